Background: an optimization exercise with open tools, aiming at small area. Do not read the settings as production practice.
RTL that was checked went through simulation tests only; none was proved equivalent to the original.
The runs stand in the order in which they began. Some may have run side by side, so a run need not build on the results above it, and the first need not be the original design.
The series may have gaps, and a smaller design here may also do less where the tests do not look.
Only the layout flow was run in runs 2 to 9, 15, 17, 20, 24, 35 and 42; the RTL was not checked for function there.
Power and IR drop assume default switching activity.

### run.sh
#!/bin/bash
# synth_recipe.tcl (not shown) runs the flow's synth.tcl, then flattens the netlist and writes it again
# the make line also repeats each setting of config.mk as NAME=value (left out here)
make -C /OpenROAD-flow-scripts/flow DESIGN_CONFIG=/design/flow/config.mk WORK_HOME=/design/flow/orfs CLKGATE_MAP_FILE= SYNTH_SCRIPT=/design/flow/synth_recipe.tcl finish
### config.mk
export PLATFORM = sky130hd
export DESIGN_NAME = Median_Finder_9inputs_8bits
export DESIGN_NICKNAME = Median_Finder_9inputs_8bits
export VERILOG_FILES = /design/flow/design.v
export SDC_FILE = /design/flow/constraint.sdc
export NUM_CORES = 4
export LEC_CHECK = 0
export CAP_MARGIN = 20
export CORE_MARGIN = 2
export CORE_UTILIZATION = 40
export SLEW_MARGIN = 20
### constraint.sdc
create_clock -name core_clock -period 2.5 [get_ports {clk}]
set_input_delay 0.5000 -clock core_clock [delete_from_list [all_inputs] [get_ports {clk}]]
set_output_delay 0.5000 -clock core_clock [all_outputs]
set_load 0.01 [all_outputs]
### design.v
module Ascending_Sorter_3inputs_8bits(min, mid, max, 
                                      in0, in1, in2,
                                      clk);
    input   wire        clk;
    input   wire [7:0]  in0, in1, in2;
    output  reg  [7:0]  min, mid, max;
    reg [7:0] rin0, rin1, rin2;
    reg       cmp0, cmp1, cmp2;   
    always @(posedge clk) begin
        rin0 <= in0;
        rin1 <= in1;
        rin2 <= in2;
        cmp0 <= (in0 < in1);
        cmp1 <= (in1 < in2);
        cmp2 <= (in2 < in0);
        case ({cmp0, cmp1, cmp2})
            3'b110: begin min <= rin0; mid <= rin1; max <= rin2; end 
            3'b100: begin min <= rin0; mid <= rin2; max <= rin1; end 
            3'b010: begin min <= rin1; mid <= rin0; max <= rin2; end 
            3'b011: begin min <= rin1; mid <= rin2; max <= rin0; end 
            3'b101: begin min <= rin2; mid <= rin0; max <= rin1; end 
            3'b001: begin min <= rin2; mid <= rin1; max <= rin0; end 
            default: begin min <= rin0; mid <= rin1; max <= rin2; end
        endcase
    end 
endmodule
module Median_Finder_9inputs_8bits(
    output wire [7:0] median_pixel,
    output wire       out_valid,
    input  wire [7:0] pixel0, pixel1, pixel2,
    input  wire [7:0] pixel3, pixel4, pixel5,
    input  wire [7:0] pixel6, pixel7, pixel8,
    input  wire       in_valid,
    input  wire       rst,
    input  wire       clk
);
    wire    [7:0] wmin0, wmid0, wmax0;
    wire    [7:0] wmin1, wmid1, wmax1;
    wire    [7:0] wmin2, wmid2, wmax2;
    wire    [7:0] wmax_col0, wmid_col1, wmin_col2;
    reg     [5:0] valid_pipe;
    always @(posedge clk) begin
        if (rst)
            valid_pipe <= 6'b0;
        else
            valid_pipe <= {valid_pipe[4:0], in_valid};
    end
    assign out_valid = valid_pipe[5];
    Ascending_Sorter_3inputs_8bits Row0(
        .min(wmin0), .mid(wmid0), .max(wmax0),
        .in0(pixel0), .in1(pixel1), .in2(pixel2),
        .clk(clk)
    );
    Ascending_Sorter_3inputs_8bits Row1(
        .min(wmin1), .mid(wmid1), .max(wmax1),
        .in0(pixel3), .in1(pixel4), .in2(pixel5),
        .clk(clk)
    );
    Ascending_Sorter_3inputs_8bits Row2(
        .min(wmin2), .mid(wmid2), .max(wmax2),
        .in0(pixel6), .in1(pixel7), .in2(pixel8),
        .clk(clk)
    );
    Ascending_Sorter_3inputs_8bits FindMax(
        .min(), .mid(), .max(wmax_col0),
        .in0(wmin0), .in1(wmin1), .in2(wmin2),        
        .clk(clk)
    );
    Ascending_Sorter_3inputs_8bits FindMid(
        .min(), .mid(wmid_col1), .max(),
        .in0(wmid0), .in1(wmid1), .in2(wmid2),        
        .clk(clk)
    );
    Ascending_Sorter_3inputs_8bits FindMin(
        .min(wmin_col2), .mid(), .max(),
        .in0(wmax0), .in1(wmax1), .in2(wmax2),        
        .clk(clk)
    );
    Ascending_Sorter_3inputs_8bits FindMedian(
        .min(), .mid(median_pixel), .max(),
        .in0(wmax_col0), .in1(wmid_col1), .in2(wmin_col2),
        .clk(clk)
    );
endmodule
==> summary.md, run 1 <==
| Metric | Value |
|---|---|
| Global routing usage on met3 | 2.51% |
| Vias in the first global route | 8915 |
| Critical-path top delay cell | clkdlybuf4s50_1 |
| Clock Latency Late Sink | 0.51 ns |
| Port Buf Inserts | 83 |
| Logic pwr share | 24.2% |
| Post-CTS setup buffer count | 0 |
| Post-synthesis register bit count | 299 |
| Max clock buf depth | 3 |
| Pint | 11.2 mW |
| WP data required | 2.00 ns |
| Initial DRC count | 528 |
| Syn Std Cell Area | 12700 sq um |
| Mean post-synth cell area | 9.72 sq um |
| Setup crit end kind | output pin |
| R2R Path Start | Row0.cmp1$_DFF_P_ |
| Post-route setup slack | 0.667 ns |
| Hold EP | FindMedian.rin1[0]$_DFF_P_ |
| Crit-path max FO | 1 |
| Layer with the highest usage | met2 |
| ANT cells | 0 |
| Initial Util | 40.5% |
| Area growth from synthesis to layout | 18.8% |
| Post-route clock skew | 0.0108 ns |
| Max_cap viols | 0 |
| Site row count | 65 |
| Switching Power | 5.02 mW |
| Final nets | 1608 |
| Setup CP Type | flip-flop to output pin |
| RR Endpoint | Row0.mid[7]$_DFF_P_ |
| 1st-pass router iterations | 5 |
| Hold path depth | 0 |
| Grt ovf | 0 |
| DRC violations left | 0 |
| Crit path cell chain | clkdlybuf4s50_1 |
| Core Region | 31400 sq um |
| Final Non-Filler Cells | 1813 |
| Syn Nets | 1531 |
| Worst path buffer plus inverter count | 1 |
| RSZ-0062 raised after global routing | false |
| Die width | 182 um |
| Post-layout instance area | 15100 sq um |
| Mapped Cells | 1309 |
| CTS tree | done |
| Setup Viol. Count Final | 0 |
| Die height | 182 um |
| GPL Wtd Cong | 0.859 |
| Worst-Margin Slew | 0.637 ns |
| Number of flops mapped to enable cells by yosys | 0 |
| Total wire length | 28300 um |
| First-pass GRT wire length | 45800 um |
| LEAKAGE | 6.91 nW |
| Hold Fails Final Rpt | 0 |
| Pins Over Slew Limit | 0 |
| Count of different cell masters after synthesis | 28 |
| Setup tns final | 0 ns |
| CP Launch Type | flip-flop |
| Number of routed nets with antenna violations | 0 |
| Initial antenna violation count | 0 |
| Power per standard cell area | 1070 nW/um^2 |
| Yosys warns | 2 |
| Vias | 9299 |
| CTS clock-pin slew for the worst setup and hold paths | 0.06 ns |
| Gr usage total | 17.2% |
| Final Cycle Share | 73.3% |
| Worst min-delay path startpoint | FindMid.mid[0]$_DFF_P_ |
| Total CTS buffers | 34 |
| Crit path time final | 1.83 ns |
| H-tree depth | 2 |
| HP Class | flip-flop to flip-flop |
| Max incr delay on CP | 0.53 ns |
| Post-CTS Hold Buffers | 0 |
| Post-DR wirelength/cell | 15.6 um |
| GR Util met2 | 28.2% |
| Top Family by Delay on Critical Path | buffers and inverters |
| Status | no timing/DRC/antenna violations |
| Hold slack | 0.370 ns |
| Commonest cells after routing, fill and taps aside | dfxtp_1, inv_1, ha_1 |
| Worst R2R Path Depth | 4 |
| Drt via density | 5.13 |
| Power share of the clock group | 32.2% |
| Switching Share | 31.0% |
| Synth Flop Type | dfxtp_1 |
| CTS Sinks | 299 |
| Share of post-route cells with drive strength above 1 | 5.39% |
| Total power | 16.2 mW |
| Commonest non-fill, non-tap cell in the layout | dfxtp_1 |
| Placed Instance Area | 13900 sq um |
| Final core utilization | 48.1% |
| Cells after DPL | 1752 |
| Max-slew headroom at the worst pin | 57.5% |
| CP arrival | 1.33 ns |
| Dpl hpwl | 21900 um |
| Clock root buffer | clkbuf_16 |
| I/O pin count | 84 |
| GR met1 Demand/Resource | 23.1% |
| Max Clock Freq | 0.545 GHz |
| Die ar. | 33200 sq um |
| Setup WS pre-CTS | 0.458 ns |
| Largest net degree at the start of global routing | 49 |
| PostCTS Resize Cnt | 0 |
| Seq pwr share | 43.6% |
| Register area share after synthesis | 47.1% |
| Share of flip-flops with an asynchronous set or reset | 0% |
| R2r setup slk | 0.74 ns |
| Peak supply drop | 0.446 mV |
## power groups by stage
stage | sequential [mW] | combinational [mW] | clock (mW)
floorplan | 6.53 | 3.18 | 0
global placement | 7.17 | 3.81 | 0
detailed placement | 7.19 | 3.93 | 0
CTS | 7.09 | 3.95 | 5.33
global route | 7.25 | 4.49 | 5.52
finish | 7.07 | 3.93 | 5.22
## Yosys cell counts (all sizes together), types with 29 or more instances
| master | n | area share (%) |
|---|---|---|
| a21o | 29 | 1.7 |
| dfxtp | 299 | 47 |
| mux2i | 33 | 2.6 |
| nand2b | 50 | 2.5 |
| o22a | 33 | 2.3 |
| inv | 147 | 4.3 |
| nor2b | 56 | 2.8 |
| buf | 29 | 1.3 |
| clkbuf | 30 | 0.89 |
| o21ai | 61 | 2.4 |
| nor2 | 73 | 2.2 |
| a21oi | 103 | 4.1 |
| o22ai | 76 | 3.7 |
| a211oi | 76 | 4.5 |
| ha | 147 | 14 |
## layer usage
metal / share of wire, % / up-vias
li1: - / 4785
met1: 48 / 4280
met2: 45 / 178
met3: 3.8 / 56
met4: 3.3 / 0
met5: 0 / -
## worst max path at each step
stage	startpoint	end	slack [ns]	cells past startpoint
finish	FindMedian.mid[0]$_DFF_P_	median_pixel[0]	0.67	1
global route	Row1.cmp1$_DFF_P_	Row1.mid[3]$_DFF_P_	0.55	4
CTS	FindMedian.mid[0]$_DFF_P_	median_pixel[0]	0.64	1
detailed placement	pixel4[1]	Row1.cmp0$_DFF_P_	0.46	6
global placement	pixel4[1]	Row1.cmp0$_DFF_P_	0.50	6
floorplan	pixel0[6]	Row0.cmp2$_DFF_P_	1.15	5
## cell type report
type / instances / area [sq um]
fill: 2879 / 16300
sequential: 299 / 5990
multi-input combinational: 804 / 5900
clock buffer: 47 / 1020
timing repair buffer: 100 / 958
inverter: 147 / 552
tap: 402 / 503
clock inverter: 14 / 189
## cells by family after synthesis
logic type	count (synthesis)	synth area share, %
adders and majority gates	147	14.5
DFF	299	47.1
buffers and inverters	206	6.53
AOI/OAI and AO/OA	407	20.5
muxes	35	2.80
and+or+nand+nor	215	8.62
## worst reg2reg max path, delay by kind of cell (launching register included)
kind | cells | cell delay [ns]
flops | 1 | 0.54
simple gates | 2 | 0.77
compound gates | 2 | 0.33
==> inputs of run 2 (changes only) <==
==> design.v (replaced) <==
module Median9_Bit(
    input  wire [8:0] b,
    output wire       m
);
    wire lo0 = b[0] & b[1] & b[2];
    wire lo1 = b[3] & b[4] & b[5];
    wire lo2 = b[6] & b[7] & b[8];
    wire hi0 = b[0] | b[1] | b[2];
    wire hi1 = b[3] | b[4] | b[5];
    wire hi2 = b[6] | b[7] | b[8];
    wire md0 = (b[0] & b[1]) | (b[1] & b[2]) | (b[0] & b[2]);
    wire md1 = (b[3] & b[4]) | (b[4] & b[5]) | (b[3] & b[5]);
    wire md2 = (b[6] & b[7]) | (b[7] & b[8]) | (b[6] & b[8]);
    wire a   = lo0 | lo1 | lo2;
    wire c   = hi0 & hi1 & hi2;
    wire d   = (md0 & md1) | (md1 & md2) | (md0 & md2);
    assign m = (a & c) | (c & d) | (a & d);
endmodule
module Median9_Level #(parameter integer B = 7) (
    input  wire [71:0] vin,
    output wire        med,
    output wire [71:0] vout
);
    wire [8:0] top;
    genvar i;
    generate
        for (i = 0; i < 9; i = i + 1) begin : g_top
            assign top[i] = vin[i*8 + B];
        end
    endgenerate
    Median9_Bit u_maj(.b(top), .m(med));
    generate
        for (i = 0; i < 9; i = i + 1) begin : g_force
            wire up = top[i] & ~med;    
            wire dn = ~top[i] & med;    
            if (B > 0) begin : g_lo
                assign vout[i*8 +: B] = ({B{up}} | vin[i*8 +: B]) & ~{B{dn}};
            end
            assign vout[i*8 + B +: 8 - B] = vin[i*8 + B +: 8 - B];
        end
    endgenerate
endmodule
module Median_Finder_9inputs_8bits(
    output wire [7:0] median_pixel,
    output wire       out_valid,
    input  wire [7:0] pixel0, pixel1, pixel2,
    input  wire [7:0] pixel3, pixel4, pixel5,
    input  wire [7:0] pixel6, pixel7, pixel8,
    input  wire       in_valid,
    input  wire       rst,
    input  wire       clk
);
    localparam integer K = 3;    
    reg valid_q;
    always @(posedge clk) begin
        if (rst) valid_q <= 1'b0;
        else     valid_q <= in_valid;
    end
    assign out_valid = valid_q;
    wire [71:0] st [0:8];
    wire [7:0]  med;
    assign st[8] = {pixel8, pixel7, pixel6, pixel5, pixel4,
                    pixel3, pixel2, pixel1, pixel0};
    wire [71:0] lvl_out [0:7];
    genvar b, i;
    generate
        for (b = 7; b >= 0; b = b - 1) begin : g_lvl
            Median9_Level #(.B(b)) u_lvl(.vin(st[b+1]), .med(med[b]), .vout(lvl_out[b]));
            if (b == K) begin : g_cut
                reg [9*K-1:0] q;
                for (i = 0; i < 9; i = i + 1) begin : g_q
                    always @(posedge clk) q[i*K +: K] <= lvl_out[b][i*8 +: K];
                    assign st[b][i*8 +: 8] = {{(8-K){1'b0}}, q[i*K +: K]};
                end
            end else begin : g_wire
                assign st[b] = lvl_out[b];
            end
        end
    endgenerate
    reg [7-K:0] med_hi_q;
    always @(posedge clk) med_hi_q <= med[7:K];
    assign median_pixel = {med_hi_q, med[K-1:0]};
endmodule
==> run 2 against run 1 <==
- the layout now fails its checks (negative setup slack)
- global-route usage up 11 points
- highest routed layer unchanged
- sequential share of layout area fell by 32 points
- die area down 59%
==> summary.md, run 2 <==
| Metric | Value |
|---|---|
| Total CTS buffers | 5 |
| Gr usage total | 28.1% |
| Die ar. | 13600 sq um |
| Most numerous cell in the Yosys netlist | maj3_1 |
| Max-slew headroom at the worst pin | 58.7% |
| WP data required | 2.66 ns |
| Vias in the first global route | 6381 |
| Most common cell on crit path | buf_4 |
| I/O pin count | 84 |
| Commonest cells after routing, fill and taps aside | buf_4, nand2_1, maj3_1 |
| DRC violations left | 0 |
| Port Buf Inserts | 83 |
| Crit-path max FO | 21 |
| Vias | 6748 |
| Final nets | 1100 |
| Number of routed nets with antenna violations | 0 |
| RSZ-0062 raised after global routing | true |
| Hold Fails Final Rpt | 0 |
| Area growth from synthesis to layout | 73.8% |
| Mean post-synth cell area | 7.07 sq um |
| Initial antenna violation count | 0 |
| SO Viols | negative setup slack |
| CTS Sinks | 33 |
| Max incr delay on CP | 0.40 ns |
| Worst-Margin Slew | 0.612 ns |
| WP depth | 38 |
| Post-route setup slack | -5.31 ns |
| Largest register FFs | 27 |
| Total wire length | 19800 um |
| Most common library cells after synthesis | maj3_1, nand2_1, a21oi_1, nor2_1, o21ai_0 |
| Commonest non-fill, non-tap cell in the layout | buf_4 |
| Crit path time final | 7.81 ns |
| Share of flip-flops with an asynchronous set or reset | 0% |
| Die height | 117 um |
| GR met1 Demand/Resource | 32.2% |
| Setup tns final | -157.90 ns |
| Mapped Cells | 719 |
| CTS clock-pin slew for the worst setup and hold paths | 0.05 ns |
| Largest net degree at the start of global routing | 31 |
| Layer with the highest usage | met2 |
| Max Clock Freq | 0.128 GHz |
| Top cell type by total area after synthesis | maj3_1 |
| Top Family by Delay on Critical Path | compound AO/OA/AOI/OAI gates |
| Setup crit end kind | flip-flop |
| Final Non-Filler Cells | 1198 |
| Yosys warns | 1 |
| Dpl hpwl | 15400 um |
| Syn Nets | 794 |
| ANT cells | 0 |
| Post-DR wirelength/cell | 16.5 um |
| Initial Util | 40.6% |
| Status | failed layout checks |
| Grt ovf | 0 |
| Hold path depth | 2 |
| Pins Over Slew Limit | 0 |
| Post-CTS Hold Buffers | 0 |
| CP Launch Type | input pin |
| Die width | 117 um |
| CP arrival | 7.97 ns |
| Global routing usage on met3 | 2.08% |
| Share of post-route cells with drive strength above 1 | 41.6% |
| Syn Std Cell Area | 5080 sq um |
| GR Util met2 | 52.7% |
| Yosys top cell area share | 23.6% |
| Setup CP Type | input pin to flip-flop |
| CTS tree | done |
| Cells after DPL | 1149 |
| Fillers | 997 |
| Post-synthesis register bit count | 33 |
| First-pass GRT wire length | 30300 um |
| Final core utilization | 70.6% |
| Top Registers | g_lvl.g_cut.q x27, med_hi_q x5, valid_q x1 |
| Clock root buffer | clkbuf_16 |
| Site row count | 41 |
| Max clock buf depth | 2 |
| Number of flops mapped to enable cells by yosys | 0 |
| 1st-pass router iterations | 5 |
| HP Class | input pin to flip-flop |
| Setup Viol. Count Final | 34 |
| Max_cap viols | 0 |
| Worst path buffer plus inverter count | 12 |
| Top cells by area, synth | maj3_1, dfxtp_1, nand2_1 |
| Critical-path top delay cell | o31a_4 |
| Final Cycle Share | 312% |
| H-tree depth | 2 |
| Core Region | 12500 sq um |
| GPL Wtd Cong | 1.01 |
| Drt via density | 5.63 |
| Synth Flop Type | dfxtp_1 |
| Register area share after synthesis | 13.0% |
| Count of different cell masters after synthesis | 68 |
| Register bank with the most flops | g_lvl.g_cut.q |
| Initial DRC count | 382 |
[run 2: changes by cell type after synthesis, sizes merged, moves of 69 or more]
cell,change
dfxtp,-266
ha,-147
maj3,+138
inv,-129
nand2,+75
a211oi,-69
[run 2: cell type report]
type	count	area, sq um	share of cell area [%]
Inverter	18	77.6	0.878
Sequential cell	33	661	7.48
Multi-Input combinational cell	624	4830	54.7
Timing Repair Buffer	343	2880	32.6
Clock buffer	5	125	1.42
Tap cell	172	215	2.44
Clock inverter	3	46.3	0.524
[run 2: metal layers]
layer	wire (um)	share of wire, %
met3	755	3.8
met5	0	0
met4	903	4.6
met1	7940	40
met2	10200	51
[run 2: what timing repair did]
item                       CTS  global route
pin swaps                   62            14
gates resized for setup    135            18
cloned                       2             0
setup endpoints to repair   34            34
setup buffers               33             8
[run 2: final timing paths]
| path | start | end | slack, ns |
|---|---|---|---|
| setup / recovery | pixel8[7] | g_lvl[3].g_cut.q[10]$_DFF_P_ | -5.31 |
| hold / removal | rst | valid_q$_SDFF_PP0_ | 0.75 |
[run 2: through the flow]
stage                     hold WS [ns]  setup slack, ns  area [sq um]
after floorplan                  0.572            -5.20          5490
after global placement            1.03            -6.04          7790
after detailed placement          1.04            -6.15          7790
after CTS                        0.755            -5.12          8670
after global routing             0.762            -5.59          8830
final                            0.748            -5.31          8830
[run 2: kinds of logic after synthesis]
| group | Yosys count | synth area share [%] |
|---|---|---|
| compound gates | 255 | 33.3 |
| simple gates | 230 | 19.9 |
| fa+ha+maj | 138 | 27.6 |
| buf+inv | 63 | 6.18 |
| flops | 33 | 13.0 |
Power of run 2 is left out: the tool's default activity adds up to more than one toggle a clock period on the data nets, which glitch-free logic cannot reach.
==> inputs of run 3 (changes only) <==
==> design.v (replaced) <==
module Median9_Bit(
    input  wire [8:0] b,
    output wire       m
);
    wire lo0 = b[0] & b[1] & b[2];
    wire lo1 = b[3] & b[4] & b[5];
    wire lo2 = b[6] & b[7] & b[8];
    wire hi0 = b[0] | b[1] | b[2];
    wire hi1 = b[3] | b[4] | b[5];
    wire hi2 = b[6] | b[7] | b[8];
    wire md0 = (b[0] & b[1]) | (b[1] & b[2]) | (b[0] & b[2]);
    wire md1 = (b[3] & b[4]) | (b[4] & b[5]) | (b[3] & b[5]);
    wire md2 = (b[6] & b[7]) | (b[7] & b[8]) | (b[6] & b[8]);
    wire a   = lo0 | lo1 | lo2;
    wire c   = hi0 & hi1 & hi2;
    wire d   = (md0 & md1) | (md1 & md2) | (md0 & md2);
    assign m = (a & c) | (c & d) | (a & d);
endmodule
module Median9_Stage #(parameter integer HI = 7, parameter integer LO = 0) (
    input  wire [9*(HI+1)-1:0] vin,
    output reg  [HI:LO]        med,
    output reg  [9*(LO+1)-1:0] vout    
);
    reg [8:0] gt, lt, e;
    integer b, i;
    always @* begin
        gt = 9'b0;
        lt = 9'b0;
        e  = 9'b0;
        for (b = HI; b >= LO; b = b - 1) begin
            for (i = 0; i < 9; i = i + 1)
                e[i] = gt[i] | (vin[i*(HI+1) + b] & ~lt[i]);
            med[b] = maj9(e);
            gt = gt | (e & ~{9{med[b]}});
            lt = lt | (~e & {9{med[b]}});
        end
        vout = {9*(LO+1){1'b0}};
        for (i = 0; i < 9; i = i + 1)
            for (b = 0; b < LO; b = b + 1)
                vout[i*(LO+1) + b] = gt[i] | (vin[i*(HI+1) + b] & ~lt[i]);
    end
    function maj9(input [8:0] x);
        reg a, c, d;
        begin
            a = (&x[2:0]) | (&x[5:3]) | (&x[8:6]);
            c = (|x[2:0]) & (|x[5:3]) & (|x[8:6]);
            d = maj3(maj3(x[0], x[1], x[2]), maj3(x[3], x[4], x[5]), maj3(x[6], x[7], x[8]));
            maj9 = maj3(a, c, d);
        end
    endfunction
    function maj3(input p, input q, input r);
        maj3 = (p & q) | (q & r) | (p & r);
    endfunction
endmodule
module Median_Finder_9inputs_8bits(
    output wire [7:0] median_pixel,
    output wire       out_valid,
    input  wire [7:0] pixel0, pixel1, pixel2,
    input  wire [7:0] pixel3, pixel4, pixel5,
    input  wire [7:0] pixel6, pixel7, pixel8,
    input  wire       in_valid,
    input  wire       rst,
    input  wire       clk
);
    localparam integer C1 = 5;    
    localparam integer C2 = 2;    
    reg [1:0] valid_q;
    always @(posedge clk) begin
        if (rst) valid_q <= 2'b0;
        else     valid_q <= {valid_q[0], in_valid};
    end
    assign out_valid = valid_q[1];
    wire [71:0] v0 = {pixel8, pixel7, pixel6, pixel5, pixel4,
                      pixel3, pixel2, pixel1, pixel0};
    wire [7:C1]      m1;
    wire [9*C1+8:0]  o1;
    Median9_Stage #(.HI(7), .LO(C1)) s1(.vin(v0), .med(m1), .vout(o1));
    reg  [9*C1-1:0]  v1_q;
    reg  [7:C1]      m1_q;
    integer i;
    always @(posedge clk) begin
        for (i = 0; i < 9; i = i + 1) v1_q[i*C1 +: C1] <= o1[i*(C1+1) +: C1];
        m1_q <= m1;
    end
    wire [C1-1:C2]   m2;
    wire [9*C2+8:0]  o2;
    Median9_Stage #(.HI(C1-1), .LO(C2)) s2(.vin(v1_q), .med(m2), .vout(o2));
    reg  [9*C2-1:0]  v2_q;
    reg  [7:C2]      m2_q;
    always @(posedge clk) begin
        for (i = 0; i < 9; i = i + 1) v2_q[i*C2 +: C2] <= o2[i*(C2+1) +: C2];
        m2_q <= {m1_q, m2};
    end
    wire [C2-1:0]    m3;
    wire [8:0]       o3;
    Median9_Stage #(.HI(C2-1), .LO(0)) s3(.vin(v2_q), .med(m3), .vout(o3));
    assign median_pixel = {m2_q, m3};
endmodule
--- a/config.mk
+++ b/config.mk
@@ -6,4 +6,5 @@
 export NUM_CORES = 4
 export LEC_CHECK = 0
+export ABC_AREA = 1
 export CAP_MARGIN = 20
 export CORE_MARGIN = 2
==> run 3 against run 2 <==
- sequential cell count grew 41
- utilization grew 15 points
- first-iteration DRC count grew 9.7%
- via count grew 5.1%
- wire length grew 20%
- maximum frequency grew 120%
- non-clock buffer count shrank 15
- the layout still fails its checks (negative setup slack)
- die area shrank 4.4%
- sequential share of layout area grew 7.3 points
- critical endpoint is now v2_q[5]$_DFF_P_
- clock-buffer cell count grew 5
- final area grew 15%
==> summary.md, run 3 <==
| Metric | Value |
|---|---|
| Largest register FFs | 45 |
| Syn Nets | 875 |
| Worst-Margin Slew | 0.332 ns |
| Core Region | 11900 sq um |
| Initial antenna violation count | 0 |
| Total CTS buffers | 9 |
| Synth Area in Compound Gates | 9.63% |
| Die ar. | 13000 sq um |
| First-pass GRT wire length | 31500 um |
| Most numerous cell in the Yosys netlist | nand2_1 |
| Yosys warns | 4 |
| Top Family by Delay on Critical Path | simple AND/OR/NAND/NOR gates |
| I/O pin count | 84 |
| Crit path time final | 3.49 ns |
| Number of routed nets with antenna violations | 0 |
| Clock Latency Late Sink | 0.35 ns |
| Post-DR wirelength/cell | 18.4 um |
| 1st-pass router iterations | 7 |
| Status | failed layout checks |
| SO Viols | negative setup slack |
| ANT cells | 0 |
| H-tree depth | 3 |
| Final Cycle Share | 139% |
| Commonest cells after routing, fill and taps aside | buf_4, nand2_1, nand3_2 |
| HP Class | flip-flop to flip-flop |
| Final core utilization | 85.5% |
| Total wire length | 23800 um |
| Most common library cells after synthesis | nand2_1, nand3_1, inv_1, dfxtp_1, nor2_1 |
| Footprint of the multi-input gates | 4810 sq um |
| Setup CP Type | flip-flop to flip-flop |
| Top Registers | v1_q x45, v2_q x18, m2_q x6 |
| Die height | 114 um |
| Fillers | 580 |
| Max clock buf depth | 2 |
| Largest family of logic cells by synthesized area | simple AND/OR/NAND/NOR gates |
| Top cells by area, synth | dfxtp_1, nand2_1, nand3_1 |
| Top cell type by total area after synthesis | dfxtp_1 |
| Register bank with the most flops | v1_q |
| Max_cap viols | 0 |
| Max Clock Freq | 0.287 GHz |
| Drt via density | 5.49 |
| Reg area | 1510 sq um |
| Syn Std Cell Area | 4850 sq um |
| Post-Synth XOR/XNOR Area | 0% |
| Adder-Cell Fraction of Synth Area | 0.413% |
| Post-synthesis register bit count | 74 |
| Post-route clock skew | 0.0104 ns |
| Vias | 7093 |
| Crit-path max FO | 6 |
| Count of different cell masters after synthesis | 35 |
| Critical-path top delay cell | dfxtp_4 |
| Post-CTS Hold Buffers | 0 |
| GPL Wtd Cong | 0.908 |
| Mapped Cells | 800 |
| Gr usage total | 31.0% |
| Port Buf Inserts | 83 |
| Largest net degree at the start of global routing | 14 |
| CTS clock-pin slew for the worst setup and hold paths | 0.06 ns |
| Simple-gate share of the synthesized area | 49.2% |
| Number of flops mapped to enable cells by yosys | 0 |
| CTS tree | done |
| Pins Over Slew Limit | 0 |
| Yosys top cell area share | 30.6% |
| Max incr delay on CP | 0.39 ns |
| Share of flip-flops with an asynchronous set or reset | 0% |
| Area growth from synthesis to layout | 110% |
| Worst path buffer plus inverter count | 2 |
| WP data required | 2.73 ns |
| RSZ-0062 raised after global routing | true |
| Post-route setup slack | -0.985 ns |
| Synth Flop Type | dfxtp_1 |
| Grt ovf | 0 |
| Setup Viol. Count Final | 68 |
| Commonest non-fill, non-tap cell in the layout | buf_4 |
| Mean post-synth cell area | 6.06 sq um |
| Max-slew headroom at the worst pin | 77.6% |
| Final nets | 1216 |
| DRC violations left | 0 |
| CP arrival | 3.72 ns |
| Clock root buffer | clkbuf_16 |
| Site row count | 40 |
| Setup crit end kind | flip-flop |
| Hold Fails Final Rpt | 0 |
| Register area share after synthesis | 30.6% |
| Share of post-route cells with drive strength above 1 | 59.1% |
| Dpl hpwl | 12800 um |
| Mux cell area share after synthesis | 0% |
| Die width | 114 um |
| CP Launch Type | flip-flop |
| Initial DRC count | 419 |
| Initial Util | 40.7% |
| CTS Sinks | 74 |
| Vias in the first global route | 6824 |
## run 3: worst reg2reg max path, cell delays in order, from the launching register on
cell and delay (ns):
dfxtp_4 0.39, nand3_2 0.11, nand2_2 0.11, nor2_4 0.04
or2_4 0.33, nand2_4 0.14, nand2_2 0.12, nand2_1 0.14
o21ai_4 0.09, nand2_1 0.09, nand2_1 0.07, nand2_2 0.08
nand2_1 0.07, nand2_2 0.09, nand2_4 0.10, buf_4 0.16
nand3_1 0.07, nand3_1 0.10, nand2_2 0.16, buf_4 0.15
nor2_4 0.05, nor2_4 0.13, nand2_4 0.11, nand2_8 0.15
nand2_8 0.10, a21oi_4 0.15, nand2_1 0.08
## run 3: repair_timing
item                                   CTS  global route
gates cloned                            10             1
setup endpoints to repair               68            68
buffers inserted                        65            21
endpoints found under the hold margin    0             0
pin swaps                              129            98
gates resized for setup                347           137
## run 3: area by class of cell
type	instances	share of cell area (%)
Multi-Input combinational cell	613	47.2
Clock inverter	6	0.417
Timing Repair Buffer	328	28.8
Sequential cell	74	14.8
Clock buffer	10	2.35
Tap cell	147	1.81
Timing Repair inverter	1	0.0491
Inverter	114	4.58
## run 3: worst paths after layout
| check | startpoint | to | slack (ns) | depth (start not counted) |
|---|---|---|---|---|
| worst min register to register | m1_q[6]$_DFF_P_ | m2_q[6]$_DFF_P_ | 0.33 | 0 |
| worst min-delay path | m1_q[6]$_DFF_P_ | m2_q[6]$_DFF_P_ | 0.33 | 0 |
| worst max-delay path | v1_q[4]$_DFF_P_ | v2_q[5]$_DFF_P_ | -0.99 | 26 |
| worst max register to register | v1_q[4]$_DFF_P_ | v2_q[5]$_DFF_P_ | -0.99 | 26 |
## run 3: routing by layer
metal | share of wire [%] | up-vias | GRT usage, %
met2 | 54 | 332 | 61.7
met4 | 8.2 | 0 | 22.8
li1 | - | 3255 | -
met5 | 0 | - | 0
met3 | 4.4 | 160 | 4.45
met1 | 33 | 3346 | 27.9
## run 3: per-stage QoR
stage / setup TNS [ns] / std cells / hold WS, ns / area [sq um] / setup slack, ns
3_3_place_gp: -91.24 / 1183 / 0.310 / 7390 / -1.66
6_report: -61.32 / 1293 / 0.330 / 10200 / -0.985
2_1_floorplan: -34.29 / 800 / 0.310 / 5200 / -0.550
4_1_cts: -44.41 / 1272 / 0.332 / 9500 / -0.796
3_5_place_dp: -98.46 / 1183 / 0.318 / 7390 / -1.76
5_1_grt: -70.78 / 1293 / 0.341 / 10200 / -1.13
## run 3: cell families after synthesis
| group | after synthesis |
|---|---|
| AO/OA/AOI/OAI | 70 |
| adder cells (fa/ha/maj) | 2 |
| buffers and inverters | 121 |
| flip-flops | 74 |
| AND/OR/NAND/NOR | 533 |
Power of run 3 is left out for the same reason.
==> inputs of run 4 (changes only) <==
==> design.v (replaced) <==
module Median_Finder_9inputs_8bits(
    output wire [7:0] median_pixel,
    output wire       out_valid,
    input  wire [7:0] pixel0, pixel1, pixel2,
    input  wire [7:0] pixel3, pixel4, pixel5,
    input  wire [7:0] pixel6, pixel7, pixel8,
    input  wire       in_valid,
    input  wire       rst,
    input  wire       clk
);
    reg [1:0] valid_q;
    always @(posedge clk) begin
        if (rst) valid_q <= 2'b0;
        else     valid_q <= {valid_q[0:0], in_valid};
    end
    assign out_valid = valid_q[1];
    wire [7:0] x0_0 = pixel0, x0_1 = pixel1, x0_2 = pixel2;
    wire [7:0] x0_3 = pixel3, x0_4 = pixel4, x0_5 = pixel5;
    wire [7:0] x0_6 = pixel6, x0_7 = pixel7, x0_8 = pixel8;
    wire [7:0] m;    
    wire e7_0 = x0_0[7];
    wire e7_1 = x0_1[7];
    wire e7_2 = x0_2[7];
    wire e7_3 = x0_3[7];
    wire e7_4 = x0_4[7];
    wire e7_5 = x0_5[7];
    wire e7_6 = x0_6[7];
    wire e7_7 = x0_7[7];
    wire e7_8 = x0_8[7];
    assign m[7] = maj9({e7_8, e7_7, e7_6, e7_5, e7_4, e7_3, e7_2, e7_1, e7_0});
    wire g7_0 = 1'b0, l7_0 = 1'b0;
    wire g7_1 = 1'b0, l7_1 = 1'b0;
    wire g7_2 = 1'b0, l7_2 = 1'b0;
    wire g7_3 = 1'b0, l7_3 = 1'b0;
    wire g7_4 = 1'b0, l7_4 = 1'b0;
    wire g7_5 = 1'b0, l7_5 = 1'b0;
    wire g7_6 = 1'b0, l7_6 = 1'b0;
    wire g7_7 = 1'b0, l7_7 = 1'b0;
    wire g7_8 = 1'b0, l7_8 = 1'b0;
    wire P6_0 = g7_0 | (x0_0[6] & e7_0);
    wire Q6_0 = e7_0 | (x0_0[6] & ~l7_0);
    wire e6_0 = m[7] ? P6_0 : Q6_0;
    wire P6_1 = g7_1 | (x0_1[6] & e7_1);
    wire Q6_1 = e7_1 | (x0_1[6] & ~l7_1);
    wire e6_1 = m[7] ? P6_1 : Q6_1;
    wire P6_2 = g7_2 | (x0_2[6] & e7_2);
    wire Q6_2 = e7_2 | (x0_2[6] & ~l7_2);
    wire e6_2 = m[7] ? P6_2 : Q6_2;
    wire P6_3 = g7_3 | (x0_3[6] & e7_3);
    wire Q6_3 = e7_3 | (x0_3[6] & ~l7_3);
    wire e6_3 = m[7] ? P6_3 : Q6_3;
    wire P6_4 = g7_4 | (x0_4[6] & e7_4);
    wire Q6_4 = e7_4 | (x0_4[6] & ~l7_4);
    wire e6_4 = m[7] ? P6_4 : Q6_4;
    wire P6_5 = g7_5 | (x0_5[6] & e7_5);
    wire Q6_5 = e7_5 | (x0_5[6] & ~l7_5);
    wire e6_5 = m[7] ? P6_5 : Q6_5;
    wire P6_6 = g7_6 | (x0_6[6] & e7_6);
    wire Q6_6 = e7_6 | (x0_6[6] & ~l7_6);
    wire e6_6 = m[7] ? P6_6 : Q6_6;
    wire P6_7 = g7_7 | (x0_7[6] & e7_7);
    wire Q6_7 = e7_7 | (x0_7[6] & ~l7_7);
    wire e6_7 = m[7] ? P6_7 : Q6_7;
    wire P6_8 = g7_8 | (x0_8[6] & e7_8);
    wire Q6_8 = e7_8 | (x0_8[6] & ~l7_8);
    wire e6_8 = m[7] ? P6_8 : Q6_8;
    wire majP6 = maj9({P6_8, P6_7, P6_6, P6_5, P6_4, P6_3, P6_2, P6_1, P6_0});
    wire majQ6 = maj9({Q6_8, Q6_7, Q6_6, Q6_5, Q6_4, Q6_3, Q6_2, Q6_1, Q6_0});
    assign m[6] = m[7] ? majP6 : majQ6;
    wire g6_0 = m[7] ? g7_0 : e7_0;
    wire l6_0 = m[7] ? (l7_0 | ~e7_0) : l7_0;
    wire g6_1 = m[7] ? g7_1 : e7_1;
    wire l6_1 = m[7] ? (l7_1 | ~e7_1) : l7_1;
    wire g6_2 = m[7] ? g7_2 : e7_2;
    wire l6_2 = m[7] ? (l7_2 | ~e7_2) : l7_2;
    wire g6_3 = m[7] ? g7_3 : e7_3;
    wire l6_3 = m[7] ? (l7_3 | ~e7_3) : l7_3;
    wire g6_4 = m[7] ? g7_4 : e7_4;
    wire l6_4 = m[7] ? (l7_4 | ~e7_4) : l7_4;
    wire g6_5 = m[7] ? g7_5 : e7_5;
    wire l6_5 = m[7] ? (l7_5 | ~e7_5) : l7_5;
    wire g6_6 = m[7] ? g7_6 : e7_6;
    wire l6_6 = m[7] ? (l7_6 | ~e7_6) : l7_6;
    wire g6_7 = m[7] ? g7_7 : e7_7;
    wire l6_7 = m[7] ? (l7_7 | ~e7_7) : l7_7;
    wire g6_8 = m[7] ? g7_8 : e7_8;
    wire l6_8 = m[7] ? (l7_8 | ~e7_8) : l7_8;
    wire P5_0 = g6_0 | (x0_0[5] & e6_0);
    wire Q5_0 = e6_0 | (x0_0[5] & ~l6_0);
    wire e5_0 = m[6] ? P5_0 : Q5_0;
    wire P5_1 = g6_1 | (x0_1[5] & e6_1);
    wire Q5_1 = e6_1 | (x0_1[5] & ~l6_1);
    wire e5_1 = m[6] ? P5_1 : Q5_1;
    wire P5_2 = g6_2 | (x0_2[5] & e6_2);
    wire Q5_2 = e6_2 | (x0_2[5] & ~l6_2);
    wire e5_2 = m[6] ? P5_2 : Q5_2;
    wire P5_3 = g6_3 | (x0_3[5] & e6_3);
    wire Q5_3 = e6_3 | (x0_3[5] & ~l6_3);
    wire e5_3 = m[6] ? P5_3 : Q5_3;
    wire P5_4 = g6_4 | (x0_4[5] & e6_4);
    wire Q5_4 = e6_4 | (x0_4[5] & ~l6_4);
    wire e5_4 = m[6] ? P5_4 : Q5_4;
    wire P5_5 = g6_5 | (x0_5[5] & e6_5);
    wire Q5_5 = e6_5 | (x0_5[5] & ~l6_5);
    wire e5_5 = m[6] ? P5_5 : Q5_5;
    wire P5_6 = g6_6 | (x0_6[5] & e6_6);
    wire Q5_6 = e6_6 | (x0_6[5] & ~l6_6);
    wire e5_6 = m[6] ? P5_6 : Q5_6;
    wire P5_7 = g6_7 | (x0_7[5] & e6_7);
    wire Q5_7 = e6_7 | (x0_7[5] & ~l6_7);
    wire e5_7 = m[6] ? P5_7 : Q5_7;
    wire P5_8 = g6_8 | (x0_8[5] & e6_8);
    wire Q5_8 = e6_8 | (x0_8[5] & ~l6_8);
    wire e5_8 = m[6] ? P5_8 : Q5_8;
    wire majP5 = maj9({P5_8, P5_7, P5_6, P5_5, P5_4, P5_3, P5_2, P5_1, P5_0});
    wire majQ5 = maj9({Q5_8, Q5_7, Q5_6, Q5_5, Q5_4, Q5_3, Q5_2, Q5_1, Q5_0});
    assign m[5] = m[6] ? majP5 : majQ5;
    wire g5_0 = m[6] ? g6_0 : e6_0;
    wire l5_0 = m[6] ? (l6_0 | ~e6_0) : l6_0;
    wire g5_1 = m[6] ? g6_1 : e6_1;
    wire l5_1 = m[6] ? (l6_1 | ~e6_1) : l6_1;
    wire g5_2 = m[6] ? g6_2 : e6_2;
    wire l5_2 = m[6] ? (l6_2 | ~e6_2) : l6_2;
    wire g5_3 = m[6] ? g6_3 : e6_3;
    wire l5_3 = m[6] ? (l6_3 | ~e6_3) : l6_3;
    wire g5_4 = m[6] ? g6_4 : e6_4;
    wire l5_4 = m[6] ? (l6_4 | ~e6_4) : l6_4;
    wire g5_5 = m[6] ? g6_5 : e6_5;
    wire l5_5 = m[6] ? (l6_5 | ~e6_5) : l6_5;
    wire g5_6 = m[6] ? g6_6 : e6_6;
    wire l5_6 = m[6] ? (l6_6 | ~e6_6) : l6_6;
    wire g5_7 = m[6] ? g6_7 : e6_7;
    wire l5_7 = m[6] ? (l6_7 | ~e6_7) : l6_7;
    wire g5_8 = m[6] ? g6_8 : e6_8;
    wire l5_8 = m[6] ? (l6_8 | ~e6_8) : l6_8;
    wire P4_0 = g5_0 | (x0_0[4] & e5_0);
    wire Q4_0 = e5_0 | (x0_0[4] & ~l5_0);
    wire e4_0 = m[5] ? P4_0 : Q4_0;
    wire P4_1 = g5_1 | (x0_1[4] & e5_1);
    wire Q4_1 = e5_1 | (x0_1[4] & ~l5_1);
    wire e4_1 = m[5] ? P4_1 : Q4_1;
    wire P4_2 = g5_2 | (x0_2[4] & e5_2);
    wire Q4_2 = e5_2 | (x0_2[4] & ~l5_2);
    wire e4_2 = m[5] ? P4_2 : Q4_2;
    wire P4_3 = g5_3 | (x0_3[4] & e5_3);
    wire Q4_3 = e5_3 | (x0_3[4] & ~l5_3);
    wire e4_3 = m[5] ? P4_3 : Q4_3;
    wire P4_4 = g5_4 | (x0_4[4] & e5_4);
    wire Q4_4 = e5_4 | (x0_4[4] & ~l5_4);
    wire e4_4 = m[5] ? P4_4 : Q4_4;
    wire P4_5 = g5_5 | (x0_5[4] & e5_5);
    wire Q4_5 = e5_5 | (x0_5[4] & ~l5_5);
    wire e4_5 = m[5] ? P4_5 : Q4_5;
    wire P4_6 = g5_6 | (x0_6[4] & e5_6);
    wire Q4_6 = e5_6 | (x0_6[4] & ~l5_6);
    wire e4_6 = m[5] ? P4_6 : Q4_6;
    wire P4_7 = g5_7 | (x0_7[4] & e5_7);
    wire Q4_7 = e5_7 | (x0_7[4] & ~l5_7);
    wire e4_7 = m[5] ? P4_7 : Q4_7;
    wire P4_8 = g5_8 | (x0_8[4] & e5_8);
    wire Q4_8 = e5_8 | (x0_8[4] & ~l5_8);
    wire e4_8 = m[5] ? P4_8 : Q4_8;
    wire majP4 = maj9({P4_8, P4_7, P4_6, P4_5, P4_4, P4_3, P4_2, P4_1, P4_0});
    wire majQ4 = maj9({Q4_8, Q4_7, Q4_6, Q4_5, Q4_4, Q4_3, Q4_2, Q4_1, Q4_0});
    assign m[4] = m[5] ? majP4 : majQ4;
    wire g4_0 = m[5] ? g5_0 : e5_0;
    wire l4_0 = m[5] ? (l5_0 | ~e5_0) : l5_0;
    wire g4_1 = m[5] ? g5_1 : e5_1;
    wire l4_1 = m[5] ? (l5_1 | ~e5_1) : l5_1;
    wire g4_2 = m[5] ? g5_2 : e5_2;
    wire l4_2 = m[5] ? (l5_2 | ~e5_2) : l5_2;
    wire g4_3 = m[5] ? g5_3 : e5_3;
    wire l4_3 = m[5] ? (l5_3 | ~e5_3) : l5_3;
    wire g4_4 = m[5] ? g5_4 : e5_4;
    wire l4_4 = m[5] ? (l5_4 | ~e5_4) : l5_4;
    wire g4_5 = m[5] ? g5_5 : e5_5;
    wire l4_5 = m[5] ? (l5_5 | ~e5_5) : l5_5;
    wire g4_6 = m[5] ? g5_6 : e5_6;
    wire l4_6 = m[5] ? (l5_6 | ~e5_6) : l5_6;
    wire g4_7 = m[5] ? g5_7 : e5_7;
    wire l4_7 = m[5] ? (l5_7 | ~e5_7) : l5_7;
    wire g4_8 = m[5] ? g5_8 : e5_8;
    wire l4_8 = m[5] ? (l5_8 | ~e5_8) : l5_8;
    wire gf0_0 = g4_0 | (e4_0 & ~m[4]);
    wire lf0_0 = l4_0 | (~e4_0 & m[4]);
    wire gf0_1 = g4_1 | (e4_1 & ~m[4]);
    wire lf0_1 = l4_1 | (~e4_1 & m[4]);
    wire gf0_2 = g4_2 | (e4_2 & ~m[4]);
    wire lf0_2 = l4_2 | (~e4_2 & m[4]);
    wire gf0_3 = g4_3 | (e4_3 & ~m[4]);
    wire lf0_3 = l4_3 | (~e4_3 & m[4]);
    wire gf0_4 = g4_4 | (e4_4 & ~m[4]);
    wire lf0_4 = l4_4 | (~e4_4 & m[4]);
    wire gf0_5 = g4_5 | (e4_5 & ~m[4]);
    wire lf0_5 = l4_5 | (~e4_5 & m[4]);
    wire gf0_6 = g4_6 | (e4_6 & ~m[4]);
    wire lf0_6 = l4_6 | (~e4_6 & m[4]);
    wire gf0_7 = g4_7 | (e4_7 & ~m[4]);
    wire lf0_7 = l4_7 | (~e4_7 & m[4]);
    wire gf0_8 = g4_8 | (e4_8 & ~m[4]);
    wire lf0_8 = l4_8 | (~e4_8 & m[4]);
    reg [3:0] x1_0, x1_1, x1_2, x1_3, x1_4, x1_5, x1_6, x1_7, x1_8;
    reg [7:4] mr0;
    always @(posedge clk) begin
        x1_0 <= ({4{gf0_0}} | x0_0[3:0]) & ~{4{lf0_0}};
        x1_1 <= ({4{gf0_1}} | x0_1[3:0]) & ~{4{lf0_1}};
        x1_2 <= ({4{gf0_2}} | x0_2[3:0]) & ~{4{lf0_2}};
        x1_3 <= ({4{gf0_3}} | x0_3[3:0]) & ~{4{lf0_3}};
        x1_4 <= ({4{gf0_4}} | x0_4[3:0]) & ~{4{lf0_4}};
        x1_5 <= ({4{gf0_5}} | x0_5[3:0]) & ~{4{lf0_5}};
        x1_6 <= ({4{gf0_6}} | x0_6[3:0]) & ~{4{lf0_6}};
        x1_7 <= ({4{gf0_7}} | x0_7[3:0]) & ~{4{lf0_7}};
        x1_8 <= ({4{gf0_8}} | x0_8[3:0]) & ~{4{lf0_8}};
        mr0 <= m[7:4];
    end
    wire e3_0 = x1_0[3];
    wire e3_1 = x1_1[3];
    wire e3_2 = x1_2[3];
    wire e3_3 = x1_3[3];
    wire e3_4 = x1_4[3];
    wire e3_5 = x1_5[3];
    wire e3_6 = x1_6[3];
    wire e3_7 = x1_7[3];
    wire e3_8 = x1_8[3];
    assign m[3] = maj9({e3_8, e3_7, e3_6, e3_5, e3_4, e3_3, e3_2, e3_1, e3_0});
    wire g3_0 = 1'b0, l3_0 = 1'b0;
    wire g3_1 = 1'b0, l3_1 = 1'b0;
    wire g3_2 = 1'b0, l3_2 = 1'b0;
    wire g3_3 = 1'b0, l3_3 = 1'b0;
    wire g3_4 = 1'b0, l3_4 = 1'b0;
    wire g3_5 = 1'b0, l3_5 = 1'b0;
    wire g3_6 = 1'b0, l3_6 = 1'b0;
    wire g3_7 = 1'b0, l3_7 = 1'b0;
    wire g3_8 = 1'b0, l3_8 = 1'b0;
    wire P2_0 = g3_0 | (x1_0[2] & e3_0);
    wire Q2_0 = e3_0 | (x1_0[2] & ~l3_0);
    wire e2_0 = m[3] ? P2_0 : Q2_0;
    wire P2_1 = g3_1 | (x1_1[2] & e3_1);
    wire Q2_1 = e3_1 | (x1_1[2] & ~l3_1);
    wire e2_1 = m[3] ? P2_1 : Q2_1;
    wire P2_2 = g3_2 | (x1_2[2] & e3_2);
    wire Q2_2 = e3_2 | (x1_2[2] & ~l3_2);
    wire e2_2 = m[3] ? P2_2 : Q2_2;
    wire P2_3 = g3_3 | (x1_3[2] & e3_3);
    wire Q2_3 = e3_3 | (x1_3[2] & ~l3_3);
    wire e2_3 = m[3] ? P2_3 : Q2_3;
    wire P2_4 = g3_4 | (x1_4[2] & e3_4);
    wire Q2_4 = e3_4 | (x1_4[2] & ~l3_4);
    wire e2_4 = m[3] ? P2_4 : Q2_4;
    wire P2_5 = g3_5 | (x1_5[2] & e3_5);
    wire Q2_5 = e3_5 | (x1_5[2] & ~l3_5);
    wire e2_5 = m[3] ? P2_5 : Q2_5;
    wire P2_6 = g3_6 | (x1_6[2] & e3_6);
    wire Q2_6 = e3_6 | (x1_6[2] & ~l3_6);
    wire e2_6 = m[3] ? P2_6 : Q2_6;
    wire P2_7 = g3_7 | (x1_7[2] & e3_7);
    wire Q2_7 = e3_7 | (x1_7[2] & ~l3_7);
    wire e2_7 = m[3] ? P2_7 : Q2_7;
    wire P2_8 = g3_8 | (x1_8[2] & e3_8);
    wire Q2_8 = e3_8 | (x1_8[2] & ~l3_8);
    wire e2_8 = m[3] ? P2_8 : Q2_8;
    wire majP2 = maj9({P2_8, P2_7, P2_6, P2_5, P2_4, P2_3, P2_2, P2_1, P2_0});
    wire majQ2 = maj9({Q2_8, Q2_7, Q2_6, Q2_5, Q2_4, Q2_3, Q2_2, Q2_1, Q2_0});
    assign m[2] = m[3] ? majP2 : majQ2;
    wire g2_0 = m[3] ? g3_0 : e3_0;
    wire l2_0 = m[3] ? (l3_0 | ~e3_0) : l3_0;
    wire g2_1 = m[3] ? g3_1 : e3_1;
    wire l2_1 = m[3] ? (l3_1 | ~e3_1) : l3_1;
    wire g2_2 = m[3] ? g3_2 : e3_2;
    wire l2_2 = m[3] ? (l3_2 | ~e3_2) : l3_2;
    wire g2_3 = m[3] ? g3_3 : e3_3;
    wire l2_3 = m[3] ? (l3_3 | ~e3_3) : l3_3;
    wire g2_4 = m[3] ? g3_4 : e3_4;
    wire l2_4 = m[3] ? (l3_4 | ~e3_4) : l3_4;
    wire g2_5 = m[3] ? g3_5 : e3_5;
    wire l2_5 = m[3] ? (l3_5 | ~e3_5) : l3_5;
    wire g2_6 = m[3] ? g3_6 : e3_6;
    wire l2_6 = m[3] ? (l3_6 | ~e3_6) : l3_6;
    wire g2_7 = m[3] ? g3_7 : e3_7;
    wire l2_7 = m[3] ? (l3_7 | ~e3_7) : l3_7;
    wire g2_8 = m[3] ? g3_8 : e3_8;
    wire l2_8 = m[3] ? (l3_8 | ~e3_8) : l3_8;
    wire P1_0 = g2_0 | (x1_0[1] & e2_0);
    wire Q1_0 = e2_0 | (x1_0[1] & ~l2_0);
    wire e1_0 = m[2] ? P1_0 : Q1_0;
    wire P1_1 = g2_1 | (x1_1[1] & e2_1);
    wire Q1_1 = e2_1 | (x1_1[1] & ~l2_1);
    wire e1_1 = m[2] ? P1_1 : Q1_1;
    wire P1_2 = g2_2 | (x1_2[1] & e2_2);
    wire Q1_2 = e2_2 | (x1_2[1] & ~l2_2);
    wire e1_2 = m[2] ? P1_2 : Q1_2;
    wire P1_3 = g2_3 | (x1_3[1] & e2_3);
    wire Q1_3 = e2_3 | (x1_3[1] & ~l2_3);
    wire e1_3 = m[2] ? P1_3 : Q1_3;
    wire P1_4 = g2_4 | (x1_4[1] & e2_4);
    wire Q1_4 = e2_4 | (x1_4[1] & ~l2_4);
    wire e1_4 = m[2] ? P1_4 : Q1_4;
    wire P1_5 = g2_5 | (x1_5[1] & e2_5);
    wire Q1_5 = e2_5 | (x1_5[1] & ~l2_5);
    wire e1_5 = m[2] ? P1_5 : Q1_5;
    wire P1_6 = g2_6 | (x1_6[1] & e2_6);
    wire Q1_6 = e2_6 | (x1_6[1] & ~l2_6);
    wire e1_6 = m[2] ? P1_6 : Q1_6;
    wire P1_7 = g2_7 | (x1_7[1] & e2_7);
    wire Q1_7 = e2_7 | (x1_7[1] & ~l2_7);
    wire e1_7 = m[2] ? P1_7 : Q1_7;
    wire P1_8 = g2_8 | (x1_8[1] & e2_8);
    wire Q1_8 = e2_8 | (x1_8[1] & ~l2_8);
    wire e1_8 = m[2] ? P1_8 : Q1_8;
    wire majP1 = maj9({P1_8, P1_7, P1_6, P1_5, P1_4, P1_3, P1_2, P1_1, P1_0});
    wire majQ1 = maj9({Q1_8, Q1_7, Q1_6, Q1_5, Q1_4, Q1_3, Q1_2, Q1_1, Q1_0});
    assign m[1] = m[2] ? majP1 : majQ1;
    wire g1_0 = m[2] ? g2_0 : e2_0;
    wire l1_0 = m[2] ? (l2_0 | ~e2_0) : l2_0;
    wire g1_1 = m[2] ? g2_1 : e2_1;
    wire l1_1 = m[2] ? (l2_1 | ~e2_1) : l2_1;
    wire g1_2 = m[2] ? g2_2 : e2_2;
    wire l1_2 = m[2] ? (l2_2 | ~e2_2) : l2_2;
    wire g1_3 = m[2] ? g2_3 : e2_3;
    wire l1_3 = m[2] ? (l2_3 | ~e2_3) : l2_3;
    wire g1_4 = m[2] ? g2_4 : e2_4;
    wire l1_4 = m[2] ? (l2_4 | ~e2_4) : l2_4;
    wire g1_5 = m[2] ? g2_5 : e2_5;
    wire l1_5 = m[2] ? (l2_5 | ~e2_5) : l2_5;
    wire g1_6 = m[2] ? g2_6 : e2_6;
    wire l1_6 = m[2] ? (l2_6 | ~e2_6) : l2_6;
    wire g1_7 = m[2] ? g2_7 : e2_7;
    wire l1_7 = m[2] ? (l2_7 | ~e2_7) : l2_7;
    wire g1_8 = m[2] ? g2_8 : e2_8;
    wire l1_8 = m[2] ? (l2_8 | ~e2_8) : l2_8;
    wire gf1_0 = g1_0 | (e1_0 & ~m[1]);
    wire lf1_0 = l1_0 | (~e1_0 & m[1]);
    wire gf1_1 = g1_1 | (e1_1 & ~m[1]);
    wire lf1_1 = l1_1 | (~e1_1 & m[1]);
    wire gf1_2 = g1_2 | (e1_2 & ~m[1]);
    wire lf1_2 = l1_2 | (~e1_2 & m[1]);
    wire gf1_3 = g1_3 | (e1_3 & ~m[1]);
    wire lf1_3 = l1_3 | (~e1_3 & m[1]);
    wire gf1_4 = g1_4 | (e1_4 & ~m[1]);
    wire lf1_4 = l1_4 | (~e1_4 & m[1]);
    wire gf1_5 = g1_5 | (e1_5 & ~m[1]);
    wire lf1_5 = l1_5 | (~e1_5 & m[1]);
    wire gf1_6 = g1_6 | (e1_6 & ~m[1]);
    wire lf1_6 = l1_6 | (~e1_6 & m[1]);
    wire gf1_7 = g1_7 | (e1_7 & ~m[1]);
    wire lf1_7 = l1_7 | (~e1_7 & m[1]);
    wire gf1_8 = g1_8 | (e1_8 & ~m[1]);
    wire lf1_8 = l1_8 | (~e1_8 & m[1]);
    reg [0:0] x2_0, x2_1, x2_2, x2_3, x2_4, x2_5, x2_6, x2_7, x2_8;
    reg [7:1] mr1;
    always @(posedge clk) begin
        x2_0 <= ({1{gf1_0}} | x1_0[0:0]) & ~{1{lf1_0}};
        x2_1 <= ({1{gf1_1}} | x1_1[0:0]) & ~{1{lf1_1}};
        x2_2 <= ({1{gf1_2}} | x1_2[0:0]) & ~{1{lf1_2}};
        x2_3 <= ({1{gf1_3}} | x1_3[0:0]) & ~{1{lf1_3}};
        x2_4 <= ({1{gf1_4}} | x1_4[0:0]) & ~{1{lf1_4}};
        x2_5 <= ({1{gf1_5}} | x1_5[0:0]) & ~{1{lf1_5}};
        x2_6 <= ({1{gf1_6}} | x1_6[0:0]) & ~{1{lf1_6}};
        x2_7 <= ({1{gf1_7}} | x1_7[0:0]) & ~{1{lf1_7}};
        x2_8 <= ({1{gf1_8}} | x1_8[0:0]) & ~{1{lf1_8}};
        mr1 <= {mr0, m[3:1]};
    end
    wire e0_0 = x2_0[0];
    wire e0_1 = x2_1[0];
    wire e0_2 = x2_2[0];
    wire e0_3 = x2_3[0];
    wire e0_4 = x2_4[0];
    wire e0_5 = x2_5[0];
    wire e0_6 = x2_6[0];
    wire e0_7 = x2_7[0];
    wire e0_8 = x2_8[0];
    assign m[0] = maj9({e0_8, e0_7, e0_6, e0_5, e0_4, e0_3, e0_2, e0_1, e0_0});
    wire g0_0 = 1'b0, l0_0 = 1'b0;
    wire g0_1 = 1'b0, l0_1 = 1'b0;
    wire g0_2 = 1'b0, l0_2 = 1'b0;
    wire g0_3 = 1'b0, l0_3 = 1'b0;
    wire g0_4 = 1'b0, l0_4 = 1'b0;
    wire g0_5 = 1'b0, l0_5 = 1'b0;
    wire g0_6 = 1'b0, l0_6 = 1'b0;
    wire g0_7 = 1'b0, l0_7 = 1'b0;
    wire g0_8 = 1'b0, l0_8 = 1'b0;
    wire gf2_0 = g0_0 | (e0_0 & ~m[0]);
    wire lf2_0 = l0_0 | (~e0_0 & m[0]);
    wire gf2_1 = g0_1 | (e0_1 & ~m[0]);
    wire lf2_1 = l0_1 | (~e0_1 & m[0]);
    wire gf2_2 = g0_2 | (e0_2 & ~m[0]);
    wire lf2_2 = l0_2 | (~e0_2 & m[0]);
    wire gf2_3 = g0_3 | (e0_3 & ~m[0]);
    wire lf2_3 = l0_3 | (~e0_3 & m[0]);
    wire gf2_4 = g0_4 | (e0_4 & ~m[0]);
    wire lf2_4 = l0_4 | (~e0_4 & m[0]);
    wire gf2_5 = g0_5 | (e0_5 & ~m[0]);
    wire lf2_5 = l0_5 | (~e0_5 & m[0]);
    wire gf2_6 = g0_6 | (e0_6 & ~m[0]);
    wire lf2_6 = l0_6 | (~e0_6 & m[0]);
    wire gf2_7 = g0_7 | (e0_7 & ~m[0]);
    wire lf2_7 = l0_7 | (~e0_7 & m[0]);
    wire gf2_8 = g0_8 | (e0_8 & ~m[0]);
    wire lf2_8 = l0_8 | (~e0_8 & m[0]);
    assign median_pixel = {mr1, m[0:0]};
    function maj9(input [8:0] v);
        begin
            maj9 = maj3((&v[2:0]) | (&v[5:3]) | (&v[8:6]),
                        (|v[2:0]) & (|v[5:3]) & (|v[8:6]),
                        maj3(maj3(v[0], v[1], v[2]), maj3(v[3], v[4], v[5]),
                             maj3(v[6], v[7], v[8])));
        end
    endfunction
    function maj3(input a, input b, input c);
        maj3 = (a & b) | (b & c) | (a & c);
    endfunction
endmodule
==> run 4 against run 3 <==
- still fails the layout checks on negative setup slack
- sequential share of layout area decreased by 4.1 points
- worst setup slack improved by 0.37 ns
- die area up 27%
- clock skew fell by 0.0026 ns
- first-iteration DRC count up 48%
- global-route usage fell by 2.2 points
- via count up 22%
- clock-buffer cell count shrank 1
- worst hold slack lost 0.0056 ns
- synthesized area grew 28%
- synthesized cell count grew 45%
==> summary.md, run 4 <==
| Metric | Value |
|---|---|
| Clock root buffer | clkbuf_16 |
| Most numerous cell in the Yosys netlist | nand2_1 |
| Status | failed layout checks |
| Setup CP Type | input pin to flip-flop |
| H-tree depth | 3 |
| LEAKAGE | 5.86 nW |
| CTS Sinks | 58 |
| Setup Viol. Count Final | 47 |
| Share of flip-flops with an asynchronous set or reset | 0% |
| Gr usage total | 28.8% |
| Yosys warns | 1 |
| CP Launch Type | input pin |
| First-pass GRT wire length | 38000 um |
| CP arrival | 3.40 ns |
| Core Region | 15200 sq um |
| HP Class | flip-flop to flip-flop |
| 1st-pass router iterations | 5 |
| Post-layout instance area | 11100 sq um |
| Mean post-synth cell area | 5.38 sq um |
| Register area share after synthesis | 18.6% |
| Top cells by area, synth | nand2_1, dfxtp_1, nand3_1 |
| Worst R2R Path Depth | 20 |
| Critical-path top delay cell | a21oi_4 |
| Grt ovf | 0 |
| Initial Util | 41.0% |
| Port Buf Inserts | 83 |
| Vias in the first global route | 8057 |
| Max incr delay on CP | 0.23 ns |
| Post-route clock skew | 0.00773 ns |
| Count of different cell masters after synthesis | 44 |
| Top cell type by total area after synthesis | nand2_1 |
| Clock Latency Late Sink | 0.34 ns |
| Top Family by Delay on Critical Path | simple AND/OR/NAND/NOR gates |
| Fillers | 1215 |
| Setup crit end kind | flip-flop |
| Commonest non-fill, non-tap cell in the layout | nand2_1 |
| Most common library cells after synthesis | nand2_1, inv_1, nand3_1, nor2_1, dfxtp_1 |
| Die height | 129 um |
| RSZ-0062 raised after global routing | true |
| Vias | 8619 |
| Met1 wire length | 11100 um |
| Footprint of the multi-input gates | 5530 sq um |
| Worst-Margin Slew | 0.425 ns |
| Area growth from synthesis to layout | 77.8% |
| Final nets | 1546 |
| CTS tree | done |
| Total wire length | 25200 um |
| Top layer in use | met4 |
| Most common cell on crit path | nand2_1 |
| Mux cell area share after synthesis | 0.161% |
| Syn Std Cell Area | 6230 sq um |
| Adder-Cell Fraction of Synth Area | 0.643% |
| I/O pin count | 84 |
| ANT cells | 0 |
| Dpl hpwl | 16800 um |
| Post-synthesis register bit count | 58 |
| Site row count | 45 |
| Final Cycle Share | 124% |
| Setup tns final | -20.84 ns |
| Routed wl met3 | 1460 um |
| Met2 wire len | 11800 um |
| Number of flops mapped to enable cells by yosys | 0 |
| Pins Over Slew Limit | 0 |
| Hold slack | 0.324 ns |
| Worst path buffer plus inverter count | 6 |
| DRC violations left | 0 |
| Max clock buf depth | 2 |
| Register bank with the most flops | mr1 |
| Reg area | 1180 sq um |
| Post-DR wirelength/cell | 15.2 um |
| Crit-path max FO | 6 |
| Total power | 13.7 mW |
| Initial DRC count | 622 |
| WP data required | 2.79 ns |
| Share of post-route cells with drive strength above 1 | 43.8% |
| Yosys top cell area share | 25.1% |
| Die ar. | 16600 sq um |
| Number of routed nets with antenna violations | 0 |
| Mapped Cells | 1157 |
| Drt via density | 5.18 |
| Largest register FFs | 7 |
| CTS clock-pin slew for the worst setup and hold paths | 0.06 ns |
| Synth Flop Type | dfxtp_1 |
| Syn Nets | 1232 |
| Max-slew headroom at the worst pin | 71.4% |
| Post-route setup slack | -0.612 ns |
| Placed Instance Area | 8710 sq um |
| Commonest cells after routing, fill and taps aside | nand2_1, buf_4, inv_1 |
| Initial antenna violation count | 0 |
| Die width | 129 um |
| GPL Wtd Cong | 0.892 |
| Largest family of logic cells by synthesized area | simple AND/OR/NAND/NOR gates |
| Hold Fails Final Rpt | 0 |
| Hold path depth | 0 |
| Synth Area in Compound Gates | 14.6% |
| Largest net degree at the start of global routing | 28 |
| Max Clock Freq | 0.321 GHz |
| SO Viols | negative setup slack |
| Simple-gate share of the synthesized area | 50.3% |
| Total CTS buffers | 9 |
| Max_cap viols | 0 |
| Peak supply drop | 0.820 mV |
| WP depth | 28 |
| Post-Synth XOR/XNOR Area | 0% |
| Crit path time final | 3.11 ns |
| Power per standard cell area | 1230 nW/um^2 |
## run 4: what timing repair did
item | CTS | global route
resized for setup | 326 | 170
endpoints found under the setup margin | 49 | 48
pin swaps | 94 | 113
cloned | 11 | 0
hold buffers | 0 | 0
setup buffers | 44 | 9
## run 4: cell type report
| class | count | area share [%] |
|---|---|---|
| flip-flops and latches | 58 | 10.7 |
| clock inverters | 7 | 0.915 |
| well taps | 188 | 2.12 |
| inverters | 203 | 7.10 |
| clock buffers | 9 | 2.03 |
| repair buffers | 328 | 27.2 |
| multi-input cells | 871 | 50.0 |
## run 4: report_power, final
part / switching (mW) / internal (mW)
Sequential: 0.322 / 1.43
Clock: 0.472 / 0.879
Combinational: 5.93 / 4.64
## run 4: cell families (layout without fill, tap and decap cells)
kind of cell / Yosys count / in the layout
flops: 58 / 58
mux: 1 / 1
simple gates: 716 / 719
compound gates: 147 / 147
fa+ha+maj: 4 / 4
buf+inv: 231 / 547
## run 4: metal layers
layer,track usage (%),vias to the layer above
met2,47.8,317
met4,8.63,0
met1,38.6,3927
li1,-,4293
met5,0,-
met3,4.32,82
## run 4: final timing paths
check	startpoint	endpoint	slack (ns)
max reg2reg	x1_7[3]$_DFF_P_	mr1[1]$_DFF_P_	-0.12
max	pixel8[6]	x1_0[0]$_DFF_P_	-0.61
min	mr0[5]$_DFF_P_	mr1[5]$_DFF_P_	0.32
min reg2reg	mr0[5]$_DFF_P_	mr1[5]$_DFF_P_	0.32
## run 4: metrics by stage
stage	instances	worst slack (ns)	utilization (%)
final	1664	-0.612	72.8
after detailed placement	1586	-1.35	57.3
after global placement	1586	-1.35	57.3
after CTS	1657	-0.388	69.1
after global routing	1664	-0.748	72.8
after floorplan	1157	-0.297	-
--- run 5: outline of the changes from run 4 ---
design.v: 412 -> 371 lines; modules unchanged: 0
  Median_Finder_9inputs_8bits: edited, 412 -> 371 lines, not shown
==> run 5 against run 4 <==
- the layout still fails its checks (negative setup slack)
- first-iteration DRC count shrank 53%
- global-route usage is 10 points lower
- die area is 6.3% higher
- largest cell class unchanged
- synthesized area grew 6.5%
- synthesized cell count decreased by 5.5%
- final area is 6.1% lower
- via count is 21% lower
- non-clock buffer count down 110
- maximum frequency is 9.8% higher
- critical path depth fell by 12
==> summary.md, run 5 <==
| Metric | Value |
|---|---|
| Number of routed nets with antenna violations | 0 |
| Port Buf Inserts | 83 |
| Final core utilization | 63.3% |
| Vias in the first global route | 6208 |
| Most common library cells after synthesis | nand2_1, inv_1, nand3_1, dfxtp_1, nor2_1 |
| Reg area | 2520 sq um |
| GPL Wtd Cong | 0.831 |
| Commonest non-fill, non-tap cell in the layout | nand2_1 |
| Register area share after synthesis | 37.1% |
| H-tree depth | 4 |
| HP Class | flip-flop to flip-flop |
| Most numerous cell in the Yosys netlist | nand2_1 |
| Setup Viol. Count Final | 5 |
| 1st-pass router iterations | 5 |
| Synth Flop Type | dfxtp_1 |
| CTS tree | done |
| Gr usage total | 18.4% |
| Post-layout instance area | 10400 sq um |
| Hold Fails Final Rpt | 0 |
| Global routing usage on met3 | 3.56% |
| Post-synthesis register bit count | 123 |
| Vias | 6843 |
| Post-CTS Hold Buffers | 0 |
| Yosys top cell area share | 37.1% |
| Clock root buffer | clkbuf_16 |
| Syn Nets | 1168 |
| Pins Over Slew Limit | 0 |
| Post-route clock skew | 0.00677 ns |
| DRC violations left | 0 |
| Die height | 133 um |
| Footprint of the multi-input gates | 3900 sq um |
| Worst R2R Path Depth | 18 |
| First-pass GRT wire length | 26500 um |
| Top cell type by total area after synthesis | dfxtp_1 |
| Mapped Cells | 1093 |
| GR met1 Demand/Resource | 21.7% |
| Die ar. | 17600 sq um |
| Hold slack | 0.326 ns |
| Dpl hpwl | 12400 um |
| Syn Std Cell Area | 6630 sq um |
| CP Launch Type | flip-flop |
| Worst-Margin Slew | 0.264 ns |
| Setup crit end kind | output pin |
| Grt ovf | 0 |
| Placed Instance Area | 8600 sq um |
| CP arrival | 2.33 ns |
| Total wire length | 17300 um |
| Initial antenna violation count | 0 |
| Fillers | 1449 |
| RSZ-0062 raised after global routing | true |
| Share of post-route cells with drive strength above 1 | 32.3% |
| Crit path time final | 2.83 ns |
| Max incr delay on CP | 0.34 ns |
| Total CTS buffers | 17 |
| Clock Latency Late Sink | 0.41 ns |
| Initial Util | 40.4% |
| Final nets | 1401 |
| Count of different cell masters after synthesis | 25 |
| Status | failed layout checks |
| Simple-gate share of the synthesized area | 41.2% |
| Site row count | 47 |
| CTS Sinks | 123 |
| Post-DR wirelength/cell | 11.1 um |
| Initial DRC count | 294 |
| Hold path depth | 0 |
| Core Region | 16400 sq um |
| Share of flip-flops with an asynchronous set or reset | 0% |
| GR Util met2 | 32.6% |
| Number of flops mapped to enable cells by yosys | 0 |
| I/O pin count | 84 |
| Max Clock Freq | 0.353 GHz |
| Post-Synth XOR/XNOR Area | 0% |
| WP data required | 2.00 ns |
| Largest family of logic cells by synthesized area | simple AND/OR/NAND/NOR gates |
| Adder-Cell Fraction of Synth Area | 0% |
| Max-slew headroom at the worst pin | 82.3% |
| Max clock buf depth | 2 |
| Area growth from synthesis to layout | 56.7% |
| Top cells by area, synth | dfxtp_1, nand2_1, inv_1 |
| Post-route setup slack | -0.333 ns |
| Yosys warns | 1 |
| CTS clock-pin slew for the worst setup and hold paths | 0.06 ns |
| Largest net degree at the start of global routing | 20 |
| Mux cell area share after synthesis | 0% |
| Synth Area in Compound Gates | 3.39% |
| Layer with the highest usage | met2 |
| Drt via density | 4.39 |
| ANT cells | 0 |
| Setup CP Type | flip-flop to output pin |
| Commonest cells after routing, fill and taps aside | nand2_1, inv_1, nand3_1 |
| Crit path cell chain | nand2_1 -> a21oi_2 -> nor2_1 -> a31oi_1 -> o21ai_1 -> nand2_2 -> buf_6 -> a21oi_2 -> buf_4 -> o21ai_1 -> nand2_1 -> nand2_1 -> nand3_1 -> nor2_1 -> nor2_1 -> buf_2 |
| Die width | 133 um |
| Final Cycle Share | 113% |
| Mean post-synth cell area | 6.07 sq um |
| Max_cap viols | 0 |
| SO Viols | negative setup slack |
| Crit-path max FO | 6 |
| Critical-path top delay cell | dfxtp_2 |
==> run 5: cell count changes after synthesis, sizes merged, moves of 5 or more <==
cell / change
o21ai: -50
o221ai: -5
a21boi: +9
buf: -17
nand3: +17
inv: +107
dfxtp: +65
a21oi: -51
nand2: -62
nor2: -55
==> run 5: final cells by class <==
class | count | area share [%]
tap | 220 | 2.65
timing repair buffer | 218 | 19.0
inverter | 308 | 11.2
clock inverter | 13 | 1.22
clock buffer | 19 | 4.26
sequential | 123 | 24.2
multi-input combinational | 658 | 37.5
==> run 5: routing by layer <==
layer / part of all wire [%] / wire [um]
met1: 43 / 7390
met2: 52 / 8980
met3: 3.1 / 540
met4: 2.1 / 368
met5: 0 / 0
==> run 5: worst paths after layout <==
path | start | endpoint | slack [ns]
worst max-delay path | x3_0[1]$_DFF_P_ | median_pixel[0] | -0.33
worst max register to register | x1_8[5]$_DFF_P_ | x2_5[2]$_DFF_P_ | -0.03
worst min register to register | mr0[7]$_DFF_P_ | mr1[7]$_DFF_P_ | 0.33
worst min-delay path | mr0[7]$_DFF_P_ | mr1[7]$_DFF_P_ | 0.33
==> run 5: logic make-up after synthesis <==
group	after synthesis
flip-flops	123
buffers and inverters	315
AND/OR/NAND/NOR	619
AO/OA/AOI/OAI	36
==> run 5: what timing repair did <==
item | in CTS | in global routing
gates resized for setup | 103 | 253
gates cloned | 3 | 3
pin swaps | 18 | 57
buffers inserted | 4 | 12
endpoints found under the setup margin | 111 | 113
==> run 5: through the flow <==
stage	instances	setup TNS [ns]	setup slack (ns)
2_1_floorplan	1093	0	0.0315
3_3_place_gp	1505	-48.00	-0.796
3_5_place_dp	1505	-50.20	-0.829
4_1_cts	1544	-0.355	-0.355
5_1_grt	1559	-4.32	-0.537
6_report	1559	-0.384	-0.333
==> run 5: critical path, delay by kind of cell (launching register included) <==
kind / cells / cell delay (ns)
DFF: 1 / 0.34
buffers and inverters: 3 / 0.40
and+or+nand+nor: 8 / 0.65
AOI/OAI and AO/OA: 5 / 0.54
Power of run 5 is not shown: the default activity estimate is doubtful for this run.
==> inputs of run 6 (changes only) <==
--- a/design.v
+++ b/design.v
@@ -9,10 +9,10 @@
     input  wire       clk
 );
-    reg [2:0] valid_q;
+    reg [3:0] valid_q;
     always @(posedge clk) begin
-        if (rst) valid_q <= 3'b0;
-        else     valid_q <= {valid_q[1:0], in_valid};
+        if (rst) valid_q <= 4'b0;
+        else     valid_q <= {valid_q[2:0], in_valid};
     end
-    assign out_valid = valid_q[2];
+    assign out_valid = valid_q[3];
     wire [7:0] x0_0 = pixel0, x0_1 = pixel1, x0_2 = pixel2;
     wire [7:0] x0_3 = pixel3, x0_4 = pixel4, x0_5 = pixel5;
@@ -357,5 +357,9 @@
     wire gf3_8 = g0_8 | (e0_8 & ~m[0]);
     wire lf3_8 = l0_8 | (~e0_8 & m[0]);
-    assign median_pixel = {mr2, m[1:0]};
+    reg [7:0] mr3;
+    always @(posedge clk) begin
+        mr3 <= {mr2, m[1:0]};
+    end
+    assign median_pixel = mr3;
     function maj9(input [8:0] v);
         begin
==> run 6 against run 5 <==
- still fails the layout checks on negative setup slack
- final area is 2.0% higher
- largest cell class unchanged
- maximum frequency rose by 12%
- synthesized area rose by 1.4%
- register-to-register slack about the same
- critical path depth up 3
- utilization increased by 0.81 points
- clock skew rose by 0.0041 ns
==> summary.md, run 6 <==
| Metric | Value |
|---|---|
| Die height | 134 um |
| Top Family by Delay on Critical Path | simple AND/OR/NAND/NOR gates |
| CTS clock-pin slew for the worst setup and hold paths | 0.06 ns |
| Max clock buf depth | 2 |
| Yosys warns | 1 |
| WP data required | 2.87 ns |
| Initial DRC count | 289 |
| Clock root buffer | clkbuf_16 |
| Register bank with the most flops | mr3 |
| Hold EP | mr3[2]$_DFF_P_ |
| Vias | 6866 |
| Max Clock Freq | 0.394 GHz |
| I/O pin count | 84 |
| Die ar. | 17900 sq um |
| Core Region | 16500 sq um |
| Post-CTS Hold Buffers | 0 |
| First-pass GRT wire length | 28300 um |
| Setup Viol. Count Final | 9 |
| Grt ovf | 0 |
| Setup CP Type | flip-flop to flip-flop |
| Gr usage total | 19.9% |
| Pins Over Slew Limit | 0 |
| Final Cycle Share | 102% |
| Post-route setup slack | -0.0393 ns |
| Top cells by area, synth | dfxtp_1, nand2_1, inv_1 |
| Site row count | 47 |
| H-tree depth | 4 |
| DRC violations left | 0 |
| Initial Util | 40.7% |
| Worst path buffer plus inverter count | 4 |
| Critical-path top delay cell | dfxtp_4 |
| R2r setup slk | -0.04 ns |
| Clock Latency Late Sink | 0.43 ns |
| Die width | 134 um |
| Area growth from synthesis to layout | 57.7% |
| Final nets | 1436 |
| Largest net degree at the start of global routing | 20 |
| Top cell type by total area after synthesis | dfxtp_1 |
| HP Class | flip-flop to flip-flop |
| CP Launch Type | flip-flop |
| Syn Std Cell Area | 6720 sq um |
| Status | failed layout checks |
| Mapped Cells | 1105 |
| Commonest non-fill, non-tap cell in the layout | nand2_1 |
| Crit path time final | 2.54 ns |
| Mean post-synth cell area | 6.09 sq um |
| Post-route clock skew | 0.0108 ns |
| CTS tree | done |
| Setup crit end kind | flip-flop |
| Fillers | 1459 |
| Share of flip-flops with an asynchronous set or reset | 0% |
| Largest register FFs | 8 |
| Initial antenna violation count | 0 |
| RSZ-0062 raised after global routing | true |
| R2R Path Start | x1_2[5]$_DFF_P_ |
| Number of routed nets with antenna violations | 0 |
| Synth Flop Type | dfxtp_1 |
| Count of different cell masters after synthesis | 24 |
| Port Buf Inserts | 83 |
| Register area share after synthesis | 39.3% |
| Crit-path max FO | 9 |
| Vias in the first global route | 6497 |
| Worst min-delay path startpoint | mr2[2]$_DFF_P_ |
| Drt via density | 4.31 |
| ANT cells | 0 |
| Worst-Margin Slew | 0.312 ns |
| Hold Fails Final Rpt | 0 |
| Total CTS buffers | 17 |
| Most common library cells after synthesis | nand2_1, inv_1, nand3_1, dfxtp_1, nor2_1 |
| Max-slew headroom at the worst pin | 79.0% |
| CP arrival | 2.91 ns |
| Post-synthesis register bit count | 132 |
| Crit path cell chain | inv_2 -> nand3_2 -> nand3_2 -> or2_4 -> nand2_4 -> buf_8 -> nand2_4 -> nand2_2 -> nand2_1 -> buf_4 -> nand2_1 -> nand3_2 -> nand2_2 -> nand3_4 -> nand2_8 -> nand3_2 -> nand2_2 -> nand2_1 -> inv_1 |
| Commonest cells after routing, fill and taps aside | nand2_1, inv_1, buf_4 |
| 1st-pass router iterations | 5 |
| CTS Sinks | 132 |
| Most common cell on crit path | nand3_2 |
| Share of post-route cells with drive strength above 1 | 30.3% |
| Setup WS pre-CTS | -0.905 ns |
| Max incr delay on CP | 0.40 ns |
| Syn Nets | 1180 |
| Total wire length | 17900 um |
| RR Endpoint | x2_0[0]$_DFF_P_ |
| Max_cap viols | 0 |
| Hold path depth | 0 |
| Worst R2R Path Depth | 19 |
| GPL Wtd Cong | 0.899 |
| Yosys top cell area share | 39.3% |
| Footprint of the multi-input gates | 3700 sq um |
| Reg area | 2680 sq um |
| Number of flops mapped to enable cells by yosys | 0 |
| SO Viols | negative setup slack |
| Post-DR wirelength/cell | 11.2 um |
| Most numerous cell in the Yosys netlist | nand2_1 |
| Dpl hpwl | 12700 um |
## run 6: cell types whose count changed after synthesis, moves of 2 or more
cell / delta
a21boi_0: -10
dfxtp_1: +9
nand2_4: -9
a21oi_1: +2
nand2_1: +19
nor2_1: +2
inv_2: +5
buf_2: +2
inv_1: -9
nand2_2: +4
o21ai_0: +2
buf_4: -2
## run 6: timing repair
| action | 4_1_cts | 5_1_grt |
|---|---|---|
| pin swaps | 17 | 51 |
| setup buffers | 6 | 7 |
| endpoints found under the setup margin | 111 | 110 |
| hold endpoints to repair | 0 | 0 |
| resized for setup | 132 | 161 |
| cloned | 5 | 3 |
## run 6: area by class of cell
type / count / area share [%]
multi-input cells: 665 / 34.9
flip-flops and latches: 132 / 25.3
repair buffers: 241 / 20.5
inverters: 304 / 10.8
clock buffers: 19 / 4.27
well taps: 220 / 2.60
clock inverters: 13 / 1.63
## run 6: cell families (layout without fill, tap and decap cells)
| kind of cell | Yosys count | count (layout) | share of synthesized area [%] |
|---|---|---|---|
| flip-flops | 132 | 132 | 39.3 |
| AND/OR/NAND/NOR | 632 | 635 | 40.4 |
| AO/OA/AOI/OAI | 30 | 30 | 2.53 |
| buffers and inverters | 311 | 577 | 17.8 |
## run 6: worst max path at each step
stage	start	end	slack [ns]	cells after the start
2_1_floorplan	pixel7[7]	x1_3[0]$_DFF_P_	0.008	21
3_3_place_gp	pixel2[7]	x1_3[5]$_DFF_P_	-0.91	22
3_5_place_dp	pixel2[7]	x1_1[3]$_DFF_P_	-0.90	22
4_1_cts	x1_2[5]$_DFF_P_	x2_1[1]$_DFF_P_	0.002	21
5_1_grt	x1_2[5]$_DFF_P_	x2_0[1]$_DFF_P_	-0.17	19
6_report	x1_2[5]$_DFF_P_	x2_0[0]$_DFF_P_	-0.04	19
## run 6: per-layer routing
metal	share of wire (%)	vias up	global-route usage [%]
met5	0	-	0
met4	3.7	0	8.51
met3	3.8	48	4.72
li1	-	3792	-
met1	43	2897	22.7
met2	50	129	35.3
## run 6: per-stage QoR
stage / instances / area, sq um / setup TNS (ns) / util [%] / hold WS [ns]
after floorplan: 1105 / 6730 / 0 / - / 0.310
after global placement: 1541 / 8870 / -57.07 / 53.7 / 0.310
after detailed placement: 1541 / 8870 / -58.28 / 53.7 / 0.312
after CTS: 1584 / 10000 / 0 / 60.6 / 0.325
after global routing: 1594 / 10600 / -4.99 / 64.2 / 0.330
final: 1594 / 10600 / -0.176 / 64.2 / 0.325
Power of run 6 is not shown: default switching activity piles up to over one toggle a cycle in this logic, so the estimate is an artifact.
==> inputs of run 7 (changes only) <==
==> flow/run.sh (new file) <==
#!/bin/bash
# Own layout flow: the standard flow, with two changes:
#  - synthesis maps the logic with the ABC script in flow/abc.script (an
#    area-oriented mapping) instead of ORFS's; the rest of the standard
#    synthesis (synth_recipe.tcl) is unchanged, so registers keep their names;
#  - port buffers are plain buffers (flow/ports.txt names the cell) instead
#    of the default delay cell.
# Each tool's output goes to a log file in the folder this runs in.
set -euo pipefail
W=$PWD
F=$W/flow
sed 's|log_cmd abc {\*}\$abc_args|log_cmd abc {*}[lreplace $abc_args 1 1 '"$F"'/abc.script]|' \
    "$FLOW_HOME/scripts/synth.tcl" > "$W/own_synth_core.tcl"
grep -q "$F/abc.script" "$W/own_synth_core.tcl"
sed "s|source \$::env(SCRIPTS_DIR)/synth.tcl|source $W/own_synth_core.tcl|" \
    "$W/synth_recipe.tcl" > "$W/own_synth.tcl"
grep -q "own_synth_core.tcl" "$W/own_synth.tcl"
bash "$W/standard.sh" "SYNTH_SCRIPT=$W/own_synth.tcl" synth > "$W/own_synth.log" 2>&1
EXTRA=()
while read -r line; do
    [[ -z "$line" || "$line" == \#* ]] || EXTRA+=("$line")
done < "$F/make_vars.txt"
bash "$W/standard.sh" "${EXTRA[@]}" finish > "$W/own_layout.log" 2>&1
==> flow/abc.script (new file) <==
strash
dch
map -a
topo
stime -c
buffer -c
upsize -c
dnsize -c
==> flow/make_vars.txt (new file) <==
# extra make variables for the layout, one per line
BUFFER_PORTS_ARGS=-buffer_cell sky130_fd_sc_hd__buf_2
==> standard.sh (new file) <==
#!/bin/bash
# synth_recipe.tcl (not shown) runs the flow's synth.tcl, then flattens the netlist and writes it again
# the make line also repeats each setting of config.mk as NAME=value (left out here)
make -C /OpenROAD-flow-scripts/flow DESIGN_CONFIG=/design/flow/config.mk WORK_HOME=/design/flow/orfs CLKGATE_MAP_FILE= SYNTH_SCRIPT=/design/flow/synth_recipe.tcl "${@:-finish}"
removed: run.sh
==> run 7 against run 6 <==
- cell count shrank 21%
- worst hold slack lost 0.047 ns
- largest cell class unchanged
- worst setup slack lost 0.49 ns
- die area shrank 16%
- clock-buffer cell count is the same
- maximum frequency shrank 16%
- still fails the layout checks on negative setup slack
- synthesized cell count shrank 31%
- sequential cell count is the same
- global-route usage grew 2.3 points
- utilization grew 8.5 points
==> summary.md, run 7 <==
| Metric | Value |
|---|---|
| Register area share after synthesis | 46.9% |
| Clock Latency Late Sink | 0.42 ns |
| Total wire length | 18000 um |
| Commonest cells after routing, fill and taps aside | buf_4, inv_1, a21oi_2 |
| Max_cap viols | 0 |
| Die height | 123 um |
| CP arrival | 3.37 ns |
| Post-synthesis register bit count | 132 |
| CTS Sinks | 132 |
| Crit path time final | 3.02 ns |
| Setup WS pre-CTS | -0.696 ns |
| First-pass GRT wire length | 25800 um |
| Number of routed nets with antenna violations | 0 |
| Most numerous cell in the Yosys netlist | inv_1 |
| Grt ovf | 0 |
| Setup CP Type | flip-flop to flip-flop |
| Setup tns final | -32.48 ns |
| Syn Nets | 838 |
| DRC violations left | 0 |
| Mean post-synth cell area | 7.38 sq um |
| Drt via density | 4.78 |
| Initial DRC count | 210 |
| Worst-Margin Slew | 0.635 ns |
| Crit-path max FO | 7 |
| Status | failed layout checks |
| Top cells by area, synth | dfxtp_1, a21oi_1, inv_1 |
| Final nets | 1134 |
| WP data required | 2.84 ns |
| Max Clock Freq | 0.331 GHz |
| R2r setup slk | -0.52 ns |
| Vias in the first global route | 5763 |
| Share of flip-flops with an asynchronous set or reset | 0% |
| CTS tree | done |
| Largest register FFs | 8 |
| Max-slew headroom at the worst pin | 57.4% |
| Final Cycle Share | 121% |
| RSZ-0062 raised after global routing | true |
| Core Region | 13800 sq um |
| Area growth from synthesis to layout | 78.5% |
| Yosys top cell area share | 46.9% |
| Clock root buffer | clkbuf_16 |
| Gr usage total | 22.2% |
| Post-CTS Hold Buffers | 0 |
| Dpl hpwl | 10800 um |
| CTS clock-pin slew for the worst setup and hold paths | 0.06 ns |
| Initial antenna violation count | 0 |
| Count of different cell masters after synthesis | 29 |
| Die ar. | 15000 sq um |
| Top cell type by total area after synthesis | dfxtp_1 |
| I/O pin count | 84 |
| Die width | 123 um |
| GPL Wtd Cong | 0.852 |
| Post-route clock skew | 0.00972 ns |
| Number of flops mapped to enable cells by yosys | 0 |
| Synth Flop Type | dfxtp_1 |
| Register bank with the most flops | mr3 |
| Largest net degree at the start of global routing | 17 |
| Total CTS buffers | 17 |
| Setup crit end kind | flip-flop |
| HP Class | input pin to flip-flop |
| Syn Std Cell Area | 5630 sq um |
| Initial Util | 40.7% |
| SO Viols | negative setup slack |
| Setup Viol. Count Final | 109 |
| Vias | 5981 |
| Most common library cells after synthesis | inv_1, a21oi_1, dfxtp_1, nor2_1, nand2_1 |
| Site row count | 43 |
| 1st-pass router iterations | 4 |
| CP Launch Type | flip-flop |
| Post-route setup slack | -0.525 ns |
| Max clock buf depth | 2 |
| Port Buf Inserts | 83 |
| H-tree depth | 4 |
| Pins Over Slew Limit | 0 |
| Hold Fails Final Rpt | 0 |
| Commonest non-fill, non-tap cell in the layout | buf_4 |
| ANT cells | 0 |
| Post-DR wirelength/cell | 14.3 um |
| Yosys warns | 1 |
| Share of post-route cells with drive strength above 1 | 61.5% |
| Mapped Cells | 763 |
-- run 7: path summary, 6_finish.rpt --
| path | cells past startpoint | endpoint | from |
|---|---|---|---|
| max | 21 | x2_8[3]$_DFF_P_ | x1_3[5]$_DFF_P_ |
| min | 2 | valid_q[2]$_SDFF_PP0_ | rst |
| max reg2reg | 21 | x2_8[3]$_DFF_P_ | x1_3[5]$_DFF_P_ |
| min reg2reg | 0 | mr3[3]$_DFF_P_ | mr2[3]$_DFF_P_ |
-- run 7: worst max-delay path, cell delays in order, from the launching register on --
cell        delay [ns]
dfxtp_2           0.36
inv_1             0.10
nor2_4            0.13
nand2_1           0.11
o221ai_1          0.14
o221ai_2          0.14
nand2_2           0.15
clkinvlp_4        0.21
nor2_2            0.17
inv_2             0.06
a21oi_4           0.19
inv_2             0.07
nor2_4            0.11
nor2_2            0.04
maj3_2            0.29
o21ai_2           0.06
nand2_2           0.09
clkinv_4          0.10
buf_12            0.12
buf_8             0.10
a21oi_4           0.07
a21oi_1           0.11
-- run 7: layout make-up --
type	count	area, sq um
sequential	132	2690
timing repair buffer	281	2160
inverter	210	826
fill	945	3780
timing repair inverter	2	15.0
clock buffer	19	433
clock inverter	13	231
multi-input combinational	415	3470
tap	180	225
-- run 7: repair_timing --
| item | CTS | global route |
|---|---|---|
| gates cloned | 5 | 0 |
| gates resized for setup | 209 | 203 |
| endpoints found under the setup margin | 111 | 111 |
| buffers inserted | 37 | 18 |
| pin swaps | 66 | 83 |
-- run 7: through the flow --
stage / instance area (sq um) / utilization, % / cells / hold slack (ns)
floorplan: 5760 / - / 763 / 0.310
global placement: 7490 / 54.2 / 1169 / 0.310
detailed placement: 7490 / 54.2 / 1169 / 0.312
CTS: 9190 / 66.4 / 1239 / 0.260
global route: 10000 / 72.7 / 1252 / 0.277
finish: 10000 / 72.7 / 1252 / 0.277
-- run 7: logic make-up after synthesis --
logic type,count (synthesis),share of synthesized area [%]
adder cells (fa/ha/maj),11,1.98
buffers and inverters,216,15.0
AO/OA/AOI/OAI,232,23.8
AND/OR/NAND/NOR,172,12.3
flip-flops,132,46.9
-- run 7: per-layer routing --
layer	up-vias	global-route usage [%]	routed length (um)
li1	2987	-	-
met5	-	0	0
met4	0	7.61	661
met1	2815	24.0	6910
met3	45	4.97	515
met2	134	42.0	9880
Power of run 7 is left out for the same reason.
## Run 8: large edit since run 7, in outline
design.v: 375 -> 451 lines; modules unchanged: 0
  Median_Finder_9inputs_8bits: edited, 375 -> 451 lines, not shown
==> flow/abc.script (replaced) <==
strash
dch
amap
topo
stime -c
==> run 8 against run 7 <==
- still fails the layout checks on negative setup slack
- die area decreased by 14%
- global-route usage increased by 6.5 points
- synthesized cell count decreased by 12%
- critical endpoint is now x2_7[0]$_DFF_P_
- worst hold slack improved by 0.052 ns
- sequential share of layout area decreased by 6.9 points
- non-clock buffer count increased by 57
- cell count decreased by 6.5%
- worst setup slack got worse by 0.73 ns
==> summary.md, run 8 <==
| Metric | Value |
|---|---|
| Status | failed layout checks |
| Initial DRC count | 371 |
| Max_cap viols | 0 |
| Total wire length | 18500 um |
| Yosys top cell area share | 34.7% |
| Worst R2R Path Depth | 20 |
| H-tree depth | 3 |
| Worst path buffer plus inverter count | 5 |
| Syn Std Cell Area | 4790 sq um |
| Critical-path top delay cell | dfxtp_4 |
| Area growth from synthesis to layout | 75.6% |
| Mux cell area share after synthesis | 0% |
| Post-CTS Hold Buffers | 0 |
| Grt ovf | 0 |
| Vias in the first global route | 6317 |
| Post-synthesis register bit count | 83 |
| Mean post-synth cell area | 7.14 sq um |
| ANT cells | 0 |
| Setup CP Type | flip-flop to flip-flop |
| Final Non-Filler Cells | 1171 |
| Largest register FFs | 8 |
| First-pass GRT wire length | 29100 um |
| Synth Flop Type | dfxtp_1 |
| Post-Synth XOR/XNOR Area | 0% |
| Initial Util | 41.4% |
| Post-DR wirelength/cell | 15.8 um |
| Setup crit end kind | flip-flop |
| Simple-gate share of the synthesized area | 20.8% |
| Cells after DPL | 1110 |
| Crit path cell chain | inv_4 -> nor2_4 -> o22ai_2 -> o221a_1 -> a21oi_2 -> a222oi_1 -> buf_4 -> inv_8 -> nor2_4 -> or2_1 -> o21ai_2 -> clkinv_2 -> nor2_4 -> nor2_1 -> o32a_1 -> a222oi_1 -> buf_4 -> o21ai_4 -> a222oi_1 -> o21a_1 |
| Die height | 113 um |
| Post-route clock skew | 0.00739 ns |
| Top Family by Delay on Critical Path | compound AO/OA/AOI/OAI gates |
| Adder-Cell Fraction of Synth Area | 0% |
| Number of routed nets with antenna violations | 0 |
| Core Region | 11600 sq um |
| Max incr delay on CP | 0.38 ns |
| CTS clock-pin slew for the worst setup and hold paths | 0.07 ns |
| Worst min-delay path startpoint | mr1[2]$_DFF_P_ |
| Setup WS pre-CTS | -1.77 ns |
| CTS Sinks | 83 |
| Hold slack | 0.330 ns |
| Final Cycle Share | 150% |
| RR Endpoint | x2_7[0]$_DFF_P_ |
| Most common library cells after synthesis | nor2_1, dfxtp_1, o21a_1, o21ai_0, nand2_1 |
| I/O pin count | 84 |
| Pins Over Slew Limit | 0 |
| Most numerous cell in the Yosys netlist | nor2_1 |
| Fillers | 919 |
| Synth Area in Compound Gates | 39.6% |
| Commonest non-fill, non-tap cell in the layout | buf_4 |
| CTS tree | done |
| Post-route setup slack | -1.26 ns |
| Hold path depth | 0 |
| Mapped Cells | 671 |
| Share of flip-flops with an asynchronous set or reset | 0% |
| CP Launch Type | flip-flop |
| Die ar. | 12900 sq um |
| Max-slew headroom at the worst pin | 60.2% |
| Crit path time final | 3.76 ns |
| 1st-pass router iterations | 7 |
| Initial antenna violation count | 0 |
| Hold EP | mr2[2]$_DFF_P_ |
| DRC violations left | 0 |
| Port Buf Inserts | 83 |
| Clock root buffer | clkbuf_16 |
| Top cell type by total area after synthesis | dfxtp_1 |
| Largest family of logic cells by synthesized area | compound AO/OA/AOI/OAI gates |
| Yosys warns | 1 |
| Vias | 6341 |
| Hold Fails Final Rpt | 0 |
| WP data required | 2.80 ns |
| Final core utilization | 72.7% |
| Largest net degree at the start of global routing | 18 |
| SO Viols | negative setup slack |
| Max clock buf depth | 2 |
| Commonest cells after routing, fill and taps aside | buf_4, nor2_1, buf_2 |
| Register area share after synthesis | 34.7% |
| Count of different cell masters after synthesis | 32 |
| R2r setup slk | -1.26 ns |
| Site row count | 39 |
| Setup Viol. Count Final | 65 |
| Clock Latency Late Sink | 0.36 ns |
| HP Class | flip-flop to flip-flop |
| Register bank with the most flops | mr2 |
| Top Registers | mr2 x8, mr1 x6 |
| Worst-Margin Slew | 0.591 ns |
| Syn Nets | 746 |
| Top cells by area, synth | dfxtp_1, nor2_1, o21a_1 |
| R2R Path Start | x1_7[4]$_DFF_P_ |
| CP arrival | 4.05 ns |
| Crit-path max FO | 8 |
| Dpl hpwl | 13900 um |
| Final nets | 1098 |
| GPL Wtd Cong | 0.917 |
| RSZ-0062 raised after global routing | true |
| Max Clock Freq | 0.266 GHz |
| Share of post-route cells with drive strength above 1 | 45.6% |
| Drt via density | 5.42 |
| Number of flops mapped to enable cells by yosys | 0 |
| Total CTS buffers | 9 |
| Die width | 113 um |
| Gr usage total | 28.6% |
-- run 8: changes by cell type after synthesis, sizes merged, moves of 34 or more --
cell,previous run,this run
o21a,2,72
dfxtp,132,83
nor2,110,144
clkinv,1,63
a21oi,182,31
inv,209,0
o21ai,28,68
-- run 8: what timing repair did --
action                                  CTS  global route
pin swaps                                40            35
gates resized for setup                  98            71
gates cloned                              3             0
endpoints found under the setup margin   66            66
setup buffers                            30            15
-- run 8: cell type report --
type / count / area [sq um] / share of cell area, %
Tap cell: 143 / 179 / 2.13
Timing Repair inverter: 1 / 16.3 / 0.193
Sequential cell: 83 / 1670 / 19.9
Clock buffer: 9 / 225 / 2.68
Clock inverter: 7 / 92.6 / 1.10
Timing Repair Buffer: 338 / 2420 / 28.8
Inverter: 63 / 314 / 3.74
Multi-Input combinational cell: 527 / 3490 / 41.5
-- run 8: worst max-delay path by stage --
stage	from	end	slack (ns)	cells after the start
final	x1_7[4]$_DFF_P_	x2_7[0]$_DFF_P_	-1.26	20
after global routing	x1_0[4]$_DFF_P_	x2_4[1]$_DFF_P_	-1.44	20
after CTS	x1_1[4]$_DFF_P_	x2_4[1]$_DFF_P_	-1.20	20
after detailed placement	pixel3[7]	x1_4[0]$_DFF_P_	-1.77	23
after global placement	pixel3[7]	x1_4[1]$_DFF_P_	-1.71	23
after floorplan	pixel3[7]	x1_4[0]$_DFF_P_	-2.11	19
-- run 8: layer usage --
metal  wire length, um  track usage (%)  part of all wire, %
met4               613             11.1                  3.3
met3               871             6.32                  4.7
met1              7440             30.9                   40
met5                 0                0                    0
met2              9570             54.2                   52
-- run 8: kinds of logic after synthesis --
logic type	Yosys count
compound gates	280
buf+inv	63
flops	83
simple gates	245
-- run 8: worst reg2reg max path, stage by stage (launching register included) --
cell      delay, ns
dfxtp_4        0.38
inv_4          0.05
nor2_4         0.13
o22ai_2        0.09
o221a_1        0.23
a21oi_2        0.12
a222oi_1       0.10
buf_4          0.19
inv_8          0.08
nor2_4         0.04
or2_1          0.22
o21ai_2        0.17
clkinv_2       0.11
nor2_4         0.10
nor2_1         0.05
o32a_1         0.36
a222oi_1       0.36
buf_4          0.23
o21ai_4        0.13
a222oi_1       0.39
o21a_1         0.18
-- run 8: stage by stage --
| stage | area, sq um | setup TNS (ns) |
|---|---|---|
| 3_5_place_dp | 7170 | -105.43 |
| 3_3_place_gp | 7170 | -100.43 |
| 2_1_floorplan | 4960 | -132.29 |
| 6_report | 8410 | -70.16 |
| 4_1_cts | 8040 | -64.39 |
| 5_1_grt | 8410 | -83.16 |
Power of run 8 is not shown: the default activity estimate is doubtful for this run.
==> inputs of run 9 (changes only) <==
==> flow/abc.script (replaced) <==
strash
dch
map -a
topo
stime -c
buffer -c
upsize -c
dnsize -c
==> run 9 against run 8 <==
- still fails the layout checks on negative setup slack
- critical path depth unchanged
- register-to-register slack better by 0.48 ns
- clock-buffer cell count up 1
- first-iteration DRC count decreased by 23%
- sequential share of layout area fell by 2.2 points
- die area grew 10%
- wire length grew 6.3%
- worst hold slack worse by 0.0044 ns
- sequential cell count did not move
- worst setup slack better by 0.48 ns
- global-route usage is 3.3 points lower
- maximum frequency grew 15%
- critical path type unchanged
- largest cell class unchanged
==> summary.md, run 9 <==
| Metric | Value |
|---|---|
| Clock root buffer | clkbuf_16 |
| RR Endpoint | x2_8[1]$_DFF_P_ |
| Reg area | 1680 sq um |
| Initial Util | 40.6% |
| Layer with the highest usage | met2 |
| Total CTS buffers | 9 |
| Setup Viol. Count Final | 65 |
| Worst path buffer plus inverter count | 5 |
| Worst-Margin Slew | 0.712 ns |
| Vias in the first global route | 6413 |
| Mean post-synth cell area | 6.32 sq um |
| Area growth from synthesis to layout | 79.4% |
| Syn Std Cell Area | 5310 sq um |
| CP arrival | 3.56 ns |
| Synth Flop Type | dfxtp_1 |
| Post-route clock skew | 0.0127 ns |
| Yosys warns | 1 |
| Hold Fails Final Rpt | 0 |
| Number of flops mapped to enable cells by yosys | 0 |
| Max_cap viols | 0 |
| Count of different cell masters after synthesis | 48 |
| Setup crit end kind | flip-flop |
| Crit path time final | 3.28 ns |
| SO Viols | negative setup slack |
| Top Family by Delay on Critical Path | compound AO/OA/AOI/OAI gates |
| Commonest non-fill, non-tap cell in the layout | buf_4 |
| Global routing usage on met3 | 3.11% |
| Crit-path max FO | 8 |
| Crit path cell chain | nand2_1 -> a21oi_4 -> nor2_1 -> o21ai_4 -> nand2_8 -> buf_8 -> nor2_4 -> inv_2 -> a21oi_4 -> o21ai_4 -> a21oi_2 -> o22ai_2 -> maj3_2 -> o31ai_4 -> nand2_4 -> inv_4 -> buf_12 -> buf_6 -> a21oi_2 -> a21oi_2 |
| Mapped Cells | 840 |
| Syn Nets | 915 |
| H-tree depth | 3 |
| Final Non-Filler Cells | 1341 |
| Clock Latency Late Sink | 0.35 ns |
| Die width | 119 um |
| Register bank with the most flops | mr2 |
| Hold EP | valid_q[1]$_SDFF_PP0_ |
| GPL Wtd Cong | 0.880 |
| CTS clock-pin slew for the worst setup and hold paths | 0.07 ns |
| Largest net degree at the start of global routing | 16 |
| Share of flip-flops with an asynchronous set or reset | 0% |
| Grt ovf | 0 |
| Cells after DPL | 1269 |
| Core Region | 13100 sq um |
| Yosys top cell area share | 31.3% |
| Dpl hpwl | 13100 um |
| Drt via density | 5.07 |
| Post-route setup slack | -0.777 ns |
| Worst min-delay path startpoint | rst |
| Initial DRC count | 287 |
| ANT cells | 0 |
| Top cell type by total area after synthesis | dfxtp_1 |
| R2r setup slk | -0.78 ns |
| Port Buf Inserts | 83 |
| Top cells by area, synth | dfxtp_1, a21oi_1, inv_1 |
| Die height | 119 um |
| Hold path depth | 2 |
| Status | failed layout checks |
| Final Cycle Share | 131% |
| 1st-pass router iterations | 5 |
| Pins Over Slew Limit | 0 |
| Site row count | 42 |
| Critical-path top delay cell | dfxtp_2 |
| Top Registers | mr2 x8, mr1 x6 |
| RSZ-0062 raised after global routing | true |
| Most common cell on crit path | a21oi_2 |
| Post-DR wirelength/cell | 14.7 um |
| Share of post-route cells with drive strength above 1 | 50.7% |
| Footprint of the multi-input gates | 4150 sq um |
| Max Clock Freq | 0.305 GHz |
| Max incr delay on CP | 0.38 ns |
| Most common library cells after synthesis | inv_1, nor2_1, a21oi_1, dfxtp_1, nand2_1 |
| Initial antenna violation count | 0 |
| WP data required | 2.78 ns |
| R2R Path Start | x1_1[4]$_DFF_P_ |
| Total wire length | 19700 um |
| I/O pin count | 84 |
| Setup CP Type | flip-flop to flip-flop |
| Register area share after synthesis | 31.3% |
| Fillers | 1010 |
| DRC violations left | 0 |
| CTS Sinks | 83 |
| Gr usage total | 25.4% |
| Max clock buf depth | 2 |
| Most numerous cell in the Yosys netlist | inv_1 |
| GR Util met2 | 47.3% |
| First-pass GRT wire length | 29100 um |
| Largest register FFs | 8 |
| HP Class | input pin to flip-flop |
| Post-synthesis register bit count | 83 |
| Max-slew headroom at the worst pin | 52.1% |
| CP Launch Type | flip-flop |
| Final nets | 1235 |
| Vias | 6801 |
| Die ar. | 14200 sq um |
| Number of routed nets with antenna violations | 0 |
| GR met1 Demand/Resource | 29.1% |
| Worst R2R Path Depth | 20 |
| Commonest cells after routing, fill and taps aside | buf_4, inv_1, nor2_1 |
| CTS tree | done |
==> run 9: cell families after synthesis <==
kind of cell / synth area share, %
simple gates: 21.1
mux: 0.377
flops: 31.3
fa+ha+maj: 0.943
compound gates: 31.5
buf+inv: 14.7
==> run 9: timing repair <==
action                                 4_1_cts  5_1_grt
buffers inserted                            40       15
cloned                                       1        1
resized for setup                          214      135
pin swaps                                   31       53
setup endpoints to repair                   65       65
endpoints found under the hold margin        0        0
hold buffers                                 0        0
==> run 9: worst max-delay path by stage <==
stage                     from               to  slack [ns]  depth (start not counted)
4_1_cts        x1_6[4]$_DFF_P_  x2_6[1]$_DFF_P_       -0.61                         18
3_5_place_dp         pixel4[7]  x1_4[4]$_DFF_P_       -1.19                         21
5_1_grt        x1_1[4]$_DFF_P_  x2_8[1]$_DFF_P_       -0.92                         21
3_3_place_gp         pixel4[7]  x1_4[4]$_DFF_P_       -1.18                         21
6_report       x1_1[4]$_DFF_P_  x2_8[1]$_DFF_P_       -0.78                         20
2_1_floorplan        pixel8[7]  x1_6[0]$_DFF_P_       -0.57                         21
==> run 9: cell type report <==
| cell class | instances | area share [%] |
|---|---|---|
| inverter | 189 | 7.87 |
| clock inverter | 6 | 0.775 |
| timing repair buffer | 321 | 25.2 |
| clock buffer | 10 | 2.51 |
| sequential | 83 | 17.7 |
| tap | 176 | 2.31 |
| timing repair inverter | 1 | 0.0920 |
| multi-input combinational | 555 | 43.5 |
==> run 9: per-layer routing <==
layer  wire length (um)  part of all wire (%)  vias up
met5                  0                     0        -
met4                669                   3.4        0
met3                711                   3.6       54
met2              10300                    52      177
met1               7980                    41     3145
li1                   -                     -     3425
==> run 9: stage by stage <==
stage	instance area, sq um	setup WS, ns	hold slack (ns)	util (%)	setup TNS, ns
floorplan	5430	-0.566	0.310	-	-28.15
global placement	7390	-1.18	0.310	56.5	-66.65
detailed placement	7390	-1.19	0.312	56.5	-66.37
CTS	8810	-0.612	0.326	67.4	-34.01
global route	9520	-0.923	0.331	72.8	-53.20
finish	9520	-0.777	0.325	72.8	-42.89
Power of run 9 is not shown: the default activity estimate is doubtful for this run.
--- run 10: outline of the changes from run 9 ---
design.v: 451 -> 447 lines; modules unchanged: 0
  Median_Finder_9inputs_8bits: edited, 451 -> 447 lines, not shown
==> flow/abc.script (replaced) <==
strash
dch
map -B 0.9
topo
stime -c
buffer -c
upsize -c
dnsize -c
==> run 10 against run 9 <==
- now clean on timing, DRC and antenna
- sequential cell count rose by 49
- non-clock buffer count fell by 224
- clock skew fell by 0.0067 ns
- largest cell class unchanged
==> summary.md, run 10 <==
| Metric | Value |
|---|---|
| Status | no timing/DRC/antenna violations |
| Yosys warns | 1 |
| Setup crit end kind | flip-flop |
| Post-DR wirelength/cell | 11.1 um |
| Post-route clock skew | 0.00599 ns |
| Vias | 6702 |
| Post-CTS setup buffer count | 0 |
| CTS clock-pin slew for the worst setup and hold paths | 0.06 ns |
| Placed Instance Area | 8130 sq um |
| Share of flip-flops with an asynchronous set or reset | 0% |
| ANT cells | 0 |
| HP Class | input pin to flip-flop |
| Synth Area in Compound Gates | 8.90% |
| Crit path time final | 2.28 ns |
| Gr usage total | 17.8% |
| Max-slew headroom at the worst pin | 55.9% |
| Total power | 12.8 mW |
| Most numerous cell in the Yosys netlist | nand2_1 |
| Grt ovf | 0 |
| Share of post-route cells with drive strength above 1 | 15.5% |
| Initial antenna violation count | 0 |
| Register bank with the most flops | mr3 |
| Site row count | 49 |
| Count of different cell masters after synthesis | 43 |
| Clock Latency Late Sink | 0.42 ns |
| Clock root buffer | clkbuf_16 |
| CTS tree | done |
| Adder-Cell Fraction of Synth Area | 0.806% |
| Footprint of the multi-input gates | 3570 sq um |
| Dpl hpwl | 13700 um |
| Cells after DPL | 1459 |
| H-tree depth | 4 |
| Mean post-synth cell area | 6.48 sq um |
| Hold Fails Final Rpt | 0 |
| Most common library cells after synthesis | nand2_1, inv_1, dfxtp_1, nand3_1, nor2_1 |
| Final nets | 1324 |
| Final Cycle Share | 91.0% |
| Register area share after synthesis | 35.4% |
| Top cells by area, synth | dfxtp_1, nand2_1, inv_1 |
| R2R Path Start | x1_0[5]$_DFF_P_ |
| Syn Std Cell Area | 7450 sq um |
| Final core utilization | 48.0% |
| Hold slack | 0.283 ns |
| Synth Flop Type | dfxtp_1 |
| Vias in the first global route | 6329 |
| Reg area | 2640 sq um |
| Initial Util | 41.1% |
| Worst min-delay path startpoint | rst |
| Total CTS buffers | 17 |
| Number of routed nets with antenna violations | 0 |
| CP arrival | 2.59 ns |
| Die height | 141 um |
| Area growth from synthesis to layout | 16.8% |
| Post-route setup slack | 0.224 ns |
| Core Region | 18100 sq um |
| DRC violations left | 0 |
| Setup CP Type | flip-flop to flip-flop |
| Drt via density | 4.50 |
| Final Non-Filler Cells | 1490 |
| Mapped Cells | 1151 |
| Largest family of logic cells by synthesized area | simple AND/OR/NAND/NOR gates |
| Top cell type by total area after synthesis | dfxtp_1 |
| RSZ-0062 raised after global routing | false |
| 1st-pass router iterations | 5 |
| Critical Path Source | x1_0[5]$_DFF_P_ |
| Largest net degree at the start of global routing | 22 |
| Mux cell area share after synthesis | 0% |
| Commonest cells after routing, fill and taps aside | nand2_1, inv_1, dfxtp_1 |
| CP Launch Type | flip-flop |
| Number of flops mapped to enable cells by yosys | 0 |
| Setup WS pre-CTS | 0.0702 ns |
| Power per standard cell area | 1470 nW/um^2 |
| Worst-Margin Slew | 0.661 ns |
| Initial DRC count | 312 |
| Post-synthesis register bit count | 132 |
| Pins Over Slew Limit | 0 |
| Die width | 141 um |
| Commonest non-fill, non-tap cell in the layout | nand2_1 |
| Peak supply drop | 0.513 mV |
| Crit-path max FO | 8 |
| Post-layout instance area | 8710 sq um |
| Die ar. | 19700 sq um |
| WP data required | 2.82 ns |
| GPL Wtd Cong | 0.857 |
| Total wire length | 16600 um |
| Max clock buf depth | 2 |
| PostCTS Resize Cnt | 0 |
| Simple-gate share of the synthesized area | 38.2% |
| Max Clock Freq | 0.439 GHz |
| Yosys top cell area share | 35.4% |
| LEAKAGE | 5.12 nW |
| I/O pin count | 84 |
| Syn Nets | 1226 |
| Post-Synth XOR/XNOR Area | 0% |
| Port Buf Inserts | 83 |
| CTS Sinks | 132 |
| Max_cap viols | 0 |
| First-pass GRT wire length | 28500 um |
| Fillers | 1895 |
| Setup Viol. Count Final | 0 |
| Post-CTS Hold Buffers | 0 |
| Largest register FFs | 8 |
| Setup tns final | 0 ns |
-- run 10: cell families after synthesis --
| group | Yosys count |
|---|---|
| AO/OA/AOI/OAI | 98 |
| adder cells (fa/ha/maj) | 6 |
| buffers and inverters | 309 |
| flip-flops | 132 |
| AND/OR/NAND/NOR | 606 |
-- run 10: path summary, 6_finish.rpt --
path | endpoint | slack (ns) | cells past startpoint
hold / removal | valid_q[3]$_SDFF_PP0_ | 0.28 | 2
hold reg to reg | mr3[4]$_DFF_P_ | 0.32 | 0
setup reg to reg | x2_5[2]$_DFF_P_ | 0.22 | 13
setup / recovery | x2_5[2]$_DFF_P_ | 0.22 | 13
-- run 10: report_power, final --
part | switching (mW) | total (mW) | internal (mW)
clock | 0.861 | 2.44 | 1.58
sequential | 0.512 | 3.59 | 3.08
combinational | 4.40 | 6.80 | 2.40
total | 5.78 | 12.8 | 7.05
-- run 10: worst max-delay path, stage by stage (launching register included) --
cell     delay (ns)
dfxtp_1        0.52
nand2_1        0.16
nand2_1        0.10
inv_1          0.05
nand2_1        0.05
inv_1          0.04
nor3_1         0.26
o21ai_0        0.16
o21a_1         0.26
buf_4          0.21
nand3_1        0.14
nand3_1        0.11
nand2_1        0.08
inv_1          0.04
-- run 10: layout make-up --
type | instances | share of cell area [%]
clock buffers | 21 | 5.17
clock inverters | 10 | 1.52
inverters | 291 | 12.5
multi-input cells | 710 | 41.0
flip-flops and latches | 132 | 30.3
well taps | 229 | 3.29
repair buffers | 97 | 6.12
-- run 10: routing by layer --
metal	GRT usage, %	up-vias	wire length [um]
li1	-	3702	-
met1	21.8	2856	7880
met2	31.3	125	7900
met3	3.11	19	538
met4	6.42	0	267
met5	0	-	0
==> inputs of run 11 (changes only) <==
==> flow/abc.script (replaced) <==
strash
dch
amap
topo
stime -c
==> run 11 against run 10 <==
- the layout now fails its checks (negative setup slack)
- utilization is 12 points higher
- cell count is 29% lower
- clock-buffer cell count is 1 lower
- die area is 24% lower
- critical path type unchanged
==> summary.md, run 11 <==
| Metric | Value |
|---|---|
| Total wire length | 17100 um |
| Yosys warns | 1 |
| Worst-Margin Slew | 0.608 ns |
| CTS Sinks | 132 |
| Post-CTS Hold Buffers | 0 |
| ANT cells | 0 |
| Crit path time final | 2.57 ns |
| Initial antenna violation count | 0 |
| Post-synthesis register bit count | 132 |
| Top cells by area, synth | dfxtp_1, o21a_1, nor2_1 |
| Most common library cells after synthesis | dfxtp_1, o21a_1, nor2_1, nand2_1, o22ai_1 |
| Top cell type by total area after synthesis | dfxtp_1 |
| Crit path cell chain | clkinv_1 -> a222oi_1 -> o22ai_2 -> o21ai_4 -> clkinv_2 -> o31a_4 -> a22oi_1 -> o21a_1 |
| Max-slew headroom at the worst pin | 59.2% |
| Port Buf Inserts | 83 |
| First-pass GRT wire length | 26900 um |
| Footprint of the multi-input gates | 3450 sq um |
| WP data required | 2.86 ns |
| Largest family of logic cells by synthesized area | compound AO/OA/AOI/OAI gates |
| RR Endpoint | x3_8[0]$_DFF_P_ |
| Number of routed nets with antenna violations | 0 |
| Status | failed layout checks |
| Site row count | 43 |
| Area growth from synthesis to layout | 47.7% |
| Worst path buffer plus inverter count | 2 |
| RSZ-0062 raised after global routing | true |
| Commonest non-fill, non-tap cell in the layout | dfxtp_1 |
| Synth Area in Compound Gates | 34.9% |
| I/O pin count | 84 |
| Setup CP Type | flip-flop to flip-flop |
| Hold EP | x1_7[3]$_DFF_P_ |
| Max Clock Freq | 0.388 GHz |
| Post-DR wirelength/cell | 16.3 um |
| Synth Flop Type | dfxtp_1 |
| Yosys top cell area share | 47.0% |
| Setup tns final | -0.810 ns |
| Total CTS buffers | 17 |
| CTS clock-pin slew for the worst setup and hold paths | 0.06 ns |
| Top Family by Delay on Critical Path | compound AO/OA/AOI/OAI gates |
| Die height | 123 um |
| Syn Std Cell Area | 5620 sq um |
| Adder-Cell Fraction of Synth Area | 0% |
| CP arrival | 2.93 ns |
| Hold Fails Final Rpt | 0 |
| Dpl hpwl | 12500 um |
| Share of post-route cells with drive strength above 1 | 36.1% |
| Count of different cell masters after synthesis | 31 |
| Gr usage total | 23.4% |
| Drt via density | 5.38 |
| Worst min-delay path startpoint | pixel7[3] |
| CTS tree | done |
| Mapped Cells | 654 |
| Max incr delay on CP | 0.57 ns |
| Crit-path max FO | 9 |
| 1st-pass router iterations | 7 |
| Final Cycle Share | 103% |
| Setup crit end kind | flip-flop |
| Hold path depth | 2 |
| SO Viols | negative setup slack |
| Post-layout instance area | 8300 sq um |
| Most numerous cell in the Yosys netlist | dfxtp_1 |
| Hold slack | 0.288 ns |
| Post-route setup slack | -0.0746 ns |
| Final nets | 934 |
| Largest register FFs | 8 |
| Commonest cells after routing, fill and taps aside | dfxtp_1, o21a_1, nor2_1 |
| Register bank with the most flops | mr3 |
| Share of flip-flops with an asynchronous set or reset | 0% |
| Post-Synth XOR/XNOR Area | 0% |
| Mux cell area share after synthesis | 0% |
| HP Class | input pin to flip-flop |
| Setup Viol. Count Final | 50 |
| Vias | 5654 |
| Die width | 123 um |
| Mean post-synth cell area | 8.59 sq um |
| Grt ovf | 0 |
| Reg area | 2650 sq um |
| R2R Path Start | x2_8[3]$_DFF_P_ |
| Die ar. | 15000 sq um |
| R2r setup slk | -0.07 ns |
| Max_cap viols | 0 |
| Register area share after synthesis | 47.0% |
| Max clock buf depth | 2 |
| Largest net degree at the start of global routing | 20 |
| Number of flops mapped to enable cells by yosys | 0 |
| Initial Util | 40.6% |
| H-tree depth | 4 |
| Syn Nets | 729 |
| Placed Instance Area | 6970 sq um |
| Final Non-Filler Cells | 1051 |
| CP Launch Type | flip-flop |
| Core Region | 13800 sq um |
| Post-route clock skew | 0.00829 ns |
| DRC violations left | 0 |
| Simple-gate share of the synthesized area | 15.5% |
| Worst R2R Path Depth | 8 |
| Vias in the first global route | 5663 |
| Clock Latency Late Sink | 0.42 ns |
| GPL Wtd Cong | 0.922 |
| Critical-path top delay cell | a222oi_1 |
| Pins Over Slew Limit | 0 |
| Initial DRC count | 322 |
| Cells after DPL | 1004 |
| Fillers | 1177 |
| Clock root buffer | clkbuf_16 |
==> run 11: cell count changes after synthesis, sizes merged, moves of 13 or more <==
cell | previous run | this run
a22oi | 0 | 32
nor2 | 91 | 108
o22ai | 16 | 41
nand3b | 19 | 0
nor2b | 0 | 15
a21oi | 26 | 13
inv | 291 | 0
o21a | 1 | 119
clkinv | 0 | 39
nand4 | 13 | 0
nand2 | 324 | 58
nand3 | 129 | 6
==> run 11: kinds of logic after synthesis <==
logic type | Yosys count
DFF | 132
buffers and inverters | 39
and+or+nand+nor | 207
AOI/OAI and AO/OA | 276
==> run 11: how the worst max path moves through the flow <==
stage | startpoint | endpoint | cells after the start
6_report | x2_8[3]$_DFF_P_ | x3_8[0]$_DFF_P_ | 8
5_1_grt | pixel8[7] | x1_8[1]$_DFF_P_ | 15
3_5_place_dp | pixel7[7] | x1_1[2]$_DFF_P_ | 15
2_1_floorplan | pixel7[7] | x1_0[0]$_DFF_P_ | 13
4_1_cts | x1_4[5]$_DFF_P_ | x2_6[0]$_DFF_P_ | 12
3_3_place_gp | pixel7[7] | x1_6[0]$_DFF_P_ | 15
==> run 11: stage by stage <==
stage / setup WS (ns) / util (%)
floorplan: -1.04 / -
global placement: -0.586 / 50.4
detailed placement: -0.759 / 50.4
CTS: -0.0109 / 58.0
global route: -0.196 / 60.0
finish: -0.0746 / 60.0
==> run 11: timing repair <==
item / CTS / global route
cloned: 4 / 1
gates resized for setup: 81 / 63
endpoints found under the setup margin: 90 / 109
pin swaps: 23 / 29
hold endpoints to repair: 0 / 0
buffers inserted: 11 / 8
==> run 11: final cells by class <==
class / instances / area share, %
multi-input cells: 486 / 41.5
flip-flops and latches: 132 / 31.9
repair buffers: 183 / 14.9
clock buffers: 20 / 5.62
well taps: 180 / 2.71
inverters: 39 / 2.08
clock inverters: 11 / 1.24
==> run 11: metal layers <==
metal / track usage (%) / share of wire [%]
met1: 26.0 / 41
met4: 13.1 / 3.7
met2: 41.2 / 51
met5: 0 / 0
met3: 5.30 / 3.5
Power of run 11 is not shown: the default activity estimate is doubtful for this run.
==> inputs of run 12 (changes only) <==
--- a/design.v
+++ b/design.v
@@ -9,10 +9,10 @@
     input  wire       clk
 );
-    reg [3:0] valid_q;
+    reg [2:0] valid_q;
     always @(posedge clk) begin
-        if (rst) valid_q <= 4'b0;
-        else     valid_q <= {valid_q[2:0], in_valid};
+        if (rst) valid_q <= 3'b0;
+        else     valid_q <= {valid_q[1:0], in_valid};
     end
-    assign out_valid = valid_q[3];
+    assign out_valid = valid_q[2];
     wire [7:0] x0_0 = pixel0, x0_1 = pixel1, x0_2 = pixel2;
     wire [7:0] x0_3 = pixel3, x0_4 = pixel4, x0_5 = pixel5;
@@ -429,9 +429,5 @@
     wire gf3_8 = g0_8 | (e0_8 & ~m[0]);
     wire lf3_8 = l0_8 | (~e0_8 & m[0]);
-    reg [7:0] mr3;
-    always @(posedge clk) begin
-        mr3 <= {mr2, m[1:0]};
-    end
-    assign median_pixel = mr3;
+    assign median_pixel = {mr2, m[1:0]};
     function maj9(input [8:0] v);
         begin
==> flow/abc.script (replaced) <==
strash
dch
map -B 0.9
topo
stime -c
buffer -c
upsize -c
dnsize -c
==> run 12 against run 11 <==
- the run now finishes clean
- first-iteration DRC count increased by 16%
- die area grew 27%
- synthesized cell count rose by 82%
- critical path type is now flip-flop to output pin
- utilization fell by 12 points
- worst setup slack improved by 0.24 ns
- via count is 20% higher
- wire length decreased by 1.2%
- maximum frequency increased by 10%
==> summary.md, run 12 <==
| Metric | Value |
|---|---|
| Footprint of the multi-input gates | 3550 sq um |
| Max clock buf depth | 2 |
| Initial DRC count | 375 |
| Top cell type by total area after synthesis | dfxtp_1 |
| Final nets | 1370 |
| Crit path cell chain | or2_2 -> o21ai_0 -> maj3_1 -> a21oi_1 -> nor2_1 -> o211ai_1 -> nand2_1 -> buf_2 |
| Max_cap viols | 0 |
| Post-DR wirelength/cell | 11.0 um |
| Fillers | 1915 |
| Power per standard cell area | 1420 nW/um^2 |
| Count of different cell masters after synthesis | 31 |
| I/O pin count | 84 |
| Commonest cells after routing, fill and taps aside | nand2_1, inv_1, nand3_1 |
| Final core utilization | 47.8% |
| GPL Wtd Cong | 0.924 |
| Total wire length | 16900 um |
| Final Cycle Share | 93.4% |
| Cells after DPL | 1504 |
| Most common library cells after synthesis | nand2_1, inv_1, nand3_1, dfxtp_1, nor2_1 |
| CP arrival | 1.84 ns |
| Clock Latency Late Sink | 0.41 ns |
| Switching Power | 5.45 mW |
| Worst path buffer plus inverter count | 1 |
| H-tree depth | 4 |
| Reg area | 2470 sq um |
| Critical-path top delay cell | dfxtp_2 |
| Die width | 138 um |
| Vias | 6803 |
| Grt ovf | 0 |
| Setup CP Type | flip-flop to output pin |
| Clock root buffer | clkbuf_16 |
| Most numerous cell in the Yosys netlist | nand2_1 |
| Syn Std Cell Area | 7210 sq um |
| Total CTS buffers | 17 |
| Mapped Cells | 1191 |
| Drt via density | 4.43 |
| Pins Over Slew Limit | 0 |
| Final Non-Filler Cells | 1535 |
| WP data required | 2.00 ns |
| Total power | 12.1 mW |
| Crit-path max FO | 4 |
| Area growth from synthesis to layout | 18.4% |
| Worst-Margin Slew | 0.498 ns |
| Hold Fails Final Rpt | 0 |
| CTS clock-pin slew for the worst setup and hold paths | 0.06 ns |
| CTS Sinks | 123 |
| Top Family by Delay on Critical Path | simple AND/OR/NAND/NOR gates |
| Gr usage total | 18.3% |
| Top cells by area, synth | dfxtp_1, nand2_1, inv_1 |
| Setup WS pre-CTS | -0.0352 ns |
| Placed Instance Area | 7940 sq um |
| Register area share after synthesis | 34.2% |
| Yosys top cell area share | 34.2% |
| Logic pwr share | 54.0% |
| Setup crit end kind | output pin |
| Vias in the first global route | 6406 |
| Core Region | 17800 sq um |
| Yosys warns | 1 |
| Share of post-route cells with drive strength above 1 | 14.1% |
| Post-CTS Hold Buffers | 0 |
| Crit path time final | 2.34 ns |
| Post-synthesis register bit count | 123 |
| Number of routed nets with antenna violations | 0 |
| Max-slew headroom at the worst pin | 66.5% |
| LEAKAGE | 5.25 nW |
| ANT cells | 0 |
| Largest net degree at the start of global routing | 30 |
| CP Launch Type | flip-flop |
| Seq pwr share | 27.1% |
| Post-route setup slack | 0.164 ns |
| Synth Flop Type | dfxtp_1 |
| Switching Share | 44.9% |
| Max incr delay on CP | 0.33 ns |
| Max Clock Freq | 0.428 GHz |
| Die ar. | 19100 sq um |
| First-pass GRT wire length | 28800 um |
| Mean post-synth cell area | 6.05 sq um |
| Peak supply drop | 0.604 mV |
| HP Class | input pin to flip-flop |
| Initial antenna violation count | 0 |
| DRC violations left | 0 |
| Setup Viol. Count Final | 0 |
| Initial Util | 40.4% |
| Site row count | 49 |
| Port Buf Inserts | 83 |
| Status | no timing/DRC/antenna violations |
| Commonest non-fill, non-tap cell in the layout | nand2_1 |
| Syn Nets | 1266 |
| R2r setup slk | 0.25 ns |
| 1st-pass router iterations | 5 |
| Post-layout instance area | 8540 sq um |
| Post-route clock skew | 0.00824 ns |
| Power share of the clock group | 18.8% |
| CTS tree | done |
| Dpl hpwl | 13900 um |
| Share of flip-flops with an asynchronous set or reset | 0% |
| Number of flops mapped to enable cells by yosys | 0 |
| RSZ-0062 raised after global routing | true |
| Die height | 138 um |
| Pint | 6.68 mW |
run 12: kinds of logic (layout without fill, tap and decap cells):
family                     count (synthesis)  in the layout  synth area share [%]
adders and majority gates                  4              4                 0.556
DFF                                      123            123                  34.2
and+or+nand+nor                          671            671                  41.2
AOI/OAI and AO/OA                         77             77                  7.31
buffers and inverters                    316            431                  16.8
run 12: final cells by class:
| type | count | area share, % |
|---|---|---|
| Multi-Input combinational cell | 752 | 41.6 |
| Inverter | 307 | 13.5 |
| Timing Repair Buffer | 94 | 5.98 |
| Tap cell | 229 | 3.36 |
| Clock buffer | 24 | 5.88 |
| Clock inverter | 6 | 0.733 |
| Sequential cell | 123 | 29.0 |
run 12: what timing repair did:
action / in CTS / in global routing
endpoints found under the setup margin: 0 / 2
resized for setup: 0 / 11
setup buffers: 0 / 1
run 12: routing by layer:
| metal | vias to the layer above | track usage (%) | wire length (um) | part of all wire [%] |
|---|---|---|---|---|
| met1 | 2869 | 22.4 | 7730 | 46 |
| met5 | - | 0 | 0 | 0 |
| li1 | 3773 | - | - | - |
| met2 | 132 | 31.5 | 8120 | 48 |
| met4 | 0 | 7.79 | 417 | 2.5 |
| met3 | 29 | 3.53 | 630 | 3.7 |
run 12: power groups by stage:
stage | clock (mW) | combinational, mW | sequential (mW)
2_1_floorplan | 0 | 5.17 | 3.17
3_3_place_gp | 0 | 6.44 | 3.30
3_5_place_dp | 0 | 6.52 | 3.32
4_1_cts | 2.34 | 6.56 | 3.28
5_1_grt | 2.43 | 7.68 | 3.39
6_report | 2.28 | 6.55 | 3.29
run 12: worst paths after layout:
| path | startpoint | to | depth (start not counted) |
|---|---|---|---|
| worst max-delay path | x3_7[1]$_DFF_P_ | median_pixel[0] | 8 |
| worst min-delay path | rst | valid_q[0]$_SDFF_PP0_ | 2 |
| worst max register to register | x2_7[3]$_DFF_P_ | x3_6[1]$_DFF_P_ | 12 |
| worst min register to register | mr1[5]$_DFF_P_ | mr2[5]$_DFF_P_ | 0 |
run 12: per-stage QoR:
step	setup TNS, ns	hold slack [ns]
4_1_cts	0	0.247
5_1_grt	-0.00482	0.265
6_report	0	0.264
3_5_place_dp	-0.683	0.314
3_3_place_gp	-0.720	0.310
2_1_floorplan	0	0.310
==> inputs of run 13 (changes only) <==
==> flow/abc.script (replaced) <==
strash
dch
map -D 2000
topo
stime -c
buffer -c
upsize -D 2000 -c
dnsize -D 2000 -c
==> run 13 against run 12 <==
- first-iteration DRC count fell by 19%
- maximum frequency is 1.2% lower
- critical endpoint unchanged
- cell count decreased by 25%
- critical path type unchanged
==> summary.md, run 13 <==
| Metric | Value |
|---|---|
| Gr usage total | 18.8% |
| Mapped Cells | 839 |
| DRC violations left | 0 |
| Number of flops mapped to enable cells by yosys | 0 |
| Syn Std Cell Area | 5780 sq um |
| Largest net degree at the start of global routing | 20 |
| Crit path cell chain | a22oi_1 -> o21ai_0 -> maj3_1 -> a21oi_1 -> o22ai_1 -> buf_2 |
| Mean post-synth cell area | 6.89 sq um |
| Die ar. | 15400 sq um |
| Initial Util | 41.3% |
| Grt ovf | 0 |
| Clock root buffer | clkbuf_16 |
| Max incr delay on CP | 0.36 ns |
| Max-slew headroom at the worst pin | 60.6% |
| Post-CTS Hold Buffers | 0 |
| Drt via density | 4.88 |
| Pint | 6.19 mW |
| Die height | 124 um |
| Final nets | 1033 |
| CTS clock-pin slew for the worst setup and hold paths | 0.05 ns |
| Most common library cells after synthesis | inv_1, a21oi_1, dfxtp_1, nor2_1, nand2_1 |
| Yosys top cell area share | 42.6% |
| Clock Latency Late Sink | 0.41 ns |
| Setup Viol. Count Final | 0 |
| Power per standard cell area | 1470 nW/um^2 |
| Total CTS buffers | 17 |
| Register area share after synthesis | 42.6% |
| CTS Sinks | 123 |
| Vias | 5616 |
| GPL Wtd Cong | 0.863 |
| Port Buf Inserts | 83 |
| Number of routed nets with antenna violations | 0 |
| Logic pwr share | 47.9% |
| WP data required | 2.00 ns |
| Status | no timing/DRC/antenna violations |
| Pins Over Slew Limit | 0 |
| Switching Power | 4.51 mW |
| CTS tree | done |
| Setup crit end kind | output pin |
| Vias in the first global route | 5402 |
| Commonest non-fill, non-tap cell in the layout | inv_1 |
| Hold slack | 0.272 ns |
| Max clock buf depth | 2 |
| Initial DRC count | 302 |
| LEAKAGE | 3.65 nW |
| I/O pin count | 84 |
| Dpl hpwl | 11200 um |
| ANT cells | 0 |
| 1st-pass router iterations | 5 |
| Share of post-route cells with drive strength above 1 | 18.0% |
| Power share of the clock group | 21.2% |
| Hold Fails Final Rpt | 0 |
| Max_cap viols | 0 |
| Most numerous cell in the Yosys netlist | inv_1 |
| Site row count | 43 |
| Fillers | 1415 |
| Core Region | 14000 sq um |
| H-tree depth | 4 |
| Setup tns final | 0 ns |
| Die width | 124 um |
| Total wire length | 14200 um |
| Yosys warns | 1 |
| Post-DR wirelength/cell | 12.4 um |
| Commonest cells after routing, fill and taps aside | inv_1, a21oi_1, nor2_1 |
| Critical-path top delay cell | dfxtp_1 |
| CP arrival | 1.86 ns |
| Setup CP Type | flip-flop to output pin |
| Syn Nets | 914 |
| Crit path time final | 2.36 ns |
| Share of flip-flops with an asynchronous set or reset | 0% |
| Max Clock Freq | 0.423 GHz |
| Peak supply drop | 0.577 mV |
| Top cells by area, synth | dfxtp_1, inv_1, a21oi_1 |
| Switching Share | 42.1% |
| Final core utilization | 51.9% |
| First-pass GRT wire length | 23700 um |
| Crit-path max FO | 4 |
| Synth Flop Type | dfxtp_1 |
| HP Class | input pin to flip-flop |
| Final Cycle Share | 94.6% |
| Area growth from synthesis to layout | 25.6% |
| Post-synthesis register bit count | 123 |
| Seq pwr share | 31.0% |
| Count of different cell masters after synthesis | 29 |
| Post-route clock skew | 0.00512 ns |
| Worst-Margin Slew | 0.590 ns |
| Top cell type by total area after synthesis | dfxtp_1 |
| Initial antenna violation count | 0 |
| CP Launch Type | flip-flop |
## run 13: path summary, 6_finish.rpt
check,from,endpoint,slack (ns),cells after the start
worst max-delay path,x3_7[0]$_DFF_P_,median_pixel[0],0.14,6
worst min-delay path,rst,valid_q[1]$_SDFF_PP0_,0.27,2
worst max register to register,x1_1[5]$_DFF_P_,x2_6[1]$_DFF_P_,0.14,10
worst min register to register,mr1[5]$_DFF_P_,mr2[5]$_DFF_P_,0.32,0
## run 13: repair_timing
action	CTS	global route
setup buffers	0	0
gates resized for setup	0	31
setup endpoints to repair	0	73
hold endpoints to repair	0	0
## run 13: per-stage QoR
step	area [sq um]	std cells	power, mW	setup slack, ns
floorplan	5780	839	6.82	0.226
global placement	6590	1119	8.15	-0.123
detailed placement	6590	1119	8.18	-0.199
CTS	7140	1150	10.5	0.0259
global route	7260	1150	11.6	-0.0266
finish	7260	1150	10.7	0.136
## run 13: kinds of logic (layout without fill, tap and decap cells)
group           count (synthesis)  count (layout)  share of synthesized area [%]
compound gates                279             279                           27.6
flops                         123             123                           42.6
buf+inv                       217             348                           14.4
fa+ha+maj                       3               3                          0.520
simple gates                  217             217                           15.0
## run 13: power by group through the flow
stage	registers, mW	logic [mW]	clock network (mW)
after floorplan	3.20	3.62	0
after global placement	3.30	4.84	0
after detailed placement	3.31	4.87	0
after CTS	3.27	4.90	2.30
after global routing	3.42	5.84	2.39
final	3.31	5.12	2.27
## run 13: metal layers
layer	up-vias	part of all wire (%)	GRT usage, %
met3	22	3.7	4.26
li1	2977	-	-
met5	-	0	0
met1	2503	45	22.2
met2	114	49	33.0
met4	0	1.9	6.87
## run 13: critical path: cells and delay by family (launching register included)
kind / cells / cell delay [ns]
buf+inv: 1 / 0.14
fa+ha+maj: 1 / 0.36
compound gates: 4 / 0.60
flops: 1 / 0.36
## run 13: final cells by class
type                            count  area (sq um)  share of cell area, %
Sequential cell                   123          2470                   34.0
Clock inverter                      7          65.1                  0.896
Multi-Input combinational cell    499          2600                   35.8
Inverter                          203           762                   10.5
Timing Repair Buffer              114           648                   8.93
Clock buffer                       24           492                   6.77
Tap cell                          180           225                   3.10
==> inputs of run 14 (changes only) <==
--- a/design.v
+++ b/design.v
@@ -9,10 +9,10 @@
     input  wire       clk
 );
-    reg [2:0] valid_q;
+    reg [3:0] valid_q;
     always @(posedge clk) begin
-        if (rst) valid_q <= 3'b0;
-        else     valid_q <= {valid_q[1:0], in_valid};
+        if (rst) valid_q <= 4'b0;
+        else     valid_q <= {valid_q[2:0], in_valid};
     end
-    assign out_valid = valid_q[2];
+    assign out_valid = valid_q[3];
     wire [7:0] x0_0 = pixel0, x0_1 = pixel1, x0_2 = pixel2;
     wire [7:0] x0_3 = pixel3, x0_4 = pixel4, x0_5 = pixel5;
@@ -65,14 +65,7 @@
     wire Q6_8 = e7_8 | (x0_8[6] & ~l7_8);
     wire e6_8 = m[7] ? P6_8 : Q6_8;
-    wire lo6_0 = m[7] ? (P6_0 & P6_1 & P6_2) : (Q6_0 & Q6_1 & Q6_2);
-    wire hi6_0 = m[7] ? (P6_0 | P6_1 | P6_2) : (Q6_0 | Q6_1 | Q6_2);
-    wire md6_0 = m[7] ? maj3(P6_0, P6_1, P6_2) : maj3(Q6_0, Q6_1, Q6_2);
-    wire lo6_1 = m[7] ? (P6_3 & P6_4 & P6_5) : (Q6_3 & Q6_4 & Q6_5);
-    wire hi6_1 = m[7] ? (P6_3 | P6_4 | P6_5) : (Q6_3 | Q6_4 | Q6_5);
-    wire md6_1 = m[7] ? maj3(P6_3, P6_4, P6_5) : maj3(Q6_3, Q6_4, Q6_5);
-    wire lo6_2 = m[7] ? (P6_6 & P6_7 & P6_8) : (Q6_6 & Q6_7 & Q6_8);
-    wire hi6_2 = m[7] ? (P6_6 | P6_7 | P6_8) : (Q6_6 | Q6_7 | Q6_8);
-    wire md6_2 = m[7] ? maj3(P6_6, P6_7, P6_8) : maj3(Q6_6, Q6_7, Q6_8);
-    assign m[6] = maj3(lo6_0 | lo6_1 | lo6_2, hi6_0 & hi6_1 & hi6_2, maj3(md6_0, md6_1, md6_2));
+    wire majP6 = maj9({P6_8, P6_7, P6_6, P6_5, P6_4, P6_3, P6_2, P6_1, P6_0});
+    wire majQ6 = maj9({Q6_8, Q6_7, Q6_6, Q6_5, Q6_4, Q6_3, Q6_2, Q6_1, Q6_0});
+    assign m[6] = m[7] ? majP6 : majQ6;
     wire g6_0 = m[7] ? g7_0 : e7_0;
     wire l6_0 = m[7] ? (l7_0 | ~e7_0) : l7_0;
@@ -111,16 +104,25 @@
     wire gf0_8 = g6_8 | (e6_8 & ~m[6]);
     wire lf0_8 = l6_8 | (~e6_8 & m[6]);
-    reg [5:0] x1_0, x1_1, x1_2, x1_3, x1_4, x1_5, x1_6, x1_7, x1_8;
+    reg [5:0] xr1_0, xr1_1, xr1_2, xr1_3, xr1_4, xr1_5, xr1_6, xr1_7, xr1_8;
+    wire [5:0] x1_0 = ~xr1_0;
+    wire [5:0] x1_1 = ~xr1_1;
+    wire [5:0] x1_2 = ~xr1_2;
+    wire [5:0] x1_3 = ~xr1_3;
+    wire [5:0] x1_4 = ~xr1_4;
+    wire [5:0] x1_5 = ~xr1_5;
+    wire [5:0] x1_6 = ~xr1_6;
+    wire [5:0] x1_7 = ~xr1_7;
+    wire [5:0] x1_8 = ~xr1_8;
     reg [7:6] mr0;
     always @(posedge clk) begin
-        x1_0 <= ({6{gf0_0}} | x0_0[5:0]) & ~{6{lf0_0}};
-        x1_1 <= ({6{gf0_1}} | x0_1[5:0]) & ~{6{lf0_1}};
-        x1_2 <= ({6{gf0_2}} | x0_2[5:0]) & ~{6{lf0_2}};
-        x1_3 <= ({6{gf0_3}} | x0_3[5:0]) & ~{6{lf0_3}};
-        x1_4 <= ({6{gf0_4}} | x0_4[5:0]) & ~{6{lf0_4}};
-        x1_5 <= ({6{gf0_5}} | x0_5[5:0]) & ~{6{lf0_5}};
-        x1_6 <= ({6{gf0_6}} | x0_6[5:0]) & ~{6{lf0_6}};
-        x1_7 <= ({6{gf0_7}} | x0_7[5:0]) & ~{6{lf0_7}};
-        x1_8 <= ({6{gf0_8}} | x0_8[5:0]) & ~{6{lf0_8}};
+        xr1_0 <= ~(({6{gf0_0}} | x0_0[5:0]) & ~{6{lf0_0}});
+        xr1_1 <= ~(({6{gf0_1}} | x0_1[5:0]) & ~{6{lf0_1}});
+        xr1_2 <= ~(({6{gf0_2}} | x0_2[5:0]) & ~{6{lf0_2}});
+        xr1_3 <= ~(({6{gf0_3}} | x0_3[5:0]) & ~{6{lf0_3}});
+        xr1_4 <= ~(({6{gf0_4}} | x0_4[5:0]) & ~{6{lf0_4}});
+        xr1_5 <= ~(({6{gf0_5}} | x0_5[5:0]) & ~{6{lf0_5}});
+        xr1_6 <= ~(({6{gf0_6}} | x0_6[5:0]) & ~{6{lf0_6}});
+        xr1_7 <= ~(({6{gf0_7}} | x0_7[5:0]) & ~{6{lf0_7}});
+        xr1_8 <= ~(({6{gf0_8}} | x0_8[5:0]) & ~{6{lf0_8}});
         mr0 <= m[7:6];
     end
@@ -171,14 +173,7 @@
     wire Q4_8 = e5_8 | (x1_8[4] & ~l5_8);
     wire e4_8 = m[5] ? P4_8 : Q4_8;
-    wire lo4_0 = m[5] ? (P4_0 & P4_1 & P4_2) : (Q4_0 & Q4_1 & Q4_2);
-    wire hi4_0 = m[5] ? (P4_0 | P4_1 | P4_2) : (Q4_0 | Q4_1 | Q4_2);
-    wire md4_0 = m[5] ? maj3(P4_0, P4_1, P4_2) : maj3(Q4_0, Q4_1, Q4_2);
-    wire lo4_1 = m[5] ? (P4_3 & P4_4 & P4_5) : (Q4_3 & Q4_4 & Q4_5);
-    wire hi4_1 = m[5] ? (P4_3 | P4_4 | P4_5) : (Q4_3 | Q4_4 | Q4_5);
-    wire md4_1 = m[5] ? maj3(P4_3, P4_4, P4_5) : maj3(Q4_3, Q4_4, Q4_5);
-    wire lo4_2 = m[5] ? (P4_6 & P4_7 & P4_8) : (Q4_6 & Q4_7 & Q4_8);
-    wire hi4_2 = m[5] ? (P4_6 | P4_7 | P4_8) : (Q4_6 | Q4_7 | Q4_8);
-    wire md4_2 = m[5] ? maj3(P4_6, P4_7, P4_8) : maj3(Q4_6, Q4_7, Q4_8);
-    assign m[4] = maj3(lo4_0 | lo4_1 | lo4_2, hi4_0 & hi4_1 & hi4_2, maj3(md4_0, md4_1, md4_2));
+    wire majP4 = maj9({P4_8, P4_7, P4_6, P4_5, P4_4, P4_3, P4_2, P4_1, P4_0});
+    wire majQ4 = maj9({Q4_8, Q4_7, Q4_6, Q4_5, Q4_4, Q4_3, Q4_2, Q4_1, Q4_0});
+    assign m[4] = m[5] ? majP4 : majQ4;
     wire g4_0 = m[5] ? g5_0 : e5_0;
     wire l4_0 = m[5] ? (l5_0 | ~e5_0) : l5_0;
@@ -217,16 +212,25 @@
     wire gf1_8 = g4_8 | (e4_8 & ~m[4]);
     wire lf1_8 = l4_8 | (~e4_8 & m[4]);
-    reg [3:0] x2_0, x2_1, x2_2, x2_3, x2_4, x2_5, x2_6, x2_7, x2_8;
+    reg [3:0] xr2_0, xr2_1, xr2_2, xr2_3, xr2_4, xr2_5, xr2_6, xr2_7, xr2_8;
+    wire [3:0] x2_0 = xr2_0;
+    wire [3:0] x2_1 = xr2_1;
+    wire [3:0] x2_2 = xr2_2;
+    wire [3:0] x2_3 = xr2_3;
+    wire [3:0] x2_4 = xr2_4;
+    wire [3:0] x2_5 = xr2_5;
+    wire [3:0] x2_6 = xr2_6;
+    wire [3:0] x2_7 = xr2_7;
+    wire [3:0] x2_8 = xr2_8;
     reg [7:4] mr1;
     always @(posedge clk) begin
-        x2_0 <= ({4{gf1_0}} | x1_0[3:0]) & ~{4{lf1_0}};
-        x2_1 <= ({4{gf1_1}} | x1_1[3:0]) & ~{4{lf1_1}};
-        x2_2 <= ({4{gf1_2}} | x1_2[3:0]) & ~{4{lf1_2}};
-        x2_3 <= ({4{gf1_3}} | x1_3[3:0]) & ~{4{lf1_3}};
-        x2_4 <= ({4{gf1_4}} | x1_4[3:0]) & ~{4{lf1_4}};
-        x2_5 <= ({4{gf1_5}} | x1_5[3:0]) & ~{4{lf1_5}};
-        x2_6 <= ({4{gf1_6}} | x1_6[3:0]) & ~{4{lf1_6}};
-        x2_7 <= ({4{gf1_7}} | x1_7[3:0]) & ~{4{lf1_7}};
-        x2_8 <= ({4{gf1_8}} | x1_8[3:0]) & ~{4{lf1_8}};
+        xr2_0 <= (({4{gf1_0}} | x1_0[3:0]) & ~{4{lf1_0}});
+        xr2_1 <= (({4{gf1_1}} | x1_1[3:0]) & ~{4{lf1_1}});
+        xr2_2 <= (({4{gf1_2}} | x1_2[3:0]) & ~{4{lf1_2}});
+        xr2_3 <= (({4{gf1_3}} | x1_3[3:0]) & ~{4{lf1_3}});
+        xr2_4 <= (({4{gf1_4}} | x1_4[3:0]) & ~{4{lf1_4}});
+        xr2_5 <= (({4{gf1_5}} | x1_5[3:0]) & ~{4{lf1_5}});
+        xr2_6 <= (({4{gf1_6}} | x1_6[3:0]) & ~{4{lf1_6}});
+        xr2_7 <= (({4{gf1_7}} | x1_7[3:0]) & ~{4{lf1_7}});
+        xr2_8 <= (({4{gf1_8}} | x1_8[3:0]) & ~{4{lf1_8}});
         mr1 <= {mr0, m[5:4]};
     end
@@ -277,14 +281,7 @@
     wire Q2_8 = e3_8 | (x2_8[2] & ~l3_8);
     wire e2_8 = m[3] ? P2_8 : Q2_8;
-    wire lo2_0 = m[3] ? (P2_0 & P2_1 & P2_2) : (Q2_0 & Q2_1 & Q2_2);
-    wire hi2_0 = m[3] ? (P2_0 | P2_1 | P2_2) : (Q2_0 | Q2_1 | Q2_2);
-    wire md2_0 = m[3] ? maj3(P2_0, P2_1, P2_2) : maj3(Q2_0, Q2_1, Q2_2);
-    wire lo2_1 = m[3] ? (P2_3 & P2_4 & P2_5) : (Q2_3 & Q2_4 & Q2_5);
-    wire hi2_1 = m[3] ? (P2_3 | P2_4 | P2_5) : (Q2_3 | Q2_4 | Q2_5);
-    wire md2_1 = m[3] ? maj3(P2_3, P2_4, P2_5) : maj3(Q2_3, Q2_4, Q2_5);
-    wire lo2_2 = m[3] ? (P2_6 & P2_7 & P2_8) : (Q2_6 & Q2_7 & Q2_8);
-    wire hi2_2 = m[3] ? (P2_6 | P2_7 | P2_8) : (Q2_6 | Q2_7 | Q2_8);
-    wire md2_2 = m[3] ? maj3(P2_6, P2_7, P2_8) : maj3(Q2_6, Q2_7, Q2_8);
-    assign m[2] = maj3(lo2_0 | lo2_1 | lo2_2, hi2_0 & hi2_1 & hi2_2, maj3(md2_0, md2_1, md2_2));
+    wire majP2 = maj9({P2_8, P2_7, P2_6, P2_5, P2_4, P2_3, P2_2, P2_1, P2_0});
+    wire majQ2 = maj9({Q2_8, Q2_7, Q2_6, Q2_5, Q2_4, Q2_3, Q2_2, Q2_1, Q2_0});
+    assign m[2] = m[3] ? majP2 : majQ2;
     wire g2_0 = m[3] ? g3_0 : e3_0;
     wire l2_0 = m[3] ? (l3_0 | ~e3_0) : l3_0;
@@ -323,16 +320,25 @@
     wire gf2_8 = g2_8 | (e2_8 & ~m[2]);
     wire lf2_8 = l2_8 | (~e2_8 & m[2]);
-    reg [1:0] x3_0, x3_1, x3_2, x3_3, x3_4, x3_5, x3_6, x3_7, x3_8;
+    reg [1:0] xr3_0, xr3_1, xr3_2, xr3_3, xr3_4, xr3_5, xr3_6, xr3_7, xr3_8;
+    wire [1:0] x3_0 = ~xr3_0;
+    wire [1:0] x3_1 = ~xr3_1;
+    wire [1:0] x3_2 = ~xr3_2;
+    wire [1:0] x3_3 = ~xr3_3;
+    wire [1:0] x3_4 = ~xr3_4;
+    wire [1:0] x3_5 = ~xr3_5;
+    wire [1:0] x3_6 = ~xr3_6;
+    wire [1:0] x3_7 = ~xr3_7;
+    wire [1:0] x3_8 = ~xr3_8;
     reg [7:2] mr2;
     always @(posedge clk) begin
-        x3_0 <= ({2{gf2_0}} | x2_0[1:0]) & ~{2{lf2_0}};
-        x3_1 <= ({2{gf2_1}} | x2_1[1:0]) & ~{2{lf2_1}};
-        x3_2 <= ({2{gf2_2}} | x2_2[1:0]) & ~{2{lf2_2}};
-        x3_3 <= ({2{gf2_3}} | x2_3[1:0]) & ~{2{lf2_3}};
-        x3_4 <= ({2{gf2_4}} | x2_4[1:0]) & ~{2{lf2_4}};
-        x3_5 <= ({2{gf2_5}} | x2_5[1:0]) & ~{2{lf2_5}};
-        x3_6 <= ({2{gf2_6}} | x2_6[1:0]) & ~{2{lf2_6}};
-        x3_7 <= ({2{gf2_7}} | x2_7[1:0]) & ~{2{lf2_7}};
-        x3_8 <= ({2{gf2_8}} | x2_8[1:0]) & ~{2{lf2_8}};
+        xr3_0 <= ~(({2{gf2_0}} | x2_0[1:0]) & ~{2{lf2_0}});
+        xr3_1 <= ~(({2{gf2_1}} | x2_1[1:0]) & ~{2{lf2_1}});
+        xr3_2 <= ~(({2{gf2_2}} | x2_2[1:0]) & ~{2{lf2_2}});
+        xr3_3 <= ~(({2{gf2_3}} | x2_3[1:0]) & ~{2{lf2_3}});
+        xr3_4 <= ~(({2{gf2_4}} | x2_4[1:0]) & ~{2{lf2_4}});
+        xr3_5 <= ~(({2{gf2_5}} | x2_5[1:0]) & ~{2{lf2_5}});
+        xr3_6 <= ~(({2{gf2_6}} | x2_6[1:0]) & ~{2{lf2_6}});
+        xr3_7 <= ~(({2{gf2_7}} | x2_7[1:0]) & ~{2{lf2_7}});
+        xr3_8 <= ~(({2{gf2_8}} | x2_8[1:0]) & ~{2{lf2_8}});
         mr2 <= {mr1, m[3:2]};
     end
@@ -383,14 +389,7 @@
     wire Q0_8 = e1_8 | (x3_8[0] & ~l1_8);
     wire e0_8 = m[1] ? P0_8 : Q0_8;
-    wire lo0_0 = m[1] ? (P0_0 & P0_1 & P0_2) : (Q0_0 & Q0_1 & Q0_2);
-    wire hi0_0 = m[1] ? (P0_0 | P0_1 | P0_2) : (Q0_0 | Q0_1 | Q0_2);
-    wire md0_0 = m[1] ? maj3(P0_0, P0_1, P0_2) : maj3(Q0_0, Q0_1, Q0_2);
-    wire lo0_1 = m[1] ? (P0_3 & P0_4 & P0_5) : (Q0_3 & Q0_4 & Q0_5);
-    wire hi0_1 = m[1] ? (P0_3 | P0_4 | P0_5) : (Q0_3 | Q0_4 | Q0_5);
-    wire md0_1 = m[1] ? maj3(P0_3, P0_4, P0_5) : maj3(Q0_3, Q0_4, Q0_5);
-    wire lo0_2 = m[1] ? (P0_6 & P0_7 & P0_8) : (Q0_6 & Q0_7 & Q0_8);
-    wire hi0_2 = m[1] ? (P0_6 | P0_7 | P0_8) : (Q0_6 | Q0_7 | Q0_8);
-    wire md0_2 = m[1] ? maj3(P0_6, P0_7, P0_8) : maj3(Q0_6, Q0_7, Q0_8);
-    assign m[0] = maj3(lo0_0 | lo0_1 | lo0_2, hi0_0 & hi0_1 & hi0_2, maj3(md0_0, md0_1, md0_2));
+    wire majP0 = maj9({P0_8, P0_7, P0_6, P0_5, P0_4, P0_3, P0_2, P0_1, P0_0});
+    wire majQ0 = maj9({Q0_8, Q0_7, Q0_6, Q0_5, Q0_4, Q0_3, Q0_2, Q0_1, Q0_0});
+    assign m[0] = m[1] ? majP0 : majQ0;
     wire g0_0 = m[1] ? g1_0 : e1_0;
     wire l0_0 = m[1] ? (l1_0 | ~e1_0) : l1_0;
@@ -429,5 +428,9 @@
     wire gf3_8 = g0_8 | (e0_8 & ~m[0]);
     wire lf3_8 = l0_8 | (~e0_8 & m[0]);
-    assign median_pixel = {mr2, m[1:0]};
+    reg [7:0] mr3;
+    always @(posedge clk) begin
+        mr3 <= {mr2, m[1:0]};
+    end
+    assign median_pixel = mr3;
     function maj9(input [8:0] v);
         begin
==> run 14 against run 13 <==
- still clean
- sequential share of layout area is 2.1 points higher
- wire length is 5.7% higher
- critical path depth is 5 higher
- critical endpoint is now xr3_8[0]$_DFF_P_
- largest cell class is now sequential cells
- largest power group unchanged
==> summary.md, run 14 <==
| Metric | Value |
|---|---|
| H-tree depth | 4 |
| Count of different cell masters after synthesis | 27 |
| Placed Instance Area | 6590 sq um |
| Met2 wire len | 7740 um |
| Final nets | 964 |
| Clock root buffer | clkbuf_16 |
| Largest net degree at the start of global routing | 21 |
| WP data required | 2.81 ns |
| Routed wl met3 | 496 um |
| DRC violations left | 0 |
| Hold EP | xr1_3[2]$_DFF_P_ |
| Die width | 122 um |
| Vias | 5455 |
| RR Endpoint | xr3_8[0]$_DFF_P_ |
| Syn Std Cell Area | 5540 sq um |
| Peak supply drop | 0.676 mV |
| Top cell type by total area after synthesis | dfxtp_1 |
| Power per standard cell area | 1500 nW/um^2 |
| Core Region | 13400 sq um |
| Die ar. | 14800 sq um |
| Top layer in use | met4 |
| ANT cells | 0 |
| Most common library cells after synthesis | dfxtp_1, nor2_1, o21ai_0, inv_1, a21oi_1 |
| Max Clock Freq | 0.424 GHz |
| Commonest cells after routing, fill and taps aside | dfxtp_1, nor2_1, o21ai_0 |
| Synth Flop Type | dfxtp_1 |
| Hold path depth | 2 |
| Largest register FFs | 8 |
| Port Buf Inserts | 83 |
| Register area share after synthesis | 47.7% |
| CTS tree | done |
| Mean post-synth cell area | 7.54 sq um |
| Status | no timing/DRC/antenna violations |
| Clock Latency Late Sink | 0.42 ns |
| Crit-path max FO | 11 |
| Site row count | 42 |
| Gr usage total | 21.2% |
| Grt ovf | 0 |
| Most numerous cell in the Yosys netlist | dfxtp_1 |
| Max clock buf depth | 2 |
| 1st-pass router iterations | 5 |
| Post-DR wirelength/cell | 13.9 um |
| Initial Util | 41.3% |
| CTS clock-pin slew for the worst setup and hold paths | 0.06 ns |
| LEAKAGE | 3.38 nW |
| Post-route clock skew | 0.00667 ns |
| First-pass GRT wire length | 24400 um |
| Syn Nets | 810 |
| Dpl hpwl | 12100 um |
| Yosys top cell area share | 47.7% |
| Number of flops mapped to enable cells by yosys | 0 |
| Cells after DPL | 1045 |
| Pins Over Slew Limit | 0 |
| Commonest non-fill, non-tap cell in the layout | dfxtp_1 |
| Total wire length | 15000 um |
| Worst R2R Path Depth | 11 |
| Worst min-delay path startpoint | pixel3[2] |
| Number of routed nets with antenna violations | 0 |
| Initial DRC count | 358 |
| Crit path time final | 2.36 ns |
| Post-layout instance area | 7310 sq um |
| CP Launch Type | flip-flop |
| Drt via density | 5.06 |
| Final Non-Filler Cells | 1078 |
| CTS Sinks | 132 |
| Final Cycle Share | 94.3% |
| Vias in the first global route | 5351 |
| Post-synthesis register bit count | 132 |
| Post-CTS Hold Buffers | 0 |
| I/O pin count | 84 |
| Setup crit end kind | flip-flop |
| Top cells by area, synth | dfxtp_1, o21ai_0, nor2_1 |
| Die height | 122 um |
| Setup Viol. Count Final | 0 |
| Max_cap viols | 0 |
| Share of flip-flops with an asynchronous set or reset | 0% |
| Mapped Cells | 735 |
| Area growth from synthesis to layout | 31.9% |
| Met1 wire length | 6510 um |
| Register bank with the most flops | mr3 |
| Worst-Margin Slew | 0.525 ns |
| GPL Wtd Cong | 0.880 |
| Hold Fails Final Rpt | 0 |
| R2R Path Start | xr2_0[3]$_DFF_P_ |
| CP arrival | 2.67 ns |
| Yosys warns | 1 |
| Total CTS buffers | 17 |
| Setup CP Type | flip-flop to flip-flop |
| Share of post-route cells with drive strength above 1 | 21.4% |
| HP Class | input pin to flip-flop |
| Initial antenna violation count | 1 |
| R2r setup slk | 0.14 ns |
| Max-slew headroom at the worst pin | 64.6% |
[run 14: changes by cell type after synthesis, sizes merged, moves of 4 or more]
cell,change
buf,-5
nand3,+5
o21ai,+72
a221oi,+6
or2,-4
o22ai,-5
dfxtp,+9
nand2,-7
maj3,+9
a22oi,-9
a21oi,-77
inv,-94
[run 14: layer usage]
layer  vias up  global-route usage, %
li1       2815                      -
met1      2517                   23.3
met2       103                   39.3
met3        20                   5.01
met4         0                   8.19
met5         -                      0
[run 14: power breakdown]
| group | switching (mW) | total, mW | internal, mW |
|---|---|---|---|
| Clock | 0.940 | 2.62 | 1.68 |
| Combinational | 3.03 | 4.90 | 1.87 |
| Sequential | 0.436 | 3.42 | 2.98 |
| Total | 4.41 | 10.9 | 6.53 |
[run 14: logic make-up after synthesis]
kind of cell | Yosys count | synth area share, %
adder cells (fa/ha/maj) | 12 | 2.17
flip-flops | 132 | 47.7
AO/OA/AOI/OAI | 263 | 27.2
buffers and inverters | 117 | 8.00
AND/OR/NAND/NOR | 211 | 15.0
[run 14: layout make-up]
| cell class | instances | area, sq um |
|---|---|---|
| repair buffers | 144 | 877 |
| fillers | 1289 | 6090 |
| multi-input cells | 486 | 2530 |
| clock buffers | 18 | 429 |
| flip-flops and latches | 132 | 2640 |
| well taps | 176 | 220 |
| clock inverters | 14 | 200 |
| inverters | 108 | 405 |
[run 14: worst max path at each step]
stage	start	end	cells after the start
after global routing	xr1_0[5]$_DFF_P_	xr2_4[0]$_DFF_P_	13
after global placement	pixel4[7]	xr1_0[0]$_DFF_P_	15
final	xr2_0[3]$_DFF_P_	xr3_8[0]$_DFF_P_	11
after CTS	xr1_0[5]$_DFF_P_	xr2_4[0]$_DFF_P_	13
after detailed placement	pixel4[7]	xr1_0[2]$_DFF_P_	15
after floorplan	pixel4[7]	xr1_3[0]$_DFF_P_	9
[run 14: what timing repair did]
item                                    CTS  global route
setup buffers                             0             1
gates resized for setup                   0            19
endpoints found under the setup margin    0            39
[run 14: per-stage QoR]
step	util (%)	setup slack (ns)	TNS (ns)	hold WS [ns]	total power, mW
after floorplan	-	0.261	0	0.310	6.58
after global placement	49.2	-0.0312	-0.361	0.310	7.91
after detailed placement	49.2	-0.102	-1.86	0.312	8.11
after CTS	53.9	0.0387	0	0.247	10.8
after global routing	54.5	-0.0115	-0.0115	0.259	11.7
final	54.5	0.142	0	0.261	10.9
[run 14: worst max-delay path, cell delays in order, from the launching register on]
cell,delay [ns]
dfxtp_1,0.41
nor2_1,0.12
nor2_1,0.14
nor2_1,0.06
a21oi_1,0.20
o221a_2,0.22
a21oi_1,0.04
maj3_1,0.36
o21ai_2,0.17
buf_4,0.20
o22ai_1,0.10
o21ai_0,0.25
==> inputs of run 15 (changes only) <==
--- a/design.v
+++ b/design.v
@@ -9,10 +9,10 @@
     input  wire       clk
 );
-    reg [3:0] valid_q;
+    reg [2:0] valid_q;
     always @(posedge clk) begin
-        if (rst) valid_q <= 4'b0;
-        else     valid_q <= {valid_q[2:0], in_valid};
+        if (rst) valid_q <= 3'b0;
+        else     valid_q <= {valid_q[1:0], in_valid};
     end
-    assign out_valid = valid_q[3];
+    assign out_valid = valid_q[2];
     wire [7:0] x0_0 = pixel0, x0_1 = pixel1, x0_2 = pixel2;
     wire [7:0] x0_3 = pixel3, x0_4 = pixel4, x0_5 = pixel5;
@@ -428,9 +428,5 @@
     wire gf3_8 = g0_8 | (e0_8 & ~m[0]);
     wire lf3_8 = l0_8 | (~e0_8 & m[0]);
-    reg [7:0] mr3;
-    always @(posedge clk) begin
-        mr3 <= {mr2, m[1:0]};
-    end
-    assign median_pixel = mr3;
+    assign median_pixel = {mr2, m[1:0]};
     function maj9(input [8:0] v);
         begin
==> run 15 against run 14 <==
- now fails the layout checks on negative setup slack
- critical path type is now flip-flop to output pin
- synthesized cell count up 1.1%
- sequential cell count decreased by 9
- sequential power fell by 7.9%
- maximum frequency decreased by 6.7%
- highest routed layer unchanged
==> summary.md, run 15 <==
| Metric | Value |
|---|---|
| Status | failed layout checks |
| SO Viols | negative setup slack |
| Largest family of logic cells by synthesized area | compound AO/OA/AOI/OAI gates |
| Max Clock Freq | 0.396 GHz |
| Total CTS buffers | 17 |
| Syn Std Cell Area | 5390 sq um |
| First-pass GRT wire length | 23000 um |
| Final core utilization | 53.0% |
| Routed wl met3 | 515 um |
| Most common library cells after synthesis | nor2_1, dfxtp_1, o21ai_0, inv_1, a21oi_1 |
| Setup tns final | -0.0264 ns |
| CTS Sinks | 123 |
| Met2 wire len | 7460 um |
| H-tree depth | 4 |
| Post-route setup slack | -0.0264 ns |
| Mux cell area share after synthesis | 0% |
| Vias in the first global route | 5113 |
| Mapped Cells | 743 |
| RSZ-0062 raised after global routing | true |
| Footprint of the multi-input gates | 2560 sq um |
| Top cells by area, synth | dfxtp_1, nor2_1, o21ai_0 |
| DRC violations left | 0 |
| Final nets | 950 |
| Site row count | 42 |
| Yosys top cell area share | 45.7% |
| Number of routed nets with antenna violations | 0 |
| Post-DR wirelength/cell | 13.7 um |
| Max_cap viols | 0 |
| LEAKAGE | 3.23 nW |
| Max clock buf depth | 2 |
| Met1 wire length | 6090 um |
| Hold slack | 0.275 ns |
| Initial DRC count | 244 |
| Setup CP Type | flip-flop to output pin |
| CP arrival | 2.03 ns |
| Crit path time final | 2.53 ns |
| Die ar. | 14400 sq um |
| GPL Wtd Cong | 0.925 |
| Vias | 5417 |
| Post-synthesis register bit count | 123 |
| Initial Util | 40.9% |
| Port Buf Inserts | 83 |
| Synth Flop Type | dfxtp_1 |
| Clock Latency Late Sink | 0.40 ns |
| Syn Nets | 818 |
| Register area share after synthesis | 45.7% |
| Hold path depth | 2 |
| Synth Area in Compound Gates | 27.7% |
| Drt via density | 5.09 |
| Largest net degree at the start of global routing | 28 |
| Hold Fails Final Rpt | 0 |
| CTS clock-pin slew for the worst setup and hold paths | 0.06 ns |
| Worst min-delay path startpoint | rst |
| Crit-path max FO | 3 |
| Mean post-synth cell area | 7.25 sq um |
| Total power | 10.5 mW |
| R2R Path Start | xr1_7[5]$_DFF_P_ |
| Cells after DPL | 1031 |
| Most numerous cell in the Yosys netlist | nor2_1 |
| Placed Instance Area | 6270 sq um |
| Top layer in use | met4 |
| Share of flip-flops with an asynchronous set or reset | 0% |
| Power per standard cell area | 1510 nW/um^2 |
| Setup WS pre-CTS | -0.175 ns |
| Initial antenna violation count | 0 |
| Pins Over Slew Limit | 0 |
| Total wire length | 14600 um |
| 1st-pass router iterations | 7 |
| Reg area | 2470 sq um |
| Setup Viol. Count Final | 1 |
| Fillers | 1267 |
| I/O pin count | 84 |
| Post-Synth XOR/XNOR Area | 0% |
| Die width | 120 um |
| Setup crit end kind | output pin |
| Adder-Cell Fraction of Synth Area | 1.30% |
| Dpl hpwl | 11700 um |
| Worst-Margin Slew | 0.636 ns |
| Hold EP | valid_q[2]$_SDFF_PP0_ |
| Final Cycle Share | 101% |
| Worst R2R Path Depth | 13 |
| Final Non-Filler Cells | 1064 |
| Clock root buffer | clkbuf_16 |
| Commonest non-fill, non-tap cell in the layout | nor2_1 |
| Post-route clock skew | 0.00799 ns |
| RR Endpoint | xr2_4[0]$_DFF_P_ |
| Gr usage total | 20.5% |
| Top cell type by total area after synthesis | dfxtp_1 |
| WP data required | 2.00 ns |
| Area growth from synthesis to layout | 29.6% |
| Post-layout instance area | 6990 sq um |
| R2r setup slk | 0.08 ns |
| ANT cells | 0 |
| Count of different cell masters after synthesis | 28 |
| HP Class | input pin to flip-flop |
| Commonest cells after routing, fill and taps aside | nor2_1, dfxtp_1, o21ai_0 |
| Yosys warns | 1 |
| Grt ovf | 0 |
| Core Region | 13200 sq um |
| Number of flops mapped to enable cells by yosys | 0 |
| Share of post-route cells with drive strength above 1 | 20.8% |
| Peak supply drop | 0.519 mV |
| CTS tree | done |
| Simple-gate share of the synthesized area | 16.9% |
| Max-slew headroom at the worst pin | 57.2% |
| CP Launch Type | flip-flop |
| Die height | 120 um |
## run 15: power breakdown
part | switching (mW) | leakage [nW] | internal, mW
clock | 0.877 | 0.290 | 1.60
combinational | 3.03 | 1.91 | 1.86
sequential | 0.365 | 1.04 | 2.78
total | 4.28 | 3.23 | 6.24
## run 15: routing by layer
| metal | vias to the layer above | track usage, % |
|---|---|---|
| met3 | 33 | 3.71 |
| met5 | - | 0 |
| met1 | 2454 | 22.8 |
| met2 | 134 | 37.0 |
| li1 | 2796 | - |
| met4 | 0 | 10.4 |
## run 15: final cells by class
| cell class | count | area share, % |
|---|---|---|
| Clock buffer | 19 | 6.34 |
| Multi-Input combinational cell | 502 | 36.7 |
| Timing Repair Buffer | 124 | 10.4 |
| Inverter | 107 | 5.75 |
| Clock inverter | 13 | 2.38 |
| Tap cell | 176 | 3.15 |
| Sequential cell | 123 | 35.3 |
## run 15: worst max path at each step
stage	startpoint	to	slack, ns	cells after the start
2_1_floorplan	pixel8[7]	xr1_8[0]$_DFF_P_	0.29	11
3_3_place_gp	pixel4[7]	xr1_4[3]$_DFF_P_	-0.09	13
3_5_place_dp	pixel7[7]	xr1_4[1]$_DFF_P_	-0.18	11
4_1_cts	xr3_8[0]$_DFF_P_	median_pixel[0]	-0.03	7
5_1_grt	xr3_8[0]$_DFF_P_	median_pixel[0]	-0.07	7
6_report	xr3_8[0]$_DFF_P_	median_pixel[0]	-0.03	7
## run 15: repair_timing
| item | 4_1_cts | 5_1_grt |
|---|---|---|
| buffers inserted | 1 | 0 |
| hold endpoints to repair | 0 | 0 |
| pin swaps | 3 | 4 |
| endpoints found under the setup margin | 1 | 53 |
| gates resized for setup | 5 | 26 |
| hold buffers | 0 | 0 |
## run 15: cells by family after synthesis
family | Yosys count
compound gates | 261
simple gates | 234
flops | 123
buf+inv | 118
fa+ha+maj | 7
## run 15: critical path: stages (launching register included)
cell     delay [ns]
dfxtp_1        0.31
and2_4         0.16
maj3_2         0.35
a21oi_2        0.16
a21oi_2        0.06
maj3_2         0.31
o22ai_1        0.12
buf_2          0.15
==> inputs of run 16 (changes only) <==
--- a/design.v
+++ b/design.v
@@ -9,10 +9,10 @@
     input  wire       clk
 );
-    reg [2:0] valid_q;
+    reg [3:0] valid_q;
     always @(posedge clk) begin
-        if (rst) valid_q <= 3'b0;
-        else     valid_q <= {valid_q[1:0], in_valid};
+        if (rst) valid_q <= 4'b0;
+        else     valid_q <= {valid_q[2:0], in_valid};
     end
-    assign out_valid = valid_q[2];
+    assign out_valid = valid_q[3];
     wire [7:0] x0_0 = pixel0, x0_1 = pixel1, x0_2 = pixel2;
     wire [7:0] x0_3 = pixel3, x0_4 = pixel4, x0_5 = pixel5;
@@ -428,5 +428,9 @@
     wire gf3_8 = g0_8 | (e0_8 & ~m[0]);
     wire lf3_8 = l0_8 | (~e0_8 & m[0]);
-    assign median_pixel = {mr2, m[1:0]};
+    reg [7:0] mr3;
+    always @(posedge clk) begin
+        mr3 <= {mr2, m[1:0]};
+    end
+    assign median_pixel = mr3;
     function maj9(input [8:0] v);
         begin
--- a/config.mk
+++ b/config.mk
@@ -10,3 +10,4 @@
 export CORE_MARGIN = 2
 export CORE_UTILIZATION = 40
+export CTS_BUF_LIST = sky130_fd_sc_hd__clkbuf_8
 export SLEW_MARGIN = 20
==> run 16 against run 15 <==
- the run now finishes clean
- sequential power is 8.6% higher
- sequential share of layout area rose by 1.8 points
- worst hold slack worse by 0.043 ns
- total power fell by 2.6%
- clock power decreased by 22%
- via count rose by 0.31%
- synthesized cell count decreased by 1.1%
- critical path type is now flip-flop to flip-flop
- largest cell class is now sequential cells
- largest power group unchanged
- highest routed layer unchanged
==> summary.md, run 16 <==
| Metric | Value |
|---|---|
| Status | no timing/DRC/antenna violations |
| Core Region | 13400 sq um |
| Max-slew headroom at the worst pin | 65.9% |
| Power per standard cell area | 1440 nW/um^2 |
| Setup WS pre-CTS | -0.102 ns |
| Max clock buf depth | 2 |
| CTS Sinks | 132 |
| Max Clock Freq | 0.424 GHz |
| Grt ovf | 0 |
| I/O pin count | 84 |
| Total power | 10.2 mW |
| Dpl hpwl | 12100 um |
| Largest register FFs | 8 |
| CTS tree | done |
| Pins Over Slew Limit | 0 |
| Setup CP Type | flip-flop to flip-flop |
| Top cell type by total area after synthesis | dfxtp_1 |
| Mapped Cells | 735 |
| 1st-pass router iterations | 5 |
| LEAKAGE | 3.29 nW |
| Die ar. | 14800 sq um |
| Final nets | 964 |
| Worst R2R Path Depth | 11 |
| Yosys warns | 1 |
| Die width | 122 um |
| Vias | 5434 |
| Peak supply drop | 0.573 mV |
| Syn Std Cell Area | 5540 sq um |
| First-pass GRT wire length | 24200 um |
| Clock Latency Late Sink | 0.45 ns |
| Hold path depth | 2 |
| Crit path time final | 2.36 ns |
| CP Launch Type | flip-flop |
| Max_cap viols | 0 |
| Final Non-Filler Cells | 1078 |
| Share of flip-flops with an asynchronous set or reset | 0% |
| Commonest non-fill, non-tap cell in the layout | dfxtp_1 |
| Share of post-route cells with drive strength above 1 | 21.4% |
| H-tree depth | 4 |
| Total wire length | 14800 um |
| Register area share after synthesis | 47.7% |
| Post-DR wirelength/cell | 13.7 um |
| Fillers | 1316 |
| Setup crit end kind | flip-flop |
| Mean post-synth cell area | 7.54 sq um |
| Yosys top cell area share | 47.7% |
| Initial antenna violation count | 1 |
| Port Buf Inserts | 83 |
| Commonest cells after routing, fill and taps aside | dfxtp_1, nor2_1, o21ai_0 |
| Count of different cell masters after synthesis | 27 |
| Gr usage total | 20.9% |
| Post-synthesis register bit count | 132 |
| Hold slack | 0.232 ns |
| Largest net degree at the start of global routing | 21 |
| Number of routed nets with antenna violations | 0 |
| Most common library cells after synthesis | dfxtp_1, nor2_1, o21ai_0, inv_1, a21oi_1 |
| Die height | 122 um |
| Most numerous cell in the Yosys netlist | dfxtp_1 |
| Syn Nets | 810 |
| Post-CTS Hold Buffers | 0 |
| Post-route setup slack | 0.143 ns |
| Cells after DPL | 1045 |
| Register bank with the most flops | mr3 |
| Initial DRC count | 283 |
| CP arrival | 2.70 ns |
| Number of flops mapped to enable cells by yosys | 0 |
| Initial Util | 41.3% |
| Synth Flop Type | dfxtp_1 |
| Site row count | 42 |
| DRC violations left | 0 |
| Setup tns final | 0 ns |
| ANT cells | 0 |
| Hold Fails Final Rpt | 0 |
| Setup Viol. Count Final | 0 |
| Total CTS buffers | 17 |
| Crit-path max FO | 11 |
| WP data required | 2.84 ns |
| Vias in the first global route | 5335 |
| Final Cycle Share | 94.3% |
| GPL Wtd Cong | 0.880 |
| Drt via density | 5.04 |
| Post-route clock skew | 0.0111 ns |
| Worst-Margin Slew | 0.506 ns |
| Clock root buffer | clkbuf_8 |
| Top cells by area, synth | dfxtp_1, o21ai_0, nor2_1 |
| HP Class | input pin to flip-flop |
| CTS clock-pin slew for the worst setup and hold paths | 0.08 ns |
| Area growth from synthesis to layout | 28.4% |
-- run 16: cell types whose count changed after synthesis, moves of 2 or more --
cell,change
a21oi_1,-3
buf_4,-2
dfxtp_1,+9
maj3_1,+5
nand2_1,-6
nor2_1,-19
nor4_1,+2
o21ai_0,+5
-- run 16: final timing paths --
check                        start               end  slack, ns
hold reg to reg     mr2[6]$_DFF_P_    mr3[6]$_DFF_P_       0.33
setup reg to reg  xr2_0[3]$_DFF_P_  xr3_8[0]$_DFF_P_       0.14
setup / recovery  xr2_0[3]$_DFF_P_  xr3_8[0]$_DFF_P_       0.14
hold / removal           pixel3[2]  xr1_3[2]$_DFF_P_       0.23
-- run 16: logic make-up (layout without fill, tap and decap cells) --
group,Yosys count,in the layout,synth area share [%]
compound gates,263,263,27.2
simple gates,211,211,15.0
flops,132,132,47.7
buf+inv,117,284,8.00
fa+ha+maj,12,12,2.17
-- run 16: layout make-up --
type                       count  area (sq um)  area share, %
inverter                     108           405           5.70
sequential                   132          2640           37.1
tap                          176           220           3.10
multi-input combinational    486          2530           35.6
clock buffer                  17           234           3.29
timing repair buffer         144           877           12.3
clock inverter                15           204           2.87
-- run 16: through the flow --
step / area [sq um] / utilization, %
after floorplan: 5540 / -
after global placement: 6590 / 49.2
after detailed placement: 6590 / 49.2
after CTS: 7030 / 52.4
after global routing: 7110 / 53.1
final: 7110 / 53.1
-- run 16: metal layers --
layer | global-route usage (%) | part of all wire (%) | up-vias
li1 | - | - | 2814
met1 | 23.2 | 43 | 2490
met2 | 38.0 | 51 | 108
met3 | 4.96 | 3.7 | 22
met4 | 8.98 | 2.1 | 0
met5 | 0 | 0 | -
-- run 16: timing repair --
item	CTS	global route
setup buffers	0	1
gates resized for setup	0	19
endpoints found under the setup margin	0	39
-- run 16: worst max-delay path, cell delays in order (launching register included) --
cell	delay, ns
dfxtp_1	0.42
nor2_1	0.12
nor2_1	0.13
nor2_1	0.06
a21oi_1	0.21
o221a_2	0.23
a21oi_1	0.04
maj3_1	0.36
o21ai_2	0.17
buf_4	0.20
o22ai_1	0.10
o21ai_0	0.23
-- run 16: power by group --
part	switching (mW)	total, mW	internal, mW
clock	0.841	1.94	1.09
sequential	0.436	3.42	2.98
combinational	3.02	4.89	1.86
total	4.30	10.2	5.94
==> run 17: too many edits to list; what changed since run 16 <==
design.v: 446 -> 171 lines; modules unchanged: 0
  Median_Finder_9inputs_8bits: edited, 446 -> 171 lines, not shown
==> run 17 against run 16 <==
- still clean
- non-clock buffer count increased by 78
- synthesized cell count increased by 12%
- final area increased by 7.8%
- clock-buffer cell count decreased by 8
- sequential cell count decreased by 49
- worst setup slack got worse by 0.068 ns
- synthesized area decreased by 1.4%
- total power decreased by 29%
==> summary.md, run 17 <==
| Metric | Value |
|---|---|
| Die width | 121 um |
| Clock root buffer | clkbuf_8 |
| Critical Path Source | xr1_3[4]$_DFF_P_ |
| Count of different cell masters after synthesis | 42 |
| Post-CTS Hold Buffers | 0 |
| CTS tree | done |
| Worst path buffer plus inverter count | 2 |
| WP data required | 2.74 ns |
| Largest net degree at the start of global routing | 20 |
| CP arrival | 2.67 ns |
| CTS Sinks | 83 |
| Most common cell on crit path | nor2_1 |
| HP Class | input pin to flip-flop |
| Setup crit end kind | flip-flop |
| Core Region | 13300 sq um |
| R2R Path Start | xr1_3[4]$_DFF_P_ |
| Power per standard cell area | 942 nW/um^2 |
| WP depth | 12 |
| Number of flops mapped to enable cells by yosys | 0 |
| Register bank with the most flops | mr2 |
| Port Buf Inserts | 83 |
| Register area share after synthesis | 30.4% |
| Share of flip-flops with an asynchronous set or reset | 0% |
| 1st-pass router iterations | 5 |
| Synth Flop Type | dfxtp_1 |
| Final Cycle Share | 97.0% |
| Commonest cells after routing, fill and taps aside | buf_4, nor2_1, nand2_1 |
| Post-synthesis register bit count | 83 |
| Total power | 7.23 mW |
| Peak supply drop | 0.500 mV |
| Site row count | 42 |
| Pins Over Slew Limit | 0 |
| Placed Instance Area | 7040 sq um |
| Area growth from synthesis to layout | 40.5% |
| Number of routed nets with antenna violations | 0 |
| Hold Fails Final Rpt | 0 |
| Total wire length | 17400 um |
| Footprint of the multi-input gates | 3700 sq um |
| Dpl hpwl | 14400 um |
| RSZ-0062 raised after global routing | true |
| Crit-path max FO | 18 |
| R2r setup slk | 0.07 ns |
| Share of post-route cells with drive strength above 1 | 34.4% |
| Yosys warns | 1 |
| Worst-Margin Slew | 0.423 ns |
| Max incr delay on CP | 0.38 ns |
| DRC violations left | 0 |
| Syn Nets | 899 |
| Post-layout instance area | 7670 sq um |
| Die height | 121 um |
| I/O pin count | 84 |
| Commonest non-fill, non-tap cell in the layout | buf_4 |
| Syn Std Cell Area | 5460 sq um |
| Most common library cells after synthesis | nor2_1, nand2_1, inv_1, a21oi_1, o21ai_0 |
| Initial DRC count | 278 |
| Max-slew headroom at the worst pin | 71.5% |
| CTS clock-pin slew for the worst setup and hold paths | 0.08 ns |
| LEAKAGE | 3.47 nW |
| Top Family by Delay on Critical Path | adder cells |
| H-tree depth | 3 |
| Most numerous cell in the Yosys netlist | nor2_1 |
| Drt via density | 5.20 |
| Crit path time final | 2.43 ns |
| Vias | 6369 |
| Gr usage total | 23.6% |
| RR Endpoint | xr2_7[1]$_DFF_P_ |
| Yosys top cell area share | 30.4% |
| GPL Wtd Cong | 0.920 |
| Vias in the first global route | 5928 |
| Largest register FFs | 8 |
| Top cells by area, synth | dfxtp_1, nor2_1, a21oi_1 |
| Top Registers | mr2 x8, mr1 x6 |
| Initial Util | 41.1% |
| Top cell type by total area after synthesis | dfxtp_1 |
| Max clock buf depth | 2 |
| Total CTS buffers | 9 |
| CP Capture Point | xr2_7[1]$_DFF_P_ |
| Mean post-synth cell area | 6.62 sq um |
| CP Launch Type | flip-flop |
| Post-route clock skew | 0.0105 ns |
| Worst R2R Path Depth | 12 |
| Fillers | 1304 |
| Mapped Cells | 824 |
| Initial antenna violation count | 1 |
| Clock Latency Late Sink | 0.36 ns |
| Max Clock Freq | 0.412 GHz |
| Crit path cell chain | inv_1 -> nor3_1 -> nor2_1 -> o21ai_0 -> maj3_1 -> maj3_2 -> nor2_1 -> o31ai_2 -> nand2_2 -> inv_8 -> o31ai_1 -> a21oi_1 |
| Status | no timing/DRC/antenna violations |
| Max_cap viols | 0 |
| Post-DR wirelength/cell | 14.2 um |
| Setup CP Type | flip-flop to flip-flop |
| Setup Viol. Count Final | 0 |
| Reg area | 1690 sq um |
| Die ar. | 14600 sq um |
| Final nets | 1119 |
| Grt ovf | 0 |
| Critical-path top delay cell | dfxtp_4 |
| First-pass GRT wire length | 27200 um |
run 17: cell types whose count changed in the layout (fill, tap and decap cells not counted), sizes merged, moves of 20 or more:
cell,previous run,this run
nor3,6,30
a31oi,1,25
dfxtp,132,83
o22ai,31,9
nor2,125,149
o31ai,0,20
nand2,63,107
buf,144,222
run 17: layout make-up:
cell class                 instances  area share (%)
antenna                            1          0.0326
multi-input combinational        623            48.2
tap                              176            2.87
sequential                        83            22.0
clock inverter                     6           0.750
clock buffer                       9            1.61
timing repair buffer             222            19.2
inverter                         105            5.33
run 17: what timing repair did:
| action | CTS | global route |
|---|---|---|
| setup endpoints to repair | 24 | 63 |
| resized for setup | 6 | 119 |
| pin swaps | 0 | 5 |
| buffers inserted | 0 | 2 |
run 17: through the flow:
stage	hold WS, ns	utilization [%]	setup TNS [ns]	instances	setup WS [ns]
detailed placement	0.312	53.0	-17.21	1207	-0.393
global placement	0.311	53.0	-15.74	1207	-0.384
finish	0.306	57.7	0	1225	0.0749
CTS	0.299	54.5	0	1222	0.00167
global route	0.308	57.7	-0.415	1224	-0.0533
floorplan	0.310	-	0	824	0.000405
run 17: report_power, final:
part	total, mW	switching, mW	internal [mW]
logic	4.14	2.50	1.64
registers	2.17	0.374	1.80
clock network	0.919	0.471	0.448
run 17: worst min-delay path by stage:
stage	depth (start not counted)	start	to	slack (ns)
floorplan	0	mr0[0]$_DFF_P_	mr1[3]$_DFF_P_	0.31
global placement	0	mr1[5]$_DFF_P_	mr2[7]$_DFF_P_	0.31
detailed placement	0	mr1[0]$_DFF_P_	mr2[2]$_DFF_P_	0.31
CTS	2	rst	valid_q[1]$_SDFF_PP0_	0.30
global route	2	rst	valid_q[1]$_SDFF_PP0_	0.31
finish	2	pixel6[3]	xr1_6[3]$_DFF_P_	0.31
run 17: metal layers:
metal | share of wire [%] | vias to the layer above | wire [um] | GRT usage (%)
met1 | 42 | 2922 | 7310 | 27.4
met2 | 52 | 139 | 9100 | 44.1
met4 | 2.0 | 0 | 357 | 7.19
met5 | 0 | - | 0 | 0
li1 | - | 3284 | - | -
met3 | 3.9 | 24 | 675 | 3.73
run 17: cell families after synthesis:
logic type / share of synthesized area, %
compound gates: 32.3
fa+ha+maj: 4.74
simple gates: 23.6
flops: 30.4
buf+inv: 8.94
==> inputs of run 18 (changes only) <==
==> design.v: back to that of run 12 <==
--- a/config.mk
+++ b/config.mk
@@ -11,3 +11,4 @@
 export CORE_UTILIZATION = 40
 export CTS_BUF_LIST = sky130_fd_sc_hd__clkbuf_8
+export GPL_TIMING_DRIVEN = 0
 export SLEW_MARGIN = 20
==> run 18 against run 17 <==
- sequential power grew 58%
- largest cell class unchanged
- largest power group unchanged
- die area up 5.7%
- worst hold slack got worse by 0.061 ns
==> summary.md, run 18 <==
| Metric | Value |
|---|---|
| Status | no timing/DRC/antenna violations |
| Mapped Cells | 839 |
| Commonest cells after routing, fill and taps aside | inv_1, a21oi_1, nor2_1 |
| Clock root buffer | clkbuf_8 |
| CP Launch Type | flip-flop |
| Final Cycle Share | 93.7% |
| Largest net degree at the start of global routing | 17 |
| Number of flops mapped to enable cells by yosys | 0 |
| Gr usage total | 18.6% |
| Max-slew headroom at the worst pin | 58.1% |
| Power share of the clock group | 17.7% |
| Hold Fails Final Rpt | 0 |
| Global routing usage on met3 | 3.61% |
| Switching Power | 4.84 mW |
| RR Endpoint | x3_2[0]$_DFF_P_ |
| Worst min-delay path startpoint | rst |
| Crit path time final | 2.34 ns |
| Commonest non-fill, non-tap cell in the layout | inv_1 |
| Layer with the highest usage | met2 |
| Critical Path Source | x3_1[1]$_DFF_P_ |
| Count of different cell masters after synthesis | 29 |
| Max clock buf depth | 2 |
| Max incr delay on CP | 0.38 ns |
| R2r setup slk | 0.20 ns |
| H-tree depth | 4 |
| Die width | 124 um |
| Grt ovf | 0 |
| Site row count | 43 |
| Power per standard cell area | 1470 nW/um^2 |
| Dpl hpwl | 11200 um |
| CTS tree | done |
| I/O pin count | 84 |
| WP depth | 7 |
| Hold path depth | 2 |
| Post-route clock skew | 0.0161 ns |
| Logic pwr share | 50.8% |
| Final core utilization | 53.0% |
| Core Region | 14000 sq um |
| Switching Share | 44.4% |
| Max_cap viols | 0 |
| Seq pwr share | 31.5% |
| Share of flip-flops with an asynchronous set or reset | 0% |
| Critical-path top delay cell | dfxtp_4 |
| WP data required | 2.00 ns |
| Yosys warns | 1 |
| Total power | 10.9 mW |
| Most numerous cell in the Yosys netlist | inv_1 |
| Clock Latency Late Sink | 0.43 ns |
| Cells after DPL | 1102 |
| Total CTS buffers | 17 |
| GPL Wtd Cong | 0.891 |
| Vias | 5637 |
| Share of post-route cells with drive strength above 1 | 22.8% |
| Syn Nets | 914 |
| Top cells by area, synth | dfxtp_1, inv_1, a21oi_1 |
| GR Util met2 | 33.0% |
| Setup Viol. Count Final | 0 |
| Worst R2R Path Depth | 15 |
| Register area share after synthesis | 42.6% |
| HP Class | input pin to flip-flop |
| Top cell type by total area after synthesis | dfxtp_1 |
| Post-DR wirelength/cell | 12.9 um |
| Mean post-synth cell area | 6.89 sq um |
| Crit path cell chain | and2_4 -> a21oi_4 -> o21ai_1 -> maj3_1 -> a21oi_1 -> o22ai_1 -> buf_6 |
| LEAKAGE | 3.64 nW |
| Pint | 6.06 mW |
| Setup crit end kind | output pin |
| Fillers | 1419 |
| Pins Over Slew Limit | 0 |
| Total wire length | 14800 um |
| Die ar. | 15400 sq um |
| Post-synthesis register bit count | 123 |
| Placed Instance Area | 6420 sq um |
| Syn Std Cell Area | 5780 sq um |
| Initial DRC count | 322 |
| R2R Path Start | x2_7[3]$_DFF_P_ |
| Setup CP Type | flip-flop to output pin |
| CTS clock-pin slew for the worst setup and hold paths | 0.08 ns |
| ANT cells | 0 |
| Worst-Margin Slew | 0.622 ns |
| Port Buf Inserts | 83 |
| Initial antenna violation count | 0 |
| CTS Sinks | 123 |
| Synth Flop Type | dfxtp_1 |
| Vias in the first global route | 5195 |
| Crit-path max FO | 5 |
| First-pass GRT wire length | 23500 um |
| Final Non-Filler Cells | 1148 |
| Drt via density | 4.91 |
| Die height | 124 um |
| Hold EP | valid_q[1]$_SDFF_PP0_ |
| Footprint of the multi-input gates | 2850 sq um |
| CP arrival | 1.84 ns |
| GR met1 Demand/Resource | 22.6% |
| Initial Util | 41.3% |
| Worst path buffer plus inverter count | 1 |
| Most common library cells after synthesis | inv_1, a21oi_1, dfxtp_1, nor2_1, nand2_1 |
| Reg area | 2490 sq um |
| Top Family by Delay on Critical Path | compound AO/OA/AOI/OAI gates |
| Max Clock Freq | 0.427 GHz |
| Area growth from synthesis to layout | 28.2% |
| Final nets | 1030 |
| Number of routed nets with antenna violations | 0 |
| Yosys top cell area share | 42.6% |
| Peak supply drop | 0.446 mV |
| Post-layout instance area | 7410 sq um |
| 1st-pass router iterations | 5 |
| DRC violations left | 0 |
-- run 18: cell count changes after synthesis, sizes merged, moves of 9 or more --
cell   change
o22ai     +27
maj3      -22
nor3      -24
a22oi     +23
inv       +96
a31oi     -23
nand3     -13
dfxtp     +40
o21ai     -55
a21oi     +62
o31ai     -20
o21a       -9
nand2     -37
nor2      -26
-- run 18: repair_timing --
action	CTS	global route
cloned	0	1
setup endpoints to repair	56	110
buffers inserted	0	14
pin swaps	2	19
gates resized for setup	20	113
hold buffers	0	0
-- run 18: power groups by stage --
stage	Sequential [mW]	Combinational [mW]	Clock, mW
finish	3.43	5.54	1.93
global route	3.54	6.24	2.05
CTS	3.32	4.91	1.96
detailed placement	3.32	4.79	0
global placement	3.30	4.75	0
floorplan	3.20	3.62	0
-- run 18: final cells by class --
type,instances,area share (%)
buffer,13,1.25
clock buffer,18,3.34
multi-input combinational,499,38.5
inverter,203,10.4
clock inverter,14,2.62
timing repair inverter,1,0.101
tap,180,3.04
timing repair buffer,97,7.11
sequential,123,33.7
-- run 18: worst max path at each step --
stage and end:
6_report median_pixel[0], 5_1_grt median_pixel[0], 4_1_cts median_pixel[0], 3_5_place_dp x1_2[3]$_DFF_P_, 3_3_place_gp x1_2[3]$_DFF_P_, 2_1_floorplan x1_1[0]$_DFF_P_
-- run 18: cells by family after synthesis --
family / after synthesis / synth area share [%]
AO/OA/AOI/OAI: 279 / 27.6
buffers and inverters: 217 / 14.4
AND/OR/NAND/NOR: 217 / 15.0
flip-flops: 123 / 42.6
adder cells (fa/ha/maj): 3 / 0.520
-- run 18: worst register-to-register path, stage by stage, from the launching register on --
cell and delay [ns]:
dfxtp_1 0.40, inv_1 0.08, nor2_1 0.11, inv_1 0.07, a21oi_1 0.14, inv_1 0.06
maj3_1 0.32, nand2_1 0.06, nand2_1 0.12, a21oi_1 0.15, nand2_1 0.07, nand2_2 0.13
inv_1 0.12, nor3_1 0.15, a21oi_1 0.08, a21oi_1 0.16
-- run 18: metal layers --
layer / part of all wire, % / up-vias
li1: - / 2974
met1: 45 / 2538
met2: 50 / 105
met3: 3.4 / 20
met4: 1.4 / 0
met5: 0 / -
-- run 18: stage by stage --
stage               TNS, ns  hold WS (ns)  setup slack [ns]
floorplan                 0         0.310             0.226
global placement     -24.11         0.310            -0.525
detailed placement   -24.59         0.312            -0.504
CTS                 -0.0198         0.223           -0.0198
global route        -0.0420         0.228           -0.0162
finish                    0         0.245             0.156
==> inputs of run 19 (changes only) <==
==> design.v: back to that of run 14 <==
==> run 19 against run 18 <==
- still clean on timing, DRC and antenna
- global-route usage grew 1.8 points
- combinational power shrank 8.8%
- total power shrank 4.6%
- clock power is essentially flat
- critical endpoint is now xr2_0[1]$_DFF_P_
- largest cell class unchanged
- largest power group unchanged
==> summary.md, run 19 <==
| Metric | Value |
|---|---|
| Status | no timing/DRC/antenna violations |
| Peak supply drop | 0.498 mV |
| Final nets | 916 |
| Simple-gate share of the synthesized area | 15.0% |
| Commonest cells after routing, fill and taps aside | dfxtp_1, nor2_1, inv_1, o21ai_0, buf_2 |
| Number of routed nets with antenna violations | 0 |
| Dpl hpwl | 11700 um |
| Top cell type by total area after synthesis | dfxtp_1 |
| Max Clock Freq | 0.420 GHz |
| Area growth from synthesis to layout | 24.6% |
| Crit path time final | 2.38 ns |
| Most numerous cell in the Yosys netlist | dfxtp_1 |
| Synth Area in Compound Gates | 27.2% |
| Count of different cell masters after synthesis | 27 |
| Drt via density | 5.18 |
| Max clock buf depth | 2 |
| Commonest non-fill, non-tap cell in the layout | dfxtp_1 |
| Share of flip-flops with an asynchronous set or reset | 0% |
| Vias in the first global route | 5192 |
| WP data required | 2.85 ns |
| Yosys top cell area share | 47.7% |
| Setup Viol. Count Final | 0 |
| Largest family of logic cells by synthesized area | compound AO/OA/AOI/OAI gates |
| CP Launch Type | flip-flop |
| Largest net degree at the start of global routing | 17 |
| Register bank with the most flops | mr3 |
| Max-slew headroom at the worst pin | 57.4% |
| CTS Sinks | 132 |
| GPL Wtd Cong | 0.925 |
| Max incr delay on CP | 0.34 ns |
| Worst path buffer plus inverter count | 4 |
| RSZ-0062 raised after global routing | true |
| Grt ovf | 0 |
| CTS clock-pin slew for the worst setup and hold paths | 0.08 ns |
| Site row count | 42 |
| Die ar. | 14800 sq um |
| Fillers | 1318 |
| Power per standard cell area | 1510 nW/um^2 |
| Top Family by Delay on Critical Path | compound AO/OA/AOI/OAI gates |
| Cells after DPL | 994 |
| Syn Nets | 810 |
| Core Region | 13400 sq um |
| Setup CP Type | flip-flop to flip-flop |
| Initial antenna violation count | 0 |
| Final Cycle Share | 95.2% |
| Post-route setup slack | 0.120 ns |
| Post-synthesis register bit count | 132 |
| Mux cell area share after synthesis | 0% |
| DRC violations left | 0 |
| Worst-Margin Slew | 0.632 ns |
| Most common cell on crit path | inv_1 |
| Mean post-synth cell area | 7.54 sq um |
| Most common library cells after synthesis | dfxtp_1, nor2_1, o21ai_0, inv_1, a21oi_1 |
| Setup crit end kind | flip-flop |
| Crit-path max FO | 10 |
| Post-CTS Hold Buffers | 0 |
| Pins Over Slew Limit | 0 |
| Post-route clock skew | 0.0110 ns |
| Gr usage total | 20.4% |
| LEAKAGE | 3.08 nW |
| Clock root buffer | clkbuf_8 |
| Top cells by area, synth | dfxtp_1, o21ai_0, nor2_1 |
| Syn Std Cell Area | 5540 sq um |
| Die width | 122 um |
| CP arrival | 2.73 ns |
| Initial DRC count | 407 |
| Number of flops mapped to enable cells by yosys | 0 |
| Largest register FFs | 8 |
| Initial Util | 41.3% |
| Hold slack | 0.242 ns |
| HP Class | input pin to flip-flop |
| Adder-Cell Fraction of Synth Area | 2.17% |
| First-pass GRT wire length | 23600 um |
| Synth Flop Type | dfxtp_1 |
| Port Buf Inserts | 83 |
| Final Non-Filler Cells | 1030 |
| I/O pin count | 84 |
| Setup WS pre-CTS | -0.670 ns |
| Post-Synth XOR/XNOR Area | 0% |
| Yosys warns | 1 |
| CTS tree | done |
| Crit path cell chain | inv_1 -> nor2_1 -> a221oi_2 -> o221ai_1 -> nand2_2 -> inv_1 -> o21ai_0 -> nand2_1 -> inv_4 -> buf_6 -> o22ai_4 -> a21oi_1 |
| Die height | 122 um |
| Clock Latency Late Sink | 0.44 ns |
| Mapped Cells | 735 |
| Final core utilization | 51.5% |
| 1st-pass router iterations | 5 |
| Register area share after synthesis | 47.7% |
| Share of post-route cells with drive strength above 1 | 19.6% |
| Max_cap viols | 0 |
| H-tree depth | 4 |
| Post-DR wirelength/cell | 14.2 um |
| Vias | 5340 |
| ANT cells | 0 |
| Critical-path top delay cell | dfxtp_1 |
| Total CTS buffers | 17 |
| Hold Fails Final Rpt | 0 |
| Total wire length | 14600 um |
-- run 19: final cells by class --
cell class | instances | area, sq um | area share [%]
flip-flops and latches | 132 | 2650 | 38.4
repair buffers | 87 | 445 | 6.46
clock buffers | 18 | 248 | 3.59
plain buffers | 9 | 55.1 | 0.798
inverters | 108 | 408 | 5.91
clock inverters | 14 | 188 | 2.72
well taps | 176 | 220 | 3.19
multi-input cells | 486 | 2690 | 39.0
-- run 19: logic make-up (layout without fill, tap and decap cells) --
kind of cell,count (synthesis),in the layout
buf+inv,117,236
compound gates,263,263
fa+ha+maj,12,12
simple gates,211,211
flops,132,132
-- run 19: metal layers --
metal  vias up  global-route usage (%)  share of wire, %  routed length (um)
li1       2723                       -                 -                   -
met3        33                    4.12               3.5                 506
met1      2454                    22.8                43                6320
met5         -                       0                 0                   0
met2       130                    37.9                51                7420
met4         0                    7.97               2.7                 388
-- run 19: report_power, final --
group	switching [mW]	internal, mW
Clock	0.883	1.04
Combinational	3.18	1.87
Sequential	0.440	2.98
-- run 19: timing repair --
action / 4_1_cts / 5_1_grt
gates cloned: 0 / 0
resized for setup: 15 / 53
pin swaps: 1 / 4
buffers inserted: 0 / 4
setup endpoints to repair: 89 / 108
-- run 19: worst paths after layout --
path / slack (ns) / cells past startpoint / from / endpoint
worst max-delay path: 0.12 / 12 / xr1_3[5]$_DFF_P_ / xr2_0[1]$_DFF_P_
worst min-delay path: 0.24 / 2 / pixel0[1] / xr1_0[1]$_DFF_P_
worst max register to register: 0.12 / 12 / xr1_3[5]$_DFF_P_ / xr2_0[1]$_DFF_P_
worst min register to register: 0.33 / 0 / mr2[3]$_DFF_P_ / mr3[3]$_DFF_P_
-- run 19: per-stage QoR --
| step | TNS [ns] | cell area (sq um) | power, mW |
|---|---|---|---|
| after floorplan | 0 | 5540 | 6.58 |
| after CTS | -1.49 | 6690 | 9.92 |
| after detailed placement | -33.96 | 6170 | 7.83 |
| after global routing | -0.196 | 6900 | 11.3 |
| after global placement | -28.99 | 6170 | 7.72 |
| final | 0 | 6900 | 10.4 |
==> inputs of run 20 (changes only) <==
==> design.v (replaced) <==
module Median_Finder_9inputs_8bits(
    output wire [7:0] median_pixel,
    output wire       out_valid,
    input  wire [7:0] pixel0, pixel1, pixel2,
    input  wire [7:0] pixel3, pixel4, pixel5,
    input  wire [7:0] pixel6, pixel7, pixel8,
    input  wire       in_valid,
    input  wire       rst,
    input  wire       clk
);
    reg [2:0] valid_q;
    always @(posedge clk) begin
        if (rst) valid_q <= 3'b0;
        else     valid_q <= {valid_q[1:0], in_valid};
    end
    assign out_valid = valid_q[2];
    wire [7:0] x0_0 = pixel0, x0_1 = pixel1, x0_2 = pixel2;
    wire [7:0] x0_3 = pixel3, x0_4 = pixel4, x0_5 = pixel5;
    wire [7:0] x0_6 = pixel6, x0_7 = pixel7, x0_8 = pixel8;
    wire [1:0] d0_0 = x0_0[7:6];
    wire [1:0] d0_1 = x0_1[7:6];
    wire [1:0] d0_2 = x0_2[7:6];
    wire [1:0] d0_3 = x0_3[7:6];
    wire [1:0] d0_4 = x0_4[7:6];
    wire [1:0] d0_5 = x0_5[7:6];
    wire [1:0] d0_6 = x0_6[7:6];
    wire [1:0] d0_7 = x0_7[7:6];
    wire [1:0] d0_8 = x0_8[7:6];
    wire c0_1 = maj9({(d0_8[1] | d0_8[0]), (d0_7[1] | d0_7[0]), (d0_6[1] | d0_6[0]), (d0_5[1] | d0_5[0]), (d0_4[1] | d0_4[0]), (d0_3[1] | d0_3[0]), (d0_2[1] | d0_2[0]), (d0_1[1] | d0_1[0]), (d0_0[1] | d0_0[0])});
    wire c0_2 = maj9({d0_8[1], d0_7[1], d0_6[1], d0_5[1], d0_4[1], d0_3[1], d0_2[1], d0_1[1], d0_0[1]});
    wire c0_3 = maj9({(d0_8[1] & d0_8[0]), (d0_7[1] & d0_7[0]), (d0_6[1] & d0_6[0]), (d0_5[1] & d0_5[0]), (d0_4[1] & d0_4[0]), (d0_3[1] & d0_3[0]), (d0_2[1] & d0_2[0]), (d0_1[1] & d0_1[0]), (d0_0[1] & d0_0[0])});
    wire [1:0] D0;
    assign D0[1] = c0_2;
    assign D0[0] = (D0[1] ? c0_3 : c0_1);
    reg [5:0] xr1_0, xr1_1, xr1_2, xr1_3, xr1_4, xr1_5, xr1_6, xr1_7, xr1_8;
    wire gt0_0 = ((d0_0[1] & ~D0[1]) | (~(~d0_0[1] & D0[1]) & d0_0[0] & ~D0[0]));
    wire lt0_0 = ((~d0_0[1] & D0[1]) | (~(d0_0[1] & ~D0[1]) & ~d0_0[0] & D0[0]));
    wire [5:0] x1_0 = ~xr1_0;
    wire gt0_1 = ((d0_1[1] & ~D0[1]) | (~(~d0_1[1] & D0[1]) & d0_1[0] & ~D0[0]));
    wire lt0_1 = ((~d0_1[1] & D0[1]) | (~(d0_1[1] & ~D0[1]) & ~d0_1[0] & D0[0]));
    wire [5:0] x1_1 = ~xr1_1;
    wire gt0_2 = ((d0_2[1] & ~D0[1]) | (~(~d0_2[1] & D0[1]) & d0_2[0] & ~D0[0]));
    wire lt0_2 = ((~d0_2[1] & D0[1]) | (~(d0_2[1] & ~D0[1]) & ~d0_2[0] & D0[0]));
    wire [5:0] x1_2 = ~xr1_2;
    wire gt0_3 = ((d0_3[1] & ~D0[1]) | (~(~d0_3[1] & D0[1]) & d0_3[0] & ~D0[0]));
    wire lt0_3 = ((~d0_3[1] & D0[1]) | (~(d0_3[1] & ~D0[1]) & ~d0_3[0] & D0[0]));
    wire [5:0] x1_3 = ~xr1_3;
    wire gt0_4 = ((d0_4[1] & ~D0[1]) | (~(~d0_4[1] & D0[1]) & d0_4[0] & ~D0[0]));
    wire lt0_4 = ((~d0_4[1] & D0[1]) | (~(d0_4[1] & ~D0[1]) & ~d0_4[0] & D0[0]));
    wire [5:0] x1_4 = ~xr1_4;
    wire gt0_5 = ((d0_5[1] & ~D0[1]) | (~(~d0_5[1] & D0[1]) & d0_5[0] & ~D0[0]));
    wire lt0_5 = ((~d0_5[1] & D0[1]) | (~(d0_5[1] & ~D0[1]) & ~d0_5[0] & D0[0]));
    wire [5:0] x1_5 = ~xr1_5;
    wire gt0_6 = ((d0_6[1] & ~D0[1]) | (~(~d0_6[1] & D0[1]) & d0_6[0] & ~D0[0]));
    wire lt0_6 = ((~d0_6[1] & D0[1]) | (~(d0_6[1] & ~D0[1]) & ~d0_6[0] & D0[0]));
    wire [5:0] x1_6 = ~xr1_6;
    wire gt0_7 = ((d0_7[1] & ~D0[1]) | (~(~d0_7[1] & D0[1]) & d0_7[0] & ~D0[0]));
    wire lt0_7 = ((~d0_7[1] & D0[1]) | (~(d0_7[1] & ~D0[1]) & ~d0_7[0] & D0[0]));
    wire [5:0] x1_7 = ~xr1_7;
    wire gt0_8 = ((d0_8[1] & ~D0[1]) | (~(~d0_8[1] & D0[1]) & d0_8[0] & ~D0[0]));
    wire lt0_8 = ((~d0_8[1] & D0[1]) | (~(d0_8[1] & ~D0[1]) & ~d0_8[0] & D0[0]));
    wire [5:0] x1_8 = ~xr1_8;
    always @(posedge clk) begin
        xr1_0 <= ~(({6{gt0_0}} | x0_0[5:0]) & ~{6{lt0_0}});
        xr1_1 <= ~(({6{gt0_1}} | x0_1[5:0]) & ~{6{lt0_1}});
        xr1_2 <= ~(({6{gt0_2}} | x0_2[5:0]) & ~{6{lt0_2}});
        xr1_3 <= ~(({6{gt0_3}} | x0_3[5:0]) & ~{6{lt0_3}});
        xr1_4 <= ~(({6{gt0_4}} | x0_4[5:0]) & ~{6{lt0_4}});
        xr1_5 <= ~(({6{gt0_5}} | x0_5[5:0]) & ~{6{lt0_5}});
        xr1_6 <= ~(({6{gt0_6}} | x0_6[5:0]) & ~{6{lt0_6}});
        xr1_7 <= ~(({6{gt0_7}} | x0_7[5:0]) & ~{6{lt0_7}});
        xr1_8 <= ~(({6{gt0_8}} | x0_8[5:0]) & ~{6{lt0_8}});
    end
    reg [1:0] mr0;
    always @(posedge clk) mr0 <= D0;
    wire [1:0] d1_0 = x1_0[5:4];
    wire [1:0] d1_1 = x1_1[5:4];
    wire [1:0] d1_2 = x1_2[5:4];
    wire [1:0] d1_3 = x1_3[5:4];
    wire [1:0] d1_4 = x1_4[5:4];
    wire [1:0] d1_5 = x1_5[5:4];
    wire [1:0] d1_6 = x1_6[5:4];
    wire [1:0] d1_7 = x1_7[5:4];
    wire [1:0] d1_8 = x1_8[5:4];
    wire c1_1 = maj9({(d1_8[1] | d1_8[0]), (d1_7[1] | d1_7[0]), (d1_6[1] | d1_6[0]), (d1_5[1] | d1_5[0]), (d1_4[1] | d1_4[0]), (d1_3[1] | d1_3[0]), (d1_2[1] | d1_2[0]), (d1_1[1] | d1_1[0]), (d1_0[1] | d1_0[0])});
    wire c1_2 = maj9({d1_8[1], d1_7[1], d1_6[1], d1_5[1], d1_4[1], d1_3[1], d1_2[1], d1_1[1], d1_0[1]});
    wire c1_3 = maj9({(d1_8[1] & d1_8[0]), (d1_7[1] & d1_7[0]), (d1_6[1] & d1_6[0]), (d1_5[1] & d1_5[0]), (d1_4[1] & d1_4[0]), (d1_3[1] & d1_3[0]), (d1_2[1] & d1_2[0]), (d1_1[1] & d1_1[0]), (d1_0[1] & d1_0[0])});
    wire [1:0] D1;
    assign D1[1] = c1_2;
    assign D1[0] = (D1[1] ? c1_3 : c1_1);
    reg [3:0] xr2_0, xr2_1, xr2_2, xr2_3, xr2_4, xr2_5, xr2_6, xr2_7, xr2_8;
    wire gt1_0 = ((d1_0[1] & ~D1[1]) | (~(~d1_0[1] & D1[1]) & d1_0[0] & ~D1[0]));
    wire lt1_0 = ((~d1_0[1] & D1[1]) | (~(d1_0[1] & ~D1[1]) & ~d1_0[0] & D1[0]));
    wire [3:0] x2_0 = xr2_0;
    wire gt1_1 = ((d1_1[1] & ~D1[1]) | (~(~d1_1[1] & D1[1]) & d1_1[0] & ~D1[0]));
    wire lt1_1 = ((~d1_1[1] & D1[1]) | (~(d1_1[1] & ~D1[1]) & ~d1_1[0] & D1[0]));
    wire [3:0] x2_1 = xr2_1;
    wire gt1_2 = ((d1_2[1] & ~D1[1]) | (~(~d1_2[1] & D1[1]) & d1_2[0] & ~D1[0]));
    wire lt1_2 = ((~d1_2[1] & D1[1]) | (~(d1_2[1] & ~D1[1]) & ~d1_2[0] & D1[0]));
    wire [3:0] x2_2 = xr2_2;
    wire gt1_3 = ((d1_3[1] & ~D1[1]) | (~(~d1_3[1] & D1[1]) & d1_3[0] & ~D1[0]));
    wire lt1_3 = ((~d1_3[1] & D1[1]) | (~(d1_3[1] & ~D1[1]) & ~d1_3[0] & D1[0]));
    wire [3:0] x2_3 = xr2_3;
    wire gt1_4 = ((d1_4[1] & ~D1[1]) | (~(~d1_4[1] & D1[1]) & d1_4[0] & ~D1[0]));
    wire lt1_4 = ((~d1_4[1] & D1[1]) | (~(d1_4[1] & ~D1[1]) & ~d1_4[0] & D1[0]));
    wire [3:0] x2_4 = xr2_4;
    wire gt1_5 = ((d1_5[1] & ~D1[1]) | (~(~d1_5[1] & D1[1]) & d1_5[0] & ~D1[0]));
    wire lt1_5 = ((~d1_5[1] & D1[1]) | (~(d1_5[1] & ~D1[1]) & ~d1_5[0] & D1[0]));
    wire [3:0] x2_5 = xr2_5;
    wire gt1_6 = ((d1_6[1] & ~D1[1]) | (~(~d1_6[1] & D1[1]) & d1_6[0] & ~D1[0]));
    wire lt1_6 = ((~d1_6[1] & D1[1]) | (~(d1_6[1] & ~D1[1]) & ~d1_6[0] & D1[0]));
    wire [3:0] x2_6 = xr2_6;
    wire gt1_7 = ((d1_7[1] & ~D1[1]) | (~(~d1_7[1] & D1[1]) & d1_7[0] & ~D1[0]));
    wire lt1_7 = ((~d1_7[1] & D1[1]) | (~(d1_7[1] & ~D1[1]) & ~d1_7[0] & D1[0]));
    wire [3:0] x2_7 = xr2_7;
    wire gt1_8 = ((d1_8[1] & ~D1[1]) | (~(~d1_8[1] & D1[1]) & d1_8[0] & ~D1[0]));
    wire lt1_8 = ((~d1_8[1] & D1[1]) | (~(d1_8[1] & ~D1[1]) & ~d1_8[0] & D1[0]));
    wire [3:0] x2_8 = xr2_8;
    always @(posedge clk) begin
        xr2_0 <= (({4{gt1_0}} | x1_0[3:0]) & ~{4{lt1_0}});
        xr2_1 <= (({4{gt1_1}} | x1_1[3:0]) & ~{4{lt1_1}});
        xr2_2 <= (({4{gt1_2}} | x1_2[3:0]) & ~{4{lt1_2}});
        xr2_3 <= (({4{gt1_3}} | x1_3[3:0]) & ~{4{lt1_3}});
        xr2_4 <= (({4{gt1_4}} | x1_4[3:0]) & ~{4{lt1_4}});
        xr2_5 <= (({4{gt1_5}} | x1_5[3:0]) & ~{4{lt1_5}});
        xr2_6 <= (({4{gt1_6}} | x1_6[3:0]) & ~{4{lt1_6}});
        xr2_7 <= (({4{gt1_7}} | x1_7[3:0]) & ~{4{lt1_7}});
        xr2_8 <= (({4{gt1_8}} | x1_8[3:0]) & ~{4{lt1_8}});
    end
    reg [3:0] mr1;
    always @(posedge clk) mr1 <= {mr0, D1};
    wire [1:0] d2_0 = x2_0[3:2];
    wire [1:0] d2_1 = x2_1[3:2];
    wire [1:0] d2_2 = x2_2[3:2];
    wire [1:0] d2_3 = x2_3[3:2];
    wire [1:0] d2_4 = x2_4[3:2];
    wire [1:0] d2_5 = x2_5[3:2];
    wire [1:0] d2_6 = x2_6[3:2];
    wire [1:0] d2_7 = x2_7[3:2];
    wire [1:0] d2_8 = x2_8[3:2];
    wire c2_1 = maj9({(d2_8[1] | d2_8[0]), (d2_7[1] | d2_7[0]), (d2_6[1] | d2_6[0]), (d2_5[1] | d2_5[0]), (d2_4[1] | d2_4[0]), (d2_3[1] | d2_3[0]), (d2_2[1] | d2_2[0]), (d2_1[1] | d2_1[0]), (d2_0[1] | d2_0[0])});
    wire c2_2 = maj9({d2_8[1], d2_7[1], d2_6[1], d2_5[1], d2_4[1], d2_3[1], d2_2[1], d2_1[1], d2_0[1]});
    wire c2_3 = maj9({(d2_8[1] & d2_8[0]), (d2_7[1] & d2_7[0]), (d2_6[1] & d2_6[0]), (d2_5[1] & d2_5[0]), (d2_4[1] & d2_4[0]), (d2_3[1] & d2_3[0]), (d2_2[1] & d2_2[0]), (d2_1[1] & d2_1[0]), (d2_0[1] & d2_0[0])});
    wire [1:0] D2;
    assign D2[1] = c2_2;
    assign D2[0] = (D2[1] ? c2_3 : c2_1);
    wire gt2_0 = ((d2_0[1] & ~D2[1]) | (~(~d2_0[1] & D2[1]) & d2_0[0] & ~D2[0]));
    wire lt2_0 = ((~d2_0[1] & D2[1]) | (~(d2_0[1] & ~D2[1]) & ~d2_0[0] & D2[0]));
    wire [1:0] f2_0 = ({2{gt2_0}} | x2_0[1:0]) & ~{2{lt2_0}};
    wire gt2_1 = ((d2_1[1] & ~D2[1]) | (~(~d2_1[1] & D2[1]) & d2_1[0] & ~D2[0]));
    wire lt2_1 = ((~d2_1[1] & D2[1]) | (~(d2_1[1] & ~D2[1]) & ~d2_1[0] & D2[0]));
    wire [1:0] f2_1 = ({2{gt2_1}} | x2_1[1:0]) & ~{2{lt2_1}};
    wire gt2_2 = ((d2_2[1] & ~D2[1]) | (~(~d2_2[1] & D2[1]) & d2_2[0] & ~D2[0]));
    wire lt2_2 = ((~d2_2[1] & D2[1]) | (~(d2_2[1] & ~D2[1]) & ~d2_2[0] & D2[0]));
    wire [1:0] f2_2 = ({2{gt2_2}} | x2_2[1:0]) & ~{2{lt2_2}};
    wire gt2_3 = ((d2_3[1] & ~D2[1]) | (~(~d2_3[1] & D2[1]) & d2_3[0] & ~D2[0]));
    wire lt2_3 = ((~d2_3[1] & D2[1]) | (~(d2_3[1] & ~D2[1]) & ~d2_3[0] & D2[0]));
    wire [1:0] f2_3 = ({2{gt2_3}} | x2_3[1:0]) & ~{2{lt2_3}};
    wire gt2_4 = ((d2_4[1] & ~D2[1]) | (~(~d2_4[1] & D2[1]) & d2_4[0] & ~D2[0]));
    wire lt2_4 = ((~d2_4[1] & D2[1]) | (~(d2_4[1] & ~D2[1]) & ~d2_4[0] & D2[0]));
    wire [1:0] f2_4 = ({2{gt2_4}} | x2_4[1:0]) & ~{2{lt2_4}};
    wire gt2_5 = ((d2_5[1] & ~D2[1]) | (~(~d2_5[1] & D2[1]) & d2_5[0] & ~D2[0]));
    wire lt2_5 = ((~d2_5[1] & D2[1]) | (~(d2_5[1] & ~D2[1]) & ~d2_5[0] & D2[0]));
    wire [1:0] f2_5 = ({2{gt2_5}} | x2_5[1:0]) & ~{2{lt2_5}};
    wire gt2_6 = ((d2_6[1] & ~D2[1]) | (~(~d2_6[1] & D2[1]) & d2_6[0] & ~D2[0]));
    wire lt2_6 = ((~d2_6[1] & D2[1]) | (~(d2_6[1] & ~D2[1]) & ~d2_6[0] & D2[0]));
    wire [1:0] f2_6 = ({2{gt2_6}} | x2_6[1:0]) & ~{2{lt2_6}};
    wire gt2_7 = ((d2_7[1] & ~D2[1]) | (~(~d2_7[1] & D2[1]) & d2_7[0] & ~D2[0]));
    wire lt2_7 = ((~d2_7[1] & D2[1]) | (~(d2_7[1] & ~D2[1]) & ~d2_7[0] & D2[0]));
    wire [1:0] f2_7 = ({2{gt2_7}} | x2_7[1:0]) & ~{2{lt2_7}};
    wire gt2_8 = ((d2_8[1] & ~D2[1]) | (~(~d2_8[1] & D2[1]) & d2_8[0] & ~D2[0]));
    wire lt2_8 = ((~d2_8[1] & D2[1]) | (~(d2_8[1] & ~D2[1]) & ~d2_8[0] & D2[0]));
    wire [1:0] f2_8 = ({2{gt2_8}} | x2_8[1:0]) & ~{2{lt2_8}};
    wire [8:0] v_1 = {(f2_8[1] | f2_8[0]), (f2_7[1] | f2_7[0]), (f2_6[1] | f2_6[0]), (f2_5[1] | f2_5[0]), (f2_4[1] | f2_4[0]), (f2_3[1] | f2_3[0]), (f2_2[1] | f2_2[0]), (f2_1[1] | f2_1[0]), (f2_0[1] | f2_0[0])};
    reg  [2:0] pr_1;
    always @(posedge clk) pr_1 <= {(&v_1[2:0]) | (&v_1[5:3]) | (&v_1[8:6]),
                              (|v_1[2:0]) & (|v_1[5:3]) & (|v_1[8:6]),
                              maj3(maj3(v_1[0], v_1[1], v_1[2]), maj3(v_1[3], v_1[4], v_1[5]),
                                   maj3(v_1[6], v_1[7], v_1[8]))};
    wire [8:0] v_2 = {f2_8[1], f2_7[1], f2_6[1], f2_5[1], f2_4[1], f2_3[1], f2_2[1], f2_1[1], f2_0[1]};
    reg  [2:0] pr_2;
    always @(posedge clk) pr_2 <= {(&v_2[2:0]) | (&v_2[5:3]) | (&v_2[8:6]),
                              (|v_2[2:0]) & (|v_2[5:3]) & (|v_2[8:6]),
                              maj3(maj3(v_2[0], v_2[1], v_2[2]), maj3(v_2[3], v_2[4], v_2[5]),
                                   maj3(v_2[6], v_2[7], v_2[8]))};
    wire [8:0] v_3 = {(f2_8[1] & f2_8[0]), (f2_7[1] & f2_7[0]), (f2_6[1] & f2_6[0]), (f2_5[1] & f2_5[0]), (f2_4[1] & f2_4[0]), (f2_3[1] & f2_3[0]), (f2_2[1] & f2_2[0]), (f2_1[1] & f2_1[0]), (f2_0[1] & f2_0[0])};
    reg  [2:0] pr_3;
    always @(posedge clk) pr_3 <= {(&v_3[2:0]) | (&v_3[5:3]) | (&v_3[8:6]),
                              (|v_3[2:0]) & (|v_3[5:3]) & (|v_3[8:6]),
                              maj3(maj3(v_3[0], v_3[1], v_3[2]), maj3(v_3[3], v_3[4], v_3[5]),
                                   maj3(v_3[6], v_3[7], v_3[8]))};
    reg [5:0] mr2;
    always @(posedge clk) mr2 <= {mr1, D2};
    wire c3_1 = maj3(pr_1[2], pr_1[1], pr_1[0]);
    wire c3_2 = maj3(pr_2[2], pr_2[1], pr_2[0]);
    wire c3_3 = maj3(pr_3[2], pr_3[1], pr_3[0]);
    wire [1:0] D3;
    assign D3[1] = c3_2;
    assign D3[0] = (D3[1] ? c3_3 : c3_1);
    assign median_pixel = {mr2, D3};
    function maj9(input [8:0] v);
        begin
            maj9 = maj3((&v[2:0]) | (&v[5:3]) | (&v[8:6]),
                        (|v[2:0]) & (|v[5:3]) & (|v[8:6]),
                        maj3(maj3(v[0], v[1], v[2]), maj3(v[3], v[4], v[5]),
                             maj3(v[6], v[7], v[8])));
        end
    endfunction
    function maj3(input a, input b, input c);
        maj3 = (a & b) | (b & c) | (a & c);
    endfunction
endmodule
==> flow/abc.script (replaced) <==
strash
dch
map -D 1500
topo
stime -c
buffer -c
upsize -D 1500 -c
dnsize -D 1500 -c
==> run 20 against run 19 <==
- sequential share of layout area decreased by 5.4 points
- worst setup slack worse by 0.22 ns
- via count is 4.4% higher
- highest routed layer unchanged
- cell count fell by 1.4%
- wire length grew 3.5%
- critical path depth grew 2
- clock skew shrank 0.0035 ns
- utilization decreased by 0.60 points
- the layout now fails its checks (negative setup slack)
- first-iteration DRC count shrank 14%
==> summary.md, run 20 <==
| Metric | Value |
|---|---|
| Status | failed layout checks |
| SO Viols | negative setup slack |
| Worst min-delay path startpoint | pixel4[5] |
| CP Launch Type | flip-flop |
| Hold Fails Final Rpt | 0 |
| Max incr delay on CP | 0.46 ns |
| R2R Path Start | xr2_7[3]$_DFF_P_ |
| I/O pin count | 84 |
| Worst path buffer plus inverter count | 2 |
| Max clock buf depth | 2 |
| Setup crit end kind | flip-flop |
| Syn Std Cell Area | 5550 sq um |
| Initial antenna violation count | 0 |
| Vias | 5574 |
| Count of different cell masters after synthesis | 48 |
| Worst R2R Path Depth | 14 |
| ANT cells | 0 |
| Initial Util | 40.5% |
| WP data required | 2.82 ns |
| HP Class | input pin to flip-flop |
| Drt via density | 5.49 |
| Post-DR wirelength/cell | 14.9 um |
| Share of post-route cells with drive strength above 1 | 27.4% |
| Number of flops mapped to enable cells by yosys | 0 |
| Top cell type by total area after synthesis | dfxtp_1 |
| CTS tree | done |
| H-tree depth | 4 |
| Commonest non-fill, non-tap cell in the layout | dfxtp_1 |
| Max-slew headroom at the worst pin | 62.6% |
| Most common cell on crit path | nor2_1 |
| Number of routed nets with antenna violations | 0 |
| RSZ-0062 raised after global routing | true |
| Gr usage total | 21.1% |
| Post-layout instance area | 6980 sq um |
| Synth Flop Type | dfxtp_1 |
| Register area share after synthesis | 41.1% |
| Critical-path top delay cell | o211ai_1 |
| Site row count | 43 |
| 1st-pass router iterations | 5 |
| GR met1 Demand/Resource | 23.3% |
| Mapped Cells | 725 |
| Share of flip-flops with an asynchronous set or reset | 0% |
| Clock Latency Late Sink | 0.43 ns |
| Crit path cell chain | buf_6 -> nor2_1 -> nand2_1 -> o311ai_2 -> a22oi_1 -> nor2_2 -> o211ai_2 -> nand2_2 -> buf_8 -> o21ai_0 -> o211ai_1 -> nor2_1 -> o22ai_1 -> nand3_1 |
| Most numerous cell in the Yosys netlist | dfxtp_1 |
| Core Region | 13700 sq um |
| Layer with the highest usage | met2 |
| R2r setup slk | -0.10 ns |
| Setup Viol. Count Final | 5 |
| Worst-Margin Slew | 0.561 ns |
| Placed Instance Area | 6170 sq um |
| Top Family by Delay on Critical Path | compound AO/OA/AOI/OAI gates |
| Post-synthesis register bit count | 114 |
| Syn Nets | 800 |
| Mean post-synth cell area | 7.66 sq um |
| Total wire length | 15100 um |
| Die width | 122 um |
| First-pass GRT wire length | 24300 um |
| Hold EP | xr1_4[5]$_DFF_P_ |
| Vias in the first global route | 5399 |
| Yosys top cell area share | 41.1% |
| Yosys warns | 1 |
| Max_cap viols | 0 |
| DRC violations left | 0 |
| RR Endpoint | pr_3[0]$_DFF_P_ |
| CTS clock-pin slew for the worst setup and hold paths | 0.07 ns |
| Total CTS buffers | 17 |
| Crit path time final | 2.60 ns |
| Final nets | 899 |
| Hold path depth | 2 |
| CTS Sinks | 114 |
| Dpl hpwl | 11900 um |
| Max Clock Freq | 0.384 GHz |
| Port Buf Inserts | 79 |
| Largest net degree at the start of global routing | 17 |
| Post-route clock skew | 0.00750 ns |
| Grt ovf | 0 |
| Commonest cells after routing, fill and taps aside | dfxtp_1, nor2_1, nand2_1 |
| Clock root buffer | clkbuf_8 |
| Most common library cells after synthesis | dfxtp_1, nor2_1, nand2_1, a21oi_1, o21ai_0 |
| Post-route setup slack | -0.102 ns |
| Pins Over Slew Limit | 0 |
| Area growth from synthesis to layout | 25.7% |
| GPL Wtd Cong | 0.899 |
| GR Util met2 | 37.4% |
| Crit-path max FO | 10 |
| Die ar. | 14800 sq um |
| Final Cycle Share | 104% |
| Setup CP Type | flip-flop to flip-flop |
| Die height | 122 um |
| Global routing usage on met3 | 4.49% |
| Top cells by area, synth | dfxtp_1, a21oi_1, o21ai_0 |
| Initial DRC count | 348 |
| CP arrival | 2.92 ns |
==> run 20: logic make-up after synthesis <==
family	count (synthesis)	share of synthesized area, %
fa+ha+maj	8	1.49
flops	114	41.1
buf+inv	95	8.11
compound gates	279	31.6
simple gates	229	17.7
==> run 20: routing by layer <==
| metal | part of all wire [%] | vias to the layer above | routed length, um |
|---|---|---|---|
| met1 | 41 | 2598 | 6250 |
| li1 | - | 2772 | - |
| met2 | 51 | 160 | 7740 |
| met4 | 3.5 | 0 | 525 |
| met5 | 0 | - | 0 |
| met3 | 4.1 | 44 | 628 |
==> run 20: area by class of cell <==
cell class | count | area, sq um
sequential | 114 | 2300
tap | 180 | 225
multi-input combinational | 516 | 3120
clock buffer | 23 | 317
fill | 1375 | 6740
clock inverter | 8 | 125
inverter | 72 | 273
buffer | 20 | 185
timing repair buffer | 83 | 438
==> run 20: repair_timing <==
action,CTS,global route
buffers inserted,3,1
resized for setup,35,63
pin swaps,7,18
hold endpoints to repair,0,0
setup endpoints to repair,43,81
hold buffers,0,0
==> run 20: stage by stage <==
| step | instances | worst slack (ns) | hold slack [ns] | util (%) | TNS, ns |
|---|---|---|---|---|---|
| after floorplan | 725 | 0.104 | 0.310 | - | 0 |
| after CTS | 1017 | -0.0585 | 0.210 | 49.3 | -0.175 |
| final | 1016 | -0.102 | 0.244 | 50.9 | -0.215 |
| after detailed placement | 984 | -0.358 | 0.315 | 45.0 | -17.04 |
| after global routing | 1016 | -0.252 | 0.220 | 50.9 | -1.70 |
| after global placement | 984 | -0.278 | 0.311 | 45.0 | -13.29 |
==> run 20: worst max path at each step <==
stage	to	start	cells after the start
final	pr_3[0]$_DFF_P_	xr2_7[3]$_DFF_P_	14
after global routing	pr_3[0]$_DFF_P_	xr2_0[3]$_DFF_P_	14
after CTS	pr_3[0]$_DFF_P_	xr2_6[3]$_DFF_P_	14
after detailed placement	xr1_5[0]$_DFF_P_	pixel4[7]	12
after global placement	xr1_5[1]$_DFF_P_	pixel7[7]	11
after floorplan	xr1_3[0]$_DFF_P_	pixel6[7]	9
Power of run 20 is not shown: the default activity estimate is doubtful for this run.
==> inputs of run 21 (changes only) <==
==> design.v: back to that of run 14 <==
==> flow/abc.script (replaced) <==
strash
dch
map -D 2000
topo
stime -c
buffer -c
upsize -D 2000 -c
dnsize -D 2000 -c
==> flow/make_vars.txt (replaced) <==
# extra make variables for the layout, one per line
BUFFER_PORTS_ARGS=-buffer_cell sky130_fd_sc_hd__buf_1
--- a/config.mk
+++ b/config.mk
@@ -10,5 +10,5 @@
 export CORE_MARGIN = 2
 export CORE_UTILIZATION = 40
-export CTS_BUF_LIST = sky130_fd_sc_hd__clkbuf_8
+export CTS_BUF_LIST = sky130_fd_sc_hd__clkbuf_4 sky130_fd_sc_hd__clkbuf_8
 export GPL_TIMING_DRIVEN = 0
 export SLEW_MARGIN = 20
==> run 21 against run 20 <==
- cell count rose by 1.2%
- worst hold slack worse by 0.0081 ns
- the run now finishes clean
- sequential cell count rose by 18
- die area down 0.24%
- wire length is 0.49% lower
- first-iteration DRC count grew 7.2%
- non-clock buffer count shrank 8
- synthesized cell count grew 1.4%
- highest routed layer unchanged
- critical path depth decreased by 4
- synthesized area down 0.25%
- final area down 3.9%
==> summary.md, run 21 <==
| Metric | Value |
|---|---|
| Site row count | 42 |
| Commonest cells after routing, fill and taps aside | dfxtp_1, nor2_1, inv_1 |
| CTS clock-pin slew for the worst setup and hold paths | 0.07 ns |
| Max-slew headroom at the worst pin | 59.6% |
| Power per standard cell area | 1520 nW/um^2 |
| CP arrival | 2.67 ns |
| Worst min-delay path startpoint | in_valid |
| Largest register FFs | 8 |
| Syn Std Cell Area | 5540 sq um |
| Yosys top cell area share | 47.7% |
| Die width | 122 um |
| Status | no timing/DRC/antenna violations |
| Commonest non-fill, non-tap cell in the layout | dfxtp_1 |
| HP Class | input pin to flip-flop |
| Core Region | 13400 sq um |
| Clock Latency Late Sink | 0.45 ns |
| I/O pin count | 84 |
| Yosys warns | 1 |
| Peak supply drop | 0.604 mV |
| Mapped Cells | 735 |
| Initial DRC count | 373 |
| GPL Wtd Cong | 0.928 |
| Setup WS pre-CTS | -0.655 ns |
| Global routing usage on met3 | 4.63% |
| Share of post-route cells with drive strength above 1 | 9.51% |
| CTS tree | done |
| Post-route setup slack | 0.144 ns |
| Max incr delay on CP | 0.40 ns |
| Mean post-synth cell area | 7.54 sq um |
| Vias | 5404 |
| Hold Fails Final Rpt | 0 |
| 1st-pass router iterations | 5 |
| Syn Nets | 810 |
| Grt ovf | 0 |
| Post-route clock skew | 0.0113 ns |
| Top cell type by total area after synthesis | dfxtp_1 |
| First-pass GRT wire length | 24400 um |
| Initial Util | 41.3% |
| Fillers | 1320 |
| Max_cap viols | 0 |
| Pins Over Slew Limit | 0 |
| Setup Viol. Count Final | 0 |
| Final Non-Filler Cells | 1028 |
| Initial antenna violation count | 0 |
| Setup CP Type | input pin to flip-flop |
| Post-DR wirelength/cell | 14.7 um |
| Crit-path max FO | 10 |
| Most common cell on crit path | clkbuf_2 |
| R2r setup slk | 0.16 ns |
| LEAKAGE | 2.82 nW |
| R2R Path Start | xr2_1[3]$_DFF_P_ |
| Final nets | 915 |
| Crit path time final | 2.36 ns |
| CP Launch Type | input pin |
| Max Clock Freq | 0.424 GHz |
| WP data required | 2.81 ns |
| GR met1 Demand/Resource | 24.0% |
| Drt via density | 5.26 |
| Worst-Margin Slew | 0.599 ns |
| Crit path cell chain | buf_1 -> nor2_1 -> a21oi_1 -> maj3_1 -> nand2_1 -> nand3_2 -> clkbuf_2 -> clkbuf_2 -> a22oi_2 -> o21ai_0 |
| Total CTS buffers | 17 |
| Share of flip-flops with an asynchronous set or reset | 0% |
| GR Util met2 | 38.2% |
| CTS Sinks | 132 |
| Dpl hpwl | 11700 um |
| Largest net degree at the start of global routing | 17 |
| Setup crit end kind | flip-flop |
| Area growth from synthesis to layout | 21.2% |
| Total wire length | 15100 um |
| Register bank with the most flops | mr3 |
| Synth Flop Type | dfxtp_1 |
| Worst path buffer plus inverter count | 3 |
| Die height | 122 um |
| Clock root buffer | clkbuf_8 |
| Number of routed nets with antenna violations | 0 |
| Most numerous cell in the Yosys netlist | dfxtp_1 |
| Critical-path top delay cell | a22oi_2 |
| Gr usage total | 21.2% |
| Final Cycle Share | 94.2% |
| Most common library cells after synthesis | dfxtp_1, nor2_1, o21ai_0, inv_1, a21oi_1 |
| Max clock buf depth | 2 |
| Top cells by area, synth | dfxtp_1, o21ai_0, nor2_1 |
| Port Buf Inserts | 83 |
| Top Family by Delay on Critical Path | buffers and inverters |
| Cells after DPL | 994 |
| Critical Path Source | pixel1[7] |
| H-tree depth | 4 |
| Vias in the first global route | 5327 |
| DRC violations left | 0 |
| Count of different cell masters after synthesis | 27 |
| Post-synthesis register bit count | 132 |
| Number of flops mapped to enable cells by yosys | 0 |
| ANT cells | 0 |
| Layer with the highest usage | met2 |
| Register area share after synthesis | 47.7% |
| Die ar. | 14800 sq um |
-- run 21: tightest hold or removal path, delay by kind of cell --
kind,cells,cell delay [ns]
and+or+nand+nor,1,0.03
buffers and inverters,2,0.11
-- run 21: routing by layer --
metal	part of all wire (%)	routed length [um]
met5	0	0
met1	42	6340
met2	50	7610
met4	2.5	382
met3	4.9	743
-- run 21: cell families after synthesis --
family / count (synthesis) / share of synthesized area, %
AOI/OAI and AO/OA: 263 / 27.2
and+or+nand+nor: 211 / 15.0
DFF: 132 / 47.7
buffers and inverters: 117 / 8.00
adders and majority gates: 12 / 2.17
-- run 21: cell type report --
cell class / instances / area [sq um] / share of cell area [%]
sequential: 132 / 2640 / 39.4
clock inverter: 14 / 154 / 2.29
clock buffer: 17 / 234 / 3.49
timing repair buffer: 86 / 334 / 4.98
buffer: 9 / 58.8 / 0.876
tap: 176 / 220 / 3.28
inverter: 108 / 408 / 6.08
multi-input combinational: 486 / 2660 / 39.6
-- run 21: repair_timing --
item                       4_1_cts  5_1_grt
gates resized for setup         17       51
hold buffers                     0        0
cloned                           0        0
pin swaps                        0        3
setup endpoints to repair       91      108
setup buffers                    0        3
-- run 21: through the flow --
step	power, mW	cell area, sq um	utilization, %	hold WS (ns)	setup TNS, ns
6_report	10.2	6710	50.1	0.236	0
2_1_floorplan	6.58	5540	-	0.310	0
5_1_grt	11.0	6710	50.1	0.222	-0.00512
3_3_place_gp	7.69	6070	45.3	0.310	-28.02
3_5_place_dp	7.83	6070	45.3	0.312	-33.21
4_1_cts	9.77	6550	48.9	0.218	-1.19
-- run 21: report_power, final --
| part | leakage, nW | internal, mW | switching, mW | total, mW |
|---|---|---|---|---|
| logic | 1.52 | 1.80 | 3.19 | 4.99 |
| clock network | 0.195 | 0.894 | 0.864 | 1.76 |
| registers | 1.11 | 2.98 | 0.441 | 3.42 |
-- run 21: worst paths after layout --
check | depth (start not counted) | end
worst max-delay path | 10 | xr1_8[3]$_DFF_P_
worst min-delay path | 3 | valid_q[0]$_SDFF_PP0_
worst min register to register | 0 | mr3[4]$_DFF_P_
worst max register to register | 11 | xr3_8[1]$_DFF_P_
==> inputs of run 22 (changes only) <==
--- a/config.mk
+++ b/config.mk
@@ -9,6 +9,6 @@
 export CAP_MARGIN = 20
 export CORE_MARGIN = 2
-export CORE_UTILIZATION = 40
-export CTS_BUF_LIST = sky130_fd_sc_hd__clkbuf_4 sky130_fd_sc_hd__clkbuf_8
+export CORE_UTILIZATION = 60
+export CTS_BUF_LIST = sky130_fd_sc_hd__clkbuf_8
 export GPL_TIMING_DRIVEN = 0
 export SLEW_MARGIN = 20
==> run 22 against run 21 <==
- die area decreased by 32%
- worst setup slack got worse by 0.058 ns
- global-route usage increased by 8.8 points
- non-clock buffer count increased by 2
- total power increased by 0.38%
- wire length decreased by 2.2%
- critical path depth increased by 2
- largest power group unchanged
==> summary.md, run 22 <==
| Metric | Value |
|---|---|
| Setup CP Type | flip-flop to flip-flop |
| Setup crit end kind | flip-flop |
| Dpl hpwl | 11200 um |
| Yosys top cell area share | 47.7% |
| Register bank with the most flops | mr3 |
| Number of routed nets with antenna violations | 0 |
| 1st-pass router iterations | 5 |
| Crit path time final | 2.41 ns |
| Setup Viol. Count Final | 0 |
| Commonest non-fill, non-tap cell in the layout | dfxtp_1 |
| CTS tree | done |
| Worst-Margin Slew | 0.489 ns |
| Share of post-route cells with drive strength above 1 | 10.2% |
| Post-synthesis register bit count | 132 |
| Most common library cells after synthesis | dfxtp_1, nor2_1, o21ai_0, inv_1, a21oi_1 |
| Post-CTS Hold Buffers | 0 |
| Pins Over Slew Limit | 0 |
| CP Launch Type | flip-flop |
| CP arrival | 2.71 ns |
| Final nets | 917 |
| Syn Std Cell Area | 5540 sq um |
| Worst min-delay path startpoint | in_valid |
| Max Clock Freq | 0.414 GHz |
| Hold path depth | 3 |
| Commonest cells after routing, fill and taps aside | dfxtp_1, nor2_1, inv_1 |
| Initial antenna violation count | 0 |
| Final Non-Filler Cells | 965 |
| Share of flip-flops with an asynchronous set or reset | 0% |
| Vias in the first global route | 5286 |
| Syn Nets | 810 |
| Worst R2R Path Depth | 12 |
| HP Class | input pin to flip-flop |
| ANT cells | 0 |
| Max_cap viols | 0 |
| Die ar. | 10000 sq um |
| Most numerous cell in the Yosys netlist | dfxtp_1 |
| Final Cycle Share | 96.6% |
| Post-route clock skew | 0.0136 ns |
| First-pass GRT wire length | 23600 um |
| Drt via density | 5.74 |
| Max-slew headroom at the worst pin | 67.0% |
| Grt ovf | 0 |
| R2R Path Start | xr1_7[5]$_DFF_P_ |
| Largest register FFs | 8 |
| Status | no timing/DRC/antenna violations |
| Max clock buf depth | 2 |
| Clock Latency Late Sink | 0.43 ns |
| LEAKAGE | 2.82 nW |
| Top cell type by total area after synthesis | dfxtp_1 |
| Area growth from synthesis to layout | 19.4% |
| Crit-path max FO | 10 |
| Site row count | 35 |
| WP data required | 2.79 ns |
| Count of different cell masters after synthesis | 27 |
| Total wire length | 14700 um |
| Initial DRC count | 310 |
| Hold EP | valid_q[0]$_SDFF_PP0_ |
| Yosys warns | 1 |
| Gr usage total | 29.9% |
| Post-route setup slack | 0.0861 ns |
| Port Buf Inserts | 83 |
| Die width | 100 um |
| RR Endpoint | xr2_8[2]$_DFF_P_ |
| DRC violations left | 0 |
| Register area share after synthesis | 47.7% |
| GPL Wtd Cong | 0.959 |
| Total power | 10.2 mW |
| Total CTS buffers | 17 |
| Mean post-synth cell area | 7.54 sq um |
| Largest net degree at the start of global routing | 17 |
| R2r setup slk | 0.09 ns |
| Die height | 100 um |
| Clock root buffer | clkbuf_8 |
| CTS Sinks | 132 |
| Cells after DPL | 929 |
| I/O pin count | 84 |
| Setup WS pre-CTS | -0.420 ns |
| Setup tns final | 0 ns |
| Number of flops mapped to enable cells by yosys | 0 |
| CTS clock-pin slew for the worst setup and hold paths | 0.08 ns |
| Post-DR wirelength/cell | 15.3 um |
| Top cells by area, synth | dfxtp_1, o21ai_0, nor2_1 |
| Initial Util | 60.8% |
| Core Region | 9110 sq um |
| Power per standard cell area | 1540 nW/um^2 |
| Mapped Cells | 735 |
| Synth Flop Type | dfxtp_1 |
| H-tree depth | 4 |
| Hold Fails Final Rpt | 0 |
| Vias | 5537 |
| Peak supply drop | 0.833 mV |
-- run 22: layer usage --
layer / vias to the layer above / part of all wire (%) / track usage (%)
met5: - / 0 / 0
met4: 0 / 1.4 / 11.0
met3: 31 / 6.1 / 6.96
met2: 240 / 51 / 53.7
met1: 2530 / 42 / 34.8
li1: 2736 / - / -
-- run 22: timing repair --
action,4_1_cts,5_1_grt
setup buffers,0,5
gates resized for setup,14,67
pin swaps,0,7
endpoints found under the setup margin,55,108
-- run 22: layout make-up --
cell class | instances | area (sq um)
sequential | 132 | 2650
multi-input combinational | 486 | 2640
fill | 756 | 2490
inverter | 108 | 408
timing repair buffer | 88 | 350
clock buffer | 17 | 234
clock inverter | 14 | 143
tap | 111 | 139
buffer | 9 | 55.1
-- run 22: logic make-up after synthesis --
family	count (synthesis)	share of synthesized area (%)
DFF	132	47.7
and+or+nand+nor	211	15.0
AOI/OAI and AO/OA	263	27.2
buffers and inverters	117	8.00
adders and majority gates	12	2.17
-- run 22: worst max-delay path by stage --
stage / start / depth (start not counted) / endpoint / slack (ns)
3_5_place_dp: pixel4[7] / 10 / xr1_4[5]$_DFF_P_ / -0.42
5_1_grt: xr1_0[5]$_DFF_P_ / 12 / xr2_8[2]$_DFF_P_ / -0.03
6_report: xr1_7[5]$_DFF_P_ / 12 / xr2_8[2]$_DFF_P_ / 0.09
3_3_place_gp: pixel4[7] / 10 / xr1_4[5]$_DFF_P_ / -0.39
2_1_floorplan: pixel4[7] / 9 / xr1_3[0]$_DFF_P_ / 0.26
4_1_cts: xr1_7[5]$_DFF_P_ / 14 / xr2_5[2]$_DFF_P_ / 0.0005
-- run 22: power breakdown --
part / internal, mW / switching (mW) / leakage [nW] / total [mW]
logic: 1.80 / 3.28 / 1.53 / 5.08
registers: 2.99 / 0.444 / 1.11 / 3.43
clock network: 0.810 / 0.892 / 0.176 / 1.70
-- run 22: metrics by stage --
stage                     hold slack [ns]  utilization (%)  cell area [sq um]
after CTS                           0.230             70.6               6430
final                               0.240             72.6               6610
after global routing                0.230             72.6               6610
after floorplan                     0.310                -               5540
after detailed placement            0.313             65.8               5990
after global placement              0.310             65.8               5990
-- run 22: worst max-delay path, stage by stage, from the launching register on --
cell and delay [ns]:
dfxtp_2 0.35, nand2_1 0.08, inv_1 0.06, nor2_2 0.12, o21bai_1 0.09, maj3_1 0.37
a221oi_1 0.26, o21ai_0 0.11, nand2_1 0.13, inv_4 0.08, buf_4 0.21, a22oi_2 0.27
a21oi_1 0.12
==> inputs of run 23 (changes only) <==
--- a/config.mk
+++ b/config.mk
@@ -9,5 +9,5 @@
 export CAP_MARGIN = 20
 export CORE_MARGIN = 2
-export CORE_UTILIZATION = 60
+export CORE_UTILIZATION = 40
 export CTS_BUF_LIST = sky130_fd_sc_hd__clkbuf_8
 export GPL_TIMING_DRIVEN = 0
==> run 23 against run 22 <==
- critical path depth is 2 lower
- clock-buffer cell count stayed put
- combinational power is 2% lower
- worst setup slack better by 0.058 ns
- sequential share of layout area is 0.66 points lower
- worst hold slack worse by 0.0040 ns
- sequential cell count stayed put
- clock power is 4% higher
- critical path type is now input pin to flip-flop
- critical endpoint is now xr1_8[3]$_DFF_P_
- largest power group unchanged
- highest routed layer unchanged
==> summary.md, run 23 <==
| Metric | Value |
|---|---|
| Status | no timing/DRC/antenna violations |
| Count of different cell masters after synthesis | 27 |
| Largest register FFs | 8 |
| Number of routed nets with antenna violations | 0 |
| Vias | 5404 |
| Setup crit end kind | flip-flop |
| Mapped Cells | 735 |
| Share of flip-flops with an asynchronous set or reset | 0% |
| Setup Viol. Count Final | 0 |
| Synth Flop Type | dfxtp_1 |
| Most numerous cell in the Yosys netlist | dfxtp_1 |
| Crit-path max FO | 10 |
| Grt ovf | 0 |
| Clock root buffer | clkbuf_8 |
| Die width | 122 um |
| R2r setup slk | 0.16 ns |
| CP arrival | 2.67 ns |
| Final Cycle Share | 94.2% |
| Max-slew headroom at the worst pin | 59.6% |
| Power per standard cell area | 1520 nW/um^2 |
| Total wire length | 15100 um |
| ANT cells | 0 |
| Max incr delay on CP | 0.40 ns |
| Most common library cells after synthesis | dfxtp_1, nor2_1, o21ai_0, inv_1, a21oi_1 |
| Register bank with the most flops | mr3 |
| Initial antenna violation count | 0 |
| Register area share after synthesis | 47.7% |
| Worst-Margin Slew | 0.599 ns |
| CTS Sinks | 132 |
| Initial DRC count | 373 |
| Commonest non-fill, non-tap cell in the layout | dfxtp_1 |
| Post-DR wirelength/cell | 14.7 um |
| Top Family by Delay on Critical Path | buffers and inverters |
| Most common cell on crit path | clkbuf_2 |
| WP data required | 2.81 ns |
| Post-route setup slack | 0.144 ns |
| Post-synthesis register bit count | 132 |
| Top cells by area, synth | dfxtp_1, o21ai_0, nor2_1 |
| Switching Share | 44.2% |
| Cells after DPL | 994 |
| Top cell type by total area after synthesis | dfxtp_1 |
| Pins Over Slew Limit | 0 |
| DRC violations left | 0 |
| Pint | 5.68 mW |
| Die height | 122 um |
| Fillers | 1320 |
| Critical Path Source | pixel1[7] |
| Setup tns final | 0 ns |
| Vias in the first global route | 5327 |
| Max_cap viols | 0 |
| Post-CTS Hold Buffers | 0 |
| Syn Std Cell Area | 5540 sq um |
| Die ar. | 14800 sq um |
| RR Endpoint | xr3_8[1]$_DFF_P_ |
| I/O pin count | 84 |
| Critical-path top delay cell | a22oi_2 |
| Hold EP | valid_q[0]$_SDFF_PP0_ |
| Switching Power | 4.49 mW |
| Setup CP Type | input pin to flip-flop |
| Max Clock Freq | 0.424 GHz |
| Area growth from synthesis to layout | 21.2% |
| Clock Latency Late Sink | 0.45 ns |
| Hold slack | 0.236 ns |
| Power share of the clock group | 17.3% |
| Final Non-Filler Cells | 1028 |
| Largest net degree at the start of global routing | 17 |
| First-pass GRT wire length | 24400 um |
| Final nets | 915 |
| H-tree depth | 4 |
| Total power | 10.2 mW |
| Worst path buffer plus inverter count | 3 |
| Crit path cell chain | buf_1 -> nor2_1 -> a21oi_1 -> maj3_1 -> nand2_1 -> nand3_2 -> clkbuf_2 -> clkbuf_2 -> a22oi_2 -> o21ai_0 |
| Post-route clock skew | 0.0113 ns |
| Worst min-delay path startpoint | in_valid |
| Logic pwr share | 49.1% |
| Port Buf Inserts | 83 |
| CTS tree | done |
| Max clock buf depth | 2 |
| Hold Fails Final Rpt | 0 |
| Drt via density | 5.26 |
| Core Region | 13400 sq um |
| CP Launch Type | input pin |
| Hold path depth | 3 |
| Gr usage total | 21.2% |
| R2R Path Start | xr2_1[3]$_DFF_P_ |
| Dpl hpwl | 11700 um |
| Share of post-route cells with drive strength above 1 | 9.51% |
| 1st-pass router iterations | 5 |
| Seq pwr share | 33.7% |
| Peak supply drop | 0.604 mV |
| Yosys top cell area share | 47.7% |
| CTS clock-pin slew for the worst setup and hold paths | 0.07 ns |
| Yosys warns | 1 |
| Total CTS buffers | 17 |
| Syn Nets | 810 |
| GPL Wtd Cong | 0.928 |
| LEAKAGE | 2.82 nW |
| Site row count | 42 |
| HP Class | input pin to flip-flop |
| Commonest cells after routing, fill and taps aside | dfxtp_1, nor2_1, inv_1 |
| Setup WS pre-CTS | -0.655 ns |
| Initial Util | 41.3% |
| Mean post-synth cell area | 7.54 sq um |
| Number of flops mapped to enable cells by yosys | 0 |
| Crit path time final | 2.36 ns |
| Worst R2R Path Depth | 11 |
## run 23: cell counts after synthesis
No cell type changed its count.
## run 23: layout make-up
| class | instances | area [sq um] | share of cell area, % |
|---|---|---|---|
| timing repair buffer | 86 | 334 | 4.98 |
| tap | 176 | 220 | 3.28 |
| clock buffer | 17 | 234 | 3.49 |
| inverter | 108 | 408 | 6.08 |
| clock inverter | 14 | 154 | 2.29 |
| multi-input combinational | 486 | 2660 | 39.6 |
| sequential | 132 | 2640 | 39.4 |
| buffer | 9 | 58.8 | 0.876 |
## run 23: power by group through the flow
| stage | combinational, mW | sequential [mW] | clock (mW) |
|---|---|---|---|
| 6_report | 4.99 | 3.42 | 1.76 |
| 5_1_grt | 5.63 | 3.51 | 1.89 |
| 4_1_cts | 4.56 | 3.42 | 1.79 |
| 3_5_place_dp | 4.37 | 3.46 | 0 |
| 3_3_place_gp | 4.23 | 3.46 | 0 |
| 2_1_floorplan | 3.25 | 3.33 | 0 |
## run 23: routing by layer
layer,share of wire [%],global-route usage [%],up-vias
met5,0,0,-
met4,2.5,9.12,0
met3,4.9,4.63,30
met2,50,38.2,159
li1,-,-,2723
met1,42,24.0,2492
## run 23: worst reg2reg max path: stages, from the launching register on
cell	delay, ns
dfxtp_1	0.42
nor2_1	0.13
nor2_1	0.17
nor2_1	0.06
a21oi_1	0.20
o221a_2	0.22
a21oi_1	0.04
maj3_1	0.38
o21ai_4	0.20
buf_4	0.17
o22ai_1	0.07
o21ai_0	0.21
## run 23: worst max path at each step
stage | endpoint | cells past startpoint | slack, ns
2_1_floorplan | xr1_3[0]$_DFF_P_ | 9 | 0.26
3_3_place_gp | xr1_4[2]$_DFF_P_ | 10 | -0.64
3_5_place_dp | xr1_4[1]$_DFF_P_ | 10 | -0.66
4_1_cts | xr1_7[3]$_DFF_P_ | 10 | -0.08
5_1_grt | xr3_4[1]$_DFF_P_ | 11 | -0.005
6_report | xr1_8[3]$_DFF_P_ | 10 | 0.14
## run 23: kinds of logic (layout without fill, tap and decap cells)
family | count (synthesis) | in the layout | synth area share (%)
AND/OR/NAND/NOR | 211 | 211 | 15.0
adder cells (fa/ha/maj) | 12 | 12 | 2.17
buffers and inverters | 117 | 234 | 8.00
AO/OA/AOI/OAI | 263 | 263 | 27.2
flip-flops | 132 | 132 | 47.7
## run 23: what timing repair did
item                       in CTS  in global routing
buffers inserted                0                  3
setup endpoints to repair      91                108
resized for setup              17                 51
pin swaps                       0                  3
## run 23: per-stage QoR
| stage | util [%] | area, sq um |
|---|---|---|
| 5_1_grt | 50.1 | 6710 |
| 3_5_place_dp | 45.3 | 6070 |
| 3_3_place_gp | 45.3 | 6070 |
| 6_report | 50.1 | 6710 |
| 2_1_floorplan | - | 5540 |
| 4_1_cts | 48.9 | 6550 |
==> inputs of run 24 (changes only) <==
==> design.v (replaced) <==
module Median_Finder_9inputs_8bits(
    output wire [7:0] median_pixel,
    output wire       out_valid,
    input  wire [7:0] pixel0, pixel1, pixel2,
    input  wire [7:0] pixel3, pixel4, pixel5,
    input  wire [7:0] pixel6, pixel7, pixel8,
    input  wire       in_valid,
    input  wire       rst,
    input  wire       clk
);
    reg [3:0] valid_q;
    always @(posedge clk) begin
        if (rst) valid_q <= 4'b0;
        else     valid_q <= {valid_q[2:0], in_valid};
    end
    assign out_valid = valid_q[3];
    wire [7:0] x0_0 = pixel0, x0_1 = pixel1, x0_2 = pixel2;
    wire [7:0] x0_3 = pixel3, x0_4 = pixel4, x0_5 = pixel5;
    wire [7:0] x0_6 = pixel6, x0_7 = pixel7, x0_8 = pixel8;
    wire [1:0] d0_0 = x0_0[7:6];
    wire [1:0] d0_1 = x0_1[7:6];
    wire [1:0] d0_2 = x0_2[7:6];
    wire [1:0] d0_3 = x0_3[7:6];
    wire [1:0] d0_4 = x0_4[7:6];
    wire [1:0] d0_5 = x0_5[7:6];
    wire [1:0] d0_6 = x0_6[7:6];
    wire [1:0] d0_7 = x0_7[7:6];
    wire [1:0] d0_8 = x0_8[7:6];
    wire c0_1 = maj9({(d0_8[1] | d0_8[0]), (d0_7[1] | d0_7[0]), (d0_6[1] | d0_6[0]), (d0_5[1] | d0_5[0]), (d0_4[1] | d0_4[0]), (d0_3[1] | d0_3[0]), (d0_2[1] | d0_2[0]), (d0_1[1] | d0_1[0]), (d0_0[1] | d0_0[0])});
    wire c0_2 = maj9({d0_8[1], d0_7[1], d0_6[1], d0_5[1], d0_4[1], d0_3[1], d0_2[1], d0_1[1], d0_0[1]});
    wire c0_3 = maj9({(d0_8[1] & d0_8[0]), (d0_7[1] & d0_7[0]), (d0_6[1] & d0_6[0]), (d0_5[1] & d0_5[0]), (d0_4[1] & d0_4[0]), (d0_3[1] & d0_3[0]), (d0_2[1] & d0_2[0]), (d0_1[1] & d0_1[0]), (d0_0[1] & d0_0[0])});
    wire [1:0] D0;
    assign D0[1] = c0_2;
    assign D0[0] = (D0[1] ? c0_3 : c0_1);
    reg [5:0] xr1_0, xr1_1, xr1_2, xr1_3, xr1_4, xr1_5, xr1_6, xr1_7, xr1_8;
    wire gt0_0 = ((d0_0[1] & ~D0[1]) | (~(~d0_0[1] & D0[1]) & d0_0[0] & ~D0[0]));
    wire lt0_0 = ((~d0_0[1] & D0[1]) | (~(d0_0[1] & ~D0[1]) & ~d0_0[0] & D0[0]));
    wire [5:0] x1_0 = ~xr1_0;
    wire gt0_1 = ((d0_1[1] & ~D0[1]) | (~(~d0_1[1] & D0[1]) & d0_1[0] & ~D0[0]));
    wire lt0_1 = ((~d0_1[1] & D0[1]) | (~(d0_1[1] & ~D0[1]) & ~d0_1[0] & D0[0]));
    wire [5:0] x1_1 = ~xr1_1;
    wire gt0_2 = ((d0_2[1] & ~D0[1]) | (~(~d0_2[1] & D0[1]) & d0_2[0] & ~D0[0]));
    wire lt0_2 = ((~d0_2[1] & D0[1]) | (~(d0_2[1] & ~D0[1]) & ~d0_2[0] & D0[0]));
    wire [5:0] x1_2 = ~xr1_2;
    wire gt0_3 = ((d0_3[1] & ~D0[1]) | (~(~d0_3[1] & D0[1]) & d0_3[0] & ~D0[0]));
    wire lt0_3 = ((~d0_3[1] & D0[1]) | (~(d0_3[1] & ~D0[1]) & ~d0_3[0] & D0[0]));
    wire [5:0] x1_3 = ~xr1_3;
    wire gt0_4 = ((d0_4[1] & ~D0[1]) | (~(~d0_4[1] & D0[1]) & d0_4[0] & ~D0[0]));
    wire lt0_4 = ((~d0_4[1] & D0[1]) | (~(d0_4[1] & ~D0[1]) & ~d0_4[0] & D0[0]));
    wire [5:0] x1_4 = ~xr1_4;
    wire gt0_5 = ((d0_5[1] & ~D0[1]) | (~(~d0_5[1] & D0[1]) & d0_5[0] & ~D0[0]));
    wire lt0_5 = ((~d0_5[1] & D0[1]) | (~(d0_5[1] & ~D0[1]) & ~d0_5[0] & D0[0]));
    wire [5:0] x1_5 = ~xr1_5;
    wire gt0_6 = ((d0_6[1] & ~D0[1]) | (~(~d0_6[1] & D0[1]) & d0_6[0] & ~D0[0]));
    wire lt0_6 = ((~d0_6[1] & D0[1]) | (~(d0_6[1] & ~D0[1]) & ~d0_6[0] & D0[0]));
    wire [5:0] x1_6 = ~xr1_6;
    wire gt0_7 = ((d0_7[1] & ~D0[1]) | (~(~d0_7[1] & D0[1]) & d0_7[0] & ~D0[0]));
    wire lt0_7 = ((~d0_7[1] & D0[1]) | (~(d0_7[1] & ~D0[1]) & ~d0_7[0] & D0[0]));
    wire [5:0] x1_7 = ~xr1_7;
    wire gt0_8 = ((d0_8[1] & ~D0[1]) | (~(~d0_8[1] & D0[1]) & d0_8[0] & ~D0[0]));
    wire lt0_8 = ((~d0_8[1] & D0[1]) | (~(d0_8[1] & ~D0[1]) & ~d0_8[0] & D0[0]));
    wire [5:0] x1_8 = ~xr1_8;
    always @(posedge clk) begin
        xr1_0 <= ~(({6{gt0_0}} | x0_0[5:0]) & ~{6{lt0_0}});
        xr1_1 <= ~(({6{gt0_1}} | x0_1[5:0]) & ~{6{lt0_1}});
        xr1_2 <= ~(({6{gt0_2}} | x0_2[5:0]) & ~{6{lt0_2}});
        xr1_3 <= ~(({6{gt0_3}} | x0_3[5:0]) & ~{6{lt0_3}});
        xr1_4 <= ~(({6{gt0_4}} | x0_4[5:0]) & ~{6{lt0_4}});
        xr1_5 <= ~(({6{gt0_5}} | x0_5[5:0]) & ~{6{lt0_5}});
        xr1_6 <= ~(({6{gt0_6}} | x0_6[5:0]) & ~{6{lt0_6}});
        xr1_7 <= ~(({6{gt0_7}} | x0_7[5:0]) & ~{6{lt0_7}});
        xr1_8 <= ~(({6{gt0_8}} | x0_8[5:0]) & ~{6{lt0_8}});
    end
    reg [1:0] mr0;
    always @(posedge clk) mr0 <= D0;
    wire [1:0] d1_0 = x1_0[5:4];
    wire [1:0] d1_1 = x1_1[5:4];
    wire [1:0] d1_2 = x1_2[5:4];
    wire [1:0] d1_3 = x1_3[5:4];
    wire [1:0] d1_4 = x1_4[5:4];
    wire [1:0] d1_5 = x1_5[5:4];
    wire [1:0] d1_6 = x1_6[5:4];
    wire [1:0] d1_7 = x1_7[5:4];
    wire [1:0] d1_8 = x1_8[5:4];
    wire c1_1 = maj9({(d1_8[1] | d1_8[0]), (d1_7[1] | d1_7[0]), (d1_6[1] | d1_6[0]), (d1_5[1] | d1_5[0]), (d1_4[1] | d1_4[0]), (d1_3[1] | d1_3[0]), (d1_2[1] | d1_2[0]), (d1_1[1] | d1_1[0]), (d1_0[1] | d1_0[0])});
    wire c1_2 = maj9({d1_8[1], d1_7[1], d1_6[1], d1_5[1], d1_4[1], d1_3[1], d1_2[1], d1_1[1], d1_0[1]});
    wire c1_3 = maj9({(d1_8[1] & d1_8[0]), (d1_7[1] & d1_7[0]), (d1_6[1] & d1_6[0]), (d1_5[1] & d1_5[0]), (d1_4[1] & d1_4[0]), (d1_3[1] & d1_3[0]), (d1_2[1] & d1_2[0]), (d1_1[1] & d1_1[0]), (d1_0[1] & d1_0[0])});
    wire [1:0] D1;
    assign D1[1] = c1_2;
    assign D1[0] = (D1[1] ? c1_3 : c1_1);
    reg [3:0] xr2_0, xr2_1, xr2_2, xr2_3, xr2_4, xr2_5, xr2_6, xr2_7, xr2_8;
    wire gt1_0 = ((d1_0[1] & ~D1[1]) | (~(~d1_0[1] & D1[1]) & d1_0[0] & ~D1[0]));
    wire lt1_0 = ((~d1_0[1] & D1[1]) | (~(d1_0[1] & ~D1[1]) & ~d1_0[0] & D1[0]));
    wire [3:0] x2_0 = xr2_0;
    wire gt1_1 = ((d1_1[1] & ~D1[1]) | (~(~d1_1[1] & D1[1]) & d1_1[0] & ~D1[0]));
    wire lt1_1 = ((~d1_1[1] & D1[1]) | (~(d1_1[1] & ~D1[1]) & ~d1_1[0] & D1[0]));
    wire [3:0] x2_1 = xr2_1;
    wire gt1_2 = ((d1_2[1] & ~D1[1]) | (~(~d1_2[1] & D1[1]) & d1_2[0] & ~D1[0]));
    wire lt1_2 = ((~d1_2[1] & D1[1]) | (~(d1_2[1] & ~D1[1]) & ~d1_2[0] & D1[0]));
    wire [3:0] x2_2 = xr2_2;
    wire gt1_3 = ((d1_3[1] & ~D1[1]) | (~(~d1_3[1] & D1[1]) & d1_3[0] & ~D1[0]));
    wire lt1_3 = ((~d1_3[1] & D1[1]) | (~(d1_3[1] & ~D1[1]) & ~d1_3[0] & D1[0]));
    wire [3:0] x2_3 = xr2_3;
    wire gt1_4 = ((d1_4[1] & ~D1[1]) | (~(~d1_4[1] & D1[1]) & d1_4[0] & ~D1[0]));
    wire lt1_4 = ((~d1_4[1] & D1[1]) | (~(d1_4[1] & ~D1[1]) & ~d1_4[0] & D1[0]));
    wire [3:0] x2_4 = xr2_4;
    wire gt1_5 = ((d1_5[1] & ~D1[1]) | (~(~d1_5[1] & D1[1]) & d1_5[0] & ~D1[0]));
    wire lt1_5 = ((~d1_5[1] & D1[1]) | (~(d1_5[1] & ~D1[1]) & ~d1_5[0] & D1[0]));
    wire [3:0] x2_5 = xr2_5;
    wire gt1_6 = ((d1_6[1] & ~D1[1]) | (~(~d1_6[1] & D1[1]) & d1_6[0] & ~D1[0]));
    wire lt1_6 = ((~d1_6[1] & D1[1]) | (~(d1_6[1] & ~D1[1]) & ~d1_6[0] & D1[0]));
    wire [3:0] x2_6 = xr2_6;
    wire gt1_7 = ((d1_7[1] & ~D1[1]) | (~(~d1_7[1] & D1[1]) & d1_7[0] & ~D1[0]));
    wire lt1_7 = ((~d1_7[1] & D1[1]) | (~(d1_7[1] & ~D1[1]) & ~d1_7[0] & D1[0]));
    wire [3:0] x2_7 = xr2_7;
    wire gt1_8 = ((d1_8[1] & ~D1[1]) | (~(~d1_8[1] & D1[1]) & d1_8[0] & ~D1[0]));
    wire lt1_8 = ((~d1_8[1] & D1[1]) | (~(d1_8[1] & ~D1[1]) & ~d1_8[0] & D1[0]));
    wire [3:0] x2_8 = xr2_8;
    always @(posedge clk) begin
        xr2_0 <= (({4{gt1_0}} | x1_0[3:0]) & ~{4{lt1_0}});
        xr2_1 <= (({4{gt1_1}} | x1_1[3:0]) & ~{4{lt1_1}});
        xr2_2 <= (({4{gt1_2}} | x1_2[3:0]) & ~{4{lt1_2}});
        xr2_3 <= (({4{gt1_3}} | x1_3[3:0]) & ~{4{lt1_3}});
        xr2_4 <= (({4{gt1_4}} | x1_4[3:0]) & ~{4{lt1_4}});
        xr2_5 <= (({4{gt1_5}} | x1_5[3:0]) & ~{4{lt1_5}});
        xr2_6 <= (({4{gt1_6}} | x1_6[3:0]) & ~{4{lt1_6}});
        xr2_7 <= (({4{gt1_7}} | x1_7[3:0]) & ~{4{lt1_7}});
        xr2_8 <= (({4{gt1_8}} | x1_8[3:0]) & ~{4{lt1_8}});
    end
    reg [3:0] mr1;
    always @(posedge clk) mr1 <= {mr0, D1};
    wire [1:0] d2_0 = x2_0[3:2];
    wire [1:0] d2_1 = x2_1[3:2];
    wire [1:0] d2_2 = x2_2[3:2];
    wire [1:0] d2_3 = x2_3[3:2];
    wire [1:0] d2_4 = x2_4[3:2];
    wire [1:0] d2_5 = x2_5[3:2];
    wire [1:0] d2_6 = x2_6[3:2];
    wire [1:0] d2_7 = x2_7[3:2];
    wire [1:0] d2_8 = x2_8[3:2];
    wire c2_1 = maj9({(d2_8[1] | d2_8[0]), (d2_7[1] | d2_7[0]), (d2_6[1] | d2_6[0]), (d2_5[1] | d2_5[0]), (d2_4[1] | d2_4[0]), (d2_3[1] | d2_3[0]), (d2_2[1] | d2_2[0]), (d2_1[1] | d2_1[0]), (d2_0[1] | d2_0[0])});
    wire c2_2 = maj9({d2_8[1], d2_7[1], d2_6[1], d2_5[1], d2_4[1], d2_3[1], d2_2[1], d2_1[1], d2_0[1]});
    wire c2_3 = maj9({(d2_8[1] & d2_8[0]), (d2_7[1] & d2_7[0]), (d2_6[1] & d2_6[0]), (d2_5[1] & d2_5[0]), (d2_4[1] & d2_4[0]), (d2_3[1] & d2_3[0]), (d2_2[1] & d2_2[0]), (d2_1[1] & d2_1[0]), (d2_0[1] & d2_0[0])});
    wire [1:0] D2;
    assign D2[1] = c2_2;
    assign D2[0] = (D2[1] ? c2_3 : c2_1);
    reg [1:0] xr3_0, xr3_1, xr3_2, xr3_3, xr3_4, xr3_5, xr3_6, xr3_7, xr3_8;
    wire gt2_0 = ((d2_0[1] & ~D2[1]) | (~(~d2_0[1] & D2[1]) & d2_0[0] & ~D2[0]));
    wire lt2_0 = ((~d2_0[1] & D2[1]) | (~(d2_0[1] & ~D2[1]) & ~d2_0[0] & D2[0]));
    wire [1:0] x3_0 = ~xr3_0;
    wire gt2_1 = ((d2_1[1] & ~D2[1]) | (~(~d2_1[1] & D2[1]) & d2_1[0] & ~D2[0]));
    wire lt2_1 = ((~d2_1[1] & D2[1]) | (~(d2_1[1] & ~D2[1]) & ~d2_1[0] & D2[0]));
    wire [1:0] x3_1 = ~xr3_1;
    wire gt2_2 = ((d2_2[1] & ~D2[1]) | (~(~d2_2[1] & D2[1]) & d2_2[0] & ~D2[0]));
    wire lt2_2 = ((~d2_2[1] & D2[1]) | (~(d2_2[1] & ~D2[1]) & ~d2_2[0] & D2[0]));
    wire [1:0] x3_2 = ~xr3_2;
    wire gt2_3 = ((d2_3[1] & ~D2[1]) | (~(~d2_3[1] & D2[1]) & d2_3[0] & ~D2[0]));
    wire lt2_3 = ((~d2_3[1] & D2[1]) | (~(d2_3[1] & ~D2[1]) & ~d2_3[0] & D2[0]));
    wire [1:0] x3_3 = ~xr3_3;
    wire gt2_4 = ((d2_4[1] & ~D2[1]) | (~(~d2_4[1] & D2[1]) & d2_4[0] & ~D2[0]));
    wire lt2_4 = ((~d2_4[1] & D2[1]) | (~(d2_4[1] & ~D2[1]) & ~d2_4[0] & D2[0]));
    wire [1:0] x3_4 = ~xr3_4;
    wire gt2_5 = ((d2_5[1] & ~D2[1]) | (~(~d2_5[1] & D2[1]) & d2_5[0] & ~D2[0]));
    wire lt2_5 = ((~d2_5[1] & D2[1]) | (~(d2_5[1] & ~D2[1]) & ~d2_5[0] & D2[0]));
    wire [1:0] x3_5 = ~xr3_5;
    wire gt2_6 = ((d2_6[1] & ~D2[1]) | (~(~d2_6[1] & D2[1]) & d2_6[0] & ~D2[0]));
    wire lt2_6 = ((~d2_6[1] & D2[1]) | (~(d2_6[1] & ~D2[1]) & ~d2_6[0] & D2[0]));
    wire [1:0] x3_6 = ~xr3_6;
    wire gt2_7 = ((d2_7[1] & ~D2[1]) | (~(~d2_7[1] & D2[1]) & d2_7[0] & ~D2[0]));
    wire lt2_7 = ((~d2_7[1] & D2[1]) | (~(d2_7[1] & ~D2[1]) & ~d2_7[0] & D2[0]));
    wire [1:0] x3_7 = ~xr3_7;
    wire gt2_8 = ((d2_8[1] & ~D2[1]) | (~(~d2_8[1] & D2[1]) & d2_8[0] & ~D2[0]));
    wire lt2_8 = ((~d2_8[1] & D2[1]) | (~(d2_8[1] & ~D2[1]) & ~d2_8[0] & D2[0]));
    wire [1:0] x3_8 = ~xr3_8;
    always @(posedge clk) begin
        xr3_0 <= ~(({2{gt2_0}} | x2_0[1:0]) & ~{2{lt2_0}});
        xr3_1 <= ~(({2{gt2_1}} | x2_1[1:0]) & ~{2{lt2_1}});
        xr3_2 <= ~(({2{gt2_2}} | x2_2[1:0]) & ~{2{lt2_2}});
        xr3_3 <= ~(({2{gt2_3}} | x2_3[1:0]) & ~{2{lt2_3}});
        xr3_4 <= ~(({2{gt2_4}} | x2_4[1:0]) & ~{2{lt2_4}});
        xr3_5 <= ~(({2{gt2_5}} | x2_5[1:0]) & ~{2{lt2_5}});
        xr3_6 <= ~(({2{gt2_6}} | x2_6[1:0]) & ~{2{lt2_6}});
        xr3_7 <= ~(({2{gt2_7}} | x2_7[1:0]) & ~{2{lt2_7}});
        xr3_8 <= ~(({2{gt2_8}} | x2_8[1:0]) & ~{2{lt2_8}});
    end
    reg [5:0] mr2;
    always @(posedge clk) mr2 <= {mr1, D2};
    wire [1:0] d3_0 = x3_0[1:0];
    wire [1:0] d3_1 = x3_1[1:0];
    wire [1:0] d3_2 = x3_2[1:0];
    wire [1:0] d3_3 = x3_3[1:0];
    wire [1:0] d3_4 = x3_4[1:0];
    wire [1:0] d3_5 = x3_5[1:0];
    wire [1:0] d3_6 = x3_6[1:0];
    wire [1:0] d3_7 = x3_7[1:0];
    wire [1:0] d3_8 = x3_8[1:0];
    wire c3_1 = maj9({(d3_8[1] | d3_8[0]), (d3_7[1] | d3_7[0]), (d3_6[1] | d3_6[0]), (d3_5[1] | d3_5[0]), (d3_4[1] | d3_4[0]), (d3_3[1] | d3_3[0]), (d3_2[1] | d3_2[0]), (d3_1[1] | d3_1[0]), (d3_0[1] | d3_0[0])});
    wire c3_2 = maj9({d3_8[1], d3_7[1], d3_6[1], d3_5[1], d3_4[1], d3_3[1], d3_2[1], d3_1[1], d3_0[1]});
    wire c3_3 = maj9({(d3_8[1] & d3_8[0]), (d3_7[1] & d3_7[0]), (d3_6[1] & d3_6[0]), (d3_5[1] & d3_5[0]), (d3_4[1] & d3_4[0]), (d3_3[1] & d3_3[0]), (d3_2[1] & d3_2[0]), (d3_1[1] & d3_1[0]), (d3_0[1] & d3_0[0])});
    wire [1:0] D3;
    assign D3[1] = c3_2;
    assign D3[0] = (D3[1] ? c3_3 : c3_1);
    reg [7:0] mr3;
    always @(posedge clk) mr3 <= {mr2, D3};
    assign median_pixel = mr3;
    function maj9(input [8:0] v);
        begin
            maj9 = maj3((&v[2:0]) | (&v[5:3]) | (&v[8:6]),
                        (|v[2:0]) & (|v[5:3]) & (|v[8:6]),
                        maj3(maj3(v[0], v[1], v[2]), maj3(v[3], v[4], v[5]),
                             maj3(v[6], v[7], v[8])));
        end
    endfunction
    function maj3(input a, input b, input c);
        maj3 = (a & b) | (b & c) | (a & c);
    endfunction
endmodule
--- a/flow/run.sh
+++ b/flow/run.sh
@@ -4,6 +4,7 @@
 #    area-oriented mapping) instead of ORFS's; the rest of the standard
 #    synthesis (synth_recipe.tcl) is unchanged, so registers keep their names;
-#  - port buffers are plain buffers (flow/ports.txt names the cell) instead
-#    of the default delay cell.
+#  - flow/make_vars.txt adds make variables to the layout steps (one per
+#    line), here the cell buffer_ports puts on every port: a small plain
+#    buffer instead of the default delay cell.
 # Each tool's output goes to a log file in the folder this runs in.
 set -euo pipefail
==> run 24 against run 23 <==
- synthesized cell count is 1.5% lower
- die area is 0.41% lower
- global-route usage is 1.0 points lower
- critical path type is now flip-flop to flip-flop
- highest routed layer unchanged
==> summary.md, run 24 <==
| Metric | Value |
|---|---|
| Status | no timing/DRC/antenna violations |
| Die height | 121 um |
| Share of flip-flops with an asynchronous set or reset | 0% |
| Initial DRC count | 292 |
| Max clock buf depth | 2 |
| Fillers | 1333 |
| Yosys warns | 1 |
| Total wire length | 14600 um |
| Core Region | 13300 sq um |
| Power per standard cell area | 1420 nW/um^2 |
| Syn Nets | 799 |
| Drt via density | 5.36 |
| Register bank with the most flops | mr3 |
| First-pass GRT wire length | 23200 um |
| Initial antenna violation count | 0 |
| Mean post-synth cell area | 7.62 sq um |
| HP Class | input pin to flip-flop |
| Commonest cells after routing, fill and taps aside | dfxtp_1, nor2_1, o21ai_0 |
| Post-DR wirelength/cell | 14.3 um |
| LEAKAGE | 2.81 nW |
| Final core utilization | 51.3% |
| I/O pin count | 84 |
| Setup Viol. Count Final | 0 |
| Die width | 121 um |
| CTS Sinks | 132 |
| Initial Util | 41.3% |
| Yosys top cell area share | 47.9% |
| Setup crit end kind | flip-flop |
| Post-route clock skew | 0.00982 ns |
| Most common library cells after synthesis | dfxtp_1, nor2_1, o21ai_0, nand2_1, inv_1 |
| Share of post-route cells with drive strength above 1 | 13.0% |
| CTS tree | done |
| Gr usage total | 20.2% |
| Commonest non-fill, non-tap cell in the layout | dfxtp_1 |
| Syn Std Cell Area | 5520 sq um |
| Setup tns final | 0 ns |
| Total power | 9.75 mW |
| RSZ-0062 raised after global routing | true |
| Top cells by area, synth | dfxtp_1, o21ai_0, nor2_1 |
| Die ar. | 14700 sq um |
| Crit-path max FO | 10 |
| Top cell type by total area after synthesis | dfxtp_1 |
| Post-CTS Hold Buffers | 0 |
| Port Buf Inserts | 80 |
| Hold Fails Final Rpt | 0 |
| Post-synthesis register bit count | 132 |
| Max Clock Freq | 0.425 GHz |
| Setup CP Type | flip-flop to flip-flop |
| Final Cycle Share | 94.2% |
| Site row count | 42 |
| Crit path time final | 2.35 ns |
| Most numerous cell in the Yosys netlist | dfxtp_1 |
| Clock Latency Late Sink | 0.44 ns |
| Mapped Cells | 724 |
| CP Launch Type | flip-flop |
| Number of routed nets with antenna violations | 0 |
| Dpl hpwl | 11200 um |
| DRC violations left | 0 |
| Number of flops mapped to enable cells by yosys | 0 |
| Peak supply drop | 0.498 mV |
| Total CTS buffers | 17 |
| Vias in the first global route | 5165 |
| Hold slack | 0.238 ns |
| Pins Over Slew Limit | 0 |
| CTS clock-pin slew for the worst setup and hold paths | 0.08 ns |
| Grt ovf | 0 |
| Max-slew headroom at the worst pin | 63.2% |
| Worst-Margin Slew | 0.551 ns |
| WP data required | 2.81 ns |
| H-tree depth | 4 |
| Synth Flop Type | dfxtp_1 |
| Area growth from synthesis to layout | 24.2% |
| 1st-pass router iterations | 5 |
| GPL Wtd Cong | 0.867 |
| Cells after DPL | 980 |
| Final nets | 906 |
| Register area share after synthesis | 47.9% |
| Max_cap viols | 0 |
| Vias | 5465 |
| CP arrival | 2.67 ns |
| Final Non-Filler Cells | 1020 |
| Count of different cell masters after synthesis | 29 |
| ANT cells | 0 |
| Largest net degree at the start of global routing | 17 |
| Largest register FFs | 8 |
| Clock root buffer | clkbuf_8 |
## run 24: cell types whose count changed after synthesis, moves of 7 or more
cell,change
o21ai_0,-9
o22ai_1,-8
nor2_1,-22
nor4_1,+7
inv_1,-27
nand2_1,+21
a31oi_1,+22
or2_2,+7
a22oi_1,-18
o31ai_1,+20
## run 24: what timing repair did
action | in CTS | in global routing
gates resized for setup | 15 | 65
buffers inserted | 2 | 8
gates cloned | 0 | 1
pin swaps | 0 | 5
endpoints found under the setup margin | 86 | 108
## run 24: worst max-delay path, stage by stage (launching register included)
cell	delay [ns]
dfxtp_1	0.31
clkbuf_4	0.18
nor2_1	0.06
a221oi_1	0.26
inv_1	0.08
or2_2	0.28
nand2_2	0.09
o211ai_1	0.11
nand2_1	0.15
inv_4	0.11
buf_6	0.18
o31ai_4	0.31
a21oi_1	0.08
## run 24: final cells by class
cell class / count / area [sq um] / area share, %
Tap cell: 176 / 220 / 3.22
Timing Repair Buffer: 90 / 377 / 5.50
Inverter: 82 / 314 / 4.59
Buffer: 11 / 67.6 / 0.986
Multi-Input combinational cell: 497 / 2780 / 40.6
Clock inverter: 15 / 203 / 2.96
Clock buffer: 17 / 234 / 3.42
Sequential cell: 132 / 2650 / 38.7
## run 24: report_power, final
| group | internal [mW] | total (mW) | switching [mW] | leakage [nW] |
|---|---|---|---|---|
| combinational | 1.61 | 4.40 | 2.79 | 1.48 |
| sequential | 2.93 | 3.42 | 0.491 | 1.11 |
| clock | 1.10 | 1.93 | 0.837 | 0.217 |
## run 24: kinds of logic (layout without fill, tap and decap cells)
group | count (synthesis) | count (layout) | synth area share (%)
AO/OA/AOI/OAI | 268 | 268 | 27.7
AND/OR/NAND/NOR | 219 | 220 | 16.1
flip-flops | 132 | 132 | 47.9
buffers and inverters | 96 | 215 | 6.65
adder cells (fa/ha/maj) | 9 | 9 | 1.63
## run 24: stage by stage
stage | area [sq um] | worst slack, ns
2_1_floorplan | 5520 | 0.179
3_3_place_gp | 6040 | -0.446
3_5_place_dp | 6040 | -0.603
4_1_cts | 6540 | -0.0852
5_1_grt | 6850 | -0.0297
6_report | 6850 | 0.146
## run 24: worst paths after layout
| path | to | startpoint | slack (ns) | cells after the start |
|---|---|---|---|---|
| setup / recovery | xr2_8[2]$_DFF_P_ | xr1_3[5]$_DFF_P_ | 0.15 | 12 |
| hold / removal | xr1_6[5]$_DFF_P_ | pixel6[5] | 0.24 | 2 |
| setup reg to reg | xr2_8[2]$_DFF_P_ | xr1_3[5]$_DFF_P_ | 0.15 | 12 |
| hold reg to reg | mr3[2]$_DFF_P_ | mr2[0]$_DFF_P_ | 0.33 | 0 |
## run 24: metal layers
layer / vias to the layer above / GRT usage, % / share of wire (%)
li1: 2737 / - / -
met1: 2524 / 22.1 / 41
met2: 169 / 37.1 / 52
met3: 35 / 3.95 / 4.8
met4: 0 / 9.55 / 2.5
met5: - / 0 / 0
==> inputs of run 25 (changes only) <==
==> design.v: back to that of run 14 <==
==> flow/abc.script (replaced) <==
strash
dch
map -D 1500
topo
stime -c
buffer -c
upsize -D 1500 -c
dnsize -D 1500 -c
==> run 25 against run 24 <==
- still clean on timing, DRC and antenna
- total power rose by 7.4%
- synthesized cell count fell by 0.28%
- non-clock buffer count fell by 8
- clock power rose by 2%
- critical endpoint is now xr2_7[3]$_DFF_P_
==> summary.md, run 25 <==
| Metric | Value |
|---|---|
| Status | no timing/DRC/antenna violations |
| Commonest cells after routing, fill and taps aside | dfxtp_1, nor2_1, inv_1, buf_1, nand2_1 |
| Worst-Margin Slew | 0.620 ns |
| Most numerous cell in the Yosys netlist | dfxtp_1 |
| Vias in the first global route | 5069 |
| Most common cell on crit path | nor2_1 |
| ANT cells | 0 |
| Post-route clock skew | 0.00901 ns |
| Mapped Cells | 722 |
| Max Clock Freq | 0.422 GHz |
| Drt via density | 5.24 |
| Top cells by area, synth | dfxtp_1, nor2_1, o21ai_0 |
| Max clock buf depth | 2 |
| Post-synthesis register bit count | 132 |
| Die height | 124 um |
| Setup Viol. Count Final | 0 |
| LEAKAGE | 2.82 nW |
| Vias | 5328 |
| Post-CTS setup buffer count | 0 |
| Dpl hpwl | 12100 um |
| Area growth from synthesis to layout | 17.4% |
| Register bank with the most flops | mr3 |
| Top cell type by total area after synthesis | dfxtp_1 |
| Setup tns final | 0 ns |
| Share of flip-flops with an asynchronous set or reset | 0% |
| Grt ovf | 0 |
| Final Cycle Share | 94.8% |
| WP data required | 2.79 ns |
| Clock root buffer | clkbuf_8 |
| Crit-path max FO | 10 |
| Most common library cells after synthesis | dfxtp_1, nor2_1, inv_1, nand2_1, o21ai_0 |
| Number of flops mapped to enable cells by yosys | 0 |
| Seq pwr share | 32.5% |
| Power share of the clock group | 18.8% |
| Core Region | 13900 sq um |
| Initial antenna violation count | 0 |
| Die width | 124 um |
| Die ar. | 15300 sq um |
| Synth Flop Type | dfxtp_1 |
| Initial Util | 41.1% |
| Syn Std Cell Area | 5730 sq um |
| GPL Wtd Cong | 0.909 |
| Pins Over Slew Limit | 0 |
| Yosys warns | 1 |
| Total wire length | 14900 um |
| Max_cap viols | 0 |
| First-pass GRT wire length | 23500 um |
| Critical-path top delay cell | a22oi_1 |
| Crit path time final | 2.37 ns |
| Pint | 6.03 mW |
| Commonest non-fill, non-tap cell in the layout | dfxtp_1 |
| Share of post-route cells with drive strength above 1 | 10.9% |
| Fillers | 1368 |
| DRC violations left | 0 |
| CTS tree | done |
| Hold Fails Final Rpt | 0 |
| RSZ-0062 raised after global routing | true |
| Max-slew headroom at the worst pin | 58.3% |
| CTS clock-pin slew for the worst setup and hold paths | 0.07 ns |
| Largest net degree at the start of global routing | 17 |
| CTS Sinks | 132 |
| H-tree depth | 4 |
| Register area share after synthesis | 46.1% |
| Initial DRC count | 296 |
| Number of routed nets with antenna violations | 0 |
| Largest register FFs | 8 |
| Peak supply drop | 0.920 mV |
| Yosys top cell area share | 46.1% |
| Logic pwr share | 48.7% |
| CP arrival | 2.66 ns |
| CP Launch Type | flip-flop |
| Gr usage total | 20.2% |
| Post-layout instance area | 6720 sq um |
| Crit path cell chain | inv_1 -> nor2_1 -> nor2_1 -> o21ai_0 -> maj3_1 -> a21oi_2 -> o21ai_1 -> and2_1 -> buf_6 -> a22oi_1 -> a21oi_1 |
| Total CTS buffers | 17 |
| Post-DR wirelength/cell | 14.7 um |
| Port Buf Inserts | 83 |
| 1st-pass router iterations | 5 |
| Setup CP Type | flip-flop to flip-flop |
| Placed Instance Area | 6260 sq um |
| Syn Nets | 797 |
| Count of different cell masters after synthesis | 40 |
| Mean post-synth cell area | 7.93 sq um |
| Site row count | 43 |
| Clock Latency Late Sink | 0.42 ns |
| I/O pin count | 84 |
| Final nets | 899 |
| Max incr delay on CP | 0.38 ns |
| HP Class | input pin to flip-flop |
| Power per standard cell area | 1560 nW/um^2 |
| Switching Power | 4.44 mW |
| Switching Share | 42.4% |
| Setup crit end kind | flip-flop |
[run 25: cell count changes after synthesis, sizes merged, moves of 3 or more]
cell,change
a22oi,+15
o21ai,+17
clkbuf,-8
or2,-6
inv,+4
nor4,-7
nor3,+4
o22ai,+5
nor2,+6
a31oi,-21
o31ai,-20
maj3,+3
buf,+4
a21boi,-3
[run 25: kinds of logic (layout without fill, tap and decap cells)]
logic type	Yosys count	after routing	share of synthesized area (%)
DFF	132	132	46.1
and+or+nand+nor	218	218	15.5
adders and majority gates	12	12	2.18
buffers and inverters	95	209	6.97
AOI/OAI and AO/OA	265	265	29.2
[run 25: through the flow]
stage	hold WS [ns]	worst slack, ns	cells	utilization [%]	power (mW)
2_1_floorplan	0.310	0.398	722	-	7.21
3_3_place_gp	0.310	-0.189	985	45.0	8.28
3_5_place_dp	0.312	-0.185	985	45.0	8.46
4_1_cts	0.217	0.140	1016	48.2	10.5
5_1_grt	0.218	-0.0618	1016	48.3	11.3
6_report	0.243	0.131	1016	48.3	10.5
[run 25: area by class of cell]
type | instances | area (sq um) | share of cell area [%]
Multi-Input combinational cell | 495 | 2700 | 40.1
Sequential cell | 132 | 2640 | 39.3
Inverter | 85 | 319 | 4.75
Timing Repair Buffer | 83 | 312 | 4.63
Clock buffer | 17 | 234 | 3.48
Tap cell | 180 | 225 | 3.35
Clock inverter | 14 | 213 | 3.16
Buffer | 10 | 80.1 | 1.19
[run 25: worst max-delay path, delay by kind of cell (launching register included)]
| kind | cells | cell delay [ns] |
|---|---|---|
| compound gates | 5 | 0.80 |
| fa+ha+maj | 1 | 0.36 |
| buf+inv | 2 | 0.31 |
| flops | 1 | 0.30 |
| simple gates | 3 | 0.46 |
[run 25: final timing paths]
kind | depth (start not counted) | slack, ns | start | end
worst min-delay path | 2 | 0.24 | pixel3[0] | xr1_3[0]$_DFF_P_
worst max register to register | 11 | 0.13 | xr1_3[5]$_DFF_P_ | xr2_7[3]$_DFF_P_
worst max-delay path | 11 | 0.13 | xr1_3[5]$_DFF_P_ | xr2_7[3]$_DFF_P_
worst min register to register | 0 | 0.33 | mr1[4]$_DFF_P_ | mr2[4]$_DFF_P_
[run 25: power by group through the flow]
| stage | Combinational [mW] | Sequential (mW) | Clock [mW] |
|---|---|---|---|
| finish | 5.10 | 3.40 | 1.97 |
| global route | 5.72 | 3.50 | 2.11 |
| CTS | 5.04 | 3.40 | 2.02 |
| detailed placement | 5.01 | 3.45 | 0 |
| global placement | 4.84 | 3.44 | 0 |
| floorplan | 3.88 | 3.33 | 0 |
[run 25: per-layer routing]
layer	global-route usage (%)	vias up	wire length, um
met4	9.02	0	326
met3	3.66	23	550
met5	0	-	0
met1	21.7	2455	6090
met2	38.2	148	7980
li1	-	2702	-
[run 25: repair_timing]
item                                    in CTS  in global routing
resized for setup                            0                  3
endpoints found under the setup margin       0                 36
hold buffers                                 0                  0
==> inputs of run 26 (changes only) <==
--- a/flow/run.sh
+++ b/flow/run.sh
@@ -4,7 +4,6 @@
 #    area-oriented mapping) instead of ORFS's; the rest of the standard
 #    synthesis (synth_recipe.tcl) is unchanged, so registers keep their names;
-#  - flow/make_vars.txt adds make variables to the layout steps (one per
-#    line), here the cell buffer_ports puts on every port: a small plain
-#    buffer instead of the default delay cell.
+#  - port buffers are plain buffers (flow/ports.txt names the cell) instead
+#    of the default delay cell.
 # Each tool's output goes to a log file in the folder this runs in.
 set -euo pipefail
==> flow/abc.script (replaced) <==
strash
dch
map -D 2000
topo
stime -c
buffer -c
upsize -D 2000 -c
dnsize -D 2000 -c
==> flow/make_vars.txt (replaced) <==
# extra make variables for the layout, one per line
BUFFER_PORTS_ARGS=-buffer_cell sky130_fd_sc_hd__buf_1
CTS_ARGS=-sink_clustering_enable -repair_clock_nets -buf_list sky130_fd_sc_hd__clkbuf_8 -dont_use_dummy_load -sink_clustering_size 20
==> run 26 against run 25 <==
- wire length fell by 0.96%
- sequential share of layout area increased by 0.85 points
- clock skew increased by 0.023 ns
- total power decreased by 7.1%
==> summary.md, run 26 <==
| Metric | Value |
|---|---|
| Commonest cells after routing, fill and taps aside | dfxtp_1, nor2_1, inv_1 |
| Status | no timing/DRC/antenna violations |
| Vias | 5418 |
| Max Clock Freq | 0.419 GHz |
| Hold Fails Final Rpt | 0 |
| Setup Viol. Count Final | 0 |
| Initial antenna violation count | 0 |
| R2R Path Start | xr2_1[3]$_DFF_P_ |
| 1st-pass router iterations | 8 |
| Post-synthesis register bit count | 132 |
| First-pass GRT wire length | 24100 um |
| Post-layout instance area | 6590 sq um |
| CP arrival | 2.68 ns |
| Syn Std Cell Area | 5540 sq um |
| Post-CTS Hold Buffers | 0 |
| HP Class | input pin to flip-flop |
| Clock root buffer | clkbuf_8 |
| CP Capture Point | xr1_3[1]$_DFF_P_ |
| Total CTS buffers | 17 |
| Top layer in use | met4 |
| Largest net degree at the start of global routing | 17 |
| Met2 wire len | 7490 um |
| Die height | 122 um |
| Hold slack | 0.245 ns |
| Post-route clock skew | 0.0316 ns |
| Number of routed nets with antenna violations | 0 |
| Max incr delay on CP | 0.38 ns |
| Register bank with the most flops | mr3 |
| Initial DRC count | 384 |
| WP depth | 10 |
| Site row count | 42 |
| Pins Over Slew Limit | 0 |
| Switching Power | 4.30 mW |
| Setup crit end kind | flip-flop |
| Pint | 5.43 mW |
| Critical Path Source | pixel1[7] |
| Hold path depth | 2 |
| Clock Latency Late Sink | 0.43 ns |
| Met1 wire length | 6290 um |
| Max-slew headroom at the worst pin | 62.2% |
| Seq pwr share | 35.2% |
| Critical-path top delay cell | maj3_1 |
| Peak supply drop | 0.540 mV |
| CTS Sinks | 132 |
| Grt ovf | 0 |
| CTS clock-pin slew for the worst setup and hold paths | 0.08 ns |
| Count of different cell masters after synthesis | 27 |
| Crit path time final | 2.39 ns |
| Power share of the clock group | 12.9% |
| Routed wl met3 | 615 um |
| R2r setup slk | 0.15 ns |
| Crit-path max FO | 10 |
| Switching Share | 44.2% |
| Dpl hpwl | 11700 um |
| Number of flops mapped to enable cells by yosys | 0 |
| GPL Wtd Cong | 0.928 |
| Gr usage total | 20.9% |
| H-tree depth | 4 |
| Worst R2R Path Depth | 11 |
| Setup WS pre-CTS | -0.655 ns |
| Share of flip-flops with an asynchronous set or reset | 0% |
| Worst path buffer plus inverter count | 3 |
| Most numerous cell in the Yosys netlist | dfxtp_1 |
| Share of post-route cells with drive strength above 1 | 8.44% |
| Syn Nets | 810 |
| Synth Flop Type | dfxtp_1 |
| Max_cap viols | 0 |
| Most common library cells after synthesis | dfxtp_1, nor2_1, o21ai_0, inv_1, a21oi_1 |
| CTS tree | done |
| WP data required | 2.79 ns |
| Mapped Cells | 735 |
| Final Non-Filler Cells | 1017 |
| Top cell type by total area after synthesis | dfxtp_1 |
| I/O pin count | 84 |
| Cells after DPL | 994 |
| RSZ-0062 raised after global routing | true |
| RR Endpoint | xr3_5[1]$_DFF_P_ |
| Total wire length | 14800 um |
| Core Region | 13400 sq um |
| Yosys top cell area share | 47.7% |
| Register area share after synthesis | 47.7% |
| Post-route setup slack | 0.113 ns |
| Yosys warns | 1 |
| DRC violations left | 0 |
| Power per standard cell area | 1480 nW/um^2 |
| Logic pwr share | 51.9% |
| Mean post-synth cell area | 7.54 sq um |
| Die width | 122 um |
| Top cells by area, synth | dfxtp_1, o21ai_0, nor2_1 |
| CP Launch Type | input pin |
| Port Buf Inserts | 83 |
| LEAKAGE | 2.76 nW |
| Post-DR wirelength/cell | 14.6 um |
| Max clock buf depth | 2 |
| Total power | 9.72 mW |
| ANT cells | 0 |
| Commonest non-fill, non-tap cell in the layout | dfxtp_1 |
| Drt via density | 5.33 |
| Initial Util | 41.3% |
| Setup CP Type | input pin to flip-flop |
| Largest register FFs | 8 |
| Final Cycle Share | 95.5% |
| Vias in the first global route | 5292 |
| Crit path cell chain | buf_1 -> nor2_1 -> a21oi_1 -> maj3_1 -> nand2_1 -> nand3_2 -> clkbuf_2 -> clkbuf_2 -> a22oi_2 -> o21ai_0 |
| Area growth from synthesis to layout | 18.9% |
| Most common cell on crit path | clkbuf_2 |
| Die ar. | 14800 sq um |
| Top Family by Delay on Critical Path | buffers and inverters |
| Final nets | 918 |
| Worst-Margin Slew | 0.562 ns |
| Placed Instance Area | 6070 sq um |
run 26: logic make-up (layout without fill, tap and decap cells):
kind of cell	count (synthesis)	in the layout	synth area share, %
adders and majority gates	12	12	2.17
AOI/OAI and AO/OA	263	263	27.2
DFF	132	132	47.7
buffers and inverters	117	223	8.00
and+or+nand+nor	211	211	15.0
run 26: worst min path at each step:
| stage | slack (ns) | from | to |
|---|---|---|---|
| after floorplan | 0.31 | mr0[6]$_DFF_P_ | mr1[6]$_DFF_P_ |
| after global placement | 0.31 | mr2[3]$_DFF_P_ | mr3[3]$_DFF_P_ |
| after detailed placement | 0.31 | mr1[7]$_DFF_P_ | mr2[7]$_DFF_P_ |
| after CTS | 0.23 | pixel3[5] | xr1_3[5]$_DFF_P_ |
| after global routing | 0.25 | pixel2[2] | xr1_2[2]$_DFF_P_ |
| final | 0.25 | pixel3[5] | xr1_3[5]$_DFF_P_ |
run 26: cell type report:
type                            count  area (sq um)
Buffer                              9          58.8
Tap cell                          176           220
Fill cell                        1340          6820
Sequential cell                   132          2640
Multi-Input combinational cell    486          2660
Timing Repair Buffer               89           357
Inverter                          108           408
Clock buffer                       17           234
run 26: layer usage:
| metal | vias to the layer above | track usage [%] |
|---|---|---|
| li1 | 2711 | - |
| met1 | 2508 | 23.6 |
| met2 | 164 | 37.7 |
| met3 | 35 | 3.93 |
| met4 | 0 | 10.2 |
| met5 | - | 0 |
run 26: metrics by stage:
| stage | setup TNS [ns] | util, % |
|---|---|---|
| floorplan | 0 | - |
| global placement | -28.02 | 45.3 |
| detailed placement | -33.21 | 45.3 |
| CTS | -0.0461 | 47.8 |
| global route | -0.0492 | 49.1 |
| finish | 0 | 49.1 |
run 26: repair_timing:
action | in CTS | in global routing
endpoints found under the setup margin | 92 | 108
cloned | 0 | 0
pin swaps | 1 | 5
gates resized for setup | 19 | 53
setup buffers | 0 | 6
endpoints found under the hold margin | 0 | 0
run 26: power by group through the flow:
stage	clock, mW	combinational [mW]	sequential, mW
finish	1.25	5.04	3.43
global route	1.38	5.69	3.52
CTS	1.29	4.56	3.42
detailed placement	0	4.37	3.46
global placement	0	4.23	3.46
floorplan	0	3.25	3.33
==> inputs of run 27 (changes only) <==
==> flow/make_vars.txt (replaced) <==
# extra make variables for the layout, one per line
BUFFER_PORTS_ARGS=-buffer_cell sky130_fd_sc_hd__buf_1
CTS_ARGS=-sink_clustering_enable -repair_clock_nets -buf_list sky130_fd_sc_hd__clkbuf_8 -dont_use_dummy_load
==> run 27 against run 26 <==
- still clean
- final area unchanged
- via count unchanged
- worst setup slack did not move
- sequential share of layout area did not move
- sequential power barely moved
- critical path depth stayed put
- global-route usage unchanged
- synthesized area unchanged
- register-to-register slack is essentially flat
- worst hold slack did not move
- utilization did not move
- wire length did not move
- critical path type unchanged
- largest cell class unchanged
==> summary.md, run 27 <==
| Metric | Value |
|---|---|
| CTS tree | done |
| Pint | 5.43 mW |
| RR Endpoint | xr3_5[1]$_DFF_P_ |
| Clock root buffer | clkbuf_8 |
| H-tree depth | 4 |
| Status | no timing/DRC/antenna violations |
| Worst min-delay path startpoint | pixel3[5] |
| Post-CTS Hold Buffers | 0 |
| Register area share after synthesis | 47.7% |
| HP Class | input pin to flip-flop |
| Final nets | 918 |
| WP depth | 10 |
| Clock Latency Late Sink | 0.43 ns |
| Initial antenna violation count | 0 |
| Core Region | 13400 sq um |
| Setup Viol. Count Final | 0 |
| LEAKAGE | 2.76 nW |
| Hold Fails Final Rpt | 0 |
| Commonest cells after routing, fill and taps aside | dfxtp_1, nor2_1, inv_1 |
| DRC violations left | 0 |
| Top cells by area, synth | dfxtp_1, o21ai_0, nor2_1 |
| WP data required | 2.79 ns |
| Crit path cell chain | buf_1 -> nor2_1 -> a21oi_1 -> maj3_1 -> nand2_1 -> nand3_2 -> clkbuf_2 -> clkbuf_2 -> a22oi_2 -> o21ai_0 |
| Initial DRC count | 384 |
| Worst path buffer plus inverter count | 3 |
| Total CTS buffers | 17 |
| Vias in the first global route | 5292 |
| CTS clock-pin slew for the worst setup and hold paths | 0.08 ns |
| Peak supply drop | 0.540 mV |
| Largest register FFs | 8 |
| Max Clock Freq | 0.419 GHz |
| Hold EP | xr1_3[5]$_DFF_P_ |
| Die height | 122 um |
| Die ar. | 14800 sq um |
| Most common library cells after synthesis | dfxtp_1, nor2_1, o21ai_0, inv_1, a21oi_1 |
| Seq pwr share | 35.2% |
| Mapped Cells | 735 |
| Switching Power | 4.30 mW |
| Gr usage total | 20.9% |
| Cells after DPL | 994 |
| Crit path time final | 2.39 ns |
| Number of flops mapped to enable cells by yosys | 0 |
| Setup crit end kind | flip-flop |
| Worst R2R Path Depth | 11 |
| Power per standard cell area | 1480 nW/um^2 |
| RSZ-0062 raised after global routing | true |
| Share of post-route cells with drive strength above 1 | 8.44% |
| First-pass GRT wire length | 24100 um |
| Total wire length | 14800 um |
| Site row count | 42 |
| Hold path depth | 2 |
| Max incr delay on CP | 0.38 ns |
| Grt ovf | 0 |
| CP arrival | 2.68 ns |
| Most common cell on crit path | clkbuf_2 |
| Fillers | 1340 |
| CP Launch Type | input pin |
| Post-synthesis register bit count | 132 |
| ANT cells | 0 |
| Register bank with the most flops | mr3 |
| Number of routed nets with antenna violations | 0 |
| Commonest non-fill, non-tap cell in the layout | dfxtp_1 |
| Final Cycle Share | 95.5% |
| Initial Util | 41.3% |
| Max clock buf depth | 2 |
| Top cell type by total area after synthesis | dfxtp_1 |
| Vias | 5418 |
| Port Buf Inserts | 83 |
| Synth Flop Type | dfxtp_1 |
| CTS Sinks | 132 |
| R2R Path Start | xr2_1[3]$_DFF_P_ |
| Syn Nets | 810 |
| Most numerous cell in the Yosys netlist | dfxtp_1 |
| Die width | 122 um |
| Setup CP Type | input pin to flip-flop |
| Worst-Margin Slew | 0.562 ns |
| I/O pin count | 84 |
| Post-DR wirelength/cell | 14.6 um |
| Top Family by Delay on Critical Path | buffers and inverters |
| Pins Over Slew Limit | 0 |
| 1st-pass router iterations | 8 |
| Yosys top cell area share | 47.7% |
| Drt via density | 5.33 |
| Critical-path top delay cell | maj3_1 |
| Setup tns final | 0 ns |
| Switching Share | 44.2% |
| Yosys warns | 1 |
| Logic pwr share | 51.9% |
| Final Non-Filler Cells | 1017 |
| Count of different cell masters after synthesis | 27 |
| GPL Wtd Cong | 0.928 |
| Share of flip-flops with an asynchronous set or reset | 0% |
| Power share of the clock group | 12.9% |
| Post-route clock skew | 0.0316 ns |
| R2r setup slk | 0.15 ns |
| Mean post-synth cell area | 7.54 sq um |
| Max_cap viols | 0 |
| Crit-path max FO | 10 |
| Syn Std Cell Area | 5540 sq um |
| Max-slew headroom at the worst pin | 62.2% |
| Largest net degree at the start of global routing | 17 |
| Dpl hpwl | 11700 um |
| Area growth from synthesis to layout | 18.9% |
run 27: how the worst max path moves through the flow:
stage	from	to	slack, ns
after global routing	pixel3[7]	xr1_3[1]$_DFF_P_	-0.01
after floorplan	pixel4[7]	xr1_3[0]$_DFF_P_	0.26
final	pixel1[7]	xr1_3[1]$_DFF_P_	0.11
after detailed placement	pixel1[7]	xr1_4[1]$_DFF_P_	-0.66
after CTS	pixel1[7]	xr1_1[3]$_DFF_P_	-0.01
after global placement	pixel1[7]	xr1_4[2]$_DFF_P_	-0.64
run 27: logic make-up (layout without fill, tap and decap cells):
kind of cell	after synthesis	after routing	synth area share (%)
AND/OR/NAND/NOR	211	211	15.0
AO/OA/AOI/OAI	263	263	27.2
adder cells (fa/ha/maj)	12	12	2.17
buffers and inverters	117	223	8.00
flip-flops	132	132	47.7
run 27: timing repair:
item	4_1_cts	5_1_grt
endpoints found under the setup margin	92	108
resized for setup	19	53
pin swaps	1	5
buffers inserted	0	6
run 27: area by class of cell:
type                    count  area [sq um]  area share (%)
inverters                 108           408            6.19
multi-input cells         486          2660            40.5
repair buffers             89           357            5.42
clock buffers              17           234            3.55
plain buffers               9          58.8           0.893
well taps                 176           220            3.34
flip-flops and latches    132          2640            40.1
run 27: worst reg2reg max path: stages (launching register included):
cell and delay, ns:
dfxtp_1 0.41, nor2_1 0.13, nor2_1 0.17, nor2_1 0.06, a21oi_1 0.20, o221a_2 0.22
a21oi_1 0.04, maj3_1 0.38, o21ai_4 0.21, buf_4 0.17, o22ai_1 0.08, o21ai_0 0.20
run 27: metal layers:
| metal | share of wire, % | GRT usage, % |
|---|---|---|
| met5 | 0 | 0 |
| met4 | 2.8 | 10.2 |
| met3 | 4.2 | 3.93 |
| met2 | 51 | 37.7 |
| met1 | 43 | 23.6 |
run 27: power by group through the flow:
| stage | combinational [mW] | clock (mW) | sequential, mW |
|---|---|---|---|
| final | 5.04 | 1.25 | 3.43 |
| after global routing | 5.69 | 1.38 | 3.52 |
| after CTS | 4.56 | 1.29 | 3.42 |
| after detailed placement | 4.37 | 0 | 3.46 |
| after global placement | 4.23 | 0 | 3.46 |
| after floorplan | 3.25 | 0 | 3.33 |
run 27: stage by stage:
| stage | hold WS [ns] | setup slack (ns) | util (%) | area [sq um] | power (mW) |
|---|---|---|---|---|---|
| after global routing | 0.246 | -0.0137 | 49.1 | 6590 | 10.6 |
| after floorplan | 0.310 | 0.261 | - | 5540 | 6.58 |
| after global placement | 0.310 | -0.635 | 45.3 | 6070 | 7.69 |
| after CTS | 0.230 | -0.0108 | 47.8 | 6400 | 9.27 |
| final | 0.245 | 0.113 | 49.1 | 6590 | 9.72 |
| after detailed placement | 0.312 | -0.655 | 45.3 | 6070 | 7.83 |
==> inputs of run 28 (changes only) <==
==> flow/make_vars.txt (replaced) <==
# extra make variables for the layout, one per line
BUFFER_PORTS_ARGS=-buffer_cell sky130_fd_sc_hd__buf_1
CTS_ARGS=-sink_clustering_enable -repair_clock_nets -buf_list sky130_fd_sc_hd__clkbuf_4 -dont_use_dummy_load -sink_clustering_size 8
==> run 28 against run 27 <==
- non-clock buffer count down 3
- synthesized area stayed put
- total power down 4.5%
- global-route usage decreased by 0.31 points
- maximum frequency is 2.4% higher
- cell count is 0.20% lower
- critical path depth increased by 2
- utilization fell by 1.1 points
==> summary.md, run 28 <==
| Metric | Value |
|---|---|
| Reg area | 2650 sq um |
| Mean post-synth cell area | 7.54 sq um |
| Die width | 122 um |
| Status | no timing/DRC/antenna violations |
| Syn Std Cell Area | 5540 sq um |
| Setup tns final | 0 ns |
| Top cells by area, synth | dfxtp_1, o21ai_0, nor2_1 |
| Setup Viol. Count Final | 0 |
| Critical Path Source | pixel3[7] |
| Vias | 5361 |
| GPL Wtd Cong | 0.928 |
| Top cell type by total area after synthesis | dfxtp_1 |
| Seq pwr share | 36.9% |
| Synth Flop Type | dfxtp_1 |
| Setup WS pre-CTS | -0.655 ns |
| Worst R2R Path Depth | 12 |
| Dpl hpwl | 11700 um |
| RR Endpoint | xr2_8[1]$_DFF_P_ |
| LEAKAGE | 2.70 nW |
| Share of post-route cells with drive strength above 1 | 8.47% |
| Hold path depth | 2 |
| Max Clock Freq | 0.429 GHz |
| Power share of the clock group | 9.8% |
| Vias in the first global route | 5272 |
| Area growth from synthesis to layout | 16.3% |
| Gr usage total | 20.6% |
| Most numerous cell in the Yosys netlist | dfxtp_1 |
| Register bank with the most flops | mr3 |
| Grt ovf | 0 |
| DRC violations left | 0 |
| Max-slew headroom at the worst pin | 60.3% |
| Hold slack | 0.164 ns |
| Max_cap viols | 0 |
| Post-route setup slack | 0.167 ns |
| Post-synthesis register bit count | 132 |
| Switching Share | 45.3% |
| Most common library cells after synthesis | dfxtp_1, nor2_1, o21ai_0, inv_1, a21oi_1 |
| Footprint of the multi-input gates | 2650 sq um |
| Commonest cells after routing, fill and taps aside | dfxtp_1, nor2_1, o21ai_0 |
| Core Region | 13400 sq um |
| Post-DR wirelength/cell | 14.5 um |
| Hold Fails Final Rpt | 0 |
| Logic pwr share | 53.2% |
| Peak supply drop | 0.487 mV |
| HP Class | input pin to flip-flop |
| Largest net degree at the start of global routing | 17 |
| R2r setup slk | 0.20 ns |
| Port Buf Inserts | 83 |
| H-tree depth | 4 |
| Syn Nets | 810 |
| Initial Util | 41.3% |
| WP data required | 2.92 ns |
| Crit path time final | 2.33 ns |
| Final nets | 915 |
| Clock Latency Late Sink | 0.51 ns |
| Final Cycle Share | 93.3% |
| Die height | 122 um |
| Switching Power | 4.20 mW |
| Commonest non-fill, non-tap cell in the layout | dfxtp_1 |
| Register area share after synthesis | 47.7% |
| Post-route clock skew | 0.0480 ns |
| First-pass GRT wire length | 23800 um |
| R2R Path Start | xr1_6[5]$_DFF_P_ |
| Mapped Cells | 735 |
| Worst-Margin Slew | 0.589 ns |
| Total CTS buffers | 17 |
| Max clock buf depth | 2 |
| Setup CP Type | input pin to flip-flop |
| Die ar. | 14800 sq um |
| Yosys top cell area share | 47.7% |
| Pins Over Slew Limit | 0 |
| CTS clock-pin slew for the worst setup and hold paths | 0.12 ns |
| Drt via density | 5.28 |
| Share of flip-flops with an asynchronous set or reset | 0% |
| Crit-path max FO | 10 |
| CP Capture Point | xr1_3[1]$_DFF_P_ |
| Setup crit end kind | flip-flop |
| Initial DRC count | 350 |
| CTS Sinks | 132 |
| Count of different cell masters after synthesis | 27 |
| Number of routed nets with antenna violations | 0 |
| Yosys warns | 1 |
| Fillers | 1365 |
| I/O pin count | 84 |
| Total wire length | 14700 um |
| Site row count | 42 |
| Pint | 5.08 mW |
| CTS tree | done |
| Clock root buffer | clkbuf_4 |
| CP Launch Type | input pin |
| 1st-pass router iterations | 5 |
| Power per standard cell area | 1440 nW/um^2 |
| Initial antenna violation count | 1 |
| Number of flops mapped to enable cells by yosys | 0 |
| CP arrival | 2.75 ns |
| Largest register FFs | 8 |
## run 28: kinds of logic after synthesis
family	Yosys count	share of synthesized area [%]
buffers and inverters	117	8.00
flip-flops	132	47.7
AO/OA/AOI/OAI	263	27.2
AND/OR/NAND/NOR	211	15.0
adder cells (fa/ha/maj)	12	2.17
## run 28: metrics by stage
step	cell area (sq um)	power [mW]	std cells	util, %
global route	6440	10.1	1015	48.1
global placement	6070	7.69	994	45.3
detailed placement	6070	7.83	994	45.3
floorplan	5540	6.58	735	-
finish	6440	9.28	1015	48.1
CTS	6290	8.92	1011	46.9
## run 28: final cells by class
cell class                      instances  area share [%]
Tap cell                              176            3.42
Antenna cell                            1          0.0389
Buffer                                  9           0.816
Timing Repair Buffer                   86            5.19
Multi-Input combinational cell        486            41.1
Sequential cell                       132            41.1
Clock buffer                           17            1.98
Inverter                              108            6.33
## run 28: what timing repair did
item | CTS | global route
endpoints found under the hold margin | 0 | 0
setup endpoints to repair | 62 | 108
hold buffers | 0 | 0
setup buffers | 0 | 3
pin swaps | 0 | 4
gates resized for setup | 17 | 48
## run 28: worst min-delay path by stage
stage | from | slack, ns | end
2_1_floorplan | mr0[6]$_DFF_P_ | 0.31 | mr1[6]$_DFF_P_
3_3_place_gp | mr2[3]$_DFF_P_ | 0.31 | mr3[3]$_DFF_P_
3_5_place_dp | mr1[7]$_DFF_P_ | 0.31 | mr2[7]$_DFF_P_
4_1_cts | pixel3[5] | 0.13 | xr1_3[5]$_DFF_P_
5_1_grt | pixel6[4] | 0.13 | xr1_6[4]$_DFF_P_
6_report | pixel3[5] | 0.16 | xr1_3[5]$_DFF_P_
## run 28: metal layers
layer  track usage (%)  up-vias  part of all wire, %
met5                 0        -                    0
met3              4.12       36                  3.9
met4              8.91        0                  3.1
met2              37.2      152                   50
met1              23.5     2458                   43
li1                  -     2715                    -
## run 28: power by group through the flow
stage	Clock, mW	Combinational (mW)	Sequential (mW)
4_1_cts	0.947	4.56	3.41
5_1_grt	1.04	5.57	3.52
3_5_place_dp	0	4.37	3.46
6_report	0.913	4.94	3.43
3_3_place_gp	0	4.23	3.46
2_1_floorplan	0	3.25	3.33
## run 28: worst max-delay path, cell delays in order
cell     delay (ns)
buf_1          0.16
inv_1          0.13
nor2_1         0.17
inv_1          0.07
nor2_1         0.13
a21oi_1        0.06
maj3_1         0.36
maj3_1         0.34
nand2_1        0.11
buf_2          0.27
o22ai_1        0.23
o21ai_0        0.22
==> inputs of run 29 (changes only) <==
==> flow/make_vars.txt (replaced) <==
# extra make variables for the layout, one per line
BUFFER_PORTS_ARGS=-buffer_cell sky130_fd_sc_hd__buf_1
CTS_ARGS=-sink_clustering_enable -repair_clock_nets -buf_list {sky130_fd_sc_hd__clkbuf_4 sky130_fd_sc_hd__clkbuf_8} -dont_use_dummy_load -sink_clustering_size 10
==> run 29 against run 28 <==
- via count increased by 1.1%
- synthesized area unchanged
- maximum frequency decreased by 2.3%
- highest routed layer unchanged
- critical endpoint unchanged
- die area unchanged
==> summary.md, run 29 <==
| Metric | Value |
|---|---|
| Hold path depth | 2 |
| Count of different cell masters after synthesis | 27 |
| Status | no timing/DRC/antenna violations |
| Top cells by area, synth | dfxtp_1, o21ai_0, nor2_1 |
| CTS clock-pin slew for the worst setup and hold paths | 0.08 ns |
| CTS tree | done |
| Max_cap viols | 0 |
| Yosys warns | 1 |
| Critical-path top delay cell | maj3_1 |
| Post-layout instance area | 6590 sq um |
| GPL Wtd Cong | 0.928 |
| Core Region | 13400 sq um |
| Reg area | 2640 sq um |
| Largest register FFs | 8 |
| Max Clock Freq | 0.419 GHz |
| Share of flip-flops with an asynchronous set or reset | 0% |
| Hold EP | xr1_3[5]$_DFF_P_ |
| Final Cycle Share | 95.5% |
| Area growth from synthesis to layout | 18.9% |
| Seq pwr share | 35.2% |
| Initial antenna violation count | 0 |
| Top Family by Delay on Critical Path | buffers and inverters |
| DRC violations left | 0 |
| Mapped Cells | 735 |
| Setup CP Type | input pin to flip-flop |
| CP Launch Type | input pin |
| Switching Power | 4.30 mW |
| Register area share after synthesis | 47.7% |
| Die ar. | 14800 sq um |
| Most common library cells after synthesis | dfxtp_1, nor2_1, o21ai_0, inv_1, a21oi_1 |
| Number of flops mapped to enable cells by yosys | 0 |
| Syn Nets | 810 |
| Post-synthesis register bit count | 132 |
| Vias | 5418 |
| Pins Over Slew Limit | 0 |
| I/O pin count | 84 |
| First-pass GRT wire length | 24100 um |
| 1st-pass router iterations | 8 |
| Max incr delay on CP | 0.38 ns |
| Worst-Margin Slew | 0.562 ns |
| CP arrival | 2.68 ns |
| Clock Latency Late Sink | 0.43 ns |
| Setup crit end kind | flip-flop |
| Post-route clock skew | 0.0316 ns |
| Register bank with the most flops | mr3 |
| Most numerous cell in the Yosys netlist | dfxtp_1 |
| Vias in the first global route | 5292 |
| Switching Share | 44.2% |
| R2R Path Start | xr2_1[3]$_DFF_P_ |
| Footprint of the multi-input gates | 2660 sq um |
| Yosys top cell area share | 47.7% |
| Die width | 122 um |
| R2r setup slk | 0.15 ns |
| Worst R2R Path Depth | 11 |
| Synth Flop Type | dfxtp_1 |
| Port Buf Inserts | 83 |
| Clock root buffer | clkbuf_8 |
| Site row count | 42 |
| Crit path time final | 2.39 ns |
| Placed Instance Area | 6070 sq um |
| H-tree depth | 4 |
| Max clock buf depth | 2 |
| CTS Sinks | 132 |
| Fillers | 1340 |
| Top cell type by total area after synthesis | dfxtp_1 |
| Logic pwr share | 51.9% |
| WP data required | 2.79 ns |
| Drt via density | 5.33 |
| Crit path cell chain | buf_1 -> nor2_1 -> a21oi_1 -> maj3_1 -> nand2_1 -> nand3_2 -> clkbuf_2 -> clkbuf_2 -> a22oi_2 -> o21ai_0 |
| Pint | 5.43 mW |
| Commonest non-fill, non-tap cell in the layout | dfxtp_1 |
| Total wire length | 14800 um |
| Number of routed nets with antenna violations | 0 |
| Largest net degree at the start of global routing | 17 |
| Power share of the clock group | 12.9% |
| Final nets | 918 |
| Share of post-route cells with drive strength above 1 | 8.44% |
| RR Endpoint | xr3_5[1]$_DFF_P_ |
| Initial Util | 41.3% |
| Post-DR wirelength/cell | 14.6 um |
| Mean post-synth cell area | 7.54 sq um |
| Gr usage total | 20.9% |
| Peak supply drop | 0.540 mV |
| Dpl hpwl | 11700 um |
| Total CTS buffers | 17 |
| Crit-path max FO | 10 |
| Grt ovf | 0 |
| Initial DRC count | 384 |
| Worst path buffer plus inverter count | 3 |
| Commonest cells after routing, fill and taps aside | dfxtp_1, nor2_1, inv_1 |
| HP Class | input pin to flip-flop |
| Worst min-delay path startpoint | pixel3[5] |
| Power per standard cell area | 1480 nW/um^2 |
| LEAKAGE | 2.76 nW |
| Setup Viol. Count Final | 0 |
| ANT cells | 0 |
| Max-slew headroom at the worst pin | 62.2% |
| Hold slack | 0.245 ns |
| Die height | 122 um |
| Hold Fails Final Rpt | 0 |
| Most common cell on crit path | clkbuf_2 |
| RSZ-0062 raised after global routing | true |
| Syn Std Cell Area | 5540 sq um |
run 29: through the flow:
step / setup TNS (ns) / worst slack (ns) / total power, mW / utilization, % / std cells
finish: 0 / 0.113 / 9.72 / 49.1 / 1017
global route: -0.0492 / -0.0137 / 10.6 / 49.1 / 1017
CTS: -0.0461 / -0.0108 / 9.27 / 47.8 / 1011
detailed placement: -33.21 / -0.655 / 7.83 / 45.3 / 994
global placement: -28.02 / -0.635 / 7.69 / 45.3 / 994
floorplan: 0 / 0.261 / 6.58 / - / 735
run 29: layer usage:
layer,global-route usage (%),routed length [um]
met4,10.2,409
met3,3.93,615
met5,0,0
met2,37.7,7490
met1,23.6,6290
run 29: kinds of logic after synthesis:
logic type | synth area share, %
buf+inv | 8.00
simple gates | 15.0
fa+ha+maj | 2.17
flops | 47.7
compound gates | 27.2
run 29: cell type report:
type,count,share of cell area [%]
sequential,132,40.1
tap,176,3.34
buffer,9,0.893
timing repair buffer,89,5.42
clock buffer,17,3.55
multi-input combinational,486,40.5
inverter,108,6.19
run 29: power by group through the flow:
stage / registers (mW) / clock network, mW / logic [mW]
global placement: 3.46 / 0 / 4.23
detailed placement: 3.46 / 0 / 4.37
CTS: 3.42 / 1.29 / 4.56
finish: 3.43 / 1.25 / 5.04
floorplan: 3.33 / 0 / 3.25
global route: 3.52 / 1.38 / 5.69
run 29: what timing repair did:
| item | CTS | global route |
|---|---|---|
| buffers inserted | 0 | 6 |
| setup endpoints to repair | 92 | 108 |
| pin swaps | 1 | 5 |
| resized for setup | 19 | 53 |
| hold buffers | 0 | 0 |
run 29: how the worst max path moves through the flow:
| stage | from | end | slack [ns] | cells after the start |
|---|---|---|---|---|
| after global placement | pixel1[7] | xr1_4[2]$_DFF_P_ | -0.64 | 10 |
| after global routing | pixel3[7] | xr1_3[1]$_DFF_P_ | -0.01 | 12 |
| after CTS | pixel1[7] | xr1_1[3]$_DFF_P_ | -0.01 | 10 |
| final | pixel1[7] | xr1_3[1]$_DFF_P_ | 0.11 | 10 |
| after floorplan | pixel4[7] | xr1_3[0]$_DFF_P_ | 0.26 | 9 |
| after detailed placement | pixel1[7] | xr1_4[1]$_DFF_P_ | -0.66 | 10 |
==> inputs of run 30 (changes only) <==
==> flow/make_vars.txt (replaced) <==
# extra make variables for the layout, one per line
BUFFER_PORTS_ARGS=-buffer_cell sky130_fd_sc_hd__buf_1
CTS_ARGS=-sink_clustering_enable -repair_clock_nets -buf_list sky130_fd_sc_hd__clkbuf_4 -dont_use_dummy_load -sink_clustering_size 8 -sink_clustering_max_diameter 40
==> run 30 against run 29 <==
- critical path depth up 2
- clock-buffer cell count is the same
- still clean on timing, DRC and antenna
- worst setup slack improved by 0.055 ns
- register-to-register slack improved by 0.05 ns
- clock skew rose by 0.016 ns
- clock power fell by 27%
- combinational power shrank 2%
- first-iteration DRC count decreased by 8.9%
- non-clock buffer count shrank 3
- global-route usage is 0.31 points lower
- total power decreased by 4.5%
==> summary.md, run 30 <==
| Metric | Value |
|---|---|
| Initial antenna violation count | 1 |
| Site row count | 42 |
| Max clock buf depth | 2 |
| Grt ovf | 0 |
| Share of post-route cells with drive strength above 1 | 8.47% |
| Cells after DPL | 994 |
| Seq pwr share | 36.9% |
| Global routing usage on met3 | 4.12% |
| Layer with the highest usage | met2 |
| Register bank with the most flops | mr3 |
| R2R Path Start | xr1_6[5]$_DFF_P_ |
| CP Launch Type | input pin |
| Gr usage total | 20.6% |
| Worst min-delay path startpoint | pixel3[5] |
| Vias | 5361 |
| Yosys warns | 1 |
| I/O pin count | 84 |
| Total power | 9.28 mW |
| Critical Path Source | pixel3[7] |
| Hold Fails Final Rpt | 0 |
| Initial Util | 41.3% |
| CP arrival | 2.75 ns |
| Pins Over Slew Limit | 0 |
| WP data required | 2.92 ns |
| Mapped Cells | 735 |
| Max_cap viols | 0 |
| Die ar. | 14800 sq um |
| Setup Viol. Count Final | 0 |
| Pint | 5.08 mW |
| First-pass GRT wire length | 23800 um |
| Commonest cells after routing, fill and taps aside | dfxtp_1, nor2_1, o21ai_0 |
| GR met1 Demand/Resource | 23.5% |
| Clock root buffer | clkbuf_4 |
| Register area share after synthesis | 47.7% |
| 1st-pass router iterations | 5 |
| Mean post-synth cell area | 7.54 sq um |
| Dpl hpwl | 11700 um |
| Die width | 122 um |
| Post-DR wirelength/cell | 14.5 um |
| HP Class | input pin to flip-flop |
| Die height | 122 um |
| Power share of the clock group | 9.8% |
| Final Cycle Share | 93.3% |
| Post-CTS Hold Buffers | 0 |
| Largest net degree at the start of global routing | 17 |
| Drt via density | 5.28 |
| Logic pwr share | 53.2% |
| H-tree depth | 4 |
| Area growth from synthesis to layout | 16.3% |
| Setup CP Type | input pin to flip-flop |
| Number of routed nets with antenna violations | 0 |
| Commonest non-fill, non-tap cell in the layout | dfxtp_1 |
| GR Util met2 | 37.2% |
| Power per standard cell area | 1440 nW/um^2 |
| Max-slew headroom at the worst pin | 60.3% |
| Max Clock Freq | 0.429 GHz |
| LEAKAGE | 2.70 nW |
| Most common library cells after synthesis | dfxtp_1, nor2_1, o21ai_0, inv_1, a21oi_1 |
| Core Region | 13400 sq um |
| CTS Sinks | 132 |
| Port Buf Inserts | 83 |
| CTS tree | done |
| Synth Flop Type | dfxtp_1 |
| Syn Nets | 810 |
| Post-route clock skew | 0.0480 ns |
| Post-synthesis register bit count | 132 |
| Top cell type by total area after synthesis | dfxtp_1 |
| Crit path time final | 2.33 ns |
| Peak supply drop | 0.487 mV |
| Count of different cell masters after synthesis | 27 |
| Switching Share | 45.3% |
| Final nets | 915 |
| Syn Std Cell Area | 5540 sq um |
| Clock Latency Late Sink | 0.51 ns |
| Total wire length | 14700 um |
| Status | no timing/DRC/antenna violations |
| Largest register FFs | 8 |
| Final Non-Filler Cells | 1015 |
| Worst-Margin Slew | 0.589 ns |
| GPL Wtd Cong | 0.928 |
| Switching Power | 4.20 mW |
| Initial DRC count | 350 |
| Yosys top cell area share | 47.7% |
| Top cells by area, synth | dfxtp_1, o21ai_0, nor2_1 |
| Total CTS buffers | 17 |
| Vias in the first global route | 5272 |
| Share of flip-flops with an asynchronous set or reset | 0% |
| Hold slack | 0.164 ns |
| Crit-path max FO | 10 |
| Number of flops mapped to enable cells by yosys | 0 |
| Most numerous cell in the Yosys netlist | dfxtp_1 |
| DRC violations left | 0 |
| CTS clock-pin slew for the worst setup and hold paths | 0.12 ns |
| Setup crit end kind | flip-flop |
## run 30: cell counts after synthesis
No cell type changed its count.
## run 30: area by class of cell
class / count / area (sq um)
Antenna cell: 1 / 2.50
Buffer: 9 / 52.6
Clock buffer: 17 / 128
Fill cell: 1365 / 6960
Inverter: 108 / 408
Multi-Input combinational cell: 486 / 2650
Sequential cell: 132 / 2650
Tap cell: 176 / 220
Timing Repair Buffer: 86 / 334
## run 30: worst paths after layout
kind,to,slack [ns],depth (start not counted)
setup / recovery,xr1_3[1]$_DFF_P_,0.17,12
hold / removal,xr1_3[5]$_DFF_P_,0.16,2
setup reg to reg,xr2_8[1]$_DFF_P_,0.20,12
hold reg to reg,mr2[5]$_DFF_P_,0.32,0
## run 30: logic make-up after synthesis
| kind of cell | Yosys count | synth area share (%) |
|---|---|---|
| and+or+nand+nor | 211 | 15.0 |
| DFF | 132 | 47.7 |
| AOI/OAI and AO/OA | 263 | 27.2 |
| adders and majority gates | 12 | 2.17 |
| buffers and inverters | 117 | 8.00 |
## run 30: repair_timing
action,in CTS,in global routing
hold endpoints to repair,0,0
pin swaps,0,4
setup endpoints to repair,62,108
resized for setup,17,48
setup buffers,0,3
## run 30: power groups by stage
stage	Sequential, mW	Clock [mW]	Combinational (mW)
2_1_floorplan	3.33	0	3.25
3_3_place_gp	3.46	0	4.23
3_5_place_dp	3.46	0	4.37
4_1_cts	3.41	0.947	4.56
5_1_grt	3.52	1.04	5.57
6_report	3.43	0.913	4.94
## run 30: through the flow
step / worst slack [ns] / instance area [sq um] / util [%] / TNS [ns]
2_1_floorplan: 0.261 / 5540 / - / 0
3_3_place_gp: -0.635 / 6070 / 45.3 / -28.02
3_5_place_dp: -0.655 / 6070 / 45.3 / -33.21
4_1_cts: -0.0169 / 6290 / 46.9 / -0.0441
5_1_grt: -0.00777 / 6440 / 48.1 / -0.0116
6_report: 0.167 / 6440 / 48.1 / 0
## run 30: critical path: stages
cell and delay [ns]:
buf_1 0.16, inv_1 0.13, nor2_1 0.17, inv_1 0.07
nor2_1 0.13, a21oi_1 0.06, maj3_1 0.36, maj3_1 0.34
nand2_1 0.11, buf_2 0.27, o22ai_1 0.23, o21ai_0 0.22
## run 30: routing by layer
layer	part of all wire (%)	vias up
li1	-	2715
met1	43	2458
met2	50	152
met3	3.9	36
met4	3.1	0
met5	0	-
==> inputs of run 31 (changes only) <==
==> flow/make_vars.txt (replaced) <==
# extra make variables for the layout, one per line
BUFFER_PORTS_ARGS=-buffer_cell sky130_fd_sc_hd__buf_1
CTS_ARGS=-sink_clustering_enable -repair_clock_nets -buf_list sky130_fd_sc_hd__clkbuf_4 -dont_use_dummy_load -sink_clustering_size 6
==> run 31 against run 30 <==
- still clean
- register-to-register slack barely moved
- global-route usage stayed put
- combinational power barely moved
- worst setup slack stayed put
- maximum frequency did not move
- sequential cell count did not move
- sequential share of layout area unchanged
- largest power group unchanged
==> summary.md, run 31 <==
| Metric | Value |
|---|---|
| Clock Latency Late Sink | 0.51 ns |
| Total wire length | 14700 um |
| Register bank with the most flops | mr3 |
| Max-slew headroom at the worst pin | 60.3% |
| Commonest non-fill, non-tap cell in the layout | dfxtp_1 |
| Die ar. | 14800 sq um |
| Gr usage total | 20.6% |
| Worst R2R Path Depth | 12 |
| First-pass GRT wire length | 23800 um |
| Most numerous cell in the Yosys netlist | dfxtp_1 |
| Total power | 9.28 mW |
| I/O pin count | 84 |
| Post-CTS Hold Buffers | 0 |
| Initial antenna violation count | 1 |
| Status | no timing/DRC/antenna violations |
| Clock root buffer | clkbuf_4 |
| R2r setup slk | 0.20 ns |
| Final Cycle Share | 93.3% |
| Dpl hpwl | 11700 um |
| CTS clock-pin slew for the worst setup and hold paths | 0.12 ns |
| WP data required | 2.92 ns |
| Max Clock Freq | 0.429 GHz |
| Post-synthesis register bit count | 132 |
| Max clock buf depth | 2 |
| Post-DR wirelength/cell | 14.5 um |
| Number of flops mapped to enable cells by yosys | 0 |
| Top cell type by total area after synthesis | dfxtp_1 |
| Share of post-route cells with drive strength above 1 | 8.47% |
| Share of flip-flops with an asynchronous set or reset | 0% |
| H-tree depth | 4 |
| Peak supply drop | 0.487 mV |
| Setup Viol. Count Final | 0 |
| Yosys warns | 1 |
| Mapped Cells | 735 |
| Critical Path Source | pixel3[7] |
| Largest net degree at the start of global routing | 17 |
| Die height | 122 um |
| Number of routed nets with antenna violations | 0 |
| Worst-Margin Slew | 0.589 ns |
| Hold path depth | 2 |
| Vias | 5361 |
| Crit path time final | 2.33 ns |
| Worst min-delay path startpoint | pixel3[5] |
| R2R Path Start | xr1_6[5]$_DFF_P_ |
| Register area share after synthesis | 47.7% |
| Post-layout instance area | 6440 sq um |
| Final nets | 915 |
| HP Class | input pin to flip-flop |
| Syn Std Cell Area | 5540 sq um |
| Yosys top cell area share | 47.7% |
| CP Launch Type | input pin |
| Count of different cell masters after synthesis | 27 |
| Syn Nets | 810 |
| Drt via density | 5.28 |
| 1st-pass router iterations | 5 |
| RR Endpoint | xr2_8[1]$_DFF_P_ |
| Vias in the first global route | 5272 |
| Top cells by area, synth | dfxtp_1, o21ai_0, nor2_1 |
| Placed Instance Area | 6070 sq um |
| Setup CP Type | input pin to flip-flop |
| Area growth from synthesis to layout | 16.3% |
| Crit-path max FO | 10 |
| Final Non-Filler Cells | 1015 |
| Hold Fails Final Rpt | 0 |
| DRC violations left | 0 |
| Pins Over Slew Limit | 0 |
| Hold EP | xr1_3[5]$_DFF_P_ |
| Total CTS buffers | 17 |
| Setup crit end kind | flip-flop |
| Power per standard cell area | 1440 nW/um^2 |
| Cells after DPL | 994 |
| Die width | 122 um |
| GPL Wtd Cong | 0.928 |
| Grt ovf | 0 |
| Post-route clock skew | 0.0480 ns |
| Mean post-synth cell area | 7.54 sq um |
| Setup tns final | 0 ns |
| Core Region | 13400 sq um |
| CP arrival | 2.75 ns |
| Initial DRC count | 350 |
| Site row count | 42 |
| Most common library cells after synthesis | dfxtp_1, nor2_1, o21ai_0, inv_1, a21oi_1 |
| Initial Util | 41.3% |
| Max_cap viols | 0 |
| Largest register FFs | 8 |
| Synth Flop Type | dfxtp_1 |
| LEAKAGE | 2.70 nW |
| CTS tree | done |
| Port Buf Inserts | 83 |
| CTS Sinks | 132 |
| Commonest cells after routing, fill and taps aside | dfxtp_1, nor2_1, o21ai_0 |
## run 31: routing by layer
| metal | vias up | GRT usage (%) | part of all wire [%] |
|---|---|---|---|
| met3 | 36 | 4.12 | 3.9 |
| li1 | 2715 | - | - |
| met5 | - | 0 | 0 |
| met1 | 2458 | 23.5 | 43 |
| met4 | 0 | 8.91 | 3.1 |
| met2 | 152 | 37.2 | 50 |
## run 31: cell type report
type | instances | area, sq um
fill | 1365 | 6960
sequential | 132 | 2650
multi-input combinational | 486 | 2650
timing repair buffer | 86 | 334
inverter | 108 | 408
buffer | 9 | 52.6
clock buffer | 17 | 128
antenna | 1 | 2.50
tap | 176 | 220
## run 31: cell families after synthesis
kind of cell | synth area share [%]
AOI/OAI and AO/OA | 27.2
adders and majority gates | 2.17
buffers and inverters | 8.00
DFF | 47.7
and+or+nand+nor | 15.0
## run 31: power by group
part	switching, mW	total, mW	internal (mW)
combinational	3.16	4.94	1.79
sequential	0.444	3.43	2.99
clock	0.603	0.913	0.311
## run 31: repair_timing
action | 4_1_cts | 5_1_grt
gates resized for setup | 17 | 48
pin swaps | 0 | 4
buffers inserted | 0 | 3
endpoints found under the setup margin | 62 | 108
## run 31: critical path: stages
cell and delay (ns):
buf_1 0.16, inv_1 0.13, nor2_1 0.17, inv_1 0.07, nor2_1 0.13, a21oi_1 0.06, maj3_1 0.36, maj3_1 0.34
nand2_1 0.11, buf_2 0.27, o22ai_1 0.23, o21ai_0 0.22
## run 31: metrics by stage
stage	worst slack, ns	hold slack (ns)	util (%)
finish	0.167	0.164	48.1
floorplan	0.261	0.310	-
global route	-0.00777	0.131	48.1
detailed placement	-0.655	0.312	45.3
CTS	-0.0169	0.131	46.9
global placement	-0.635	0.310	45.3
## run 31: worst max path at each step
stage / endpoint / slack, ns
6_report: xr1_3[1]$_DFF_P_ / 0.17
5_1_grt: xr2_8[1]$_DFF_P_ / -0.008
4_1_cts: xr1_5[4]$_DFF_P_ / -0.02
3_5_place_dp: xr1_4[1]$_DFF_P_ / -0.66
3_3_place_gp: xr1_4[2]$_DFF_P_ / -0.64
2_1_floorplan: xr1_3[0]$_DFF_P_ / 0.26
==> inputs of run 32 (changes only) <==
--- a/flow/run.sh
+++ b/flow/run.sh
@@ -4,6 +4,7 @@
 #    area-oriented mapping) instead of ORFS's; the rest of the standard
 #    synthesis (synth_recipe.tcl) is unchanged, so registers keep their names;
-#  - port buffers are plain buffers (flow/ports.txt names the cell) instead
-#    of the default delay cell.
+#  - flow/make_vars.txt adds make variables to the layout steps (one per
+#    line), here the cell buffer_ports puts on every port: a small plain
+#    buffer instead of the default delay cell.
 # Each tool's output goes to a log file in the folder this runs in.
 set -euo pipefail
==> flow/make_vars.txt (replaced) <==
# extra make variables for the layout, one per line
BUFFER_PORTS_ARGS=-buffer_cell sky130_fd_sc_hd__buf_1
CTS_ARGS=-sink_clustering_enable -repair_clock_nets -buf_list sky130_fd_sc_hd__clkbuf_4 -dont_use_dummy_load -sink_clustering_size 8
==> run 32 against run 31 <==
- still clean
- sequential cell count unchanged
- clock skew unchanged
- highest routed layer unchanged
- largest power group unchanged
- critical path depth unchanged
==> summary.md, run 32 <==
| Metric | Value |
|---|---|
| Die width | 122 um |
| Largest net degree at the start of global routing | 17 |
| Post-DR wirelength/cell | 14.5 um |
| Most common library cells after synthesis | dfxtp_1, nor2_1, o21ai_0, inv_1, a21oi_1 |
| Post-CTS Hold Buffers | 0 |
| Synth Area in Compound Gates | 27.2% |
| Seq pwr share | 36.9% |
| Yosys top cell area share | 47.7% |
| Cells after DPL | 994 |
| WP data required | 2.92 ns |
| Top cells by area, synth | dfxtp_1, o21ai_0, nor2_1 |
| Clock root buffer | clkbuf_4 |
| Top cell type by total area after synthesis | dfxtp_1 |
| Mean post-synth cell area | 7.54 sq um |
| Synth Flop Type | dfxtp_1 |
| Fillers | 1365 |
| CP Launch Type | input pin |
| Yosys warns | 1 |
| Final Cycle Share | 93.3% |
| Syn Std Cell Area | 5540 sq um |
| Clock Latency Late Sink | 0.51 ns |
| Simple-gate share of the synthesized area | 15.0% |
| Post-Synth XOR/XNOR Area | 0% |
| Setup WS pre-CTS | -0.655 ns |
| Mux cell area share after synthesis | 0% |
| Adder-Cell Fraction of Synth Area | 2.17% |
| Crit path time final | 2.33 ns |
| Hold slack | 0.164 ns |
| Port Buf Inserts | 83 |
| Register bank with the most flops | mr3 |
| Pins Over Slew Limit | 0 |
| Max_cap viols | 0 |
| Power share of the clock group | 9.8% |
| Reg area | 2650 sq um |
| Footprint of the multi-input gates | 2650 sq um |
| Area growth from synthesis to layout | 16.3% |
| Final nets | 915 |
| 1st-pass router iterations | 5 |
| Count of different cell masters after synthesis | 27 |
| Gr usage total | 20.6% |
| Pint | 5.08 mW |
| Syn Nets | 810 |
| Largest family of logic cells by synthesized area | compound AO/OA/AOI/OAI gates |
| H-tree depth | 4 |
| Number of flops mapped to enable cells by yosys | 0 |
| Total power | 9.28 mW |
| LEAKAGE | 2.70 nW |
| HP Class | input pin to flip-flop |
| Largest register FFs | 8 |
| CTS Sinks | 132 |
| Dpl hpwl | 11700 um |
| Initial DRC count | 350 |
| Logic pwr share | 53.2% |
| Register area share after synthesis | 47.7% |
| Initial antenna violation count | 1 |
| Worst-Margin Slew | 0.589 ns |
| Post-route setup slack | 0.167 ns |
| Die ar. | 14800 sq um |
| I/O pin count | 84 |
| Site row count | 42 |
| CTS clock-pin slew for the worst setup and hold paths | 0.12 ns |
| Mapped Cells | 735 |
| Grt ovf | 0 |
| Hold Fails Final Rpt | 0 |
| Total CTS buffers | 17 |
| Peak supply drop | 0.487 mV |
| Switching Share | 45.3% |
| Share of flip-flops with an asynchronous set or reset | 0% |
| GPL Wtd Cong | 0.928 |
| Post-route clock skew | 0.0480 ns |
| Final Non-Filler Cells | 1015 |
| Power per standard cell area | 1440 nW/um^2 |
| Core Region | 13400 sq um |
| Total wire length | 14700 um |
| Crit-path max FO | 10 |
| Vias | 5361 |
| Number of routed nets with antenna violations | 0 |
| Setup Viol. Count Final | 0 |
| Die height | 122 um |
| CTS tree | done |
| Drt via density | 5.28 |
| Initial Util | 41.3% |
| Most numerous cell in the Yosys netlist | dfxtp_1 |
| Post-synthesis register bit count | 132 |
| Max Clock Freq | 0.429 GHz |
| First-pass GRT wire length | 23800 um |
| Vias in the first global route | 5272 |
| Max clock buf depth | 2 |
| Commonest non-fill, non-tap cell in the layout | dfxtp_1 |
| Setup crit end kind | flip-flop |
| Setup CP Type | input pin to flip-flop |
| Switching Power | 4.20 mW |
| CP arrival | 2.75 ns |
| Max-slew headroom at the worst pin | 60.3% |
| Status | no timing/DRC/antenna violations |
| Commonest cells after routing, fill and taps aside | dfxtp_1, nor2_1, o21ai_0 |
| Share of post-route cells with drive strength above 1 | 8.47% |
| DRC violations left | 0 |
[run 32: final timing paths]
kind                     from                to  slack [ns]  cells past startpoint
min reg2reg    mr1[5]$_DFF_P_    mr2[5]$_DFF_P_        0.32                      0
max                 pixel3[7]  xr1_3[1]$_DFF_P_        0.17                     12
max reg2reg  xr1_6[5]$_DFF_P_  xr2_8[1]$_DFF_P_        0.20                     12
min                 pixel3[5]  xr1_3[5]$_DFF_P_        0.16                      2
[run 32: per-stage QoR]
stage	utilization, %	area, sq um	setup TNS, ns
detailed placement	45.3	6070	-33.21
floorplan	-	5540	0
CTS	46.9	6290	-0.0441
global route	48.1	6440	-0.0116
finish	48.1	6440	0
global placement	45.3	6070	-28.02
[run 32: per-layer routing]
layer | vias up | track usage [%] | wire [um]
li1 | 2715 | - | -
met1 | 2458 | 23.5 | 6310
met2 | 152 | 37.2 | 7360
met3 | 36 | 4.12 | 573
met4 | 0 | 8.91 | 454
met5 | - | 0 | 0
[run 32: kinds of logic (layout without fill, tap and decap cells)]
logic type               count (synthesis)  after routing
AND/OR/NAND/NOR                        211            211
adder cells (fa/ha/maj)                 12             12
flip-flops                             132            132
buffers and inverters                  117            220
other                                    0              1
AO/OA/AOI/OAI                          263            263
[run 32: area by class of cell]
class	count	area share, %
clock buffers	17	1.98
plain buffers	9	0.816
flip-flops and latches	132	41.1
multi-input cells	486	41.1
inverters	108	6.33
diodes	1	0.0389
well taps	176	3.42
repair buffers	86	5.19
[run 32: worst max-delay path: stages]
cell and delay [ns]:
buf_1 0.16, inv_1 0.13, nor2_1 0.17, inv_1 0.07, nor2_1 0.13, a21oi_1 0.06, maj3_1 0.36, maj3_1 0.34
nand2_1 0.11, buf_2 0.27, o22ai_1 0.23, o21ai_0 0.22
[run 32: timing repair]
item,4_1_cts,5_1_grt
cloned,0,0
endpoints found under the setup margin,62,108
pin swaps,0,4
setup buffers,0,3
resized for setup,17,48
[run 32: power groups by stage]
stage	logic, mW	registers (mW)	clock network [mW]
global placement	4.23	3.46	0
floorplan	3.25	3.33	0
finish	4.94	3.43	0.913
detailed placement	4.37	3.46	0
CTS	4.56	3.41	0.947
global route	5.57	3.52	1.04
==> inputs of run 33 (changes only) <==
--- a/flow/run.sh
+++ b/flow/run.sh
@@ -4,7 +4,6 @@
 #    area-oriented mapping) instead of ORFS's; the rest of the standard
 #    synthesis (synth_recipe.tcl) is unchanged, so registers keep their names;
-#  - flow/make_vars.txt adds make variables to the layout steps (one per
-#    line), here the cell buffer_ports puts on every port: a small plain
-#    buffer instead of the default delay cell.
+#  - port buffers are plain buffers (flow/ports.txt names the cell) instead
+#    of the default delay cell.
 # Each tool's output goes to a log file in the folder this runs in.
 set -euo pipefail
==> flow/make_vars.txt (replaced) <==
# extra make variables for the layout, one per line
BUFFER_PORTS_ARGS=-buffer_cell sky130_fd_sc_hd__buf_1
CTS_ARGS=-sink_clustering_enable -repair_clock_nets -buf_list sky130_fd_sc_hd__clkbuf_4 -dont_use_dummy_load -sink_buffer_max_cap_derate 0.7
==> run 33 against run 32 <==
- sequential cell count unchanged
- final area unchanged
- non-clock buffer count is the same
- via count unchanged
- critical path depth did not move
- clock skew did not move
- cell count did not move
- utilization did not move
- die area stayed put
- worst setup slack did not move
- first-iteration DRC count unchanged
- synthesized cell count did not move
- critical path type unchanged
- highest routed layer unchanged
==> summary.md, run 33 <==
| Metric | Value |
|---|---|
| Status | no timing/DRC/antenna violations |
| Crit-path max FO | 10 |
| Site row count | 42 |
| Footprint of the multi-input gates | 2650 sq um |
| Setup WS pre-CTS | -0.655 ns |
| Max clock buf depth | 2 |
| Post-route clock skew | 0.0480 ns |
| H-tree depth | 4 |
| Power per standard cell area | 1440 nW/um^2 |
| Peak supply drop | 0.487 mV |
| I/O pin count | 84 |
| Post-route setup slack | 0.167 ns |
| Core Region | 13400 sq um |
| Vias in the first global route | 5272 |
| WP data required | 2.92 ns |
| Most numerous cell in the Yosys netlist | dfxtp_1 |
| Fillers | 1365 |
| Reg area | 2650 sq um |
| Initial antenna violation count | 1 |
| Register area share after synthesis | 47.7% |
| Layer with the highest usage | met2 |
| DRC violations left | 0 |
| Top cells by area, synth | dfxtp_1, o21ai_0, nor2_1 |
| Critical-path top delay cell | maj3_1 |
| Number of routed nets with antenna violations | 0 |
| Grt ovf | 0 |
| Largest register FFs | 8 |
| Total wire length | 14700 um |
| Hold slack | 0.164 ns |
| Number of flops mapped to enable cells by yosys | 0 |
| Share of post-route cells with drive strength above 1 | 8.47% |
| Vias | 5361 |
| Cells after DPL | 994 |
| Post-CTS Hold Buffers | 0 |
| Total CTS buffers | 17 |
| Worst path buffer plus inverter count | 4 |
| Total power | 9.28 mW |
| Most common library cells after synthesis | dfxtp_1, nor2_1, o21ai_0, inv_1, a21oi_1 |
| Largest net degree at the start of global routing | 17 |
| HP Class | input pin to flip-flop |
| Die height | 122 um |
| Syn Std Cell Area | 5540 sq um |
| Mapped Cells | 735 |
| Mean post-synth cell area | 7.54 sq um |
| Drt via density | 5.28 |
| Port Buf Inserts | 83 |
| Yosys top cell area share | 47.7% |
| Syn Nets | 810 |
| Clock root buffer | clkbuf_4 |
| Max incr delay on CP | 0.36 ns |
| Dpl hpwl | 11700 um |
| Logic pwr share | 53.2% |
| Power share of the clock group | 9.8% |
| Area growth from synthesis to layout | 16.3% |
| CTS Sinks | 132 |
| Post-DR wirelength/cell | 14.5 um |
| Final nets | 915 |
| Yosys warns | 1 |
| CP Launch Type | input pin |
| 1st-pass router iterations | 5 |
| CP arrival | 2.75 ns |
| Crit path cell chain | buf_1 -> inv_1 -> nor2_1 -> inv_1 -> nor2_1 -> a21oi_1 -> maj3_1 -> maj3_1 -> nand2_1 -> buf_2 -> o22ai_1 -> o21ai_0 |
| Commonest non-fill, non-tap cell in the layout | dfxtp_1 |
| Post-synthesis register bit count | 132 |
| Setup Viol. Count Final | 0 |
| Synth Flop Type | dfxtp_1 |
| Initial Util | 41.3% |
| Pint | 5.08 mW |
| Hold Fails Final Rpt | 0 |
| Switching Power | 4.20 mW |
| Register bank with the most flops | mr3 |
| Clock Latency Late Sink | 0.51 ns |
| CTS clock-pin slew for the worst setup and hold paths | 0.12 ns |
| Switching Share | 45.3% |
| CTS tree | done |
| Crit path time final | 2.33 ns |
| LEAKAGE | 2.70 nW |
| Initial DRC count | 350 |
| Max_cap viols | 0 |
| First-pass GRT wire length | 23800 um |
| Die ar. | 14800 sq um |
| Max-slew headroom at the worst pin | 60.3% |
| Seq pwr share | 36.9% |
| Top Family by Delay on Critical Path | adder cells |
| Max Clock Freq | 0.429 GHz |
| Final Cycle Share | 93.3% |
| Final Non-Filler Cells | 1015 |
| Top cell type by total area after synthesis | dfxtp_1 |
| Global routing usage on met3 | 4.12% |
| Count of different cell masters after synthesis | 27 |
| GR met1 Demand/Resource | 23.5% |
| Worst-Margin Slew | 0.589 ns |
| Setup crit end kind | flip-flop |
| Pins Over Slew Limit | 0 |
| Share of flip-flops with an asynchronous set or reset | 0% |
| Die width | 122 um |
| GR Util met2 | 37.2% |
| Setup CP Type | input pin to flip-flop |
| Commonest cells after routing, fill and taps aside | dfxtp_1, nor2_1, o21ai_0 |
| Gr usage total | 20.6% |
| GPL Wtd Cong | 0.928 |
-- run 33: layer usage --
metal / part of all wire (%) / vias up
li1: - / 2715
met1: 43 / 2458
met2: 50 / 152
met3: 3.9 / 36
met4: 3.1 / 0
met5: 0 / -
-- run 33: power by group through the flow --
stage	Sequential, mW	Clock (mW)	Combinational (mW)
floorplan	3.33	0	3.25
global placement	3.46	0	4.23
detailed placement	3.46	0	4.37
CTS	3.41	0.947	4.56
global route	3.52	1.04	5.57
finish	3.43	0.913	4.94
-- run 33: final cells by class --
cell class	count	share of cell area [%]
flip-flops and latches	132	41.1
multi-input cells	486	41.1
inverters	108	6.33
repair buffers	86	5.19
well taps	176	3.42
clock buffers	17	1.98
plain buffers	9	0.816
diodes	1	0.0389
-- run 33: cell families after synthesis --
group / after synthesis / share of synthesized area, %
flip-flops: 132 / 47.7
AO/OA/AOI/OAI: 263 / 27.2
adder cells (fa/ha/maj): 12 / 2.17
buffers and inverters: 117 / 8.00
AND/OR/NAND/NOR: 211 / 15.0
-- run 33: metrics by stage --
step | TNS [ns] | area (sq um) | utilization (%)
4_1_cts | -0.0441 | 6290 | 46.9
6_report | 0 | 6440 | 48.1
3_5_place_dp | -33.21 | 6070 | 45.3
3_3_place_gp | -28.02 | 6070 | 45.3
5_1_grt | -0.0116 | 6440 | 48.1
2_1_floorplan | 0 | 5540 | -
-- run 33: final timing paths --
path / slack [ns] / to / start / cells past startpoint
hold reg to reg: 0.32 / mr2[5]$_DFF_P_ / mr1[5]$_DFF_P_ / 0
setup / recovery: 0.17 / xr1_3[1]$_DFF_P_ / pixel3[7] / 12
setup reg to reg: 0.20 / xr2_8[1]$_DFF_P_ / xr1_6[5]$_DFF_P_ / 12
hold / removal: 0.16 / xr1_3[5]$_DFF_P_ / pixel3[5] / 2
-- run 33: timing repair --
| item | CTS | global route |
|---|---|---|
| buffers inserted | 0 | 3 |
| endpoints found under the hold margin | 0 | 0 |
| gates resized for setup | 17 | 48 |
| pin swaps | 0 | 4 |
| setup endpoints to repair | 62 | 108 |
==> inputs of run 34 (changes only) <==
==> flow/make_vars.txt (replaced) <==
# extra make variables for the layout, one per line
BUFFER_PORTS_ARGS=-buffer_cell sky130_fd_sc_hd__buf_1
CTS_ARGS=-sink_clustering_enable -repair_clock_nets -buf_list sky130_fd_sc_hd__clkbuf_4 -dont_use_dummy_load -sink_clustering_size 8
--- a/config.mk
+++ b/config.mk
@@ -10,5 +10,5 @@
 export CORE_MARGIN = 2
 export CORE_UTILIZATION = 40
-export CTS_BUF_LIST = sky130_fd_sc_hd__clkbuf_8
 export GPL_TIMING_DRIVEN = 0
+export SETUP_SLACK_MARGIN = -0.1
 export SLEW_MARGIN = 20
==> run 34 against run 33 <==
- the layout now fails its checks (negative setup slack)
- sequential cell count is the same
- synthesized area is the same
- critical path depth is 2 lower
- register-to-register slack worse by 0.08 ns
- critical endpoint is now xr1_8[3]$_DFF_P_
- largest power group unchanged
==> summary.md, run 34 <==
| Metric | Value |
|---|---|
| Status | failed layout checks |
| SO Viols | negative setup slack |
| Total wire length | 14700 um |
| Post-DR wirelength/cell | 14.4 um |
| Placed Instance Area | 6070 sq um |
| Seq pwr share | 37.1% |
| Gr usage total | 20.5% |
| Max clock buf depth | 2 |
| Setup crit end kind | flip-flop |
| Final nets | 915 |
| Pint | 5.05 mW |
| DRC violations left | 0 |
| Met2 wire len | 7280 um |
| Site row count | 42 |
| Worst-Margin Slew | 0.693 ns |
| Number of routed nets with antenna violations | 0 |
| Setup Viol. Count Final | 24 |
| Reg area | 2650 sq um |
| WP data required | 2.85 ns |
| Number of flops mapped to enable cells by yosys | 0 |
| I/O pin count | 84 |
| Yosys warns | 1 |
| Largest register FFs | 8 |
| Dpl hpwl | 11700 um |
| Post-route setup slack | -0.0681 ns |
| Logic pwr share | 53.0% |
| Hold Fails Final Rpt | 0 |
| Max_cap viols | 0 |
| Initial Util | 41.3% |
| Share of post-route cells with drive strength above 1 | 6.21% |
| Grt ovf | 0 |
| Final Non-Filler Cells | 1015 |
| Top cell type by total area after synthesis | dfxtp_1 |
| Drt via density | 5.28 |
| Cells after DPL | 994 |
| Power per standard cell area | 1450 nW/um^2 |
| Post-CTS Hold Buffers | 0 |
| Commonest non-fill, non-tap cell in the layout | dfxtp_1 |
| Vias | 5362 |
| Clock root buffer | clkbuf_4 |
| First-pass GRT wire length | 23700 um |
| Commonest cells after routing, fill and taps aside | dfxtp_1, nor2_1, o21ai_0 |
| Setup WS pre-CTS | -0.655 ns |
| GPL Wtd Cong | 0.928 |
| Initial antenna violation count | 1 |
| Max-slew headroom at the worst pin | 53.3% |
| Clock Latency Late Sink | 0.51 ns |
| Vias in the first global route | 5253 |
| Die height | 122 um |
| Final core utilization | 47.6% |
| CP arrival | 2.91 ns |
| Crit-path max FO | 10 |
| CTS Sinks | 132 |
| Mapped Cells | 735 |
| Mean post-synth cell area | 7.54 sq um |
| Fillers | 1359 |
| CTS tree | done |
| Pins Over Slew Limit | 0 |
| Yosys top cell area share | 47.7% |
| Die ar. | 14800 sq um |
| Port Buf Inserts | 83 |
| LEAKAGE | 2.69 nW |
| Register area share after synthesis | 47.7% |
| RSZ-0062 raised after global routing | true |
| Footprint of the multi-input gates | 2590 sq um |
| Total CTS buffers | 17 |
| Setup CP Type | input pin to flip-flop |
| Share of flip-flops with an asynchronous set or reset | 0% |
| Syn Std Cell Area | 5540 sq um |
| Switching Power | 4.18 mW |
| Synth Flop Type | dfxtp_1 |
| Syn Nets | 810 |
| Hold path depth | 2 |
| Top cells by area, synth | dfxtp_1, o21ai_0, nor2_1 |
| HP Class | input pin to flip-flop |
| Register bank with the most flops | mr3 |
| Die width | 122 um |
| Count of different cell masters after synthesis | 27 |
| Area growth from synthesis to layout | 15.2% |
| Post-route clock skew | 0.0479 ns |
| Most numerous cell in the Yosys netlist | dfxtp_1 |
| Worst R2R Path Depth | 11 |
| Post-synthesis register bit count | 132 |
| Max Clock Freq | 0.389 GHz |
| CP Launch Type | input pin |
| Peak supply drop | 0.500 mV |
| Power share of the clock group | 9.9% |
| Total power | 9.23 mW |
| Post-layout instance area | 6380 sq um |
| Met1 wire length | 6260 um |
| Top layer in use | met4 |
| H-tree depth | 4 |
| Final Cycle Share | 103% |
| Most common library cells after synthesis | dfxtp_1, nor2_1, o21ai_0, inv_1, a21oi_1 |
| Routed wl met3 | 627 um |
| 1st-pass router iterations | 5 |
| Core Region | 13400 sq um |
| Initial DRC count | 390 |
| Largest net degree at the start of global routing | 17 |
| Switching Share | 45.3% |
| CTS clock-pin slew for the worst setup and hold paths | 0.12 ns |
| Crit path time final | 2.57 ns |
## run 34: worst paths after layout
path                          from          endpoint  slack, ns
hold / removal           pixel3[5]  xr1_3[5]$_DFF_P_       0.16
setup / recovery         pixel1[7]  xr1_8[3]$_DFF_P_      -0.07
hold reg to reg     mr1[5]$_DFF_P_    mr2[5]$_DFF_P_       0.33
setup reg to reg  xr2_1[3]$_DFF_P_  xr3_0[1]$_DFF_P_       0.12
## run 34: layer usage
layer | GRT usage [%] | up-vias
li1 | - | 2706
met1 | 23.4 | 2465
met2 | 36.9 | 151
met3 | 4.07 | 40
met4 | 9.20 | 0
met5 | 0 | -
## run 34: power by group through the flow
stage / combinational, mW / sequential (mW) / clock (mW)
after global routing: 5.52 / 3.51 / 1.04
after CTS: 4.46 / 3.41 / 0.947
after global placement: 4.23 / 3.46 / 0
after detailed placement: 4.37 / 3.46 / 0
after floorplan: 3.25 / 3.33 / 0
final: 4.89 / 3.42 / 0.917
## run 34: through the flow
stage          hold WS (ns)  TNS (ns)
5_1_grt               0.131     -7.93
3_3_place_gp          0.310    -28.02
4_1_cts               0.131     -1.71
2_1_floorplan         0.310         0
6_report              0.159    -0.818
3_5_place_dp          0.312    -33.21
## run 34: what timing repair did
action	in CTS	in global routing
pin swaps	0	2
setup buffers	0	3
setup endpoints to repair	50	97
cloned	0	0
gates resized for setup	6	34
## run 34: cell type report
class	count	area share (%)
timing repair buffer	86	5.23
inverter	108	6.39
clock buffer	17	2.00
tap	176	3.45
antenna	1	0.0392
sequential	132	41.4
buffer	9	0.784
multi-input combinational	486	40.7
## run 34: cell families (layout without fill, tap and decap cells)
group | count (synthesis) | in the layout | share of synthesized area (%)
compound gates | 263 | 263 | 27.2
simple gates | 211 | 211 | 15.0
flops | 132 | 132 | 47.7
buf+inv | 117 | 220 | 8.00
fa+ha+maj | 12 | 12 | 2.17
other cells | 0 | 1 | 0
## run 34: worst max-delay path: stages
cell and delay [ns]:
buf_1 0.11, nor2_1 0.25, a21oi_1 0.08, maj3_1 0.38, nand2_1 0.07, nand3_1 0.25, clkbuf_1 0.31, clkbuf_1 0.31
a22oi_1 0.49, o21ai_0 0.16
==> inputs of run 35 (changes only) <==
==> design.v: back to that of run 24 <==
--- a/flow/run.sh
+++ b/flow/run.sh
@@ -1,9 +1,12 @@
 #!/bin/bash
-# Own layout flow: the standard flow, with two changes:
-#  - synthesis maps the logic with the ABC script in flow/abc.script (an
-#    area-oriented mapping) instead of ORFS's; the rest of the standard
-#    synthesis (synth_recipe.tcl) is unchanged, so registers keep their names;
-#  - port buffers are plain buffers (flow/ports.txt names the cell) instead
-#    of the default delay cell.
+# Own layout flow: the standard flow, with these changes:
+#  - synthesis maps the logic with the ABC script in flow/abc.script (a
+#    mapping to a 2 ns delay target with area recovery) instead of ORFS's;
+#    the rest of the standard synthesis (synth_recipe.tcl) is unchanged, so
+#    registers keep their names;
+#  - flow/make_vars.txt adds make variables to the layout steps (one per
+#    line): the cell buffer_ports puts on every port (a small plain buffer
+#    instead of the default delay cell) and the clock tree options (small
+#    clock buffers, no dummy loads).
 # Each tool's output goes to a log file in the folder this runs in.
 set -euo pipefail
--- a/config.mk
+++ b/config.mk
@@ -10,5 +10,5 @@
 export CORE_MARGIN = 2
 export CORE_UTILIZATION = 40
+export CTS_BUF_LIST = sky130_fd_sc_hd__clkbuf_8
 export GPL_TIMING_DRIVEN = 0
-export SETUP_SLACK_MARGIN = -0.1
 export SLEW_MARGIN = 20
==> run 35 against run 34 <==
- the run now finishes clean
- first-iteration DRC count decreased by 42%
- clock-buffer cell count unchanged
- sequential cell count unchanged
- non-clock buffer count increased by 6
- register-to-register slack got worse by 0.02 ns
- final area increased by 2.0%
- total power decreased by 5.8%
- critical endpoint is now xr2_1[2]$_DFF_P_
==> summary.md, run 35 <==
| Metric | Value |
|---|---|
| Status | no timing/DRC/antenna violations |
| Pint | 4.84 mW |
| Seq pwr share | 39.3% |
| Setup crit end kind | flip-flop |
| Vias | 5382 |
| Met2 wire len | 7220 um |
| CTS tree | done |
| CTS clock-pin slew for the worst setup and hold paths | 0.12 ns |
| Crit-path max FO | 10 |
| Register area share after synthesis | 47.9% |
| Share of post-route cells with drive strength above 1 | 10.7% |
| H-tree depth | 4 |
| Initial Util | 41.3% |
| Commonest cells after routing, fill and taps aside | dfxtp_1, nor2_1, o21ai_0 |
| Hold Fails Final Rpt | 0 |
| Worst-Margin Slew | 0.548 ns |
| Largest register FFs | 8 |
| Initial antenna violation count | 1 |
| Total power | 8.69 mW |
| Setup CP Type | flip-flop to flip-flop |
| Most numerous cell in the Yosys netlist | dfxtp_1 |
| Site row count | 42 |
| Setup Viol. Count Final | 0 |
| Post-CTS Hold Buffers | 0 |
| Syn Std Cell Area | 5520 sq um |
| Count of different cell masters after synthesis | 29 |
| Clock Latency Late Sink | 0.53 ns |
| RSZ-0062 raised after global routing | true |
| Logic pwr share | 50.2% |
| Synth Flop Type | dfxtp_1 |
| Number of flops mapped to enable cells by yosys | 0 |
| Die height | 121 um |
| Top cells by area, synth | dfxtp_1, o21ai_0, nor2_1 |
| DRC violations left | 0 |
| Initial DRC count | 226 |
| Post-route clock skew | 0.0399 ns |
| Die width | 121 um |
| Number of routed nets with antenna violations | 0 |
| Share of flip-flops with an asynchronous set or reset | 0% |
| Yosys warns | 1 |
| CP arrival | 2.77 ns |
| Power per standard cell area | 1340 nW/um^2 |
| Max clock buf depth | 2 |
| Post-synthesis register bit count | 132 |
| Yosys top cell area share | 47.9% |
| Final Non-Filler Cells | 1005 |
| Pins Over Slew Limit | 0 |
| Area growth from synthesis to layout | 18.0% |
| First-pass GRT wire length | 22900 um |
| WP data required | 2.87 ns |
| Final Cycle Share | 95.9% |
| Register bank with the most flops | mr3 |
| GPL Wtd Cong | 0.867 |
| Dpl hpwl | 11200 um |
| Max Clock Freq | 0.417 GHz |
| Total wire length | 14200 um |
| Met1 wire length | 5870 um |
| LEAKAGE | 2.66 nW |
| Largest net degree at the start of global routing | 17 |
| Cells after DPL | 980 |
| Peak supply drop | 0.405 mV |
| Syn Nets | 799 |
| Most common library cells after synthesis | dfxtp_1, nor2_1, o21ai_0, nand2_1, inv_1 |
| HP Class | input pin to flip-flop |
| Vias in the first global route | 5118 |
| Reg area | 2650 sq um |
| Mean post-synth cell area | 7.62 sq um |
| Footprint of the multi-input gates | 2760 sq um |
| I/O pin count | 84 |
| Total CTS buffers | 17 |
| Power share of the clock group | 10.6% |
| Drt via density | 5.36 |
| Crit path time final | 2.40 ns |
| Switching Power | 3.85 mW |
| Grt ovf | 0 |
| Routed wl met3 | 635 um |
| Fillers | 1379 |
| CP Launch Type | flip-flop |
| Switching Share | 44.3% |
| Port Buf Inserts | 80 |
| Mapped Cells | 724 |
| Max-slew headroom at the worst pin | 63.1% |
| Gr usage total | 20.0% |
| CTS Sinks | 132 |
| Post-DR wirelength/cell | 14.1 um |
| Final nets | 905 |
| Top cell type by total area after synthesis | dfxtp_1 |
| Max_cap viols | 0 |
| Commonest non-fill, non-tap cell in the layout | dfxtp_1 |
| Die ar. | 14700 sq um |
| Core Region | 13300 sq um |
| Clock root buffer | clkbuf_4 |
| 1st-pass router iterations | 4 |
| Top layer in use | met4 |
[run 35: cell types whose count changed after synthesis, moves of 18 or more]
cell | before | now
a22oi_1 | 26 | 8
a31oi_1 | 1 | 23
inv_1 | 107 | 80
nand2_1 | 63 | 84
nor2_1 | 125 | 103
o31ai_1 | 0 | 20
[run 35: final cells by class]
class,instances,share of cell area (%)
multi-input cells,496,42.3
repair buffers,90,5.77
flip-flops and latches,132,40.7
clock buffers,17,1.96
well taps,176,3.38
plain buffers,11,0.942
inverters,82,4.83
diodes,1,0.0385
[run 35: timing repair]
action / in CTS / in global routing
pin swaps: 0 / 2
gates resized for setup: 9 / 60
setup buffers: 2 / 8
endpoints found under the setup margin: 54 / 102
endpoints found under the hold margin: 0 / 0
[run 35: path summary, 6_finish.rpt]
check,start,to,slack [ns],cells after the start
worst min register to register,mr2[0]$_DFF_P_,mr3[2]$_DFF_P_,0.33,0
worst min-delay path,pixel1[3],xr1_1[3]$_DFF_P_,0.15,2
worst max-delay path,xr1_3[5]$_DFF_P_,xr2_1[2]$_DFF_P_,0.10,12
worst max register to register,xr1_3[5]$_DFF_P_,xr2_1[2]$_DFF_P_,0.10,12
[run 35: through the flow]
step,cell area [sq um],setup TNS [ns],worst slack (ns),utilization (%),hold slack [ns]
final,6510,0,0.101,48.8,0.145
after global routing,6510,-0.650,-0.0622,48.8,0.105
after CTS,6210,0,0.00126,46.5,0.106
after detailed placement,6040,-33.47,-0.603,45.2,0.312
after global placement,6040,-23.23,-0.446,45.2,0.312
after floorplan,5520,0,0.179,-,0.310
[run 35: metal layers]
layer,global-route usage (%),vias to the layer above
li1,-,2723
met5,0,-
met1,21.6,2461
met4,9.34,0
met2,36.7,156
met3,4.42,42
[run 35: power by group through the flow]
| stage | logic (mW) | registers [mW] | clock network [mW] |
|---|---|---|---|
| after floorplan | 2.75 | 3.29 | 0 |
| after global placement | 3.59 | 3.42 | 0 |
| after detailed placement | 3.71 | 3.43 | 0 |
| after CTS | 3.86 | 3.40 | 0.942 |
| after global routing | 4.90 | 3.51 | 1.04 |
| final | 4.36 | 3.41 | 0.917 |
[run 35: kinds of logic (layout without fill, tap and decap cells)]
group | Yosys count | count (layout) | share of synthesized area (%)
compound gates | 268 | 268 | 27.7
simple gates | 219 | 219 | 16.1
flops | 132 | 132 | 47.9
buf+inv | 96 | 200 | 6.65
fa+ha+maj | 9 | 9 | 1.63
other cells | 0 | 1 | 0
[run 35: critical path, stage by stage (launching register included)]
cell      delay, ns
dfxtp_1        0.32
clkbuf_4       0.17
nor2_1         0.06
a221oi_1       0.26
inv_1          0.08
or2_2          0.28
nand2_2        0.09
o211ai_1       0.12
nand2_1        0.16
inv_4          0.10
buf_4          0.22
a31oi_2        0.24
a21oi_1        0.12
==> inputs of run 36 (changes only) <==
==> design.v: back to that of run 14 <==
==> flow/abc.script (replaced) <==
strash
&get -n
&fraig -x
&put
dc2
strash
&get -n
&dch -f
&nf -D 2000
&put
topo
stime -c
buffer -c
upsize -D 2000 -c
dnsize -D 2000 -c
--- a/config.mk
+++ b/config.mk
@@ -10,5 +10,5 @@
 export CORE_MARGIN = 2
 export CORE_UTILIZATION = 40
-export CTS_BUF_LIST = sky130_fd_sc_hd__clkbuf_8
 export GPL_TIMING_DRIVEN = 0
+export SETUP_SLACK_MARGIN = 0.05
 export SLEW_MARGIN = 20
==> run 36 against run 35 <==
- synthesized area shrank 0.86%
- still clean on timing, DRC and antenna
- synthesized cell count shrank 20%
- maximum frequency is 1.5% higher
- wire length is 2.9% lower
- register-to-register slack improved by 0.04 ns
- critical path depth decreased by 3
- total power rose by 9.4%
- global-route usage fell by 1.1 points
- worst hold slack got worse by 0.0086 ns
==> summary.md, run 36 <==
| Metric | Value |
|---|---|
| Status | no timing/DRC/antenna violations |
| Placed Instance Area | 6000 sq um |
| Crit path time final | 2.36 ns |
| Largest net degree at the start of global routing | 17 |
| Syn Nets | 657 |
| Max Clock Freq | 0.423 GHz |
| Hold Fails Final Rpt | 0 |
| Initial Util | 41.1% |
| Die height | 121 um |
| Port Buf Inserts | 77 |
| Most common library cells after synthesis | dfxtp_1, o21ai_0, a21oi_1, maj3_1, nand2_1 |
| Total CTS buffers | 17 |
| Crit-path max FO | 10 |
| Hold path depth | 2 |
| 1st-pass router iterations | 5 |
| First-pass GRT wire length | 21500 um |
| Register bank with the most flops | mr3 |
| Worst R2R Path Depth | 9 |
| Post-synthesis register bit count | 132 |
| Final Non-Filler Cells | 857 |
| Post-layout instance area | 6390 sq um |
| Yosys warns | 1 |
| Synth Flop Type | dfxtp_1 |
| Final Cycle Share | 94.5% |
| Syn Std Cell Area | 5470 sq um |
| HP Class | input pin to flip-flop |
| Drt via density | 5.64 |
| Top cells by area, synth | dfxtp_1, maj3_1, o21ai_0 |
| Max-slew headroom at the worst pin | 70.8% |
| Setup CP Type | flip-flop to flip-flop |
| Share of flip-flops with an asynchronous set or reset | 0% |
| Max_cap viols | 0 |
| Seq pwr share | 37.1% |
| Setup crit end kind | flip-flop |
| Area growth from synthesis to layout | 16.9% |
| Site row count | 42 |
| Commonest cells after routing, fill and taps aside | dfxtp_1, buf_1, o21ai_0 |
| Total wire length | 13800 um |
| Cells after DPL | 835 |
| RSZ-0062 raised after global routing | false |
| Most numerous cell in the Yosys netlist | dfxtp_1 |
| Mean post-synth cell area | 9.39 sq um |
| Setup Viol. Count Final | 0 |
| Count of different cell masters after synthesis | 39 |
| Switching Power | 3.92 mW |
| Mapped Cells | 582 |
| Vias | 4836 |
| Initial DRC count | 285 |
| Setup tns final | 0 ns |
| Power share of the clock group | 9.8% |
| Die width | 121 um |
| CTS clock-pin slew for the worst setup and hold paths | 0.11 ns |
| Number of flops mapped to enable cells by yosys | 0 |
| LEAKAGE | 2.30 nW |
| Number of routed nets with antenna violations | 0 |
| WP data required | 2.90 ns |
| Post-route clock skew | 0.0389 ns |
| Post-DR wirelength/cell | 16.1 um |
| Peak supply drop | 0.497 mV |
| DRC violations left | 0 |
| Clock Latency Late Sink | 0.54 ns |
| CP Launch Type | flip-flop |
| Largest register FFs | 8 |
| GPL Wtd Cong | 0.948 |
| Dpl hpwl | 10400 um |
| Max clock buf depth | 2 |
| Commonest non-fill, non-tap cell in the layout | dfxtp_1 |
| Share of post-route cells with drive strength above 1 | 15.7% |
| Worst-Margin Slew | 0.433 ns |
| Pins Over Slew Limit | 0 |
| Die ar. | 14600 sq um |
| Logic pwr share | 53.1% |
| Gr usage total | 18.9% |
| CTS Sinks | 132 |
| Power per standard cell area | 1490 nW/um^2 |
| Register area share after synthesis | 48.3% |
| Vias in the first global route | 4604 |
| Yosys top cell area share | 48.3% |
| Initial antenna violation count | 1 |
| I/O pin count | 84 |
| Top cell type by total area after synthesis | dfxtp_1 |
| Final nets | 757 |
| H-tree depth | 4 |
| CTS tree | done |
| Core Region | 13300 sq um |
| Total power | 9.51 mW |
| Clock root buffer | clkbuf_4 |
| Grt ovf | 0 |
| Pint | 5.59 mW |
| CP arrival | 2.76 ns |
| Switching Share | 41.2% |
[run 36: cell count changes after synthesis, moves of 17 or more]
cell      previous run  this run
nor3_1               1        27
o21bai_1             1        18
a21oi_1             73        52
o21ai_0            103        80
inv_1               80         3
o31ai_1             20         0
a31oi_1             23         0
a22o_1               1        22
nand2_1             84        29
maj3_1               9        45
nor2_1             103        25
[run 36: worst max-delay path, cell delays in order, from the launching register on]
cell and delay, ns:
dfxtp_1 0.33, clkbuf_4 0.19, nor4_4 0.30, a21oi_1 0.08, maj3_1 0.37, maj3_1 0.39
o31ai_4 0.11, buf_4 0.20, o22a_1 0.21, a21oi_1 0.09
[run 36: per-layer routing]
layer / wire [um] / vias to the layer above / GRT usage, %
met5: 0 / - / 0
met4: 286 / 0 / 7.27
met1: 5970 / 2298 / 21.8
met2: 6950 / 114 / 33.5
met3: 564 / 22 / 4.61
li1: - / 2402 / -
[run 36: kinds of logic after synthesis]
logic type / count (synthesis) / share of synthesized area, %
AO/OA/AOI/OAI: 243 / 28.8
flip-flops: 132 / 48.3
AND/OR/NAND/NOR: 128 / 11.0
adder cells (fa/ha/maj): 48 / 8.86
buffers and inverters: 31 / 3.02
[run 36: area by class of cell]
cell class | count | area (sq um)
multi-input cells | 419 | 2840
fillers | 1317 | 6900
repair buffers | 84 | 354
well taps | 176 | 220
flip-flops and latches | 132 | 2660
plain buffers | 24 | 175
diodes | 1 | 2.50
clock buffers | 17 | 128
inverters | 4 | 15.0
[run 36: power groups by stage]
stage	registers, mW	logic [mW]	clock network (mW)
2_1_floorplan	3.37	3.36	0
3_3_place_gp	3.48	4.19	0
3_5_place_dp	3.50	4.31	0
4_1_cts	3.48	4.51	0.958
5_1_grt	3.62	5.53	1.05
6_report	3.53	5.05	0.931
[run 36: final timing paths]
| kind | slack (ns) | to | start |
|---|---|---|---|
| setup / recovery | 0.14 | xr2_5[0]$_DFF_P_ | xr1_3[5]$_DFF_P_ |
| hold / removal | 0.14 | xr1_3[4]$_DFF_P_ | pixel3[4] |
| setup reg to reg | 0.14 | xr2_5[0]$_DFF_P_ | xr1_3[5]$_DFF_P_ |
| hold reg to reg | 0.33 | mr3[5]$_DFF_P_ | mr2[5]$_DFF_P_ |
[run 36: what timing repair did]
action	in CTS	in global routing
setup buffers	5	1
endpoints found under the setup margin	54	55
hold buffers	0	0
hold endpoints to repair	0	0
pin swaps	1	6
gates cloned	0	1
gates resized for setup	25	42
[run 36: stage by stage]
step | utilization [%] | setup WS [ns] | hold slack, ns
after CTS | 46.7 | 0.0550 | 0.0865
after floorplan | - | 0.0521 | 0.310
after detailed placement | 45.1 | -0.360 | 0.312
final | 48.1 | 0.137 | 0.136
after global routing | 48.1 | 0.0296 | 0.0998
after global placement | 45.1 | -0.311 | 0.310
--- run 37: outline of the changes from run 36 ---
design.v: 446 -> 217 lines; modules unchanged: 0
  Median_Finder_9inputs_8bits: edited, 446 -> 217 lines, shown in part
==> module Median_Finder_9inputs_8bits, changes in run 37, first 32 of 613 lines <==
@@ -9,428 +9,199 @@
     input  wire       clk
 );
-    reg [3:0] valid_q;
+    reg [2:0] valid_q;
     always @(posedge clk) begin
-        if (rst) valid_q <= 4'b0;
-        else     valid_q <= {valid_q[2:0], in_valid};
+        if (rst) valid_q <= 3'b0;
+        else     valid_q <= {valid_q[1:0], in_valid};
     end
-    assign out_valid = valid_q[3];
+    assign out_valid = valid_q[2];
     wire [7:0] x0_0 = pixel0, x0_1 = pixel1, x0_2 = pixel2;
     wire [7:0] x0_3 = pixel3, x0_4 = pixel4, x0_5 = pixel5;
     wire [7:0] x0_6 = pixel6, x0_7 = pixel7, x0_8 = pixel8;
-    wire [7:0] m;    
-    wire e7_0 = x0_0[7];
-    wire e7_1 = x0_1[7];
-    wire e7_2 = x0_2[7];
-    wire e7_3 = x0_3[7];
-    wire e7_4 = x0_4[7];
-    wire e7_5 = x0_5[7];
-    wire e7_6 = x0_6[7];
-    wire e7_7 = x0_7[7];
-    wire e7_8 = x0_8[7];
-    assign m[7] = maj9({e7_8, e7_7, e7_6, e7_5, e7_4, e7_3, e7_2, e7_1, e7_0});
-    wire g7_0 = 1'b0, l7_0 = 1'b0;
-    wire g7_1 = 1'b0, l7_1 = 1'b0;
-    wire g7_2 = 1'b0, l7_2 = 1'b0;
-    wire g7_3 = 1'b0, l7_3 = 1'b0;
-    wire g7_4 = 1'b0, l7_4 = 1'b0;
==> flow/abc.script (replaced) <==
strash
dch
map -D 2000
topo
stime -c
buffer -c
upsize -D 2000 -c
dnsize -D 2000 -c
==> flow/make_vars.txt (replaced) <==
# extra make variables for the layout, one per line
BUFFER_PORTS_ARGS=-buffer_cell sky130_fd_sc_hd__buf_1
CTS_ARGS=-sink_clustering_enable -repair_clock_nets -buf_list sky130_fd_sc_hd__clkbuf_8 -dont_use_dummy_load
--- a/config.mk
+++ b/config.mk
@@ -10,5 +10,5 @@
 export CORE_MARGIN = 2
 export CORE_UTILIZATION = 40
+export CTS_BUF_LIST = sky130_fd_sc_hd__clkbuf_8
 export GPL_TIMING_DRIVEN = 0
-export SETUP_SLACK_MARGIN = 0.05
 export SLEW_MARGIN = 20
==> run 37 against run 36 <==
- still clean on timing, DRC and antenna
- die area decreased by 3.3%
- sequential power decreased by 27%
- via count increased by 17%
- clock-buffer cell count decreased by 8
- cell count increased by 22%
- non-clock buffer count decreased by 9
- maximum frequency decreased by 3.8%
- final area decreased by 0.33%
==> summary.md, run 37 <==
| Metric | Value |
|---|---|
| Status | no timing/DRC/antenna violations |
| Crit path cell chain | buf_2 -> inv_2 -> a21oi_1 -> maj3_1 -> maj3_1 -> maj3_1 -> o21ai_4 -> nand2_4 -> clkbuf_16 -> o21ai_4 -> o21ai_0 |
| CTS clock-pin slew for the worst setup and hold paths | 0.09 ns |
| Dpl hpwl | 12600 um |
| Footprint of the multi-input gates | 3210 sq um |
| Syn Nets | 852 |
| Largest net degree at the start of global routing | 17 |
| Max incr delay on CP | 0.40 ns |
| R2R Path Start | xr1_1[4]$_DFF_P_ |
| Cells after DPL | 1028 |
| Hold EP | xr1_1[2]$_DFF_P_ |
| LEAKAGE | 2.57 nW |
| CP arrival | 2.69 ns |
| R2r setup slk | 0.21 ns |
| CTS Sinks | 99 |
| Final Cycle Share | 98.2% |
| Share of flip-flops with an asynchronous set or reset | 0% |
| Hold Fails Final Rpt | 0 |
| Max Clock Freq | 0.407 GHz |
| Mean post-synth cell area | 6.79 sq um |
| Site row count | 41 |
| Placed Instance Area | 5790 sq um |
| Port Buf Inserts | 79 |
| Setup Viol. Count Final | 0 |
| Commonest cells after routing, fill and taps aside | nor2_1, nand2_1, dfxtp_1 |
| Yosys top cell area share | 37.5% |
| Commonest non-fill, non-tap cell in the layout | nor2_1 |
| Pins Over Slew Limit | 0 |
| Max_cap viols | 0 |
| Switching Power | 3.15 mW |
| Power share of the clock group | 11.4% |
| Grt ovf | 0 |
| Die ar. | 14100 sq um |
| I/O pin count | 84 |
| Reg area | 1990 sq um |
| Vias | 5653 |
| Most common library cells after synthesis | nor2_1, nand2_1, dfxtp_1, a21oi_1, inv_1 |
| Most common cell on crit path | maj3_1 |
| RR Endpoint | xr2_8[0]$_DFF_P_ |
| WP data required | 2.73 ns |
| Hold slack | 0.298 ns |
| Yosys warns | 1 |
| Total CTS buffers | 9 |
| Number of routed nets with antenna violations | 0 |
| Worst path buffer plus inverter count | 3 |
| Logic pwr share | 51.2% |
| Area growth from synthesis to layout | 20.7% |
| Mapped Cells | 777 |
| HP Class | input pin to flip-flop |
| Post-route clock skew | 0.0227 ns |
| Pint | 3.79 mW |
| Max-slew headroom at the worst pin | 66.8% |
| Top cells by area, synth | dfxtp_1, nor2_1, a21oi_1 |
| Syn Std Cell Area | 5280 sq um |
| Critical-path top delay cell | maj3_1 |
| Largest register FFs | 7 |
| Share of post-route cells with drive strength above 1 | 15.1% |
| CTS tree | done |
| Peak supply drop | 0.406 mV |
| CP Launch Type | input pin |
| Worst-Margin Slew | 0.495 ns |
| Worst min-delay path startpoint | pixel1[2] |
| Worst R2R Path Depth | 11 |
| Fillers | 1299 |
| Most numerous cell in the Yosys netlist | nor2_1 |
| Die width | 119 um |
| Total wire length | 16000 um |
| Initial Util | 41.3% |
| Power per standard cell area | 1090 nW/um^2 |
| Count of different cell masters after synthesis | 38 |
| Number of flops mapped to enable cells by yosys | 0 |
| GPL Wtd Cong | 0.996 |
| 1st-pass router iterations | 5 |
| H-tree depth | 3 |
| Register area share after synthesis | 37.5% |
| Final Non-Filler Cells | 1044 |
| Synth Flop Type | dfxtp_1 |
| Initial DRC count | 329 |
| Setup CP Type | input pin to flip-flop |
| Post-layout instance area | 6370 sq um |
| Crit-path max FO | 6 |
| Die height | 119 um |
| Clock Latency Late Sink | 0.36 ns |
| Top cell type by total area after synthesis | dfxtp_1 |
| DRC violations left | 0 |
| Hold path depth | 2 |
| Gr usage total | 22.5% |
| Seq pwr share | 37.3% |
| Drt via density | 5.41 |
| Setup crit end kind | flip-flop |
| Initial antenna violation count | 0 |
| Crit path time final | 2.46 ns |
| First-pass GRT wire length | 25700 um |
| Post-synthesis register bit count | 99 |
| Core Region | 12800 sq um |
| Max clock buf depth | 2 |
| Vias in the first global route | 5474 |
| Final nets | 949 |
| Top Family by Delay on Critical Path | adder cells |
| Clock root buffer | clkbuf_8 |
| RSZ-0062 raised after global routing | true |
| Switching Share | 45.3% |
| Post-DR wirelength/cell | 15.4 um |
| Register bank with the most flops | mr2 |
| ANT cells | 0 |
==> run 37: cell count changes in the layout (fill, tap and decap cells not counted), sizes merged, moves of 17 or more <==
cell    change
a21oi      +41
a22o       -30
buf        -17
dfxtp      -33
inv        +84
maj3       -30
nand2      +75
nor2      +127
o21bai     -17
o22a       -21
==> run 37: routing by layer <==
metal,vias to the layer above,GRT usage [%],share of wire [%]
met1,2608,25.6,42
met2,155,41.2,51
met5,-,0,0
met3,37,3.54,4.3
li1,2853,-,-
met4,0,10.2,3.4
==> run 37: worst max path at each step <==
| stage | start | to | slack (ns) | cells after the start |
|---|---|---|---|---|
| detailed placement | pixel8[7] | xr1_5[4]$_DFF_P_ | -0.68 | 15 |
| global route | pixel8[7] | xr1_4[4]$_DFF_P_ | -0.08 | 13 |
| global placement | pixel5[7] | xr1_5[4]$_DFF_P_ | -0.62 | 15 |
| CTS | pixel2[7] | xr1_5[4]$_DFF_P_ | -0.007 | 13 |
| finish | pixel8[7] | xr1_7[4]$_DFF_P_ | 0.04 | 11 |
| floorplan | pixel1[7] | xr1_1[0]$_DFF_P_ | 0.007 | 11 |
==> run 37: area by class of cell <==
cell class | instances | share of cell area, %
clock buffers | 9 | 1.94
plain buffers | 13 | 1.57
multi-input cells | 577 | 50.5
repair buffers | 86 | 6.03
inverters | 88 | 5.38
well taps | 172 | 3.38
flip-flops and latches | 99 | 31.2
==> run 37: worst register-to-register path: cells and delay by family (launching register included) <==
| kind | cells | cell delay [ns] |
|---|---|---|
| flops | 1 | 0.36 |
| compound gates | 6 | 0.91 |
| buf+inv | 2 | 0.48 |
| simple gates | 3 | 0.44 |
==> run 37: through the flow <==
stage	util (%)	total power, mW	setup TNS (ns)	setup slack [ns]
6_report	49.9	6.94	0	0.0448
3_5_place_dp	45.3	5.73	-35.81	-0.676
4_1_cts	47.3	6.63	-0.00739	-0.00739
2_1_floorplan	-	4.80	0	0.00653
5_1_grt	49.9	7.56	-1.25	-0.0841
3_3_place_gp	45.3	5.65	-33.14	-0.620
==> run 37: power groups by stage <==
stage | Clock (mW) | Combinational, mW | Sequential [mW]
final | 0.792 | 3.56 | 2.59
after floorplan | 0 | 2.30 | 2.50
after global routing | 0.882 | 4.00 | 2.67
after global placement | 0 | 3.03 | 2.61
after CTS | 0.812 | 3.23 | 2.59
after detailed placement | 0 | 3.11 | 2.62
==> run 37: repair_timing <==
action,in CTS,in global routing
hold buffers,0,0
pin swaps,1,8
setup buffers,1,4
gates resized for setup,30,110
endpoints found under the setup margin,81,81
gates cloned,0,2
==> run 37: cell families (layout without fill, tap and decap cells) <==
family | after synthesis | after routing | share of synthesized area, %
buffers and inverters | 101 | 196 | 7.70
DFF | 99 | 99 | 37.5
adders and majority gates | 18 | 18 | 3.53
and+or+nand+nor | 298 | 298 | 22.5
AOI/OAI and AO/OA | 261 | 261 | 28.8
==> inputs of run 38 (changes only) <==
==> design.v: back to that of run 14 <==
--- a/flow/run.sh
+++ b/flow/run.sh
@@ -1,12 +1,9 @@
 #!/bin/bash
-# Own layout flow: the standard flow, with these changes:
-#  - synthesis maps the logic with the ABC script in flow/abc.script (a
-#    mapping to a 2 ns delay target with area recovery) instead of ORFS's;
-#    the rest of the standard synthesis (synth_recipe.tcl) is unchanged, so
-#    registers keep their names;
-#  - flow/make_vars.txt adds make variables to the layout steps (one per
-#    line): the cell buffer_ports puts on every port (a small plain buffer
-#    instead of the default delay cell) and the clock tree options (small
-#    clock buffers, no dummy loads).
+# Own layout flow: the standard flow, with two changes:
+#  - synthesis maps the logic with the ABC script in flow/abc.script (an
+#    area-oriented mapping) instead of ORFS's; the rest of the standard
+#    synthesis (synth_recipe.tcl) is unchanged, so registers keep their names;
+#  - port buffers are plain buffers (flow/ports.txt names the cell) instead
+#    of the default delay cell.
 # Each tool's output goes to a log file in the folder this runs in.
 set -euo pipefail
==> flow/make_vars.txt (replaced) <==
# extra make variables for the layout, one per line
BUFFER_PORTS_ARGS=-buffer_cell sky130_fd_sc_hd__buf_1
CTS_ARGS=-sink_clustering_enable -repair_clock_nets -root_buf sky130_fd_sc_hd__clkbuf_8 -buf_list sky130_fd_sc_hd__clkbuf_4 -dont_use_dummy_load
==> run 38 against run 37 <==
- clock skew increased by 0.026 ns
- critical endpoint is now xr1_3[1]$_DFF_P_
- non-clock buffer count down 3
- total power grew 35%
- final area grew 1.6%
- worst setup slack better by 0.026 ns
- synthesized area increased by 4.9%
- combinational power is 41% higher
- global-route usage fell by 1.9 points
- critical path depth shrank 1
- clock-buffer cell count up 8
- utilization fell by 1.6 points
==> summary.md, run 38 <==
| Metric | Value |
|---|---|
| Die ar. | 14800 sq um |
| Synth Flop Type | dfxtp_1 |
| WP data required | 2.76 ns |
| Adder-Cell Fraction of Synth Area | 2.17% |
| Port Buf Inserts | 83 |
| CTS tree | done |
| CP Launch Type | input pin |
| Final nets | 916 |
| 1st-pass router iterations | 5 |
| Initial DRC count | 395 |
| Register bank with the most flops | mr3 |
| Power per standard cell area | 1450 nW/um^2 |
| Vias | 5385 |
| RSZ-0062 raised after global routing | true |
| Critical Path Source | pixel1[7] |
| Post-route clock skew | 0.0485 ns |
| Most numerous cell in the Yosys netlist | dfxtp_1 |
| Yosys warns | 1 |
| Largest family of logic cells by synthesized area | compound AO/OA/AOI/OAI gates |
| Top Family by Delay on Critical Path | buffers and inverters |
| Grt ovf | 0 |
| Worst R2R Path Depth | 11 |
| Die width | 122 um |
| Final core utilization | 48.3% |
| Register area share after synthesis | 47.7% |
| Clock Latency Late Sink | 0.41 ns |
| LEAKAGE | 2.72 nW |
| Crit path time final | 2.43 ns |
| CP Capture Point | xr1_3[1]$_DFF_P_ |
| Vias in the first global route | 5276 |
| Initial antenna violation count | 0 |
| CTS clock-pin slew for the worst setup and hold paths | 0.12 ns |
| Share of post-route cells with drive strength above 1 | 8.70% |
| R2R Path Start | xr2_1[3]$_DFF_P_ |
| Status | no timing/DRC/antenna violations |
| Max_cap viols | 0 |
| Total wire length | 14700 um |
| Setup CP Type | input pin to flip-flop |
| Top cells by area, synth | dfxtp_1, o21ai_0, nor2_1 |
| Crit-path max FO | 10 |
| Post-CTS Hold Buffers | 0 |
| Gr usage total | 20.6% |
| Worst path buffer plus inverter count | 3 |
| Syn Std Cell Area | 5540 sq um |
| Post-Synth XOR/XNOR Area | 0% |
| Max-slew headroom at the worst pin | 66.5% |
| Total CTS buffers | 17 |
| Yosys top cell area share | 47.7% |
| R2r setup slk | 0.15 ns |
| GPL Wtd Cong | 0.928 |
| Top cell type by total area after synthesis | dfxtp_1 |
| Count of different cell masters after synthesis | 27 |
| Post-DR wirelength/cell | 14.5 um |
| Dpl hpwl | 11700 um |
| Worst-Margin Slew | 0.497 ns |
| Mapped Cells | 735 |
| Max clock buf depth | 2 |
| Most common cell on crit path | clkbuf_2 |
| Hold path depth | 2 |
| Crit path cell chain | buf_1 -> nor2_1 -> a21oi_1 -> maj3_1 -> nand2_1 -> nand3_2 -> clkbuf_2 -> clkbuf_2 -> a22oi_2 -> o21ai_0 |
| Final Cycle Share | 97.2% |
| Peak supply drop | 0.491 mV |
| Max incr delay on CP | 0.38 ns |
| Setup crit end kind | flip-flop |
| Area growth from synthesis to layout | 16.9% |
| Most common library cells after synthesis | dfxtp_1, nor2_1, o21ai_0, inv_1, a21oi_1 |
| WP depth | 10 |
| Setup tns final | 0 ns |
| ANT cells | 0 |
| DRC violations left | 0 |
| Drt via density | 5.31 |
| Number of flops mapped to enable cells by yosys | 0 |
| Worst min-delay path startpoint | pixel3[5] |
| Largest register FFs | 8 |
| Post-layout instance area | 6470 sq um |
| CTS Sinks | 132 |
| RR Endpoint | xr3_8[1]$_DFF_P_ |
| Critical-path top delay cell | maj3_1 |
| I/O pin count | 84 |
| Hold Fails Final Rpt | 0 |
| Mux cell area share after synthesis | 0% |
| Initial Util | 41.3% |
| HP Class | input pin to flip-flop |
| Commonest cells after routing, fill and taps aside | dfxtp_1, nor2_1, inv_1 |
| Placed Instance Area | 6070 sq um |
| H-tree depth | 4 |
| Mean post-synth cell area | 7.54 sq um |
| Max Clock Freq | 0.412 GHz |
| Core Region | 13400 sq um |
| Share of flip-flops with an asynchronous set or reset | 0% |
| Site row count | 42 |
| Synth Area in Compound Gates | 27.2% |
| CP arrival | 2.69 ns |
| Pins Over Slew Limit | 0 |
| Final Non-Filler Cells | 1015 |
| Largest net degree at the start of global routing | 17 |
| Commonest non-fill, non-tap cell in the layout | dfxtp_1 |
| Die height | 122 um |
| Syn Nets | 810 |
| Cells after DPL | 994 |
| Total power | 9.37 mW |
| First-pass GRT wire length | 23800 um |
| Number of routed nets with antenna violations | 0 |
| Simple-gate share of the synthesized area | 15.0% |
| Post-synthesis register bit count | 132 |
| Setup Viol. Count Final | 0 |
| Clock root buffer | clkbuf_8 |
## run 38: cell count changes in the layout (fill, tap and decap cells not counted), sizes merged, moves of 18 or more
cell and delta:
a21oi -24, a22oi +18, dfxtp +33, inv +20, nand2 -41, nor2 -27
o21ai +18, o22ai +25
## run 38: cell families after synthesis
| kind of cell | after synthesis |
|---|---|
| adder cells (fa/ha/maj) | 12 |
| AO/OA/AOI/OAI | 263 |
| buffers and inverters | 117 |
| AND/OR/NAND/NOR | 211 |
| flip-flops | 132 |
## run 38: through the flow
stage | worst slack (ns) | hold slack, ns
after global placement | -0.635 | 0.310
after CTS | -0.132 | 0.247
after floorplan | 0.261 | 0.310
after detailed placement | -0.655 | 0.312
after global routing | -0.0382 | 0.249
final | 0.0707 | 0.263
## run 38: timing repair
action / 4_1_cts / 5_1_grt
buffers inserted: 1 / 3
endpoints found under the setup margin: 100 / 108
pin swaps: 1 / 5
resized for setup: 17 / 57
hold endpoints to repair: 0 / 0
## run 38: report_power, final
group	internal, mW	switching [mW]
clock	0.333	0.604
combinational	1.82	3.18
sequential	2.98	0.440
total	5.14	4.23
## run 38: routing by layer
layer,wire length [um],track usage (%)
met2,7390,37.3
met1,6280,23.5
met5,0,0
met3,578,4.07
met4,428,8.91
## run 38: area by class of cell
class                      instances  area (sq um)
buffer                             9          55.1
clock buffer                      17           134
fill                            1353          6930
inverter                         108           408
multi-input combinational        486          2670
sequential                       132          2650
tap                              176           220
timing repair buffer              87           342
## run 38: worst register-to-register path: stages, from the launching register on
cell and delay [ns]:
dfxtp_1 0.42, nor2_1 0.13, nor2_1 0.17, nor2_1 0.06
a21oi_1 0.20, o221a_2 0.22, a21oi_1 0.04, maj3_1 0.38
o21ai_4 0.20, buf_4 0.17, o22ai_1 0.07, o21ai_0 0.21
## run 38: worst min-delay path by stage
stage          slack (ns)          endpoint
4_1_cts              0.25  xr1_3[5]$_DFF_P_
3_5_place_dp         0.31    mr2[7]$_DFF_P_
3_3_place_gp         0.31    mr3[3]$_DFF_P_
6_report             0.26  xr1_3[5]$_DFF_P_
2_1_floorplan        0.31    mr1[6]$_DFF_P_
5_1_grt              0.25  xr1_6[4]$_DFF_P_
==> inputs of run 39 (changes only) <==
==> design.v: back to that of run 37 <==
--- a/flow/run.sh
+++ b/flow/run.sh
@@ -1,9 +1,12 @@
 #!/bin/bash
-# Own layout flow: the standard flow, with two changes:
-#  - synthesis maps the logic with the ABC script in flow/abc.script (an
-#    area-oriented mapping) instead of ORFS's; the rest of the standard
-#    synthesis (synth_recipe.tcl) is unchanged, so registers keep their names;
-#  - port buffers are plain buffers (flow/ports.txt names the cell) instead
-#    of the default delay cell.
+# Own layout flow: the standard flow, with these changes:
+#  - synthesis maps the logic with the ABC script in flow/abc.script (a
+#    mapping to a 2 ns delay target with area recovery) instead of ORFS's;
+#    the rest of the standard synthesis (synth_recipe.tcl) is unchanged, so
+#    registers keep their names;
+#  - flow/make_vars.txt adds make variables to the layout steps (one per
+#    line): the cell buffer_ports puts on every port (a small plain buffer
+#    instead of the default delay cell) and the clock tree options (small
+#    clock buffers, no dummy loads).
 # Each tool's output goes to a log file in the folder this runs in.
 set -euo pipefail
==> run 39 against run 38 <==
- still clean
- global-route usage increased by 1.9 points
- synthesized cell count up 5.7%
- worst setup slack lost 0.026 ns
- total power is 26% lower
- non-clock buffer count rose by 3
- final area decreased by 1.6%
- synthesized area is 4.7% lower
- clock-buffer cell count is 8 lower
- critical path type unchanged
==> summary.md, run 39 <==
| Metric | Value |
|---|---|
| CP Launch Type | input pin |
| Initial antenna violation count | 0 |
| Syn Nets | 852 |
| Setup tns final | 0 ns |
| Routed wl met3 | 690 um |
| Top layer in use | met4 |
| Port Buf Inserts | 79 |
| Syn Std Cell Area | 5280 sq um |
| Max_cap viols | 0 |
| GPL Wtd Cong | 0.996 |
| Number of routed nets with antenna violations | 0 |
| Most common library cells after synthesis | nor2_1, nand2_1, dfxtp_1, a21oi_1, inv_1 |
| Vias | 5653 |
| Setup CP Type | input pin to flip-flop |
| Reg area | 1990 sq um |
| Site row count | 41 |
| Mapped Cells | 777 |
| Max clock buf depth | 2 |
| Power per standard cell area | 1090 nW/um^2 |
| Critical Path Source | pixel8[7] |
| Area growth from synthesis to layout | 20.7% |
| Met2 wire len | 8120 um |
| 1st-pass router iterations | 5 |
| Total CTS buffers | 9 |
| ANT cells | 0 |
| CP Capture Point | xr1_7[4]$_DFF_P_ |
| Largest net degree at the start of global routing | 17 |
| Grt ovf | 0 |
| Total wire length | 16000 um |
| Die width | 119 um |
| Commonest non-fill, non-tap cell in the layout | nor2_1 |
| Pins Over Slew Limit | 0 |
| CTS clock-pin slew for the worst setup and hold paths | 0.09 ns |
| Clock root buffer | clkbuf_8 |
| CTS tree | done |
| Setup crit end kind | flip-flop |
| Footprint of the multi-input gates | 3210 sq um |
| Vias in the first global route | 5474 |
| Crit-path max FO | 6 |
| Synth Flop Type | dfxtp_1 |
| Post-CTS Hold Buffers | 0 |
| Yosys top cell area share | 37.5% |
| Post-route setup slack | 0.0448 ns |
| Fillers | 1299 |
| Setup Viol. Count Final | 0 |
| Largest register FFs | 7 |
| Die height | 119 um |
| Gr usage total | 22.5% |
| Mean post-synth cell area | 6.79 sq um |
| Final Cycle Share | 98.2% |
| Top cells by area, synth | dfxtp_1, nor2_1, a21oi_1 |
| Worst R2R Path Depth | 11 |
| Initial DRC count | 329 |
| LEAKAGE | 2.57 nW |
| Initial Util | 41.3% |
| Share of post-route cells with drive strength above 1 | 15.1% |
| Post-synthesis register bit count | 99 |
| Max-slew headroom at the worst pin | 66.8% |
| Final nets | 949 |
| Top cell type by total area after synthesis | dfxtp_1 |
| WP data required | 2.73 ns |
| Peak supply drop | 0.406 mV |
| Post-DR wirelength/cell | 15.4 um |
| DRC violations left | 0 |
| Most numerous cell in the Yosys netlist | nor2_1 |
| Max Clock Freq | 0.407 GHz |
| Dpl hpwl | 12600 um |
| Register bank with the most flops | mr2 |
| Crit path time final | 2.46 ns |
| Die ar. | 14100 sq um |
| Cells after DPL | 1028 |
| Core Region | 12800 sq um |
| Count of different cell masters after synthesis | 38 |
| Clock Latency Late Sink | 0.36 ns |
| R2R Path Start | xr1_1[4]$_DFF_P_ |
| Worst-Margin Slew | 0.495 ns |
| Met1 wire length | 6680 um |
| H-tree depth | 3 |
| Share of flip-flops with an asynchronous set or reset | 0% |
| Commonest cells after routing, fill and taps aside | nor2_1, nand2_1, dfxtp_1 |
| R2r setup slk | 0.21 ns |
| Final Non-Filler Cells | 1044 |
| Setup WS pre-CTS | -0.676 ns |
| CP arrival | 2.69 ns |
| CTS Sinks | 99 |
| Post-route clock skew | 0.0227 ns |
| Drt via density | 5.41 |
| I/O pin count | 84 |
| Yosys warns | 1 |
| RSZ-0062 raised after global routing | true |
| Register area share after synthesis | 37.5% |
| HP Class | input pin to flip-flop |
| Number of flops mapped to enable cells by yosys | 0 |
| RR Endpoint | xr2_8[0]$_DFF_P_ |
| First-pass GRT wire length | 25700 um |
| Hold Fails Final Rpt | 0 |
| Status | no timing/DRC/antenna violations |
run 39: cell types whose count changed in the layout (fill, tap and decap cells not counted), sizes merged, moves of 13 or more:
cell   before  now
nor2      125  152
dfxtp     132   99
nor3        6   20
a21oi      70   94
nand2      63  104
a22oi      26    8
o21ai     113   95
a31oi       1   14
inv       108   88
o22ai      31    6
run 39: cell families after synthesis:
kind of cell               after synthesis  share of synthesized area (%)
buffers and inverters                  101                           7.70
adders and majority gates               18                           3.53
DFF                                     99                           37.5
AOI/OAI and AO/OA                      261                           28.8
and+or+nand+nor                        298                           22.5
run 39: worst min-delay path by stage:
stage | startpoint | to | slack (ns) | cells after the start
2_1_floorplan | mr0[0]$_DFF_P_ | mr1[2]$_DFF_P_ | 0.31 | 0
3_3_place_gp | mr0[2]$_DFF_P_ | mr1[4]$_DFF_P_ | 0.31 | 0
3_5_place_dp | mr0[1]$_DFF_P_ | mr1[3]$_DFF_P_ | 0.31 | 0
4_1_cts | pixel1[2] | xr1_1[2]$_DFF_P_ | 0.28 | 2
5_1_grt | pixel1[2] | xr1_1[2]$_DFF_P_ | 0.29 | 2
6_report | pixel1[2] | xr1_1[2]$_DFF_P_ | 0.30 | 2
run 39: power by group:
group | switching (mW) | internal, mW
logic | 2.27 | 1.28
registers | 0.402 | 2.19
clock network | 0.469 | 0.323
total | 3.15 | 3.79
run 39: timing repair:
item	CTS	global route
resized for setup	30	110
endpoints found under the setup margin	81	81
gates cloned	0	2
pin swaps	1	8
buffers inserted	1	4
run 39: through the flow:
step	total power [mW]	utilization [%]	hold slack, ns	area (sq um)
detailed placement	5.73	45.3	0.312	5790
finish	6.94	49.9	0.298	6370
global route	7.56	49.9	0.293	6370
CTS	6.63	47.3	0.285	6040
global placement	5.65	45.3	0.310	5790
floorplan	4.80	-	0.310	5280
run 39: cell type report:
cell class                      instances  share of cell area (%)
Timing Repair Buffer                   86                    6.03
Clock buffer                            9                    1.94
Multi-Input combinational cell        577                    50.5
Inverter                               88                    5.38
Buffer                                 13                    1.57
Tap cell                              172                    3.38
Sequential cell                        99                    31.2
run 39: routing by layer:
metal,vias up,global-route usage (%)
met5,-,0
met3,37,3.54
met1,2608,25.6
li1,2853,-
met4,0,10.2
met2,155,41.2
run 39: worst max-delay path, cell delays in order:
cell       delay (ns)
buf_2            0.14
inv_2            0.13
a21oi_1          0.09
maj3_1           0.37
maj3_1           0.33
maj3_1           0.40
o21ai_4          0.10
nand2_4          0.10
clkbuf_16        0.19
o21ai_4          0.21
o21ai_0          0.10
==> inputs of run 40 (changes only) <==
==> flow/abc.script (replaced) <==
strash
dch
map -D 1800
topo
stime -c
buffer -c
upsize -D 1800 -c
dnsize -D 1800 -c
==> flow/make_vars.txt (replaced) <==
# extra make variables for the layout, one per line
BUFFER_PORTS_ARGS=-buffer_cell sky130_fd_sc_hd__buf_1
CTS_ARGS=-sink_clustering_enable -repair_clock_nets -buf_list sky130_fd_sc_hd__clkbuf_8 -dont_use_dummy_load
==> run 40 against run 39 <==
- non-clock buffer count shrank 7
- still clean
- synthesized cell count decreased by 0.90%
- sequential power about the same
- first-iteration DRC count is 29% lower
- cell count is 0.67% lower
- total power fell by 3.3%
- worst hold slack worse by 0.0055 ns
- synthesized area increased by 2.0%
- worst setup slack improved by 0.063 ns
- final area fell by 3.6%
==> summary.md, run 40 <==
| Metric | Value |
|---|---|
| ANT cells | 0 |
| CTS Sinks | 99 |
| Global routing usage on met3 | 3.61% |
| Reg area | 1980 sq um |
| Crit path cell chain | nand2_1 -> nand2_1 -> o21ai_0 -> maj3_1 -> maj3_1 -> buf_4 -> buf_1 |
| Total wire length | 14200 um |
| R2R Path Start | xr1_8[4]$_DFF_P_ |
| Hold EP | xr1_7[1]$_DFF_P_ |
| Grt ovf | 0 |
| Most numerous cell in the Yosys netlist | nor2_1 |
| Total power | 6.71 mW |
| Syn Std Cell Area | 5390 sq um |
| HP Class | input pin to flip-flop |
| Cells after DPL | 1029 |
| Initial DRC count | 235 |
| Crit path time final | 2.39 ns |
| GPL Wtd Cong | 0.899 |
| Setup tns final | 0 ns |
| Die ar. | 14400 sq um |
| Setup Viol. Count Final | 0 |
| Mean post-synth cell area | 6.99 sq um |
| Register bank with the most flops | mr2 |
| Yosys warns | 1 |
| CP arrival | 1.89 ns |
| GR met1 Demand/Resource | 24.6% |
| Footprint of the multi-input gates | 3110 sq um |
| Largest register FFs | 7 |
| Site row count | 42 |
| Synth Flop Type | dfxtp_1 |
| Share of flip-flops with an asynchronous set or reset | 0% |
| Register area share after synthesis | 36.8% |
| CTS tree | done |
| Dpl hpwl | 11700 um |
| R2r setup slk | 0.24 ns |
| Pins Over Slew Limit | 0 |
| Drt via density | 5.10 |
| Clock Latency Late Sink | 0.37 ns |
| Top cell type by total area after synthesis | dfxtp_1 |
| Hold Fails Final Rpt | 0 |
| Most common library cells after synthesis | nor2_1, nand2_1, dfxtp_1, a21oi_1, inv_1 |
| I/O pin count | 84 |
| Area growth from synthesis to layout | 14.0% |
| Commonest non-fill, non-tap cell in the layout | nor2_1 |
| First-pass GRT wire length | 23600 um |
| Initial antenna violation count | 0 |
| CTS clock-pin slew for the worst setup and hold paths | 0.09 ns |
| Final Cycle Share | 95.7% |
| Post-route clock skew | 0.0199 ns |
| Gr usage total | 20.4% |
| Layer with the highest usage | met2 |
| Crit-path max FO | 3 |
| Final nets | 938 |
| Post-DR wirelength/cell | 13.7 um |
| Worst R2R Path Depth | 11 |
| Count of different cell masters after synthesis | 43 |
| Power per standard cell area | 1090 nW/um^2 |
| Die height | 120 um |
| GR Util met2 | 37.1% |
| RSZ-0062 raised after global routing | false |
| Syn Nets | 845 |
| Largest net degree at the start of global routing | 20 |
| Fillers | 1358 |
| Number of routed nets with antenna violations | 0 |
| Post-CTS Hold Buffers | 0 |
| Number of flops mapped to enable cells by yosys | 0 |
| Worst path buffer plus inverter count | 2 |
| RR Endpoint | xr2_8[2]$_DFF_P_ |
| Critical-path top delay cell | maj3_1 |
| DRC violations left | 0 |
| Setup CP Type | flip-flop to output pin |
| Final Non-Filler Cells | 1037 |
| Top cells by area, synth | dfxtp_1, nor2_1, nand2_1 |
| Clock root buffer | clkbuf_8 |
| 1st-pass router iterations | 4 |
| LEAKAGE | 2.49 nW |
| Commonest cells after routing, fill and taps aside | nor2_1, nand2_1, dfxtp_1 |
| Share of post-route cells with drive strength above 1 | 12.7% |
| Vias in the first global route | 5084 |
| Total CTS buffers | 9 |
| Max clock buf depth | 2 |
| Max-slew headroom at the worst pin | 67.8% |
| Setup crit end kind | output pin |
| Max Clock Freq | 0.418 GHz |
| Hold path depth | 2 |
| H-tree depth | 3 |
| Post-CTS setup buffer count | 0 |
| Worst-Margin Slew | 0.479 ns |
| Max_cap viols | 0 |
| WP depth | 7 |
| Port Buf Inserts | 83 |
| Core Region | 13200 sq um |
| Initial Util | 40.8% |
| WP data required | 2.00 ns |
| Status | no timing/DRC/antenna violations |
| Vias | 5291 |
| Max incr delay on CP | 0.36 ns |
| Peak supply drop | 0.376 mV |
| CP Launch Type | flip-flop |
| Yosys top cell area share | 36.8% |
| Die width | 120 um |
| Mapped Cells | 770 |
| Top Family by Delay on Critical Path | adder cells |
| Worst min-delay path startpoint | pixel7[1] |
| Post-synthesis register bit count | 99 |
run 40: cell types whose count changed in the layout (fill, tap and decap cells not counted), moves of 6 or more:
cell and change:
a21oi_1 -6, a21oi_2 +7, a31oi_1 +7, a31oi_2 -8, buf_1 +10, buf_2 -9
buf_4 -6, inv_1 -7, nand2_1 +17, o21ai_0 -30, o21ai_1 +29
run 40: repair_timing:
action                                  CTS  global route
pin swaps                                 0             4
hold endpoints to repair                  0             0
endpoints found under the setup margin   34            81
gates resized for setup                   2            48
run 40: cell families after synthesis:
| family | after synthesis | synth area share [%] |
|---|---|---|
| and+or+nand+nor | 308 | 22.6 |
| adders and majority gates | 18 | 3.53 |
| buffers and inverters | 88 | 6.76 |
| DFF | 99 | 36.8 |
| AOI/OAI and AO/OA | 257 | 30.3 |
run 40: final cells by class:
cell class | instances | area share (%)
inverters | 78 | 4.89
well taps | 176 | 3.59
clock buffers | 9 | 2.02
flip-flops and latches | 99 | 32.3
multi-input cells | 583 | 50.7
repair buffers | 83 | 5.24
plain buffers | 9 | 1.22
run 40: worst max path at each step:
stage,end,startpoint
final,median_pixel[0],xr3_1$_DFF_P_
after global placement,xr1_5[4]$_DFF_P_,pixel1[7]
after floorplan,xr1_4[1]$_DFF_P_,pixel7[6]
after detailed placement,xr1_7[3]$_DFF_P_,pixel1[7]
after global routing,xr1_5[3]$_DFF_P_,pixel6[5]
after CTS,xr1_7[3]$_DFF_P_,pixel1[7]
run 40: stage by stage:
step	setup slack [ns]	hold slack [ns]	instance area [sq um]	util (%)
2_1_floorplan	0.126	0.310	5390	-
3_3_place_gp	-0.373	0.311	5920	44.9
3_5_place_dp	-0.373	0.312	5920	44.9
4_1_cts	0.0150	0.272	6050	45.8
5_1_grt	0.00125	0.287	6140	46.5
6_report	0.108	0.292	6140	46.5
run 40: where the power goes:
group	total, mW	leakage (nW)	switching [mW]	internal (mW)
logic	3.33	1.59	2.12	1.21
clock network	0.797	0.0647	0.474	0.323
registers	2.58	0.833	0.391	2.19
total	6.71	2.49	2.98	3.73
run 40: routing by layer:
layer | part of all wire [%] | routed length, um
met1 | 44 | 6320
met2 | 51 | 7310
met3 | 2.9 | 406
met4 | 1.4 | 193
met5 | 0 | 0
==> inputs of run 41 (changes only) <==
--- a/flow/run.sh
+++ b/flow/run.sh
@@ -2,5 +2,5 @@
 # Own layout flow: the standard flow, with these changes:
 #  - synthesis maps the logic with the ABC script in flow/abc.script (a
-#    mapping to a 2 ns delay target with area recovery) instead of ORFS's;
+#    mapping to a 1.8 ns delay target with area recovery) instead of ORFS's;
 #    the rest of the standard synthesis (synth_recipe.tcl) is unchanged, so
 #    registers keep their names;
==> run 41 against run 40 <==
- sequential power about the same
- clock power is essentially flat
- critical endpoint unchanged
- critical path type unchanged
- still clean
- register-to-register slack barely moved
- die area stayed put
- cell count is the same
==> summary.md, run 41 <==
| Metric | Value |
|---|---|
| WP data required | 2.00 ns |
| LEAKAGE | 2.49 nW |
| Die width | 120 um |
| Drt via density | 5.10 |
| Switching Power | 2.98 mW |
| Clock root buffer | clkbuf_8 |
| Max Clock Freq | 0.418 GHz |
| Mapped Cells | 770 |
| Area growth from synthesis to layout | 14.0% |
| Largest family of logic cells by synthesized area | compound AO/OA/AOI/OAI gates |
| Core Region | 13200 sq um |
| Hold Fails Final Rpt | 0 |
| Crit path time final | 2.39 ns |
| Peak supply drop | 0.376 mV |
| Top cells by area, synth | dfxtp_1, nor2_1, nand2_1 |
| Share of post-route cells with drive strength above 1 | 12.7% |
| Pins Over Slew Limit | 0 |
| Initial Util | 40.8% |
| Die ar. | 14400 sq um |
| Vias in the first global route | 5084 |
| First-pass GRT wire length | 23600 um |
| CP Launch Type | flip-flop |
| Status | no timing/DRC/antenna violations |
| Vias | 5291 |
| Commonest non-fill, non-tap cell in the layout | nor2_1 |
| Register bank with the most flops | mr2 |
| Dpl hpwl | 11700 um |
| Post-route setup slack | 0.108 ns |
| Number of routed nets with antenna violations | 0 |
| Largest register FFs | 7 |
| Final Non-Filler Cells | 1037 |
| RSZ-0062 raised after global routing | false |
| Largest net degree at the start of global routing | 20 |
| Mux cell area share after synthesis | 0% |
| Total power | 6.71 mW |
| Syn Nets | 845 |
| Port Buf Inserts | 83 |
| Total CTS buffers | 9 |
| Final Cycle Share | 95.7% |
| Register area share after synthesis | 36.8% |
| Syn Std Cell Area | 5390 sq um |
| CTS clock-pin slew for the worst setup and hold paths | 0.09 ns |
| Share of flip-flops with an asynchronous set or reset | 0% |
| GPL Wtd Cong | 0.899 |
| Max_cap viols | 0 |
| Yosys top cell area share | 36.8% |
| ANT cells | 0 |
| Simple-gate share of the synthesized area | 22.6% |
| Most numerous cell in the Yosys netlist | nor2_1 |
| Max clock buf depth | 2 |
| Pint | 3.73 mW |
| Final core utilization | 46.5% |
| Commonest cells after routing, fill and taps aside | nor2_1, nand2_1, dfxtp_1 |
| Power share of the clock group | 11.9% |
| Seq pwr share | 38.5% |
| Adder-Cell Fraction of Synth Area | 3.53% |
| Number of flops mapped to enable cells by yosys | 0 |
| DRC violations left | 0 |
| Setup CP Type | flip-flop to output pin |
| Setup WS pre-CTS | -0.373 ns |
| Max-slew headroom at the worst pin | 67.8% |
| Yosys warns | 1 |
| Logic pwr share | 49.6% |
| Gr usage total | 20.4% |
| Final nets | 938 |
| Mean post-synth cell area | 6.99 sq um |
| Crit-path max FO | 3 |
| Post-route clock skew | 0.0199 ns |
| Initial antenna violation count | 0 |
| Site row count | 42 |
| Post-synthesis register bit count | 99 |
| Total wire length | 14200 um |
| Most common library cells after synthesis | nor2_1, nand2_1, dfxtp_1, a21oi_1, inv_1 |
| HP Class | input pin to flip-flop |
| Post-DR wirelength/cell | 13.7 um |
| Setup crit end kind | output pin |
| Clock Latency Late Sink | 0.37 ns |
| Switching Share | 44.5% |
| Power per standard cell area | 1090 nW/um^2 |
| CTS Sinks | 99 |
| Grt ovf | 0 |
| Initial DRC count | 235 |
| Count of different cell masters after synthesis | 43 |
| Synth Flop Type | dfxtp_1 |
| 1st-pass router iterations | 4 |
| Synth Area in Compound Gates | 30.3% |
| Top cell type by total area after synthesis | dfxtp_1 |
| CTS tree | done |
| Worst-Margin Slew | 0.479 ns |
| CP arrival | 1.89 ns |
| I/O pin count | 84 |
| Setup Viol. Count Final | 0 |
| Post-Synth XOR/XNOR Area | 0% |
| Die height | 120 um |
| H-tree depth | 3 |
| Setup tns final | 0 ns |
| Cells after DPL | 1029 |
run 41: cell counts in the layout (fill, tap and decap cells not counted):
Identical to the previous run, type by type.
run 41: layout make-up:
| class | instances | area [sq um] |
|---|---|---|
| timing repair buffer | 83 | 322 |
| sequential | 99 | 1980 |
| inverter | 78 | 300 |
| tap | 176 | 220 |
| buffer | 9 | 75.1 |
| fill | 1358 | 7050 |
| multi-input combinational | 583 | 3110 |
| clock buffer | 9 | 124 |
run 41: worst paths after layout:
kind                     from          endpoint  slack, ns  cells after the start
min                 pixel7[1]  xr1_7[1]$_DFF_P_       0.29                      2
max             xr3_1$_DFF_P_   median_pixel[0]       0.11                      7
max reg2reg  xr1_8[4]$_DFF_P_  xr2_8[2]$_DFF_P_       0.24                     11
min reg2reg    mr0[0]$_DFF_P_    mr1[2]$_DFF_P_       0.32                      0
run 41: routing by layer:
metal / global-route usage (%) / wire [um] / vias up
li1: - / - / 2809
met1: 24.6 / 6320 / 2400
met2: 37.1 / 7310 / 66
met3: 3.61 / 406 / 16
met4: 5.59 / 193 / 0
met5: 0 / 0 / -
run 41: power by group through the flow:
stage / registers (mW) / clock network (mW) / logic [mW]
CTS: 2.59 / 0.827 / 3.20
floorplan: 2.51 / 0 / 2.41
finish: 2.58 / 0.797 / 3.33
detailed placement: 2.63 / 0 / 3.19
global route: 2.67 / 0.895 / 3.81
global placement: 2.62 / 0 / 3.17
run 41: per-stage QoR:
step / cell area, sq um / hold slack [ns]
floorplan: 5390 / 0.310
global placement: 5920 / 0.311
detailed placement: 5920 / 0.312
CTS: 6050 / 0.272
global route: 6140 / 0.287
finish: 6140 / 0.292
run 41: critical path, cell delays in order (launching register included):
cell and delay [ns]:
dfxtp_1 0.35, nand2_1 0.07, nand2_1 0.06, o21ai_0 0.10, maj3_1 0.36, maj3_1 0.33
buf_4 0.13, buf_1 0.11
run 41: kinds of logic (layout without fill, tap and decap cells):
kind of cell	Yosys count	count (layout)
adder cells (fa/ha/maj)	18	18
flip-flops	99	99
AND/OR/NAND/NOR	308	308
buffers and inverters	88	179
AO/OA/AOI/OAI	257	257
run 41: what timing repair did:
action                                  4_1_cts  5_1_grt
gates resized for setup                       2       48
buffers inserted                              0        0
pin swaps                                     0        4
hold buffers                                  0        0
endpoints found under the setup margin       34       81
==> inputs of run 42 (changes only) <==
--- a/design.v
+++ b/design.v
@@ -150,55 +150,40 @@
     assign D2[1] = c2_2;
     assign D2[0] = (D2[1] ? c2_3 : c2_1);
-    reg [0:0] xr3_0, xr3_1, xr3_2, xr3_3, xr3_4, xr3_5, xr3_6, xr3_7, xr3_8;
     wire gt2_0 = ((d2_0[1] & ~D2[1]) | (~(~d2_0[1] & D2[1]) & d2_0[0] & ~D2[0]));
     wire lt2_0 = ((~d2_0[1] & D2[1]) | (~(d2_0[1] & ~D2[1]) & ~d2_0[0] & D2[0]));
-    wire [0:0] x3_0 = ~xr3_0;
+    wire [0:0] f2_0 = ({1{gt2_0}} | x2_0[0:0]) & ~{1{lt2_0}};
     wire gt2_1 = ((d2_1[1] & ~D2[1]) | (~(~d2_1[1] & D2[1]) & d2_1[0] & ~D2[0]));
     wire lt2_1 = ((~d2_1[1] & D2[1]) | (~(d2_1[1] & ~D2[1]) & ~d2_1[0] & D2[0]));
-    wire [0:0] x3_1 = ~xr3_1;
+    wire [0:0] f2_1 = ({1{gt2_1}} | x2_1[0:0]) & ~{1{lt2_1}};
     wire gt2_2 = ((d2_2[1] & ~D2[1]) | (~(~d2_2[1] & D2[1]) & d2_2[0] & ~D2[0]));
     wire lt2_2 = ((~d2_2[1] & D2[1]) | (~(d2_2[1] & ~D2[1]) & ~d2_2[0] & D2[0]));
-    wire [0:0] x3_2 = ~xr3_2;
+    wire [0:0] f2_2 = ({1{gt2_2}} | x2_2[0:0]) & ~{1{lt2_2}};
     wire gt2_3 = ((d2_3[1] & ~D2[1]) | (~(~d2_3[1] & D2[1]) & d2_3[0] & ~D2[0]));
     wire lt2_3 = ((~d2_3[1] & D2[1]) | (~(d2_3[1] & ~D2[1]) & ~d2_3[0] & D2[0]));
-    wire [0:0] x3_3 = ~xr3_3;
+    wire [0:0] f2_3 = ({1{gt2_3}} | x2_3[0:0]) & ~{1{lt2_3}};
     wire gt2_4 = ((d2_4[1] & ~D2[1]) | (~(~d2_4[1] & D2[1]) & d2_4[0] & ~D2[0]));
     wire lt2_4 = ((~d2_4[1] & D2[1]) | (~(d2_4[1] & ~D2[1]) & ~d2_4[0] & D2[0]));
-    wire [0:0] x3_4 = ~xr3_4;
+    wire [0:0] f2_4 = ({1{gt2_4}} | x2_4[0:0]) & ~{1{lt2_4}};
     wire gt2_5 = ((d2_5[1] & ~D2[1]) | (~(~d2_5[1] & D2[1]) & d2_5[0] & ~D2[0]));
     wire lt2_5 = ((~d2_5[1] & D2[1]) | (~(d2_5[1] & ~D2[1]) & ~d2_5[0] & D2[0]));
-    wire [0:0] x3_5 = ~xr3_5;
+    wire [0:0] f2_5 = ({1{gt2_5}} | x2_5[0:0]) & ~{1{lt2_5}};
     wire gt2_6 = ((d2_6[1] & ~D2[1]) | (~(~d2_6[1] & D2[1]) & d2_6[0] & ~D2[0]));
     wire lt2_6 = ((~d2_6[1] & D2[1]) | (~(d2_6[1] & ~D2[1]) & ~d2_6[0] & D2[0]));
-    wire [0:0] x3_6 = ~xr3_6;
+    wire [0:0] f2_6 = ({1{gt2_6}} | x2_6[0:0]) & ~{1{lt2_6}};
     wire gt2_7 = ((d2_7[1] & ~D2[1]) | (~(~d2_7[1] & D2[1]) & d2_7[0] & ~D2[0]));
     wire lt2_7 = ((~d2_7[1] & D2[1]) | (~(d2_7[1] & ~D2[1]) & ~d2_7[0] & D2[0]));
-    wire [0:0] x3_7 = ~xr3_7;
+    wire [0:0] f2_7 = ({1{gt2_7}} | x2_7[0:0]) & ~{1{lt2_7}};
     wire gt2_8 = ((d2_8[1] & ~D2[1]) | (~(~d2_8[1] & D2[1]) & d2_8[0] & ~D2[0]));
     wire lt2_8 = ((~d2_8[1] & D2[1]) | (~(d2_8[1] & ~D2[1]) & ~d2_8[0] & D2[0]));
-    wire [0:0] x3_8 = ~xr3_8;
-    always @(posedge clk) begin
-        xr3_0 <= ~(({1{gt2_0}} | x2_0[0:0]) & ~{1{lt2_0}});
-        xr3_1 <= ~(({1{gt2_1}} | x2_1[0:0]) & ~{1{lt2_1}});
-        xr3_2 <= ~(({1{gt2_2}} | x2_2[0:0]) & ~{1{lt2_2}});
-        xr3_3 <= ~(({1{gt2_3}} | x2_3[0:0]) & ~{1{lt2_3}});
-        xr3_4 <= ~(({1{gt2_4}} | x2_4[0:0]) & ~{1{lt2_4}});
-        xr3_5 <= ~(({1{gt2_5}} | x2_5[0:0]) & ~{1{lt2_5}});
-        xr3_6 <= ~(({1{gt2_6}} | x2_6[0:0]) & ~{1{lt2_6}});
-        xr3_7 <= ~(({1{gt2_7}} | x2_7[0:0]) & ~{1{lt2_7}});
-        xr3_8 <= ~(({1{gt2_8}} | x2_8[0:0]) & ~{1{lt2_8}});
-    end
+    wire [0:0] f2_8 = ({1{gt2_8}} | x2_8[0:0]) & ~{1{lt2_8}};
+    wire [8:0] v_1 = {f2_8[0], f2_7[0], f2_6[0], f2_5[0], f2_4[0], f2_3[0], f2_2[0], f2_1[0], f2_0[0]};
+    reg  [2:0] pr_1;
+    always @(posedge clk) pr_1 <= {(&v_1[2:0]) | (&v_1[5:3]) | (&v_1[8:6]),
+                              (|v_1[2:0]) & (|v_1[5:3]) & (|v_1[8:6]),
+                              maj3(maj3(v_1[0], v_1[1], v_1[2]), maj3(v_1[3], v_1[4], v_1[5]),
+                                   maj3(v_1[6], v_1[7], v_1[8]))};
     reg [6:0] mr2;
     always @(posedge clk) mr2 <= {mr1, D2};
-    wire [0:0] d3_0 = x3_0[0:0];
-    wire [0:0] d3_1 = x3_1[0:0];
-    wire [0:0] d3_2 = x3_2[0:0];
-    wire [0:0] d3_3 = x3_3[0:0];
-    wire [0:0] d3_4 = x3_4[0:0];
-    wire [0:0] d3_5 = x3_5[0:0];
-    wire [0:0] d3_6 = x3_6[0:0];
-    wire [0:0] d3_7 = x3_7[0:0];
-    wire [0:0] d3_8 = x3_8[0:0];
-    wire c3_1 = maj9({d3_8[0], d3_7[0], d3_6[0], d3_5[0], d3_4[0], d3_3[0], d3_2[0], d3_1[0], d3_0[0]});
+    wire c3_1 = maj3(pr_1[2], pr_1[1], pr_1[0]);
     wire [0:0] D3;
     assign D3[0] = c3_1;
--- a/flow/run.sh
+++ b/flow/run.sh
@@ -2,5 +2,5 @@
 # Own layout flow: the standard flow, with these changes:
 #  - synthesis maps the logic with the ABC script in flow/abc.script (a
-#    mapping to a 1.8 ns delay target with area recovery) instead of ORFS's;
+#    mapping to a 2 ns delay target with area recovery) instead of ORFS's;
 #    the rest of the standard synthesis (synth_recipe.tcl) is unchanged, so
 #    registers keep their names;
==> run 42 against run 41 <==
- clock power shrank 3.5%
- sequential cell count shrank 6
- largest cell class unchanged
- non-clock buffer count grew 7
- register-to-register slack lost 0.14 ns
- still clean
- critical endpoint is now xr1_6[4]$_DFF_P_
- final area grew 6.1%
- critical path type is now input pin to flip-flop
==> summary.md, run 42 <==
| Metric | Value |
|---|---|
| WP data required | 2.77 ns |
| Total CTS buffers | 9 |
| Cells after DPL | 1022 |
| I/O pin count | 84 |
| Hold Fails Final Rpt | 0 |
| Max_cap viols | 0 |
| Post-synthesis register bit count | 93 |
| R2r setup slk | 0.10 ns |
| Crit path time final | 2.42 ns |
| Fillers | 1392 |
| Setup Viol. Count Final | 0 |
| Hold path depth | 2 |
| First-pass GRT wire length | 23700 um |
| CTS clock-pin slew for the worst setup and hold paths | 0.08 ns |
| Post-route clock skew | 0.0216 ns |
| CTS Sinks | 93 |
| Post-CTS Hold Buffers | 0 |
| Die height | 120 um |
| Gr usage total | 20.9% |
| Setup CP Type | input pin to flip-flop |
| Die width | 120 um |
| Vias | 5462 |
| Crit-path max FO | 10 |
| Mux cell area share after synthesis | 0% |
| Post-DR wirelength/cell | 14.8 um |
| Initial DRC count | 286 |
| Commonest cells after routing, fill and taps aside | nor2_1, dfxtp_1, nand2_1 |
| H-tree depth | 3 |
| GPL Wtd Cong | 0.906 |
| Syn Std Cell Area | 5340 sq um |
| Final nets | 938 |
| Pins Over Slew Limit | 0 |
| Share of flip-flops with an asynchronous set or reset | 0% |
| CTS tree | done |
| Peak supply drop | 0.524 mV |
| Mean post-synth cell area | 7.00 sq um |
| Drt via density | 5.27 |
| Power per standard cell area | 1240 nW/um^2 |
| Register area share after synthesis | 34.9% |
| Critical Path Source | pixel4[6] |
| Port Buf Inserts | 83 |
| Area growth from synthesis to layout | 22.0% |
| HP Class | input pin to flip-flop |
| Number of flops mapped to enable cells by yosys | 0 |
| Vias in the first global route | 4964 |
| Largest register FFs | 7 |
| Core Region | 13100 sq um |
| R2R Path Start | xr2_0[2]$_DFF_P_ |
| Max clock buf depth | 2 |
| Synth Flop Type | dfxtp_1 |
| Mapped Cells | 763 |
| Number of routed nets with antenna violations | 0 |
| 1st-pass router iterations | 5 |
| Register bank with the most flops | mr2 |
| Final Non-Filler Cells | 1037 |
| Most common library cells after synthesis | nor2_1, dfxtp_1, nand2_1, a21oi_1, inv_1 |
| Yosys warns | 1 |
| CP Capture Point | xr1_6[4]$_DFF_P_ |
| Max-slew headroom at the worst pin | 67.3% |
| Largest net degree at the start of global routing | 16 |
| Max Clock Freq | 0.412 GHz |
| DRC violations left | 0 |
| Syn Nets | 838 |
| Final Cycle Share | 97.0% |
| Yosys top cell area share | 34.9% |
| Synth Area in Compound Gates | 30.7% |
| CP arrival | 2.69 ns |
| LEAKAGE | 2.55 nW |
| Largest family of logic cells by synthesized area | compound AO/OA/AOI/OAI gates |
| ANT cells | 0 |
| Critical-path top delay cell | maj3_2 |
| Site row count | 42 |
| Max incr delay on CP | 0.29 ns |
| WP depth | 15 |
| Die ar. | 14300 sq um |
| CP Launch Type | input pin |
| Worst-Margin Slew | 0.491 ns |
| Worst R2R Path Depth | 15 |
| Count of different cell masters after synthesis | 50 |
| Setup crit end kind | flip-flop |
| Clock root buffer | clkbuf_8 |
| Most common cell on crit path | maj3_2 |
| Clock Latency Late Sink | 0.37 ns |
| Commonest non-fill, non-tap cell in the layout | nor2_1 |
| Crit path cell chain | clkbuf_2 -> inv_1 -> nand2_2 -> nand2_1 -> a21oi_1 -> maj3_2 -> maj3_2 -> and2_4 -> inv_2 -> buf_8 -> o31ai_4 -> nand2_4 -> inv_4 -> o21a_1 -> o21ai_1 |
| Total wire length | 15300 um |
| Top cells by area, synth | dfxtp_1, nor2_1, a21oi_1 |
| Worst path buffer plus inverter count | 5 |
| Grt ovf | 0 |
| Top cell type by total area after synthesis | dfxtp_1 |
| Dpl hpwl | 12100 um |
| Initial Util | 40.6% |
| Status | no timing/DRC/antenna violations |
| Top Family by Delay on Critical Path | buffers and inverters |
| Share of post-route cells with drive strength above 1 | 22.5% |
| RSZ-0062 raised after global routing | true |
| RR Endpoint | pr_1[0]$_DFF_P_ |
| Simple-gate share of the synthesized area | 22.4% |
| Post-Synth XOR/XNOR Area | 0% |
| Most numerous cell in the Yosys netlist | nor2_1 |
| Initial antenna violation count | 0 |
| Adder-Cell Fraction of Synth Area | 3.73% |
| Setup tns final | 0 ns |
## run 42: where the power goes
group | internal [mW] | leakage [nW] | switching (mW)
Clock | 0.323 | 0.0647 | 0.447
Combinational | 1.85 | 1.70 | 2.99
Sequential | 2.05 | 0.783 | 0.426
Total | 4.23 | 2.55 | 3.86
## run 42: cell families (layout without fill, tap and decap cells)
kind of cell,Yosys count,in the layout
flip-flops,93,93
AO/OA/AOI/OAI,260,260
buffers and inverters,107,205
adder cells (fa/ha/maj),19,19
AND/OR/NAND/NOR,284,284
## run 42: through the flow
step / hold WS [ns] / worst slack (ns) / area, sq um / util, % / total power [mW]
CTS: 0.285 / 0.00310 / 6060 / 46.1 / 7.30
finish: 0.292 / 0.0756 / 6510 / 49.6 / 8.09
floorplan: 0.310 / 0.139 / 5340 / - / 5.44
detailed placement: 0.312 / -0.499 / 5870 / 44.7 / 6.44
global route: 0.285 / -0.0363 / 6510 / 49.6 / 8.73
global placement: 0.312 / -0.507 / 5870 / 44.7 / 6.42
## run 42: what timing repair did
item / in CTS / in global routing
hold endpoints to repair: 0 / 0
buffers inserted: 0 / 5
endpoints found under the setup margin: 65 / 75
gates cloned: 0 / 1
gates resized for setup: 21 / 132
pin swaps: 0 / 14
## run 42: how the worst min path moves through the flow
| stage | startpoint | endpoint | slack [ns] |
|---|---|---|---|
| 3_3_place_gp | mr1[4]$_DFF_P_ | mr2[6]$_DFF_P_ | 0.31 |
| 2_1_floorplan | mr0[0]$_DFF_P_ | mr1[2]$_DFF_P_ | 0.31 |
| 3_5_place_dp | mr0[0]$_DFF_P_ | mr1[2]$_DFF_P_ | 0.31 |
| 4_1_cts | pixel4[4] | xr1_4[4]$_DFF_P_ | 0.29 |
| 6_report | pixel4[4] | xr1_4[4]$_DFF_P_ | 0.29 |
| 5_1_grt | pixel4[4] | xr1_4[4]$_DFF_P_ | 0.28 |
## run 42: area by class of cell
class	instances	area [sq um]	share of cell area, %
Multi-Input combinational cell	563	3410	52.4
Sequential cell	93	1880	28.9
Timing Repair Buffer	89	394	6.05
Inverter	97	383	5.88
Tap cell	176	220	3.38
Clock buffer	9	124	1.90
Buffer	10	93.8	1.44
## run 42: per-layer routing
metal,GRT usage [%],up-vias,part of all wire (%)
met3,3.56,23,3.8
met4,7.13,0,1.9
met1,26.3,2498,45
met2,36.1,126,49
li1,-,2815,-
met5,0,-,0
==> inputs of run 43 (changes only) <==
==> design.v: back to that of run 37 <==
--- a/flow/run.sh
+++ b/flow/run.sh
@@ -2,5 +2,5 @@
 # Own layout flow: the standard flow, with these changes:
 #  - synthesis maps the logic with the ABC script in flow/abc.script (a
-#    mapping to a 2 ns delay target with area recovery) instead of ORFS's;
+#    mapping to a 1.8 ns delay target with area recovery) instead of ORFS's;
 #    the rest of the standard synthesis (synth_recipe.tcl) is unchanged, so
 #    registers keep their names;
==> flow/make_vars.txt (replaced) <==
# extra make variables for the layout, one per line
BUFFER_PORTS_ARGS=-buffer_cell sky130_fd_sc_hd__buf_1
CTS_ARGS=-sink_clustering_enable -repair_clock_nets -buf_list sky130_fd_sc_hd__clkbuf_8 -dont_use_dummy_load
RECOVER_POWER=100
==> run 43 against run 42 <==
- via count is 2.5% lower
- sequential share of layout area is 3.5 points higher
- largest power group unchanged
- wire length is 7.0% lower
- register-to-register slack better by 0.14 ns
- total power is 17% lower
- first-iteration DRC count is 16% lower
- combinational power is 31% lower
- non-clock buffer count is 7 lower
- die area is 0.81% higher
- synthesized area is 0.84% higher
==> summary.md, run 43 <==
| Metric | Value |
|---|---|
| Share of flip-flops with an asynchronous set or reset | 0% |
| Grt ovf | 0 |
| Core Region | 13200 sq um |
| Post-CTS Hold Buffers | 0 |
| Pins Over Slew Limit | 0 |
| Final Cycle Share | 95.8% |
| Worst R2R Path Depth | 11 |
| CTS tree | done |
| Setup WS pre-CTS | -0.373 ns |
| Port Buf Inserts | 83 |
| Max Clock Freq | 0.418 GHz |
| Final core utilization | 46.4% |
| Initial antenna violation count | 0 |
| Mapped Cells | 770 |
| Number of flops mapped to enable cells by yosys | 0 |
| Hold slack | 0.291 ns |
| Most common library cells after synthesis | nor2_1, nand2_1, dfxtp_1, a21oi_1, inv_1 |
| CP Launch Type | flip-flop |
| Post-DR wirelength/cell | 13.7 um |
| Worst min-delay path startpoint | pixel7[1] |
| Yosys warns | 1 |
| Post-route clock skew | 0.0200 ns |
| Crit-path max FO | 3 |
| Drt via density | 5.14 |
| Cells after DPL | 1029 |
| Crit path time final | 2.39 ns |
| Die height | 120 um |
| Number of routed nets with antenna violations | 0 |
| Count of different cell masters after synthesis | 43 |
| Yosys top cell area share | 36.8% |
| I/O pin count | 84 |
| Largest register FFs | 7 |
| Die ar. | 14400 sq um |
| Fillers | 1360 |
| Register bank with the most flops | mr2 |
| Post-route setup slack | 0.106 ns |
| Syn Std Cell Area | 5390 sq um |
| Max_cap viols | 0 |
| Setup Viol. Count Final | 0 |
| Setup crit end kind | output pin |
| Most numerous cell in the Yosys netlist | nor2_1 |
| Die width | 120 um |
| Synth Flop Type | dfxtp_1 |
| Total wire length | 14200 um |
| Peak supply drop | 0.378 mV |
| Clock Latency Late Sink | 0.38 ns |
| Setup CP Type | flip-flop to output pin |
| Share of post-route cells with drive strength above 1 | 12.4% |
| Top cell type by total area after synthesis | dfxtp_1 |
| Site row count | 42 |
| Post-CTS setup buffer count | 0 |
| Total CTS buffers | 9 |
| R2R Path Start | xr1_8[4]$_DFF_P_ |
| Max-slew headroom at the worst pin | 67.8% |
| Vias in the first global route | 5084 |
| CP arrival | 1.89 ns |
| Reg area | 1980 sq um |
| Vias | 5325 |
| Footprint of the multi-input gates | 3100 sq um |
| HP Class | input pin to flip-flop |
| CTS clock-pin slew for the worst setup and hold paths | 0.09 ns |
| Dpl hpwl | 11700 um |
| Final Non-Filler Cells | 1037 |
| Power per standard cell area | 1090 nW/um^2 |
| Largest net degree at the start of global routing | 20 |
| Worst-Margin Slew | 0.479 ns |
| Critical Path Source | xr3_1$_DFF_P_ |
| Hold Fails Final Rpt | 0 |
| Final nets | 938 |
| Placed Instance Area | 5920 sq um |
| Top cells by area, synth | dfxtp_1, nor2_1, nand2_1 |
| Post-layout instance area | 6130 sq um |
| Initial DRC count | 240 |
| Status | no timing/DRC/antenna violations |
| DRC violations left | 0 |
| H-tree depth | 3 |
| Post-synthesis register bit count | 99 |
| CTS Sinks | 99 |
| Commonest non-fill, non-tap cell in the layout | nor2_1 |
| Initial Util | 40.8% |
| 1st-pass router iterations | 5 |
| RR Endpoint | xr2_8[2]$_DFF_P_ |
| R2r setup slk | 0.24 ns |
| Commonest cells after routing, fill and taps aside | nor2_1, nand2_1, dfxtp_1 |
| LEAKAGE | 2.49 nW |
| Max clock buf depth | 2 |
| GPL Wtd Cong | 0.899 |
| Area growth from synthesis to layout | 13.8% |
| Hold path depth | 2 |
| ANT cells | 0 |
| Clock root buffer | clkbuf_8 |
| Syn Nets | 845 |
| Register area share after synthesis | 36.8% |
| First-pass GRT wire length | 23600 um |
| Mean post-synth cell area | 6.99 sq um |
| Hold EP | xr1_7[1]$_DFF_P_ |
| Gr usage total | 20.4% |
| WP data required | 2.00 ns |
## run 43: worst max-delay path, cell delays in order, from the launching register on
cell,delay [ns]
dfxtp_1,0.35
nand2_1,0.07
nand2_1,0.06
o21ai_0,0.10
maj3_1,0.36
maj3_1,0.33
buf_4,0.13
buf_1,0.11
## run 43: kinds of logic (layout without fill, tap and decap cells)
family	after synthesis	after routing	share of synthesized area, %
simple gates	308	308	22.6
compound gates	257	257	30.3
flops	99	99	36.8
buf+inv	88	179	6.76
fa+ha+maj	18	18	3.53
## run 43: cell type report
type	count	share of cell area (%)
multi-input combinational	583	50.6
sequential	99	32.4
timing repair buffer	83	5.25
inverter	78	4.90
tap	176	3.59
clock buffer	9	2.02
buffer	9	1.23
## run 43: per-layer routing
metal	global-route usage [%]	wire, um	vias to the layer above
met4	5.59	250	0
met1	24.6	6300	2412
met2	37.1	7260	87
li1	-	-	2807
met3	3.61	426	19
met5	0	0	-
## run 43: metrics by stage
step	power, mW	TNS, ns
6_report	6.70	0
5_1_grt	7.36	-0.00139
4_1_cts	6.62	0
3_5_place_dp	5.81	-18.26
3_3_place_gp	5.79	-18.81
2_1_floorplan	4.92	0
## run 43: power by group
part / internal (mW) / switching [mW] / total, mW
Clock: 0.323 / 0.474 / 0.797
Sequential: 2.19 / 0.393 / 2.58
Combinational: 1.21 / 2.11 / 3.32
## run 43: worst max-delay path by stage
stage | endpoint | cells after the start | slack [ns]
2_1_floorplan | xr1_4[1]$_DFF_P_ | 10 | 0.13
3_3_place_gp | xr1_5[4]$_DFF_P_ | 15 | -0.37
3_5_place_dp | xr1_7[3]$_DFF_P_ | 15 | -0.37
4_1_cts | xr1_7[3]$_DFF_P_ | 15 | 0.01
5_1_grt | xr1_8[4]$_DFF_P_ | 15 | -0.001
6_report | median_pixel[0] | 7 | 0.11
## run 43: what timing repair did
action,4_1_cts,5_1_grt
resized for setup,2,48
endpoints found under the hold margin,0,0
pin swaps,0,4
endpoints found under the setup margin,34,81
==> inputs of run 44 (changes only) <==
==> flow/abc.script (replaced) <==
strash
dch
map -D 1800
topo
stime -c
buffer -c
dnsize -D 1800 -c
==> flow/make_vars.txt (replaced) <==
# extra make variables for the layout, one per line
BUFFER_PORTS_ARGS=-buffer_cell sky130_fd_sc_hd__buf_1
CTS_ARGS=-sink_clustering_enable -repair_clock_nets -buf_list sky130_fd_sc_hd__clkbuf_8 -dont_use_dummy_load
==> run 44 against run 43 <==
- first-iteration DRC count is 43% higher
- final area up 6.1%
- highest routed layer unchanged
- total power up 3.6%
- cell count is 0.96% higher
- sequential cell count stayed put
- synthesized area decreased by 4.0%
- largest power group unchanged
- synthesized cell count unchanged
- global-route usage up 1.7 points
- utilization grew 5.1 points
- non-clock buffer count rose by 13
- via count grew 4.5%
- critical path depth is 4 higher
==> summary.md, run 44 <==
| Metric | Value |
|---|---|
| Post-layout instance area | 6500 sq um |
| HP Class | input pin to flip-flop |
| Yosys top cell area share | 38.4% |
| Clock root buffer | clkbuf_8 |
| Syn Std Cell Area | 5170 sq um |
| Share of flip-flops with an asynchronous set or reset | 0% |
| Gr usage total | 22.1% |
| Top cells by area, synth | dfxtp_1, nor2_1, o21ai_0 |
| Fillers | 1304 |
| CTS Sinks | 99 |
| CTS tree | done |
| Initial Util | 40.9% |
| Yosys warns | 1 |
| Die ar. | 13800 sq um |
| Hold Fails Final Rpt | 0 |
| Final nets | 952 |
| Count of different cell masters after synthesis | 29 |
| Final Cycle Share | 97.9% |
| Grt ovf | 0 |
| Commonest non-fill, non-tap cell in the layout | nor2_1 |
| RR Endpoint | xr2_6[2]$_DFF_P_ |
| LEAKAGE | 2.63 nW |
| Critical-path top delay cell | maj3_1 |
| Most numerous cell in the Yosys netlist | nor2_1 |
| Final Non-Filler Cells | 1047 |
| Crit-path max FO | 5 |
| Share of post-route cells with drive strength above 1 | 19.2% |
| Setup WS pre-CTS | -0.825 ns |
| Max_cap viols | 0 |
| WP data required | 2.79 ns |
| Max-slew headroom at the worst pin | 64.5% |
| Worst R2R Path Depth | 11 |
| Port Buf Inserts | 83 |
| CP arrival | 2.74 ns |
| Register area share after synthesis | 38.4% |
| Crit path cell chain | buf_2 -> nor3_2 -> maj3_1 -> maj3_1 -> maj3_1 -> o211ai_1 -> nand2_1 -> nand2_4 -> clkbuf_16 -> o21ai_4 -> o21ai_1 |
| First-pass GRT wire length | 24400 um |
| Clock Latency Late Sink | 0.37 ns |
| CTS clock-pin slew for the worst setup and hold paths | 0.08 ns |
| Drt via density | 5.31 |
| Mapped Cells | 770 |
| Post-synthesis register bit count | 99 |
| Site row count | 41 |
| Hold path depth | 2 |
| Core Region | 12600 sq um |
| Top cell type by total area after synthesis | dfxtp_1 |
| Worst-Margin Slew | 0.526 ns |
| R2R Path Start | xr1_8[4]$_DFF_P_ |
| I/O pin count | 84 |
| Hold EP | xr1_1[2]$_DFF_P_ |
| Total wire length | 15700 um |
| Mean post-synth cell area | 6.71 sq um |
| Logic pwr share | 51.3% |
| Total power | 6.95 mW |
| Peak supply drop | 0.464 mV |
| Worst min-delay path startpoint | pixel1[2] |
| Commonest cells after routing, fill and taps aside | nor2_1, nand2_1, dfxtp_1 |
| Top Family by Delay on Critical Path | adder cells |
| RSZ-0062 raised after global routing | true |
| Register bank with the most flops | mr2 |
| Synth Flop Type | dfxtp_1 |
| Switching Share | 44.9% |
| Dpl hpwl | 12400 um |
| Pins Over Slew Limit | 0 |
| Crit path time final | 2.45 ns |
| Die width | 118 um |
| ANT cells | 0 |
| Post-route clock skew | 0.0157 ns |
| Largest register FFs | 7 |
| Area growth from synthesis to layout | 25.8% |
| Setup Viol. Count Final | 0 |
| Die height | 118 um |
| Number of routed nets with antenna violations | 0 |
| CP Launch Type | input pin |
| Pint | 3.83 mW |
| Initial DRC count | 343 |
| Most common cell on crit path | maj3_1 |
| Status | no timing/DRC/antenna violations |
| DRC violations left | 0 |
| Max incr delay on CP | 0.36 ns |
| Most common library cells after synthesis | nor2_1, nand2_1, dfxtp_1, o21ai_0, a21oi_1 |
| Worst path buffer plus inverter count | 2 |
| Largest net degree at the start of global routing | 16 |
| Power per standard cell area | 1070 nW/um^2 |
| Post-CTS Hold Buffers | 0 |
| Power share of the clock group | 11.3% |
| R2r setup slk | 0.14 ns |
| Post-DR wirelength/cell | 15.0 um |
| Vias | 5563 |
| Number of flops mapped to enable cells by yosys | 0 |
| Setup crit end kind | flip-flop |
| Vias in the first global route | 5287 |
| Syn Nets | 845 |
| Initial antenna violation count | 0 |
| Cells after DPL | 1025 |
| 1st-pass router iterations | 5 |
| H-tree depth | 3 |
| GPL Wtd Cong | 0.948 |
| Switching Power | 3.12 mW |
| Placed Instance Area | 5690 sq um |
| Setup CP Type | input pin to flip-flop |
| Max Clock Freq | 0.408 GHz |
| Total CTS buffers | 9 |
| Seq pwr share | 37.4% |
| Max clock buf depth | 2 |
| Post-route setup slack | 0.0518 ns |
[run 44: cells by family after synthesis]
kind of cell / synth area share [%]
fa+ha+maj: 3.49
compound gates: 28.1
flops: 38.4
buf+inv: 6.61
simple gates: 23.4
[run 44: what timing repair did]
action	CTS	global route
buffers inserted	1	10
endpoints found under the setup margin	81	82
gates resized for setup	58	193
cloned	0	2
pin swaps	2	22
[run 44: how the worst max path moves through the flow]
stage                  endpoint        startpoint  cells past startpoint
2_1_floorplan  xr1_0[0]$_DFF_P_         pixel1[7]                     10
3_3_place_gp   xr1_3[4]$_DFF_P_         pixel7[7]                     15
3_5_place_dp   xr1_3[1]$_DFF_P_         pixel7[7]                     15
4_1_cts        xr1_0[2]$_DFF_P_         pixel7[6]                     15
5_1_grt        xr2_6[1]$_DFF_P_  xr1_6[4]$_DFF_P_                     13
6_report       xr1_3[1]$_DFF_P_         pixel3[6]                     11
[run 44: final cells by class]
type	instances	area, sq um	share of cell area, %
Multi-Input combinational cell	583	3290	50.5
Sequential cell	99	1990	30.6
Timing Repair Buffer	95	472	7.25
Inverter	78	322	4.95
Tap cell	172	215	3.31
Clock buffer	9	124	1.90
Buffer	10	87.6	1.35
Timing Repair inverter	1	6.26	0.0962
[run 44: power groups by stage]
stage	combinational [mW]	sequential (mW)	clock (mW)
3_3_place_gp	2.95	2.62	0
3_5_place_dp	3.02	2.63	0
5_1_grt	4.01	2.68	0.879
4_1_cts	3.16	2.59	0.808
2_1_floorplan	2.24	2.51	0
6_report	3.56	2.60	0.786
[run 44: per-stage QoR]
stage / hold slack [ns] / util (%) / setup TNS, ns
floorplan: 0.310 / - / -2.20
global placement: 0.311 / 45.1 / -34.92
detailed placement: 0.312 / 45.1 / -38.83
CTS: 0.292 / 47.1 / 0
global route: 0.286 / 51.5 / -0.417
finish: 0.292 / 51.5 / 0
[run 44: layer usage]
layer	routed length, um	track usage, %	share of wire (%)	vias up
met1	6210	24.2	39	2515
li1	-	-	-	2848
met2	8240	41.7	52	154
met3	600	2.71	3.8	46
met4	691	11.1	4.4	0
met5	0	0	0	-

afterwards: timing with drivers on the ports:
Ports are ideal in the flow. The routed layouts listed here were re-timed in OpenROAD.
Step 1 assumes that a clkbuf_16 drives the clock port and a buf_2 every other input.
Step 2 times the ports against the registers' clock, not the clock port: input delays grow and output delays shrink by t, the midpoint of the rising clock arrivals with the driver on.
a / b / c = ideal ports / drivers / drivers and shift; a / b = the first two.
run	t, ns	setup WS [ns]	worst setup path at the end
run 1	0.548	0.667 / 0.620 / 0.449	input to register
run 2	0.317	-5.310 / -5.315 / -5.632	input to register
run 3	0.386	-0.985 / -0.985 / -1.346	input to register
run 4	0.382	-0.612 / -0.595 / -0.977	input to register
run 5	0.448	-0.333 / -0.373 / -0.210	input to register
run 6	0.467	-0.039 / -0.039 / -0.268	input to register
run 7	0.457	-0.525 / -0.525 / -0.681	input to register
run 8	0.395	-1.255 / -1.255 / -1.510	input to register
run 9	0.389	-0.777 / -0.777 / -1.106	input to register
run 10	0.455	0.224 / 0.224 / 0.059	input to register
run 11	0.454	-0.075 / -0.075 / -0.459	input to register
run 12	0.454	0.164 / 0.119 / -0.057	input to register
run 13	0.446	0.136 / 0.096 / -0.178	input to register
run 14	0.454	0.142 / 0.142 / -0.129	input to register
run 15	0.439	-0.026 / -0.067 / -0.169	input to register
run 16	0.473	0.143 / 0.143 / -0.105	input to register
run 17	0.394	0.075 / 0.075 / -0.288	input to register
run 18	0.461	0.156 / 0.121 / -0.232	input to register
run 19	0.465	0.120 / 0.120 / -0.316	input to register
run 20	0.464	-0.102 / -0.102 / -0.345	input to register
run 21	0.475	0.144 / 0.156 / -0.320	input to register
run 22	0.459	0.086 / 0.086 / -0.301	input to register
run 23	0.475	0.144 / 0.156 / -0.320	input to register
run 24	0.467	0.146 / 0.146 / -0.300	input to register
run 25	0.454	0.131 / 0.131 / -0.197	input to register
run 26	0.457	0.113 / 0.125 / -0.332	input to register
run 27	0.457	0.113 / 0.125 / -0.332	input to register
run 28	0.521	0.167 / 0.178 / -0.343	input to register
run 29	0.457	0.113 / 0.125 / -0.332	input to register
run 30	0.521	0.167 / 0.178 / -0.343	input to register
run 31	0.521	0.167 / 0.178 / -0.343	input to register
run 32	0.521	0.167 / 0.178 / -0.343	input to register
run 33	0.521	0.167 / 0.178 / -0.343	input to register
run 34	0.522	-0.068 / -0.058 / -0.580	input to register
run 35	0.545	0.101 / 0.101 / -0.343	input to register
run 36	0.551	0.137 / 0.137 / -0.390	input to register
run 37	0.389	0.045 / 0.062 / -0.327	input to register
run 38	0.420	0.071 / 0.082 / -0.339	input to register
run 39	0.389	0.045 / 0.062 / -0.327	input to register
run 40	0.396	0.108 / 0.077 / -0.266	input to register
run 41	0.396	0.108 / 0.077 / -0.266	input to register
run 42	0.387	0.076 / 0.080 / -0.307	input to register
run 43	0.397	0.106 / 0.075 / -0.280	input to register
run 44	0.395	0.052 / 0.062 / -0.333	input to register
With both steps, setup timing fails in 30 of these runs, where it was met with ideal ports. For run 36, which loses most, drivers alone change the setup slack by 0.000 ns; drivers and shift together by -0.527 ns.
